Background: an optimization exercise with open tools, aiming at small area. Do not read the settings as production practice.
At most, simulation tests tie the RTL to the original design; equivalence was not proved.
Runs are listed by start time; runs that overlapped did not see each other's results, and the first one shown may already differ from the original design.
Some runs may be left out. An edit can pass the tests and still lose a function that they never use.
Only the layout flow was run in runs 2, 3, 9 to 11, 21, 22 and 26; the RTL was not checked for function there.
The flow treats the clock pin as an ideal source, which a real chip does not have.

<file path="flow/run.sh">
#!/bin/bash
# synth_recipe.tcl (not shown) runs the flow's synth.tcl, then flattens the netlist and writes it again
# the make line also repeats each setting of config.mk as NAME=value (left out here)
make -C /OpenROAD-flow-scripts/flow DESIGN_CONFIG=/design/flow/config.mk WORK_HOME=/design/flow/orfs CLKGATE_MAP_FILE= SYNTH_SCRIPT=/design/flow/synth_recipe.tcl finish
</file>
<file path="flow/config.mk">
export PLATFORM = sky130hd
export DESIGN_NAME = quant_mac_top
export DESIGN_NICKNAME = quant_mac_top
export VERILOG_FILES = /design/flow/design.v
export SDC_FILE = /design/flow/constraint.sdc
export NUM_CORES = 4
export LEC_CHECK = 0
export CAP_MARGIN = 20
export CORE_MARGIN = 2
export CORE_UTILIZATION = 40
export SLEW_MARGIN = 20
</file>
<file path="flow/constraint.sdc">
create_clock -name core_clock -period 11.5 [get_ports {clk}]
set_input_delay 2.3000 -clock core_clock [delete_from_list [all_inputs] [get_ports {clk}]]
set_output_delay 2.3000 -clock core_clock [all_outputs]
set_load 0.01 [all_outputs]
</file>
<file path="flow/design.v">
module quant_mac_top (
    input  wire         clk,
    input  wire         mode,
    input  wire [15:0]  value,
    input  wire [15:0]  weight,
    input  wire [27:0]  ints,
    input  wire [17:0]  fps,
    output reg  [27:0]  intr,
    output reg  [17:0]  fpr
);
reg         mode_q;
reg [15:0]  value_q, weight_q;
reg [27:0]  ints_q;
reg [17:0]  fps_q;
wire [27:0] intr_d;
wire [17:0] fpr_d;
always @(posedge clk) begin
    mode_q   <= mode;
    value_q  <= value;
    weight_q <= weight;
    ints_q   <= ints;
    fps_q    <= fps;
    intr     <= intr_d;
    fpr      <= fpr_d;
end
mac_ve5_1intmode u_mac (
    .mode   (mode_q),
    .value  (value_q),
    .weight (weight_q),
    .ints   (ints_q),
    .fps    (fps_q),
    .intr   (intr_d),
    .fpr    (fpr_d)
);
endmodule

module mac_ve5_1intmode(
	mode,
    value, weight,
    ints, fps,
    intr, fpr
);
input   wire                mode;    
input   wire    [15: 0]     value, weight;
input   wire    [27: 0]     ints;    
input   wire    [17: 0]     fps;     
output  wire    [27: 0]     intr;    
output  wire    [17: 0]     fpr;     
wire                            weight_notzero  =   |weight;
wire                            value_notzero   =   |value;
wire    signed      [12: 0]     mul_weight  =   mode    ?   { weight[15] & weight_notzero, ~weight[15] & weight_notzero, weight[10:0] } :
                                                            { {5{weight[7]}}, weight[7:0] } ;
wire    signed      [12: 0]     mul_value   =   mode    ?   { 1'b0, value_notzero, value[10:0] } :
                                                            { 5'h0, value[7:0] } ;
wire    signed      [24: 0]     mul_result  =   mul_value * mul_weight;
wire    signed      [13: 0]     mul_result_fp=  mul_result[24:11]; 
wire    unsigned    [ 3: 0]     exp_weight  =   weight[14:11];
wire    unsigned    [ 4: 0]     exp_value   =   value[15:11];
wire    unsigned    [ 5: 0]     exp_mul_result = exp_value + exp_weight - 5'hc;
wire    unsigned    [ 4: 0]     fps_exp     =   fps[17:13];
wire    signed      [12: 0]     fps_man     =   fps[12:0];
assign                          intr        =   ints + { {12{mul_result[15]}}, mul_result[15:0] };
wire    signed      [ 5: 0]     shift       =   exp_mul_result - fps_exp;
wire                            mul_lt_fps  =   ~shift[5];
wire    signed      [13: 0]     acc_mul     =   mul_result_fp   >>> ( ~mul_lt_fps ? -shift : 0 );
wire    signed      [12: 0]     acc_fps     =   fps_man         >>> (  mul_lt_fps ?  shift : 0 );
wire    signed      [13: 0]     acc_fp_m    =   acc_mul + { acc_fps[12], acc_fps } ;
integer                         i;
reg     signed      [ 4: 0]     fpr_m_norm_shift;
always @* begin
    fpr_m_norm_shift = 0;
    for (i = 0; i < 13; i = i + 1) begin
        if (acc_fp_m[i] ^ acc_fp_m[13])
            fpr_m_norm_shift = 5'd11-i;
   end
end
wire    signed      [12: 0]     fpr_m       = &fpr_m_norm_shift ? acc_fp_m[13:1] : acc_fp_m << ( fpr_m_norm_shift );
wire    unsigned    [ 4: 0]     fpr_e       = ( mul_lt_fps ? exp_mul_result : fps_exp ) + ( -fpr_m_norm_shift );
assign                          fpr         =   { fpr_e, fpr_m };
endmodule 
</file>
==> impl_metrics.tcl, run 1 <==
set metrics [dict create \
    synth_compound_area_share_pct 15.3 \
    synth-xor-area-share_pct 5.08 \
    die_w_um 182 \
    avgSynthCellArea_sq_um 8.81 \
    synthMuxAreaShare_pct 3.38 \
    final_cell_mix "inv_1 (189), nand2_1 (158), ha_1 (145), clkdlybuf4s50_1 (125), dfxtp_1 (124)" \
    synthSimpleGateAreaFrac_pct 16.4 \
    grt_max_degree 23 \
    cts_max_path_buffers 2 \
    antenna_cells 0 \
    register_area_sq_um 2500 \
    hold_violations 0 \
    crit_fanout 8 \
    start_util_pct 40.4 \
    synth-main-ff-cell "dfxtp_1" \
    cts_made_buffers 17 \
    yosysTopAreaCellShare_pct 19.8 \
    required_ns 11.81 \
    cpMostUsedCell "fa_1" \
    finalSetupViolCount 0 \
    grt.overflow.total 0 \
    first_pass_iters 5 \
    seq_area_frac_synth_pct 19.8 \
    fin_util_pct 50.0 \
    post_drt_wl_per_cell_um 15.9 \
    cts.htree.levels 4 \
    r2r-end "fpr[17]" \
    port_buffers 125 \
    rrSetupSlack_ns 0.51 \
    grtUsageTotal_pct 20.4 \
    ant_nets 0 \
    clock_skew_ns 0.00870 \
    fin_crit_ns 10.99 \
    tightest_slew_ns 0.772 \
    slowest_delay_ns 0.55 \
    clkSinkCount 125 \
    start_kind "register" \
    place_inst 2015 \
    synthAdderAreaFrac_pct 32.8 \
    drcViolationCount 0 \
    cts_hold_buf 0 \
    r2r_cells 47 \
    synth.ff_latch_count 125 \
    maxSlewViolCount 0 \
    clkSlewWorstSetupHoldPaths_ns 0.07 \
    worstSetupEndpointType "register" \
    die_h_um 182 \
    max_slew_margin_pct 48.4 \
    syn_to_final_growth_pct 23.9 \
    synth-edff-count 0 \
    cpMaxStageDelayCell "fa_1" \
    synthArstFlopShare_pct 0 \
    synth_nets 1781 \
    cts_tree "yes" \
    die_area_sq_um 33100 \
    min_delay_path_depth 1 \
    synth_top_family_by_area "adder cells" \
    drive_above_1_share_pct 12.2 \
    grt_pass1_wl_um 53900 \
    min_path_type "reg -> reg" \
    viasPerCell 5.20 \
    antenna_found_initial 0 \
    hold_path_startpoint "ints_q[0]" \
    layout.nets 1983 \
    gp_congestion 0.876 \
    clk_latency_ns 0.44 \
    worst_hold_path.endpoint "intr[0]" \
    yosys_warnings 2 \
    drv_cap 0 \
    cts_root_buf "clkbuf_16" \
    grt_pass1_vias 11040 \
    postSynthCellCount 1438 \
    worstPathArrival_ns 11.30 \
    r2r-start "weight_q[4]" \
    num_vias 10686 \
    status "complete, no violations" \
    yosysTopAreaCell "dfxtp_1" \
    holdWs_ns 0.455 \
    pin_count 126 \
    crit_type "reg -> reg" \
    yosys-top-cells-area "dfxtp_1 (20%), fa_1 (18%), ha_1 (15%)" \
    num_rows 65 \
    fmax_mhz 91.0 \
    period_share_pct 95.5 \
    hpwl_um 26900 \
    drt_wl_total_um 32700 \
    layoutNonFillerInstCount 2055 \
    fillerInstances 3009 \
    final_common_cell "inv_1" \
    multiInputGateArea_sq_um 9350 \
    synthDistinctLibCells 83 \
    synth_area_sq_um 12700 \
    drtIter0Drc 556 \
    core-area_sq_um 31400 \
]
cell families (layout without fill, tap and decap cells):
group                    count (synthesis)  in the layout
multiplexers                            29             29
AO/OA/AOI/OAI                          288            288
flip-flops                             125            125
adder cells (fa/ha/maj)                263            263
XOR/XNOR                                71             71
AND/OR/NAND/NOR                        424            424
buffers and inverters                  238            453
state kept, by name (all words and copies together), names as in the netlist:
signal,count
fps_q,18
weight_q,16
mode_q,1
ints_q,28
value_q,16
intr,28
fpr,18
stage by stage:
stage / area [sq um] / setup TNS, ns / worst slack (ns)
after floorplan: 12700 / 0 / 0.413
after global placement: 15000 / 0 / 0.213
after detailed placement: 15000 / 0 / 0.133
after CTS: 15500 / 0 / 0.0608
after global routing: 15700 / -0.246 / -0.0782
final: 15700 / 0 / 0.515
metal layers:
| metal | up-vias | share of wire [%] | GRT usage (%) |
|---|---|---|---|
| met1 | 5124 | 44 | 24.8 |
| met3 | 34 | 3.6 | 3.51 |
| li1 | 5307 | - | - |
| met2 | 221 | 51 | 37.1 |
| met5 | - | 0 | 0 |
| met4 | 0 | 1.7 | 5.45 |
area by class of cell:
class / count / share of cell area (%)
clock inverter: 15 / 0.941
clock buffer: 17 / 2.71
inverter: 192 / 4.73
sequential: 125 / 15.9
timing repair buffer: 229 / 12.9
tap: 402 / 3.20
multi-input combinational: 1075 / 59.5
critical path, delay by kind of cell, from the launching register on:
family / cells / cell delay, ns
adder cells (fa/ha/maj): 10 / 3.76
XOR/XNOR: 3 / 0.52
AND/OR/NAND/NOR: 10 / 1.90
flip-flops: 1 / 0.31
AO/OA/AOI/OAI: 18 / 3.82
buffers and inverters: 6 / 0.53
Yosys cell counts (5+ instances only):
library cell	n
xnor2_1	43
clkbuf_1	43
mux2i_1	13
dfxtp_1	125
nor3_1	19
o21bai_1	10
nand4_1	10
or2_2	9
nand2b_1	14
nor2b_1	27
o221ai_1	5
inv_1	189
fa_1	115
xor2_1	26
a311oi_1	5
nand2_1	159
o211ai_1	8
a21o_1	31
o22ai_1	5
o21ai_0	56
or3_1	5
a21oi_1	69
a211oi_1	14
and3_1	23
o21a_1	9
a31oi_1	18
a211o_1	9
mux4_2	9
nor4_1	14
ha_1	148
nand3_1	21
nor2_1	69
and2_1	35
worst max-delay path by stage:
stage	startpoint	cells after the start	slack, ns	endpoint
detailed placement	weight_q[4]	45	0.13	fpr[10]
global route	weight_q[4]	49	-0.08	fpr[9]
CTS	weight_q[4]	45	0.06	fpr[10]
finish	weight_q[4]	47	0.51	fpr[17]
floorplan	weight_q[10]	47	0.41	fpr[17]
global placement	weight_q[4]	45	0.21	fpr[10]
what timing repair did:
item / 4_1_cts / 5_1_grt
setup buffers: 0 / 7
endpoints found under the setup margin: 0 / 16
resized for setup: 0 / 35
Power of run 1 is left out: the tool's default activity adds up to more than one toggle a clock period on the data nets, which glitch-free logic cannot reach.
==> run 2, diff against run 1 <==
==> flow/design.v (replaced) <==
module quant_mac_top (
    input  wire         clk,
    input  wire         mode,
    input  wire [15:0]  value,
    input  wire [15:0]  weight,
    input  wire [27:0]  ints,
    input  wire [17:0]  fps,
    output reg  [27:0]  intr,
    output reg  [17:0]  fpr
);
reg         mode_q;
reg [15:0]  value_q, weight_q;
reg [27:0]  ints_q;
reg [17:0]  fps_q;
wire [27:0] intr_d;
wire [17:0] fpr_d;
always @(posedge clk) begin
    mode_q   <= mode;
    value_q  <= value;
    weight_q <= weight;
    ints_q   <= ints;
    fps_q    <= fps;
    intr     <= intr_d;
    fpr      <= fpr_d;
end
mac_ve5_1intmode u_mac (
    .mode   (mode_q),
    .value  (value_q),
    .weight (weight_q),
    .ints   (ints_q),
    .fps    (fps_q),
    .intr   (intr_d),
    .fpr    (fpr_d)
);
endmodule

module mac_ve5_1intmode(
    mode,
    value, weight,
    ints, fps,
    intr, fpr
);
input   wire                mode;    
input   wire    [15: 0]     value, weight;
input   wire    [27: 0]     ints;    
input   wire    [17: 0]     fps;     
output  wire    [27: 0]     intr;    
output  wire    [17: 0]     fpr;     
wire nzv = |value;
wire nzw = |weight;
wire n0 = mode & value[8];
wire n1 = mode & value[9];
wire n2 = mode & value[10];
wire n3 = mode & nzv;
wire n4 = mode ? weight[8] : weight[7];
wire n5 = mode ? weight[9] : weight[7];
wire n6 = mode ? weight[10] : weight[7];
wire n7 = mode ? (~weight[15] & nzw) : weight[7];
wire n8 = mode ? weight[15] : weight[7];
wire n9 = value[0] & weight[0];
wire n10 = value[1] & weight[0];
wire n11 = value[2] & weight[0];
wire n12 = value[3] & weight[0];
wire n13 = value[4] & weight[0];
wire n14 = value[5] & weight[0];
wire n15 = value[6] & weight[0];
wire n16 = value[7] & weight[0];
wire n17 = n0 & weight[0];
wire n18 = n1 & weight[0];
wire n19 = n2 & weight[0];
wire n20 = n3 & weight[0];
wire n21 = value[0] & weight[1];
wire n22 = value[1] & weight[1];
wire n23 = value[2] & weight[1];
wire n24 = value[3] & weight[1];
wire n25 = value[4] & weight[1];
wire n26 = value[5] & weight[1];
wire n27 = value[6] & weight[1];
wire n28 = value[7] & weight[1];
wire n29 = n0 & weight[1];
wire n30 = n1 & weight[1];
wire n31 = n2 & weight[1];
wire n32 = n3 & weight[1];
wire n33 = value[0] & weight[2];
wire n34 = value[1] & weight[2];
wire n35 = value[2] & weight[2];
wire n36 = value[3] & weight[2];
wire n37 = value[4] & weight[2];
wire n38 = value[5] & weight[2];
wire n39 = value[6] & weight[2];
wire n40 = value[7] & weight[2];
wire n41 = n0 & weight[2];
wire n42 = n1 & weight[2];
wire n43 = n2 & weight[2];
wire n44 = n3 & weight[2];
wire n45 = value[0] & weight[3];
wire n46 = value[1] & weight[3];
wire n47 = value[2] & weight[3];
wire n48 = value[3] & weight[3];
wire n49 = value[4] & weight[3];
wire n50 = value[5] & weight[3];
wire n51 = value[6] & weight[3];
wire n52 = value[7] & weight[3];
wire n53 = n0 & weight[3];
wire n54 = n1 & weight[3];
wire n55 = n2 & weight[3];
wire n56 = n3 & weight[3];
wire n57 = value[0] & weight[4];
wire n58 = value[1] & weight[4];
wire n59 = value[2] & weight[4];
wire n60 = value[3] & weight[4];
wire n61 = value[4] & weight[4];
wire n62 = value[5] & weight[4];
wire n63 = value[6] & weight[4];
wire n64 = value[7] & weight[4];
wire n65 = n0 & weight[4];
wire n66 = n1 & weight[4];
wire n67 = n2 & weight[4];
wire n68 = n3 & weight[4];
wire n69 = value[0] & weight[5];
wire n70 = value[1] & weight[5];
wire n71 = value[2] & weight[5];
wire n72 = value[3] & weight[5];
wire n73 = value[4] & weight[5];
wire n74 = value[5] & weight[5];
wire n75 = value[6] & weight[5];
wire n76 = value[7] & weight[5];
wire n77 = n0 & weight[5];
wire n78 = n1 & weight[5];
wire n79 = n2 & weight[5];
wire n80 = n3 & weight[5];
wire n81 = value[0] & weight[6];
wire n82 = value[1] & weight[6];
wire n83 = value[2] & weight[6];
wire n84 = value[3] & weight[6];
wire n85 = value[4] & weight[6];
wire n86 = value[5] & weight[6];
wire n87 = value[6] & weight[6];
wire n88 = value[7] & weight[6];
wire n89 = n0 & weight[6];
wire n90 = n1 & weight[6];
wire n91 = n2 & weight[6];
wire n92 = n3 & weight[6];
wire n93 = value[0] & weight[7];
wire n94 = value[1] & weight[7];
wire n95 = value[2] & weight[7];
wire n96 = value[3] & weight[7];
wire n97 = value[4] & weight[7];
wire n98 = value[5] & weight[7];
wire n99 = value[6] & weight[7];
wire n100 = value[7] & weight[7];
wire n101 = n0 & weight[7];
wire n102 = n1 & weight[7];
wire n103 = n2 & weight[7];
wire n104 = n3 & weight[7];
wire n105 = value[0] & n4;
wire n106 = value[1] & n4;
wire n107 = value[2] & n4;
wire n108 = value[3] & n4;
wire n109 = value[4] & n4;
wire n110 = value[5] & n4;
wire n111 = value[6] & n4;
wire n112 = value[7] & n4;
wire n113 = n0 & n4;
wire n114 = n1 & n4;
wire n115 = n2 & n4;
wire n116 = n3 & n4;
wire n117 = value[0] & n5;
wire n118 = value[1] & n5;
wire n119 = value[2] & n5;
wire n120 = value[3] & n5;
wire n121 = value[4] & n5;
wire n122 = value[5] & n5;
wire n123 = value[6] & n5;
wire n124 = value[7] & n5;
wire n125 = n0 & n5;
wire n126 = n1 & n5;
wire n127 = n2 & n5;
wire n128 = n3 & n5;
wire n129 = value[0] & n6;
wire n130 = value[1] & n6;
wire n131 = value[2] & n6;
wire n132 = value[3] & n6;
wire n133 = value[4] & n6;
wire n134 = value[5] & n6;
wire n135 = value[6] & n6;
wire n136 = value[7] & n6;
wire n137 = n0 & n6;
wire n138 = n1 & n6;
wire n139 = n2 & n6;
wire n140 = n3 & n6;
wire n141 = value[0] & n7;
wire n142 = value[1] & n7;
wire n143 = value[2] & n7;
wire n144 = value[3] & n7;
wire n145 = value[4] & n7;
wire n146 = value[5] & n7;
wire n147 = value[6] & n7;
wire n148 = value[7] & n7;
wire n149 = n0 & n7;
wire n150 = n1 & n7;
wire n151 = n2 & n7;
wire n152 = n3 & n7;
wire n153 = ~(value[0] & n8);
wire n154 = ~(value[1] & n8);
wire n155 = ~(value[2] & n8);
wire n156 = ~(value[3] & n8);
wire n157 = ~(value[4] & n8);
wire n158 = ~(value[5] & n8);
wire n159 = ~(value[6] & n8);
wire n160 = ~(value[7] & n8);
wire n161 = ~(n0 & n8);
wire n162 = ~(n1 & n8);
wire n163 = ~(n2 & n8);
wire n164 = ~(n3 & n8);
wire n165, n166;
mac_ha u_n165 (.a(n18), .b(n29), .s(n165), .co(n166));
wire n167, n168;
mac_fa u_n167 (.a(n19), .b(n30), .c(n41), .s(n167), .co(n168));
wire n169, n170;
mac_ha u_n169 (.a(n52), .b(n63), .s(n169), .co(n170));
wire n171, n172;
mac_fa u_n171 (.a(n20), .b(n31), .c(n42), .s(n171), .co(n172));
wire n173, n174;
mac_fa u_n173 (.a(n53), .b(n64), .c(n75), .s(n173), .co(n174));
wire n175, n176;
mac_ha u_n175 (.a(n86), .b(n97), .s(n175), .co(n176));
wire n177, n178;
mac_fa u_n177 (.a(n32), .b(n43), .c(n54), .s(n177), .co(n178));
wire n179, n180;
mac_fa u_n179 (.a(n65), .b(n76), .c(n87), .s(n179), .co(n180));
wire n181, n182;
mac_fa u_n181 (.a(n98), .b(n109), .c(n120), .s(n181), .co(n182));
wire n183, n184;
mac_ha u_n183 (.a(n131), .b(n142), .s(n183), .co(n184));
wire n185, n186;
mac_fa u_n185 (.a(n44), .b(n55), .c(n66), .s(n185), .co(n186));
wire n187, n188;
mac_fa u_n187 (.a(n77), .b(n88), .c(n99), .s(n187), .co(n188));
wire n189, n190;
mac_fa u_n189 (.a(n110), .b(n121), .c(n132), .s(n189), .co(n190));
wire n191, n192;
mac_fa u_n191 (.a(n56), .b(n67), .c(n78), .s(n191), .co(n192));
wire n193, n194;
mac_fa u_n193 (.a(n89), .b(n100), .c(n111), .s(n193), .co(n194));
wire n195, n196;
mac_fa u_n195 (.a(n68), .b(n79), .c(n90), .s(n195), .co(n196));
wire n197, n198;
mac_ha u_n197 (.a(n15), .b(n26), .s(n197), .co(n198));
wire n199, n200;
mac_fa u_n199 (.a(n16), .b(n27), .c(n38), .s(n199), .co(n200));
wire n201, n202;
mac_ha u_n201 (.a(n49), .b(n60), .s(n201), .co(n202));
wire n203, n204;
mac_fa u_n203 (.a(n17), .b(n28), .c(n39), .s(n203), .co(n204));
wire n205, n206;
mac_fa u_n205 (.a(n50), .b(n61), .c(n72), .s(n205), .co(n206));
wire n207, n208;
mac_ha u_n207 (.a(n83), .b(n94), .s(n207), .co(n208));
wire n209, n210;
mac_fa u_n209 (.a(n165), .b(n40), .c(n51), .s(n209), .co(n210));
wire n211, n212;
mac_fa u_n211 (.a(n62), .b(n73), .c(n84), .s(n211), .co(n212));
wire n213, n214;
mac_fa u_n213 (.a(n95), .b(n106), .c(n117), .s(n213), .co(n214));
wire n215, n216;
mac_fa u_n215 (.a(n166), .b(n167), .c(n169), .s(n215), .co(n216));
wire n217, n218;
mac_fa u_n217 (.a(n74), .b(n85), .c(n96), .s(n217), .co(n218));
wire n219, n220;
mac_fa u_n219 (.a(n107), .b(n118), .c(n129), .s(n219), .co(n220));
wire n221, n222;
mac_fa u_n221 (.a(n168), .b(n170), .c(n171), .s(n221), .co(n222));
wire n223, n224;
mac_fa u_n223 (.a(n173), .b(n175), .c(n108), .s(n223), .co(n224));
wire n225, n226;
mac_fa u_n225 (.a(n119), .b(n130), .c(n141), .s(n225), .co(n226));
wire n227, n228;
mac_fa u_n227 (.a(n172), .b(n174), .c(n176), .s(n227), .co(n228));
wire n229, n230;
mac_fa u_n229 (.a(n177), .b(n179), .c(n181), .s(n229), .co(n230));
wire n231 = n183 ^ n153;
wire n232 = ~n231;
wire n233 = n183 | n153;
wire n234, n235;
mac_fa u_n234 (.a(n178), .b(n180), .c(n182), .s(n234), .co(n235));
wire n236, n237;
mac_fa u_n236 (.a(n184), .b(n185), .c(n187), .s(n236), .co(n237));
wire n238, n239;
mac_fa u_n238 (.a(n189), .b(n143), .c(n154), .s(n238), .co(n239));
wire n240, n241;
mac_fa u_n240 (.a(n186), .b(n188), .c(n190), .s(n240), .co(n241));
wire n242, n243;
mac_fa u_n242 (.a(n191), .b(n193), .c(n122), .s(n242), .co(n243));
wire n244, n245;
mac_fa u_n244 (.a(n133), .b(n144), .c(n155), .s(n244), .co(n245));
wire n246, n247;
mac_fa u_n246 (.a(n192), .b(n194), .c(n195), .s(n246), .co(n247));
wire n248, n249;
mac_fa u_n248 (.a(n101), .b(n112), .c(n123), .s(n248), .co(n249));
wire n250, n251;
mac_fa u_n250 (.a(n134), .b(n145), .c(n156), .s(n250), .co(n251));
wire n252, n253;
mac_fa u_n252 (.a(n196), .b(n80), .c(n91), .s(n252), .co(n253));
wire n254, n255;
mac_fa u_n254 (.a(n102), .b(n113), .c(n124), .s(n254), .co(n255));
wire n256, n257;
mac_fa u_n256 (.a(n135), .b(n146), .c(n157), .s(n256), .co(n257));
wire n258, n259;
mac_fa u_n258 (.a(n92), .b(n103), .c(n114), .s(n258), .co(n259));
wire n260, n261;
mac_fa u_n260 (.a(n125), .b(n136), .c(n147), .s(n260), .co(n261));
wire n262, n263;
mac_fa u_n262 (.a(n104), .b(n115), .c(n126), .s(n262), .co(n263));
wire n264, n265;
mac_ha u_n264 (.a(n13), .b(n24), .s(n264), .co(n265));
wire n266, n267;
mac_fa u_n266 (.a(n14), .b(n25), .c(n36), .s(n266), .co(n267));
wire n268, n269;
mac_ha u_n268 (.a(n47), .b(n58), .s(n268), .co(n269));
wire n270, n271;
mac_fa u_n270 (.a(n197), .b(n37), .c(n48), .s(n270), .co(n271));
wire n272, n273;
mac_fa u_n272 (.a(n59), .b(n70), .c(n81), .s(n272), .co(n273));
wire n274, n275;
mac_fa u_n274 (.a(n198), .b(n199), .c(n201), .s(n274), .co(n275));
wire n276, n277;
mac_fa u_n276 (.a(n71), .b(n82), .c(n93), .s(n276), .co(n277));
wire n278, n279;
mac_fa u_n278 (.a(n200), .b(n202), .c(n203), .s(n278), .co(n279));
wire n280, n281;
mac_fa u_n280 (.a(n205), .b(n207), .c(n105), .s(n280), .co(n281));
wire n282, n283;
mac_fa u_n282 (.a(n204), .b(n206), .c(n208), .s(n282), .co(n283));
wire n284, n285;
mac_fa u_n284 (.a(n209), .b(n211), .c(n213), .s(n284), .co(n285));
wire n286, n287;
mac_fa u_n286 (.a(n210), .b(n212), .c(n214), .s(n286), .co(n287));
wire n288, n289;
mac_fa u_n288 (.a(n215), .b(n217), .c(n219), .s(n288), .co(n289));
wire n290, n291;
mac_fa u_n290 (.a(n216), .b(n218), .c(n220), .s(n290), .co(n291));
wire n292, n293;
mac_fa u_n292 (.a(n221), .b(n223), .c(n225), .s(n292), .co(n293));
wire n294, n295;
mac_fa u_n294 (.a(n222), .b(n224), .c(n226), .s(n294), .co(n295));
wire n296, n297;
mac_fa u_n296 (.a(n227), .b(n229), .c(n232), .s(n296), .co(n297));
wire n298, n299;
mac_fa u_n298 (.a(n228), .b(n230), .c(n233), .s(n298), .co(n299));
wire n300, n301;
mac_fa u_n300 (.a(n234), .b(n236), .c(n238), .s(n300), .co(n301));
wire n302, n303;
mac_fa u_n302 (.a(n235), .b(n237), .c(n239), .s(n302), .co(n303));
wire n304, n305;
mac_fa u_n304 (.a(n240), .b(n242), .c(n244), .s(n304), .co(n305));
wire n306, n307;
mac_fa u_n306 (.a(n241), .b(n243), .c(n245), .s(n306), .co(n307));
wire n308, n309;
mac_fa u_n308 (.a(n246), .b(n248), .c(n250), .s(n308), .co(n309));
wire n310, n311;
mac_fa u_n310 (.a(n247), .b(n249), .c(n251), .s(n310), .co(n311));
wire n312, n313;
mac_fa u_n312 (.a(n252), .b(n254), .c(n256), .s(n312), .co(n313));
wire n314, n315;
mac_fa u_n314 (.a(n253), .b(n255), .c(n257), .s(n314), .co(n315));
wire n316, n317;
mac_fa u_n316 (.a(n258), .b(n260), .c(n158), .s(n316), .co(n317));
wire n318, n319;
mac_fa u_n318 (.a(n259), .b(n261), .c(n262), .s(n318), .co(n319));
wire n320, n321;
mac_fa u_n320 (.a(n137), .b(n148), .c(n159), .s(n320), .co(n321));
wire n322, n323;
mac_fa u_n322 (.a(n263), .b(n116), .c(n127), .s(n322), .co(n323));
wire n324, n325;
mac_fa u_n324 (.a(n138), .b(n149), .c(n160), .s(n324), .co(n325));
wire n326, n327;
mac_fa u_n326 (.a(n128), .b(n139), .c(n150), .s(n326), .co(n327));
wire n328, n329;
mac_ha u_n328 (.a(n12), .b(n23), .s(n328), .co(n329));
wire n330, n331;
mac_fa u_n330 (.a(n264), .b(n35), .c(n46), .s(n330), .co(n331));
wire n332, n333;
mac_fa u_n332 (.a(n265), .b(n266), .c(n268), .s(n332), .co(n333));
wire n334, n335;
mac_fa u_n334 (.a(n267), .b(n269), .c(n270), .s(n334), .co(n335));
wire n336, n337;
mac_fa u_n336 (.a(n271), .b(n273), .c(n274), .s(n336), .co(n337));
wire n338, n339;
mac_fa u_n338 (.a(n275), .b(n277), .c(n278), .s(n338), .co(n339));
wire n340, n341;
mac_fa u_n340 (.a(n279), .b(n281), .c(n282), .s(n340), .co(n341));
wire n342, n343;
mac_fa u_n342 (.a(n283), .b(n285), .c(n286), .s(n342), .co(n343));
wire n344, n345;
mac_fa u_n344 (.a(n287), .b(n289), .c(n290), .s(n344), .co(n345));
wire n346, n347;
mac_fa u_n346 (.a(n291), .b(n293), .c(n294), .s(n346), .co(n347));
wire n348, n349;
mac_fa u_n348 (.a(n295), .b(n297), .c(n298), .s(n348), .co(n349));
wire n350, n351;
mac_fa u_n350 (.a(n299), .b(n301), .c(n302), .s(n350), .co(n351));
wire n352, n353;
mac_fa u_n352 (.a(n303), .b(n305), .c(n306), .s(n352), .co(n353));
wire n354, n355;
mac_fa u_n354 (.a(n307), .b(n309), .c(n310), .s(n354), .co(n355));
wire n356, n357;
mac_fa u_n356 (.a(n311), .b(n313), .c(n314), .s(n356), .co(n357));
wire n358, n359;
mac_fa u_n358 (.a(n315), .b(n317), .c(n318), .s(n358), .co(n359));
wire n360, n361;
mac_fa u_n360 (.a(n319), .b(n321), .c(n322), .s(n360), .co(n361));
wire n362, n363;
mac_fa u_n362 (.a(n323), .b(n325), .c(n326), .s(n362), .co(n363));
wire n364, n365;
mac_fa u_n364 (.a(n327), .b(n140), .c(n151), .s(n364), .co(n365));
wire n366, n367;
mac_ha u_n366 (.a(n11), .b(n22), .s(n366), .co(n367));
wire n368, n369;
mac_fa u_n368 (.a(n328), .b(n34), .c(n45), .s(n368), .co(n369));
wire n370, n371;
mac_fa u_n370 (.a(n329), .b(n330), .c(n57), .s(n370), .co(n371));
wire n372, n373;
mac_fa u_n372 (.a(n331), .b(n332), .c(n69), .s(n372), .co(n373));
wire n374, n375;
mac_fa u_n374 (.a(n333), .b(n334), .c(n272), .s(n374), .co(n375));
wire n376, n377;
mac_fa u_n376 (.a(n335), .b(n336), .c(n276), .s(n376), .co(n377));
wire n378, n379;
mac_fa u_n378 (.a(n337), .b(n338), .c(n280), .s(n378), .co(n379));
wire n380, n381;
mac_fa u_n380 (.a(n339), .b(n340), .c(n284), .s(n380), .co(n381));
wire n382, n383;
mac_fa u_n382 (.a(n341), .b(n342), .c(n288), .s(n382), .co(n383));
wire n384, n385;
mac_fa u_n384 (.a(n343), .b(n344), .c(n292), .s(n384), .co(n385));
wire n386, n387;
mac_fa u_n386 (.a(n345), .b(n346), .c(n296), .s(n386), .co(n387));
wire n388, n389;
mac_fa u_n388 (.a(n347), .b(n348), .c(n300), .s(n388), .co(n389));
wire n390, n391;
mac_fa u_n390 (.a(n349), .b(n350), .c(n304), .s(n390), .co(n391));
wire n392, n393;
mac_fa u_n392 (.a(n351), .b(n352), .c(n308), .s(n392), .co(n393));
wire n394, n395;
mac_fa u_n394 (.a(n353), .b(n354), .c(n312), .s(n394), .co(n395));
wire n396, n397;
mac_fa u_n396 (.a(n355), .b(n356), .c(n316), .s(n396), .co(n397));
wire n398, n399;
mac_fa u_n398 (.a(n357), .b(n358), .c(n320), .s(n398), .co(n399));
wire n400, n401;
mac_fa u_n400 (.a(n359), .b(n360), .c(n324), .s(n400), .co(n401));
wire n402, n403;
mac_fa u_n402 (.a(n361), .b(n362), .c(n161), .s(n402), .co(n403));
wire n404, n405;
mac_fa u_n404 (.a(n363), .b(n364), .c(n162), .s(n404), .co(n405));
wire n406, n407;
mac_fa u_n406 (.a(n365), .b(n152), .c(n163), .s(n406), .co(n407));
wire n408 = n10 & n21;
wire n409 = n10 ^ n21;
wire n410 = n366 & n33;
wire n411 = n366 ^ n33;
wire n412 = n367 & n368;
wire n413 = n367 ^ n368;
wire n414 = n369 & n370;
wire n415 = n369 ^ n370;
wire n416 = n371 & n372;
wire n417 = n371 ^ n372;
wire n418 = n373 & n374;
wire n419 = n373 ^ n374;
wire n420 = n375 & n376;
wire n421 = n375 ^ n376;
wire n422 = n377 & n378;
wire n423 = n377 ^ n378;
wire n424 = n379 & n380;
wire n425 = n379 ^ n380;
wire n426 = n381 & n382;
wire n427 = n381 ^ n382;
wire n428 = n383 & n384;
wire n429 = n383 ^ n384;
wire n430 = n385 & n386;
wire n431 = n385 ^ n386;
wire n432 = n387 & n388;
wire n433 = n387 ^ n388;
wire n434 = n389 & n390;
wire n435 = n389 ^ n390;
wire n436 = n391 & n392;
wire n437 = n391 ^ n392;
wire n438 = n393 & n394;
wire n439 = n393 ^ n394;
wire n440 = n395 & n396;
wire n441 = n395 ^ n396;
wire n442 = n397 & n398;
wire n443 = n397 ^ n398;
wire n444 = n399 & n400;
wire n445 = n399 ^ n400;
wire n446 = n401 & n402;
wire n447 = n401 ^ n402;
wire n448 = n403 & n404;
wire n449 = n403 ^ n404;
wire n450 = n405 & n406;
wire n451 = n405 ^ n406;
wire n452 = n407 & n164;
wire n453 = n407 ^ n164;
wire n454 = n409 & n9;
wire n455 = n413 & n410;
wire n456 = n412 | n455;
wire n457 = n413 & n411;
wire n458 = n417 & n414;
wire n459 = n416 | n458;
wire n460 = n417 & n415;
wire n461 = n421 & n418;
wire n462 = n420 | n461;
wire n463 = n421 & n419;
wire n464 = n425 & n422;
wire n465 = n424 | n464;
wire n466 = n425 & n423;
wire n467 = n429 & n426;
wire n468 = n428 | n467;
wire n469 = n429 & n427;
wire n470 = n433 & n430;
wire n471 = n432 | n470;
wire n472 = n433 & n431;
wire n473 = n437 & n434;
wire n474 = n436 | n473;
wire n475 = n437 & n435;
wire n476 = n441 & n438;
wire n477 = n440 | n476;
wire n478 = n441 & n439;
wire n479 = n445 & n442;
wire n480 = n444 | n479;
wire n481 = n445 & n443;
wire n482 = n449 & n446;
wire n483 = n448 | n482;
wire n484 = n449 & n447;
wire n485 = n453 & n450;
wire n486 = n452 | n485;
wire n487 = n453 & n451;
wire n488 = n457 & n408;
wire n489 = n456 | n488;
wire n490 = n457 & n454;
wire n491 = n463 & n459;
wire n492 = n462 | n491;
wire n493 = n463 & n460;
wire n494 = n469 & n465;
wire n495 = n468 | n494;
wire n496 = n469 & n466;
wire n497 = n475 & n471;
wire n498 = n474 | n497;
wire n499 = n475 & n472;
wire n500 = n481 & n477;
wire n501 = n480 | n500;
wire n502 = n481 & n478;
wire n503 = n487 & n483;
wire n504 = n486 | n503;
wire n505 = n487 & n484;
wire n506 = n493 & n489;
wire n507 = n492 | n506;
wire n508 = n493 & n490;
wire n509 = n499 & n495;
wire n510 = n498 | n509;
wire n511 = n499 & n496;
wire n512 = n505 & n501;
wire n513 = n504 | n512;
wire n514 = n505 & n502;
wire n515 = n511 & n507;
wire n516 = n510 | n515;
wire n517 = n511 & n508;
wire n518 = n514 & n516;
wire n519 = n513 | n518;
wire n520 = n514 & n517;
wire n521 = n496 & n507;
wire n522 = n495 | n521;
wire n523 = n496 & n508;
wire n524 = n502 & n516;
wire n525 = n501 | n524;
wire n526 = n502 & n517;
wire n527 = n460 & n489;
wire n528 = n459 | n527;
wire n529 = n460 & n490;
wire n530 = n466 & n507;
wire n531 = n465 | n530;
wire n532 = n466 & n508;
wire n533 = n472 & n522;
wire n534 = n471 | n533;
wire n535 = n472 & n523;
wire n536 = n478 & n516;
wire n537 = n477 | n536;
wire n538 = n478 & n517;
wire n539 = n484 & n525;
wire n540 = n483 | n539;
wire n541 = n484 & n526;
wire n542 = n411 & n408;
wire n543 = n410 | n542;
wire n544 = n411 & n454;
wire n545 = n415 & n489;
wire n546 = n414 | n545;
wire n547 = n415 & n490;
wire n548 = n419 & n528;
wire n549 = n418 | n548;
wire n550 = n419 & n529;
wire n551 = n423 & n507;
wire n552 = n422 | n551;
wire n553 = n423 & n508;
wire n554 = n427 & n531;
wire n555 = n426 | n554;
wire n556 = n427 & n532;
wire n557 = n431 & n522;
wire n558 = n430 | n557;
wire n559 = n431 & n523;
wire n560 = n435 & n534;
wire n561 = n434 | n560;
wire n562 = n435 & n535;
wire n563 = n439 & n516;
wire n564 = n438 | n563;
wire n565 = n439 & n517;
wire n566 = n443 & n537;
wire n567 = n442 | n566;
wire n568 = n443 & n538;
wire n569 = n447 & n525;
wire n570 = n446 | n569;
wire n571 = n447 & n526;
wire n572 = n451 & n540;
wire n573 = n450 | n572;
wire n574 = n451 & n541;
wire n575 = n411 ^ n408;
wire n576 = n413 ^ n543;
wire n577 = n415 ^ n489;
wire n578 = n417 ^ n546;
wire n579 = n419 ^ n528;
wire n580 = n421 ^ n549;
wire n581 = n423 ^ n507;
wire n582 = n425 ^ n552;
wire n583 = n427 ^ n531;
wire n584 = n429 ^ n555;
wire n585 = n431 ^ n522;
wire n586 = n433 ^ n558;
wire n587 = n435 ^ n534;
wire n588 = n437 ^ n561;
wire n589 = n439 ^ n516;
wire n590 = n441 ^ n564;
wire n591 = n443 ^ n537;
wire n592 = n445 ^ n567;
wire n593 = n447 ^ n525;
wire n594 = n449 ^ n570;
wire n595 = n451 ^ n540;
wire n596 = n453 ^ n573;
wire n597 = ~n519;
wire [24:0] prod = {n597, n596, n595, n594, n593, n592, n591, n590, n589, n588, n587, n586, n585, n584, n583, n582, n581, n580, n579, n578, n577, n576, n575, n409, n9};
wire n598, n599;
mac_ha u_n598 (.a(ints[0]), .b(n9), .s(n598), .co(n599));
wire n600, n601;
mac_fa u_n600 (.a(ints[1]), .b(n409), .c(n599), .s(n600), .co(n601));
wire n602, n603;
mac_fa u_n602 (.a(ints[2]), .b(n575), .c(n601), .s(n602), .co(n603));
wire n604, n605;
mac_fa u_n604 (.a(ints[3]), .b(n576), .c(n603), .s(n604), .co(n605));
wire n606, n607;
mac_fa u_n606 (.a(ints[4]), .b(n577), .c(n605), .s(n606), .co(n607));
wire n608, n609;
mac_fa u_n608 (.a(ints[5]), .b(n578), .c(n607), .s(n608), .co(n609));
wire n610, n611;
mac_fa u_n610 (.a(ints[6]), .b(n579), .c(n609), .s(n610), .co(n611));
wire n612, n613;
mac_fa u_n612 (.a(ints[7]), .b(n580), .c(n611), .s(n612), .co(n613));
wire n614, n615;
mac_ha u_n614 (.a(ints[8]), .b(n581), .s(n614), .co(n615));
wire n616, n617;
mac_fa u_n616 (.a(ints[9]), .b(n582), .c(n615), .s(n616), .co(n617));
wire n618, n619;
mac_fa u_n618 (.a(ints[10]), .b(n583), .c(n617), .s(n618), .co(n619));
wire n620, n621;
mac_fa u_n620 (.a(ints[11]), .b(n584), .c(n619), .s(n620), .co(n621));
wire n622, n623;
mac_fa u_n622 (.a(ints[12]), .b(n585), .c(n621), .s(n622), .co(n623));
wire n624, n625;
mac_fa u_n624 (.a(ints[13]), .b(n586), .c(n623), .s(n624), .co(n625));
wire n626, n627;
mac_fa u_n626 (.a(ints[14]), .b(n587), .c(n625), .s(n626), .co(n627));
wire n628, n629;
mac_fa u_n628 (.a(ints[15]), .b(n588), .c(n627), .s(n628), .co(n629));
wire n630 = n614 ^ n613;
wire n631 = n613 & n614;
wire n632 = n616 ^ n631;
wire n633 = n614 & n616;
wire n634 = n613 & n633;
wire n635 = n618 ^ n634;
wire n636 = n633 & n618;
wire n637 = n613 & n636;
wire n638 = n620 ^ n637;
wire n639 = n636 & n620;
wire n640 = n613 & n639;
wire n641 = n622 ^ n640;
wire n642 = n639 & n622;
wire n643 = n613 & n642;
wire n644 = n624 ^ n643;
wire n645 = n642 & n624;
wire n646 = n613 & n645;
wire n647 = n626 ^ n646;
wire n648 = n645 & n626;
wire n649 = n613 & n648;
wire n650 = n628 ^ n649;
wire n651 = n648 & n628;
wire n652 = n613 & n651;
wire n653 = n629 | n652;
wire n654 = n653 & ~prod[15];
wire n655 = ~n653 & prod[15];
wire n656 = (n654 & 1) | (n655 & 1);
wire n657 = ints[16] ^ n656;
wire n658 = ~ints[16];
wire n659 = (n654 & ints[16]) | (n655 & n658);
wire n660 = ints[17] ^ n659;
wire n661 = ints[16] & ints[17];
wire n662 = ~ints[17];
wire n663 = n658 & n662;
wire n664 = (n654 & n661) | (n655 & n663);
wire n665 = ints[18] ^ n664;
wire n666 = n661 & ints[18];
wire n667 = ~ints[18];
wire n668 = n663 & n667;
wire n669 = (n654 & n666) | (n655 & n668);
wire n670 = ints[19] ^ n669;
wire n671 = n666 & ints[19];
wire n672 = ~ints[19];
wire n673 = n668 & n672;
wire n674 = (n654 & n671) | (n655 & n673);
wire n675 = ints[20] ^ n674;
wire n676 = n671 & ints[20];
wire n677 = ~ints[20];
wire n678 = n673 & n677;
wire n679 = (n654 & n676) | (n655 & n678);
wire n680 = ints[21] ^ n679;
wire n681 = n676 & ints[21];
wire n682 = ~ints[21];
wire n683 = n678 & n682;
wire n684 = (n654 & n681) | (n655 & n683);
wire n685 = ints[22] ^ n684;
wire n686 = n681 & ints[22];
wire n687 = ~ints[22];
wire n688 = n683 & n687;
wire n689 = (n654 & n686) | (n655 & n688);
wire n690 = ints[23] ^ n689;
wire n691 = n686 & ints[23];
wire n692 = ~ints[23];
wire n693 = n688 & n692;
wire n694 = (n654 & n691) | (n655 & n693);
wire n695 = ints[24] ^ n694;
wire n696 = n691 & ints[24];
wire n697 = ~ints[24];
wire n698 = n693 & n697;
wire n699 = (n654 & n696) | (n655 & n698);
wire n700 = ints[25] ^ n699;
wire n701 = n696 & ints[25];
wire n702 = ~ints[25];
wire n703 = n698 & n702;
wire n704 = (n654 & n701) | (n655 & n703);
wire n705 = ints[26] ^ n704;
wire n706 = n701 & ints[26];
wire n707 = ~ints[26];
wire n708 = n703 & n707;
wire n709 = (n654 & n706) | (n655 & n708);
wire n710 = ints[27] ^ n709;
wire n711 = n706 & ints[27];
wire n712 = ~ints[27];
wire n713 = n708 & n712;
assign intr = {n710, n705, n700, n695, n690, n685, n680, n675, n670, n665, n660, n657, n650, n647, n644, n641, n638, n635, n632, n630, n612, n610, n608, n606, n604, n602, n600, n598};
wire n714, n715;
mac_ha u_n714 (.a(value[13]), .b(weight[13]), .s(n714), .co(n715));
wire n716, n717;
mac_ha u_n716 (.a(value[14]), .b(weight[14]), .s(n716), .co(n717));
wire n718 = ~value[15];
wire n719, n720;
mac_ha u_n719 (.a(value[11]), .b(weight[11]), .s(n719), .co(n720));
wire n721, n722;
mac_fa u_n721 (.a(value[12]), .b(weight[12]), .c(n720), .s(n721), .co(n722));
wire n723 = n714 ^ n722;
wire n724 = ~n723;
wire n725 = n714 | n722;
wire n726, n727;
mac_fa u_n726 (.a(n715), .b(n716), .c(n725), .s(n726), .co(n727));
wire n728, n729;
mac_fa u_n728 (.a(n717), .b(n718), .c(n727), .s(n728), .co(n729));
wire n730 = value[15] ^ n729;
wire n731 = ~n730;
wire n732 = value[15] | n729;
wire [5:0] ep = {n731, n728, n726, n724, n721, n719};
wire n733 = ~fps[13];
wire n734 = ~fps[14];
wire n735 = ~fps[15];
wire n736 = ~fps[16];
wire n737 = ~fps[17];
wire n738, n739;
mac_ha u_n738 (.a(value[11]), .b(weight[11]), .s(n738), .co(n739));
wire n740, n741;
mac_ha u_n740 (.a(value[12]), .b(weight[12]), .s(n740), .co(n741));
wire n742, n743;
mac_fa u_n742 (.a(value[13]), .b(weight[13]), .c(n735), .s(n742), .co(n743));
wire n744, n745;
mac_ha u_n744 (.a(value[14]), .b(weight[14]), .s(n744), .co(n745));
wire n746, n747;
mac_ha u_n746 (.a(value[15]), .b(n737), .s(n746), .co(n747));
wire n748, n749;
mac_ha u_n748 (.a(n738), .b(n733), .s(n748), .co(n749));
wire n750, n751;
mac_fa u_n750 (.a(n739), .b(n740), .c(n734), .s(n750), .co(n751));
wire n752 = n741 ^ n742;
wire n753 = ~n752;
wire n754 = n741 | n742;
wire n755, n756;
mac_fa u_n755 (.a(n743), .b(n744), .c(n736), .s(n755), .co(n756));
wire n757 = n745 ^ n746;
wire n758 = ~n757;
wire n759 = n745 | n746;
wire n760 = ~n748;
wire n761, n762;
mac_fa u_n761 (.a(n749), .b(n750), .c(n748), .s(n761), .co(n762));
wire n763, n764;
mac_fa u_n763 (.a(n751), .b(n753), .c(n762), .s(n763), .co(n764));
wire n765, n766;
mac_fa u_n765 (.a(n754), .b(n755), .c(n764), .s(n765), .co(n766));
wire n767, n768;
mac_fa u_n767 (.a(n756), .b(n758), .c(n766), .s(n767), .co(n768));
wire n769, n770;
mac_fa u_n769 (.a(n759), .b(n747), .c(n768), .s(n769), .co(n770));
wire [5:0] d = {n769, n767, n765, n763, n761, n760};
wire neg = d[5];
wire n771 = d[0] ^ neg;
wire n772 = d[1] ^ neg;
wire n773 = d[2] ^ neg;
wire n774 = d[3] ^ neg;
wire n775 = d[4] ^ neg;
wire n776 = ~d[0] & neg;
wire n777 = n772 ^ n776;
wire n778 = n776 & n772;
wire n779 = n773 ^ n778;
wire n780 = n778 & n773;
wire n781 = n774 ^ n780;
wire n782 = n780 & n774;
wire n783 = n775 ^ n782;
wire n784 = n782 & n775;
wire [5:0] amt = {n784, n783, n781, n779, n777, n760};
wire [13:0] pm = prod[24:11];
wire [13:0] fm = {fps[12], fps[12:0]};
wire [13:0] xs = neg ? pm : fm;
wire [13:0] ys = neg ? fm : pm;
wire signed [13:0] xss = $signed(xs) >>> amt[3:0];
wire [13:0] xsh = (amt[5] | amt[4]) ? {14{xs[13]}} : xss;
wire n785 = xsh[0] & ys[0];
wire n786 = xsh[0] ^ ys[0];
wire n787 = xsh[1] & ys[1];
wire n788 = xsh[1] ^ ys[1];
wire n789 = xsh[2] & ys[2];
wire n790 = xsh[2] ^ ys[2];
wire n791 = xsh[3] & ys[3];
wire n792 = xsh[3] ^ ys[3];
wire n793 = xsh[4] & ys[4];
wire n794 = xsh[4] ^ ys[4];
wire n795 = xsh[5] & ys[5];
wire n796 = xsh[5] ^ ys[5];
wire n797 = xsh[6] & ys[6];
wire n798 = xsh[6] ^ ys[6];
wire n799 = xsh[7] & ys[7];
wire n800 = xsh[7] ^ ys[7];
wire n801 = xsh[8] & ys[8];
wire n802 = xsh[8] ^ ys[8];
wire n803 = xsh[9] & ys[9];
wire n804 = xsh[9] ^ ys[9];
wire n805 = xsh[10] & ys[10];
wire n806 = xsh[10] ^ ys[10];
wire n807 = xsh[11] & ys[11];
wire n808 = xsh[11] ^ ys[11];
wire n809 = xsh[12] & ys[12];
wire n810 = xsh[12] ^ ys[12];
wire n811 = xsh[13] & ys[13];
wire n812 = xsh[13] ^ ys[13];
wire n813 = n788 & n785;
wire n814 = n787 | n813;
wire n815 = n788 & n786;
wire n816 = n792 & n789;
wire n817 = n791 | n816;
wire n818 = n792 & n790;
wire n819 = n796 & n793;
wire n820 = n795 | n819;
wire n821 = n796 & n794;
wire n822 = n800 & n797;
wire n823 = n799 | n822;
wire n824 = n800 & n798;
wire n825 = n804 & n801;
wire n826 = n803 | n825;
wire n827 = n804 & n802;
wire n828 = n808 & n805;
wire n829 = n807 | n828;
wire n830 = n808 & n806;
wire n831 = n812 & n809;
wire n832 = n811 | n831;
wire n833 = n812 & n810;
wire n834 = n818 & n814;
wire n835 = n817 | n834;
wire n836 = n818 & n815;
wire n837 = n824 & n820;
wire n838 = n823 | n837;
wire n839 = n824 & n821;
wire n840 = n830 & n826;
wire n841 = n829 | n840;
wire n842 = n830 & n827;
wire n843 = n839 & n835;
wire n844 = n838 | n843;
wire n845 = n839 & n836;
wire n846 = n842 & n844;
wire n847 = n841 | n846;
wire n848 = n842 & n845;
wire n849 = n821 & n835;
wire n850 = n820 | n849;
wire n851 = n821 & n836;
wire n852 = n827 & n844;
wire n853 = n826 | n852;
wire n854 = n827 & n845;
wire n855 = n833 & n847;
wire n856 = n832 | n855;
wire n857 = n833 & n848;
wire n858 = n790 & n814;
wire n859 = n789 | n858;
wire n860 = n790 & n815;
wire n861 = n794 & n835;
wire n862 = n793 | n861;
wire n863 = n794 & n836;
wire n864 = n798 & n850;
wire n865 = n797 | n864;
wire n866 = n798 & n851;
wire n867 = n802 & n844;
wire n868 = n801 | n867;
wire n869 = n802 & n845;
wire n870 = n806 & n853;
wire n871 = n805 | n870;
wire n872 = n806 & n854;
wire n873 = n810 & n847;
wire n874 = n809 | n873;
wire n875 = n810 & n848;
wire n876 = n788 ^ n785;
wire n877 = n790 ^ n814;
wire n878 = n792 ^ n859;
wire n879 = n794 ^ n835;
wire n880 = n796 ^ n862;
wire n881 = n798 ^ n850;
wire n882 = n800 ^ n865;
wire n883 = n802 ^ n844;
wire n884 = n804 ^ n868;
wire n885 = n806 ^ n853;
wire n886 = n808 ^ n871;
wire n887 = n810 ^ n847;
wire n888 = n812 ^ n874;
wire [13:0] acc = {n888, n887, n886, n885, n884, n883, n882, n881, n880, n879, n878, n877, n876, n786};
wire [12:0] tt = acc[12:0] ^ {13{acc[13]}};
reg [3:0] L;
always @* begin
    casez (tt)
        13'b1????????????: L = 4'd0;
        13'b01???????????: L = 4'd1;
        13'b001??????????: L = 4'd2;
        13'b0001?????????: L = 4'd3;
        13'b00001????????: L = 4'd4;
        13'b000001???????: L = 4'd5;
        13'b0000001??????: L = 4'd6;
        13'b00000001?????: L = 4'd7;
        13'b000000001????: L = 4'd8;
        13'b0000000001???: L = 4'd9;
        13'b00000000001??: L = 4'd10;
        13'b000000000001?: L = 4'd11;
        13'b0000000000001: L = 4'd12;
        default: L = 4'd1;
    endcase
end
wire [13:0] accsh = acc << L;
wire n889 = neg ? fps[13] : ep[0];
wire n890 = neg ? fps[14] : ep[1];
wire n891 = neg ? fps[15] : ep[2];
wire n892 = neg ? fps[16] : ep[3];
wire n893 = neg ? fps[17] : ep[4];
wire n894 = ~n889;
wire n895 = n890 ^ n889;
wire n896 = n889 & n890;
wire n897 = n891 ^ n896;
wire n898 = n896 & n891;
wire n899 = n892 ^ n898;
wire n900 = n898 & n892;
wire n901 = n893 ^ n900;
wire n902 = n900 & n893;
wire n903 = ~L[0];
wire n904 = ~L[1];
wire n905 = ~L[2];
wire n906 = ~L[3];
wire n907 = n894 & n903;
wire n908 = n894 ^ n903;
wire n909 = n895 & n904;
wire n910 = n895 ^ n904;
wire n911 = n897 & n905;
wire n912 = n897 ^ n905;
wire n913 = n899 & n906;
wire n914 = n899 ^ n906;
wire n915 = ~n901;
wire n916 = n907 | n908;
wire n917 = n910 & n916;
wire n918 = n909 | n917;
wire n919 = n910 & n908;
wire n920 = n914 & n911;
wire n921 = n913 | n920;
wire n922 = n914 & n912;
wire n923 = n912 & n918;
wire n924 = n911 | n923;
wire n925 = n912 & n919;
wire n926 = n922 & n918;
wire n927 = n921 | n926;
wire n928 = n922 & n919;
wire n929 = n915 & n927;
wire n930 = n901 | n929;
wire n931 = n915 & n928;
wire n932 = ~n908;
wire n933 = n910 ^ n916;
wire n934 = n912 ^ n918;
wire n935 = n914 ^ n924;
wire n936 = n915 ^ n927;
assign fpr = {n936, n935, n934, n933, n932, accsh[13:1]};
endmodule
module mac_fa(a, b, c, s, co);
input wire a, b, c;
output wire s, co;
assign s = a ^ b ^ c;
assign co = (a & b) | (c & (a ^ b));
endmodule
module mac_ha(a, b, s, co);
input wire a, b;
output wire s, co;
assign s = a ^ b;
assign co = a & b;
endmodule
--- a/flow/config.mk
+++ b/flow/config.mk
@@ -10,2 +10,4 @@
 export CORE_UTILIZATION = 40
 export SLEW_MARGIN = 20
+export SYNTH_HIERARCHICAL = 1
+export SYNTH_MINIMUM_KEEP_SIZE = 0
==> run 2 against run 1 <==
Effect of this change: routed wire length fell by 12%; flip-flop and latch count unchanged; count of clock-buffer cells in the layout grew 5; die area shrank 9.0%; clock skew increased by 0.0028 ns; maximum frequency is 0.25% lower; global-route usage is 0.88 points lower; hold slack worse by 0.032 ns; via count down 18%; core utilization up 1.3 points; critical path depth grew 4; synthesized cell count is 20% lower.
==> impl_metrics.tcl, run 2 <==
set metrics [dict create \
    antenna_cells 0 \
    required_ns 11.81 \
    num_rows 62 \
    layoutNonFillerInstCount 1727 \
    netlist_top_cells_count "fa_1 (154), dfxtp_1 (125), and2_1 (90), inv_1 (87), nand2_1 (82)" \
    die_w_um 174 \
    num_vias 8733 \
    max_slew_margin_pct 50.4 \
    place_inst 1683 \
    first_pass_iters 6 \
    gp_congestion 0.935 \
    cpMostUsedCell "a21oi_2" \
    yosysTopAreaCell "fa_1" \
    postSynthCellCount 1157 \
    viasPerCell 5.06 \
    synth-main-ff-cell "dfxtp_1" \
    maxSlewViolCount 0 \
    post_drt_wl_per_cell_um 16.6 \
    port_buffers 125 \
    synthArstFlopShare_pct 0 \
    synth_nets 1462 \
    synth_area_sq_um 11500 \
    grt_pass1_vias 9025 \
    final_cell_area_sq_um 14600 \
    final_common_cell "fa_1" \
    fillerInstances 2635 \
    tightest_slew_ns 0.743 \
    synth_most_common_cell "fa_1" \
    worstPathArrival_ns 11.32 \
    seq_area_frac_synth_pct 21.8 \
    cts_root_buf "clkbuf_16" \
    drtIter0Drc 517 \
    ant_nets 0 \
    slowest_delay_ns 0.55 \
    cts_tree "yes" \
    clock_skew_ns 0.0115 \
    crit_fanout 5 \
    drt_wl_total_um 28700 \
    yosys-top-cells-area "fa_1 (27%), dfxtp_1 (22%), ha_1 (7.7%)" \
    hpwl_um 23000 \
    reg_top3 "intr x28, ints_q x28" \
    drive_above_1_share_pct 20.1 \
    start_kind "register" \
    fmax_mhz 90.8 \
    grt_pass1_wl_um 46500 \
    core-area_sq_um 28500 \
    clkSlewWorstSetupHoldPaths_ns 0.06 \
    yosysTopAreaCellShare_pct 26.8 \
    final_cell_mix "fa_1 (134), clkdlybuf4s50_1 (125), dfxtp_1 (119), buf_4 (111), and2_1 (86)" \
    hold_violations 0 \
    synthDistinctLibCells 66 \
    clk_latency_ns 0.42 \
    crit_type "reg -> reg" \
    clkSinkCount 125 \
    antenna_found_initial 0 \
    die_h_um 174 \
    crit_buf_inv 4 \
    synth-edff-count 0 \
    grt_max_degree 30 \
    status "complete, no violations" \
    syn_to_final_growth_pct 26.9 \
    worstSetupEndpointType "register" \
    placedInstanceArea_sq_um 13600 \
    synth.ff_latch_count 125 \
    min_path_type "reg -> reg" \
    cp_top_family "adder cells" \
    layout.nets 1637 \
    cts.htree.levels 4 \
    period_share_pct 95.8 \
    drcViolationCount 0 \
    drv_cap 0 \
    fin_setup_tns_ns 0 \
    die_area_sq_um 30100 \
    yosys_warnings 8 \
    cts_hold_buf 0 \
    cpMaxStageDelayCell "fa_2" \
    rsz0062_at_grt "true" \
    grtUsageTotal_pct 19.5 \
    avgSynthCellArea_sq_um 9.94 \
    fin_crit_ns 11.01 \
    cts_max_path_buffers 2 \
    pin_count 126 \
    start_util_pct 40.4 \
    finalSetupViolCount 0 \
    grt.overflow.total 0 \
    cts_made_buffers 17 \
]
run 2: final timing paths:
| path | from | to | slack [ns] | cells after the start |
|---|---|---|---|---|
| worst max register to register | value_q[1] | fpr[16] | 0.49 | 51 |
| worst min register to register | ints_q[27] | intr[27] | 0.42 | 1 |
| worst max-delay path | value_q[1] | fpr[16] | 0.49 | 51 |
| worst min-delay path | ints_q[27] | intr[27] | 0.42 | 1 |
run 2: final cells by class:
| type | instances | area (sq um) | area share (%) |
|---|---|---|---|
| multi-input combinational | 855 | 8600 | 58.9 |
| tap | 384 | 480 | 3.29 |
| inverter | 90 | 340 | 2.33 |
| clock inverter | 8 | 45.0 | 0.309 |
| sequential | 125 | 2510 | 17.2 |
| clock buffer | 22 | 464 | 3.18 |
| timing repair buffer | 243 | 2160 | 14.8 |
run 2: worst reg2reg max path: cells and delay by family (launching register included):
family | cells | cell delay, ns
flops | 1 | 0.33
fa+ha+maj | 13 | 5.03
mux | 2 | 0.49
simple gates | 10 | 1.69
buf+inv | 4 | 0.30
compound gates | 21 | 2.95
xor+xnor | 1 | 0.14
run 2: timing repair:
item                                    4_1_cts  5_1_grt
setup buffers                                 2       12
endpoints found under the setup margin        9       17
pin swaps                                     6       72
resized for setup                            12       84
run 2: kinds of logic (layout without fill, tap and decap cells):
family | count (synthesis) | in the layout | synth area share [%]
fa+ha+maj | 225 | 225 | 34.5
flops | 125 | 125 | 21.8
mux | 57 | 57 | 7.16
simple gates | 368 | 368 | 16.9
xor+xnor | 46 | 46 | 3.50
compound gates | 159 | 159 | 9.08
buf+inv | 177 | 363 | 7.04
run 2: per-layer routing:
layer  track usage, %  wire length, um
met5                0                0
met4             7.42              833
met3             3.14              995
met2             33.1            14200
met1             25.1            12600
run 2: per-module statistics from Yosys (local to each module, per instance):
| module | copies in the design | cell area (sq um) | flops+latches |
|---|---|---|---|
| mac_ha | 21 | 12.5 | 0 |
| mac_ve5_1intmode | 1 | 6050 | 0 |
| quant_mac_top | 1 | 2500 | 125 |
| mac_fa | 134 | 20.0 | 0 |
run 2: per-stage QoR:
step / setup slack, ns / utilization, % / hold slack, ns
2_1_floorplan: 0.00509 / - / 0.522
3_3_place_gp: -0.124 / 47.7 / 0.416
3_5_place_dp: -0.258 / 47.7 / 0.417
4_1_cts: 0.00550 / 49.8 / 0.424
5_1_grt: -0.145 / 51.3 / 0.438
6_report: 0.487 / 51.3 / 0.423
Power of run 2 is left out for the same reason.
==> run 3, diff against run 2 <==
==> flow/flow/run.sh (new file) <==
#!/bin/bash
# Standard ORFS layout with area-oriented settings:
#  - port buffers use the smallest buffer (buf_1) instead of the resizer's pick
#  - CTS with clkbuf_4 and no dummy loads
#  - power recovery (downsizing of cells with positive slack) after global route
# make's full output goes to flow.log in this folder; ORFS keeps per-step logs
# under orfs/logs/.
set -euo pipefail
bash standard.sh \
  BUFFER_PORTS_ARGS="-buffer_cell sky130_fd_sc_hd__buf_1" \
  CTS_ARGS="-sink_clustering_enable -repair_clock_nets -dont_use_dummy_load -buf_list sky130_fd_sc_hd__clkbuf_4 -sink_clustering_size 30" \
  RECOVER_POWER=100 \
  finish > flow.log 2>&1
==> flow/standard.sh (new file) <==
#!/bin/bash
# synth_recipe.tcl (not shown) runs the flow's synth.tcl, then flattens the netlist and writes it again
# the make line also repeats each setting of config.mk as NAME=value (left out here)
make -C /OpenROAD-flow-scripts/flow DESIGN_CONFIG=/design/flow/config.mk WORK_HOME=/design/flow/orfs CLKGATE_MAP_FILE= SYNTH_SCRIPT=/design/flow/synth_recipe.tcl "${@:-finish}"
--- a/flow/config.mk
+++ b/flow/config.mk
@@ -9,4 +9,7 @@
 export CORE_MARGIN = 2
 export CORE_UTILIZATION = 40
+export CTS_BUF_LIST = sky130_fd_sc_hd__clkbuf_4
+export CTS_CLUSTER_SIZE = 30
+export GPL_TIMING_DRIVEN = 0
 export SLEW_MARGIN = 20
 export SYNTH_HIERARCHICAL = 1
removed: flow/run.sh
==> run 3 against run 2 <==
Effect of this change: now fails the layout checks on setup timing; worst setup slack worse by 0.52 ns; sequential share of layout area up 1.3 points; via count up 0.90%; first-iteration DRC count down 4.6%; critical path depth up 2; routed wire length down 0.53%; clock skew up 0.024 ns; register-to-register slack worse by 0.52 ns; highest routed layer unchanged; count of clock-buffer cells in the layout down 5.
==> impl_metrics.tcl, run 3 <==
set metrics [dict create \
    fin_util_pct 47.9 \
    seq_area_frac_synth_pct 21.8 \
    worstPathArrival_ns 11.94 \
    yosysTopAreaCellShare_pct 26.8 \
    netlist_top_cells_count "fa_1 (154), dfxtp_1 (125), and2_1 (90), inv_1 (87), nand2_1 (82)" \
    hold_path_startpoint "ints_q[27]" \
    avgSynthCellArea_sq_um 9.94 \
    placedInstanceArea_sq_um 12500 \
    layout_setup_ws_ns -0.0377 \
    tightest_slew_ns 0.832 \
    final_cell_mix "fa_1 (132), buf_1 (125), dfxtp_1 (117), inv_1 (84), and2_1 (81)" \
    cts_root_buf "clkbuf_4" \
    worst_hold_path.endpoint "intr[27]" \
    cts_made_buffers 17 \
    synth_most_common_cell "fa_1" \
    fillerInstances 2738 \
    grt_max_degree 17 \
    r2r-start "value_q[0]" \
    register_area_sq_um 2510 \
    cts.htree.levels 4 \
    synth.ff_latch_count 125 \
    start_util_pct 40.4 \
    required_ns 11.90 \
    wl_met3_um 1140 \
    so_faults "setup timing" \
    fmax_mhz 86.7 \
    syn_to_final_growth_pct 18.5 \
    drv_cap 0 \
    final_cell_area_sq_um 13600 \
    crit_type "reg -> reg" \
    ant_nets 0 \
    max_slew_margin_pct 44.4 \
    rrSetupSlack_ns -0.04 \
    clk_latency_ns 0.55 \
    maxSlewViolCount 0 \
    finalSetupViolCount 2 \
    slowest_delay_ns 0.57 \
    post_drt_wl_per_cell_um 16.5 \
    start_kind "register" \
    grt.overflow.total 0 \
    min_path_type "reg -> reg" \
    die_area_sq_um 30100 \
    status "finished with violations" \
    cts_hold_buf 0 \
    crit_fanout 5 \
    antenna_found_initial 1 \
    die_h_um 174 \
    synth_area_sq_um 11500 \
    pin_count 126 \
    cpMostUsedCell "fa_2" \
    num_rows 62 \
    die_w_um 174 \
    core-area_sq_um 28500 \
    drive_above_1_share_pct 20.0 \
    fin_crit_ns 11.54 \
    drcViolationCount 0 \
    synth_nets 1462 \
    grt_pass1_wl_um 45800 \
    cts_tree "yes" \
    synthDistinctLibCells 66 \
    r2r-end "fpr[16]" \
    postSynthCellCount 1157 \
    yosysTopAreaCell "fa_1" \
    port_buffers 125 \
    clock_skew_ns 0.0357 \
    gp_congestion 0.888 \
    yosys_warnings 8 \
    drtIter0Drc 493 \
    wl_met2_um 14200 \
    clkSinkCount 125 \
    synth-main-ff-cell "dfxtp_1" \
    grtUsageTotal_pct 19.3 \
    crit_buf_inv 6 \
    cpMaxStageDelayCell "fa_2" \
    r2r_cells 53 \
    yosys-top-cells-area "fa_1 (27%), dfxtp_1 (22%), ha_1 (7.7%)" \
    grt_pass1_vias 8962 \
    final_common_cell "fa_1" \
    num_vias 8812 \
    layout.nets 1656 \
    period_share_pct 100 \
    rsz0062_at_grt "true" \
    cts_max_path_buffers 2 \
    cp_top_family "adder cells" \
    drt_wl_total_um 28600 \
    first_pass_iters 5 \
    highest_layer "met4" \
    min_delay_path_depth 2 \
    hpwl_um 22600 \
    wl_met1_um 12500 \
    place_ws_ns -2.30 \
    reg_top3 "intr x28, ints_q x28" \
    worstSetupEndpointType "register" \
    synthArstFlopShare_pct 0 \
    clkSlewWorstSetupHoldPaths_ns 0.10 \
    synth-edff-count 0 \
    hold_violations 0 \
    viasPerCell 5.08 \
    multiInputGateArea_sq_um 8790 \
]
[run 3: logic make-up after synthesis]
logic type / share of synthesized area [%]
buffers and inverters: 7.04
muxes: 7.16
DFF: 21.8
AOI/OAI and AO/OA: 9.08
adders and majority gates: 34.5
and+or+nand+nor: 16.9
xor gates and xnor gates: 3.50
[run 3: cell type report]
class,count,area share (%)
antenna,1,0.0184
buffer,83,3.54
clock buffer,17,0.936
inverter,90,2.50
multi-input combinational,856,64.5
sequential,125,18.5
tap,384,3.53
timing repair buffer,178,6.55
[run 3: through the flow]
stage	std cells	setup TNS [ns]	hold WS (ns)
after floorplan	1157	0	0.522
after global placement	1666	-27.22	0.533
after detailed placement	1666	-28.29	0.532
after CTS	1720	-0.0334	0.545
after global routing	1734	-3.23	0.553
final	1734	-0.0521	0.546
[run 3: metal layers]
metal,GRT usage [%],up-vias
li1,-,4216
met1,24.7,4315
met2,33.3,232
met3,3.25,49
met4,6.27,0
met5,0,-
[run 3: how the worst max path moves through the flow]
stage	from	endpoint	slack [ns]	depth (start not counted)
final	value_q[0]	fpr[16]	-0.04	53
after global routing	value_q[0]	fpr[16]	-0.49	51
after CTS	value_q[14]	fpr[16]	-0.03	51
after detailed placement	value_q[12]	fpr[16]	-2.30	49
after global placement	value_q[12]	fpr[16]	-2.24	49
after floorplan	value_q[12]	fpr[16]	0.005	54
[run 3: worst register-to-register path, delay by kind of cell, from the launching register on]
family                     cells  cell delay (ns)
buffers and inverters          6             0.52
adders and majority gates     13             5.02
AOI/OAI and AO/OA             21             3.08
muxes                          2             0.51
and+or+nand+nor               10             1.75
DFF                            1             0.38
xor gates and xnor gates       1             0.15
[run 3: Yosys stat by module, one instance, submodules excluded]
| module | flip-flops and latches | cell area [sq um] |
|---|---|---|
| mac_fa | 0 | 20.0 |
| mac_ha | 0 | 12.5 |
| mac_ve5_1intmode | 0 | 6050 |
| quant_mac_top | 125 | 2500 |
[run 3: repair_timing]
action	CTS	global route
setup buffers	40	14
endpoints found under the setup margin	18	17
pin swaps	66	52
resized for setup	108	50
gates cloned	0	1
Power of run 3 is left out for the same reason.
==> run 4, diff against run 3 <==
==> flow/design.v (replaced) <==
module quant_mac_top (
    input  wire         clk,
    input  wire         mode,
    input  wire [15:0]  value,
    input  wire [15:0]  weight,
    input  wire [27:0]  ints,
    input  wire [17:0]  fps,
    output reg  [27:0]  intr,
    output reg  [17:0]  fpr
);
reg         mode_q;
reg [15:0]  value_q, weight_q;
reg [27:0]  ints_q;
reg [17:0]  fps_q;
wire [27:0] intr_d;
wire [17:0] fpr_d;
always @(posedge clk) begin
    mode_q   <= mode;
    value_q  <= value;
    weight_q <= weight;
    ints_q   <= ints;
    fps_q    <= fps;
    intr     <= intr_d;
    fpr      <= fpr_d;
end
mac_ve5_1intmode u_mac (
    .mode   (mode_q),
    .value  (value_q),
    .weight (weight_q),
    .ints   (ints_q),
    .fps    (fps_q),
    .intr   (intr_d),
    .fpr    (fpr_d)
);
endmodule

module mac_ve5_1intmode(
    mode,
    value, weight,
    ints, fps,
    intr, fpr
);
input   wire                mode;    
input   wire    [15: 0]     value, weight;
input   wire    [27: 0]     ints;    
input   wire    [17: 0]     fps;     
output  wire    [27: 0]     intr;    
output  wire    [17: 0]     fpr;     
wire n1 = |value;
wire n2 = |weight;
wire n3;
c_and2 u_n3 (.a(mode), .b(value[8]), .y(n3));
wire n4;
c_and2 u_n4 (.a(mode), .b(value[9]), .y(n4));
wire n5;
c_and2 u_n5 (.a(mode), .b(value[10]), .y(n5));
wire n6;
c_and2 u_n6 (.a(mode), .b(n1), .y(n6));
wire n7;
c_mux2 u_n7 (.a(weight[7]), .b(weight[8]), .s(mode), .y(n7));
wire n8;
c_mux2 u_n8 (.a(weight[7]), .b(weight[9]), .s(mode), .y(n8));
wire n9;
c_mux2 u_n9 (.a(weight[7]), .b(weight[10]), .s(mode), .y(n9));
wire n10;
c_andn u_n10 (.a(n2), .b(weight[15]), .y(n10));
wire n11;
c_mux2 u_n11 (.a(weight[7]), .b(n10), .s(mode), .y(n11));
wire n12;
c_mux2 u_n12 (.a(weight[7]), .b(weight[15]), .s(mode), .y(n12));
wire n13;
c_nand2 u_n13 (.a(value[0]), .b(weight[0]), .y(n13));
wire n14;
c_nand2 u_n14 (.a(value[1]), .b(weight[0]), .y(n14));
wire n15;
c_nand2 u_n15 (.a(value[2]), .b(weight[0]), .y(n15));
wire n16;
c_nand2 u_n16 (.a(value[3]), .b(weight[0]), .y(n16));
wire n17;
c_nand2 u_n17 (.a(value[4]), .b(weight[0]), .y(n17));
wire n18;
c_nand2 u_n18 (.a(value[5]), .b(weight[0]), .y(n18));
wire n19;
c_nand2 u_n19 (.a(value[6]), .b(weight[0]), .y(n19));
wire n20;
c_nand2 u_n20 (.a(value[7]), .b(weight[0]), .y(n20));
wire n21;
c_nand2 u_n21 (.a(n3), .b(weight[0]), .y(n21));
wire n22;
c_nand2 u_n22 (.a(n4), .b(weight[0]), .y(n22));
wire n23;
c_nand2 u_n23 (.a(n5), .b(weight[0]), .y(n23));
wire n24;
c_nand2 u_n24 (.a(n6), .b(weight[0]), .y(n24));
wire n25;
c_nand2 u_n25 (.a(value[0]), .b(weight[1]), .y(n25));
wire n26;
c_nand2 u_n26 (.a(value[1]), .b(weight[1]), .y(n26));
wire n27;
c_nand2 u_n27 (.a(value[2]), .b(weight[1]), .y(n27));
wire n28;
c_nand2 u_n28 (.a(value[3]), .b(weight[1]), .y(n28));
wire n29;
c_nand2 u_n29 (.a(value[4]), .b(weight[1]), .y(n29));
wire n30;
c_nand2 u_n30 (.a(value[5]), .b(weight[1]), .y(n30));
wire n31;
c_nand2 u_n31 (.a(value[6]), .b(weight[1]), .y(n31));
wire n32;
c_nand2 u_n32 (.a(value[7]), .b(weight[1]), .y(n32));
wire n33;
c_nand2 u_n33 (.a(n3), .b(weight[1]), .y(n33));
wire n34;
c_nand2 u_n34 (.a(n4), .b(weight[1]), .y(n34));
wire n35;
c_nand2 u_n35 (.a(n5), .b(weight[1]), .y(n35));
wire n36;
c_nand2 u_n36 (.a(n6), .b(weight[1]), .y(n36));
wire n37;
c_nand2 u_n37 (.a(value[0]), .b(weight[2]), .y(n37));
wire n38;
c_nand2 u_n38 (.a(value[1]), .b(weight[2]), .y(n38));
wire n39;
c_nand2 u_n39 (.a(value[2]), .b(weight[2]), .y(n39));
wire n40;
c_nand2 u_n40 (.a(value[3]), .b(weight[2]), .y(n40));
wire n41;
c_nand2 u_n41 (.a(value[4]), .b(weight[2]), .y(n41));
wire n42;
c_nand2 u_n42 (.a(value[5]), .b(weight[2]), .y(n42));
wire n43;
c_nand2 u_n43 (.a(value[6]), .b(weight[2]), .y(n43));
wire n44;
c_nand2 u_n44 (.a(value[7]), .b(weight[2]), .y(n44));
wire n45;
c_nand2 u_n45 (.a(n3), .b(weight[2]), .y(n45));
wire n46;
c_nand2 u_n46 (.a(n4), .b(weight[2]), .y(n46));
wire n47;
c_nand2 u_n47 (.a(n5), .b(weight[2]), .y(n47));
wire n48;
c_nand2 u_n48 (.a(n6), .b(weight[2]), .y(n48));
wire n49;
c_nand2 u_n49 (.a(value[0]), .b(weight[3]), .y(n49));
wire n50;
c_nand2 u_n50 (.a(value[1]), .b(weight[3]), .y(n50));
wire n51;
c_nand2 u_n51 (.a(value[2]), .b(weight[3]), .y(n51));
wire n52;
c_nand2 u_n52 (.a(value[3]), .b(weight[3]), .y(n52));
wire n53;
c_nand2 u_n53 (.a(value[4]), .b(weight[3]), .y(n53));
wire n54;
c_nand2 u_n54 (.a(value[5]), .b(weight[3]), .y(n54));
wire n55;
c_nand2 u_n55 (.a(value[6]), .b(weight[3]), .y(n55));
wire n56;
c_nand2 u_n56 (.a(value[7]), .b(weight[3]), .y(n56));
wire n57;
c_nand2 u_n57 (.a(n3), .b(weight[3]), .y(n57));
wire n58;
c_nand2 u_n58 (.a(n4), .b(weight[3]), .y(n58));
wire n59;
c_nand2 u_n59 (.a(n5), .b(weight[3]), .y(n59));
wire n60;
c_nand2 u_n60 (.a(n6), .b(weight[3]), .y(n60));
wire n61;
c_nand2 u_n61 (.a(value[0]), .b(weight[4]), .y(n61));
wire n62;
c_nand2 u_n62 (.a(value[1]), .b(weight[4]), .y(n62));
wire n63;
c_nand2 u_n63 (.a(value[2]), .b(weight[4]), .y(n63));
wire n64;
c_nand2 u_n64 (.a(value[3]), .b(weight[4]), .y(n64));
wire n65;
c_nand2 u_n65 (.a(value[4]), .b(weight[4]), .y(n65));
wire n66;
c_nand2 u_n66 (.a(value[5]), .b(weight[4]), .y(n66));
wire n67;
c_nand2 u_n67 (.a(value[6]), .b(weight[4]), .y(n67));
wire n68;
c_nand2 u_n68 (.a(value[7]), .b(weight[4]), .y(n68));
wire n69;
c_nand2 u_n69 (.a(n3), .b(weight[4]), .y(n69));
wire n70;
c_nand2 u_n70 (.a(n4), .b(weight[4]), .y(n70));
wire n71;
c_nand2 u_n71 (.a(n5), .b(weight[4]), .y(n71));
wire n72;
c_nand2 u_n72 (.a(n6), .b(weight[4]), .y(n72));
wire n73;
c_nand2 u_n73 (.a(value[0]), .b(weight[5]), .y(n73));
wire n74;
c_nand2 u_n74 (.a(value[1]), .b(weight[5]), .y(n74));
wire n75;
c_nand2 u_n75 (.a(value[2]), .b(weight[5]), .y(n75));
wire n76;
c_nand2 u_n76 (.a(value[3]), .b(weight[5]), .y(n76));
wire n77;
c_nand2 u_n77 (.a(value[4]), .b(weight[5]), .y(n77));
wire n78;
c_nand2 u_n78 (.a(value[5]), .b(weight[5]), .y(n78));
wire n79;
c_nand2 u_n79 (.a(value[6]), .b(weight[5]), .y(n79));
wire n80;
c_nand2 u_n80 (.a(value[7]), .b(weight[5]), .y(n80));
wire n81;
c_nand2 u_n81 (.a(n3), .b(weight[5]), .y(n81));
wire n82;
c_nand2 u_n82 (.a(n4), .b(weight[5]), .y(n82));
wire n83;
c_nand2 u_n83 (.a(n5), .b(weight[5]), .y(n83));
wire n84;
c_nand2 u_n84 (.a(n6), .b(weight[5]), .y(n84));
wire n85;
c_nand2 u_n85 (.a(value[0]), .b(weight[6]), .y(n85));
wire n86;
c_nand2 u_n86 (.a(value[1]), .b(weight[6]), .y(n86));
wire n87;
c_nand2 u_n87 (.a(value[2]), .b(weight[6]), .y(n87));
wire n88;
c_nand2 u_n88 (.a(value[3]), .b(weight[6]), .y(n88));
wire n89;
c_nand2 u_n89 (.a(value[4]), .b(weight[6]), .y(n89));
wire n90;
c_nand2 u_n90 (.a(value[5]), .b(weight[6]), .y(n90));
wire n91;
c_nand2 u_n91 (.a(value[6]), .b(weight[6]), .y(n91));
wire n92;
c_nand2 u_n92 (.a(value[7]), .b(weight[6]), .y(n92));
wire n93;
c_nand2 u_n93 (.a(n3), .b(weight[6]), .y(n93));
wire n94;
c_nand2 u_n94 (.a(n4), .b(weight[6]), .y(n94));
wire n95;
c_nand2 u_n95 (.a(n5), .b(weight[6]), .y(n95));
wire n96;
c_nand2 u_n96 (.a(n6), .b(weight[6]), .y(n96));
wire n97;
c_nand2 u_n97 (.a(value[0]), .b(weight[7]), .y(n97));
wire n98;
c_nand2 u_n98 (.a(value[1]), .b(weight[7]), .y(n98));
wire n99;
c_nand2 u_n99 (.a(value[2]), .b(weight[7]), .y(n99));
wire n100;
c_nand2 u_n100 (.a(value[3]), .b(weight[7]), .y(n100));
wire n101;
c_nand2 u_n101 (.a(value[4]), .b(weight[7]), .y(n101));
wire n102;
c_nand2 u_n102 (.a(value[5]), .b(weight[7]), .y(n102));
wire n103;
c_nand2 u_n103 (.a(value[6]), .b(weight[7]), .y(n103));
wire n104;
c_nand2 u_n104 (.a(value[7]), .b(weight[7]), .y(n104));
wire n105;
c_nand2 u_n105 (.a(n3), .b(weight[7]), .y(n105));
wire n106;
c_nand2 u_n106 (.a(n4), .b(weight[7]), .y(n106));
wire n107;
c_nand2 u_n107 (.a(n5), .b(weight[7]), .y(n107));
wire n108;
c_nand2 u_n108 (.a(n6), .b(weight[7]), .y(n108));
wire n109;
c_nand2 u_n109 (.a(value[0]), .b(n7), .y(n109));
wire n110;
c_nand2 u_n110 (.a(value[1]), .b(n7), .y(n110));
wire n111;
c_nand2 u_n111 (.a(value[2]), .b(n7), .y(n111));
wire n112;
c_nand2 u_n112 (.a(value[3]), .b(n7), .y(n112));
wire n113;
c_nand2 u_n113 (.a(value[4]), .b(n7), .y(n113));
wire n114;
c_nand2 u_n114 (.a(value[5]), .b(n7), .y(n114));
wire n115;
c_nand2 u_n115 (.a(value[6]), .b(n7), .y(n115));
wire n116;
c_nand2 u_n116 (.a(value[7]), .b(n7), .y(n116));
wire n117;
c_nand2 u_n117 (.a(n3), .b(n7), .y(n117));
wire n118;
c_nand2 u_n118 (.a(n4), .b(n7), .y(n118));
wire n119;
c_nand2 u_n119 (.a(n5), .b(n7), .y(n119));
wire n120;
c_nand2 u_n120 (.a(n6), .b(n7), .y(n120));
wire n121;
c_nand2 u_n121 (.a(value[0]), .b(n8), .y(n121));
wire n122;
c_nand2 u_n122 (.a(value[1]), .b(n8), .y(n122));
wire n123;
c_nand2 u_n123 (.a(value[2]), .b(n8), .y(n123));
wire n124;
c_nand2 u_n124 (.a(value[3]), .b(n8), .y(n124));
wire n125;
c_nand2 u_n125 (.a(value[4]), .b(n8), .y(n125));
wire n126;
c_nand2 u_n126 (.a(value[5]), .b(n8), .y(n126));
wire n127;
c_nand2 u_n127 (.a(value[6]), .b(n8), .y(n127));
wire n128;
c_nand2 u_n128 (.a(value[7]), .b(n8), .y(n128));
wire n129;
c_nand2 u_n129 (.a(n3), .b(n8), .y(n129));
wire n130;
c_nand2 u_n130 (.a(n4), .b(n8), .y(n130));
wire n131;
c_nand2 u_n131 (.a(n5), .b(n8), .y(n131));
wire n132;
c_nand2 u_n132 (.a(n6), .b(n8), .y(n132));
wire n133;
c_nand2 u_n133 (.a(value[0]), .b(n9), .y(n133));
wire n134;
c_nand2 u_n134 (.a(value[1]), .b(n9), .y(n134));
wire n135;
c_nand2 u_n135 (.a(value[2]), .b(n9), .y(n135));
wire n136;
c_nand2 u_n136 (.a(value[3]), .b(n9), .y(n136));
wire n137;
c_nand2 u_n137 (.a(value[4]), .b(n9), .y(n137));
wire n138;
c_nand2 u_n138 (.a(value[5]), .b(n9), .y(n138));
wire n139;
c_nand2 u_n139 (.a(value[6]), .b(n9), .y(n139));
wire n140;
c_nand2 u_n140 (.a(value[7]), .b(n9), .y(n140));
wire n141;
c_nand2 u_n141 (.a(n3), .b(n9), .y(n141));
wire n142;
c_nand2 u_n142 (.a(n4), .b(n9), .y(n142));
wire n143;
c_nand2 u_n143 (.a(n5), .b(n9), .y(n143));
wire n144;
c_nand2 u_n144 (.a(n6), .b(n9), .y(n144));
wire n145;
c_nand2 u_n145 (.a(value[0]), .b(n11), .y(n145));
wire n146;
c_nand2 u_n146 (.a(value[1]), .b(n11), .y(n146));
wire n147;
c_nand2 u_n147 (.a(value[2]), .b(n11), .y(n147));
wire n148;
c_nand2 u_n148 (.a(value[3]), .b(n11), .y(n148));
wire n149;
c_nand2 u_n149 (.a(value[4]), .b(n11), .y(n149));
wire n150;
c_nand2 u_n150 (.a(value[5]), .b(n11), .y(n150));
wire n151;
c_nand2 u_n151 (.a(value[6]), .b(n11), .y(n151));
wire n152;
c_nand2 u_n152 (.a(value[7]), .b(n11), .y(n152));
wire n153;
c_nand2 u_n153 (.a(n3), .b(n11), .y(n153));
wire n154;
c_nand2 u_n154 (.a(n4), .b(n11), .y(n154));
wire n155;
c_nand2 u_n155 (.a(n5), .b(n11), .y(n155));
wire n156;
c_nand2 u_n156 (.a(n6), .b(n11), .y(n156));
wire n157;
c_and2 u_n157 (.a(value[0]), .b(n12), .y(n157));
wire n158;
c_and2 u_n158 (.a(value[1]), .b(n12), .y(n158));
wire n159;
c_and2 u_n159 (.a(value[2]), .b(n12), .y(n159));
wire n160;
c_and2 u_n160 (.a(value[3]), .b(n12), .y(n160));
wire n161;
c_and2 u_n161 (.a(value[4]), .b(n12), .y(n161));
wire n162;
c_and2 u_n162 (.a(value[5]), .b(n12), .y(n162));
wire n163;
c_and2 u_n163 (.a(value[6]), .b(n12), .y(n163));
wire n164;
c_and2 u_n164 (.a(value[7]), .b(n12), .y(n164));
wire n165;
c_and2 u_n165 (.a(n3), .b(n12), .y(n165));
wire n166;
c_and2 u_n166 (.a(n4), .b(n12), .y(n166));
wire n167;
c_and2 u_n167 (.a(n5), .b(n12), .y(n167));
wire n168;
c_and2 u_n168 (.a(n6), .b(n12), .y(n168));
wire n169;
c_xnor2 u_n169 (.a(n44), .b(n55), .y(n169));
wire n170;
c_or2 u_n170 (.a(n44), .b(n55), .y(n170));
wire n171, n172;
c_fa u_n171 (.a(n56), .b(n67), .c(n78), .s(n171), .co(n172));
wire n173;
c_xnor2 u_n173 (.a(n89), .b(n100), .y(n173));
wire n174;
c_or2 u_n174 (.a(n89), .b(n100), .y(n174));
wire n175, n176;
c_fa u_n175 (.a(n68), .b(n79), .c(n90), .s(n175), .co(n176));
wire n177, n178;
c_fa u_n177 (.a(n101), .b(n35), .c(n46), .s(n177), .co(n178));
wire n179;
c_xnor2 u_n179 (.a(n57), .b(n112), .y(n179));
wire n180;
c_or2 u_n180 (.a(n57), .b(n112), .y(n180));
wire n181, n182;
c_ha u_n181 (.a(n80), .b(n91), .s(n181), .co(n182));
wire n183, n184;
c_fa u_n183 (.a(n102), .b(n47), .c(n58), .s(n183), .co(n184));
wire n185, n186;
c_fa u_n185 (.a(n69), .b(n113), .c(n124), .s(n185), .co(n186));
wire n187;
c_xnor2 u_n187 (.a(n135), .b(n157), .y(n187));
wire n188;
c_or2 u_n188 (.a(n135), .b(n157), .y(n188));
wire n189, n190;
c_fa u_n189 (.a(n92), .b(n103), .c(n59), .s(n189), .co(n190));
wire n191, n192;
c_fa u_n191 (.a(n70), .b(n81), .c(n114), .s(n191), .co(n192));
wire n193, n194;
c_fa u_n193 (.a(n125), .b(n136), .c(n158), .s(n193), .co(n194));
wire n195, n196;
c_fa u_n195 (.a(n104), .b(n71), .c(n82), .s(n195), .co(n196));
wire n197, n198;
c_fa u_n197 (.a(n93), .b(n115), .c(n126), .s(n197), .co(n198));
wire n199, n200;
c_fa u_n199 (.a(n83), .b(n94), .c(n105), .s(n199), .co(n200));
wire n201;
c_xnor2 u_n201 (.a(n19), .b(n30), .y(n201));
wire n202;
c_or2 u_n202 (.a(n19), .b(n30), .y(n202));
wire n203, n204;
c_fa u_n203 (.a(n20), .b(n31), .c(n42), .s(n203), .co(n204));
wire n205;
c_xnor2 u_n205 (.a(n53), .b(n64), .y(n205));
wire n206;
c_or2 u_n206 (.a(n53), .b(n64), .y(n206));
wire n207, n208;
c_fa u_n207 (.a(n32), .b(n43), .c(n54), .s(n207), .co(n208));
wire n209, n210;
c_fa u_n209 (.a(n65), .b(n76), .c(n87), .s(n209), .co(n210));
wire n211;
c_xnor2 u_n211 (.a(n98), .b(n21), .y(n211));
wire n212;
c_or2 u_n212 (.a(n98), .b(n21), .y(n212));
wire n213, n214;
c_fa u_n213 (.a(n66), .b(n77), .c(n88), .s(n213), .co(n214));
wire n215, n216;
c_fa u_n215 (.a(n99), .b(n169), .c(n22), .s(n215), .co(n216));
wire n217, n218;
c_fa u_n217 (.a(n33), .b(n110), .c(n121), .s(n217), .co(n218));
wire n219, n220;
c_fa u_n219 (.a(n170), .b(n173), .c(n23), .s(n219), .co(n220));
wire n221, n222;
c_fa u_n221 (.a(n34), .b(n45), .c(n111), .s(n221), .co(n222));
wire n223, n224;
c_fa u_n223 (.a(n122), .b(n133), .c(n171), .s(n223), .co(n224));
wire n225, n226;
c_fa u_n225 (.a(n174), .b(n123), .c(n134), .s(n225), .co(n226));
wire n227, n228;
c_fa u_n227 (.a(n172), .b(n175), .c(n179), .s(n227), .co(n228));
wire n229, n230;
c_fa u_n229 (.a(n24), .b(n177), .c(n145), .s(n229), .co(n230));
wire n231, n232;
c_fa u_n231 (.a(n181), .b(n176), .c(n180), .s(n231), .co(n232));
wire n233, n234;
c_fa u_n233 (.a(n178), .b(n187), .c(n36), .s(n233), .co(n234));
wire n235, n236;
c_fa u_n235 (.a(n183), .b(n146), .c(n185), .s(n235), .co(n236));
wire n237, n238;
c_fa u_n237 (.a(n182), .b(n184), .c(n188), .s(n237), .co(n238));
wire n239, n240;
c_fa u_n239 (.a(n48), .b(n189), .c(n186), .s(n239), .co(n240));
wire n241, n242;
c_fa u_n241 (.a(n147), .b(n191), .c(n193), .s(n241), .co(n242));
wire n243, n244;
c_fa u_n243 (.a(n137), .b(n159), .c(n190), .s(n243), .co(n244));
wire n245, n246;
c_fa u_n245 (.a(n60), .b(n195), .c(n192), .s(n245), .co(n246));
wire n247, n248;
c_fa u_n247 (.a(n148), .b(n194), .c(n197), .s(n247), .co(n248));
wire n249, n250;
c_fa u_n249 (.a(n116), .b(n127), .c(n138), .s(n249), .co(n250));
wire n251, n252;
c_fa u_n251 (.a(n160), .b(n196), .c(n72), .s(n251), .co(n252));
wire n253, n254;
c_fa u_n253 (.a(n199), .b(n198), .c(n149), .s(n253), .co(n254));
wire n255, n256;
c_fa u_n255 (.a(n95), .b(n106), .c(n117), .s(n255), .co(n256));
wire n257, n258;
c_fa u_n257 (.a(n128), .b(n139), .c(n161), .s(n257), .co(n258));
wire n259, n260;
c_fa u_n259 (.a(n200), .b(n84), .c(n150), .s(n259), .co(n260));
wire n261, n262;
c_fa u_n261 (.a(n107), .b(n118), .c(n129), .s(n261), .co(n262));
wire n263, n264;
c_fa u_n263 (.a(n140), .b(n162), .c(n96), .s(n263), .co(n264));
wire n265, n266;
c_fa u_n265 (.a(n119), .b(n130), .c(n141), .s(n265), .co(n266));
wire n267;
c_xnor2 u_n267 (.a(n17), .b(n28), .y(n267));
wire n268;
c_or2 u_n268 (.a(n17), .b(n28), .y(n268));
wire n269, n270;
c_fa u_n269 (.a(n18), .b(n29), .c(n40), .s(n269), .co(n270));
wire n271;
c_xnor2 u_n271 (.a(n51), .b(n62), .y(n271));
wire n272;
c_or2 u_n272 (.a(n51), .b(n62), .y(n272));
wire n273, n274;
c_fa u_n273 (.a(n41), .b(n52), .c(n63), .s(n273), .co(n274));
wire n275, n276;
c_fa u_n275 (.a(n74), .b(n85), .c(n201), .s(n275), .co(n276));
wire n277, n278;
c_fa u_n277 (.a(n75), .b(n86), .c(n97), .s(n277), .co(n278));
wire n279, n280;
c_fa u_n279 (.a(n202), .b(n205), .c(n203), .s(n279), .co(n280));
wire n281, n282;
c_fa u_n281 (.a(n206), .b(n109), .c(n204), .s(n281), .co(n282));
wire n283, n284;
c_fa u_n283 (.a(n207), .b(n209), .c(n211), .s(n283), .co(n284));
wire n285, n286;
c_fa u_n285 (.a(n208), .b(n210), .c(n213), .s(n285), .co(n286));
wire n287, n288;
c_fa u_n287 (.a(n212), .b(n215), .c(n217), .s(n287), .co(n288));
wire n289, n290;
c_fa u_n289 (.a(n214), .b(n216), .c(n219), .s(n289), .co(n290));
wire n291, n292;
c_fa u_n291 (.a(n218), .b(n221), .c(n223), .s(n291), .co(n292));
wire n293, n294;
c_fa u_n293 (.a(n220), .b(n222), .c(n225), .s(n293), .co(n294));
wire n295, n296;
c_fa u_n295 (.a(n224), .b(n227), .c(n229), .s(n295), .co(n296));
wire n297, n298;
c_fa u_n297 (.a(n226), .b(n228), .c(n231), .s(n297), .co(n298));
wire n299, n300;
c_fa u_n299 (.a(n233), .b(n230), .c(n235), .s(n299), .co(n300));
wire n301, n302;
c_fa u_n301 (.a(n232), .b(n234), .c(n237), .s(n301), .co(n302));
wire n303, n304;
c_fa u_n303 (.a(n236), .b(n239), .c(n241), .s(n303), .co(n304));
wire n305, n306;
c_fa u_n305 (.a(n238), .b(n243), .c(n240), .s(n305), .co(n306));
wire n307, n308;
c_fa u_n307 (.a(n245), .b(n247), .c(n242), .s(n307), .co(n308));
wire n309, n310;
c_fa u_n309 (.a(n249), .b(n244), .c(n251), .s(n309), .co(n310));
wire n311, n312;
c_fa u_n311 (.a(n246), .b(n248), .c(n253), .s(n311), .co(n312));
wire n313, n314;
c_fa u_n313 (.a(n250), .b(n255), .c(n257), .s(n313), .co(n314));
wire n315, n316;
c_fa u_n315 (.a(n252), .b(n254), .c(n259), .s(n315), .co(n316));
wire n317, n318;
c_fa u_n317 (.a(n256), .b(n151), .c(n258), .s(n317), .co(n318));
wire n319, n320;
c_fa u_n319 (.a(n261), .b(n263), .c(n260), .s(n319), .co(n320));
wire n321, n322;
c_fa u_n321 (.a(n163), .b(n108), .c(n262), .s(n321), .co(n322));
wire n323, n324;
c_fa u_n323 (.a(n152), .b(n265), .c(n264), .s(n323), .co(n324));
wire n325, n326;
c_fa u_n325 (.a(n131), .b(n142), .c(n164), .s(n325), .co(n326));
wire n327, n328;
c_fa u_n327 (.a(n120), .b(n266), .c(n153), .s(n327), .co(n328));
wire n329, n330;
c_fa u_n329 (.a(n143), .b(n165), .c(n132), .s(n329), .co(n330));
wire n331;
c_xnor2 u_n331 (.a(n16), .b(n27), .y(n331));
wire n332;
c_or2 u_n332 (.a(n16), .b(n27), .y(n332));
wire n333, n334;
c_fa u_n333 (.a(n39), .b(n50), .c(n61), .s(n333), .co(n334));
wire n335, n336;
c_fa u_n335 (.a(n73), .b(n268), .c(n271), .s(n335), .co(n336));
wire n337, n338;
c_fa u_n337 (.a(n272), .b(n270), .c(n273), .s(n337), .co(n338));
wire n339, n340;
c_fa u_n339 (.a(n274), .b(n277), .c(n276), .s(n339), .co(n340));
wire n341, n342;
c_fa u_n341 (.a(n278), .b(n280), .c(n281), .s(n341), .co(n342));
wire n343, n344;
c_fa u_n343 (.a(n282), .b(n285), .c(n284), .s(n343), .co(n344));
wire n345, n346;
c_fa u_n345 (.a(n286), .b(n289), .c(n288), .s(n345), .co(n346));
wire n347, n348;
c_fa u_n347 (.a(n290), .b(n293), .c(n292), .s(n347), .co(n348));
wire n349, n350;
c_fa u_n349 (.a(n294), .b(n297), .c(n296), .s(n349), .co(n350));
wire n351, n352;
c_fa u_n351 (.a(n298), .b(n301), .c(n300), .s(n351), .co(n352));
wire n353, n354;
c_fa u_n353 (.a(n302), .b(n305), .c(n304), .s(n353), .co(n354));
wire n355, n356;
c_fa u_n355 (.a(n306), .b(n309), .c(n308), .s(n355), .co(n356));
wire n357, n358;
c_fa u_n357 (.a(n313), .b(n310), .c(n312), .s(n357), .co(n358));
wire n359, n360;
c_fa u_n359 (.a(n317), .b(n314), .c(n316), .s(n359), .co(n360));
wire n361, n362;
c_fa u_n361 (.a(n318), .b(n321), .c(n323), .s(n361), .co(n362));
wire n363, n364;
c_fa u_n363 (.a(n325), .b(n322), .c(n327), .s(n363), .co(n364));
wire n365, n366;
c_fa u_n365 (.a(n154), .b(n326), .c(n329), .s(n365), .co(n366));
wire n367, n368;
c_fa u_n367 (.a(n166), .b(n144), .c(n155), .s(n367), .co(n368));
wire n369;
c_xnor2 u_n369 (.a(n15), .b(n26), .y(n369));
wire n370;
c_or2 u_n370 (.a(n15), .b(n26), .y(n370));
wire n371, n372;
c_fa u_n371 (.a(n38), .b(n49), .c(n331), .s(n371), .co(n372));
wire n373, n374;
c_fa u_n373 (.a(n332), .b(n267), .c(n333), .s(n373), .co(n374));
wire n375, n376;
c_fa u_n375 (.a(n334), .b(n269), .c(n335), .s(n375), .co(n376));
wire n377, n378;
c_fa u_n377 (.a(n336), .b(n275), .c(n337), .s(n377), .co(n378));
wire n379, n380;
c_fa u_n379 (.a(n338), .b(n279), .c(n339), .s(n379), .co(n380));
wire n381, n382;
c_fa u_n381 (.a(n283), .b(n340), .c(n341), .s(n381), .co(n382));
wire n383, n384;
c_fa u_n383 (.a(n287), .b(n342), .c(n343), .s(n383), .co(n384));
wire n385, n386;
c_fa u_n385 (.a(n344), .b(n291), .c(n345), .s(n385), .co(n386));
wire n387, n388;
c_fa u_n387 (.a(n346), .b(n295), .c(n347), .s(n387), .co(n388));
wire n389, n390;
c_fa u_n389 (.a(n348), .b(n299), .c(n349), .s(n389), .co(n390));
wire n391, n392;
c_fa u_n391 (.a(n303), .b(n350), .c(n351), .s(n391), .co(n392));
wire n393, n394;
c_fa u_n393 (.a(n307), .b(n352), .c(n353), .s(n393), .co(n394));
wire n395, n396;
c_fa u_n395 (.a(n311), .b(n354), .c(n355), .s(n395), .co(n396));
wire n397, n398;
c_fa u_n397 (.a(n315), .b(n356), .c(n357), .s(n397), .co(n398));
wire n399, n400;
c_fa u_n399 (.a(n319), .b(n358), .c(n359), .s(n399), .co(n400));
wire n401, n402;
c_fa u_n401 (.a(n320), .b(n361), .c(n360), .s(n401), .co(n402));
wire n403, n404;
c_fa u_n403 (.a(n324), .b(n363), .c(n362), .s(n403), .co(n404));
wire n405, n406;
c_fa u_n405 (.a(n328), .b(n365), .c(n364), .s(n405), .co(n406));
wire n407, n408;
c_fa u_n407 (.a(n330), .b(n367), .c(n366), .s(n407), .co(n408));
wire n409, n410;
c_fa u_n409 (.a(n167), .b(n156), .c(n368), .s(n409), .co(n410));
wire n411;
c_xor2 u_n411 (.a(n14), .b(n25), .y(n411));
wire n412;
c_or2 u_n412 (.a(n14), .b(n25), .y(n412));
wire n413;
c_xnor2 u_n413 (.a(n369), .b(n37), .y(n413));
wire n414;
c_or2 u_n414 (.a(n369), .b(n37), .y(n414));
wire n415;
c_o21ai u_n415 (.a1(n413), .a2(n412), .b(n414), .y(n415));
wire n416;
c_xor2 u_n416 (.a(n413), .b(n412), .y(n416));
wire n417;
c_xor2 u_n417 (.a(n370), .b(n371), .y(n417));
wire n418;
c_nor2 u_n418 (.a(n370), .b(n371), .y(n418));
wire n419;
c_a21oi u_n419 (.a1(n417), .a2(n415), .b(n418), .y(n419));
wire n420;
c_xor2 u_n420 (.a(n417), .b(n415), .y(n420));
wire n421;
c_xnor2 u_n421 (.a(n372), .b(n373), .y(n421));
wire n422;
c_or2 u_n422 (.a(n372), .b(n373), .y(n422));
wire n423;
c_o21ai u_n423 (.a1(n421), .a2(n419), .b(n422), .y(n423));
wire n424;
c_xor2 u_n424 (.a(n421), .b(n419), .y(n424));
wire n425;
c_xor2 u_n425 (.a(n374), .b(n375), .y(n425));
wire n426;
c_nor2 u_n426 (.a(n374), .b(n375), .y(n426));
wire n427;
c_a21oi u_n427 (.a1(n425), .a2(n423), .b(n426), .y(n427));
wire n428;
c_xor2 u_n428 (.a(n425), .b(n423), .y(n428));
wire n429;
c_xnor2 u_n429 (.a(n376), .b(n377), .y(n429));
wire n430;
c_or2 u_n430 (.a(n376), .b(n377), .y(n430));
wire n431;
c_o21ai u_n431 (.a1(n429), .a2(n427), .b(n430), .y(n431));
wire n432;
c_xor2 u_n432 (.a(n429), .b(n427), .y(n432));
wire n433;
c_xor2 u_n433 (.a(n378), .b(n379), .y(n433));
wire n434;
c_nor2 u_n434 (.a(n378), .b(n379), .y(n434));
wire n435;
c_a21oi u_n435 (.a1(n433), .a2(n431), .b(n434), .y(n435));
wire n436;
c_xor2 u_n436 (.a(n433), .b(n431), .y(n436));
wire n437;
c_xnor2 u_n437 (.a(n380), .b(n381), .y(n437));
wire n438;
c_or2 u_n438 (.a(n380), .b(n381), .y(n438));
wire n439;
c_o21ai u_n439 (.a1(n437), .a2(n435), .b(n438), .y(n439));
wire n440;
c_xor2 u_n440 (.a(n437), .b(n435), .y(n440));
wire n441;
c_xor2 u_n441 (.a(n382), .b(n383), .y(n441));
wire n442;
c_nor2 u_n442 (.a(n382), .b(n383), .y(n442));
wire n443;
c_a21oi u_n443 (.a1(n441), .a2(n439), .b(n442), .y(n443));
wire n444;
c_xor2 u_n444 (.a(n441), .b(n439), .y(n444));
wire n445;
c_xnor2 u_n445 (.a(n384), .b(n385), .y(n445));
wire n446;
c_or2 u_n446 (.a(n384), .b(n385), .y(n446));
wire n447;
c_o21ai u_n447 (.a1(n445), .a2(n443), .b(n446), .y(n447));
wire n448;
c_xor2 u_n448 (.a(n445), .b(n443), .y(n448));
wire n449;
c_xor2 u_n449 (.a(n386), .b(n387), .y(n449));
wire n450;
c_nor2 u_n450 (.a(n386), .b(n387), .y(n450));
wire n451;
c_a21oi u_n451 (.a1(n449), .a2(n447), .b(n450), .y(n451));
wire n452;
c_xor2 u_n452 (.a(n449), .b(n447), .y(n452));
wire n453;
c_xnor2 u_n453 (.a(n388), .b(n389), .y(n453));
wire n454;
c_or2 u_n454 (.a(n388), .b(n389), .y(n454));
wire n455;
c_o21ai u_n455 (.a1(n453), .a2(n451), .b(n454), .y(n455));
wire n456;
c_xor2 u_n456 (.a(n453), .b(n451), .y(n456));
wire n457;
c_xor2 u_n457 (.a(n390), .b(n391), .y(n457));
wire n458;
c_nor2 u_n458 (.a(n390), .b(n391), .y(n458));
wire n459;
c_a21oi u_n459 (.a1(n457), .a2(n455), .b(n458), .y(n459));
wire n460;
c_xor2 u_n460 (.a(n457), .b(n455), .y(n460));
wire n461;
c_xnor2 u_n461 (.a(n392), .b(n393), .y(n461));
wire n462;
c_or2 u_n462 (.a(n392), .b(n393), .y(n462));
wire n463;
c_o21ai u_n463 (.a1(n461), .a2(n459), .b(n462), .y(n463));
wire n464;
c_xor2 u_n464 (.a(n461), .b(n459), .y(n464));
wire n465;
c_xor2 u_n465 (.a(n394), .b(n395), .y(n465));
wire n466;
c_nor2 u_n466 (.a(n394), .b(n395), .y(n466));
wire n467;
c_a21oi u_n467 (.a1(n465), .a2(n463), .b(n466), .y(n467));
wire n468;
c_xor2 u_n468 (.a(n465), .b(n463), .y(n468));
wire n469;
c_xnor2 u_n469 (.a(n396), .b(n397), .y(n469));
wire n470;
c_or2 u_n470 (.a(n396), .b(n397), .y(n470));
wire n471;
c_o21ai u_n471 (.a1(n469), .a2(n467), .b(n470), .y(n471));
wire n472;
c_xor2 u_n472 (.a(n469), .b(n467), .y(n472));
wire n473;
c_xor2 u_n473 (.a(n398), .b(n399), .y(n473));
wire n474;
c_nor2 u_n474 (.a(n398), .b(n399), .y(n474));
wire n475;
c_a21oi u_n475 (.a1(n473), .a2(n471), .b(n474), .y(n475));
wire n476;
c_xor2 u_n476 (.a(n473), .b(n471), .y(n476));
wire n477;
c_xnor2 u_n477 (.a(n400), .b(n401), .y(n477));
wire n478;
c_or2 u_n478 (.a(n400), .b(n401), .y(n478));
wire n479;
c_o21ai u_n479 (.a1(n477), .a2(n475), .b(n478), .y(n479));
wire n480;
c_xor2 u_n480 (.a(n477), .b(n475), .y(n480));
wire n481;
c_xor2 u_n481 (.a(n402), .b(n403), .y(n481));
wire n482;
c_nor2 u_n482 (.a(n402), .b(n403), .y(n482));
wire n483;
c_a21oi u_n483 (.a1(n481), .a2(n479), .b(n482), .y(n483));
wire n484;
c_xor2 u_n484 (.a(n481), .b(n479), .y(n484));
wire n485;
c_xnor2 u_n485 (.a(n404), .b(n405), .y(n485));
wire n486;
c_or2 u_n486 (.a(n404), .b(n405), .y(n486));
wire n487;
c_o21ai u_n487 (.a1(n485), .a2(n483), .b(n486), .y(n487));
wire n488;
c_xor2 u_n488 (.a(n485), .b(n483), .y(n488));
wire n489;
c_xor2 u_n489 (.a(n406), .b(n407), .y(n489));
wire n490;
c_nor2 u_n490 (.a(n406), .b(n407), .y(n490));
wire n491;
c_a21oi u_n491 (.a1(n489), .a2(n487), .b(n490), .y(n491));
wire n492;
c_xor2 u_n492 (.a(n489), .b(n487), .y(n492));
wire n493;
c_xnor2 u_n493 (.a(n408), .b(n409), .y(n493));
wire n494;
c_or2 u_n494 (.a(n408), .b(n409), .y(n494));
wire n495;
c_o21ai u_n495 (.a1(n493), .a2(n491), .b(n494), .y(n495));
wire n496;
c_xor2 u_n496 (.a(n493), .b(n491), .y(n496));
wire n497;
c_xor2 u_n497 (.a(n410), .b(n168), .y(n497));
wire n498;
c_nor2 u_n498 (.a(n410), .b(n168), .y(n498));
wire n499;
c_a21oi u_n499 (.a1(n497), .a2(n495), .b(n498), .y(n499));
wire n500;
c_xor2 u_n500 (.a(n497), .b(n495), .y(n500));
wire n501;
c_inv u_n501 (.a(n13), .y(n501));
wire [24:0] prod = {n499, n500, n496, n492, n488, n484, n480, n476, n472, n468, n464, n460, n456, n452, n448, n444, n440, n436, n432, n428, n424, n420, n416, n411, n501};
wire n502, n503;
c_ha u_n502 (.a(ints[0]), .b(n501), .s(n502), .co(n503));
wire n504, n505;
c_fa u_n504 (.a(ints[1]), .b(n411), .c(n503), .s(n504), .co(n505));
wire n506, n507;
c_fa u_n506 (.a(ints[2]), .b(n416), .c(n505), .s(n506), .co(n507));
wire n508, n509;
c_fa u_n508 (.a(ints[3]), .b(n420), .c(n507), .s(n508), .co(n509));
wire n510, n511;
c_fa u_n510 (.a(ints[4]), .b(n424), .c(n509), .s(n510), .co(n511));
wire n512, n513;
c_fa u_n512 (.a(ints[5]), .b(n428), .c(n511), .s(n512), .co(n513));
wire n514, n515;
c_fa u_n514 (.a(ints[6]), .b(n432), .c(n513), .s(n514), .co(n515));
wire n516, n517;
c_fa u_n516 (.a(ints[7]), .b(n436), .c(n515), .s(n516), .co(n517));
wire n518, n519;
c_fa u_n518 (.a(ints[8]), .b(n440), .c(n517), .s(n518), .co(n519));
wire n520, n521;
c_fa u_n520 (.a(ints[9]), .b(n444), .c(n519), .s(n520), .co(n521));
wire n522, n523;
c_fa u_n522 (.a(ints[10]), .b(n448), .c(n521), .s(n522), .co(n523));
wire n524, n525;
c_fa u_n524 (.a(ints[11]), .b(n452), .c(n523), .s(n524), .co(n525));
wire n526, n527;
c_fa u_n526 (.a(ints[12]), .b(n456), .c(n525), .s(n526), .co(n527));
wire n528, n529;
c_fa u_n528 (.a(ints[13]), .b(n460), .c(n527), .s(n528), .co(n529));
wire n530, n531;
c_fa u_n530 (.a(ints[14]), .b(n464), .c(n529), .s(n530), .co(n531));
wire n532, n533;
c_fa u_n532 (.a(ints[15]), .b(n468), .c(n531), .s(n532), .co(n533));
wire c16 = n533;
wire inc = c16 & ~prod[15];
wire dec = ~c16 & prod[15];
wire [11:0] ih = ints[27:16];
wire [11:0] ones, zeros;
assign ones[0] = 1'b1;
assign zeros[0] = 1'b1;
assign ones[1] = ones[0] & ih[0];
assign zeros[1] = zeros[0] & ~ih[0];
assign ones[2] = ones[1] & ih[1];
assign zeros[2] = zeros[1] & ~ih[1];
assign ones[3] = ones[2] & ih[2];
assign zeros[3] = zeros[2] & ~ih[2];
assign ones[4] = ones[3] & ih[3];
assign zeros[4] = zeros[3] & ~ih[3];
assign ones[5] = ones[4] & ih[4];
assign zeros[5] = zeros[4] & ~ih[4];
assign ones[6] = ones[5] & ih[5];
assign zeros[6] = zeros[5] & ~ih[5];
assign ones[7] = ones[6] & ih[6];
assign zeros[7] = zeros[6] & ~ih[6];
assign ones[8] = ones[7] & ih[7];
assign zeros[8] = zeros[7] & ~ih[7];
assign ones[9] = ones[8] & ih[8];
assign zeros[9] = zeros[8] & ~ih[8];
assign ones[10] = ones[9] & ih[9];
assign zeros[10] = zeros[9] & ~ih[9];
assign ones[11] = ones[10] & ih[10];
assign zeros[11] = zeros[10] & ~ih[10];
wire [11:0] hi = ih ^ (({12{inc}} & ones) | ({12{dec}} & zeros));
assign intr = {hi, n532, n530, n528, n526, n524, n522, n520, n518, n516, n514, n512, n510, n508, n506, n504, n502};
wire n534, n535;
c_ha u_n534 (.a(value[12]), .b(weight[12]), .s(n534), .co(n535));
wire n536;
c_xnor2 u_n536 (.a(value[13]), .b(weight[13]), .y(n536));
wire n537;
c_or2 u_n537 (.a(value[13]), .b(weight[13]), .y(n537));
wire n538, n539;
c_ha u_n538 (.a(value[14]), .b(weight[14]), .s(n538), .co(n539));
wire n540;
c_inv u_n540 (.a(value[11]), .y(n540));
wire n541, n542;
c_ha u_n541 (.a(n540), .b(weight[11]), .s(n541), .co(n542));
wire n543;
c_inv u_n543 (.a(fps[14]), .y(n543));
wire n544, n545;
c_fa u_n544 (.a(value[11]), .b(n543), .c(n534), .s(n544), .co(n545));
wire n546;
c_inv u_n546 (.a(fps[15]), .y(n546));
wire n547, n548;
c_fa u_n547 (.a(n546), .b(n535), .c(n536), .s(n547), .co(n548));
wire n549;
c_inv u_n549 (.a(fps[16]), .y(n549));
wire n550, n551;
c_fa u_n550 (.a(n549), .b(n537), .c(n538), .s(n550), .co(n551));
wire n552;
c_inv u_n552 (.a(n539), .y(n552));
wire n553, n554;
c_fa u_n553 (.a(value[15]), .b(fps[17]), .c(n552), .s(n553), .co(n554));
wire n555;
c_xnor2 u_n555 (.a(n541), .b(fps[13]), .y(n555));
wire n556;
c_orn u_n556 (.a(fps[13]), .b(n541), .y(n556));
wire n557;
c_xnor2 u_n557 (.a(n542), .b(n544), .y(n557));
wire n558;
c_nand2 u_n558 (.a(n542), .b(n544), .y(n558));
wire n559;
c_o21ai u_n559 (.a1(n557), .a2(n556), .b(n558), .y(n559));
wire n560;
c_xor2 u_n560 (.a(n557), .b(n556), .y(n560));
wire n561;
c_xor2 u_n561 (.a(n545), .b(n547), .y(n561));
wire n562;
c_and2 u_n562 (.a(n545), .b(n547), .y(n562));
wire n563;
c_a21oi u_n563 (.a1(n561), .a2(n559), .b(n562), .y(n563));
wire n564;
c_xor2 u_n564 (.a(n561), .b(n559), .y(n564));
wire n565;
c_xnor2 u_n565 (.a(n548), .b(n550), .y(n565));
wire n566;
c_nand2 u_n566 (.a(n548), .b(n550), .y(n566));
wire n567;
c_o21ai u_n567 (.a1(n565), .a2(n563), .b(n566), .y(n567));
wire n568;
c_xor2 u_n568 (.a(n565), .b(n563), .y(n568));
wire n569;
c_xnor2 u_n569 (.a(n551), .b(n553), .y(n569));
wire n570;
c_andn u_n570 (.a(n551), .b(n553), .y(n570));
wire n571;
c_a21oi u_n571 (.a1(n569), .a2(n567), .b(n570), .y(n571));
wire n572;
c_xor2 u_n572 (.a(n569), .b(n567), .y(n572));
wire n573;
c_xnor2 u_n573 (.a(n554), .b(value[15]), .y(n573));
wire n574;
c_xnor2 u_n574 (.a(n573), .b(n571), .y(n574));
wire [5:0] d = {n574, n572, n568, n564, n560, n555};
wire neg = d[5];
wire [3:0] amt;
assign amt[0] = d[0];
assign amt[1] = d[1] ^ (neg & d[0]);
assign amt[2] = d[2] ^ (neg & (d[1] | d[0]));
assign amt[3] = d[3] ^ (neg & (d[2] | d[1] | d[0]));
wire sat = neg ? (~d[4] | (d[3:0] == 4'd0)) : d[4];
wire n575;
c_xnor2 u_n575 (.a(value[13]), .b(weight[13]), .y(n575));
wire n576;
c_or2 u_n576 (.a(value[13]), .b(weight[13]), .y(n576));
wire n577, n578;
c_ha u_n577 (.a(value[14]), .b(weight[14]), .s(n577), .co(n578));
wire n579, n580;
c_ha u_n579 (.a(value[11]), .b(weight[11]), .s(n579), .co(n580));
wire n581;
c_inv u_n581 (.a(value[12]), .y(n581));
wire n582, n583;
c_fa u_n582 (.a(n581), .b(weight[12]), .c(n580), .s(n582), .co(n583));
wire n584, n585;
c_fa u_n584 (.a(value[12]), .b(n575), .c(n583), .s(n584), .co(n585));
wire n586, n587;
c_fa u_n586 (.a(n576), .b(n577), .c(n585), .s(n586), .co(n587));
wire n588;
c_inv u_n588 (.a(value[15]), .y(n588));
wire n589, n590;
c_fa u_n589 (.a(n578), .b(n588), .c(n587), .s(n589), .co(n590));
wire [4:0] ep2 = {n589, n586, n584, n582, n579};
wire [4:0] ef2 = {fps[17:14] + 4'd1, fps[13]};
wire [4:0] eb2 = neg ? ef2 : ep2;
wire n591;
c_mux2i u_n591 (.a(fps[0]), .b(n452), .s(neg), .y(n591));
wire n592;
c_mux2i u_n592 (.a(n452), .b(fps[0]), .s(neg), .y(n592));
wire n593;
c_mux2i u_n593 (.a(fps[1]), .b(n456), .s(neg), .y(n593));
wire n594;
c_mux2i u_n594 (.a(n456), .b(fps[1]), .s(neg), .y(n594));
wire n595;
c_mux2i u_n595 (.a(fps[2]), .b(n460), .s(neg), .y(n595));
wire n596;
c_mux2i u_n596 (.a(n460), .b(fps[2]), .s(neg), .y(n596));
wire n597;
c_mux2i u_n597 (.a(fps[3]), .b(n464), .s(neg), .y(n597));
wire n598;
c_mux2i u_n598 (.a(n464), .b(fps[3]), .s(neg), .y(n598));
wire n599;
c_mux2i u_n599 (.a(fps[4]), .b(n468), .s(neg), .y(n599));
wire n600;
c_mux2i u_n600 (.a(n468), .b(fps[4]), .s(neg), .y(n600));
wire n601;
c_mux2i u_n601 (.a(fps[5]), .b(n472), .s(neg), .y(n601));
wire n602;
c_mux2i u_n602 (.a(n472), .b(fps[5]), .s(neg), .y(n602));
wire n603;
c_mux2i u_n603 (.a(fps[6]), .b(n476), .s(neg), .y(n603));
wire n604;
c_mux2i u_n604 (.a(n476), .b(fps[6]), .s(neg), .y(n604));
wire n605;
c_mux2i u_n605 (.a(fps[7]), .b(n480), .s(neg), .y(n605));
wire n606;
c_mux2i u_n606 (.a(n480), .b(fps[7]), .s(neg), .y(n606));
wire n607;
c_mux2i u_n607 (.a(fps[8]), .b(n484), .s(neg), .y(n607));
wire n608;
c_mux2i u_n608 (.a(n484), .b(fps[8]), .s(neg), .y(n608));
wire n609;
c_mux2i u_n609 (.a(fps[9]), .b(n488), .s(neg), .y(n609));
wire n610;
c_mux2i u_n610 (.a(n488), .b(fps[9]), .s(neg), .y(n610));
wire n611;
c_mux2i u_n611 (.a(fps[10]), .b(n492), .s(neg), .y(n611));
wire n612;
c_mux2i u_n612 (.a(n492), .b(fps[10]), .s(neg), .y(n612));
wire n613;
c_mux2i u_n613 (.a(fps[11]), .b(n496), .s(neg), .y(n613));
wire n614;
c_mux2i u_n614 (.a(n496), .b(fps[11]), .s(neg), .y(n614));
wire n615;
c_mux2i u_n615 (.a(fps[12]), .b(n500), .s(neg), .y(n615));
wire n616;
c_mux2i u_n616 (.a(n500), .b(fps[12]), .s(neg), .y(n616));
wire n617;
c_mux2i u_n617 (.a(fps[12]), .b(n499), .s(neg), .y(n617));
wire n618;
c_mux2i u_n618 (.a(n499), .b(fps[12]), .s(neg), .y(n618));
wire n619;
c_mux2i u_n619 (.a(n591), .b(n593), .s(amt[0]), .y(n619));
wire n620;
c_mux2i u_n620 (.a(n593), .b(n595), .s(amt[0]), .y(n620));
wire n621;
c_mux2i u_n621 (.a(n595), .b(n597), .s(amt[0]), .y(n621));
wire n622;
c_mux2i u_n622 (.a(n597), .b(n599), .s(amt[0]), .y(n622));
wire n623;
c_mux2i u_n623 (.a(n599), .b(n601), .s(amt[0]), .y(n623));
wire n624;
c_mux2i u_n624 (.a(n601), .b(n603), .s(amt[0]), .y(n624));
wire n625;
c_mux2i u_n625 (.a(n603), .b(n605), .s(amt[0]), .y(n625));
wire n626;
c_mux2i u_n626 (.a(n605), .b(n607), .s(amt[0]), .y(n626));
wire n627;
c_mux2i u_n627 (.a(n607), .b(n609), .s(amt[0]), .y(n627));
wire n628;
c_mux2i u_n628 (.a(n609), .b(n611), .s(amt[0]), .y(n628));
wire n629;
c_mux2i u_n629 (.a(n611), .b(n613), .s(amt[0]), .y(n629));
wire n630;
c_mux2i u_n630 (.a(n613), .b(n615), .s(amt[0]), .y(n630));
wire n631;
c_mux2i u_n631 (.a(n615), .b(n617), .s(amt[0]), .y(n631));
wire n632;
c_mux2i u_n632 (.a(n619), .b(n621), .s(amt[1]), .y(n632));
wire n633;
c_mux2i u_n633 (.a(n620), .b(n622), .s(amt[1]), .y(n633));
wire n634;
c_mux2i u_n634 (.a(n621), .b(n623), .s(amt[1]), .y(n634));
wire n635;
c_mux2i u_n635 (.a(n622), .b(n624), .s(amt[1]), .y(n635));
wire n636;
c_mux2i u_n636 (.a(n623), .b(n625), .s(amt[1]), .y(n636));
wire n637;
c_mux2i u_n637 (.a(n624), .b(n626), .s(amt[1]), .y(n637));
wire n638;
c_mux2i u_n638 (.a(n625), .b(n627), .s(amt[1]), .y(n638));
wire n639;
c_mux2i u_n639 (.a(n626), .b(n628), .s(amt[1]), .y(n639));
wire n640;
c_mux2i u_n640 (.a(n627), .b(n629), .s(amt[1]), .y(n640));
wire n641;
c_mux2i u_n641 (.a(n628), .b(n630), .s(amt[1]), .y(n641));
wire n642;
c_mux2i u_n642 (.a(n629), .b(n631), .s(amt[1]), .y(n642));
wire n643;
c_inv u_n643 (.a(n617), .y(n643));
wire n644;
c_mux2i u_n644 (.a(n630), .b(n643), .s(amt[1]), .y(n644));
wire n645;
c_mux2i u_n645 (.a(n631), .b(n643), .s(amt[1]), .y(n645));
wire n646;
c_mux2i u_n646 (.a(n632), .b(n636), .s(amt[2]), .y(n646));
wire n647;
c_mux2i u_n647 (.a(n633), .b(n637), .s(amt[2]), .y(n647));
wire n648;
c_mux2i u_n648 (.a(n634), .b(n638), .s(amt[2]), .y(n648));
wire n649;
c_mux2i u_n649 (.a(n635), .b(n639), .s(amt[2]), .y(n649));
wire n650;
c_mux2i u_n650 (.a(n636), .b(n640), .s(amt[2]), .y(n650));
wire n651;
c_mux2i u_n651 (.a(n637), .b(n641), .s(amt[2]), .y(n651));
wire n652;
c_mux2i u_n652 (.a(n638), .b(n642), .s(amt[2]), .y(n652));
wire n653;
c_mux2i u_n653 (.a(n639), .b(n644), .s(amt[2]), .y(n653));
wire n654;
c_mux2i u_n654 (.a(n640), .b(n645), .s(amt[2]), .y(n654));
wire n655;
c_mux2i u_n655 (.a(n641), .b(n617), .s(amt[2]), .y(n655));
wire n656;
c_mux2i u_n656 (.a(n642), .b(n617), .s(amt[2]), .y(n656));
wire n657;
c_mux2i u_n657 (.a(n644), .b(n617), .s(amt[2]), .y(n657));
wire n658;
c_mux2i u_n658 (.a(n645), .b(n617), .s(amt[2]), .y(n658));
wire s8a = ~amt[3] & ~sat;
wire s8b = amt[3] & ~sat;
wire s8f = amt[3] | sat;
wire n659;
c_a222oi u_n659 (.a1(n646), .a2(s8a), .b1(n654), .b2(s8b), .c1(n643), .c2(sat), .y(n659));
wire n660;
c_a222oi u_n660 (.a1(n647), .a2(s8a), .b1(n655), .b2(s8b), .c1(n643), .c2(sat), .y(n660));
wire n661;
c_a222oi u_n661 (.a1(n648), .a2(s8a), .b1(n656), .b2(s8b), .c1(n643), .c2(sat), .y(n661));
wire n662;
c_a222oi u_n662 (.a1(n649), .a2(s8a), .b1(n657), .b2(s8b), .c1(n643), .c2(sat), .y(n662));
wire n663;
c_a222oi u_n663 (.a1(n650), .a2(s8a), .b1(n658), .b2(s8b), .c1(n643), .c2(sat), .y(n663));
wire n664;
c_mux2i u_n664 (.a(n651), .b(n643), .s(s8f), .y(n664));
wire n665;
c_mux2i u_n665 (.a(n652), .b(n643), .s(s8f), .y(n665));
wire n666;
c_mux2i u_n666 (.a(n653), .b(n643), .s(s8f), .y(n666));
wire n667;
c_mux2i u_n667 (.a(n654), .b(n643), .s(s8f), .y(n667));
wire n668;
c_mux2i u_n668 (.a(n655), .b(n643), .s(s8f), .y(n668));
wire n669;
c_mux2i u_n669 (.a(n656), .b(n643), .s(s8f), .y(n669));
wire n670;
c_mux2i u_n670 (.a(n657), .b(n643), .s(s8f), .y(n670));
wire n671;
c_mux2i u_n671 (.a(n658), .b(n643), .s(s8f), .y(n671));
wire n672;
c_xor2 u_n672 (.a(n659), .b(n592), .y(n672));
wire n673;
c_or2 u_n673 (.a(n659), .b(n592), .y(n673));
wire n674;
c_xnor2 u_n674 (.a(n660), .b(n594), .y(n674));
wire n675;
c_or2 u_n675 (.a(n660), .b(n594), .y(n675));
wire n676;
c_o21ai u_n676 (.a1(n674), .a2(n673), .b(n675), .y(n676));
wire n677;
c_xor2 u_n677 (.a(n674), .b(n673), .y(n677));
wire n678;
c_xor2 u_n678 (.a(n661), .b(n596), .y(n678));
wire n679;
c_nor2 u_n679 (.a(n661), .b(n596), .y(n679));
wire n680;
c_a21oi u_n680 (.a1(n678), .a2(n676), .b(n679), .y(n680));
wire n681;
c_xor2 u_n681 (.a(n678), .b(n676), .y(n681));
wire n682;
c_xnor2 u_n682 (.a(n662), .b(n598), .y(n682));
wire n683;
c_or2 u_n683 (.a(n662), .b(n598), .y(n683));
wire n684;
c_o21ai u_n684 (.a1(n682), .a2(n680), .b(n683), .y(n684));
wire n685;
c_xor2 u_n685 (.a(n682), .b(n680), .y(n685));
wire n686;
c_xor2 u_n686 (.a(n663), .b(n600), .y(n686));
wire n687;
c_nor2 u_n687 (.a(n663), .b(n600), .y(n687));
wire n688;
c_a21oi u_n688 (.a1(n686), .a2(n684), .b(n687), .y(n688));
wire n689;
c_xor2 u_n689 (.a(n686), .b(n684), .y(n689));
wire n690;
c_xnor2 u_n690 (.a(n664), .b(n602), .y(n690));
wire n691;
c_or2 u_n691 (.a(n664), .b(n602), .y(n691));
wire n692;
c_o21ai u_n692 (.a1(n690), .a2(n688), .b(n691), .y(n692));
wire n693;
c_xor2 u_n693 (.a(n690), .b(n688), .y(n693));
wire n694;
c_xor2 u_n694 (.a(n665), .b(n604), .y(n694));
wire n695;
c_nor2 u_n695 (.a(n665), .b(n604), .y(n695));
wire n696;
c_a21oi u_n696 (.a1(n694), .a2(n692), .b(n695), .y(n696));
wire n697;
c_xor2 u_n697 (.a(n694), .b(n692), .y(n697));
wire n698;
c_xnor2 u_n698 (.a(n666), .b(n606), .y(n698));
wire n699;
c_or2 u_n699 (.a(n666), .b(n606), .y(n699));
wire n700;
c_o21ai u_n700 (.a1(n698), .a2(n696), .b(n699), .y(n700));
wire n701;
c_xor2 u_n701 (.a(n698), .b(n696), .y(n701));
wire n702;
c_xor2 u_n702 (.a(n667), .b(n608), .y(n702));
wire n703;
c_nor2 u_n703 (.a(n667), .b(n608), .y(n703));
wire n704;
c_a21oi u_n704 (.a1(n702), .a2(n700), .b(n703), .y(n704));
wire n705;
c_xor2 u_n705 (.a(n702), .b(n700), .y(n705));
wire n706;
c_xnor2 u_n706 (.a(n668), .b(n610), .y(n706));
wire n707;
c_or2 u_n707 (.a(n668), .b(n610), .y(n707));
wire n708;
c_o21ai u_n708 (.a1(n706), .a2(n704), .b(n707), .y(n708));
wire n709;
c_xor2 u_n709 (.a(n706), .b(n704), .y(n709));
wire n710;
c_xor2 u_n710 (.a(n669), .b(n612), .y(n710));
wire n711;
c_nor2 u_n711 (.a(n669), .b(n612), .y(n711));
wire n712;
c_a21oi u_n712 (.a1(n710), .a2(n708), .b(n711), .y(n712));
wire n713;
c_xor2 u_n713 (.a(n710), .b(n708), .y(n713));
wire n714;
c_xnor2 u_n714 (.a(n670), .b(n614), .y(n714));
wire n715;
c_or2 u_n715 (.a(n670), .b(n614), .y(n715));
wire n716;
c_o21ai u_n716 (.a1(n714), .a2(n712), .b(n715), .y(n716));
wire n717;
c_xor2 u_n717 (.a(n714), .b(n712), .y(n717));
wire n718;
c_xor2 u_n718 (.a(n671), .b(n616), .y(n718));
wire n719;
c_nor2 u_n719 (.a(n671), .b(n616), .y(n719));
wire n720;
c_a21oi u_n720 (.a1(n718), .a2(n716), .b(n719), .y(n720));
wire n721;
c_xor2 u_n721 (.a(n718), .b(n716), .y(n721));
wire n722;
c_xor2 u_n722 (.a(n617), .b(n618), .y(n722));
wire n723;
c_xnor2 u_n723 (.a(n722), .b(n720), .y(n723));
wire [13:0] acc = {n723, n721, n717, n713, n709, n705, n701, n697, n693, n689, n685, n681, n677, n672};
wire [12:0] tt = acc[12:0] ^ {13{acc[13]}};
reg [3:0] L;
always @* begin
    casez (tt)
        13'b1????????????: L = 4'd0;
        13'b01???????????: L = 4'd1;
        13'b001??????????: L = 4'd2;
        13'b0001?????????: L = 4'd3;
        13'b00001????????: L = 4'd4;
        13'b000001???????: L = 4'd5;
        13'b0000001??????: L = 4'd6;
        13'b00000001?????: L = 4'd7;
        13'b000000001????: L = 4'd8;
        13'b0000000001???: L = 4'd9;
        13'b00000000001??: L = 4'd10;
        13'b000000000001?: L = 4'd11;
        13'b0000000000001: L = 4'd12;
        default: L = 4'd1;
    endcase
end
wire [13:0] accsh = acc << L;
wire n724;
c_xnor2 u_n724 (.a(eb2[0]), .b(L[0]), .y(n724));
wire n725;
c_orn u_n725 (.a(L[0]), .b(eb2[0]), .y(n725));
wire n726;
c_xor2 u_n726 (.a(eb2[1]), .b(L[1]), .y(n726));
wire n727;
c_orn u_n727 (.a(L[1]), .b(eb2[1]), .y(n727));
wire n728;
c_o21ai u_n728 (.a1(n726), .a2(n725), .b(n727), .y(n728));
wire n729;
c_xor2 u_n729 (.a(n726), .b(n725), .y(n729));
wire n730;
c_xnor2 u_n730 (.a(eb2[2]), .b(L[2]), .y(n730));
wire n731;
c_andn u_n731 (.a(eb2[2]), .b(L[2]), .y(n731));
wire n732;
c_a21oi u_n732 (.a1(n730), .a2(n728), .b(n731), .y(n732));
wire n733;
c_xor2 u_n733 (.a(n730), .b(n728), .y(n733));
wire n734;
c_xor2 u_n734 (.a(eb2[3]), .b(L[3]), .y(n734));
wire n735;
c_orn u_n735 (.a(L[3]), .b(eb2[3]), .y(n735));
wire n736;
c_o21ai u_n736 (.a1(n734), .a2(n732), .b(n735), .y(n736));
wire n737;
c_xor2 u_n737 (.a(n734), .b(n732), .y(n737));
wire n738;
c_xnor2 u_n738 (.a(eb2[4]), .b(n736), .y(n738));
assign fpr = {n738, n737, n733, n729, n724, accsh[13:1]};
endmodule
module c_a21oi(a1, a2, b, y);
input wire a1, a2, b;
output wire y;
assign y = ~((a1 & a2) | b);
endmodule
module c_a222oi(a1, a2, b1, b2, c1, c2, y);
input wire a1, a2, b1, b2, c1, c2;
output wire y;
assign y = ~((a1 & a2) | (b1 & b2) | (c1 & c2));
endmodule
module c_and2(a, b, y);
input wire a, b;
output wire y;
assign y = a & b;
endmodule
module c_andn(a, b, y);
input wire a, b;
output wire y;
assign y = a & ~b;
endmodule
module c_fa(a, b, c, s, co);
input wire a, b, c;
output wire s, co;
assign s = a ^ b ^ c;
assign co = (a & b) | (c & (a ^ b));
endmodule
module c_ha(a, b, s, co);
input wire a, b;
output wire s, co;
assign s = a ^ b;
assign co = a & b;
endmodule
module c_inv(a, y);
input wire a;
output wire y;
assign y = ~a;
endmodule
module c_mux2(a, b, s, y);
input wire a, b, s;
output wire y;
assign y = s ? b : a;
endmodule
module c_mux2i(a, b, s, y);
input wire a, b, s;
output wire y;
assign y = ~(s ? b : a);
endmodule
module c_nand2(a, b, y);
input wire a, b;
output wire y;
assign y = ~(a & b);
endmodule
module c_nor2(a, b, y);
input wire a, b;
output wire y;
assign y = ~(a | b);
endmodule
module c_o21ai(a1, a2, b, y);
input wire a1, a2, b;
output wire y;
assign y = ~((a1 | a2) & b);
endmodule
module c_or2(a, b, y);
input wire a, b;
output wire y;
assign y = a | b;
endmodule
module c_orn(a, b, y);
input wire a, b;
output wire y;
assign y = a | ~b;
endmodule
module c_xnor2(a, b, y);
input wire a, b;
output wire y;
assign y = ~(a ^ b);
endmodule
module c_xor2(a, b, y);
input wire a, b;
output wire y;
assign y = a ^ b;
endmodule
==> flow/run.sh (new file) <==
#!/bin/bash
# synth_recipe.tcl (not shown) runs the flow's synth.tcl, then flattens the netlist and writes it again
# the make line also repeats each setting of config.mk as NAME=value (left out here)
make -C /OpenROAD-flow-scripts/flow DESIGN_CONFIG=/design/flow/config.mk WORK_HOME=/design/flow/orfs CLKGATE_MAP_FILE= SYNTH_SCRIPT=/design/flow/synth_recipe.tcl finish
--- a/flow/config.mk
+++ b/flow/config.mk
@@ -9,7 +9,4 @@
 export CORE_MARGIN = 2
 export CORE_UTILIZATION = 40
-export CTS_BUF_LIST = sky130_fd_sc_hd__clkbuf_4
-export CTS_CLUSTER_SIZE = 30
-export GPL_TIMING_DRIVEN = 0
 export SLEW_MARGIN = 20
 export SYNTH_HIERARCHICAL = 1
removed: flow/flow/run.sh
removed: flow/standard.sh
==> run 4 against run 3 <==
Effect of this change: the run now finishes clean; via count is 18% lower; die area is 14% lower; maximum frequency is 7.8% higher; sequential share of layout area is 2.0 points higher; clock skew is 0.026 ns lower; worst setup slack better by 0.83 ns; synthesized area is 14% lower; flip-flop and latch count stayed put; first-iteration DRC count is 16% lower.
==> impl_metrics.tcl, run 4 <==
set metrics [dict create \
    yosysTopAreaCell "fa_1" \
    seq_area_frac_synth_pct 25.3 \
    met3_usage_pct 4.42 \
    yosys-top-cells-area "fa_1 (27%), dfxtp_1 (25%), mux2i_1 (10%)" \
    clock_skew_ns 0.00986 \
    crit_type "reg -> reg" \
    synthAdderAreaFrac_pct 28.0 \
    drcViolationCount 0 \
    r2r-start "weight_q[13]" \
    start_kind "register" \
    start_util_pct 40.7 \
    synthMuxAreaShare_pct 11.8 \
    drv_cap 0 \
    grt_pass1_vias 7800 \
    grt_max_degree 40 \
    min_path_type "reg -> reg" \
    fin_util_pct 50.9 \
    worstPathArrival_ns 11.00 \
    first_pass_iters 5 \
    avgSynthCellArea_sq_um 10.4 \
    cts_made_buffers 17 \
    drtIter0Drc 414 \
    cpMostUsedCell "o21ai_2" \
    postSynthCellCount 949 \
    clk_latency_ns 0.42 \
    grtUsageTotal_pct 19.3 \
    num_rows 57 \
    tightest_slew_ns 1.06 \
    cts_root_buf "clkbuf_16" \
    yosys_warnings 8 \
    r2r-end "fpr[7]" \
    synth_area_sq_um 9900 \
    grt_busiest_layer "met2" \
    finalSetupViolCount 0 \
    synth.ff_latch_count 125 \
    synthSimpleGateAreaFrac_pct 14.7 \
    synth_most_common_cell "nand2_1" \
    viasPerCell 5.05 \
    slowest_delay_ns 0.50 \
    r2r_cells 50 \
    placedInstanceArea_sq_um 11600 \
    fin_crit_ns 10.70 \
    yosysTopAreaCellShare_pct 26.7 \
    die_area_sq_um 26000 \
    cts.htree.levels 4 \
    antenna_cells 0 \
    pin_count 126 \
    synth-main-ff-cell "dfxtp_1" \
    antenna_found_initial 0 \
    gp_congestion 0.861 \
    crit_buf_inv 2 \
    hold_violations 0 \
    post_drt_wl_per_cell_um 16.5 \
    grt.overflow.total 0 \
    clkSinkCount 125 \
    fmax_mhz 93.4 \
    crit_fanout 17 \
    cts_tree "yes" \
    grt_util_met1_pct 26.1 \
    final_cell_area_sq_um 12400 \
    rrSetupSlack_ns 0.80 \
    final_common_cell "nand2_1" \
    synth_nets 1171 \
    syn_to_final_growth_pct 25.0 \
    period_share_pct 93.1 \
    drive_above_1_share_pct 13.8 \
    grt_pass1_wl_um 39300 \
    grt_use_met2_pct 31.0 \
    min_delay_path_depth 1 \
    synthDistinctLibCells 52 \
    netlist_top_cells_count "nand2_1 (158), fa_1 (132), dfxtp_1 (125), mux2i_1 (101), xor2_1 (68)" \
    max_slew_margin_pct 29.1 \
    cts_max_path_buffers 2 \
    layout.nets 1320 \
    hpwl_um 18200 \
    drt_wl_total_um 23700 \
    clkSlewWorstSetupHoldPaths_ns 0.06 \
    synth_compound_area_share_pct 6.45 \
    core-area_sq_um 24300 \
    port_buffers 125 \
    synth_top_family_by_area "adder cells" \
    hold_path_startpoint "ints_q[27]" \
    synth-xor-area-share_pct 10.7 \
    maxSlewViolCount 0 \
    synth-edff-count 0 \
    cts_hold_buf 0 \
    synthArstFlopShare_pct 0 \
    reg_top3 "intr x28, ints_q x28" \
    status "complete, no violations" \
    final_cell_mix "nand2_1 (158), fa_1 (132), clkdlybuf4s50_1 (125), dfxtp_1 (108), mux2i_1 (98)" \
    cpMaxStageDelayCell "fa_1" \
    worst_hold_path.endpoint "intr[27]" \
    num_vias 7246 \
    holdWs_ns 0.429 \
    worstSetupEndpointType "register" \
    cp_top_family "compound AO/OA/AOI/OAI gates" \
    ant_nets 0 \
    required_ns 11.80 \
    die_w_um 161 \
    die_h_um 161 \
]
[run 4: cell count changes in the layout (fill, tap and decap cells not counted), sizes merged, moves of 67 or more]
cell	delta
clkdlybuf4s50	+125
nand2	+77
inv	-67
mux2i	+75
buf	-173
and2	-71
[run 4: layout make-up]
class                      count  area, sq um
inverter                      20         75.1
fill                        2226        11900
timing repair buffer         162         1540
clock buffer                  20          457
sequential                   125         2540
clock inverter                11          118
tap                          324          405
multi-input combinational    772         7240
[run 4: what timing repair did]
action                                  4_1_cts  5_1_grt
gates resized for setup                      11       39
pin swaps                                     0        3
cloned                                        0        1
endpoints found under the setup margin        6       17
buffers inserted                              0        5
[run 4: cell families (layout without fill, tap and decap cells)]
| logic type | count (synthesis) | count (layout) |
|---|---|---|
| compound gates | 86 | 87 |
| xor+xnor | 121 | 121 |
| fa+ha+maj | 142 | 142 |
| buf+inv | 53 | 213 |
| flops | 125 | 125 |
| mux | 113 | 113 |
| simple gates | 309 | 309 |
[run 4: worst max-delay path by stage]
stage                       from      end  slack [ns]  depth (start not counted)
CTS                   value_q[5]  fpr[11]       0.003                         48
floorplan            value_q[12]  fpr[17]        0.49                         41
global placement    weight_q[13]  fpr[11]        0.19                         49
detailed placement   weight_q[7]  fpr[11]       -0.04                         47
finish              weight_q[13]   fpr[7]        0.80                         50
global route        weight_q[13]  fpr[11]       -0.04                         51
[run 4: per-stage QoR]
step	TNS [ns]	cells	setup WS [ns]
final	0	1434	0.795
after global routing	-0.101	1434	-0.0436
after CTS	0	1428	0.00338
after detailed placement	-0.0953	1397	-0.0445
after global placement	0	1397	0.192
after floorplan	0	949	0.493
[run 4: routing by layer]
layer	wire (um)	up-vias
met5	0	-
met4	361	0
met3	1490	23
met2	11100	224
met1	10800	3548
li1	-	3451
[run 4: Yosys stat by module, one instance, submodules excluded, excerpt]
module / times used / flops+latches
c_fa: 132 / 0
c_and2: 17 / 0
c_xor2: 64 / 0
quant_mac_top: 1 / 125
c_andn: 3 / 0
c_or2: 32 / 0
c_a222oi: 5 / 0
c_nor2: 17 / 0
c_mux2i: 75 / 0
c_inv: 9 / 0
c_orn: 4 / 0
c_o21ai: 21 / 0
c_ha: 7 / 0
[run 4: worst register-to-register path: cells and delay by family (launching register included)]
family                     cells  cell delay [ns]
muxes                          7             1.50
xor gates and xnor gates       4             0.84
buffers and inverters          2             0.35
AOI/OAI and AO/OA             26             4.17
adders and majority gates      4             1.78
and+or+nand+nor                7             1.56
DFF                            1             0.40
Power of run 4 is left out for the same reason.
==> run 5, diff against run 4 <==
==> flow/flow/run.sh (new file) <==
#!/bin/bash
# Standard ORFS layout with area-oriented settings:
#  - buffers from synthesis removed before placement (flow/pre_gpl.tcl),
#    placement not timing-driven (no speculative resizer buffering)
#  - port buffers use the smallest buffer (buf_1) instead of the resizer's pick
#  - CTS with clkbuf_8 and no dummy loads
# make's full output goes to flow.log in this folder; ORFS keeps per-step logs
# under orfs/logs/.
set -euo pipefail
HERE=$(pwd)
bash standard.sh \
  PRE_GLOBAL_PLACE_TCL="$HERE/flow/pre_gpl.tcl" \
  GPL_TIMING_DRIVEN=0 \
  BUFFER_PORTS_ARGS="-buffer_cell sky130_fd_sc_hd__buf_1" \
  CTS_ARGS="-sink_clustering_enable -repair_clock_nets -dont_use_dummy_load -buf_list sky130_fd_sc_hd__clkbuf_8 -sink_clustering_size 20" \
  finish > flow.log 2>&1
==> flow/flow/pre_gpl.tcl (new file) <==
# Remove the buffers synthesis left on pass-through nets before placement
# (the standard flow does this only in timing-driven placement mode).
remove_buffers
==> flow/standard.sh (new file) <==
#!/bin/bash
# synth_recipe.tcl (not shown) runs the flow's synth.tcl, then flattens the netlist and writes it again
# the make line also repeats each setting of config.mk as NAME=value (left out here)
make -C /OpenROAD-flow-scripts/flow DESIGN_CONFIG=/design/flow/config.mk WORK_HOME=/design/flow/orfs CLKGATE_MAP_FILE= SYNTH_SCRIPT=/design/flow/synth_recipe.tcl "${@:-finish}"
removed: flow/run.sh
==> run 5 against run 4 <==
Effect of this change: cell count shrank 1.0%; hold slack improved by 0.013 ns; flip-flop and latch count unchanged; core utilization fell by 4.0 points; synthesized area is the same; critical endpoint is now fpr[8]; highest routed layer unchanged; clock skew grew 0.024 ns; synthesized cell count is the same; sequential share of layout area increased by 1.9 points; critical path depth unchanged.
==> impl_metrics.tcl, run 5 <==
set metrics [dict create \
    status "complete, no violations" \
    final_cell_area_sq_um 11400 \
    crit_fanout 13 \
    final_common_cell "nand2_1" \
    r2r-start "weight_q[1]" \
    drt_wl_total_um 22500 \
    tightest_slew_ns 0.845 \
    start_util_pct 40.7 \
    grt_pass1_wl_um 37400 \
    gp_congestion 0.848 \
    finalSetupViolCount 0 \
    synthArstFlopShare_pct 0 \
    worstPathArrival_ns 11.26 \
    synthAdderAreaFrac_pct 28.0 \
    placedInstanceArea_sq_um 10600 \
    reg_top3 "intr x28, ints_q x28" \
    synth-main-ff-cell "dfxtp_1" \
    synthDistinctLibCells 52 \
    yosysTopAreaCellShare_pct 26.7 \
    first_pass_iters 5 \
    hpwl_um 16900 \
    crit_buf_inv 1 \
    crit_type "reg -> reg" \
    core-area_sq_um 24300 \
    rrSetupSlack_ns 0.60 \
    die_h_um 161 \
    fin_crit_ns 10.90 \
    synth_nets 1171 \
    clkSlewWorstSetupHoldPaths_ns 0.08 \
    cpMostUsedCell "a21oi_2" \
    place_inst 1371 \
    period_share_pct 94.8 \
    yosys-top-cells-area "fa_1 (27%), dfxtp_1 (25%), mux2i_1 (10%)" \
    synthMuxAreaShare_pct 11.8 \
    cts_max_path_buffers 2 \
    port_buffers 125 \
    pin_count 126 \
    yosysTopAreaCell "fa_1" \
    layoutNonFillerInstCount 1419 \
    worst_hold_path.endpoint "intr[27]" \
    worstSetupEndpointType "register" \
    hold_path_startpoint "ints_q[27]" \
    avgSynthCellArea_sq_um 10.4 \
    maxSlewViolCount 0 \
    die_area_sq_um 26000 \
    postSynthCellCount 949 \
    holdWs_ns 0.442 \
    clk_latency_ns 0.46 \
    synthSimpleGateAreaFrac_pct 14.7 \
    fillerInstances 2312 \
    fmax_mhz 91.7 \
    syn_to_final_growth_pct 15.2 \
    seq_area_frac_synth_pct 25.3 \
    cpMaxStageDelayCell "or4_4" \
    synth_top_family_by_area "adder cells" \
    grt_max_degree 19 \
    layout.nets 1319 \
    num_vias 7235 \
    num_rows 57 \
    cts_tree "yes" \
    synth-xor-area-share_pct 10.7 \
    antenna_found_initial 0 \
    drive_above_1_share_pct 13.7 \
    r2r-end "fpr[8]" \
    antenna_cells 0 \
    min_delay_path_depth 1 \
    drv_cap 0 \
    ant_nets 0 \
    clock_skew_ns 0.0339 \
    r2r_cells 50 \
    drtIter0Drc 435 \
    hold_violations 0 \
    drcViolationCount 0 \
    grt_pass1_vias 7564 \
    grtUsageTotal_pct 18.3 \
    required_ns 11.86 \
    synth_area_sq_um 9900 \
    synth_compound_area_share_pct 6.45 \
    cp_top_family "compound AO/OA/AOI/OAI gates" \
    die_w_um 161 \
    cts.htree.levels 4 \
    synth.ff_latch_count 125 \
    clkSinkCount 125 \
    min_path_type "reg -> reg" \
    start_kind "register" \
    cts_made_buffers 17 \
    cts_root_buf "clkbuf_8" \
    yosys_warnings 8 \
    synth_most_common_cell "nand2_1" \
    grt.overflow.total 0 \
    max_slew_margin_pct 43.5 \
    slowest_delay_ns 0.53 \
    final_cell_mix "nand2_1 (158), fa_1 (132), buf_1 (125), dfxtp_1 (108), mux2i_1 (98)" \
    synth-edff-count 0 \
    netlist_top_cells_count "nand2_1 (158), fa_1 (132), dfxtp_1 (125), mux2i_1 (101), xor2_1 (68)" \
    viasPerCell 5.10 \
    post_drt_wl_per_cell_um 15.8 \
]
run 5: how the worst max path moves through the flow:
stage | cells past startpoint | to | slack (ns) | from
finish | 50 | fpr[8] | 0.60 | weight_q[1]
floorplan | 41 | fpr[17] | 0.49 | value_q[12]
CTS | 53 | fpr[17] | 0.03 | weight_q[2]
detailed placement | 48 | fpr[17] | -1.35 | mode_q
global placement | 36 | fpr[17] | -2.35 | value_q[12]
global route | 50 | fpr[9] | -0.09 | value_q[2]
run 5: what timing repair did:
item                                    in CTS  in global routing
pin swaps                                    4                 12
buffers inserted                            13                 18
endpoints found under the setup margin      17                 17
gates resized for setup                     40                 34
hold buffers                                 0                  0
run 5: metal layers:
metal	track usage (%)	part of all wire [%]
met5	0	0
met4	6.49	2.1
met3	3.83	5.8
met2	30.0	47
met1	24.0	45
run 5: cell type report:
class	instances	area [sq um]	share of cell area (%)
Tap cell	324	405	3.55
Clock buffer	17	234	2.05
Timing Repair Buffer	162	798	7.00
Inverter	20	78.8	0.691
Multi-Input combinational cell	771	7330	64.3
Sequential cell	125	2560	22.4
run 5: cells by family (layout without fill, tap and decap cells):
kind of cell / after synthesis / after routing
muxes: 113 / 113
adders and majority gates: 142 / 142
and+or+nand+nor: 309 / 309
AOI/OAI and AO/OA: 86 / 86
buffers and inverters: 53 / 199
xor gates and xnor gates: 121 / 121
DFF: 125 / 125
run 5: Yosys stat by module (local to each module, per instance), excerpt:
module	area, sq um	cells inside
c_mux2	15.0	1
c_inv	3.75	1
c_mux2i	10.0	1
c_or2	6.26	1
c_andn	13.8	1
c_ha	12.5	1
run 5: metrics by stage:
| stage | worst slack, ns | utilization, % | TNS (ns) |
|---|---|---|---|
| floorplan | 0.493 | - | 0 |
| global placement | -2.35 | 43.3 | -34.77 |
| detailed placement | -1.35 | 43.8 | -17.97 |
| CTS | 0.0324 | 45.7 | 0 |
| global route | -0.0894 | 46.9 | -0.283 |
| finish | 0.597 | 46.9 | 0 |
Power of run 5 is left out for the same reason.
==> run 6, diff against run 5 <==
==> flow/flow/run.sh (replaced) <==
#!/bin/bash
# Standard ORFS layout with area-oriented settings:
#  - port buffers use the smallest buffer (buf_1) instead of the resizer's pick
#  - CTS with clkbuf_8 and no dummy loads
# make's full output goes to flow.log in this folder; ORFS keeps per-step logs
# under orfs/logs/.
set -euo pipefail
bash standard.sh \
  BUFFER_PORTS_ARGS="-buffer_cell sky130_fd_sc_hd__buf_1" \
  CTS_ARGS="-sink_clustering_enable -repair_clock_nets -dont_use_dummy_load -buf_list sky130_fd_sc_hd__clkbuf_8 -sink_clustering_size 20" \
  finish > flow.log 2>&1
removed: flow/flow/pre_gpl.tcl
==> run 6 against run 5 <==
Effect of this change: highest routed layer unchanged; synthesized area unchanged; design area is 0.70% lower; first-iteration DRC count shrank 9.9%; cell count rose by 1.1%; via count fell by 0.70%.
==> impl_metrics.tcl, run 6 <==
set metrics [dict create \
    tightest_slew_ns 0.919 \
    drtIter0Drc 392 \
    layout.nets 1334 \
    clk_latency_ns 0.45 \
    yosysTopAreaCellShare_pct 26.7 \
    maxSlewViolCount 0 \
    netlist_top_cells_count "nand2_1 (158), fa_1 (132), dfxtp_1 (125), mux2i_1 (101), xor2_1 (68)" \
    cts_made_buffers 17 \
    min_path_type "reg -> reg" \
    synthDistinctLibCells 52 \
    ant_nets 0 \
    start_util_pct 40.7 \
    grt_pass1_wl_um 38900 \
    crit_start "weight_q[6]" \
    avgSynthCellArea_sq_um 10.4 \
    finalSetupViolCount 0 \
    cpMostUsedCell "a21oi_2" \
    synth-xor-area-share_pct 10.7 \
    synth_compound_area_share_pct 6.45 \
    drt_wl_total_um 23400 \
    post_drt_wl_per_cell_um 16.3 \
    fin_crit_ns 10.82 \
    synthSimpleGateAreaFrac_pct 14.7 \
    die_area_sq_um 26000 \
    hpwl_um 18200 \
    grt.overflow.total 0 \
    port_buffers 125 \
    syn_to_final_growth_pct 14.4 \
    required_ns 11.83 \
    r2r-start "weight_q[6]" \
    clkSinkCount 125 \
    synth.ff_latch_count 125 \
    synthAdderAreaFrac_pct 28.0 \
    cts.htree.levels 4 \
    drv_cap 0 \
    synthMuxAreaShare_pct 11.8 \
    fmax_mhz 92.4 \
    yosysTopAreaCell "fa_1" \
    clock_skew_ns 0.0342 \
    drcViolationCount 0 \
    final_cell_mix "nand2_1 (158), fa_1 (132), buf_1 (125), dfxtp_1 (114), mux2i_1 (100)" \
    first_pass_iters 5 \
    die_w_um 161 \
    grt_pass1_vias 7618 \
    seq_area_frac_synth_pct 25.3 \
    clkSlewWorstSetupHoldPaths_ns 0.07 \
    gp_congestion 0.869 \
    cts_root_buf "clkbuf_8" \
    grt_max_degree 25 \
    slowest_delay_ns 0.54 \
    crit_type "reg -> reg" \
    fin_util_pct 46.6 \
    hold_violations 0 \
    cpMaxStageDelayCell "dfxtp_1" \
    hold_path_startpoint "ints_q[27]" \
    num_vias 7184 \
    postSynthCellCount 949 \
    reg_top3 "intr x28, ints_q x28" \
    drive_above_1_share_pct 12.8 \
    worstPathArrival_ns 11.15 \
    max_slew_margin_pct 38.5 \
    yosys-top-cells-area "fa_1 (27%), dfxtp_1 (25%), mux2i_1 (10%)" \
    status "complete, no violations" \
    antenna_found_initial 0 \
    post_cts_buffers 0 \
    synth_most_common_cell "nand2_1" \
    synth-edff-count 0 \
    cts_max_path_buffers 2 \
    synth_top_family_by_area "adder cells" \
    start_kind "register" \
    grtUsageTotal_pct 19.1 \
    worstSetupEndpointType "register" \
    core-area_sq_um 24300 \
    synth-main-ff-cell "dfxtp_1" \
    antenna_cells 0 \
    crit_fanout 8 \
    cts_tree "yes" \
    final_common_cell "nand2_1" \
    num_rows 57 \
    viasPerCell 5.01 \
    pin_count 126 \
    yosys_warnings 8 \
    synth_nets 1171 \
    synth_area_sq_um 9900 \
    period_share_pct 94.1 \
    die_h_um 161 \
    synthArstFlopShare_pct 0 \
]
## run 6: path summary, 6_finish.rpt
path	slack, ns	cells past startpoint	endpoint
worst max-delay path	0.68	49	fpr[7]
worst min-delay path	0.43	1	intr[27]
worst max register to register	0.68	49	fpr[7]
worst min register to register	0.43	1	intr[27]
## run 6: area by class of cell
cell class              instances  area, sq um
inverters                      20         75.1
clock buffers                  17          234
multi-input cells             771         7210
repair buffers                177          880
flip-flops and latches        125         2520
well taps                     324          405
fillers                      2340        13000
## run 6: per-layer routing
layer	GRT usage (%)	share of wire, %
met1	26.2	46
met3	3.93	5.1
met4	5.76	1.9
met2	30.5	47
met5	0	0
## run 6: repair_timing
action,CTS,global route
endpoints found under the setup margin,0,17
resized for setup,0,33
hold buffers,0,0
## run 6: logic make-up (layout without fill, tap and decap cells)
logic type                 count (synthesis)  after routing
DFF                                      125            125
and+or+nand+nor                          309            309
buffers and inverters                     53            214
muxes                                    113            113
adders and majority gates                142            142
xor gates and xnor gates                 121            121
AOI/OAI and AO/OA                         86             86
## run 6: per-stage QoR
step                      hold slack (ns)  setup TNS, ns  setup WS, ns  instances  area (sq um)
after floorplan                     0.414              0         0.493        949          9900
after global placement              0.427              0         0.356       1417         11000
after detailed placement            0.429              0         0.135       1417         11000
after CTS                           0.433              0        0.0562       1434         11200
after global routing                0.452         -0.120       -0.0544       1434         11300
final                               0.428              0         0.676       1434         11300
## run 6: worst max-delay path, delay by kind of cell, from the launching register on
kind	cells	cell delay, ns
flip-flops	1	0.54
AND/OR/NAND/NOR	3	0.72
buffers and inverters	4	0.69
multiplexers	6	1.10
XOR/XNOR	4	0.77
AO/OA/AOI/OAI	27	4.46
adder cells (fa/ha/maj)	5	2.40
## run 6: per-module statistics from Yosys (local to each module, per instance), a selection
module         area, sq um  times used  flip-flops and latches  cells
quant_mac_top         2500           1                     125    125
c_fa                  20.0         132                       0      1
c_a21oi               8.76          20                       0      1
c_xnor2               8.76          40                       0      1
c_orn                 6.26           4                       0      1
c_or2                 6.26          32                       0      1
c_nand2               3.75         146                       0      1
c_nor2                3.75          17                       0      1
Power of run 6 is left out for the same reason.
==> run 7, diff against run 6 <==
--- a/flow/flow/run.sh
+++ b/flow/flow/run.sh
@@ -1,4 +1,6 @@
 #!/bin/bash
 # Standard ORFS layout with area-oriented settings:
+#  - before placement, combinational cells are set to their smallest size
+#    (flow/pre_gpl.tcl); the resizer upsizes where timing needs it
 #  - port buffers use the smallest buffer (buf_1) instead of the resizer's pick
 #  - CTS with clkbuf_8 and no dummy loads
@@ -6,5 +8,7 @@
 # under orfs/logs/.
 set -euo pipefail
+HERE=$(pwd)
 bash standard.sh \
+  PRE_GLOBAL_PLACE_TCL="$HERE/flow/pre_gpl.tcl" \
   BUFFER_PORTS_ARGS="-buffer_cell sky130_fd_sc_hd__buf_1" \
   CTS_ARGS="-sink_clustering_enable -repair_clock_nets -dont_use_dummy_load -buf_list sky130_fd_sc_hd__clkbuf_8 -sink_clustering_size 20" \
==> flow/flow/pre_gpl.tcl (new file) <==
# Before global placement: set every combinational cell to its smallest
# drive strength (synthesis maps the one-gate modules in isolation and
# often picks larger sizes); the resizer upsizes where timing needs it.
set n 0
foreach inst [get_cells *] {
  set ref [get_property $inst ref_name]
  if {[regexp {^(sky130_fd_sc_hd__[a-z0-9]+)_([0-9]+)$} $ref -> base size]} {
    if {$size <= 1} { continue }
    if {[regexp {dfxtp|dfrtp|clkbuf|clkinv|conb|tap|fill|decap|dlygate|clkdly} $base]} { continue }
    set target "${base}_1"
    if {[llength [get_lib_cells -quiet */$target]] == 0} { continue }
    replace_cell [get_property $inst full_name] $target
    incr n
  }
}
puts "pre_gpl.tcl: downsized $n cells"
==> run 7 against run 6 <==
Effect of this change: first-iteration DRC count decreased by 5.9%; cell count decreased by 0.49%; synthesized cell count unchanged; core utilization decreased by 0.66 points; count of clock-buffer cells in the layout unchanged; clock skew decreased by 0.012 ns; maximum frequency decreased by 0.53%; critical path type unchanged; critical endpoint is now fpr[11]; largest cell class unchanged.
==> impl_metrics.tcl, run 7 <==
set metrics [dict create \
    cts_tree "yes" \
    first_pass_iters 5 \
    antenna_found_initial 0 \
    crit_fanout 17 \
    grt_pass1_wl_um 37600 \
    fillerInstances 2340 \
    ant_nets 0 \
    antenna_cells 0 \
    pin_count 126 \
    drive_above_1_share_pct 10.2 \
    synth-main-ff-cell "dfxtp_1" \
    cts_root_buf "clkbuf_8" \
    status "complete, no violations" \
    start_kind "register" \
    period_share_pct 94.6 \
    yosysTopAreaCell "fa_1" \
    num_rows 57 \
    required_ns 11.86 \
    yosys-top-cells-area "fa_1 (27%), dfxtp_1 (25%), mux2i_1 (10%)" \
    port_buffers 125 \
    grt_max_degree 25 \
    cts_hold_buf 0 \
    num_vias 7264 \
    min_path_type "reg -> reg" \
    max_slew_margin_pct 28.3 \
    clk_latency_ns 0.44 \
    avgSynthCellArea_sq_um 10.4 \
    min_delay_path_depth 1 \
    viasPerCell 5.09 \
    place_inst 1407 \
    synth_most_common_cell "nand2_1" \
    grt.overflow.total 0 \
    holdWs_ns 0.440 \
    reg_top3 "intr x28, ints_q x28" \
    fin_crit_ns 10.88 \
    yosys_warnings 8 \
    start_util_pct 40.7 \
    finalSetupViolCount 0 \
    cpMaxStageDelayCell "fa_1" \
    clkSlewWorstSetupHoldPaths_ns 0.08 \
    synthDistinctLibCells 52 \
    die_area_sq_um 26000 \
    yosysTopAreaCellShare_pct 26.7 \
    clkSinkCount 125 \
    postSynthCellCount 949 \
    cts.htree.levels 4 \
    drcViolationCount 0 \
    core-area_sq_um 24300 \
    hold_violations 0 \
    seq_area_frac_synth_pct 25.3 \
    synth.ff_latch_count 125 \
    worstPathArrival_ns 11.24 \
    crit_type "reg -> reg" \
    layout.nets 1327 \
    r2r_cells 51 \
    drv_cap 0 \
    grt_pass1_vias 7502 \
    layoutNonFillerInstCount 1427 \
    final_cell_mix "nand2_1 (159), fa_1 (132), buf_1 (125), dfxtp_1 (109), mux2i_1 (97)" \
    die_w_um 161 \
    tightest_slew_ns 1.07 \
    netlist_top_cells_count "nand2_1 (158), fa_1 (132), dfxtp_1 (125), mux2i_1 (101), xor2_1 (68)" \
    gp_congestion 0.900 \
    slowest_delay_ns 0.51 \
    worstSetupEndpointType "register" \
    clock_skew_ns 0.0222 \
    cts_made_buffers 17 \
    grtUsageTotal_pct 18.5 \
    cts_max_path_buffers 2 \
    synthArstFlopShare_pct 0 \
    maxSlewViolCount 0 \
    post_drt_wl_per_cell_um 16.0 \
    hpwl_um 17800 \
    fmax_mhz 91.9 \
    final_common_cell "nand2_1" \
    synth-edff-count 0 \
    drtIter0Drc 369 \
    synth_area_sq_um 9900 \
    drt_wl_total_um 22800 \
    synth_nets 1171 \
    die_h_um 161 \
    fin_setup_tns_ns 0 \
    rrSetupSlack_ns 0.62 \
    syn_to_final_growth_pct 12.8 \
]
run 7: kinds of logic after synthesis:
kind of cell / Yosys count / synth area share (%)
buffers and inverters: 53 / 3.09
flip-flops: 125 / 25.3
AND/OR/NAND/NOR: 309 / 14.7
multiplexers: 113 / 11.8
AO/OA/AOI/OAI: 86 / 6.45
XOR/XNOR: 121 / 10.7
adder cells (fa/ha/maj): 142 / 28.0
run 7: per-stage QoR:
stage,setup WS (ns),util [%],cell area [sq um]
6_report,0.618,45.9,11200
5_1_grt,-0.100,45.9,11200
4_1_cts,0.0116,45.2,11000
3_5_place_dp,-0.0916,44.1,10700
3_3_place_gp,0.0771,44.1,10700
2_1_floorplan,0.493,-,9900
run 7: repair_timing:
action,CTS,global route
gates resized for setup,12,44
setup endpoints to repair,6,17
setup buffers,0,3
cloned,0,0
pin swaps,1,8
run 7: modules after synthesis (local to each module, per instance), a selection:
module,cells,times used,flops+latches
c_ha,1,7,0
c_o21ai,1,21,0
c_nand2,1,146,0
c_mux2i,1,75,0
c_andn,1,3,0
c_a21oi,1,20,0
c_fa,1,132,0
mac_ve5_1intmode,227,1,0
c_nor2,1,17,0
quant_mac_top,125,1,125
run 7: critical path: cells and delay by family (launching register included):
kind                     cells  cell delay [ns]
buffers and inverters        2             0.40
XOR/XNOR                     4             0.76
AND/OR/NAND/NOR              6             1.41
flip-flops                   1             0.41
multiplexers                 8             1.78
AO/OA/AOI/OAI               27             4.24
adder cells (fa/ha/maj)      4             1.80
run 7: area by class of cell:
class / instances / area, sq um / area share [%]
tap: 324 / 405 / 3.63
timing repair buffer: 170 / 832 / 7.45
multi-input combinational: 771 / 7080 / 63.4
inverter: 20 / 75.1 / 0.672
sequential: 125 / 2540 / 22.8
clock buffer: 17 / 234 / 2.10
run 7: worst paths after layout:
check,end,startpoint
max,fpr[11],weight_q[2]
min,intr[27],ints_q[27]
max reg2reg,fpr[11],weight_q[2]
min reg2reg,intr[27],ints_q[27]
run 7: layer usage:
metal  up-vias  part of all wire (%)  global-route usage (%)
met2       218                    46                    29.3
met3        35                   5.7                    4.65
met4         0                   2.2                    5.84
met1      3563                    46                    25.1
met5         -                     0                       0
li1       3448                     -                       -
Power of run 7 is left out for the same reason.
==> run 8, diff against run 7 <==
==> flow/flow/run.sh (replaced) <==
#!/bin/bash
# Standard ORFS layout with area-oriented settings:
#  - before placement, combinational cells are set to their smallest size
#    (flow/pre_gpl.tcl); the resizer upsizes where timing needs it
#  - port buffers use the smallest buffer (buf_1) instead of the resizer's pick
#  - CTS with clkbuf_4 and no dummy loads
# make's full output goes to flow.log in this folder; ORFS keeps per-step logs
# under orfs/logs/.
set -euo pipefail
HERE=$(pwd)
bash standard.sh \
  PRE_GLOBAL_PLACE_TCL="$HERE/flow/pre_gpl.tcl" \
  BUFFER_PORTS_ARGS="-buffer_cell sky130_fd_sc_hd__buf_1" \
  CTS_ARGS="-sink_clustering_enable -repair_clock_nets -dont_use_dummy_load -buf_list sky130_fd_sc_hd__clkbuf_4 -sink_clustering_size 10 -sink_clustering_max_diameter 40" \
  finish > flow.log 2>&1
==> run 8 against run 7 <==
Effect of this change: critical path depth is 1 lower; design area is 1.0% lower; synthesized cell count stayed put; clock skew is 0.013 ns higher; critical path type unchanged.
==> impl_metrics.tcl, run 8 <==
set metrics [dict create \
    postSynthCellCount 949 \
    drt_wl_total_um 22800 \
    hold_violations 0 \
    period_share_pct 94.4 \
    drtIter0Drc 320 \
    layout.nets 1327 \
    yosys_warnings 8 \
    clkSinkCount 125 \
    drive_above_1_share_pct 10.1 \
    yosysTopAreaCellShare_pct 26.7 \
    cpMostUsedCell "a21oi_2" \
    grtUsageTotal_pct 18.4 \
    grt.overflow.total 0 \
    clk_latency_ns 0.53 \
    met3_usage_pct 4.11 \
    synth_nets 1171 \
    final_common_cell "nand2_1" \
    crit_buf_inv 4 \
    cpMaxStageDelayCell "fa_1" \
    required_ns 11.94 \
    cts_tree "yes" \
    crit_fanout 17 \
    start_kind "register" \
    cts_hold_buf 0 \
    fin_crit_ns 10.85 \
    synth-edff-count 0 \
    slowest_delay_ns 0.54 \
    grt_busiest_layer "met2" \
    avgSynthCellArea_sq_um 10.4 \
    max_slew_margin_pct 28.5 \
    cp_top_family "compound AO/OA/AOI/OAI gates" \
    drv_cap 0 \
    hpwl_um 17800 \
    cts.htree.levels 4 \
    pin_count 126 \
    first_pass_iters 5 \
    die_w_um 161 \
    synth_area_sq_um 9900 \
    maxSlewViolCount 0 \
    synthArstFlopShare_pct 0 \
    seq_area_frac_synth_pct 25.3 \
    synth_most_common_cell "nand2_1" \
    yosys-top-cells-area "fa_1 (27%), dfxtp_1 (25%), mux2i_1 (10%)" \
    drcViolationCount 0 \
    cp-endpoint "fpr[11]" \
    die_area_sq_um 26000 \
    viasPerCell 5.08 \
    cts_root_buf "clkbuf_4" \
    r2r-start "mode_q" \
    min_path_type "reg -> reg" \
    synthDistinctLibCells 52 \
    antenna_found_initial 1 \
    r2r_cells 50 \
    ant_nets 0 \
    yosysTopAreaCell "fa_1" \
    grt_util_met1_pct 25.2 \
    grt_pass1_wl_um 37600 \
    worstSetupEndpointType "register" \
    netlist_top_cells_count "nand2_1 (158), fa_1 (132), dfxtp_1 (125), mux2i_1 (101), xor2_1 (68)" \
    clock_skew_ns 0.0353 \
    synth-main-ff-cell "dfxtp_1" \
    status "complete, no violations" \
    crit_type "reg -> reg" \
    num_vias 7249 \
    syn_to_final_growth_pct 11.7 \
    fmax_mhz 92.2 \
    holdWs_ns 0.446 \
    num_rows 57 \
    crit_cells 50 \
    rrSetupSlack_ns 0.65 \
    grt_use_met2_pct 29.3 \
    worstPathArrival_ns 11.29 \
    cts_made_buffers 17 \
    reg_top3 "intr x28, ints_q x28" \
    post_drt_wl_per_cell_um 15.9 \
    port_buffers 125 \
    crit_start "mode_q" \
    r2r-end "fpr[11]" \
    synth.ff_latch_count 125 \
    layoutNonFillerInstCount 1428 \
    die_h_um 161 \
    clkSlewWorstSetupHoldPaths_ns 0.12 \
    gp_congestion 0.900 \
    grt_pass1_vias 7516 \
    final_cell_mix "nand2_1 (159), fa_1 (132), buf_1 (125), dfxtp_1 (109), mux2i_1 (98)" \
    tightest_slew_ns 1.07 \
    core-area_sq_um 24300 \
    start_util_pct 40.7 \
    finalSetupViolCount 0 \
    cts_max_path_buffers 2 \
    grt_max_degree 25 \
    place_inst 1407 \
]
[run 8: cell counts after synthesis]
No cell type changed its count.
[run 8: worst min path at each step]
stage                     from  endpoint  slack [ns]  depth (start not counted)
floorplan           ints_q[27]  intr[27]        0.41                          1
global placement    ints_q[27]  intr[27]        0.43                          1
detailed placement  ints_q[27]  intr[27]        0.44                          1
CTS                 ints_q[23]  intr[23]        0.45                          1
global route        ints_q[27]  intr[27]        0.48                          1
finish              ints_q[27]  intr[27]        0.45                          1
[run 8: cells by family (layout without fill, tap and decap cells)]
logic type / after synthesis / in the layout / synth area share (%)
muxes: 113 / 113 / 11.8
xor gates and xnor gates: 121 / 121 / 10.7
DFF: 125 / 125 / 25.3
buffers and inverters: 53 / 207 / 3.09
other: 0 / 1 / 0
and+or+nand+nor: 309 / 309 / 14.7
AOI/OAI and AO/OA: 86 / 86 / 6.45
adders and majority gates: 142 / 142 / 28.0
[run 8: final cells by class]
cell class / instances / area, sq um
Multi-Input combinational cell: 771 / 7070
Antenna cell: 1 / 2.50
Timing Repair Buffer: 170 / 832
Fill cell: 2372 / 13300
Tap cell: 324 / 405
Inverter: 20 / 75.1
Sequential cell: 125 / 2540
Clock buffer: 17 / 128
[run 8: Yosys stat by module, one instance, submodules excluded, a selection]
module            copies in the design  flip-flops and latches
c_a21oi                             20                       0
c_a222oi                             5                       0
c_and2                              17                       0
c_andn                               3                       0
c_fa                               132                       0
c_ha                                 7                       0
c_mux2                               5                       0
c_mux2i                             75                       0
c_nand2                            146                       0
c_o21ai                             21                       0
c_or2                               32                       0
c_orn                                4                       0
c_xnor2                             40                       0
c_xor2                              64                       0
mac_ve5_1intmode                     1                       0
quant_mac_top                        1                     125
[run 8: worst register-to-register path, delay by kind of cell (launching register included)]
family                   cells  cell delay [ns]
AO/OA/AOI/OAI               26             4.14
XOR/XNOR                     4             0.74
adder cells (fa/ha/maj)      5             2.40
buffers and inverters        4             0.77
flip-flops                   1             0.34
multiplexers                 7             1.40
AND/OR/NAND/NOR              4             0.98
[run 8: timing repair]
| item | CTS | global route |
|---|---|---|
| gates resized for setup | 12 | 42 |
| setup buffers | 0 | 3 |
| pin swaps | 1 | 8 |
| setup endpoints to repair | 7 | 17 |
[run 8: per-layer routing]
| metal | share of wire, % | vias to the layer above |
|---|---|---|
| met4 | 2.3 | 0 |
| li1 | - | 3456 |
| met2 | 45 | 220 |
| met1 | 46 | 3540 |
| met3 | 5.7 | 33 |
| met5 | 0 | - |
[run 8: metrics by stage]
stage               instance area [sq um]  TNS, ns  setup WS, ns  utilization, %
global route                        11100   -0.366       -0.0940            45.4
global placement                    10700        0        0.0771            44.1
detailed placement                  10700   -0.308       -0.0916            44.1
finish                              11100        0         0.649            45.4
CTS                                 10900        0       0.00494            44.8
floorplan                            9900        0         0.493               -
Power of run 8 is left out for the same reason.
## Run 9: large edit since run 8, in outline
flow/design.v: 1396 -> 1403 lines; modules unchanged: 17
  mac_ve5_1intmode: edited, 1278 -> 1280 lines, shown in part
  c_a22oi: new, 5 lines
==> module mac_ve5_1intmode, changes in run 9, first 50 of 2049 lines <==
@@ -11,820 +11,812 @@
 output  wire    [27: 0]     intr;    
 output  wire    [17: 0]     fpr;     
-wire n1 = |value;
-wire n2 = |weight;
+wire z = ~mode | ((|value) & (|weight));
+wire n1;
+c_and2 u_n1 (.a(mode), .b(value[8]), .y(n1));
+wire n2;
+c_and2 u_n2 (.a(mode), .b(value[9]), .y(n2));
 wire n3;
-c_and2 u_n3 (.a(mode), .b(value[8]), .y(n3));
+c_and2 u_n3 (.a(mode), .b(value[10]), .y(n3));
 wire n4;
-c_and2 u_n4 (.a(mode), .b(value[9]), .y(n4));
+c_mux2 u_n4 (.a(weight[7]), .b(weight[8]), .s(mode), .y(n4));
 wire n5;
-c_and2 u_n5 (.a(mode), .b(value[10]), .y(n5));
+c_mux2 u_n5 (.a(weight[7]), .b(weight[9]), .s(mode), .y(n5));
 wire n6;
-c_and2 u_n6 (.a(mode), .b(n1), .y(n6));
+c_mux2 u_n6 (.a(weight[7]), .b(weight[10]), .s(mode), .y(n6));
 wire n7;
-c_mux2 u_n7 (.a(weight[7]), .b(weight[8]), .s(mode), .y(n7));
+c_andn u_n7 (.a(mode), .b(weight[15]), .y(n7));
 wire n8;
-c_mux2 u_n8 (.a(weight[7]), .b(weight[9]), .s(mode), .y(n8));
+c_and2 u_n8 (.a(mode), .b(weight[15]), .y(n8));
 wire n9;
-c_mux2 u_n9 (.a(weight[7]), .b(weight[10]), .s(mode), .y(n9));
+c_andn u_n9 (.a(weight[7]), .b(mode), .y(n9));
 wire n10;
-c_andn u_n10 (.a(n2), .b(weight[15]), .y(n10));
+c_or2 u_n10 (.a(n9), .b(n8), .y(n10));
 wire n11;
-c_mux2 u_n11 (.a(weight[7]), .b(n10), .s(mode), .y(n11));
+c_inv u_n11 (.a(value[0]), .y(n11));
 wire n12;
-c_mux2 u_n12 (.a(weight[7]), .b(weight[15]), .s(mode), .y(n12));
+c_inv u_n12 (.a(value[1]), .y(n12));
 wire n13;
-c_nand2 u_n13 (.a(value[0]), .b(weight[0]), .y(n13));
+c_inv u_n13 (.a(value[2]), .y(n13));
 wire n14;
-c_nand2 u_n14 (.a(value[1]), .b(weight[0]), .y(n14));
+c_inv u_n14 (.a(value[3]), .y(n14));
 wire n15;
-c_nand2 u_n15 (.a(value[2]), .b(weight[0]), .y(n15));
+c_inv u_n15 (.a(value[4]), .y(n15));
 wire n16;
==> module c_a22oi as of run 9 <==
module c_a22oi(a1, a2, b1, b2, y);
input wire a1, a2, b1, b2;
output wire y;
assign y = ~((a1 & a2) | (b1 & b2));
endmodule
==> flow/flow/run.sh (replaced) <==
#!/bin/bash
# Standard ORFS layout with area-oriented settings:
#  - before placement, combinational cells are set to their smallest size
#    (flow/pre_gpl.tcl); the resizer upsizes where timing needs it
#  - port buffers use the smallest buffer (buf_1) instead of the resizer's pick
#  - CTS with clkbuf_8 and no dummy loads
# make's full output goes to flow.log in this folder; ORFS keeps per-step logs
# under orfs/logs/.
set -euo pipefail
HERE=$(pwd)
bash standard.sh \
  PRE_GLOBAL_PLACE_TCL="$HERE/flow/pre_gpl.tcl" \
  BUFFER_PORTS_ARGS="-buffer_cell sky130_fd_sc_hd__buf_1" \
  CTS_ARGS="-sink_clustering_enable -repair_clock_nets -dont_use_dummy_load -buf_list sky130_fd_sc_hd__clkbuf_8 -sink_clustering_size 20" \
  finish > flow.log 2>&1
==> run 9 against run 8 <==
Effect of this change: routed wire length rose by 5.3%; count of clock-buffer cells in the layout did not move; critical path depth rose by 2; hold slack improved by 0.011 ns; flip-flop and latch count did not move; register-to-register slack got worse by 0.15 ns; synthesized cell count rose by 0.74%; non-clock buffer count rose by 68; clock skew barely moved.
==> impl_metrics.tcl, run 9 <==
set metrics [dict create \
    status "complete, no violations" \
    wl_met1_um 10900 \
    first_pass_iters 6 \
    antenna_found_initial 0 \
    cts_hold_buf 0 \
    grtUsageTotal_pct 18.7 \
    synth_area_sq_um 9980 \
    synthArstFlopShare_pct 0 \
    yosysTopAreaCell "dfxtp_1" \
    die_h_um 162 \
    layout.nets 1392 \
    synthDistinctLibCells 64 \
    cts_root_buf "clkbuf_8" \
    yosys_warnings 8 \
    drcViolationCount 0 \
    cpMostUsedCell "a21oi_2" \
    final_common_cell "nand2_1" \
    netlist_top_cells_count "nand2_1 (157), dfxtp_1 (125), fa_1 (124), xor2_1 (69), mux2i_1 (67)" \
    post_drt_wl_per_cell_um 16.0 \
    drtIter0Drc 547 \
    hold_path_startpoint "ints_q[0]" \
    final_cell_area_sq_um 11700 \
    postSynthCellCount 956 \
    cpMaxStageDelayCell "fa_1" \
    clk_latency_ns 0.45 \
    core-area_sq_um 24400 \
    fmax_mhz 90.9 \
    synth-edff-count 0 \
    yosysTopAreaCellShare_pct 25.1 \
    die_w_um 162 \
    die_area_sq_um 26200 \
    syn_to_final_growth_pct 16.7 \
    yosys-top-cells-area "dfxtp_1 (25%), fa_1 (25%), mux2i_1 (6.7%)" \
    maxSlewViolCount 0 \
    wl_met2_um 11300 \
    crit_type "reg -> reg" \
    required_ns 11.82 \
    clock_skew_ns 0.0355 \
    crit_start "mode_q" \
    fin_setup_tns_ns 0 \
    tightest_slew_ns 0.976 \
    max_slew_margin_pct 34.7 \
    hold_violations 0 \
    layoutNonFillerInstCount 1500 \
    clkSlewWorstSetupHoldPaths_ns 0.07 \
    final_cell_mix "nand2_1 (158), buf_1 (125), fa_1 (124), buf_4 (111), dfxtp_1 (110)" \
    grt.overflow.total 0 \
    seq_area_frac_synth_pct 25.1 \
    period_share_pct 95.7 \
    reg_top3 "intr x28, ints_q x28" \
    port_buffers 125 \
    synth.ff_latch_count 125 \
    finalSetupViolCount 0 \
    start_util_pct 40.9 \
    worstPathArrival_ns 11.32 \
    clkSinkCount 125 \
    gp_congestion 0.953 \
    grt_max_degree 27 \
    fillerInstances 2407 \
    cts_tree "yes" \
    viasPerCell 5.13 \
    min_path_type "reg -> reg" \
    num_vias 7700 \
    worstSetupEndpointType "register" \
    drt_wl_total_um 24000 \
    ant_nets 0 \
    holdWs_ns 0.457 \
    grt_pass1_vias 7820 \
    wl_met3_um 1360 \
    synth_most_common_cell "nand2_1" \
    pin_count 126 \
    drv_cap 0 \
    avgSynthCellArea_sq_um 10.4 \
    cts.htree.levels 4 \
    crit_fanout 13 \
    hpwl_um 18600 \
    placedInstanceArea_sq_um 11100 \
    num_rows 57 \
    grt_pass1_wl_um 38700 \
    highest_layer "met4" \
    fin_crit_ns 11.00 \
    antenna_cells 0 \
    slowest_delay_ns 0.56 \
    synth_nets 1170 \
    cts_made_buffers 17 \
    synth-main-ff-cell "dfxtp_1" \
    start_kind "register" \
    r2r-start "mode_q" \
    place_inst 1475 \
    drive_above_1_share_pct 16.9 \
    cts_max_path_buffers 2 \
]
-- run 9: cell count changes after synthesis, moves of 5 or more --
cell,before,now
nor2b_4,3,10
a21oi_1,9,1
and2_1,20,11
buf_2,1,7
a222oi_1,5,16
o22ai_1,1,8
mux2i_1,101,67
mux2_2,7,2
inv_1,20,29
fa_1,132,124
a22oi_2,1,29
-- run 9: path summary, 6_finish.rpt --
kind / endpoint / slack (ns) / cells after the start
max: fpr[10] / 0.50 / 52
min: intr[0] / 0.46 / 1
max reg2reg: fpr[10] / 0.50 / 52
min reg2reg: intr[0] / 0.46 / 1
-- run 9: modules after synthesis, one instance, submodules excluded, a selection --
| module | cell area (sq um) | flip-flops and latches |
|---|---|---|
| quant_mac_top | 2500 | 125 |
| mac_ve5_1intmode | 1620 | 0 |
| c_mux2 | 15.0 | 0 |
| c_andn | 13.8 | 0 |
| c_a22oi | 12.5 | 0 |
| c_a222oi | 10.0 | 0 |
| c_mux2i | 10.0 | 0 |
| c_xor2 | 8.76 | 0 |
| c_a21oi | 8.76 | 0 |
| c_orn | 6.26 | 0 |
| c_and2 | 6.26 | 0 |
| c_or2 | 6.26 | 0 |
| c_o21ai | 5.00 | 0 |
| c_inv | 3.75 | 0 |
| c_nand2 | 3.75 | 0 |
| c_nor2 | 3.75 | 0 |
-- run 9: per-layer routing --
layer / up-vias / global-route usage (%)
met5: - / 0
met4: 0 / 5.43
met3: 31 / 3.35
met2: 258 / 30.2
met1: 3737 / 25.8
li1: 3674 / -
-- run 9: logic make-up (layout without fill, tap and decap cells) --
logic type                 count (synthesis)  count (layout)  share of synthesized area [%]
and+or+nand+nor                          310             310                           15.4
xor gates and xnor gates                 118             118                           10.4
AOI/OAI and AO/OA                        128             128                           11.4
adders and majority gates                134             134                           26.1
DFF                                      125             125                           25.1
buffers and inverters                     65             285                           3.55
muxes                                     76              76                           8.04
-- run 9: final cells by class --
type / instances / area [sq um] / area share (%)
Clock buffer: 17 / 234 / 2.01
Inverter: 30 / 116 / 0.999
Multi-Input combinational cell: 766 / 7040 / 60.4
Sequential cell: 125 / 2540 / 21.8
Tap cell: 324 / 405 / 3.48
Timing Repair Buffer: 238 / 1320 / 11.3
-- run 9: critical path: cells and delay by family, from the launching register on --
family / cells / cell delay (ns)
buffers and inverters: 9 / 1.54
AND/OR/NAND/NOR: 3 / 0.98
XOR/XNOR: 4 / 0.76
multiplexers: 5 / 0.82
flip-flops: 1 / 0.39
adder cells (fa/ha/maj): 4 / 2.01
AO/OA/AOI/OAI: 27 / 4.35
-- run 9: stage by stage --
| stage | util (%) | setup WS [ns] |
|---|---|---|
| 4_1_cts | 46.4 | 0.0762 |
| 3_3_place_gp | 45.4 | 0.140 |
| 3_5_place_dp | 45.4 | 0.0234 |
| 2_1_floorplan | - | 0.0838 |
| 5_1_grt | 47.8 | -0.125 |
| 6_report | 47.8 | 0.495 |
-- run 9: timing repair --
item / in CTS / in global routing
endpoints found under the setup margin: 4 / 17
buffers inserted: 0 / 7
resized for setup: 1 / 75
pin swaps: 0 / 11
gates cloned: 0 / 1
Power of run 9 is left out for the same reason.
==> run 10, diff against run 9 <==
--- a/flow/config.mk
+++ b/flow/config.mk
@@ -6,8 +6,8 @@
 export NUM_CORES = 4
 export LEC_CHECK = 0
-export CAP_MARGIN = 20
+export CAP_MARGIN = 5
 export CORE_MARGIN = 2
 export CORE_UTILIZATION = 40
-export SLEW_MARGIN = 20
+export SLEW_MARGIN = 5
 export SYNTH_HIERARCHICAL = 1
 export SYNTH_MINIMUM_KEEP_SIZE = 0
==> run 10 against run 9 <==
Effect of this change: still clean on timing, DRC and antenna; synthesized cell count stayed put; non-clock buffer count is 1 higher; via count about the same; worst setup slack is essentially flat; count of clock-buffer cells in the layout unchanged; first-iteration DRC count up 10%; die area stayed put; sequential share of layout area about the same; critical endpoint is now fpr[7].
==> impl_metrics.tcl, run 10 <==
set metrics [dict create \
    layout_setup_ws_ns 0.495 \
    gp_congestion 0.953 \
    fillerInstances 2404 \
    cts.htree.levels 4 \
    synth_area_sq_um 9980 \
    crit_start "mode_q" \
    yosysTopAreaCell "dfxtp_1" \
    synth_most_common_cell "nand2_1" \
    final_cell_mix "nand2_1 (158), buf_1 (125), fa_1 (124), buf_4 (112), dfxtp_1 (110)" \
    antenna_found_initial 0 \
    r2r-start "mode_q" \
    worstSetupEndpointType "register" \
    clkSlewWorstSetupHoldPaths_ns 0.07 \
    fin_crit_ns 11.01 \
    num_vias 7698 \
    num_rows 57 \
    netlist_top_cells_count "nand2_1 (157), dfxtp_1 (125), fa_1 (124), xor2_1 (69), mux2i_1 (67)" \
    viasPerCell 5.13 \
    crit_type "reg -> reg" \
    core-area_sq_um 24400 \
    clock_skew_ns 0.0355 \
    grtUsageTotal_pct 18.7 \
    synthArstFlopShare_pct 0 \
    clk_latency_ns 0.45 \
    max_slew_margin_pct 23.8 \
    r2r_cells 51 \
    grt_pass1_vias 7820 \
    drcViolationCount 0 \
    die_w_um 162 \
    grt.overflow.total 0 \
    tightest_slew_ns 1.14 \
    cts_root_buf "clkbuf_8" \
    clkSinkCount 125 \
    place_ws_ns 0.0234 \
    synth-edff-count 0 \
    hold_violations 0 \
    synthDistinctLibCells 64 \
    first_pass_iters 8 \
    yosysTopAreaCellShare_pct 25.1 \
    post_drt_wl_per_cell_um 15.9 \
    fmax_mhz 90.9 \
    rrSetupSlack_ns 0.49 \
    start_kind "register" \
    yosys-top-cells-area "dfxtp_1 (25%), fa_1 (25%), mux2i_1 (6.7%)" \
    cts_made_buffers 17 \
    r2r-end "fpr[7]" \
    finalSetupViolCount 0 \
    synth-main-ff-cell "dfxtp_1" \
    start_util_pct 40.9 \
    worstPathArrival_ns 11.31 \
    layout.nets 1393 \
    period_share_pct 95.7 \
    synth.ff_latch_count 125 \
    drv_cap 0 \
    maxSlewViolCount 0 \
    ant_nets 0 \
    drtIter0Drc 603 \
    required_ns 11.80 \
    port_buffers 125 \
    cts_hold_buf 0 \
    grt_pass1_wl_um 38700 \
    hpwl_um 18600 \
    min_path_type "reg -> reg" \
    die_area_sq_um 26200 \
    drive_above_1_share_pct 17.0 \
    avgSynthCellArea_sq_um 10.4 \
    crit_fanout 12 \
    pin_count 126 \
    status "complete, no violations" \
    drt_wl_total_um 23800 \
    seq_area_frac_synth_pct 25.1 \
    cts_max_path_buffers 2 \
    cts_tree "yes" \
    slowest_delay_ns 0.60 \
    die_h_um 162 \
    reg_top3 "intr x28, ints_q x28" \
    yosys_warnings 8 \
    syn_to_final_growth_pct 16.7 \
    synth_nets 1170 \
    postSynthCellCount 956 \
    grt_max_degree 27 \
    cp-endpoint "fpr[7]" \
    cpMostUsedCell "a21oi_2" \
    final_common_cell "nand2_1" \
    cpMaxStageDelayCell "a222oi_1" \
    antenna_cells 0 \
    fin_setup_tns_ns 0 \
]
run 10: cell counts after synthesis:
No cell type changed its count.
run 10: cell type report:
class                      count  area [sq um]  share of cell area, %
multi-input combinational    766          7030                   60.4
sequential                   125          2540                   21.8
timing repair buffer         239          1330                   11.4
tap                          324           405                   3.48
clock buffer                  17           234                   2.01
inverter                      30           116                  0.999
run 10: per-module statistics from Yosys (local to each module, per instance), a selection:
module | flops+latches | area (sq um)
c_fa | 0 | 20.0
c_orn | 0 | 6.26
c_xnor2 | 0 | 8.76
mac_ve5_1intmode | 0 | 1620
c_and2 | 0 | 6.26
c_mux2 | 0 | 15.0
c_mux2i | 0 | 10.0
c_inv | 0 | 3.75
c_or2 | 0 | 6.26
run 10: worst min-delay path by stage:
stage                     to        from  slack, ns  cells after the start
floorplan           intr[27]  ints_q[27]       0.41                      1
global placement    intr[27]  ints_q[27]       0.42                      1
detailed placement  intr[27]  ints_q[27]       0.42                      1
CTS                  intr[0]   ints_q[0]       0.46                      1
global route        intr[27]  ints_q[27]       0.48                      1
finish               intr[0]   ints_q[0]       0.46                      1
run 10: cell families (layout without fill, tap and decap cells):
logic type	Yosys count	count (layout)	share of synthesized area [%]
compound gates	128	128	11.4
simple gates	310	310	15.4
flops	125	125	25.1
buf+inv	65	286	3.55
xor+xnor	118	118	10.4
mux	76	76	8.04
fa+ha+maj	134	134	26.1
run 10: per-stage QoR:
step           hold slack [ns]  util, %  std cells  area [sq um]
3_5_place_dp             0.424     45.4       1475         11100
5_1_grt                  0.480     47.8       1501         11600
2_1_floorplan            0.409        -        956          9980
4_1_cts                  0.463     46.4       1492         11300
3_3_place_gp             0.415     45.4       1475         11100
6_report                 0.457     47.8       1501         11600
run 10: per-layer routing:
layer | part of all wire [%] | GRT usage, %
met1 | 45 | 25.8
met5 | 0 | 0
met2 | 47 | 30.2
met3 | 5.7 | 3.35
met4 | 1.8 | 5.43
run 10: worst max-delay path, delay by kind of cell (launching register included):
kind                       cells  cell delay [ns]
buffers and inverters          8             1.35
DFF                            1             0.39
muxes                          4             0.82
and+or+nand+nor                4             1.27
xor gates and xnor gates       4             0.76
AOI/OAI and AO/OA             27             4.25
adders and majority gates      4             2.01
run 10: what timing repair did:
item,4_1_cts,5_1_grt
resized for setup,1,75
pin swaps,0,11
hold endpoints to repair,0,0
cloned,0,1
buffers inserted,0,8
endpoints found under the setup margin,4,17
Power of run 10 is left out for the same reason.
==> run 11, diff against run 10 <==
--- a/flow/flow/run.sh
+++ b/flow/flow/run.sh
@@ -1,5 +1,6 @@
 #!/bin/bash
 # Standard ORFS layout with area-oriented settings:
-#  - before placement, combinational cells are set to their smallest size
+#  - placement not timing-driven (no speculative resizer buffering)
+#  - before placement, synthesis buffers removed and combinational cells are set to their smallest size
 #    (flow/pre_gpl.tcl); the resizer upsizes where timing needs it
 #  - port buffers use the smallest buffer (buf_1) instead of the resizer's pick
@@ -11,4 +12,5 @@
 bash standard.sh \
   PRE_GLOBAL_PLACE_TCL="$HERE/flow/pre_gpl.tcl" \
+  GPL_TIMING_DRIVEN=0 \
   BUFFER_PORTS_ARGS="-buffer_cell sky130_fd_sc_hd__buf_1" \
   CTS_ARGS="-sink_clustering_enable -repair_clock_nets -dont_use_dummy_load -buf_list sky130_fd_sc_hd__clkbuf_8 -sink_clustering_size 20" \
--- a/flow/flow/pre_gpl.tcl
+++ b/flow/flow/pre_gpl.tcl
@@ -1,5 +1,7 @@
-# Before global placement: set every combinational cell to its smallest
+# Before global placement: remove the buffers synthesis left (the standard
+# flow does this only in timing-driven placement mode), then set every combinational cell to its smallest
 # drive strength (synthesis maps the one-gate modules in isolation and
 # often picks larger sizes); the resizer upsizes where timing needs it.
+remove_buffers
 set n 0
 foreach inst [get_cells *] {
--- a/flow/config.mk
+++ b/flow/config.mk
@@ -6,8 +6,8 @@
 export NUM_CORES = 4
 export LEC_CHECK = 0
-export CAP_MARGIN = 5
+export CAP_MARGIN = 20
 export CORE_MARGIN = 2
 export CORE_UTILIZATION = 40
-export SLEW_MARGIN = 5
+export SLEW_MARGIN = 20
 export SYNTH_HIERARCHICAL = 1
 export SYNTH_MINIMUM_KEEP_SIZE = 0
==> run 11 against run 10 <==
Effect of this change: critical path type unchanged; via count down 1.1%; count of clock-buffer cells in the layout unchanged; still clean on timing, DRC and antenna; sequential share of layout area up 0.29 points.
==> impl_metrics.tcl, run 11 <==
set metrics [dict create \
    status "complete, no violations" \
    cts_max_path_buffers 2 \
    synth-edff-count 0 \
    tightest_slew_ns 0.960 \
    cts_made_buffers 17 \
    postSynthCellCount 956 \
    antenna_found_initial 0 \
    finalSetupViolCount 0 \
    fin_util_pct 47.6 \
    worstPathArrival_ns 11.41 \
    drv_cap 0 \
    die_area_sq_um 26200 \
    core-area_sq_um 24400 \
    gp_congestion 0.871 \
    holdWs_ns 0.433 \
    drive_above_1_share_pct 16.8 \
    fillerInstances 2350 \
    synthDistinctLibCells 64 \
    die_w_um 162 \
    hold_violations 0 \
    num_rows 57 \
    drt_wl_total_um 23800 \
    hold_path_startpoint "ints_q[27]" \
    grt_max_degree 20 \
    cts_tree "yes" \
    period_share_pct 96.6 \
    worstSetupEndpointType "register" \
    crit_fanout 7 \
    port_buffers 125 \
    multiInputGateArea_sq_um 7220 \
    clkSinkCount 125 \
    pin_count 126 \
    cts_hold_buf 0 \
    synth_area_sq_um 9980 \
    hpwl_um 16800 \
    syn_to_final_growth_pct 16.4 \
    register_area_sq_um 2560 \
    maxSlewViolCount 0 \
    netlist_top_cells_count "nand2_1 (157), dfxtp_1 (125), fa_1 (124), xor2_1 (69), mux2i_1 (67)" \
    crit_type "reg -> reg" \
    yosys_warnings 8 \
    drtIter0Drc 515 \
    cpMostUsedCell "a21oi_2" \
    yosysTopAreaCellShare_pct 25.1 \
    clock_skew_ns 0.0226 \
    synthArstFlopShare_pct 0 \
    reg_top3 "intr x28, ints_q x28" \
    drcViolationCount 0 \
    final_common_cell "nand2_1" \
    fin_setup_tns_ns 0 \
    start_util_pct 40.9 \
    cts.htree.levels 4 \
    grt.overflow.total 0 \
    fmax_mhz 90.1 \
    yosys-top-cells-area "dfxtp_1 (25%), fa_1 (25%), mux2i_1 (6.7%)" \
    num_vias 7617 \
    slowest_delay_ns 0.52 \
    synth.ff_latch_count 125 \
    required_ns 11.80 \
    synth-main-ff-cell "dfxtp_1" \
    seq_area_frac_synth_pct 25.1 \
    synth_nets 1170 \
    grtUsageTotal_pct 18.3 \
    crit_start "mode_q" \
    die_h_um 162 \
    ant_nets 0 \
    fin_crit_ns 11.10 \
    post_drt_wl_per_cell_um 16.3 \
    max_slew_margin_pct 35.8 \
    clk_latency_ns 0.44 \
    synth_most_common_cell "nand2_1" \
    grt_pass1_vias 7720 \
    layout.nets 1353 \
    cpMaxStageDelayCell "fa_1" \
    avgSynthCellArea_sq_um 10.4 \
    antenna_cells 0 \
    cts_root_buf "clkbuf_8" \
    grt_pass1_wl_um 38000 \
    r2r-start "mode_q" \
    clkSlewWorstSetupHoldPaths_ns 0.07 \
    yosysTopAreaCell "dfxtp_1" \
    min_path_type "reg -> reg" \
    viasPerCell 5.21 \
    final_cell_mix "nand2_1 (155), buf_1 (125), fa_1 (123), dfxtp_1 (107)" \
    start_kind "register" \
    first_pass_iters 5 \
]
run 11: cell counts after synthesis:
No cell type changed its count.
run 11: path summary, 6_finish.rpt:
kind              end  slack [ns]  depth (start not counted)
min          intr[27]        0.43                          1
max reg2reg    fpr[7]        0.40                         52
min reg2reg  intr[27]        0.43                          1
max            fpr[7]        0.40                         52
run 11: kinds of logic after synthesis:
kind of cell             after synthesis  share of synthesized area [%]
AO/OA/AOI/OAI                        128                           11.4
XOR/XNOR                             118                           10.4
adder cells (fa/ha/maj)              134                           26.1
buffers and inverters                 65                           3.55
flip-flops                           125                           25.1
multiplexers                          76                           8.04
AND/OR/NAND/NOR                      310                           15.4
run 11: area by class of cell:
cell class                      count  share of cell area, %
Inverter                           30                   1.02
Sequential cell                   125                   22.1
Multi-Input combinational cell    768                   62.2
Tap cell                          324                   3.49
Clock buffer                       17                   2.01
Timing Repair Buffer              197                   9.23
run 11: metal layers:
layer | track usage (%) | vias up | wire length (um)
li1 | - | 3594 | -
met1 | 23.8 | 3732 | 10400
met2 | 30.9 | 261 | 11700
met3 | 3.22 | 30 | 1290
met4 | 6.23 | 0 | 429
met5 | 0 | - | 0
run 11: per-module statistics from Yosys, one instance, submodules excluded, a selection:
module   cell area (sq um)  copies in the design  cells  flip-flops and latches
c_a22oi               12.5                    29      1                       0
c_a21oi               8.76                    20      1                       0
c_o21ai               5.00                    21      1                       0
c_or2                 6.26                    30      1                       0
c_nand2               3.75                   138      1                       0
c_ha                  12.5                     8      1                       0
c_and2                6.26                    10      1                       0
run 11: repair_timing:
| action | 4_1_cts | 5_1_grt |
|---|---|---|
| gates resized for setup | 77 | 59 |
| pin swaps | 9 | 53 |
| endpoints found under the setup margin | 17 | 17 |
| setup buffers | 20 | 45 |
| cloned | 0 | 2 |
run 11: stage by stage:
step / area [sq um] / std cells / setup WS (ns)
after floorplan: 9980 / 956 / 0.0838
after global placement: 10300 / 1370 / -5.37
after detailed placement: 10400 / 1377 / -2.52
after CTS: 11000 / 1414 / 0.000262
after global routing: 11600 / 1461 / -0.123
final: 11600 / 1461 / 0.397
run 11: critical path, delay by kind of cell, from the launching register on:
kind | cells | cell delay [ns]
XOR/XNOR | 3 | 0.41
AO/OA/AOI/OAI | 28 | 4.86
buffers and inverters | 5 | 0.76
multiplexers | 6 | 1.28
adder cells (fa/ha/maj) | 5 | 2.31
flip-flops | 1 | 0.34
AND/OR/NAND/NOR | 5 | 0.98
Power of run 11 is left out for the same reason.
==> run 12, diff against run 11 <==
--- a/flow/design.v
+++ b/flow/design.v
@@ -1210,11 +1210,11 @@
 c_xor2 u_n688 (.a(n685), .b(n683), .y(n688));
 wire n689;
-c_xnor2 u_n689 (.a(n657), .b(n597), .y(n689));
+c_inv u_n689 (.a(n687), .y(n689));
 wire n690;
-c_or2 u_n690 (.a(n657), .b(n597), .y(n690));
+c_xor2 u_n690 (.a(n657), .b(n597), .y(n690));
 wire n691;
-c_o21ai u_n691 (.a1(n689), .a2(n687), .b(n690), .y(n691));
+c_nor2 u_n691 (.a(n657), .b(n597), .y(n691));
 wire n692;
-c_xor2 u_n692 (.a(n689), .b(n687), .y(n692));
+c_xor2 u_n692 (.a(n690), .b(n689), .y(n692));
 wire n693;
 c_xor2 u_n693 (.a(n658), .b(n599), .y(n693));
@@ -1222,45 +1222,69 @@
 c_nor2 u_n694 (.a(n658), .b(n599), .y(n694));
 wire n695;
-c_a21oi u_n695 (.a1(n693), .a2(n691), .b(n694), .y(n695));
+c_a21o u_n695 (.a1(n689), .a2(n690), .b(n691), .y(n695));
 wire n696;
-c_xor2 u_n696 (.a(n693), .b(n691), .y(n696));
+c_xor2 u_n696 (.a(n693), .b(n695), .y(n696));
 wire n697;
-c_xnor2 u_n697 (.a(n659), .b(n601), .y(n697));
+c_a21o u_n697 (.a1(n693), .a2(n691), .b(n694), .y(n697));
 wire n698;
-c_or2 u_n698 (.a(n659), .b(n601), .y(n698));
+c_and2 u_n698 (.a(n690), .b(n693), .y(n698));
 wire n699;
-c_o21ai u_n699 (.a1(n697), .a2(n695), .b(n698), .y(n699));
+c_xor2 u_n699 (.a(n659), .b(n601), .y(n699));
 wire n700;
-c_xor2 u_n700 (.a(n697), .b(n695), .y(n700));
+c_nor2 u_n700 (.a(n659), .b(n601), .y(n700));
 wire n701;
-c_xor2 u_n701 (.a(n660), .b(n603), .y(n701));
+c_a21o u_n701 (.a1(n689), .a2(n698), .b(n697), .y(n701));
 wire n702;
-c_nor2 u_n702 (.a(n660), .b(n603), .y(n702));
+c_xor2 u_n702 (.a(n699), .b(n701), .y(n702));
 wire n703;
-c_a21oi u_n703 (.a1(n701), .a2(n699), .b(n702), .y(n703));
+c_a21o u_n703 (.a1(n699), .a2(n697), .b(n700), .y(n703));
 wire n704;
-c_xor2 u_n704 (.a(n701), .b(n699), .y(n704));
+c_and2 u_n704 (.a(n698), .b(n699), .y(n704));
 wire n705;
-c_xnor2 u_n705 (.a(n661), .b(n605), .y(n705));
+c_xor2 u_n705 (.a(n660), .b(n603), .y(n705));
 wire n706;
-c_or2 u_n706 (.a(n661), .b(n605), .y(n706));
+c_nor2 u_n706 (.a(n660), .b(n603), .y(n706));
 wire n707;
-c_o21ai u_n707 (.a1(n705), .a2(n703), .b(n706), .y(n707));
+c_a21o u_n707 (.a1(n689), .a2(n704), .b(n703), .y(n707));
 wire n708;
-c_xor2 u_n708 (.a(n705), .b(n703), .y(n708));
+c_xor2 u_n708 (.a(n705), .b(n707), .y(n708));
 wire n709;
-c_xor2 u_n709 (.a(n662), .b(n607), .y(n709));
+c_a21o u_n709 (.a1(n705), .a2(n703), .b(n706), .y(n709));
 wire n710;
-c_nor2 u_n710 (.a(n662), .b(n607), .y(n710));
+c_and2 u_n710 (.a(n704), .b(n705), .y(n710));
 wire n711;
-c_a21oi u_n711 (.a1(n709), .a2(n707), .b(n710), .y(n711));
+c_xor2 u_n711 (.a(n661), .b(n605), .y(n711));
 wire n712;
-c_xor2 u_n712 (.a(n709), .b(n707), .y(n712));
+c_nor2 u_n712 (.a(n661), .b(n605), .y(n712));
 wire n713;
-c_xor2 u_n713 (.a(n608), .b(n609), .y(n713));
+c_a21o u_n713 (.a1(n689), .a2(n710), .b(n709), .y(n713));
 wire n714;
-c_xnor2 u_n714 (.a(n713), .b(n711), .y(n714));
-wire [13:0] acc = {n714, n712, n708, n704, n700, n696, n692, n688, n684, n680, n676, n672, n668, n663};
-wire [12:0] tt = acc[12:0] ^ {13{acc[13]}};
+c_xor2 u_n714 (.a(n711), .b(n713), .y(n714));
+wire n715;
+c_a21o u_n715 (.a1(n711), .a2(n709), .b(n712), .y(n715));
+wire n716;
+c_and2 u_n716 (.a(n710), .b(n711), .y(n716));
+wire n717;
+c_xor2 u_n717 (.a(n662), .b(n607), .y(n717));
+wire n718;
+c_nor2 u_n718 (.a(n662), .b(n607), .y(n718));
+wire n719;
+c_a21o u_n719 (.a1(n689), .a2(n716), .b(n715), .y(n719));
+wire n720;
+c_xor2 u_n720 (.a(n717), .b(n719), .y(n720));
+wire n721;
+c_a21o u_n721 (.a1(n717), .a2(n715), .b(n718), .y(n721));
+wire n722;
+c_and2 u_n722 (.a(n716), .b(n717), .y(n722));
+wire n723;
+c_xor2 u_n723 (.a(n608), .b(n609), .y(n723));
+wire n724;
+c_nor2 u_n724 (.a(n608), .b(n609), .y(n724));
+wire n725;
+c_a21o u_n725 (.a1(n689), .a2(n722), .b(n721), .y(n725));
+wire n726;
+c_xor2 u_n726 (.a(n723), .b(n725), .y(n726));
+wire [13:0] acc = {n726, n720, n714, n708, n702, n696, n692, n688, n684, n680, n676, n672, n668, n663};
+wire [12:0] tt = acc[12:0] ^ acc[13:1];
 reg [3:0] L;
 always @* begin
@@ -1283,35 +1307,40 @@
 end
 wire [13:0] accsh = acc << L;
-wire n715;
-c_xnor2 u_n715 (.a(eb2[0]), .b(L[0]), .y(n715));
-wire n716;
-c_orn u_n716 (.a(L[0]), .b(eb2[0]), .y(n716));
-wire n717;
-c_xor2 u_n717 (.a(eb2[1]), .b(L[1]), .y(n717));
-wire n718;
-c_orn u_n718 (.a(L[1]), .b(eb2[1]), .y(n718));
-wire n719;
-c_o21ai u_n719 (.a1(n717), .a2(n716), .b(n718), .y(n719));
-wire n720;
-c_xor2 u_n720 (.a(n717), .b(n716), .y(n720));
-wire n721;
-c_xnor2 u_n721 (.a(eb2[2]), .b(L[2]), .y(n721));
-wire n722;
-c_andn u_n722 (.a(eb2[2]), .b(L[2]), .y(n722));
-wire n723;
-c_a21oi u_n723 (.a1(n721), .a2(n719), .b(n722), .y(n723));
-wire n724;
-c_xor2 u_n724 (.a(n721), .b(n719), .y(n724));
-wire n725;
-c_xor2 u_n725 (.a(eb2[3]), .b(L[3]), .y(n725));
-wire n726;
-c_orn u_n726 (.a(L[3]), .b(eb2[3]), .y(n726));
 wire n727;
-c_o21ai u_n727 (.a1(n725), .a2(n723), .b(n726), .y(n727));
+c_xnor2 u_n727 (.a(eb2[0]), .b(L[0]), .y(n727));
 wire n728;
-c_xor2 u_n728 (.a(n725), .b(n723), .y(n728));
+c_orn u_n728 (.a(L[0]), .b(eb2[0]), .y(n728));
 wire n729;
-c_xnor2 u_n729 (.a(eb2[4]), .b(n727), .y(n729));
-assign fpr = {n729, n728, n724, n720, n715, accsh[13:1]};
+c_xor2 u_n729 (.a(eb2[1]), .b(L[1]), .y(n729));
+wire n730;
+c_orn u_n730 (.a(L[1]), .b(eb2[1]), .y(n730));
+wire n731;
+c_o21ai u_n731 (.a1(n729), .a2(n728), .b(n730), .y(n731));
+wire n732;
+c_xor2 u_n732 (.a(n729), .b(n728), .y(n732));
+wire n733;
+c_xnor2 u_n733 (.a(eb2[2]), .b(L[2]), .y(n733));
+wire n734;
+c_andn u_n734 (.a(eb2[2]), .b(L[2]), .y(n734));
+wire n735;
+c_a21oi u_n735 (.a1(n733), .a2(n731), .b(n734), .y(n735));
+wire n736;
+c_xor2 u_n736 (.a(n733), .b(n731), .y(n736));
+wire n737;
+c_xor2 u_n737 (.a(eb2[3]), .b(L[3]), .y(n737));
+wire n738;
+c_orn u_n738 (.a(L[3]), .b(eb2[3]), .y(n738));
+wire n739;
+c_o21ai u_n739 (.a1(n737), .a2(n735), .b(n738), .y(n739));
+wire n740;
+c_xor2 u_n740 (.a(n737), .b(n735), .y(n740));
+wire n741;
+c_xnor2 u_n741 (.a(eb2[4]), .b(n739), .y(n741));
+assign fpr = {n741, n740, n736, n732, n727, accsh[13:1]};
+endmodule
+module c_a21o(a1, a2, b, y);
+input wire a1, a2, b;
+output wire y;
+assign y = (a1 & a2) | b;
 endmodule
 module c_a21oi(a1, a2, b, y);
==> run 12 against run 11 <==
Effect of this change: first-iteration DRC count rose by 14%; worst setup slack better by 0.21 ns; critical path depth fell by 7; clock skew up 0.0012 ns; non-clock buffer count is 46 lower; die area decreased by 0.59%; register-to-register slack improved by 0.21 ns; synthesized area fell by 0.60%; sequential share of layout area rose by 1.1 points; maximum frequency is 2.0% higher; critical path type unchanged; critical endpoint is now fpr[10].
==> impl_metrics.tcl, run 12 <==
set metrics [dict create \
    viasPerCell 5.20 \
    final_cell_mix "nand2_1 (161), buf_1 (125), fa_1 (124), dfxtp_1 (108), xor2_1 (64)" \
    cts_root_buf "clkbuf_8" \
    grt_pass1_vias 7407 \
    port_buffers 125 \
    synthArstFlopShare_pct 0 \
    maxSlewViolCount 0 \
    synthDistinctLibCells 62 \
    grt.overflow.total 0 \
    reg_top3 "intr x28, ints_q x28" \
    yosys_warnings 8 \
    start_util_pct 40.8 \
    postSynthCellCount 962 \
    drt_wl_total_um 22400 \
    drive_above_1_share_pct 9.58 \
    slowest_delay_ns 0.51 \
    fin_util_pct 45.5 \
    pin_count 126 \
    layout.nets 1312 \
    crit_fanout 17 \
    yosys-top-cells-area "dfxtp_1 (25%), fa_1 (25%), mux2i_1 (6.4%)" \
    first_pass_iters 9 \
    grtUsageTotal_pct 17.4 \
    synth-edff-count 0 \
    cts_tree "yes" \
    cts_made_buffers 17 \
    yosysTopAreaCellShare_pct 25.2 \
    rrSetupSlack_ns 0.61 \
    max_slew_margin_pct 34.2 \
    r2r-start "weight_q[7]" \
    post_drt_wl_per_cell_um 15.7 \
    worstSetupEndpointType "register" \
    clkSlewWorstSetupHoldPaths_ns 0.08 \
    netlist_top_cells_count "nand2_1 (161), dfxtp_1 (125), fa_1 (124), xor2_1 (72), mux2i_1 (63)" \
    crit_start "weight_q[7]" \
    hpwl_um 16400 \
    fmax_mhz 91.8 \
    r2r-end "fpr[10]" \
    syn_to_final_growth_pct 11.5 \
    antenna_cells 0 \
    grt_pass1_wl_um 36000 \
    grt_max_degree 27 \
    num_vias 7382 \
    cpMaxStageDelayCell "fa_1" \
    fin_crit_ns 10.89 \
    min_path_type "reg -> reg" \
    required_ns 11.81 \
    period_share_pct 94.7 \
    die_h_um 161 \
    core-area_sq_um 24300 \
    synth_most_common_cell "nand2_1" \
    drv_cap 0 \
    clock_skew_ns 0.0238 \
    yosysTopAreaCell "dfxtp_1" \
    gp_congestion 0.844 \
    r2r_cells 45 \
    cts_hold_buf 0 \
    seq_area_frac_synth_pct 25.2 \
    cts.htree.levels 4 \
    finalSetupViolCount 0 \
    drtIter0Drc 586 \
    tightest_slew_ns 0.983 \
    crit_type "reg -> reg" \
    cts_max_path_buffers 2 \
    synth_area_sq_um 9920 \
    hold_violations 0 \
    cp-endpoint "fpr[10]" \
    clk_latency_ns 0.45 \
    synth-main-ff-cell "dfxtp_1" \
    ant_nets 0 \
    num_rows 57 \
    drcViolationCount 0 \
    synth_nets 1176 \
    final_common_cell "nand2_1" \
    die_area_sq_um 26100 \
    status "complete, no violations" \
    synth.ff_latch_count 125 \
    clkSinkCount 125 \
    cpMostUsedCell "a21oi_1" \
    avgSynthCellArea_sq_um 10.3 \
    worstPathArrival_ns 11.20 \
    antenna_found_initial 0 \
    start_kind "register" \
    die_w_um 161 \
]
run 12: layout make-up:
cell class	instances	area [sq um]
Fill cell	2373	13300
Multi-Input combinational cell	773	7060
Clock buffer	17	234
Inverter	30	115
Tap cell	324	405
Timing Repair Buffer	151	683
Sequential cell	125	2560
run 12: kinds of logic (layout without fill, tap and decap cells):
family	count (synthesis)	count (layout)	synth area share, %
compound gates	137	138	12.0
xor+xnor	117	117	10.3
fa+ha+maj	134	134	26.3
buf+inv	66	198	3.44
flops	125	125	25.2
mux	71	71	7.38
simple gates	312	313	15.3
run 12: Yosys stat by module, one instance, submodules excluded, excerpt:
module         cells  flops+latches  copies in the design  cell area, sq um
c_nor2             1              0                    19              3.75
c_orn              1              0                     4              6.26
c_inv              1              0                    20              3.75
c_mux2             1              0                     3              15.0
c_o21ai            1              0                    18              5.00
c_xor2             1              0                    67              8.76
quant_mac_top    125            125                     1              2500
c_nand2            1              0                   138              3.75
c_andn             1              0                    10              13.8
c_xnor2            1              0                    35              8.76
c_a222oi           1              0                    16              10.0
c_a21o             1              0                    11              7.51
run 12: routing by layer:
| metal | track usage, % | share of wire [%] | vias up |
|---|---|---|---|
| met1 | 23.1 | 44 | 3616 |
| met2 | 29.3 | 48 | 236 |
| met5 | 0 | 0 | - |
| met3 | 3.11 | 6.3 | 17 |
| li1 | - | - | 3513 |
| met4 | 5.11 | 1.3 | 0 |
run 12: worst min-delay path by stage:
stage | startpoint | endpoint | cells after the start
finish | ints_q[27] | intr[27] | 1
CTS | ints_q[27] | intr[27] | 1
global route | ints_q[27] | intr[27] | 1
floorplan | ints_q[27] | intr[27] | 1
detailed placement | ints_q[27] | intr[27] | 1
global placement | ints_q[27] | intr[27] | 1
run 12: critical path, delay by kind of cell, from the launching register on:
family / cells / cell delay, ns
and+or+nand+nor: 4 / 0.91
xor gates and xnor gates: 3 / 0.76
muxes: 3 / 0.66
AOI/OAI and AO/OA: 27 / 5.19
buffers and inverters: 3 / 0.42
DFF: 1 / 0.48
adders and majority gates: 5 / 2.34
run 12: repair_timing:
action	in CTS	in global routing
buffers inserted	4	18
cloned	0	2
pin swaps	0	12
resized for setup	39	47
setup endpoints to repair	17	17
run 12: per-stage QoR:
stage	cells	TNS [ns]	setup WS [ns]	hold WS, ns	area, sq um
global route	1420	-0.168	-0.0492	0.453	11100
floorplan	962	0	0.595	0.409	9920
CTS	1400	0	0.0514	0.442	10700
global placement	1375	-26.87	-1.75	0.413	10300
finish	1420	0	0.610	0.436	11100
detailed placement	1379	-27.05	-1.78	0.436	10300
Power of run 12 is left out for the same reason.
==> run 13, diff against run 12 <==
==> flow/flow/run.sh (replaced) <==
#!/bin/bash
# Standard ORFS layout with area-oriented settings:
#  - before placement, combinational cells are set to their smallest size
#    (flow/pre_gpl.tcl); the resizer upsizes where timing needs it
#  - port buffers use the smallest buffer (buf_1) instead of the resizer's pick
#  - CTS with clkbuf_8 and no dummy loads
# make's full output goes to flow.log in this folder; ORFS keeps per-step logs
# under orfs/logs/.
set -euo pipefail
HERE=$(pwd)
bash standard.sh \
  PRE_GLOBAL_PLACE_TCL="$HERE/flow/pre_gpl.tcl" \
  BUFFER_PORTS_ARGS="-buffer_cell sky130_fd_sc_hd__buf_1" \
  CTS_ARGS="-sink_clustering_enable -repair_clock_nets -dont_use_dummy_load -buf_list sky130_fd_sc_hd__clkbuf_8 -sink_clustering_size 20" \
  finish > flow.log 2>&1
--- a/flow/flow/pre_gpl.tcl
+++ b/flow/flow/pre_gpl.tcl
@@ -1,7 +1,5 @@
-# Before global placement: remove the buffers synthesis left (the standard
-# flow does this only in timing-driven placement mode), then set every combinational cell to its smallest
+# Before global placement: set every combinational cell to its smallest
 # drive strength (synthesis maps the one-gate modules in isolation and
 # often picks larger sizes); the resizer upsizes where timing needs it.
-remove_buffers
 set n 0
 foreach inst [get_cells *] {
==> run 13 against run 12 <==
Effect of this change: still clean; critical path depth decreased by 1; design area decreased by 0.80%; register-to-register slack better by 0.13 ns; global-route usage increased by 0.96 points; count of clock-buffer cells in the layout unchanged; clock skew grew 0.0097 ns; synthesized area unchanged; routed wire length increased by 3.0%; worst setup slack improved by 0.13 ns; synthesized cell count did not move; core utilization shrank 0.37 points; critical path type unchanged.
==> impl_metrics.tcl, run 13 <==
set metrics [dict create \
    status "complete, no violations" \
    layoutNonFillerInstCount 1436 \
    grt_max_degree 28 \
    clk_latency_ns 0.45 \
    core-area_sq_um 24300 \
    slowest_delay_ns 0.53 \
    syn_to_final_growth_pct 10.6 \
    clkSlewWorstSetupHoldPaths_ns 0.08 \
    synthArstFlopShare_pct 0 \
    cpMaxStageDelayCell "fa_1" \
    antenna_cells 0 \
    fillerInstances 2375 \
    port_buffers 125 \
    min_path_type "reg -> reg" \
    grt.overflow.total 0 \
    drive_above_1_share_pct 8.18 \
    grt_pass1_vias 7458 \
    gp_congestion 0.986 \
    netlist_top_cells_count "nand2_1 (161), dfxtp_1 (125), fa_1 (124), xor2_1 (72), mux2i_1 (63)" \
    die_area_sq_um 26100 \
    pin_count 126 \
    drtIter0Drc 664 \
    finalSetupViolCount 0 \
    yosys_warnings 8 \
    start_util_pct 40.8 \
    maxSlewViolCount 0 \
    fmax_mhz 92.9 \
    cts_max_path_buffers 2 \
    hold_violations 0 \
    num_vias 7469 \
    cpMostUsedCell "o21ai_1" \
    avgSynthCellArea_sq_um 10.3 \
    rsz0062_at_grt "false" \
    required_ns 11.81 \
    place_inst 1417 \
    hpwl_um 18300 \
    yosys-top-cells-area "dfxtp_1 (25%), fa_1 (25%), mux2i_1 (6.4%)" \
    first_pass_iters 8 \
    die_w_um 161 \
    worstSetupEndpointType "register" \
    drt_wl_total_um 23000 \
    cts_root_buf "clkbuf_8" \
    cts_hold_buf 0 \
    grt_pass1_wl_um 37500 \
    seq_area_frac_synth_pct 25.2 \
    tightest_slew_ns 0.979 \
    yosysTopAreaCell "dfxtp_1" \
    drv_cap 0 \
    yosysTopAreaCellShare_pct 25.2 \
    synth_nets 1176 \
    fin_crit_ns 10.76 \
    clkSinkCount 125 \
    post_drt_wl_per_cell_um 16.0 \
    viasPerCell 5.20 \
    cts_made_buffers 17 \
    cts_tree "yes" \
    synth_area_sq_um 9920 \
    antenna_found_initial 0 \
    synth.ff_latch_count 125 \
    max_slew_margin_pct 34.5 \
    synthDistinctLibCells 62 \
    layout.nets 1328 \
    clock_skew_ns 0.0335 \
    postSynthCellCount 962 \
    cts.htree.levels 4 \
    final_common_cell "nand2_1" \
    drcViolationCount 0 \
    grtUsageTotal_pct 18.4 \
    period_share_pct 93.6 \
    crit_fanout 17 \
    start_kind "register" \
    final_cell_mix "nand2_1 (161), buf_1 (125), fa_1 (124), dfxtp_1 (112), xor2_1 (67)" \
    ant_nets 0 \
    reg_top3 "intr x28, ints_q x28" \
    fin_setup_tns_ns 0 \
    synth-edff-count 0 \
    synth-main-ff-cell "dfxtp_1" \
    crit_type "reg -> reg" \
    synth_most_common_cell "nand2_1" \
    worstPathArrival_ns 11.07 \
    die_h_um 161 \
    num_rows 57 \
]
-- run 13: cells by family (layout without fill, tap and decap cells) --
group | count (synthesis) | in the layout | share of synthesized area [%]
buf+inv | 66 | 216 | 3.44
fa+ha+maj | 134 | 134 | 26.3
compound gates | 137 | 137 | 12.0
simple gates | 312 | 312 | 15.3
mux | 71 | 71 | 7.38
flops | 125 | 125 | 25.2
xor+xnor | 117 | 117 | 10.3
-- run 13: per-layer routing --
metal	GRT usage, %	part of all wire, %	vias up
met2	29.8	47	264
met3	3.90	6.4	33
met1	24.9	45	3628
li1	-	-	3544
met4	5.19	1.6	0
met5	0	0	-
-- run 13: layout make-up --
cell class | instances | area, sq um | area share, %
tap | 324 | 405 | 3.70
multi-input combinational | 771 | 6890 | 62.8
clock buffer | 17 | 234 | 2.13
timing repair buffer | 169 | 800 | 7.29
inverter | 30 | 113 | 1.03
sequential | 125 | 2520 | 23.0
-- run 13: what timing repair did --
item	4_1_cts	5_1_grt
setup endpoints to repair	0	17
setup buffers	0	2
gates resized for setup	0	34
-- run 13: metrics by stage --
step | util, % | hold WS, ns | setup slack [ns] | cell area, sq um
2_1_floorplan | - | 0.409 | 0.595 | 9920
3_3_place_gp | 43.5 | 0.414 | 0.397 | 10600
3_5_place_dp | 43.5 | 0.419 | 0.202 | 10600
4_1_cts | 44.5 | 0.433 | 0.104 | 10800
5_1_grt | 45.1 | 0.443 | 0.0141 | 11000
6_report | 45.1 | 0.429 | 0.736 | 11000
-- run 13: path summary, 6_finish.rpt --
path               from       end  slack (ns)  depth (start not counted)
max              mode_q   fpr[11]        0.74                         44
min          ints_q[27]  intr[27]        0.43                          1
max reg2reg      mode_q   fpr[11]        0.74                         44
min reg2reg  ints_q[27]  intr[27]        0.43                          1
-- run 13: Yosys stat by module (local to each module, per instance), a selection --
module,flops+latches,copies in the design,area [sq um]
c_a22oi,0,29,12.5
c_andn,0,10,13.8
c_fa,0,124,20.0
c_ha,0,8,12.5
c_inv,0,20,3.75
mac_ve5_1intmode,0,1,1490
c_mux2i,0,47,10.0
c_a21o,0,11,7.51
c_a222oi,0,16,10.0
-- run 13: worst max-delay path, delay by kind of cell (launching register included) --
kind / cells / cell delay [ns]
fa+ha+maj: 5 / 2.34
buf+inv: 5 / 0.83
xor+xnor: 4 / 0.99
flops: 1 / 0.43
simple gates: 5 / 0.74
compound gates: 21 / 4.31
mux: 4 / 0.96
Power of run 13 is left out for the same reason.
==> run 14, diff against run 13 <==
--- a/flow/design.v
+++ b/flow/design.v
@@ -757,11 +757,11 @@
 c_xor2 u_n455 (.a(n452), .b(n450), .y(n455));
 wire n456;
-c_xnor2 u_n456 (.a(n381), .b(n382), .y(n456));
+c_inv u_n456 (.a(n454), .y(n456));
 wire n457;
-c_or2 u_n457 (.a(n381), .b(n382), .y(n457));
+c_xor2 u_n457 (.a(n381), .b(n382), .y(n457));
 wire n458;
-c_o21ai u_n458 (.a1(n456), .a2(n454), .b(n457), .y(n458));
+c_nor2 u_n458 (.a(n381), .b(n382), .y(n458));
 wire n459;
-c_xor2 u_n459 (.a(n456), .b(n454), .y(n459));
+c_xor2 u_n459 (.a(n457), .b(n456), .y(n459));
 wire n460;
 c_xor2 u_n460 (.a(n383), .b(n384), .y(n460));
@@ -769,88 +769,110 @@
 c_nor2 u_n461 (.a(n383), .b(n384), .y(n461));
 wire n462;
-c_a21oi u_n462 (.a1(n460), .a2(n458), .b(n461), .y(n462));
+c_a21o u_n462 (.a1(n456), .a2(n457), .b(n458), .y(n462));
 wire n463;
-c_xor2 u_n463 (.a(n460), .b(n458), .y(n463));
+c_xor2 u_n463 (.a(n460), .b(n462), .y(n463));
 wire n464;
-c_xnor2 u_n464 (.a(n385), .b(n386), .y(n464));
+c_a21o u_n464 (.a1(n460), .a2(n458), .b(n461), .y(n464));
 wire n465;
-c_or2 u_n465 (.a(n385), .b(n386), .y(n465));
+c_and2 u_n465 (.a(n457), .b(n460), .y(n465));
 wire n466;
-c_o21ai u_n466 (.a1(n464), .a2(n462), .b(n465), .y(n466));
+c_xor2 u_n466 (.a(n385), .b(n386), .y(n466));
 wire n467;
-c_xor2 u_n467 (.a(n464), .b(n462), .y(n467));
+c_nor2 u_n467 (.a(n385), .b(n386), .y(n467));
 wire n468;
-c_xor2 u_n468 (.a(n387), .b(n388), .y(n468));
+c_a21o u_n468 (.a1(n456), .a2(n465), .b(n464), .y(n468));
 wire n469;
-c_nor2 u_n469 (.a(n387), .b(n388), .y(n469));
+c_xor2 u_n469 (.a(n466), .b(n468), .y(n469));
 wire n470;
-c_a21oi u_n470 (.a1(n468), .a2(n466), .b(n469), .y(n470));
+c_a21o u_n470 (.a1(n466), .a2(n464), .b(n467), .y(n470));
 wire n471;
-c_xor2 u_n471 (.a(n468), .b(n466), .y(n471));
+c_and2 u_n471 (.a(n465), .b(n466), .y(n471));
 wire n472;
-c_xnor2 u_n472 (.a(n389), .b(n166), .y(n472));
+c_xor2 u_n472 (.a(n387), .b(n388), .y(n472));
 wire n473;
-c_or2 u_n473 (.a(n389), .b(n166), .y(n473));
+c_nor2 u_n473 (.a(n387), .b(n388), .y(n473));
 wire n474;
-c_o21ai u_n474 (.a1(n472), .a2(n470), .b(n473), .y(n474));
+c_a21o u_n474 (.a1(n456), .a2(n471), .b(n470), .y(n474));
 wire n475;
-c_xor2 u_n475 (.a(n472), .b(n470), .y(n475));
+c_xor2 u_n475 (.a(n472), .b(n474), .y(n475));
 wire n476;
-c_xnor2 u_n476 (.a(n9), .b(n167), .y(n476));
+c_a21o u_n476 (.a1(n472), .a2(n470), .b(n473), .y(n476));
 wire n477;
-c_andn u_n477 (.a(n9), .b(n167), .y(n477));
+c_and2 u_n477 (.a(n471), .b(n472), .y(n477));
 wire n478;
-c_a21oi u_n478 (.a1(n476), .a2(n474), .b(n477), .y(n478));
+c_xor2 u_n478 (.a(n389), .b(n166), .y(n478));
 wire n479;
-c_xor2 u_n479 (.a(n476), .b(n474), .y(n479));
+c_nor2 u_n479 (.a(n389), .b(n166), .y(n479));
 wire n480;
-c_xnor2 u_n480 (.a(n10), .b(n478), .y(n480));
+c_a21o u_n480 (.a1(n456), .a2(n477), .b(n476), .y(n480));
 wire n481;
-c_inv u_n481 (.a(n23), .y(n481));
-wire [24:0] prod = {n480, n479, n475, n471, n467, n463, n459, n455, n451, n447, n443, n439, n435, n431, n427, n423, n419, n415, n411, n407, n403, n399, n395, n390, n481};
+c_xor2 u_n481 (.a(n478), .b(n480), .y(n481));
 wire n482;
-c_and2 u_n482 (.a(n431), .b(z), .y(n482));
+c_a21o u_n482 (.a1(n478), .a2(n476), .b(n479), .y(n482));
 wire n483;
-c_and2 u_n483 (.a(n435), .b(z), .y(n483));
+c_and2 u_n483 (.a(n477), .b(n478), .y(n483));
 wire n484;
-c_and2 u_n484 (.a(n439), .b(z), .y(n484));
+c_xnor2 u_n484 (.a(n9), .b(n167), .y(n484));
 wire n485;
-c_and2 u_n485 (.a(n443), .b(z), .y(n485));
+c_andn u_n485 (.a(n9), .b(n167), .y(n485));
 wire n486;
-c_and2 u_n486 (.a(n447), .b(z), .y(n486));
-wire n487, n488;
-c_ha u_n487 (.a(ints[0]), .b(n481), .s(n487), .co(n488));
-wire n489, n490;
-c_fa u_n489 (.a(ints[1]), .b(n390), .c(n488), .s(n489), .co(n490));
-wire n491, n492;
-c_fa u_n491 (.a(ints[2]), .b(n395), .c(n490), .s(n491), .co(n492));
-wire n493, n494;
-c_fa u_n493 (.a(ints[3]), .b(n399), .c(n492), .s(n493), .co(n494));
-wire n495, n496;
-c_fa u_n495 (.a(ints[4]), .b(n403), .c(n494), .s(n495), .co(n496));
-wire n497, n498;
-c_fa u_n497 (.a(ints[5]), .b(n407), .c(n496), .s(n497), .co(n498));
-wire n499, n500;
-c_fa u_n499 (.a(ints[6]), .b(n411), .c(n498), .s(n499), .co(n500));
-wire n501, n502;
-c_fa u_n501 (.a(ints[7]), .b(n415), .c(n500), .s(n501), .co(n502));
-wire n503, n504;
-c_fa u_n503 (.a(ints[8]), .b(n419), .c(n502), .s(n503), .co(n504));
-wire n505, n506;
-c_fa u_n505 (.a(ints[9]), .b(n423), .c(n504), .s(n505), .co(n506));
-wire n507, n508;
-c_fa u_n507 (.a(ints[10]), .b(n427), .c(n506), .s(n507), .co(n508));
-wire n509, n510;
-c_fa u_n509 (.a(ints[11]), .b(n482), .c(n508), .s(n509), .co(n510));
-wire n511, n512;
-c_fa u_n511 (.a(ints[12]), .b(n483), .c(n510), .s(n511), .co(n512));
-wire n513, n514;
-c_fa u_n513 (.a(ints[13]), .b(n484), .c(n512), .s(n513), .co(n514));
-wire n515, n516;
-c_fa u_n515 (.a(ints[14]), .b(n485), .c(n514), .s(n515), .co(n516));
-wire n517, n518;
-c_fa u_n517 (.a(ints[15]), .b(n486), .c(n516), .s(n517), .co(n518));
-wire c16 = n518;
-wire p15 = n486;
+c_a21o u_n486 (.a1(n456), .a2(n483), .b(n482), .y(n486));
+wire n487;
+c_xor2 u_n487 (.a(n484), .b(n486), .y(n487));
+wire n488;
+c_a21o u_n488 (.a1(n484), .a2(n482), .b(n485), .y(n488));
+wire n489;
+c_and2 u_n489 (.a(n483), .b(n484), .y(n489));
+wire n490;
+c_a21o u_n490 (.a1(n456), .a2(n489), .b(n488), .y(n490));
+wire n491;
+c_xor2 u_n491 (.a(n10), .b(n490), .y(n491));
+wire n492;
+c_inv u_n492 (.a(n23), .y(n492));
+wire [24:0] prod = {n491, n487, n481, n475, n469, n463, n459, n455, n451, n447, n443, n439, n435, n431, n427, n423, n419, n415, n411, n407, n403, n399, n395, n390, n492};
+wire n493;
+c_and2 u_n493 (.a(n431), .b(z), .y(n493));
+wire n494;
+c_and2 u_n494 (.a(n435), .b(z), .y(n494));
+wire n495;
+c_and2 u_n495 (.a(n439), .b(z), .y(n495));
+wire n496;
+c_and2 u_n496 (.a(n443), .b(z), .y(n496));
+wire n497;
+c_and2 u_n497 (.a(n447), .b(z), .y(n497));
+wire n498, n499;
+c_ha u_n498 (.a(ints[0]), .b(n492), .s(n498), .co(n499));
+wire n500, n501;
+c_fa u_n500 (.a(ints[1]), .b(n390), .c(n499), .s(n500), .co(n501));
+wire n502, n503;
+c_fa u_n502 (.a(ints[2]), .b(n395), .c(n501), .s(n502), .co(n503));
+wire n504, n505;
+c_fa u_n504 (.a(ints[3]), .b(n399), .c(n503), .s(n504), .co(n505));
+wire n506, n507;
+c_fa u_n506 (.a(ints[4]), .b(n403), .c(n505), .s(n506), .co(n507));
+wire n508, n509;
+c_fa u_n508 (.a(ints[5]), .b(n407), .c(n507), .s(n508), .co(n509));
+wire n510, n511;
+c_fa u_n510 (.a(ints[6]), .b(n411), .c(n509), .s(n510), .co(n511));
+wire n512, n513;
+c_fa u_n512 (.a(ints[7]), .b(n415), .c(n511), .s(n512), .co(n513));
+wire n514, n515;
+c_fa u_n514 (.a(ints[8]), .b(n419), .c(n513), .s(n514), .co(n515));
+wire n516, n517;
+c_fa u_n516 (.a(ints[9]), .b(n423), .c(n515), .s(n516), .co(n517));
+wire n518, n519;
+c_fa u_n518 (.a(ints[10]), .b(n427), .c(n517), .s(n518), .co(n519));
+wire n520, n521;
+c_fa u_n520 (.a(ints[11]), .b(n493), .c(n519), .s(n520), .co(n521));
+wire n522, n523;
+c_fa u_n522 (.a(ints[12]), .b(n494), .c(n521), .s(n522), .co(n523));
+wire n524, n525;
+c_fa u_n524 (.a(ints[13]), .b(n495), .c(n523), .s(n524), .co(n525));
+wire n526, n527;
+c_fa u_n526 (.a(ints[14]), .b(n496), .c(n525), .s(n526), .co(n527));
+wire n528, n529;
+c_fa u_n528 (.a(ints[15]), .b(n497), .c(n527), .s(n528), .co(n529));
+wire c16 = n529;
+wire p15 = n497;
 wire inc = c16 & ~p15;
 wire dec = ~c16 & p15;
@@ -882,74 +904,74 @@
 assign zeros[11] = zeros[10] & ~ih[10];
 wire [11:0] hi = ih ^ (({12{inc}} & ones) | ({12{dec}} & zeros));
-assign intr = {hi, n517, n515, n513, n511, n509, n507, n505, n503, n501, n499, n497, n495, n493, n491, n489, n487};
-wire n519, n520;
-c_ha u_n519 (.a(value[12]), .b(weight[12]), .s(n519), .co(n520));
-wire n521;
-c_xnor2 u_n521 (.a(value[13]), .b(weight[13]), .y(n521));
-wire n522;
-c_or2 u_n522 (.a(value[13]), .b(weight[13]), .y(n522));
-wire n523, n524;
-c_ha u_n523 (.a(value[14]), .b(weight[14]), .s(n523), .co(n524));
-wire n525;
-c_inv u_n525 (.a(value[11]), .y(n525));
-wire n526, n527;
-c_ha u_n526 (.a(n525), .b(weight[11]), .s(n526), .co(n527));
-wire n528;
-c_inv u_n528 (.a(fps[14]), .y(n528));
-wire n529, n530;
-c_fa u_n529 (.a(value[11]), .b(n528), .c(n519), .s(n529), .co(n530));
-wire n531;
-c_inv u_n531 (.a(fps[15]), .y(n531));
-wire n532, n533;
-c_fa u_n532 (.a(n531), .b(n520), .c(n521), .s(n532), .co(n533));
-wire n534;
-c_inv u_n534 (.a(fps[16]), .y(n534));
-wire n535, n536;
-c_fa u_n535 (.a(n534), .b(n522), .c(n523), .s(n535), .co(n536));
-wire n537;
-c_inv u_n537 (.a(n524), .y(n537));
-wire n538, n539;
-c_fa u_n538 (.a(value[15]), .b(fps[17]), .c(n537), .s(n538), .co(n539));
-wire n540;
-c_xnor2 u_n540 (.a(n526), .b(fps[13]), .y(n540));
-wire n541;
-c_orn u_n541 (.a(fps[13]), .b(n526), .y(n541));
+assign intr = {hi, n528, n526, n524, n522, n520, n518, n516, n514, n512, n510, n508, n506, n504, n502, n500, n498};
+wire n530, n531;
+c_ha u_n530 (.a(value[12]), .b(weight[12]), .s(n530), .co(n531));
+wire n532;
+c_xnor2 u_n532 (.a(value[13]), .b(weight[13]), .y(n532));
+wire n533;
+c_or2 u_n533 (.a(value[13]), .b(weight[13]), .y(n533));
+wire n534, n535;
+c_ha u_n534 (.a(value[14]), .b(weight[14]), .s(n534), .co(n535));
+wire n536;
+c_inv u_n536 (.a(value[11]), .y(n536));
+wire n537, n538;
+c_ha u_n537 (.a(n536), .b(weight[11]), .s(n537), .co(n538));
+wire n539;
+c_inv u_n539 (.a(fps[14]), .y(n539));
+wire n540, n541;
+c_fa u_n540 (.a(value[11]), .b(n539), .c(n530), .s(n540), .co(n541));
 wire n542;
-c_xnor2 u_n542 (.a(n527), .b(n529), .y(n542));
-wire n543;
-c_nand2 u_n543 (.a(n527), .b(n529), .y(n543));
-wire n544;
-c_o21ai u_n544 (.a1(n542), .a2(n541), .b(n543), .y(n544));
+c_inv u_n542 (.a(fps[15]), .y(n542));
+wire n543, n544;
+c_fa u_n543 (.a(n542), .b(n531), .c(n532), .s(n543), .co(n544));
 wire n545;
-c_xor2 u_n545 (.a(n542), .b(n541), .y(n545));
-wire n546;
-c_xor2 u_n546 (.a(n530), .b(n532), .y(n546));
-wire n547;
-c_and2 u_n547 (.a(n530), .b(n532), .y(n547));
+c_inv u_n545 (.a(fps[16]), .y(n545));
+wire n546, n547;
+c_fa u_n546 (.a(n545), .b(n533), .c(n534), .s(n546), .co(n547));
 wire n548;
-c_a21oi u_n548 (.a1(n546), .a2(n544), .b(n547), .y(n548));
-wire n549;
-c_xor2 u_n549 (.a(n546), .b(n544), .y(n549));
-wire n550;
-c_xnor2 u_n550 (.a(n533), .b(n535), .y(n550));
+c_inv u_n548 (.a(n535), .y(n548));
+wire n549, n550;
+c_fa u_n549 (.a(value[15]), .b(fps[17]), .c(n548), .s(n549), .co(n550));
 wire n551;
-c_nand2 u_n551 (.a(n533), .b(n535), .y(n551));
+c_xnor2 u_n551 (.a(n537), .b(fps[13]), .y(n551));
 wire n552;
-c_o21ai u_n552 (.a1(n550), .a2(n548), .b(n551), .y(n552));
+c_orn u_n552 (.a(fps[13]), .b(n537), .y(n552));
 wire n553;
-c_xor2 u_n553 (.a(n550), .b(n548), .y(n553));
+c_xnor2 u_n553 (.a(n538), .b(n540), .y(n553));
 wire n554;
-c_xnor2 u_n554 (.a(n536), .b(n538), .y(n554));
+c_nand2 u_n554 (.a(n538), .b(n540), .y(n554));
 wire n555;
-c_andn u_n555 (.a(n536), .b(n538), .y(n555));
+c_o21ai u_n555 (.a1(n553), .a2(n552), .b(n554), .y(n555));
 wire n556;
-c_a21oi u_n556 (.a1(n554), .a2(n552), .b(n555), .y(n556));
+c_xor2 u_n556 (.a(n553), .b(n552), .y(n556));
 wire n557;
-c_xor2 u_n557 (.a(n554), .b(n552), .y(n557));
+c_xor2 u_n557 (.a(n541), .b(n543), .y(n557));
 wire n558;
-c_xnor2 u_n558 (.a(n539), .b(value[15]), .y(n558));
+c_and2 u_n558 (.a(n541), .b(n543), .y(n558));
 wire n559;
-c_xnor2 u_n559 (.a(n558), .b(n556), .y(n559));
-wire [5:0] d = {n559, n557, n553, n549, n545, n540};
+c_a21oi u_n559 (.a1(n557), .a2(n555), .b(n558), .y(n559));
+wire n560;
+c_xor2 u_n560 (.a(n557), .b(n555), .y(n560));
+wire n561;
+c_xnor2 u_n561 (.a(n544), .b(n546), .y(n561));
+wire n562;
+c_nand2 u_n562 (.a(n544), .b(n546), .y(n562));
+wire n563;
+c_o21ai u_n563 (.a1(n561), .a2(n559), .b(n562), .y(n563));
+wire n564;
+c_xor2 u_n564 (.a(n561), .b(n559), .y(n564));
+wire n565;
+c_xnor2 u_n565 (.a(n547), .b(n549), .y(n565));
+wire n566;
+c_andn u_n566 (.a(n547), .b(n549), .y(n566));
+wire n567;
+c_a21oi u_n567 (.a1(n565), .a2(n563), .b(n566), .y(n567));
+wire n568;
+c_xor2 u_n568 (.a(n565), .b(n563), .y(n568));
+wire n569;
+c_xnor2 u_n569 (.a(n550), .b(value[15]), .y(n569));
+wire n570;
+c_xnor2 u_n570 (.a(n569), .b(n567), .y(n570));
+wire [5:0] d = {n570, n568, n564, n560, n556, n551};
 wire neg = d[5];
 wire [3:0] amt;
@@ -959,331 +981,331 @@
 assign amt[3] = d[3] ^ (neg & (d[2] | d[1] | d[0]));
 wire sat = neg ? (~d[4] | (d[3:0] == 4'd0)) : d[4];
-wire n560;
-c_andn u_n560 (.a(n540), .b(neg), .y(n560));
-wire n561;
-c_andn u_n561 (.a(n545), .b(neg), .y(n561));
-wire n562;
-c_andn u_n562 (.a(n549), .b(neg), .y(n562));
-wire n563;
-c_andn u_n563 (.a(n553), .b(neg), .y(n563));
-wire n564;
-c_andn u_n564 (.a(n557), .b(neg), .y(n564));
-wire n565, n566;
-c_ha u_n565 (.a(n562), .b(fps[15]), .s(n565), .co(n566));
-wire n567, n568;
-c_ha u_n567 (.a(n563), .b(fps[16]), .s(n567), .co(n568));
-wire n569, n570;
-c_ha u_n569 (.a(n564), .b(fps[17]), .s(n569), .co(n570));
-wire n571, n572;
-c_ha u_n571 (.a(n560), .b(fps[13]), .s(n571), .co(n572));
+wire n571;
+c_andn u_n571 (.a(n551), .b(neg), .y(n571));
+wire n572;
+c_andn u_n572 (.a(n556), .b(neg), .y(n572));
 wire n573;
-c_inv u_n573 (.a(n561), .y(n573));
-wire n574, n575;
-c_fa u_n574 (.a(n573), .b(fps[14]), .c(n572), .s(n574), .co(n575));
+c_andn u_n573 (.a(n560), .b(neg), .y(n573));
+wire n574;
+c_andn u_n574 (.a(n564), .b(neg), .y(n574));
+wire n575;
+c_andn u_n575 (.a(n568), .b(neg), .y(n575));
 wire n576, n577;
-c_fa u_n576 (.a(n561), .b(n565), .c(n575), .s(n576), .co(n577));
+c_ha u_n576 (.a(n573), .b(fps[15]), .s(n576), .co(n577));
 wire n578, n579;
-c_fa u_n578 (.a(n566), .b(n567), .c(n577), .s(n578), .co(n579));
+c_ha u_n578 (.a(n574), .b(fps[16]), .s(n578), .co(n579));
 wire n580, n581;
-c_fa u_n580 (.a(n568), .b(n569), .c(n579), .s(n580), .co(n581));
-wire [4:0] eb2 = {n580, n578, n576, n574, n571};
+c_ha u_n580 (.a(n575), .b(fps[17]), .s(n580), .co(n581));
+wire n582, n583;
+c_ha u_n582 (.a(n571), .b(fps[13]), .s(n582), .co(n583));
+wire n584;
+c_inv u_n584 (.a(n572), .y(n584));
+wire n585, n586;
+c_fa u_n585 (.a(n584), .b(fps[14]), .c(n583), .s(n585), .co(n586));
+wire n587, n588;
+c_fa u_n587 (.a(n572), .b(n576), .c(n586), .s(n587), .co(n588));
+wire n589, n590;
+c_fa u_n589 (.a(n577), .b(n578), .c(n588), .s(n589), .co(n590));
+wire n591, n592;
+c_fa u_n591 (.a(n579), .b(n580), .c(n590), .s(n591), .co(n592));
+wire [4:0] eb2 = {n591, n589, n587, n585, n582};
 wire selpx = neg & z;
 wire selfx = ~neg;
 wire selpy = ~neg & z;
 wire selfy = neg;
-wire n582;
-c_a22oi u_n582 (.a1(selpx), .a2(n431), .b1(selfx), .b2(fps[0]), .y(n582));
-wire n583;
-c_a22oi u_n583 (.a1(selpy), .a2(n431), .b1(selfy), .b2(fps[0]), .y(n583));
-wire n584;
-c_a22oi u_n584 (.a1(selpx), .a2(n435), .b1(selfx), .b2(fps[1]), .y(n584));
-wire n585;
-c_a22oi u_n585 (.a1(selpy), .a2(n435), .b1(selfy), .b2(fps[1]), .y(n585));
-wire n586;
-c_a22oi u_n586 (.a1(selpx), .a2(n439), .b1(selfx), .b2(fps[2]), .y(n586));
-wire n587;
-c_a22oi u_n587 (.a1(selpy), .a2(n439), .b1(selfy), .b2(fps[2]), .y(n587));
-wire n588;
-c_a22oi u_n588 (.a1(selpx), .a2(n443), .b1(selfx), .b2(fps[3]), .y(n588));
-wire n589;
-c_a22oi u_n589 (.a1(selpy), .a2(n443), .b1(selfy), .b2(fps[3]), .y(n589));
-wire n590;
-c_a22oi u_n590 (.a1(selpx), .a2(n447), .b1(selfx), .b2(fps[4]), .y(n590));
-wire n591;
-c_a22oi u_n591 (.a1(selpy), .a2(n447), .b1(selfy), .b2(fps[4]), .y(n591));
-wire n592;
-c_a22oi u_n592 (.a1(selpx), .a2(n451), .b1(selfx), .b2(fps[5]), .y(n592));
 wire n593;
-c_a22oi u_n593 (.a1(selpy), .a2(n451), .b1(selfy), .b2(fps[5]), .y(n593));
+c_a22oi u_n593 (.a1(selpx), .a2(n431), .b1(selfx), .b2(fps[0]), .y(n593));
 wire n594;
-c_a22oi u_n594 (.a1(selpx), .a2(n455), .b1(selfx), .b2(fps[6]), .y(n594));
+c_a22oi u_n594 (.a1(selpy), .a2(n431), .b1(selfy), .b2(fps[0]), .y(n594));
 wire n595;
-c_a22oi u_n595 (.a1(selpy), .a2(n455), .b1(selfy), .b2(fps[6]), .y(n595));
+c_a22oi u_n595 (.a1(selpx), .a2(n435), .b1(selfx), .b2(fps[1]), .y(n595));
 wire n596;
-c_a22oi u_n596 (.a1(selpx), .a2(n459), .b1(selfx), .b2(fps[7]), .y(n596));
+c_a22oi u_n596 (.a1(selpy), .a2(n435), .b1(selfy), .b2(fps[1]), .y(n596));
 wire n597;
-c_a22oi u_n597 (.a1(selpy), .a2(n459), .b1(selfy), .b2(fps[7]), .y(n597));
+c_a22oi u_n597 (.a1(selpx), .a2(n439), .b1(selfx), .b2(fps[2]), .y(n597));
 wire n598;
-c_a22oi u_n598 (.a1(selpx), .a2(n463), .b1(selfx), .b2(fps[8]), .y(n598));
+c_a22oi u_n598 (.a1(selpy), .a2(n439), .b1(selfy), .b2(fps[2]), .y(n598));
 wire n599;
-c_a22oi u_n599 (.a1(selpy), .a2(n463), .b1(selfy), .b2(fps[8]), .y(n599));
+c_a22oi u_n599 (.a1(selpx), .a2(n443), .b1(selfx), .b2(fps[3]), .y(n599));
 wire n600;
-c_a22oi u_n600 (.a1(selpx), .a2(n467), .b1(selfx), .b2(fps[9]), .y(n600));
+c_a22oi u_n600 (.a1(selpy), .a2(n443), .b1(selfy), .b2(fps[3]), .y(n600));
 wire n601;
-c_a22oi u_n601 (.a1(selpy), .a2(n467), .b1(selfy), .b2(fps[9]), .y(n601));
+c_a22oi u_n601 (.a1(selpx), .a2(n447), .b1(selfx), .b2(fps[4]), .y(n601));
 wire n602;
-c_a22oi u_n602 (.a1(selpx), .a2(n471), .b1(selfx), .b2(fps[10]), .y(n602));
+c_a22oi u_n602 (.a1(selpy), .a2(n447), .b1(selfy), .b2(fps[4]), .y(n602));
 wire n603;
-c_a22oi u_n603 (.a1(selpy), .a2(n471), .b1(selfy), .b2(fps[10]), .y(n603));
+c_a22oi u_n603 (.a1(selpx), .a2(n451), .b1(selfx), .b2(fps[5]), .y(n603));
 wire n604;
-c_a22oi u_n604 (.a1(selpx), .a2(n475), .b1(selfx), .b2(fps[11]), .y(n604));
+c_a22oi u_n604 (.a1(selpy), .a2(n451), .b1(selfy), .b2(fps[5]), .y(n604));
 wire n605;
-c_a22oi u_n605 (.a1(selpy), .a2(n475), .b1(selfy), .b2(fps[11]), .y(n605));
+c_a22oi u_n605 (.a1(selpx), .a2(n455), .b1(selfx), .b2(fps[6]), .y(n605));
 wire n606;
-c_a22oi u_n606 (.a1(selpx), .a2(n479), .b1(selfx), .b2(fps[12]), .y(n606));
+c_a22oi u_n606 (.a1(selpy), .a2(n455), .b1(selfy), .b2(fps[6]), .y(n606));
 wire n607;
-c_a22oi u_n607 (.a1(selpy), .a2(n479), .b1(selfy), .b2(fps[12]), .y(n607));
+c_a22oi u_n607 (.a1(selpx), .a2(n459), .b1(selfx), .b2(fps[7]), .y(n607));
 wire n608;
-c_a22oi u_n608 (.a1(selpx), .a2(n480), .b1(selfx), .b2(fps[12]), .y(n608));
+c_a22oi u_n608 (.a1(selpy), .a2(n459), .b1(selfy), .b2(fps[7]), .y(n608));
 wire n609;
-c_a22oi u_n609 (.a1(selpy), .a2(n480), .b1(selfy), .b2(fps[12]), .y(n609));
+c_a22oi u_n609 (.a1(selpx), .a2(n463), .b1(selfx), .b2(fps[8]), .y(n609));
 wire n610;
-c_mux2i u_n610 (.a(n582), .b(n584), .s(amt[0]), .y(n610));
+c_a22oi u_n610 (.a1(selpy), .a2(n463), .b1(selfy), .b2(fps[8]), .y(n610));
 wire n611;
-c_mux2i u_n611 (.a(n584), .b(n586), .s(amt[0]), .y(n611));
+c_a22oi u_n611 (.a1(selpx), .a2(n469), .b1(selfx), .b2(fps[9]), .y(n611));
 wire n612;
-c_mux2i u_n612 (.a(n586), .b(n588), .s(amt[0]), .y(n612));
+c_a22oi u_n612 (.a1(selpy), .a2(n469), .b1(selfy), .b2(fps[9]), .y(n612));
 wire n613;
-c_mux2i u_n613 (.a(n588), .b(n590), .s(amt[0]), .y(n613));
+c_a22oi u_n613 (.a1(selpx), .a2(n475), .b1(selfx), .b2(fps[10]), .y(n613));
 wire n614;
-c_mux2i u_n614 (.a(n590), .b(n592), .s(amt[0]), .y(n614));
+c_a22oi u_n614 (.a1(selpy), .a2(n475), .b1(selfy), .b2(fps[10]), .y(n614));
 wire n615;
-c_mux2i u_n615 (.a(n592), .b(n594), .s(amt[0]), .y(n615));
+c_a22oi u_n615 (.a1(selpx), .a2(n481), .b1(selfx), .b2(fps[11]), .y(n615));
 wire n616;
-c_mux2i u_n616 (.a(n594), .b(n596), .s(amt[0]), .y(n616));
+c_a22oi u_n616 (.a1(selpy), .a2(n481), .b1(selfy), .b2(fps[11]), .y(n616));
 wire n617;
-c_mux2i u_n617 (.a(n596), .b(n598), .s(amt[0]), .y(n617));
+c_a22oi u_n617 (.a1(selpx), .a2(n487), .b1(selfx), .b2(fps[12]), .y(n617));
 wire n618;
-c_mux2i u_n618 (.a(n598), .b(n600), .s(amt[0]), .y(n618));
+c_a22oi u_n618 (.a1(selpy), .a2(n487), .b1(selfy), .b2(fps[12]), .y(n618));
 wire n619;
-c_mux2i u_n619 (.a(n600), .b(n602), .s(amt[0]), .y(n619));
+c_a22oi u_n619 (.a1(selpx), .a2(n491), .b1(selfx), .b2(fps[12]), .y(n619));
 wire n620;
-c_mux2i u_n620 (.a(n602), .b(n604), .s(amt[0]), .y(n620));
+c_a22oi u_n620 (.a1(selpy), .a2(n491), .b1(selfy), .b2(fps[12]), .y(n620));
 wire n621;
-c_mux2i u_n621 (.a(n604), .b(n606), .s(amt[0]), .y(n621));
+c_mux2i u_n621 (.a(n593), .b(n595), .s(amt[0]), .y(n621));
 wire n622;
-c_mux2i u_n622 (.a(n606), .b(n608), .s(amt[0]), .y(n622));
+c_mux2i u_n622 (.a(n595), .b(n597), .s(amt[0]), .y(n622));
 wire n623;
-c_mux2i u_n623 (.a(n610), .b(n612), .s(amt[1]), .y(n623));
+c_mux2i u_n623 (.a(n597), .b(n599), .s(amt[0]), .y(n623));
 wire n624;
-c_mux2i u_n624 (.a(n611), .b(n613), .s(amt[1]), .y(n624));
+c_mux2i u_n624 (.a(n599), .b(n601), .s(amt[0]), .y(n624));
 wire n625;
-c_mux2i u_n625 (.a(n612), .b(n614), .s(amt[1]), .y(n625));
+c_mux2i u_n625 (.a(n601), .b(n603), .s(amt[0]), .y(n625));
 wire n626;
-c_mux2i u_n626 (.a(n613), .b(n615), .s(amt[1]), .y(n626));
+c_mux2i u_n626 (.a(n603), .b(n605), .s(amt[0]), .y(n626));
 wire n627;
-c_mux2i u_n627 (.a(n614), .b(n616), .s(amt[1]), .y(n627));
+c_mux2i u_n627 (.a(n605), .b(n607), .s(amt[0]), .y(n627));
 wire n628;
-c_mux2i u_n628 (.a(n615), .b(n617), .s(amt[1]), .y(n628));
+c_mux2i u_n628 (.a(n607), .b(n609), .s(amt[0]), .y(n628));
 wire n629;
-c_mux2i u_n629 (.a(n616), .b(n618), .s(amt[1]), .y(n629));
+c_mux2i u_n629 (.a(n609), .b(n611), .s(amt[0]), .y(n629));
 wire n630;
-c_mux2i u_n630 (.a(n617), .b(n619), .s(amt[1]), .y(n630));
+c_mux2i u_n630 (.a(n611), .b(n613), .s(amt[0]), .y(n630));
 wire n631;
-c_mux2i u_n631 (.a(n618), .b(n620), .s(amt[1]), .y(n631));
+c_mux2i u_n631 (.a(n613), .b(n615), .s(amt[0]), .y(n631));
 wire n632;
-c_mux2i u_n632 (.a(n619), .b(n621), .s(amt[1]), .y(n632));
+c_mux2i u_n632 (.a(n615), .b(n617), .s(amt[0]), .y(n632));
 wire n633;
-c_mux2i u_n633 (.a(n620), .b(n622), .s(amt[1]), .y(n633));
+c_mux2i u_n633 (.a(n617), .b(n619), .s(amt[0]), .y(n633));
 wire n634;
-c_inv u_n634 (.a(n608), .y(n634));
+c_mux2i u_n634 (.a(n621), .b(n623), .s(amt[1]), .y(n634));
 wire n635;
-c_mux2i u_n635 (.a(n621), .b(n634), .s(amt[1]), .y(n635));
+c_mux2i u_n635 (.a(n622), .b(n624), .s(amt[1]), .y(n635));
 wire n636;
-c_mux2i u_n636 (.a(n622), .b(n634), .s(amt[1]), .y(n636));
+c_mux2i u_n636 (.a(n623), .b(n625), .s(amt[1]), .y(n636));
 wire n637;
-c_mux2i u_n637 (.a(n623), .b(n627), .s(amt[2]), .y(n637));
+c_mux2i u_n637 (.a(n624), .b(n626), .s(amt[1]), .y(n637));
 wire n638;
-c_mux2i u_n638 (.a(n624), .b(n628), .s(amt[2]), .y(n638));
+c_mux2i u_n638 (.a(n625), .b(n627), .s(amt[1]), .y(n638));
 wire n639;
-c_mux2i u_n639 (.a(n625), .b(n629), .s(amt[2]), .y(n639));
+c_mux2i u_n639 (.a(n626), .b(n628), .s(amt[1]), .y(n639));
 wire n640;
-c_mux2i u_n640 (.a(n626), .b(n630), .s(amt[2]), .y(n640));
+c_mux2i u_n640 (.a(n627), .b(n629), .s(amt[1]), .y(n640));
 wire n641;
-c_mux2i u_n641 (.a(n627), .b(n631), .s(amt[2]), .y(n641));
+c_mux2i u_n641 (.a(n628), .b(n630), .s(amt[1]), .y(n641));
 wire n642;
-c_mux2i u_n642 (.a(n628), .b(n632), .s(amt[2]), .y(n642));
+c_mux2i u_n642 (.a(n629), .b(n631), .s(amt[1]), .y(n642));
 wire n643;
-c_mux2i u_n643 (.a(n629), .b(n633), .s(amt[2]), .y(n643));
+c_mux2i u_n643 (.a(n630), .b(n632), .s(amt[1]), .y(n643));
 wire n644;
-c_mux2i u_n644 (.a(n630), .b(n635), .s(amt[2]), .y(n644));
+c_mux2i u_n644 (.a(n631), .b(n633), .s(amt[1]), .y(n644));
 wire n645;
-c_mux2i u_n645 (.a(n631), .b(n636), .s(amt[2]), .y(n645));
+c_inv u_n645 (.a(n619), .y(n645));
 wire n646;
-c_mux2i u_n646 (.a(n632), .b(n608), .s(amt[2]), .y(n646));
+c_mux2i u_n646 (.a(n632), .b(n645), .s(amt[1]), .y(n646));
 wire n647;
-c_mux2i u_n647 (.a(n633), .b(n608), .s(amt[2]), .y(n647));
+c_mux2i u_n647 (.a(n633), .b(n645), .s(amt[1]), .y(n647));
 wire n648;
-c_mux2i u_n648 (.a(n635), .b(n608), .s(amt[2]), .y(n648));
+c_mux2i u_n648 (.a(n634), .b(n638), .s(amt[2]), .y(n648));
 wire n649;
-c_mux2i u_n649 (.a(n636), .b(n608), .s(amt[2]), .y(n649));
-wire s8a = ~amt[3] & ~sat;
-wire s8b = amt[3] & ~sat;
-wire s8f = amt[3] | sat;
+c_mux2i u_n649 (.a(n635), .b(n639), .s(amt[2]), .y(n649));
 wire n650;
-c_a222oi u_n650 (.a1(n637), .a2(s8a), .b1(n645), .b2(s8b), .c1(n634), .c2(sat), .y(n650));
+c_mux2i u_n650 (.a(n636), .b(n640), .s(amt[2]), .y(n650));
 wire n651;
-c_a222oi u_n651 (.a1(n638), .a2(s8a), .b1(n646), .b2(s8b), .c1(n634), .c2(sat), .y(n651));
+c_mux2i u_n651 (.a(n637), .b(n641), .s(amt[2]), .y(n651));
 wire n652;
-c_a222oi u_n652 (.a1(n639), .a2(s8a), .b1(n647), .b2(s8b), .c1(n634), .c2(sat), .y(n652));
+c_mux2i u_n652 (.a(n638), .b(n642), .s(amt[2]), .y(n652));
 wire n653;
-c_a222oi u_n653 (.a1(n640), .a2(s8a), .b1(n648), .b2(s8b), .c1(n634), .c2(sat), .y(n653));
+c_mux2i u_n653 (.a(n639), .b(n643), .s(amt[2]), .y(n653));
 wire n654;
-c_a222oi u_n654 (.a1(n641), .a2(s8a), .b1(n649), .b2(s8b), .c1(n634), .c2(sat), .y(n654));
+c_mux2i u_n654 (.a(n640), .b(n644), .s(amt[2]), .y(n654));
 wire n655;
-c_mux2i u_n655 (.a(n642), .b(n634), .s(s8f), .y(n655));
+c_mux2i u_n655 (.a(n641), .b(n646), .s(amt[2]), .y(n655));
 wire n656;
-c_mux2i u_n656 (.a(n643), .b(n634), .s(s8f), .y(n656));
+c_mux2i u_n656 (.a(n642), .b(n647), .s(amt[2]), .y(n656));
 wire n657;
-c_mux2i u_n657 (.a(n644), .b(n634), .s(s8f), .y(n657));
+c_mux2i u_n657 (.a(n643), .b(n619), .s(amt[2]), .y(n657));
 wire n658;
-c_mux2i u_n658 (.a(n645), .b(n634), .s(s8f), .y(n658));
+c_mux2i u_n658 (.a(n644), .b(n619), .s(amt[2]), .y(n658));
 wire n659;
-c_mux2i u_n659 (.a(n646), .b(n634), .s(s8f), .y(n659));
+c_mux2i u_n659 (.a(n646), .b(n619), .s(amt[2]), .y(n659));
 wire n660;
-c_mux2i u_n660 (.a(n647), .b(n634), .s(s8f), .y(n660));
+c_mux2i u_n660 (.a(n647), .b(n619), .s(amt[2]), .y(n660));
+wire s8a = ~amt[3] & ~sat;
+wire s8b = amt[3] & ~sat;
+wire s8f = amt[3] | sat;
 wire n661;
-c_mux2i u_n661 (.a(n648), .b(n634), .s(s8f), .y(n661));
+c_a222oi u_n661 (.a1(n648), .a2(s8a), .b1(n656), .b2(s8b), .c1(n645), .c2(sat), .y(n661));
 wire n662;
-c_mux2i u_n662 (.a(n649), .b(n634), .s(s8f), .y(n662));
+c_a222oi u_n662 (.a1(n649), .a2(s8a), .b1(n657), .b2(s8b), .c1(n645), .c2(sat), .y(n662));
 wire n663;
-c_xor2 u_n663 (.a(n650), .b(n583), .y(n663));
+c_a222oi u_n663 (.a1(n650), .a2(s8a), .b1(n658), .b2(s8b), .c1(n645), .c2(sat), .y(n663));
 wire n664;
-c_or2 u_n664 (.a(n650), .b(n583), .y(n664));
+c_a222oi u_n664 (.a1(n651), .a2(s8a), .b1(n659), .b2(s8b), .c1(n645), .c2(sat), .y(n664));
 wire n665;
-c_xnor2 u_n665 (.a(n651), .b(n585), .y(n665));
+c_a222oi u_n665 (.a1(n652), .a2(s8a), .b1(n660), .b2(s8b), .c1(n645), .c2(sat), .y(n665));
 wire n666;
-c_or2 u_n666 (.a(n651), .b(n585), .y(n666));
+c_mux2i u_n666 (.a(n653), .b(n645), .s(s8f), .y(n666));
 wire n667;
-c_o21ai u_n667 (.a1(n665), .a2(n664), .b(n666), .y(n667));
+c_mux2i u_n667 (.a(n654), .b(n645), .s(s8f), .y(n667));
 wire n668;
-c_xor2 u_n668 (.a(n665), .b(n664), .y(n668));
+c_mux2i u_n668 (.a(n655), .b(n645), .s(s8f), .y(n668));
 wire n669;
-c_xor2 u_n669 (.a(n652), .b(n587), .y(n669));
+c_mux2i u_n669 (.a(n656), .b(n645), .s(s8f), .y(n669));
 wire n670;
-c_nor2 u_n670 (.a(n652), .b(n587), .y(n670));
+c_mux2i u_n670 (.a(n657), .b(n645), .s(s8f), .y(n670));
 wire n671;
-c_a21oi u_n671 (.a1(n669), .a2(n667), .b(n670), .y(n671));
+c_mux2i u_n671 (.a(n658), .b(n645), .s(s8f), .y(n671));
 wire n672;
-c_xor2 u_n672 (.a(n669), .b(n667), .y(n672));
+c_mux2i u_n672 (.a(n659), .b(n645), .s(s8f), .y(n672));
 wire n673;
-c_xnor2 u_n673 (.a(n653), .b(n589), .y(n673));
+c_mux2i u_n673 (.a(n660), .b(n645), .s(s8f), .y(n673));
 wire n674;
-c_or2 u_n674 (.a(n653), .b(n589), .y(n674));
+c_xor2 u_n674 (.a(n661), .b(n594), .y(n674));
 wire n675;
-c_o21ai u_n675 (.a1(n673), .a2(n671), .b(n674), .y(n675));
+c_or2 u_n675 (.a(n661), .b(n594), .y(n675));
 wire n676;
-c_xor2 u_n676 (.a(n673), .b(n671), .y(n676));
+c_xnor2 u_n676 (.a(n662), .b(n596), .y(n676));
 wire n677;
-c_xor2 u_n677 (.a(n654), .b(n591), .y(n677));
+c_or2 u_n677 (.a(n662), .b(n596), .y(n677));
 wire n678;
-c_nor2 u_n678 (.a(n654), .b(n591), .y(n678));
+c_o21ai u_n678 (.a1(n676), .a2(n675), .b(n677), .y(n678));
 wire n679;
-c_a21oi u_n679 (.a1(n677), .a2(n675), .b(n678), .y(n679));
+c_xor2 u_n679 (.a(n676), .b(n675), .y(n679));
 wire n680;
-c_xor2 u_n680 (.a(n677), .b(n675), .y(n680));
+c_xor2 u_n680 (.a(n663), .b(n598), .y(n680));
 wire n681;
-c_xnor2 u_n681 (.a(n655), .b(n593), .y(n681));
+c_nor2 u_n681 (.a(n663), .b(n598), .y(n681));
 wire n682;
-c_or2 u_n682 (.a(n655), .b(n593), .y(n682));
+c_a21oi u_n682 (.a1(n680), .a2(n678), .b(n681), .y(n682));
 wire n683;
-c_o21ai u_n683 (.a1(n681), .a2(n679), .b(n682), .y(n683));
+c_xor2 u_n683 (.a(n680), .b(n678), .y(n683));
 wire n684;
-c_xor2 u_n684 (.a(n681), .b(n679), .y(n684));
+c_xnor2 u_n684 (.a(n664), .b(n600), .y(n684));
 wire n685;
-c_xor2 u_n685 (.a(n656), .b(n595), .y(n685));
+c_or2 u_n685 (.a(n664), .b(n600), .y(n685));
 wire n686;
-c_nor2 u_n686 (.a(n656), .b(n595), .y(n686));
+c_o21ai u_n686 (.a1(n684), .a2(n682), .b(n685), .y(n686));
 wire n687;
-c_a21oi u_n687 (.a1(n685), .a2(n683), .b(n686), .y(n687));
+c_xor2 u_n687 (.a(n684), .b(n682), .y(n687));
 wire n688;
-c_xor2 u_n688 (.a(n685), .b(n683), .y(n688));
+c_xor2 u_n688 (.a(n665), .b(n602), .y(n688));
 wire n689;
-c_inv u_n689 (.a(n687), .y(n689));
+c_nor2 u_n689 (.a(n665), .b(n602), .y(n689));
 wire n690;
-c_xor2 u_n690 (.a(n657), .b(n597), .y(n690));
+c_a21oi u_n690 (.a1(n688), .a2(n686), .b(n689), .y(n690));
 wire n691;
-c_nor2 u_n691 (.a(n657), .b(n597), .y(n691));
+c_xor2 u_n691 (.a(n688), .b(n686), .y(n691));
 wire n692;
-c_xor2 u_n692 (.a(n690), .b(n689), .y(n692));
+c_xnor2 u_n692 (.a(n666), .b(n604), .y(n692));
 wire n693;
-c_xor2 u_n693 (.a(n658), .b(n599), .y(n693));
+c_or2 u_n693 (.a(n666), .b(n604), .y(n693));
 wire n694;
-c_nor2 u_n694 (.a(n658), .b(n599), .y(n694));
+c_o21ai u_n694 (.a1(n692), .a2(n690), .b(n693), .y(n694));
 wire n695;
-c_a21o u_n695 (.a1(n689), .a2(n690), .b(n691), .y(n695));
+c_xor2 u_n695 (.a(n692), .b(n690), .y(n695));
 wire n696;
-c_xor2 u_n696 (.a(n693), .b(n695), .y(n696));
+c_xor2 u_n696 (.a(n667), .b(n606), .y(n696));
 wire n697;
-c_a21o u_n697 (.a1(n693), .a2(n691), .b(n694), .y(n697));
+c_nor2 u_n697 (.a(n667), .b(n606), .y(n697));
 wire n698;
-c_and2 u_n698 (.a(n690), .b(n693), .y(n698));
+c_a21oi u_n698 (.a1(n696), .a2(n694), .b(n697), .y(n698));
 wire n699;
-c_xor2 u_n699 (.a(n659), .b(n601), .y(n699));
+c_xor2 u_n699 (.a(n696), .b(n694), .y(n699));
 wire n700;
-c_nor2 u_n700 (.a(n659), .b(n601), .y(n700));
+c_inv u_n700 (.a(n698), .y(n700));
 wire n701;
-c_a21o u_n701 (.a1(n689), .a2(n698), .b(n697), .y(n701));
+c_xor2 u_n701 (.a(n668), .b(n608), .y(n701));
 wire n702;
-c_xor2 u_n702 (.a(n699), .b(n701), .y(n702));
+c_nor2 u_n702 (.a(n668), .b(n608), .y(n702));
 wire n703;
-c_a21o u_n703 (.a1(n699), .a2(n697), .b(n700), .y(n703));
+c_xor2 u_n703 (.a(n701), .b(n700), .y(n703));
 wire n704;
-c_and2 u_n704 (.a(n698), .b(n699), .y(n704));
+c_xor2 u_n704 (.a(n669), .b(n610), .y(n704));
 wire n705;
-c_xor2 u_n705 (.a(n660), .b(n603), .y(n705));
+c_nor2 u_n705 (.a(n669), .b(n610), .y(n705));
 wire n706;
-c_nor2 u_n706 (.a(n660), .b(n603), .y(n706));
+c_a21o u_n706 (.a1(n700), .a2(n701), .b(n702), .y(n706));
 wire n707;
-c_a21o u_n707 (.a1(n689), .a2(n704), .b(n703), .y(n707));
+c_xor2 u_n707 (.a(n704), .b(n706), .y(n707));
 wire n708;
-c_xor2 u_n708 (.a(n705), .b(n707), .y(n708));
+c_a21o u_n708 (.a1(n704), .a2(n702), .b(n705), .y(n708));
 wire n709;
-c_a21o u_n709 (.a1(n705), .a2(n703), .b(n706), .y(n709));
+c_and2 u_n709 (.a(n701), .b(n704), .y(n709));
 wire n710;
-c_and2 u_n710 (.a(n704), .b(n705), .y(n710));
+c_xor2 u_n710 (.a(n670), .b(n612), .y(n710));
 wire n711;
-c_xor2 u_n711 (.a(n661), .b(n605), .y(n711));
+c_nor2 u_n711 (.a(n670), .b(n612), .y(n711));
 wire n712;
-c_nor2 u_n712 (.a(n661), .b(n605), .y(n712));
+c_a21o u_n712 (.a1(n700), .a2(n709), .b(n708), .y(n712));
 wire n713;
-c_a21o u_n713 (.a1(n689), .a2(n710), .b(n709), .y(n713));
+c_xor2 u_n713 (.a(n710), .b(n712), .y(n713));
 wire n714;
-c_xor2 u_n714 (.a(n711), .b(n713), .y(n714));
+c_a21o u_n714 (.a1(n710), .a2(n708), .b(n711), .y(n714));
 wire n715;
-c_a21o u_n715 (.a1(n711), .a2(n709), .b(n712), .y(n715));
+c_and2 u_n715 (.a(n709), .b(n710), .y(n715));
 wire n716;
-c_and2 u_n716 (.a(n710), .b(n711), .y(n716));
+c_xor2 u_n716 (.a(n671), .b(n614), .y(n716));
 wire n717;
-c_xor2 u_n717 (.a(n662), .b(n607), .y(n717));
+c_nor2 u_n717 (.a(n671), .b(n614), .y(n717));
 wire n718;
-c_nor2 u_n718 (.a(n662), .b(n607), .y(n718));
+c_a21o u_n718 (.a1(n700), .a2(n715), .b(n714), .y(n718));
 wire n719;
-c_a21o u_n719 (.a1(n689), .a2(n716), .b(n715), .y(n719));
+c_xor2 u_n719 (.a(n716), .b(n718), .y(n719));
 wire n720;
-c_xor2 u_n720 (.a(n717), .b(n719), .y(n720));
+c_a21o u_n720 (.a1(n716), .a2(n714), .b(n717), .y(n720));
 wire n721;
-c_a21o u_n721 (.a1(n717), .a2(n715), .b(n718), .y(n721));
+c_and2 u_n721 (.a(n715), .b(n716), .y(n721));
 wire n722;
-c_and2 u_n722 (.a(n716), .b(n717), .y(n722));
+c_xor2 u_n722 (.a(n672), .b(n616), .y(n722));
 wire n723;
-c_xor2 u_n723 (.a(n608), .b(n609), .y(n723));
+c_nor2 u_n723 (.a(n672), .b(n616), .y(n723));
 wire n724;
-c_nor2 u_n724 (.a(n608), .b(n609), .y(n724));
+c_a21o u_n724 (.a1(n700), .a2(n721), .b(n720), .y(n724));
 wire n725;
-c_a21o u_n725 (.a1(n689), .a2(n722), .b(n721), .y(n725));
+c_xor2 u_n725 (.a(n722), .b(n724), .y(n725));
 wire n726;
-c_xor2 u_n726 (.a(n723), .b(n725), .y(n726));
-wire [13:0] acc = {n726, n720, n714, n708, n702, n696, n692, n688, n684, n680, n676, n672, n668, n663};
+c_a21o u_n726 (.a1(n722), .a2(n720), .b(n723), .y(n726));
+wire n727;
+c_and2 u_n727 (.a(n721), .b(n722), .y(n727));
+wire n728;
+c_xor2 u_n728 (.a(n673), .b(n618), .y(n728));
+wire n729;
+c_nor2 u_n729 (.a(n673), .b(n618), .y(n729));
+wire n730;
+c_a21o u_n730 (.a1(n700), .a2(n727), .b(n726), .y(n730));
+wire n731;
+c_xor2 u_n731 (.a(n728), .b(n730), .y(n731));
+wire n732;
+c_a21o u_n732 (.a1(n728), .a2(n726), .b(n729), .y(n732));
+wire n733;
+c_and2 u_n733 (.a(n727), .b(n728), .y(n733));
+wire n734;
+c_xor2 u_n734 (.a(n619), .b(n620), .y(n734));
+wire n735;
+c_nor2 u_n735 (.a(n619), .b(n620), .y(n735));
+wire n736;
+c_a21o u_n736 (.a1(n700), .a2(n733), .b(n732), .y(n736));
+wire n737;
+c_xor2 u_n737 (.a(n734), .b(n736), .y(n737));
+wire [13:0] acc = {n737, n731, n725, n719, n713, n707, n703, n699, n695, n691, n687, n683, n679, n674};
 wire [12:0] tt = acc[12:0] ^ acc[13:1];
 reg [3:0] L;
@@ -1307,35 +1329,35 @@
 end
 wire [13:0] accsh = acc << L;
-wire n727;
-c_xnor2 u_n727 (.a(eb2[0]), .b(L[0]), .y(n727));
-wire n728;
-c_orn u_n728 (.a(L[0]), .b(eb2[0]), .y(n728));
-wire n729;
-c_xor2 u_n729 (.a(eb2[1]), .b(L[1]), .y(n729));
-wire n730;
-c_orn u_n730 (.a(L[1]), .b(eb2[1]), .y(n730));
-wire n731;
-c_o21ai u_n731 (.a1(n729), .a2(n728), .b(n730), .y(n731));
-wire n732;
-c_xor2 u_n732 (.a(n729), .b(n728), .y(n732));
-wire n733;
-c_xnor2 u_n733 (.a(eb2[2]), .b(L[2]), .y(n733));
-wire n734;
-c_andn u_n734 (.a(eb2[2]), .b(L[2]), .y(n734));
-wire n735;
-c_a21oi u_n735 (.a1(n733), .a2(n731), .b(n734), .y(n735));
-wire n736;
-c_xor2 u_n736 (.a(n733), .b(n731), .y(n736));
-wire n737;
-c_xor2 u_n737 (.a(eb2[3]), .b(L[3]), .y(n737));
 wire n738;
-c_orn u_n738 (.a(L[3]), .b(eb2[3]), .y(n738));
+c_xnor2 u_n738 (.a(eb2[0]), .b(L[0]), .y(n738));
 wire n739;
-c_o21ai u_n739 (.a1(n737), .a2(n735), .b(n738), .y(n739));
+c_orn u_n739 (.a(L[0]), .b(eb2[0]), .y(n739));
 wire n740;
-c_xor2 u_n740 (.a(n737), .b(n735), .y(n740));
+c_xor2 u_n740 (.a(eb2[1]), .b(L[1]), .y(n740));
 wire n741;
-c_xnor2 u_n741 (.a(eb2[4]), .b(n739), .y(n741));
-assign fpr = {n741, n740, n736, n732, n727, accsh[13:1]};
+c_orn u_n741 (.a(L[1]), .b(eb2[1]), .y(n741));
+wire n742;
+c_o21ai u_n742 (.a1(n740), .a2(n739), .b(n741), .y(n742));
+wire n743;
+c_xor2 u_n743 (.a(n740), .b(n739), .y(n743));
+wire n744;
+c_xnor2 u_n744 (.a(eb2[2]), .b(L[2]), .y(n744));
+wire n745;
+c_andn u_n745 (.a(eb2[2]), .b(L[2]), .y(n745));
+wire n746;
+c_a21oi u_n746 (.a1(n744), .a2(n742), .b(n745), .y(n746));
+wire n747;
+c_xor2 u_n747 (.a(n744), .b(n742), .y(n747));
+wire n748;
+c_xor2 u_n748 (.a(eb2[3]), .b(L[3]), .y(n748));
+wire n749;
+c_orn u_n749 (.a(L[3]), .b(eb2[3]), .y(n749));
+wire n750;
+c_o21ai u_n750 (.a1(n748), .a2(n746), .b(n749), .y(n750));
+wire n751;
+c_xor2 u_n751 (.a(n748), .b(n746), .y(n751));
+wire n752;
+c_xnor2 u_n752 (.a(eb2[4]), .b(n750), .y(n752));
+assign fpr = {n752, n751, n747, n743, n738, accsh[13:1]};
 endmodule
 module c_a21o(a1, a2, b, y);
==> run 14 against run 13 <==
Effect of this change: still clean on timing, DRC and antenna; critical path type unchanged; count of clock-buffer cells in the layout stayed put; via count shrank 0.78%; synthesized area up 0.67%; non-clock buffer count down 16.
==> impl_metrics.tcl, run 14 <==
set metrics [dict create \
    yosys_warnings 8 \
    clkSinkCount 125 \
    seq_area_frac_synth_pct 25.1 \
    hpwl_um 17800 \
    start_kind "register" \
    cpMaxStageDelayCell "fa_1" \
    cts.htree.levels 4 \
    drt_wl_total_um 22900 \
    synth.ff_latch_count 125 \
    yosysTopAreaCellShare_pct 25.1 \
    fillerInstances 2426 \
    cts_tree "yes" \
    period_share_pct 92.5 \
    antenna_cells 0 \
    clkSlewWorstSetupHoldPaths_ns 0.07 \
    reg_top3 "intr x28, ints_q x28" \
    required_ns 11.82 \
    status "complete, no violations" \
    synth-main-ff-cell "dfxtp_1" \
    synthDistinctLibCells 62 \
    hold_violations 0 \
    cts_max_path_buffers 2 \
    ant_nets 0 \
    crit_fanout 14 \
    rrSetupSlack_ns 0.86 \
    slowest_delay_ns 0.52 \
    synth_area_sq_um 9990 \
    clock_skew_ns 0.0232 \
    drive_above_1_share_pct 6.24 \
    post_drt_wl_per_cell_um 16.0 \
    port_buffers 125 \
    layout.nets 1321 \
    drv_cap 0 \
    synthArstFlopShare_pct 0 \
    rsz0062_at_grt "false" \
    clk_latency_ns 0.43 \
    grt.overflow.total 0 \
    place_ws_ns 0.385 \
    grt_max_degree 27 \
    worstPathArrival_ns 10.96 \
    antenna_found_initial 0 \
    max_slew_margin_pct 32.5 \
    multiInputGateArea_sq_um 6970 \
    num_rows 57 \
    layoutNonFillerInstCount 1429 \
    final_common_cell "nand2_1" \
    synth_nets 1184 \
    netlist_top_cells_count "nand2_1 (159), dfxtp_1 (125), fa_1 (124), xor2_1 (77), mux2i_1 (63)" \
    crit_type "reg -> reg" \
    min_path_type "reg -> reg" \
    syn_to_final_growth_pct 9.30 \
    hold_path_startpoint "ints_q[27]" \
    r2r-end "fpr[11]" \
    grt_pass1_vias 7656 \
    fin_setup_tns_ns 0 \
    die_w_um 162 \
    drtIter0Drc 568 \
    viasPerCell 5.19 \
    start_util_pct 40.9 \
    yosys-top-cells-area "dfxtp_1 (25%), fa_1 (25%), xor2_1 (6.8%)" \
    register_area_sq_um 2510 \
    synth-edff-count 0 \
    worst_hold_path.endpoint "intr[27]" \
    num_vias 7411 \
    die_area_sq_um 26200 \
    postSynthCellCount 970 \
    synth_most_common_cell "nand2_1" \
    avgSynthCellArea_sq_um 10.3 \
    gp_congestion 0.912 \
    maxSlewViolCount 0 \
    cts_root_buf "clkbuf_8" \
    holdWs_ns 0.446 \
    final_cell_mix "nand2_1 (159), buf_1 (125), fa_1 (124), dfxtp_1 (115), xor2_1 (71)" \
    worstSetupEndpointType "register" \
    place_inst 1411 \
    finalSetupViolCount 0 \
    min_delay_path_depth 1 \
    layout_setup_ws_ns 0.858 \
    first_pass_iters 6 \
    tightest_slew_ns 1.01 \
    yosysTopAreaCell "dfxtp_1" \
    r2r-start "mode_q" \
    fmax_mhz 94.0 \
    grtUsageTotal_pct 18.3 \
    die_h_um 162 \
    pin_count 126 \
    core-area_sq_um 24400 \
    r2r_cells 43 \
    cts_made_buffers 17 \
    fin_crit_ns 10.64 \
    drcViolationCount 0 \
    grt_pass1_wl_um 37900 \
]
## run 14: cell count changes after synthesis, moves of 2 or more
| cell | delta |
|---|---|
| a21oi_2 | -3 |
| or2_1 | -3 |
| a21o_1 | +11 |
| clkbuf_1 | -2 |
| and2_1 | +6 |
| nand2_1 | -2 |
| xor2_1 | +5 |
| xnor2_1 | -5 |
| o21ai_1 | -3 |
## run 14: Yosys stat by module (local to each module, per instance), excerpt
module	flops+latches	copies in the design
c_or2	0	24
c_andn	0	10
c_xnor2	0	31
c_nor2	0	22
c_fa	0	124
c_a21o	0	22
c_xor2	0	71
c_a21oi	0	14
c_and2	0	20
c_nand2	0	138
c_orn	0	4
quant_mac_top	125	1
c_ha	0	8
c_mux2	0	3
## run 14: through the flow
step           cell area, sq um  util [%]
3_3_place_gp              10500      43.2
5_1_grt                   10900      44.8
2_1_floorplan              9990         -
4_1_cts                   10800      44.2
3_5_place_dp              10500      43.2
6_report                  10900      44.8
## run 14: how the worst max path moves through the flow
stage | start | end | cells after the start
finish | mode_q | fpr[11] | 43
detailed placement | mode_q | fpr[9] | 42
floorplan | value_q[12] | fpr[17] | 38
CTS | mode_q | fpr[9] | 42
global placement | value_q[3] | fpr[8] | 46
global route | mode_q | fpr[11] | 45
## run 14: critical path, delay by kind of cell, from the launching register on
family                   cells  cell delay, ns
AO/OA/AOI/OAI               21            4.57
adder cells (fa/ha/maj)      4            1.80
multiplexers                 6            1.53
XOR/XNOR                     4            1.01
buffers and inverters        4            0.62
AND/OR/NAND/NOR              4            0.53
flip-flops                   1            0.46
## run 14: metal layers
| layer | track usage, % | part of all wire, % | up-vias |
|---|---|---|---|
| met1 | 24.6 | 45 | 3579 |
| li1 | - | - | 3525 |
| met5 | 0 | 0 | - |
| met3 | 3.27 | 5.9 | 37 |
| met2 | 30.2 | 47 | 270 |
| met4 | 5.95 | 2.1 | 0 |
## run 14: logic make-up after synthesis
| group | Yosys count | synth area share (%) |
|---|---|---|
| AND/OR/NAND/NOR | 314 | 15.4 |
| AO/OA/AOI/OAI | 143 | 12.4 |
| adder cells (fa/ha/maj) | 134 | 26.1 |
| flip-flops | 125 | 25.1 |
| XOR/XNOR | 117 | 10.3 |
| multiplexers | 71 | 7.33 |
| buffers and inverters | 66 | 3.43 |
## run 14: repair_timing
action	CTS	global route
resized for setup	0	27
hold buffers	0	0
endpoints found under the setup margin	0	17
buffers inserted	0	1
## run 14: final cells by class
type	instances	share of cell area, %
sequential	125	23.0
multi-input combinational	779	63.8
clock buffer	17	2.14
inverter	31	1.07
tap	324	3.71
timing repair buffer	153	6.22
Power of run 14 is left out for the same reason.
==> run 15, diff against run 14 <==
--- a/flow/config.mk
+++ b/flow/config.mk
@@ -8,5 +8,6 @@
 export CAP_MARGIN = 20
 export CORE_MARGIN = 2
-export CORE_UTILIZATION = 40
+export CORE_UTILIZATION = 60
+export PLACE_DENSITY = 0.75
 export SLEW_MARGIN = 20
 export SYNTH_HIERARCHICAL = 1
==> run 15 against run 14 <==
Effect of this change: still clean; maximum frequency hardly changed; global-route usage is 7.2 points higher; worst setup slack worse by 0.0022 ns; synthesized cell count stayed put; critical path depth stayed put; flip-flop and latch count stayed put; design area is 1.8% lower; routed wire length is 6.8% lower; clock skew hardly changed; register-to-register slack hardly changed; critical path type unchanged.
==> impl_metrics.tcl, run 15 <==
set metrics [dict create \
    status "complete, no violations" \
    port_buffers 125 \
    synth_area_sq_um 9990 \
    period_share_pct 92.6 \
    netlist_top_cells_count "nand2_1 (159), dfxtp_1 (125), fa_1 (124), xor2_1 (77), mux2i_1 (63)" \
    yosysTopAreaCell "dfxtp_1" \
    cts_root_buf "clkbuf_8" \
    tightest_slew_ns 1.09 \
    grt_max_degree 27 \
    clk_latency_ns 0.45 \
    drtIter0Drc 761 \
    antenna_found_initial 0 \
    synth.ff_latch_count 125 \
    synth_compound_area_share_pct 12.4 \
    yosys-top-cells-area "dfxtp_1 (25%), fa_1 (25%), xor2_1 (6.8%)" \
    cts_hold_buf 0 \
    r2r-start "mode_q" \
    synthMuxAreaShare_pct 7.33 \
    core-area_sq_um 16400 \
    crit_fanout 12 \
    synthArstFlopShare_pct 0 \
    crit_cells 43 \
    drcViolationCount 0 \
    seq_area_frac_synth_pct 25.1 \
    cpMostUsedCell "o21ai_1" \
    synth-edff-count 0 \
    gp_congestion 0.916 \
    layout.nets 1317 \
    cpMaxStageDelayCell "fa_1" \
    drv_cap 0 \
    fillerInstances 1393 \
    worstSetupEndpointType "register" \
    start_kind "register" \
    num_rows 47 \
    hold_violations 0 \
    slowest_delay_ns 0.55 \
    min_path_type "reg -> reg" \
    post_drt_wl_per_cell_um 16.1 \
    first_pass_iters 6 \
    drt_wl_total_um 21300 \
    reg_top3 "intr x28, ints_q x28" \
    start_util_pct 60.9 \
    die_w_um 133 \
    clock_skew_ns 0.0232 \
    cts_tree "yes" \
    synth_most_common_cell "nand2_1" \
    max_slew_margin_pct 27.1 \
    postSynthCellCount 970 \
    ant_nets 0 \
    fin_crit_ns 10.64 \
    crit_buf_inv 5 \
    final_cell_area_sq_um 10700 \
    yosys_warnings 8 \
    clkSinkCount 125 \
    r2r_cells 43 \
    crit_start "mode_q" \
    synth-main-ff-cell "dfxtp_1" \
    grt_pass1_wl_um 35700 \
    hold_path_startpoint "ints_q[27]" \
    grtUsageTotal_pct 25.5 \
    crit_type "reg -> reg" \
    rrSetupSlack_ns 0.86 \
    final_cell_mix "nand2_1 (159), buf_1 (125), fa_1 (124), dfxtp_1 (112), xor2_1 (73)" \
    die_h_um 133 \
    cts_max_path_buffers 2 \
    worstPathArrival_ns 10.98 \
    synthSimpleGateAreaFrac_pct 15.4 \
    fmax_mhz 93.9 \
    required_ns 11.83 \
    maxSlewViolCount 0 \
    pin_count 126 \
    viasPerCell 5.71 \
    synthAdderAreaFrac_pct 26.1 \
    synth_nets 1184 \
    grt_pass1_vias 7600 \
    cts.htree.levels 4 \
    clkSlewWorstSetupHoldPaths_ns 0.08 \
    avgSynthCellArea_sq_um 10.3 \
    drive_above_1_share_pct 6.27 \
    finalSetupViolCount 0 \
    r2r-end "fpr[9]" \
    num_vias 7539 \
    hpwl_um 16500 \
    final_common_cell "nand2_1" \
    syn_to_final_growth_pct 7.38 \
    synthDistinctLibCells 62 \
    synth-xor-area-share_pct 10.3 \
    cts_made_buffers 17 \
    placedInstanceArea_sq_um 10400 \
    fin_util_pct 65.4 \
    synth_top_family_by_area "adder cells" \
    grt.overflow.total 0 \
    die_area_sq_um 17700 \
    antenna_cells 0 \
    cp-endpoint "fpr[9]" \
    yosysTopAreaCellShare_pct 25.1 \
    cp_top_family "compound AO/OA/AOI/OAI gates" \
]
## run 15: cells by family after synthesis
group | count (synthesis)
AND/OR/NAND/NOR | 314
AO/OA/AOI/OAI | 143
adder cells (fa/ha/maj) | 134
flip-flops | 125
XOR/XNOR | 117
multiplexers | 71
buffers and inverters | 66
## run 15: stage by stage
step                setup WS (ns)  hold slack (ns)  setup TNS [ns]  instances
floorplan                   0.569            0.409               0        970
global placement            0.777            0.416               0       1299
detailed placement          0.375            0.419               0       1299
CTS                         0.362            0.431               0       1316
global route              -0.0451            0.464         -0.0929       1321
finish                      0.855            0.427               0       1321
## run 15: layout make-up
| cell class | instances | area (sq um) | area share (%) |
|---|---|---|---|
| clock buffers | 17 | 234 | 2.18 |
| inverters | 31 | 116 | 1.09 |
| multi-input cells | 779 | 6920 | 64.5 |
| flip-flops and latches | 125 | 2520 | 23.5 |
| well taps | 220 | 275 | 2.57 |
| repair buffers | 149 | 653 | 6.09 |
## run 15: what timing repair did
item                                    in CTS  in global routing
endpoints found under the setup margin       0                 17
resized for setup                            0                 30
buffers inserted                             0                  5
endpoints found under the hold margin        0                  0
## run 15: routing by layer
metal | global-route usage [%] | vias up | routed length, um
li1 | - | 3548 | -
met1 | 32.7 | 3600 | 8690
met2 | 42.6 | 349 | 10300
met3 | 6.21 | 42 | 1810
met4 | 8.78 | 0 | 526
met5 | 0 | - | 0
## run 15: worst reg2reg max path: cells and delay by family, from the launching register on
family,cells,cell delay (ns)
multiplexers,4,0.77
XOR/XNOR,4,0.81
AO/OA/AOI/OAI,22,4.47
buffers and inverters,5,0.86
AND/OR/NAND/NOR,3,0.93
adder cells (fa/ha/maj),5,2.34
flip-flops,1,0.35
## run 15: worst min-delay path by stage
stage                           to  slack (ns)  depth (start not counted)
after detailed placement  intr[27]        0.42                          1
after global routing      intr[27]        0.46                          1
after global placement    intr[27]        0.42                          1
final                     intr[27]        0.43                          1
after CTS                 intr[27]        0.43                          1
after floorplan           intr[27]        0.41                          1
## run 15: Yosys stat by module, one instance, submodules excluded, excerpt
| module | times used | area (sq um) | flip-flops and latches |
|---|---|---|---|
| c_a21o | 22 | 7.51 | 0 |
| c_andn | 10 | 13.8 | 0 |
| c_mux2 | 3 | 15.0 | 0 |
| c_a21oi | 14 | 8.76 | 0 |
| c_nand2 | 138 | 3.75 | 0 |
| c_ha | 8 | 12.5 | 0 |
| c_or2 | 24 | 6.26 | 0 |
Power of run 15 is left out for the same reason.
==> run 16, diff against run 15 <==
--- a/flow/config.mk
+++ b/flow/config.mk
@@ -8,6 +8,6 @@
 export CAP_MARGIN = 20
 export CORE_MARGIN = 2
-export CORE_UTILIZATION = 60
-export PLACE_DENSITY = 0.75
+export CORE_UTILIZATION = 75
+export PLACE_DENSITY = 0.85
 export SLEW_MARGIN = 20
 export SYNTH_HIERARCHICAL = 1
==> run 16 against run 15 <==
Effect of this change: still clean on timing, DRC and antenna; hold slack gained 0.027 ns; sequential share of layout area grew 0.27 points; synthesized area is the same; critical path depth shrank 2; design area shrank 1.2%; via count grew 4.6%; global-route usage grew 8.6 points; flip-flop and latch count is the same; critical path type unchanged.
==> impl_metrics.tcl, run 16 <==
set metrics [dict create \
    status "complete, no violations" \
    start_util_pct 76.0 \
    port_buffers 125 \
    cts.repair.resized 0 \
    gp_congestion 0.945 \
    post_drt_wl_per_cell_um 18.3 \
    drt_wl_total_um 23200 \
    post_cts_buffers 0 \
    clk_latency_ns 0.44 \
    worstPathArrival_ns 11.19 \
    synth-main-ff-cell "dfxtp_1" \
    grt_pass1_wl_um 38100 \
    viasPerCell 6.22 \
    drtIter0Drc 830 \
    crit_type "reg -> reg" \
    die_w_um 119 \
    synth_area_sq_um 9990 \
    grt_pass1_vias 8160 \
    hpwl_um 17400 \
    r2r_cells 41 \
    synthArstFlopShare_pct 0 \
    clkSinkCount 125 \
    final_common_cell "nand2_1" \
    start_kind "register" \
    multiInputGateArea_sq_um 6910 \
    synth.ff_latch_count 125 \
    final_cell_mix "nand2_1 (159), buf_1 (125), fa_1 (124), dfxtp_1 (109), xor2_1 (75)" \
    finalSetupViolCount 0 \
    cts_root_buf "clkbuf_8" \
    grtUsageTotal_pct 34.1 \
    fillerInstances 865 \
    worstSetupEndpointType "register" \
    cpMaxStageDelayCell "xor2_1" \
    avgSynthCellArea_sq_um 10.3 \
    cts_made_buffers 17 \
    core-area_sq_um 13100 \
    drcViolationCount 0 \
    min_delay_path_depth 1 \
    fin_setup_tns_ns 0 \
    cts_hold_buf 0 \
    max_slew_margin_pct 27.4 \
    grt_max_degree 27 \
    crit_fanout 13 \
    synth-edff-count 0 \
    clkSlewWorstSetupHoldPaths_ns 0.08 \
    fin_util_pct 80.7 \
    slowest_delay_ns 0.88 \
    hold_path_startpoint "ints_q[17]" \
    reg_top3 "intr x28, ints_q x28" \
    syn_to_final_growth_pct 6.10 \
    ant_nets 0 \
    period_share_pct 94.5 \
    antenna_cells 0 \
    worst_hold_path.endpoint "intr[17]" \
    hold_violations 0 \
    required_ns 11.82 \
    r2r-start "weight_q[2]" \
    rrSetupSlack_ns 0.64 \
    maxSlewViolCount 0 \
    fmax_mhz 92.0 \
    num_rows 42 \
    grt.overflow.total 0 \
    cts.htree.levels 4 \
    drive_above_1_share_pct 5.58 \
    tightest_slew_ns 1.08 \
    synth_nets 1184 \
    postSynthCellCount 970 \
    cts_max_path_buffers 2 \
    layout_setup_ws_ns 0.635 \
    antenna_found_initial 0 \
    yosys-top-cells-area "dfxtp_1 (25%), fa_1 (25%), xor2_1 (6.8%)" \
    die_area_sq_um 14300 \
    clock_skew_ns 0.0263 \
    seq_area_frac_synth_pct 25.1 \
    place_ws_ns 0.253 \
    drv_cap 0 \
    fin_crit_ns 10.86 \
    yosysTopAreaCellShare_pct 25.1 \
    first_pass_iters 9 \
    cpMostUsedCell "o21ai_1" \
    yosysTopAreaCell "dfxtp_1" \
    cts_tree "yes" \
    register_area_sq_um 2520 \
    synthDistinctLibCells 62 \
    synth_most_common_cell "nand2_1" \
    min_path_type "reg -> reg" \
    layout.nets 1309 \
    yosys_warnings 8 \
    pin_count 126 \
    r2r-end "fpr[9]" \
    netlist_top_cells_count "nand2_1 (159), dfxtp_1 (125), fa_1 (124), xor2_1 (77), mux2i_1 (63)" \
    num_vias 7887 \
    die_h_um 119 \
]
run 16: cell types whose count changed in the layout (fill, tap and decap cells not counted):
cell / previous run / this run
dfxtp_4: 2 / 0
xor2_2: 3 / 1
xnor2_2: 2 / 1
a21oi_1: 16 / 17
buf_6: 1 / 0
dfxtp_1: 112 / 109
xnor2_4: 0 / 1
a21oi_2: 1 / 0
buf_4: 23 / 16
xor2_1: 73 / 75
dfxtp_2: 11 / 16
run 16: worst max path at each step:
stage	startpoint	endpoint	slack (ns)	cells after the start
2_1_floorplan	value_q[12]	fpr[17]	0.57	38
3_3_place_gp	mode_q	fpr[9]	0.69	41
3_5_place_dp	mode_q	fpr[9]	0.25	40
6_report	weight_q[2]	fpr[9]	0.64	41
5_1_grt	value_q[3]	fpr[9]	-0.13	44
4_1_cts	weight_q[7]	fpr[9]	0.18	43
run 16: layout make-up:
type                            instances  share of cell area (%)
Timing Repair Buffer                  141                    5.56
Inverter                               31                    1.10
Multi-Input combinational cell        779                    65.2
Tap cell                              176                    2.08
Clock buffer                           17                    2.21
Sequential cell                       125                    23.8
run 16: metal layers:
layer	share of wire [%]	vias to the layer above	GRT usage [%]	wire length, um
li1	-	3528	-	-
met1	38	3796	41.5	8740
met2	48	465	56.1	11300
met3	9.7	98	9.00	2250
met4	4.2	0	17.8	978
met5	0	-	0	0
run 16: cell families after synthesis:
logic type               Yosys count  share of synthesized area (%)
XOR/XNOR                         117                           10.3
AND/OR/NAND/NOR                  314                           15.4
buffers and inverters             66                           3.43
AO/OA/AOI/OAI                    143                           12.4
flip-flops                       125                           25.1
adder cells (fa/ha/maj)          134                           26.1
multiplexers                      71                           7.33
run 16: per-stage QoR:
| step | cells | hold WS (ns) | area [sq um] |
|---|---|---|---|
| floorplan | 970 | 0.409 | 9990 |
| global placement | 1252 | 0.411 | 10300 |
| detailed placement | 1252 | 0.443 | 10300 |
| CTS | 1269 | 0.462 | 10500 |
| global route | 1269 | 0.484 | 10600 |
| finish | 1269 | 0.454 | 10600 |
run 16: worst max-delay path: cells and delay by family (launching register included):
kind	cells	cell delay, ns
fa+ha+maj	3	1.48
mux	4	0.71
compound gates	26	5.62
xor+xnor	4	1.51
simple gates	2	0.49
flops	1	0.54
buf+inv	2	0.36
run 16: per-module statistics from Yosys, one instance, submodules excluded, excerpt:
module	cells inside	area, sq um
c_mux2i	1	10.0
c_a222oi	1	10.0
c_o21ai	1	5.00
c_a21oi	1	8.76
c_inv	1	3.75
c_fa	1	20.0
c_xor2	1	8.76
Power of run 16 is left out for the same reason.
==> run 17, diff against run 16 <==
==> flow/flow/run.sh (replaced) <==
#!/bin/bash
# Standard ORFS layout with area-oriented settings:
#  - placement not timing-driven (no speculative resizer buffering)
#  - before placement, synthesis buffers removed and combinational cells set
#    to their smallest size (flow/pre_gpl.tcl); the resizer upsizes where
#    timing needs it
#  - port buffers use the smallest buffer (buf_1) instead of the resizer's pick
#  - CTS with clkbuf_8 and no dummy loads; afterwards the clock of the fpr
#    registers is delayed by a buffer chain (flow/post_cts.tcl), skew for the
#    internal register-to-register paths; timing is repaired after global
#    routing
# make's full output goes to flow.log in this folder; ORFS keeps per-step logs
# under orfs/logs/.
set -euo pipefail
HERE=$(pwd)
export SKEW_CELLS="sky130_fd_sc_hd__clkdlybuf4s50_1 sky130_fd_sc_hd__clkbuf_4"
bash standard.sh \
  PRE_GLOBAL_PLACE_TCL="$HERE/flow/pre_gpl.tcl" \
  POST_CTS_TCL="$HERE/flow/post_cts.tcl" \
  SKIP_CTS_REPAIR_TIMING=1 \
  GPL_TIMING_DRIVEN=0 \
  BUFFER_PORTS_ARGS="-buffer_cell sky130_fd_sc_hd__buf_1" \
  CTS_ARGS="-sink_clustering_enable -repair_clock_nets -dont_use_dummy_load -buf_list sky130_fd_sc_hd__clkbuf_8 -sink_clustering_size 20" \
  finish > flow.log 2>&1
==> flow/flow/post_cts.tcl (new file) <==
# After CTS: delay the clock of the fpr output registers, which end the
# longest register-to-register paths (operand registers -> fp16 result).
# Each clock net that reaches fpr registers gets a short chain of clock
# buffers in front of those registers only.  This is skew for the internal
# paths: it leaves less time, not more, on the paths from these registers
# to the output ports.
set cells $::env(SKEW_CELLS)
set groups [dict create]
foreach inst [get_cells *] {
  set name [get_property $inst full_name]
  if {![string match "fpr*" $name]} { continue }
  set pin [get_pins -of_objects $inst -filter "direction == input"]
  set clk ""
  foreach p $pin {
    if {[get_property $p lib_pin_name] == "CLK"} { set clk $p }
  }
  if {$clk == ""} { continue }
  set net [get_nets -of_objects $clk]
  dict lappend groups [get_property $net full_name] $clk
}
set i 0
dict for {netname pins} $groups {
  set net $netname
  set k 0
  foreach cell $cells {
    set nn "skewnet_${i}_$k"
    insert_buffer -buffer_cell $cell -net [get_nets $net] -load_pins $pins -buffer_name "skewbuf_${i}_$k" -net_name $nn
    set net $nn
    incr k
  }
  puts "post_cts.tcl: group $i on $netname: [llength $pins] registers"
  incr i
}
global_connect
detailed_placement
estimate_parasitics -placement
report_clock_skew
--- a/flow/flow/pre_gpl.tcl
+++ b/flow/flow/pre_gpl.tcl
@@ -1,5 +1,7 @@
-# Before global placement: set every combinational cell to its smallest
+# Before global placement: remove the buffers synthesis left (the standard
+# flow does this only in timing-driven placement mode), then set every combinational cell to its smallest
 # drive strength (synthesis maps the one-gate modules in isolation and
 # often picks larger sizes); the resizer upsizes where timing needs it.
+remove_buffers
 set n 0
 foreach inst [get_cells *] {
--- a/flow/config.mk
+++ b/flow/config.mk
@@ -8,6 +8,6 @@
 export CAP_MARGIN = 20
 export CORE_MARGIN = 2
-export CORE_UTILIZATION = 75
-export PLACE_DENSITY = 0.85
+export CORE_UTILIZATION = 60
+export PLACE_DENSITY = 0.75
 export SLEW_MARGIN = 20
 export SYNTH_HIERARCHICAL = 1
==> run 17 against run 16 <==
Effect of this change: die area rose by 24%; routed wire length fell by 12%; synthesized area did not move; first-iteration DRC count fell by 37%; still clean on timing, DRC and antenna; worst setup slack improved by 0.31 ns; largest cell class unchanged.
==> impl_metrics.tcl, run 17 <==
set metrics [dict create \
    r2r-start "mode_q" \
    synth-edff-count 0 \
    fmax_mhz 94.8 \
    fin_setup_tns_ns 0 \
    core-area_sq_um 16400 \
    yosys-top-cells-area "dfxtp_1 (25%), fa_1 (25%), xor2_1 (6.8%)" \
    final_common_cell "nand2_1" \
    avgSynthCellArea_sq_um 10.3 \
    synth_nets 1184 \
    register_area_sq_um 2530 \
    crit_type "reg -> reg" \
    drtIter0Drc 521 \
    pin_count 126 \
    die_area_sq_um 17700 \
    seq_area_frac_synth_pct 25.1 \
    num_vias 7421 \
    postSynthCellCount 970 \
    finalSetupViolCount 0 \
    layout_setup_ws_ns 0.947 \
    grt_max_degree 27 \
    die_w_um 133 \
    synth.ff_latch_count 125 \
    num_rows 47 \
    drv_cap 0 \
    maxSlewViolCount 0 \
    final_cell_mix "nand2_1 (159), buf_1 (125), fa_1 (124), dfxtp_1 (108), xor2_1 (72)" \
    die_h_um 133 \
    hold_path_startpoint "fps_q[13]" \
    synth-main-ff-cell "dfxtp_1" \
    clkSinkCount 125 \
    cts_tree "yes" \
    reg_top3 "intr x28, ints_q x28" \
    yosysTopAreaCellShare_pct 25.1 \
    cpMaxStageDelayCell "a221o_2" \
    yosysTopAreaCell "dfxtp_1" \
    antenna_found_initial 0 \
    multiInputGateArea_sq_um 6960 \
    worst_hold_path.endpoint "fpr[13]" \
    yosys_warnings 8 \
    r2r-end "fpr[17]" \
    first_pass_iters 6 \
    tightest_slew_ns 0.981 \
    max_slew_margin_pct 34.4 \
    grt_pass1_vias 7449 \
    min_delay_path_depth 2 \
    wl_met1_um 8630 \
    clock_skew_ns 0.631 \
    post_drt_wl_per_cell_um 15.6 \
    start_util_pct 60.9 \
    antenna_cells 0 \
    syn_to_final_growth_pct 7.27 \
    fillerInstances 1343 \
    worstSetupEndpointType "register" \
    r2r_cells 41 \
    rrSetupSlack_ns 0.95 \
    ant_nets 0 \
    synth_most_common_cell "nand2_1" \
    slowest_delay_ns 0.60 \
    start_kind "register" \
    grtUsageTotal_pct 24.1 \
    synthArstFlopShare_pct 0 \
    period_share_pct 91.8 \
    gp_congestion 0.908 \
    required_ns 12.45 \
    hpwl_um 15500 \
    highest_layer "met4" \
    port_buffers 125 \
    netlist_top_cells_count "nand2_1 (159), dfxtp_1 (125), fa_1 (124), xor2_1 (77), mux2i_1 (63)" \
    drcViolationCount 0 \
    min_path_type "reg -> reg" \
    crit_fanout 26 \
    place_ws_ns -1.01 \
    clkSlewWorstSetupHoldPaths_ns 0.06 \
    wl_met2_um 10000 \
    fin_util_pct 65.3 \
    clk_latency_ns 1.05 \
    fin_crit_ns 10.55 \
    layout.nets 1307 \
    wl_met3_um 1360 \
    drive_above_1_share_pct 5.96 \
    status "complete, no violations" \
    synthDistinctLibCells 62 \
    hold_violations 0 \
    grt.overflow.total 0 \
    synth_area_sq_um 9990 \
    grt_pass1_wl_um 33800 \
    cpMostUsedCell "o21ai_1" \
    viasPerCell 5.66 \
    worstPathArrival_ns 11.50 \
    drt_wl_total_um 20500 \
]
run 17: cell counts after synthesis:
Identical to the previous run, type by type.
run 17: modules after synthesis, one instance, submodules excluded, a selection:
module,cells inside,flops+latches
c_or2,1,0
c_o21ai,1,0
c_a21o,1,0
c_inv,1,0
c_a22oi,1,0
c_andn,1,0
c_and2,1,0
c_orn,1,0
run 17: worst max-delay path by stage:
stage              end         from  cells past startpoint  slack (ns)
2_1_floorplan  fpr[17]  value_q[12]                     38        0.57
3_3_place_gp   fpr[10]  weight_q[7]                     40       -0.99
3_5_place_dp   fpr[17]  weight_q[7]                     41       -1.01
5_1_grt        fpr[17]       mode_q                     42       -0.06
6_report       fpr[17]       mode_q                     41        0.95
run 17: kinds of logic (layout without fill, tap and decap cells):
| family | after synthesis | count (layout) | synth area share (%) |
|---|---|---|---|
| AND/OR/NAND/NOR | 314 | 314 | 15.4 |
| multiplexers | 71 | 71 | 7.33 |
| XOR/XNOR | 117 | 117 | 10.3 |
| buffers and inverters | 66 | 187 | 3.43 |
| flip-flops | 125 | 125 | 25.1 |
| adder cells (fa/ha/maj) | 134 | 134 | 26.1 |
| AO/OA/AOI/OAI | 143 | 143 | 12.4 |
run 17: area by class of cell, without the clock buffers:
class / instances / area share (%)
multi-input cells: 779 / 64.9
flip-flops and latches: 125 / 23.6
repair buffers: 131 / 4.98
well taps: 220 / 2.57
inverters: 31 / 1.09
run 17: per-stage QoR:
step / instance area (sq um) / std cells / hold slack, ns
finish: 10700 / 1311 / 0.144
global route: 10700 / 1311 / 0.165
detailed placement: 10300 / 1284 / 0.417
global placement: 10200 / 1280 / 0.415
floorplan: 9990 / 970 / 0.409
run 17: routing by layer:
metal,vias up,global-route usage (%)
met5,-,0
met4,0,10.1
met3,47,5.06
met2,289,39.8
met1,3576,31.1
li1,3509,-
run 17: worst max-delay path, delay by kind of cell, from the launching register on:
family	cells	cell delay, ns
AOI/OAI and AO/OA	22	4.94
xor gates and xnor gates	4	0.98
adders and majority gates	5	2.36
buffers and inverters	3	0.60
DFF	1	0.53
muxes	2	0.41
and+or+nand+nor	5	1.22
Power of run 17 is left out for the same reason.
==> run 18, diff against run 17 <==
--- a/flow/config.mk
+++ b/flow/config.mk
@@ -8,6 +8,5 @@
 export CAP_MARGIN = 20
 export CORE_MARGIN = 2
-export CORE_UTILIZATION = 60
-export PLACE_DENSITY = 0.75
+export CORE_UTILIZATION = 40
 export SLEW_MARGIN = 20
 export SYNTH_HIERARCHICAL = 1
==> run 18 against run 17 <==
Effect of this change: flip-flop and latch count did not move; hold slack got worse by 0.025 ns; maximum frequency rose by 0.30%; first-iteration DRC count fell by 10%; die area rose by 48%; design area rose by 0.71%; via count fell by 1.7%; synthesized cell count did not move; synthesized area did not move; critical path depth did not move; register-to-register slack improved by 0.03 ns; worst setup slack improved by 0.031 ns; highest routed layer unchanged.
==> impl_metrics.tcl, run 18 <==
set metrics [dict create \
    core-area_sq_um 24400 \
    min_path_type "reg -> reg" \
    wl_met2_um 10600 \
    seq_area_frac_synth_pct 25.1 \
    pin_count 126 \
    clkSinkCount 125 \
    antenna_found_initial 0 \
    synth-main-ff-cell "dfxtp_1" \
    rrSetupSlack_ns 0.98 \
    num_vias 7297 \
    synth-edff-count 0 \
    crit_buf_inv 4 \
    port_buffers 125 \
    synthAdderAreaFrac_pct 26.1 \
    die_h_um 162 \
    multiInputGateArea_sq_um 6950 \
    required_ns 12.49 \
    clkSlewWorstSetupHoldPaths_ns 0.10 \
    drcViolationCount 0 \
    die_w_um 162 \
    yosysTopAreaCellShare_pct 25.1 \
    synth-xor-area-share_pct 10.3 \
    r2r_cells 41 \
    avgSynthCellArea_sq_um 10.3 \
    fmax_mhz 95.0 \
    max_slew_margin_pct 36.2 \
    register_area_sq_um 2510 \
    num_rows 57 \
    hold_violations 0 \
    crit_cells 41 \
    finalSetupViolCount 0 \
    clock_skew_ns 0.642 \
    grt_pass1_vias 7528 \
    antenna_cells 0 \
    crit_type "reg -> reg" \
    synthArstFlopShare_pct 0 \
    grt_pass1_wl_um 37000 \
    postSynthCellCount 970 \
    crit_start "weight_q[7]" \
    viasPerCell 5.17 \
    tightest_slew_ns 0.953 \
    first_pass_iters 8 \
    cpMaxStageDelayCell "a221o_2" \
    final_cell_mix "nand2_1 (159), buf_1 (125), fa_1 (124), dfxtp_1 (118), xor2_1 (72)" \
    cp-endpoint "fpr[17]" \
    r2r-start "weight_q[7]" \
    wl_met1_um 10000 \
    post_drt_wl_per_cell_um 15.6 \
    fin_util_pct 44.2 \
    synth_top_family_by_area "adder cells" \
    synth_most_common_cell "nand2_1" \
    synth_area_sq_um 9990 \
    maxSlewViolCount 0 \
    cpMostUsedCell "o21ai_1" \
    worstPathArrival_ns 11.51 \
    drive_above_1_share_pct 4.69 \
    fin_crit_ns 10.52 \
    fillerInstances 2429 \
    start_util_pct 40.9 \
    yosysTopAreaCell "dfxtp_1" \
    grt_max_degree 27 \
    rsz0062_at_grt "false" \
    synth_compound_area_share_pct 12.4 \
    synthSimpleGateAreaFrac_pct 15.4 \
    r2r-end "fpr[17]" \
    wl_met3_um 1080 \
    slowest_delay_ns 0.61 \
    synth_nets 1184 \
    cp_top_family "compound AO/OA/AOI/OAI gates" \
    status "complete, no violations" \
    synthDistinctLibCells 62 \
    worstSetupEndpointType "register" \
    yosys_warnings 8 \
    hpwl_um 16900 \
    ant_nets 0 \
    synth.ff_latch_count 125 \
    gp_congestion 0.849 \
    netlist_top_cells_count "nand2_1 (159), dfxtp_1 (125), fa_1 (124), xor2_1 (77), mux2i_1 (63)" \
    syn_to_final_growth_pct 8.03 \
    die_area_sq_um 26200 \
    clk_latency_ns 1.05 \
    synthMuxAreaShare_pct 7.33 \
    drtIter0Drc 469 \
    period_share_pct 91.5 \
    grt.overflow.total 0 \
    highest_layer "met4" \
    cts_tree "yes" \
    crit_fanout 21 \
    reg_top3 "intr x28, ints_q x28" \
    yosys-top-cells-area "dfxtp_1 (25%), fa_1 (25%), xor2_1 (6.8%)" \
    start_kind "register" \
    drt_wl_total_um 22100 \
    drv_cap 0 \
    layout.nets 1303 \
    grtUsageTotal_pct 17.9 \
    final_common_cell "nand2_1" \
]
## run 18: cell counts after synthesis
No cell type changed its count.
## run 18: worst register-to-register path: cells and delay by family, from the launching register on
kind | cells | cell delay (ns)
muxes | 2 | 0.40
DFF | 1 | 0.60
buffers and inverters | 4 | 0.68
xor gates and xnor gates | 4 | 0.97
adders and majority gates | 5 | 2.33
and+or+nand+nor | 4 | 1.18
AOI/OAI and AO/OA | 22 | 4.96
## run 18: how the worst min path moves through the flow
stage | from | to | slack, ns | cells after the start
finish | fps_q[13] | fpr[13] | 0.12 | 2
global route | fps_q[13] | fpr[13] | 0.12 | 2
detailed placement | ints_q[27] | intr[27] | 0.42 | 1
global placement | ints_q[27] | intr[27] | 0.43 | 1
floorplan | ints_q[27] | intr[27] | 0.41 | 1
## run 18: metal layers
metal,vias to the layer above,global-route usage (%)
met5,-,0
met4,0,5.91
met3,33,3.58
met2,209,29.1
met1,3552,24.0
li1,3503,-
## run 18: through the flow
| stage | setup TNS (ns) | worst slack [ns] | area (sq um) | hold WS, ns | instances |
|---|---|---|---|---|---|
| 2_1_floorplan | 0 | 0.569 | 9990 | 0.409 | 970 |
| 3_3_place_gp | -16.44 | -1.15 | 10300 | 0.427 | 1384 |
| 3_5_place_dp | -16.61 | -1.17 | 10400 | 0.424 | 1388 |
| 5_1_grt | 0 | 0.0100 | 10800 | 0.120 | 1411 |
| 6_report | 0 | 0.978 | 10800 | 0.118 | 1411 |
## run 18: area by class of cell, without the clock buffers
type | count | share of cell area, %
timing repair buffer | 129 | 4.77
sequential | 125 | 23.3
tap | 324 | 3.76
inverter | 31 | 1.08
multi-input combinational | 779 | 64.4
## run 18: cells by family after synthesis
logic type / Yosys count
and+or+nand+nor: 314
AOI/OAI and AO/OA: 143
adders and majority gates: 134
buffers and inverters: 66
DFF: 125
muxes: 71
xor gates and xnor gates: 117
## run 18: modules after synthesis, one instance, submodules excluded, a selection
module | flops+latches | times used
quant_mac_top | 125 | 1
c_fa | 0 | 124
c_mux2 | 0 | 3
c_andn | 0 | 10
c_a21oi | 0 | 14
c_a21o | 0 | 22
c_orn | 0 | 4
c_and2 | 0 | 20
c_or2 | 0 | 24
c_nand2 | 0 | 138
Power of run 18 is left out for the same reason.
==> run 19, diff against run 18 <==
==> flow/flow/run.sh (replaced) <==
#!/bin/bash
# Standard ORFS layout with area-oriented settings:
#  - before placement, combinational cells are set to their smallest size
#    (flow/pre_gpl.tcl); the resizer upsizes where timing needs it
#  - port buffers use the smallest buffer (buf_1) instead of the resizer's pick
#  - CTS with clkbuf_8 and no dummy loads
# make's full output goes to flow.log in this folder; ORFS keeps per-step logs
# under orfs/logs/.
set -euo pipefail
HERE=$(pwd)
bash standard.sh \
  PRE_GLOBAL_PLACE_TCL="$HERE/flow/pre_gpl.tcl" \
  BUFFER_PORTS_ARGS="-buffer_cell sky130_fd_sc_hd__buf_1" \
  CTS_ARGS="-sink_clustering_enable -repair_clock_nets -dont_use_dummy_load -buf_list sky130_fd_sc_hd__clkbuf_8 -sink_clustering_size 30 -sink_clustering_max_diameter 100" \
  finish > flow.log 2>&1
--- a/flow/flow/pre_gpl.tcl
+++ b/flow/flow/pre_gpl.tcl
@@ -1,7 +1,5 @@
-# Before global placement: remove the buffers synthesis left (the standard
-# flow does this only in timing-driven placement mode), then set every combinational cell to its smallest
+# Before global placement: set every combinational cell to its smallest
 # drive strength (synthesis maps the one-gate modules in isolation and
 # often picks larger sizes); the resizer upsizes where timing needs it.
-remove_buffers
 set n 0
 foreach inst [get_cells *] {
--- a/flow/config.mk
+++ b/flow/config.mk
@@ -8,5 +8,6 @@
 export CAP_MARGIN = 20
 export CORE_MARGIN = 2
-export CORE_UTILIZATION = 40
+export CORE_UTILIZATION = 75
+export PLACE_DENSITY = 0.85
 export SLEW_MARGIN = 20
 export SYNTH_HIERARCHICAL = 1
removed: flow/flow/post_cts.tcl
==> run 19 against run 18 <==
Effect of this change: still clean; first-iteration DRC count grew 77%; critical path depth unchanged; synthesized area did not move; critical path type unchanged; critical endpoint is now fpr[9].
==> impl_metrics.tcl, run 19 <==
set metrics [dict create \
    status "complete, no violations" \
    rrSetupSlack_ns 0.64 \
    drtIter0Drc 830 \
    fin_crit_ns 10.86 \
    final_cell_mix "nand2_1 (159), buf_1 (125), fa_1 (124), dfxtp_1 (109), xor2_1 (75)" \
    grt_pass1_wl_um 38100 \
    tightest_slew_ns 1.08 \
    post_drt_wl_per_cell_um 18.3 \
    ant_nets 0 \
    min_path_type "reg -> reg" \
    yosysTopAreaCellShare_pct 25.1 \
    port_buffers 125 \
    crit_type "reg -> reg" \
    reg_top3 "intr x28, ints_q x28" \
    antenna_cells 0 \
    grt_max_degree 27 \
    synth-main-ff-cell "dfxtp_1" \
    slowest_delay_ns 0.88 \
    synthArstFlopShare_pct 0 \
    cts_tree "yes" \
    yosysTopAreaCell "dfxtp_1" \
    worstPathArrival_ns 11.19 \
    seq_area_frac_synth_pct 25.1 \
    cts_made_buffers 17 \
    period_share_pct 94.5 \
    viasPerCell 6.22 \
    crit_buf_inv 2 \
    synth_most_common_cell "nand2_1" \
    fin_util_pct 80.7 \
    place_ws_ns 0.253 \
    worstSetupEndpointType "register" \
    die_h_um 119 \
    start_util_pct 76.0 \
    drive_above_1_share_pct 5.58 \
    max_slew_margin_pct 27.4 \
    pin_count 126 \
    place_inst 1252 \
    cts_hold_buf 0 \
    synth_nets 1184 \
    synth-edff-count 0 \
    cpMaxStageDelayCell "xor2_1" \
    die_w_um 119 \
    clkSlewWorstSetupHoldPaths_ns 0.08 \
    cp_top_family "compound AO/OA/AOI/OAI gates" \
    yosys_warnings 8 \
    num_vias 7887 \
    die_area_sq_um 14300 \
    layoutNonFillerInstCount 1269 \
    postSynthCellCount 970 \
    gp_congestion 0.945 \
    clock_skew_ns 0.0263 \
    syn_to_final_growth_pct 6.10 \
    avgSynthCellArea_sq_um 10.3 \
    grt_pass1_vias 8160 \
    grt.overflow.total 0 \
    final_common_cell "nand2_1" \
    cts_max_path_buffers 2 \
    clkSinkCount 125 \
    layout.nets 1309 \
    drt_wl_total_um 23200 \
    cts.htree.levels 4 \
    clk_latency_ns 0.44 \
    synth.ff_latch_count 125 \
    layout_setup_ws_ns 0.635 \
    netlist_top_cells_count "nand2_1 (159), dfxtp_1 (125), fa_1 (124), xor2_1 (77), mux2i_1 (63)" \
    finalSetupViolCount 0 \
    cts_root_buf "clkbuf_8" \
    grtUsageTotal_pct 34.1 \
    fmax_mhz 92.0 \
    required_ns 11.82 \
    yosys-top-cells-area "dfxtp_1 (25%), fa_1 (25%), xor2_1 (6.8%)" \
    num_rows 42 \
    post_cts_buffers 0 \
    hpwl_um 17400 \
    start_kind "register" \
    cpMostUsedCell "o21ai_1" \
    crit_fanout 13 \
    core-area_sq_um 13100 \
    first_pass_iters 9 \
    drv_cap 0 \
    synthDistinctLibCells 62 \
    synth_area_sq_um 9990 \
    hold_violations 0 \
    maxSlewViolCount 0 \
    drcViolationCount 0 \
    antenna_found_initial 0 \
]
-- run 19: cell types whose count changed in the layout (fill, tap and decap cells not counted), sizes merged --
| cell | delta |
|---|---|
| clkbuf | -3 |
| buf | +12 |
| clkdlybuf4s50 | -3 |
-- run 19: path summary, 6_finish.rpt --
| check | startpoint | endpoint | depth (start not counted) |
|---|---|---|---|
| max | weight_q[2] | fpr[9] | 41 |
| min | ints_q[17] | intr[17] | 1 |
| max reg2reg | weight_q[2] | fpr[9] | 41 |
| min reg2reg | ints_q[17] | intr[17] | 1 |
-- run 19: per-layer routing --
layer | GRT usage, % | vias to the layer above | wire length (um) | share of wire, %
met5 | 0 | - | 0 | 0
met4 | 17.8 | 0 | 978 | 4.2
met3 | 9.00 | 98 | 2250 | 9.7
met2 | 56.1 | 465 | 11300 | 48
met1 | 41.5 | 3796 | 8740 | 38
li1 | - | 3528 | - | -
-- run 19: metrics by stage --
step	hold WS [ns]	TNS [ns]	cell area [sq um]
floorplan	0.409	0	9990
global placement	0.411	0	10300
detailed placement	0.443	0	10300
CTS	0.462	0	10500
global route	0.484	-0.305	10600
finish	0.454	0	10600
-- run 19: area by class of cell --
| class | instances | area, sq um |
|---|---|---|
| fillers | 865 | 2540 |
| flip-flops and latches | 125 | 2520 |
| inverters | 31 | 116 |
| repair buffers | 141 | 589 |
| clock buffers | 17 | 234 |
| multi-input cells | 779 | 6910 |
| well taps | 176 | 220 |
-- run 19: cell families after synthesis --
kind of cell    count (synthesis)  share of synthesized area, %
compound gates                143                          12.4
xor+xnor                      117                          10.3
fa+ha+maj                     134                          26.1
buf+inv                        66                          3.43
flops                         125                          25.1
mux                            71                          7.33
simple gates                  314                          15.4
-- run 19: worst register-to-register path, delay by kind of cell (launching register included) --
family                   cells  cell delay, ns
buffers and inverters        2            0.37
AND/OR/NAND/NOR              2            0.49
XOR/XNOR                     4            1.51
AO/OA/AOI/OAI               26            5.63
multiplexers                 4            0.71
adder cells (fa/ha/maj)      3            1.48
flip-flops                   1            0.54
-- run 19: what timing repair did --
item | 4_1_cts | 5_1_grt
gates resized for setup | 0 | 27
setup endpoints to repair | 0 | 17
endpoints found under the hold margin | 0 | 0
-- run 19: Yosys stat by module (local to each module, per instance), excerpt --
module	area, sq um	times used	cells inside
c_mux2	15.0	3	1
c_orn	6.26	4	1
c_fa	20.0	124	1
c_and2	6.26	20	1
c_xor2	8.76	71	1
c_mux2i	10.0	47	1
c_a222oi	10.0	16	1
Power of run 19 is left out for the same reason.
==> run 20, diff against run 19 <==
==> flow/flow/run.sh (replaced) <==
#!/bin/bash
# Standard ORFS layout with area-oriented settings:
#  - placement not timing-driven (no speculative resizer buffering)
#  - before placement, synthesis buffers removed and combinational cells set
#    to their smallest size (flow/pre_gpl.tcl); the resizer upsizes where
#    timing needs it
#  - port buffers use the smallest buffer (buf_1) instead of the resizer's pick
#  - CTS with clkbuf_8 and no dummy loads; afterwards the clock of the fpr
#    registers is delayed by a buffer chain (flow/post_cts.tcl), skew for the
#    internal register-to-register paths; timing is repaired after global
#    routing, followed by power recovery (downsizing where slack allows)
# make's full output goes to flow.log in this folder; ORFS keeps per-step logs
# under orfs/logs/.
set -euo pipefail
HERE=$(pwd)
export SKEW_CELLS="sky130_fd_sc_hd__clkdlybuf4s50_1 sky130_fd_sc_hd__clkbuf_4"
bash standard.sh \
  PRE_GLOBAL_PLACE_TCL="$HERE/flow/pre_gpl.tcl" \
  POST_CTS_TCL="$HERE/flow/post_cts.tcl" \
  SKIP_CTS_REPAIR_TIMING=1 \
  RECOVER_POWER=100 \
  GPL_TIMING_DRIVEN=0 \
  BUFFER_PORTS_ARGS="-buffer_cell sky130_fd_sc_hd__buf_1" \
  CTS_ARGS="-sink_clustering_enable -repair_clock_nets -dont_use_dummy_load -buf_list sky130_fd_sc_hd__clkbuf_8 -sink_clustering_size 20" \
  finish > flow.log 2>&1
==> flow/flow/post_cts.tcl (new file) <==
# After CTS: delay the clock of the fpr output registers, which end the
# longest register-to-register paths (operand registers -> fp16 result).
# Each clock net that reaches fpr registers gets a short chain of clock
# buffers in front of those registers only.  This is skew for the internal
# paths: it leaves less time, not more, on the paths from these registers
# to the output ports.
set cells $::env(SKEW_CELLS)
set groups [dict create]
foreach inst [get_cells *] {
  set name [get_property $inst full_name]
  if {![string match "fpr*" $name]} { continue }
  set pin [get_pins -of_objects $inst -filter "direction == input"]
  set clk ""
  foreach p $pin {
    if {[get_property $p lib_pin_name] == "CLK"} { set clk $p }
  }
  if {$clk == ""} { continue }
  set net [get_nets -of_objects $clk]
  dict lappend groups [get_property $net full_name] $clk
}
set i 0
dict for {netname pins} $groups {
  set net $netname
  set k 0
  foreach cell $cells {
    set nn "skewnet_${i}_$k"
    insert_buffer -buffer_cell $cell -net [get_nets $net] -load_pins $pins -buffer_name "skewbuf_${i}_$k" -net_name $nn
    set net $nn
    incr k
  }
  puts "post_cts.tcl: group $i on $netname: [llength $pins] registers"
  incr i
}
global_connect
detailed_placement
estimate_parasitics -placement
report_clock_skew
--- a/flow/flow/pre_gpl.tcl
+++ b/flow/flow/pre_gpl.tcl
@@ -1,5 +1,7 @@
-# Before global placement: set every combinational cell to its smallest
+# Before global placement: remove the buffers synthesis left (the standard
+# flow does this only in timing-driven placement mode), then set every combinational cell to its smallest
 # drive strength (synthesis maps the one-gate modules in isolation and
 # often picks larger sizes); the resizer upsizes where timing needs it.
+remove_buffers
 set n 0
 foreach inst [get_cells *] {
--- a/flow/config.mk
+++ b/flow/config.mk
@@ -8,6 +8,5 @@
 export CAP_MARGIN = 20
 export CORE_MARGIN = 2
-export CORE_UTILIZATION = 75
-export PLACE_DENSITY = 0.85
+export CORE_UTILIZATION = 40
 export SLEW_MARGIN = 20
 export SYNTH_HIERARCHICAL = 1
==> run 20 against run 19 <==
Effect of this change: die area grew 84%; clock skew grew 0.62 ns; register-to-register slack gained 0.34 ns; routed wire length shrank 5.0%; global-route usage shrank 16 points; cell count grew 11%; flip-flop and latch count is the same; core utilization shrank 36 points; maximum frequency grew 3.3%; first-iteration DRC count shrank 43%; highest routed layer unchanged.
==> impl_metrics.tcl, run 20 <==
set metrics [dict create \
    status "complete, no violations" \
    clkSlewWorstSetupHoldPaths_ns 0.10 \
    drt_wl_total_um 22100 \
    viasPerCell 5.17 \
    grt_pass1_vias 7528 \
    antenna_cells 0 \
    drv_cap 0 \
    fin_crit_ns 10.52 \
    synth_area_sq_um 9990 \
    r2r_cells 41 \
    pin_count 126 \
    reg_top3 "intr x28, ints_q x28" \
    tightest_slew_ns 0.953 \
    r2r-end "fpr[17]" \
    clock_skew_ns 0.642 \
    crit_fanout 21 \
    synthMuxAreaShare_pct 7.33 \
    min_delay_path_depth 2 \
    start_util_pct 40.9 \
    grt_max_degree 27 \
    maxSlewViolCount 0 \
    num_rows 57 \
    synth-main-ff-cell "dfxtp_1" \
    synth_compound_area_share_pct 12.4 \
    worstSetupEndpointType "register" \
    required_ns 12.49 \
    antenna_found_initial 0 \
    clk_latency_ns 1.05 \
    cts_tree "yes" \
    synth-edff-count 0 \
    postSynthCellCount 970 \
    rrSetupSlack_ns 0.98 \
    avgSynthCellArea_sq_um 10.3 \
    hold_path_startpoint "fps_q[13]" \
    hold_violations 0 \
    gp_congestion 0.849 \
    synth_most_common_cell "nand2_1" \
    fmax_mhz 95.0 \
    period_share_pct 91.5 \
    yosysTopAreaCell "dfxtp_1" \
    max_slew_margin_pct 36.2 \
    min_path_type "reg -> reg" \
    slowest_delay_ns 0.61 \
    finalSetupViolCount 0 \
    syn_to_final_growth_pct 8.03 \
    die_w_um 162 \
    clkSinkCount 125 \
    synthArstFlopShare_pct 0 \
    die_area_sq_um 26200 \
    fillerInstances 2429 \
    crit_type "reg -> reg" \
    die_h_um 162 \
    port_buffers 125 \
    drcViolationCount 0 \
    register_area_sq_um 2510 \
    grtUsageTotal_pct 17.9 \
    synth_nets 1184 \
    core-area_sq_um 24400 \
    ant_nets 0 \
    yosys_warnings 8 \
    fin_setup_tns_ns 0 \
    final_common_cell "nand2_1" \
    synth.ff_latch_count 125 \
    synthSimpleGateAreaFrac_pct 15.4 \
    synthDistinctLibCells 62 \
    crit_buf_inv 4 \
    first_pass_iters 8 \
    worstPathArrival_ns 11.51 \
    place_inst 1388 \
    final_cell_mix "nand2_1 (159), buf_1 (125), fa_1 (124), dfxtp_1 (118), xor2_1 (72)" \
    final_cell_area_sq_um 10800 \
    synth-xor-area-share_pct 10.3 \
    cpMostUsedCell "o21ai_1" \
    placedInstanceArea_sq_um 10400 \
    rsz0062_at_grt "false" \
    num_vias 7297 \
    grt.overflow.total 0 \
    cp_top_family "compound AO/OA/AOI/OAI gates" \
    synth_top_family_by_area "adder cells" \
    drive_above_1_share_pct 4.69 \
    drtIter0Drc 469 \
    cpMaxStageDelayCell "a221o_2" \
    layout.nets 1303 \
    grt_pass1_wl_um 37000 \
    r2r-start "weight_q[7]" \
    start_kind "register" \
    multiInputGateArea_sq_um 6950 \
    yosysTopAreaCellShare_pct 25.1 \
    seq_area_frac_synth_pct 25.1 \
    synthAdderAreaFrac_pct 26.1 \
    netlist_top_cells_count "nand2_1 (159), dfxtp_1 (125), fa_1 (124), xor2_1 (77), mux2i_1 (63)" \
    worst_hold_path.endpoint "fpr[13]" \
    layoutNonFillerInstCount 1411 \
    post_drt_wl_per_cell_um 15.6 \
    hpwl_um 16900 \
    yosys-top-cells-area "dfxtp_1 (25%), fa_1 (25%), xor2_1 (6.8%)" \
]
==> run 20: cell counts after synthesis <==
No cell type changed its count.
==> run 20: cells by family after synthesis <==
logic type,after synthesis
AOI/OAI and AO/OA,143
xor gates and xnor gates,117
adders and majority gates,134
buffers and inverters,66
DFF,125
muxes,71
and+or+nand+nor,314
==> run 20: modules after synthesis (local to each module, per instance), a selection <==
module / times used / cell area, sq um / cells inside
c_a21o: 22 / 7.51 / 1
c_a21oi: 14 / 8.76 / 1
c_a222oi: 16 / 10.0 / 1
c_andn: 10 / 13.8 / 1
c_fa: 124 / 20.0 / 1
c_mux2: 3 / 15.0 / 1
c_mux2i: 47 / 10.0 / 1
c_nand2: 138 / 3.75 / 1
c_nor2: 22 / 3.75 / 1
c_o21ai: 15 / 5.00 / 1
c_or2: 24 / 6.26 / 1
c_xnor2: 31 / 8.76 / 1
c_xor2: 71 / 8.76 / 1
quant_mac_top: 1 / 2500 / 125
==> run 20: worst max-delay path by stage <==
stage | start | to | slack, ns | cells past startpoint
2_1_floorplan | value_q[12] | fpr[17] | 0.57 | 38
3_3_place_gp | weight_q[7] | fpr[17] | -1.15 | 41
3_5_place_dp | weight_q[7] | fpr[17] | -1.17 | 41
5_1_grt | weight_q[0] | fpr[17] | 0.01 | 43
6_report | weight_q[7] | fpr[17] | 0.98 | 41
==> run 20: worst min-delay path: cells and delay by family, from the launching register on <==
kind,cells,cell delay [ns]
xor gates and xnor gates,1,0.08
adders and majority gates,1,0.18
DFF,1,0.40
==> run 20: layout make-up, without the clock buffers <==
type	count	area share (%)
Multi-Input combinational cell	779	64.4
Tap cell	324	3.76
Sequential cell	125	23.3
Inverter	31	1.08
Timing Repair Buffer	129	4.77
==> run 20: stage by stage <==
step                      setup WS [ns]  hold WS, ns  util, %
after global placement            -1.15        0.427     42.4
after detailed placement          -1.17        0.424     42.7
final                             0.978        0.118     44.2
after global routing             0.0100        0.120     44.2
after floorplan                   0.569        0.409        -
==> run 20: routing by layer <==
| metal | GRT usage (%) | wire (um) | vias up | share of wire (%) |
|---|---|---|---|---|
| met5 | 0 | 0 | - | 0 |
| met4 | 5.91 | 403 | 0 | 1.8 |
| met3 | 3.58 | 1080 | 33 | 4.9 |
| met2 | 29.1 | 10600 | 209 | 48 |
| met1 | 24.0 | 10000 | 3552 | 45 |
| li1 | - | - | 3503 | - |
Power of run 20 is left out for the same reason.
==> run 21, diff against run 20 <==
--- a/flow/design.v
+++ b/flow/design.v
@@ -934,44 +934,22 @@
 c_fa u_n549 (.a(value[15]), .b(fps[17]), .c(n548), .s(n549), .co(n550));
 wire n551;
-c_xnor2 u_n551 (.a(n537), .b(fps[13]), .y(n551));
-wire n552;
-c_orn u_n552 (.a(fps[13]), .b(n537), .y(n552));
-wire n553;
-c_xnor2 u_n553 (.a(n538), .b(n540), .y(n553));
-wire n554;
-c_nand2 u_n554 (.a(n538), .b(n540), .y(n554));
-wire n555;
-c_o21ai u_n555 (.a1(n553), .a2(n552), .b(n554), .y(n555));
-wire n556;
-c_xor2 u_n556 (.a(n553), .b(n552), .y(n556));
-wire n557;
-c_xor2 u_n557 (.a(n541), .b(n543), .y(n557));
-wire n558;
-c_and2 u_n558 (.a(n541), .b(n543), .y(n558));
-wire n559;
-c_a21oi u_n559 (.a1(n557), .a2(n555), .b(n558), .y(n559));
+c_inv u_n551 (.a(fps[13]), .y(n551));
+wire n552, n553;
+c_ha u_n552 (.a(n537), .b(n551), .s(n552), .co(n553));
+wire n554, n555;
+c_fa u_n554 (.a(n538), .b(n540), .c(n553), .s(n554), .co(n555));
+wire n556, n557;
+c_fa u_n556 (.a(n541), .b(n543), .c(n555), .s(n556), .co(n557));
+wire n558, n559;
+c_fa u_n558 (.a(n544), .b(n546), .c(n557), .s(n558), .co(n559));
 wire n560;
-c_xor2 u_n560 (.a(n557), .b(n555), .y(n560));
-wire n561;
-c_xnor2 u_n561 (.a(n544), .b(n546), .y(n561));
-wire n562;
-c_nand2 u_n562 (.a(n544), .b(n546), .y(n562));
+c_inv u_n560 (.a(n549), .y(n560));
+wire n561, n562;
+c_fa u_n561 (.a(n547), .b(n560), .c(n559), .s(n561), .co(n562));
 wire n563;
-c_o21ai u_n563 (.a1(n561), .a2(n559), .b(n562), .y(n563));
-wire n564;
-c_xor2 u_n564 (.a(n561), .b(n559), .y(n564));
-wire n565;
-c_xnor2 u_n565 (.a(n547), .b(n549), .y(n565));
-wire n566;
-c_andn u_n566 (.a(n547), .b(n549), .y(n566));
-wire n567;
-c_a21oi u_n567 (.a1(n565), .a2(n563), .b(n566), .y(n567));
-wire n568;
-c_xor2 u_n568 (.a(n565), .b(n563), .y(n568));
-wire n569;
-c_xnor2 u_n569 (.a(n550), .b(value[15]), .y(n569));
-wire n570;
-c_xnor2 u_n570 (.a(n569), .b(n567), .y(n570));
-wire [5:0] d = {n570, n568, n564, n560, n556, n551};
+c_inv u_n563 (.a(n550), .y(n563));
+wire n564, n565;
+c_fa u_n564 (.a(n563), .b(value[15]), .c(n562), .s(n564), .co(n565));
+wire [5:0] d = {n564, n561, n558, n556, n554, n552};
 wire neg = d[5];
 wire [3:0] amt;
@@ -981,119 +959,129 @@
 assign amt[3] = d[3] ^ (neg & (d[2] | d[1] | d[0]));
 wire sat = neg ? (~d[4] | (d[3:0] == 4'd0)) : d[4];
-wire n571;
-c_andn u_n571 (.a(n551), .b(neg), .y(n571));
-wire n572;
-c_andn u_n572 (.a(n556), .b(neg), .y(n572));
-wire n573;
-c_andn u_n573 (.a(n560), .b(neg), .y(n573));
-wire n574;
-c_andn u_n574 (.a(n564), .b(neg), .y(n574));
-wire n575;
-c_andn u_n575 (.a(n568), .b(neg), .y(n575));
-wire n576, n577;
-c_ha u_n576 (.a(n573), .b(fps[15]), .s(n576), .co(n577));
-wire n578, n579;
-c_ha u_n578 (.a(n574), .b(fps[16]), .s(n578), .co(n579));
+wire n566;
+c_andn u_n566 (.a(n552), .b(neg), .y(n566));
+wire n567;
+c_andn u_n567 (.a(n554), .b(neg), .y(n567));
+wire n568;
+c_andn u_n568 (.a(n556), .b(neg), .y(n568));
+wire n569;
+c_andn u_n569 (.a(n558), .b(neg), .y(n569));
+wire n570;
+c_andn u_n570 (.a(n561), .b(neg), .y(n570));
+wire n571, n572;
+c_ha u_n571 (.a(n568), .b(fps[15]), .s(n571), .co(n572));
+wire n573, n574;
+c_ha u_n573 (.a(n569), .b(fps[16]), .s(n573), .co(n574));
+wire n575, n576;
+c_ha u_n575 (.a(n570), .b(fps[17]), .s(n575), .co(n576));
+wire n577, n578;
+c_ha u_n577 (.a(n566), .b(fps[13]), .s(n577), .co(n578));
+wire n579;
+c_inv u_n579 (.a(n567), .y(n579));
 wire n580, n581;
-c_ha u_n580 (.a(n575), .b(fps[17]), .s(n580), .co(n581));
+c_fa u_n580 (.a(n579), .b(fps[14]), .c(n578), .s(n580), .co(n581));
 wire n582, n583;
-c_ha u_n582 (.a(n571), .b(fps[13]), .s(n582), .co(n583));
-wire n584;
-c_inv u_n584 (.a(n572), .y(n584));
-wire n585, n586;
-c_fa u_n585 (.a(n584), .b(fps[14]), .c(n583), .s(n585), .co(n586));
-wire n587, n588;
-c_fa u_n587 (.a(n572), .b(n576), .c(n586), .s(n587), .co(n588));
-wire n589, n590;
-c_fa u_n589 (.a(n577), .b(n578), .c(n588), .s(n589), .co(n590));
-wire n591, n592;
-c_fa u_n591 (.a(n579), .b(n580), .c(n590), .s(n591), .co(n592));
-wire [4:0] eb2 = {n591, n589, n587, n585, n582};
+c_fa u_n582 (.a(n567), .b(n571), .c(n581), .s(n582), .co(n583));
+wire n584, n585;
+c_fa u_n584 (.a(n572), .b(n573), .c(n583), .s(n584), .co(n585));
+wire n586, n587;
+c_fa u_n586 (.a(n574), .b(n575), .c(n585), .s(n586), .co(n587));
+wire [4:0] eb2 = {n586, n584, n582, n580, n577};
 wire selpx = neg & z;
 wire selfx = ~neg;
 wire selpy = ~neg & z;
 wire selfy = neg;
+wire n588;
+c_a22oi u_n588 (.a1(selpx), .a2(n431), .b1(selfx), .b2(fps[0]), .y(n588));
+wire n589;
+c_a22oi u_n589 (.a1(selpy), .a2(n431), .b1(selfy), .b2(fps[0]), .y(n589));
+wire n590;
+c_a22oi u_n590 (.a1(selpx), .a2(n435), .b1(selfx), .b2(fps[1]), .y(n590));
+wire n591;
+c_a22oi u_n591 (.a1(selpy), .a2(n435), .b1(selfy), .b2(fps[1]), .y(n591));
+wire n592;
+c_a22oi u_n592 (.a1(selpx), .a2(n439), .b1(selfx), .b2(fps[2]), .y(n592));
 wire n593;
-c_a22oi u_n593 (.a1(selpx), .a2(n431), .b1(selfx), .b2(fps[0]), .y(n593));
+c_a22oi u_n593 (.a1(selpy), .a2(n439), .b1(selfy), .b2(fps[2]), .y(n593));
 wire n594;
-c_a22oi u_n594 (.a1(selpy), .a2(n431), .b1(selfy), .b2(fps[0]), .y(n594));
+c_a22oi u_n594 (.a1(selpx), .a2(n443), .b1(selfx), .b2(fps[3]), .y(n594));
 wire n595;
-c_a22oi u_n595 (.a1(selpx), .a2(n435), .b1(selfx), .b2(fps[1]), .y(n595));
+c_a22oi u_n595 (.a1(selpy), .a2(n443), .b1(selfy), .b2(fps[3]), .y(n595));
 wire n596;
-c_a22oi u_n596 (.a1(selpy), .a2(n435), .b1(selfy), .b2(fps[1]), .y(n596));
+c_a22oi u_n596 (.a1(selpx), .a2(n447), .b1(selfx), .b2(fps[4]), .y(n596));
 wire n597;
-c_a22oi u_n597 (.a1(selpx), .a2(n439), .b1(selfx), .b2(fps[2]), .y(n597));
+c_a22oi u_n597 (.a1(selpy), .a2(n447), .b1(selfy), .b2(fps[4]), .y(n597));
 wire n598;
-c_a22oi u_n598 (.a1(selpy), .a2(n439), .b1(selfy), .b2(fps[2]), .y(n598));
+c_a22oi u_n598 (.a1(selpx), .a2(n451), .b1(selfx), .b2(fps[5]), .y(n598));
 wire n599;
-c_a22oi u_n599 (.a1(selpx), .a2(n443), .b1(selfx), .b2(fps[3]), .y(n599));
+c_a22oi u_n599 (.a1(selpy), .a2(n451), .b1(selfy), .b2(fps[5]), .y(n599));
 wire n600;
-c_a22oi u_n600 (.a1(selpy), .a2(n443), .b1(selfy), .b2(fps[3]), .y(n600));
+c_a22oi u_n600 (.a1(selpx), .a2(n455), .b1(selfx), .b2(fps[6]), .y(n600));
 wire n601;
-c_a22oi u_n601 (.a1(selpx), .a2(n447), .b1(selfx), .b2(fps[4]), .y(n601));
+c_a22oi u_n601 (.a1(selpy), .a2(n455), .b1(selfy), .b2(fps[6]), .y(n601));
 wire n602;
-c_a22oi u_n602 (.a1(selpy), .a2(n447), .b1(selfy), .b2(fps[4]), .y(n602));
+c_a22oi u_n602 (.a1(selpx), .a2(n459), .b1(selfx), .b2(fps[7]), .y(n602));
 wire n603;
-c_a22oi u_n603 (.a1(selpx), .a2(n451), .b1(selfx), .b2(fps[5]), .y(n603));
+c_a22oi u_n603 (.a1(selpy), .a2(n459), .b1(selfy), .b2(fps[7]), .y(n603));
 wire n604;
-c_a22oi u_n604 (.a1(selpy), .a2(n451), .b1(selfy), .b2(fps[5]), .y(n604));
+c_a22oi u_n604 (.a1(selpx), .a2(n463), .b1(selfx), .b2(fps[8]), .y(n604));
 wire n605;
-c_a22oi u_n605 (.a1(selpx), .a2(n455), .b1(selfx), .b2(fps[6]), .y(n605));
+c_a22oi u_n605 (.a1(selpy), .a2(n463), .b1(selfy), .b2(fps[8]), .y(n605));
 wire n606;
-c_a22oi u_n606 (.a1(selpy), .a2(n455), .b1(selfy), .b2(fps[6]), .y(n606));
+c_a22oi u_n606 (.a1(selpx), .a2(n469), .b1(selfx), .b2(fps[9]), .y(n606));
 wire n607;
-c_a22oi u_n607 (.a1(selpx), .a2(n459), .b1(selfx), .b2(fps[7]), .y(n607));
+c_a22oi u_n607 (.a1(selpy), .a2(n469), .b1(selfy), .b2(fps[9]), .y(n607));
 wire n608;
-c_a22oi u_n608 (.a1(selpy), .a2(n459), .b1(selfy), .b2(fps[7]), .y(n608));
+c_a22oi u_n608 (.a1(selpx), .a2(n475), .b1(selfx), .b2(fps[10]), .y(n608));
 wire n609;
-c_a22oi u_n609 (.a1(selpx), .a2(n463), .b1(selfx), .b2(fps[8]), .y(n609));
+c_a22oi u_n609 (.a1(selpy), .a2(n475), .b1(selfy), .b2(fps[10]), .y(n609));
 wire n610;
-c_a22oi u_n610 (.a1(selpy), .a2(n463), .b1(selfy), .b2(fps[8]), .y(n610));
+c_a22oi u_n610 (.a1(selpx), .a2(n481), .b1(selfx), .b2(fps[11]), .y(n610));
 wire n611;
-c_a22oi u_n611 (.a1(selpx), .a2(n469), .b1(selfx), .b2(fps[9]), .y(n611));
+c_a22oi u_n611 (.a1(selpy), .a2(n481), .b1(selfy), .b2(fps[11]), .y(n611));
 wire n612;
-c_a22oi u_n612 (.a1(selpy), .a2(n469), .b1(selfy), .b2(fps[9]), .y(n612));
+c_a22oi u_n612 (.a1(selpx), .a2(n487), .b1(selfx), .b2(fps[12]), .y(n612));
 wire n613;
-c_a22oi u_n613 (.a1(selpx), .a2(n475), .b1(selfx), .b2(fps[10]), .y(n613));
+c_a22oi u_n613 (.a1(selpy), .a2(n487), .b1(selfy), .b2(fps[12]), .y(n613));
 wire n614;
-c_a22oi u_n614 (.a1(selpy), .a2(n475), .b1(selfy), .b2(fps[10]), .y(n614));
+c_a22oi u_n614 (.a1(selpx), .a2(n491), .b1(selfx), .b2(fps[12]), .y(n614));
 wire n615;
-c_a22oi u_n615 (.a1(selpx), .a2(n481), .b1(selfx), .b2(fps[11]), .y(n615));
+c_a22oi u_n615 (.a1(selpy), .a2(n491), .b1(selfy), .b2(fps[12]), .y(n615));
 wire n616;
-c_a22oi u_n616 (.a1(selpy), .a2(n481), .b1(selfy), .b2(fps[11]), .y(n616));
+c_mux2i u_n616 (.a(n588), .b(n590), .s(amt[0]), .y(n616));
 wire n617;
-c_a22oi u_n617 (.a1(selpx), .a2(n487), .b1(selfx), .b2(fps[12]), .y(n617));
+c_mux2i u_n617 (.a(n590), .b(n592), .s(amt[0]), .y(n617));
 wire n618;
-c_a22oi u_n618 (.a1(selpy), .a2(n487), .b1(selfy), .b2(fps[12]), .y(n618));
+c_mux2i u_n618 (.a(n592), .b(n594), .s(amt[0]), .y(n618));
 wire n619;
-c_a22oi u_n619 (.a1(selpx), .a2(n491), .b1(selfx), .b2(fps[12]), .y(n619));
+c_mux2i u_n619 (.a(n594), .b(n596), .s(amt[0]), .y(n619));
 wire n620;
-c_a22oi u_n620 (.a1(selpy), .a2(n491), .b1(selfy), .b2(fps[12]), .y(n620));
+c_mux2i u_n620 (.a(n596), .b(n598), .s(amt[0]), .y(n620));
 wire n621;
-c_mux2i u_n621 (.a(n593), .b(n595), .s(amt[0]), .y(n621));
+c_mux2i u_n621 (.a(n598), .b(n600), .s(amt[0]), .y(n621));
 wire n622;
-c_mux2i u_n622 (.a(n595), .b(n597), .s(amt[0]), .y(n622));
+c_mux2i u_n622 (.a(n600), .b(n602), .s(amt[0]), .y(n622));
 wire n623;
-c_mux2i u_n623 (.a(n597), .b(n599), .s(amt[0]), .y(n623));
+c_mux2i u_n623 (.a(n602), .b(n604), .s(amt[0]), .y(n623));
 wire n624;
-c_mux2i u_n624 (.a(n599), .b(n601), .s(amt[0]), .y(n624));
+c_mux2i u_n624 (.a(n604), .b(n606), .s(amt[0]), .y(n624));
 wire n625;
-c_mux2i u_n625 (.a(n601), .b(n603), .s(amt[0]), .y(n625));
+c_mux2i u_n625 (.a(n606), .b(n608), .s(amt[0]), .y(n625));
 wire n626;
-c_mux2i u_n626 (.a(n603), .b(n605), .s(amt[0]), .y(n626));
+c_mux2i u_n626 (.a(n608), .b(n610), .s(amt[0]), .y(n626));
 wire n627;
-c_mux2i u_n627 (.a(n605), .b(n607), .s(amt[0]), .y(n627));
+c_mux2i u_n627 (.a(n610), .b(n612), .s(amt[0]), .y(n627));
 wire n628;
-c_mux2i u_n628 (.a(n607), .b(n609), .s(amt[0]), .y(n628));
+c_mux2i u_n628 (.a(n612), .b(n614), .s(amt[0]), .y(n628));
 wire n629;
-c_mux2i u_n629 (.a(n609), .b(n611), .s(amt[0]), .y(n629));
+c_mux2i u_n629 (.a(n616), .b(n618), .s(amt[1]), .y(n629));
 wire n630;
-c_mux2i u_n630 (.a(n611), .b(n613), .s(amt[0]), .y(n630));
+c_mux2i u_n630 (.a(n617), .b(n619), .s(amt[1]), .y(n630));
 wire n631;
-c_mux2i u_n631 (.a(n613), .b(n615), .s(amt[0]), .y(n631));
+c_mux2i u_n631 (.a(n618), .b(n620), .s(amt[1]), .y(n631));
 wire n632;
-c_mux2i u_n632 (.a(n615), .b(n617), .s(amt[0]), .y(n632));
+c_mux2i u_n632 (.a(n619), .b(n621), .s(amt[1]), .y(n632));
 wire n633;
-c_mux2i u_n633 (.a(n617), .b(n619), .s(amt[0]), .y(n633));
+c_mux2i u_n633 (.a(n620), .b(n622), .s(amt[1]), .y(n633));
 wire n634;
 c_mux2i u_n634 (.a(n621), .b(n623), .s(amt[1]), .y(n634));
@@ -1109,19 +1097,19 @@
 c_mux2i u_n639 (.a(n626), .b(n628), .s(amt[1]), .y(n639));
 wire n640;
-c_mux2i u_n640 (.a(n627), .b(n629), .s(amt[1]), .y(n640));
+c_inv u_n640 (.a(n614), .y(n640));
 wire n641;
-c_mux2i u_n641 (.a(n628), .b(n630), .s(amt[1]), .y(n641));
+c_mux2i u_n641 (.a(n627), .b(n640), .s(amt[1]), .y(n641));
 wire n642;
-c_mux2i u_n642 (.a(n629), .b(n631), .s(amt[1]), .y(n642));
+c_mux2i u_n642 (.a(n628), .b(n640), .s(amt[1]), .y(n642));
 wire n643;
-c_mux2i u_n643 (.a(n630), .b(n632), .s(amt[1]), .y(n643));
+c_mux2i u_n643 (.a(n629), .b(n633), .s(amt[2]), .y(n643));
 wire n644;
-c_mux2i u_n644 (.a(n631), .b(n633), .s(amt[1]), .y(n644));
+c_mux2i u_n644 (.a(n630), .b(n634), .s(amt[2]), .y(n644));
 wire n645;
-c_inv u_n645 (.a(n619), .y(n645));
+c_mux2i u_n645 (.a(n631), .b(n635), .s(amt[2]), .y(n645));
 wire n646;
-c_mux2i u_n646 (.a(n632), .b(n645), .s(amt[1]), .y(n646));
+c_mux2i u_n646 (.a(n632), .b(n636), .s(amt[2]), .y(n646));
 wire n647;
-c_mux2i u_n647 (.a(n633), .b(n645), .s(amt[1]), .y(n647));
+c_mux2i u_n647 (.a(n633), .b(n637), .s(amt[2]), .y(n647));
 wire n648;
 c_mux2i u_n648 (.a(n634), .b(n638), .s(amt[2]), .y(n648));
@@ -1129,183 +1117,173 @@
 c_mux2i u_n649 (.a(n635), .b(n639), .s(amt[2]), .y(n649));
 wire n650;
-c_mux2i u_n650 (.a(n636), .b(n640), .s(amt[2]), .y(n650));
+c_mux2i u_n650 (.a(n636), .b(n641), .s(amt[2]), .y(n650));
 wire n651;
-c_mux2i u_n651 (.a(n637), .b(n641), .s(amt[2]), .y(n651));
+c_mux2i u_n651 (.a(n637), .b(n642), .s(amt[2]), .y(n651));
 wire n652;
-c_mux2i u_n652 (.a(n638), .b(n642), .s(amt[2]), .y(n652));
+c_mux2i u_n652 (.a(n638), .b(n614), .s(amt[2]), .y(n652));
 wire n653;
-c_mux2i u_n653 (.a(n639), .b(n643), .s(amt[2]), .y(n653));
+c_mux2i u_n653 (.a(n639), .b(n614), .s(amt[2]), .y(n653));
 wire n654;
-c_mux2i u_n654 (.a(n640), .b(n644), .s(amt[2]), .y(n654));
+c_mux2i u_n654 (.a(n641), .b(n614), .s(amt[2]), .y(n654));
 wire n655;
-c_mux2i u_n655 (.a(n641), .b(n646), .s(amt[2]), .y(n655));
+c_mux2i u_n655 (.a(n642), .b(n614), .s(amt[2]), .y(n655));
+wire s8a = ~amt[3] & ~sat;
+wire s8b = amt[3] & ~sat;
+wire s8f = amt[3] | sat;
 wire n656;
-c_mux2i u_n656 (.a(n642), .b(n647), .s(amt[2]), .y(n656));
+c_a222oi u_n656 (.a1(n643), .a2(s8a), .b1(n651), .b2(s8b), .c1(n640), .c2(sat), .y(n656));
 wire n657;
-c_mux2i u_n657 (.a(n643), .b(n619), .s(amt[2]), .y(n657));
+c_a222oi u_n657 (.a1(n644), .a2(s8a), .b1(n652), .b2(s8b), .c1(n640), .c2(sat), .y(n657));
 wire n658;
-c_mux2i u_n658 (.a(n644), .b(n619), .s(amt[2]), .y(n658));
+c_a222oi u_n658 (.a1(n645), .a2(s8a), .b1(n653), .b2(s8b), .c1(n640), .c2(sat), .y(n658));
 wire n659;
-c_mux2i u_n659 (.a(n646), .b(n619), .s(amt[2]), .y(n659));
+c_a222oi u_n659 (.a1(n646), .a2(s8a), .b1(n654), .b2(s8b), .c1(n640), .c2(sat), .y(n659));
 wire n660;
-c_mux2i u_n660 (.a(n647), .b(n619), .s(amt[2]), .y(n660));
-wire s8a = ~amt[3] & ~sat;
-wire s8b = amt[3] & ~sat;
-wire s8f = amt[3] | sat;
+c_a222oi u_n660 (.a1(n647), .a2(s8a), .b1(n655), .b2(s8b), .c1(n640), .c2(sat), .y(n660));
 wire n661;
-c_a222oi u_n661 (.a1(n648), .a2(s8a), .b1(n656), .b2(s8b), .c1(n645), .c2(sat), .y(n661));
+c_mux2i u_n661 (.a(n648), .b(n640), .s(s8f), .y(n661));
 wire n662;
-c_a222oi u_n662 (.a1(n649), .a2(s8a), .b1(n657), .b2(s8b), .c1(n645), .c2(sat), .y(n662));
+c_mux2i u_n662 (.a(n649), .b(n640), .s(s8f), .y(n662));
 wire n663;
-c_a222oi u_n663 (.a1(n650), .a2(s8a), .b1(n658), .b2(s8b), .c1(n645), .c2(sat), .y(n663));
+c_mux2i u_n663 (.a(n650), .b(n640), .s(s8f), .y(n663));
 wire n664;
-c_a222oi u_n664 (.a1(n651), .a2(s8a), .b1(n659), .b2(s8b), .c1(n645), .c2(sat), .y(n664));
+c_mux2i u_n664 (.a(n651), .b(n640), .s(s8f), .y(n664));
 wire n665;
-c_a222oi u_n665 (.a1(n652), .a2(s8a), .b1(n660), .b2(s8b), .c1(n645), .c2(sat), .y(n665));
+c_mux2i u_n665 (.a(n652), .b(n640), .s(s8f), .y(n665));
 wire n666;
-c_mux2i u_n666 (.a(n653), .b(n645), .s(s8f), .y(n666));
+c_mux2i u_n666 (.a(n653), .b(n640), .s(s8f), .y(n666));
 wire n667;
-c_mux2i u_n667 (.a(n654), .b(n645), .s(s8f), .y(n667));
+c_mux2i u_n667 (.a(n654), .b(n640), .s(s8f), .y(n667));
 wire n668;
-c_mux2i u_n668 (.a(n655), .b(n645), .s(s8f), .y(n668));
+c_mux2i u_n668 (.a(n655), .b(n640), .s(s8f), .y(n668));
 wire n669;
-c_mux2i u_n669 (.a(n656), .b(n645), .s(s8f), .y(n669));
+c_xor2 u_n669 (.a(n656), .b(n589), .y(n669));
 wire n670;
-c_mux2i u_n670 (.a(n657), .b(n645), .s(s8f), .y(n670));
+c_or2 u_n670 (.a(n656), .b(n589), .y(n670));
 wire n671;
-c_mux2i u_n671 (.a(n658), .b(n645), .s(s8f), .y(n671));
+c_xnor2 u_n671 (.a(n657), .b(n591), .y(n671));
 wire n672;
-c_mux2i u_n672 (.a(n659), .b(n645), .s(s8f), .y(n672));
+c_or2 u_n672 (.a(n657), .b(n591), .y(n672));
 wire n673;
-c_mux2i u_n673 (.a(n660), .b(n645), .s(s8f), .y(n673));
+c_o21ai u_n673 (.a1(n671), .a2(n670), .b(n672), .y(n673));
 wire n674;
-c_xor2 u_n674 (.a(n661), .b(n594), .y(n674));
+c_xor2 u_n674 (.a(n671), .b(n670), .y(n674));
 wire n675;
-c_or2 u_n675 (.a(n661), .b(n594), .y(n675));
+c_xor2 u_n675 (.a(n658), .b(n593), .y(n675));
 wire n676;
-c_xnor2 u_n676 (.a(n662), .b(n596), .y(n676));
+c_nor2 u_n676 (.a(n658), .b(n593), .y(n676));
 wire n677;
-c_or2 u_n677 (.a(n662), .b(n596), .y(n677));
+c_a21oi u_n677 (.a1(n675), .a2(n673), .b(n676), .y(n677));
 wire n678;
-c_o21ai u_n678 (.a1(n676), .a2(n675), .b(n677), .y(n678));
+c_xor2 u_n678 (.a(n675), .b(n673), .y(n678));
 wire n679;
-c_xor2 u_n679 (.a(n676), .b(n675), .y(n679));
+c_xnor2 u_n679 (.a(n659), .b(n595), .y(n679));
 wire n680;
-c_xor2 u_n680 (.a(n663), .b(n598), .y(n680));
+c_or2 u_n680 (.a(n659), .b(n595), .y(n680));
 wire n681;
-c_nor2 u_n681 (.a(n663), .b(n598), .y(n681));
+c_o21ai u_n681 (.a1(n679), .a2(n677), .b(n680), .y(n681));
 wire n682;
-c_a21oi u_n682 (.a1(n680), .a2(n678), .b(n681), .y(n682));
+c_xor2 u_n682 (.a(n679), .b(n677), .y(n682));
 wire n683;
-c_xor2 u_n683 (.a(n680), .b(n678), .y(n683));
+c_xor2 u_n683 (.a(n660), .b(n597), .y(n683));
 wire n684;
-c_xnor2 u_n684 (.a(n664), .b(n600), .y(n684));
+c_nor2 u_n684 (.a(n660), .b(n597), .y(n684));
 wire n685;
-c_or2 u_n685 (.a(n664), .b(n600), .y(n685));
+c_a21oi u_n685 (.a1(n683), .a2(n681), .b(n684), .y(n685));
 wire n686;
-c_o21ai u_n686 (.a1(n684), .a2(n682), .b(n685), .y(n686));
+c_xor2 u_n686 (.a(n683), .b(n681), .y(n686));
 wire n687;
-c_xor2 u_n687 (.a(n684), .b(n682), .y(n687));
+c_xnor2 u_n687 (.a(n661), .b(n599), .y(n687));
 wire n688;
-c_xor2 u_n688 (.a(n665), .b(n602), .y(n688));
+c_or2 u_n688 (.a(n661), .b(n599), .y(n688));
 wire n689;
-c_nor2 u_n689 (.a(n665), .b(n602), .y(n689));
+c_o21ai u_n689 (.a1(n687), .a2(n685), .b(n688), .y(n689));
 wire n690;
-c_a21oi u_n690 (.a1(n688), .a2(n686), .b(n689), .y(n690));
+c_xor2 u_n690 (.a(n687), .b(n685), .y(n690));
 wire n691;
-c_xor2 u_n691 (.a(n688), .b(n686), .y(n691));
+c_xor2 u_n691 (.a(n662), .b(n601), .y(n691));
 wire n692;
-c_xnor2 u_n692 (.a(n666), .b(n604), .y(n692));
+c_nor2 u_n692 (.a(n662), .b(n601), .y(n692));
 wire n693;
-c_or2 u_n693 (.a(n666), .b(n604), .y(n693));
+c_a21oi u_n693 (.a1(n691), .a2(n689), .b(n692), .y(n693));
 wire n694;
-c_o21ai u_n694 (.a1(n692), .a2(n690), .b(n693), .y(n694));
+c_xor2 u_n694 (.a(n691), .b(n689), .y(n694));
 wire n695;
-c_xor2 u_n695 (.a(n692), .b(n690), .y(n695));
+c_inv u_n695 (.a(n693), .y(n695));
 wire n696;
-c_xor2 u_n696 (.a(n667), .b(n606), .y(n696));
+c_xor2 u_n696 (.a(n663), .b(n603), .y(n696));
 wire n697;
-c_nor2 u_n697 (.a(n667), .b(n606), .y(n697));
+c_nor2 u_n697 (.a(n663), .b(n603), .y(n697));
 wire n698;
-c_a21oi u_n698 (.a1(n696), .a2(n694), .b(n697), .y(n698));
+c_xor2 u_n698 (.a(n696), .b(n695), .y(n698));
 wire n699;
-c_xor2 u_n699 (.a(n696), .b(n694), .y(n699));
+c_xor2 u_n699 (.a(n664), .b(n605), .y(n699));
 wire n700;
-c_inv u_n700 (.a(n698), .y(n700));
+c_nor2 u_n700 (.a(n664), .b(n605), .y(n700));
 wire n701;
-c_xor2 u_n701 (.a(n668), .b(n608), .y(n701));
+c_a21o u_n701 (.a1(n695), .a2(n696), .b(n697), .y(n701));
 wire n702;
-c_nor2 u_n702 (.a(n668), .b(n608), .y(n702));
+c_xor2 u_n702 (.a(n699), .b(n701), .y(n702));
 wire n703;
-c_xor2 u_n703 (.a(n701), .b(n700), .y(n703));
+c_a21o u_n703 (.a1(n699), .a2(n697), .b(n700), .y(n703));
 wire n704;
-c_xor2 u_n704 (.a(n669), .b(n610), .y(n704));
+c_and2 u_n704 (.a(n696), .b(n699), .y(n704));
 wire n705;
-c_nor2 u_n705 (.a(n669), .b(n610), .y(n705));
+c_xor2 u_n705 (.a(n665), .b(n607), .y(n705));
 wire n706;
-c_a21o u_n706 (.a1(n700), .a2(n701), .b(n702), .y(n706));
+c_nor2 u_n706 (.a(n665), .b(n607), .y(n706));
 wire n707;
-c_xor2 u_n707 (.a(n704), .b(n706), .y(n707));
+c_a21o u_n707 (.a1(n695), .a2(n704), .b(n703), .y(n707));
 wire n708;
-c_a21o u_n708 (.a1(n704), .a2(n702), .b(n705), .y(n708));
+c_xor2 u_n708 (.a(n705), .b(n707), .y(n708));
 wire n709;
-c_and2 u_n709 (.a(n701), .b(n704), .y(n709));
+c_a21o u_n709 (.a1(n705), .a2(n703), .b(n706), .y(n709));
 wire n710;
-c_xor2 u_n710 (.a(n670), .b(n612), .y(n710));
+c_and2 u_n710 (.a(n704), .b(n705), .y(n710));
 wire n711;
-c_nor2 u_n711 (.a(n670), .b(n612), .y(n711));
+c_xor2 u_n711 (.a(n666), .b(n609), .y(n711));
 wire n712;
-c_a21o u_n712 (.a1(n700), .a2(n709), .b(n708), .y(n712));
+c_nor2 u_n712 (.a(n666), .b(n609), .y(n712));
 wire n713;
-c_xor2 u_n713 (.a(n710), .b(n712), .y(n713));
+c_a21o u_n713 (.a1(n695), .a2(n710), .b(n709), .y(n713));
 wire n714;
-c_a21o u_n714 (.a1(n710), .a2(n708), .b(n711), .y(n714));
+c_xor2 u_n714 (.a(n711), .b(n713), .y(n714));
 wire n715;
-c_and2 u_n715 (.a(n709), .b(n710), .y(n715));
+c_a21o u_n715 (.a1(n711), .a2(n709), .b(n712), .y(n715));
 wire n716;
-c_xor2 u_n716 (.a(n671), .b(n614), .y(n716));
+c_and2 u_n716 (.a(n710), .b(n711), .y(n716));
 wire n717;
-c_nor2 u_n717 (.a(n671), .b(n614), .y(n717));
+c_xor2 u_n717 (.a(n667), .b(n611), .y(n717));
 wire n718;
-c_a21o u_n718 (.a1(n700), .a2(n715), .b(n714), .y(n718));
+c_nor2 u_n718 (.a(n667), .b(n611), .y(n718));
 wire n719;
-c_xor2 u_n719 (.a(n716), .b(n718), .y(n719));
+c_a21o u_n719 (.a1(n695), .a2(n716), .b(n715), .y(n719));
 wire n720;
-c_a21o u_n720 (.a1(n716), .a2(n714), .b(n717), .y(n720));
+c_xor2 u_n720 (.a(n717), .b(n719), .y(n720));
 wire n721;
-c_and2 u_n721 (.a(n715), .b(n716), .y(n721));
+c_a21o u_n721 (.a1(n717), .a2(n715), .b(n718), .y(n721));
 wire n722;
-c_xor2 u_n722 (.a(n672), .b(n616), .y(n722));
+c_and2 u_n722 (.a(n716), .b(n717), .y(n722));
 wire n723;
-c_nor2 u_n723 (.a(n672), .b(n616), .y(n723));
+c_xor2 u_n723 (.a(n668), .b(n613), .y(n723));
 wire n724;
-c_a21o u_n724 (.a1(n700), .a2(n721), .b(n720), .y(n724));
+c_nor2 u_n724 (.a(n668), .b(n613), .y(n724));
 wire n725;
-c_xor2 u_n725 (.a(n722), .b(n724), .y(n725));
+c_a21o u_n725 (.a1(n695), .a2(n722), .b(n721), .y(n725));
 wire n726;
-c_a21o u_n726 (.a1(n722), .a2(n720), .b(n723), .y(n726));
+c_xor2 u_n726 (.a(n723), .b(n725), .y(n726));
 wire n727;
-c_and2 u_n727 (.a(n721), .b(n722), .y(n727));
+c_a21o u_n727 (.a1(n723), .a2(n721), .b(n724), .y(n727));
 wire n728;
-c_xor2 u_n728 (.a(n673), .b(n618), .y(n728));
+c_and2 u_n728 (.a(n722), .b(n723), .y(n728));
 wire n729;
-c_nor2 u_n729 (.a(n673), .b(n618), .y(n729));
+c_xor2 u_n729 (.a(n614), .b(n615), .y(n729));
 wire n730;
-c_a21o u_n730 (.a1(n700), .a2(n727), .b(n726), .y(n730));
+c_nor2 u_n730 (.a(n614), .b(n615), .y(n730));
 wire n731;
-c_xor2 u_n731 (.a(n728), .b(n730), .y(n731));
+c_a21o u_n731 (.a1(n695), .a2(n728), .b(n727), .y(n731));
 wire n732;
-c_a21o u_n732 (.a1(n728), .a2(n726), .b(n729), .y(n732));
-wire n733;
-c_and2 u_n733 (.a(n727), .b(n728), .y(n733));
-wire n734;
-c_xor2 u_n734 (.a(n619), .b(n620), .y(n734));
-wire n735;
-c_nor2 u_n735 (.a(n619), .b(n620), .y(n735));
-wire n736;
-c_a21o u_n736 (.a1(n700), .a2(n733), .b(n732), .y(n736));
-wire n737;
-c_xor2 u_n737 (.a(n734), .b(n736), .y(n737));
-wire [13:0] acc = {n737, n731, n725, n719, n713, n707, n703, n699, n695, n691, n687, n683, n679, n674};
+c_xor2 u_n732 (.a(n729), .b(n731), .y(n732));
+wire [13:0] acc = {n732, n726, n720, n714, n708, n702, n698, n694, n690, n686, n682, n678, n674, n669};
 wire [12:0] tt = acc[12:0] ^ acc[13:1];
 reg [3:0] L;
@@ -1329,35 +1307,35 @@
 end
 wire [13:0] accsh = acc << L;
+wire n733;
+c_xnor2 u_n733 (.a(eb2[0]), .b(L[0]), .y(n733));
+wire n734;
+c_orn u_n734 (.a(L[0]), .b(eb2[0]), .y(n734));
+wire n735;
+c_xor2 u_n735 (.a(eb2[1]), .b(L[1]), .y(n735));
+wire n736;
+c_orn u_n736 (.a(L[1]), .b(eb2[1]), .y(n736));
+wire n737;
+c_o21ai u_n737 (.a1(n735), .a2(n734), .b(n736), .y(n737));
 wire n738;
-c_xnor2 u_n738 (.a(eb2[0]), .b(L[0]), .y(n738));
+c_xor2 u_n738 (.a(n735), .b(n734), .y(n738));
 wire n739;
-c_orn u_n739 (.a(L[0]), .b(eb2[0]), .y(n739));
+c_xnor2 u_n739 (.a(eb2[2]), .b(L[2]), .y(n739));
 wire n740;
-c_xor2 u_n740 (.a(eb2[1]), .b(L[1]), .y(n740));
+c_andn u_n740 (.a(eb2[2]), .b(L[2]), .y(n740));
 wire n741;
-c_orn u_n741 (.a(L[1]), .b(eb2[1]), .y(n741));
+c_a21oi u_n741 (.a1(n739), .a2(n737), .b(n740), .y(n741));
 wire n742;
-c_o21ai u_n742 (.a1(n740), .a2(n739), .b(n741), .y(n742));
+c_xor2 u_n742 (.a(n739), .b(n737), .y(n742));
 wire n743;
-c_xor2 u_n743 (.a(n740), .b(n739), .y(n743));
+c_xor2 u_n743 (.a(eb2[3]), .b(L[3]), .y(n743));
 wire n744;
-c_xnor2 u_n744 (.a(eb2[2]), .b(L[2]), .y(n744));
+c_orn u_n744 (.a(L[3]), .b(eb2[3]), .y(n744));
 wire n745;
-c_andn u_n745 (.a(eb2[2]), .b(L[2]), .y(n745));
+c_o21ai u_n745 (.a1(n743), .a2(n741), .b(n744), .y(n745));
 wire n746;
-c_a21oi u_n746 (.a1(n744), .a2(n742), .b(n745), .y(n746));
+c_xor2 u_n746 (.a(n743), .b(n741), .y(n746));
 wire n747;
-c_xor2 u_n747 (.a(n744), .b(n742), .y(n747));
-wire n748;
-c_xor2 u_n748 (.a(eb2[3]), .b(L[3]), .y(n748));
-wire n749;
-c_orn u_n749 (.a(L[3]), .b(eb2[3]), .y(n749));
-wire n750;
-c_o21ai u_n750 (.a1(n748), .a2(n746), .b(n749), .y(n750));
-wire n751;
-c_xor2 u_n751 (.a(n748), .b(n746), .y(n751));
-wire n752;
-c_xnor2 u_n752 (.a(eb2[4]), .b(n750), .y(n752));
-assign fpr = {n752, n751, n747, n743, n738, accsh[13:1]};
+c_xnor2 u_n747 (.a(eb2[4]), .b(n745), .y(n747));
+assign fpr = {n747, n746, n742, n738, n733, accsh[13:1]};
 endmodule
 module c_a21o(a1, a2, b, y);
==> flow/flow/run.sh (replaced) <==
#!/bin/bash
# Standard ORFS layout with area-oriented settings:
#  - before placement, combinational cells are set to their smallest size
#    (flow/pre_gpl.tcl); the resizer upsizes where timing needs it
#  - port buffers use the smallest buffer (buf_1) instead of the resizer's pick
#  - CTS with clkbuf_4 and no dummy loads
# make's full output goes to flow.log in this folder; ORFS keeps per-step logs
# under orfs/logs/.
set -euo pipefail
HERE=$(pwd)
bash standard.sh \
  PRE_GLOBAL_PLACE_TCL="$HERE/flow/pre_gpl.tcl" \
  BUFFER_PORTS_ARGS="-buffer_cell sky130_fd_sc_hd__buf_1" \
  CTS_ARGS="-sink_clustering_enable -repair_clock_nets -dont_use_dummy_load -buf_list sky130_fd_sc_hd__clkbuf_4 -sink_clustering_size 10 -sink_clustering_max_diameter 40" \
  finish > flow.log 2>&1
--- a/flow/flow/pre_gpl.tcl
+++ b/flow/flow/pre_gpl.tcl
@@ -1,7 +1,5 @@
-# Before global placement: remove the buffers synthesis left (the standard
-# flow does this only in timing-driven placement mode), then set every combinational cell to its smallest
+# Before global placement: set every combinational cell to its smallest
 # drive strength (synthesis maps the one-gate modules in isolation and
 # often picks larger sizes); the resizer upsizes where timing needs it.
-remove_buffers
 set n 0
 foreach inst [get_cells *] {
--- a/flow/config.mk
+++ b/flow/config.mk
@@ -8,5 +8,6 @@
 export CAP_MARGIN = 20
 export CORE_MARGIN = 2
-export CORE_UTILIZATION = 40
+export CORE_UTILIZATION = 75
+export PLACE_DENSITY = 0.85
 export SLEW_MARGIN = 20
 export SYNTH_HIERARCHICAL = 1
removed: flow/flow/post_cts.tcl
==> run 21 against run 20 <==
Effect of this change: clock skew decreased by 0.60 ns; flip-flop and latch count unchanged; first-iteration DRC count increased by 84%; sequential share of layout area increased by 0.65 points; critical path depth unchanged; cell count decreased by 10%; design area decreased by 2.3%; critical path type unchanged.
==> impl_metrics.tcl, run 21 <==
set metrics [dict create \
    status "complete, no violations" \
    crit_start "mode_q" \
    yosys-top-cells-area "fa_1 (26%), dfxtp_1 (25%), mux2i_1 (6.3%)" \
    core-area_sq_um 13100 \
    postSynthCellCount 962 \
    synth_nets 1182 \
    final_cell_mix "nand2_1 (159), fa_1 (129), buf_1 (125), dfxtp_1 (110), xor2_1 (69)" \
    cts.htree.levels 4 \
    reg_top3 "intr x28, ints_q x28" \
    pin_count 126 \
    yosysTopAreaCell "fa_1" \
    gp_congestion 0.975 \
    synthDistinctLibCells 62 \
    crit_fanout 26 \
    placedInstanceArea_sq_um 10300 \
    finalSetupViolCount 0 \
    grtUsageTotal_pct 33.1 \
    start_util_pct 76.1 \
    drcViolationCount 0 \
    max_slew_margin_pct 34.2 \
    crit_cells 41 \
    final_common_cell "nand2_1" \
    cpMaxStageDelayCell "fa_1" \
    clk_latency_ns 0.53 \
    cts_hold_buf 0 \
    synthAdderAreaFrac_pct 27.3 \
    synth_area_sq_um 9960 \
    netlist_top_cells_count "nand2_1 (159), fa_1 (129), dfxtp_1 (125), xor2_1 (71), mux2i_1 (63)" \
    fmax_mhz 93.2 \
    cts_made_buffers 17 \
    port_buffers 125 \
    crit_type "reg -> reg" \
    drtIter0Drc 865 \
    die_area_sq_um 14200 \
    synth.ff_latch_count 125 \
    fin_crit_ns 10.72 \
    cts_max_path_buffers 2 \
    fillerInstances 850 \
    r2r-start "mode_q" \
    drt_wl_total_um 22100 \
    grt_pass1_vias 7936 \
    ant_nets 0 \
    crit_buf_inv 3 \
    synth-edff-count 0 \
    worstSetupEndpointType "register" \
    final_cell_area_sq_um 10500 \
    hold_violations 0 \
    antenna_found_initial 1 \
    clock_skew_ns 0.0406 \
    synth_most_common_cell "nand2_1" \
    post_drt_wl_per_cell_um 17.4 \
    r2r-end "fpr[9]" \
    synth_top_family_by_area "adder cells" \
    cp_top_family "compound AO/OA/AOI/OAI gates" \
    yosysTopAreaCellShare_pct 25.9 \
    cts_root_buf "clkbuf_4" \
    worstPathArrival_ns 11.10 \
    cts_tree "yes" \
    grt_max_degree 27 \
    cp-endpoint "fpr[9]" \
    multiInputGateArea_sq_um 6880 \
    period_share_pct 93.3 \
    num_vias 7686 \
    die_h_um 119 \
    first_pass_iters 9 \
    synth-xor-area-share_pct 9.33 \
    yosys_warnings 8 \
    drive_above_1_share_pct 6.31 \
    r2r_cells 41 \
    tightest_slew_ns 0.984 \
    synth_compound_area_share_pct 12.1 \
    clkSinkCount 125 \
    synthMuxAreaShare_pct 7.35 \
    die_w_um 119 \
    min_path_type "reg -> reg" \
    rrSetupSlack_ns 0.78 \
    syn_to_final_growth_pct 5.83 \
    required_ns 11.87 \
    layout.nets 1315 \
    num_rows 42 \
    avgSynthCellArea_sq_um 10.3 \
    register_area_sq_um 2520 \
    drv_cap 0 \
    start_kind "register" \
    grt_pass1_wl_um 36800 \
    synth-main-ff-cell "dfxtp_1" \
    seq_area_frac_synth_pct 25.1 \
    fin_setup_tns_ns 0 \
    grt.overflow.total 0 \
    clkSlewWorstSetupHoldPaths_ns 0.12 \
    hpwl_um 17400 \
    synthSimpleGateAreaFrac_pct 15.2 \
    slowest_delay_ns 0.54 \
    viasPerCell 6.05 \
    synthArstFlopShare_pct 0 \
    maxSlewViolCount 0 \
]
-- run 21: how the worst min path moves through the flow --
stage	from	to	slack [ns]	depth (start not counted)
6_report	ints_q[26]	intr[26]	0.43	1
5_1_grt	ints_q[26]	intr[26]	0.46	1
4_1_cts	ints_q[26]	intr[26]	0.43	1
3_5_place_dp	ints_q[27]	intr[27]	0.43	1
3_3_place_gp	ints_q[27]	intr[27]	0.41	1
2_1_floorplan	ints_q[27]	intr[27]	0.41	1
-- run 21: kinds of logic after synthesis --
kind of cell	count (synthesis)
compound gates	138
xor+xnor	106
simple gates	312
buf+inv	70
mux	71
fa+ha+maj	140
flops	125
-- run 21: through the flow --
step	setup slack (ns)	util, %	instances	hold WS [ns]
after floorplan	0.942	-	962	0.409
final	0.776	80.5	1270	0.427
after detailed placement	0.174	78.6	1248	0.433
after global routing	-0.00585	80.5	1270	0.463
after global placement	0.527	78.6	1248	0.413
after CTS	0.0484	79.6	1265	0.434
-- run 21: repair_timing --
item | in CTS | in global routing
setup buffers | 0 | 4
endpoints found under the setup margin | 0 | 17
resized for setup | 0 | 31
-- run 21: final cells by class --
cell class / count / share of cell area (%)
Tap cell: 176 / 2.09
Clock buffer: 17 / 1.21
Antenna cell: 1 / 0.0238
Inverter: 34 / 1.21
Timing Repair Buffer: 150 / 6.23
Sequential cell: 125 / 24.0
Multi-Input combinational cell: 767 / 65.3
-- run 21: modules after synthesis (local to each module, per instance), a selection --
module,cells,times used,flops+latches,area [sq um]
c_fa,1,129,0,20.0
c_a22oi,1,29,0,12.5
c_xor2,1,66,0,8.76
c_a222oi,1,16,0,10.0
c_or2,1,24,0,6.26
c_xnor2,1,25,0,8.76
-- run 21: layer usage --
metal  wire [um]  part of all wire (%)  GRT usage (%)
met1        8670                    39           42.0
met2       10700                    49           54.6
met3        1860                   8.4           7.47
met4         843                   3.8           14.8
met5           0                     0              0
Power of run 21 is left out for the same reason.
==> run 22, diff against run 21 <==
==> flow/flow/run.sh (replaced) <==
#!/bin/bash
# Standard ORFS layout with area-oriented settings:
#  - placement not timing-driven (no speculative resizer buffering)
#  - before placement, synthesis buffers removed and combinational cells set
#    to their smallest size (flow/pre_gpl.tcl); the resizer upsizes where
#    timing needs it
#  - port buffers use the smallest buffer (buf_1) instead of the resizer's pick
#  - CTS with clkbuf_4 and no dummy loads; afterwards the clock of the fpr
#    registers is delayed by a buffer chain (flow/post_cts.tcl), skew for the
#    internal register-to-register paths; timing is repaired after global
#    routing
# make's full output goes to flow.log in this folder; ORFS keeps per-step logs
# under orfs/logs/.
set -euo pipefail
HERE=$(pwd)
export SKEW_CELLS="sky130_fd_sc_hd__clkdlybuf4s50_1 sky130_fd_sc_hd__clkbuf_4"
bash standard.sh \
  PRE_GLOBAL_PLACE_TCL="$HERE/flow/pre_gpl.tcl" \
  POST_CTS_TCL="$HERE/flow/post_cts.tcl" \
  SKIP_CTS_REPAIR_TIMING=1 \
  GPL_TIMING_DRIVEN=0 \
  BUFFER_PORTS_ARGS="-buffer_cell sky130_fd_sc_hd__buf_1" \
  CTS_ARGS="-sink_clustering_enable -repair_clock_nets -dont_use_dummy_load -buf_list sky130_fd_sc_hd__clkbuf_4 -sink_clustering_size 10 -sink_clustering_max_diameter 40" \
  finish > flow.log 2>&1
==> flow/flow/post_cts.tcl (new file) <==
# After CTS: delay the clock of the fpr output registers, which end the
# longest register-to-register paths (operand registers -> fp16 result).
# Each clock net that reaches fpr registers gets a short chain of clock
# buffers in front of those registers only.  This is skew for the internal
# paths: it leaves less time, not more, on the paths from these registers
# to the output ports.
set cells $::env(SKEW_CELLS)
set groups [dict create]
foreach inst [get_cells *] {
  set name [get_property $inst full_name]
  if {![string match "fpr*" $name]} { continue }
  set pin [get_pins -of_objects $inst -filter "direction == input"]
  set clk ""
  foreach p $pin {
    if {[get_property $p lib_pin_name] == "CLK"} { set clk $p }
  }
  if {$clk == ""} { continue }
  set net [get_nets -of_objects $clk]
  dict lappend groups [get_property $net full_name] $clk
}
set i 0
dict for {netname pins} $groups {
  set net $netname
  set k 0
  foreach cell $cells {
    set nn "skewnet_${i}_$k"
    insert_buffer -buffer_cell $cell -net [get_nets $net] -load_pins $pins -buffer_name "skewbuf_${i}_$k" -net_name $nn
    set net $nn
    incr k
  }
  puts "post_cts.tcl: group $i on $netname: [llength $pins] registers"
  incr i
}
global_connect
detailed_placement
estimate_parasitics -placement
report_clock_skew
--- a/flow/flow/pre_gpl.tcl
+++ b/flow/flow/pre_gpl.tcl
@@ -1,5 +1,7 @@
-# Before global placement: set every combinational cell to its smallest
+# Before global placement: remove the buffers synthesis left (the standard
+# flow does this only in timing-driven placement mode), then set every combinational cell to its smallest
 # drive strength (synthesis maps the one-gate modules in isolation and
 # often picks larger sizes); the resizer upsizes where timing needs it.
+remove_buffers
 set n 0
 foreach inst [get_cells *] {
==> run 22 against run 21 <==
Effect of this change: the layout now fails its checks (hold timing); die area stayed put; design area is essentially flat; flip-flop and latch count is the same; maximum frequency rose by 0.25%; register-to-register slack better by 0.03 ns; critical endpoint is now fpr[17]; critical path type unchanged; clock skew rose by 0.59 ns; worst setup slack better by 0.027 ns; cell count down 0.71%; routed wire length is 4.6% lower; core utilization decreased by 0.077 points.
==> impl_metrics.tcl, run 22 <==
set metrics [dict create \
    status "finished with violations" \
    so_faults "hold timing" \
    placedInstanceArea_sq_um 10200 \
    avgSynthCellArea_sq_um 10.3 \
    layout.nets 1306 \
    synth-main-ff-cell "dfxtp_1" \
    grtUsageTotal_pct 31.3 \
    yosys_warnings 8 \
    grt_max_degree 28 \
    drv_cap 0 \
    finalSetupViolCount 0 \
    hpwl_um 16000 \
    first_pass_iters 8 \
    drcViolationCount 0 \
    drt_wl_total_um 21100 \
    synthArstFlopShare_pct 0 \
    cts_tree "yes" \
    maxSlewViolCount 0 \
    postSynthCellCount 962 \
    final_common_cell "nand2_1" \
    core-area_sq_um 13100 \
    reg_top3 "intr x28, ints_q x28" \
    die_h_um 119 \
    num_vias 7567 \
    synth.ff_latch_count 125 \
    synth_nets 1182 \
    yosys-top-cells-area "fa_1 (26%), dfxtp_1 (25%), mux2i_1 (6.3%)" \
    cpMaxStageDelayCell "a221o_4" \
    drive_above_1_share_pct 5.63 \
    final_cell_mix "nand2_1 (159), fa_1 (129), buf_1 (125), dfxtp_1 (110), xor2_1 (66)" \
    clkSlewWorstSetupHoldPaths_ns 0.09 \
    slowest_delay_ns 0.58 \
    hold_violations 1 \
    netlist_top_cells_count "nand2_1 (159), fa_1 (129), dfxtp_1 (125), xor2_1 (71), mux2i_1 (63)" \
    max_slew_margin_pct 33.6 \
    final_cell_area_sq_um 10500 \
    drtIter0Drc 692 \
    cpMostUsedCell "o21ai_1" \
    antenna_found_initial 1 \
    required_ns 12.54 \
    viasPerCell 6.00 \
    tightest_slew_ns 0.993 \
    yosysTopAreaCellShare_pct 25.9 \
    grt_pass1_wl_um 35000 \
    grt_pass1_vias 7717 \
    holdWs_ns -0.00155 \
    port_buffers 125 \
    synth_most_common_cell "nand2_1" \
    period_share_pct 93.0 \
    min_path_type "reg -> reg" \
    crit_type "reg -> reg" \
    start_util_pct 76.1 \
    post_drt_wl_per_cell_um 16.7 \
    fin_crit_ns 10.70 \
    worstPathArrival_ns 11.73 \
    crit_fanout 21 \
    die_area_sq_um 14200 \
    clock_skew_ns 0.630 \
    synth_area_sq_um 9960 \
    synth-edff-count 0 \
    num_rows 42 \
    synthDistinctLibCells 62 \
    rsz0062_at_grt "false" \
    syn_to_final_growth_pct 5.73 \
    die_w_um 119 \
    pin_count 126 \
    yosysTopAreaCell "fa_1" \
    start_kind "register" \
    grt.overflow.total 0 \
    seq_area_frac_synth_pct 25.1 \
    gp_congestion 0.947 \
    ant_nets 0 \
    worstSetupEndpointType "register" \
    clkSinkCount 125 \
    clk_latency_ns 1.12 \
    fmax_mhz 93.5 \
]
run 22: cell counts after synthesis:
Identical to the previous run, type by type.
run 22: logic make-up (layout without fill, tap and decap cells):
family / Yosys count / after routing / share of synthesized area, %
other cells: 0 / 1 / 0
xor+xnor: 106 / 106 / 9.33
flops: 125 / 125 / 25.1
fa+ha+maj: 140 / 140 / 27.3
mux: 71 / 71 / 7.35
compound gates: 138 / 138 / 12.1
simple gates: 312 / 312 / 15.2
buf+inv: 70 / 192 / 3.58
run 22: final timing paths:
check / startpoint / to / slack (ns) / cells past startpoint
setup / recovery: weight_q[7] / fpr[17] / 0.80 / 42
hold / removal: fps_q[13] / fpr[13] / -0.002 / 2
setup reg to reg: weight_q[7] / fpr[17] / 0.80 / 42
hold reg to reg: fps_q[13] / fpr[13] / -0.002 / 2
run 22: worst max-delay path, delay by kind of cell, from the launching register on:
kind                     cells  cell delay (ns)
AO/OA/AOI/OAI               22             5.08
XOR/XNOR                     4             1.00
adder cells (fa/ha/maj)      5             2.32
buffers and inverters        5             0.82
flip-flops                   1             0.49
multiplexers                 2             0.42
AND/OR/NAND/NOR              4             1.04
run 22: per-stage QoR:
step | std cells | hold slack (ns) | util, % | setup WS, ns | setup TNS (ns)
3_3_place_gp | 1227 | 0.412 | 77.4 | -0.988 | -14.29
3_5_place_dp | 1229 | 0.422 | 77.7 | -1.16 | -16.00
2_1_floorplan | 962 | 0.409 | - | 0.942 | 0
6_report | 1261 | -0.00155 | 80.4 | 0.803 | 0
5_1_grt | 1261 | 0.00956 | 80.4 | 0.0359 | 0
run 22: Yosys stat by module (local to each module, per instance), excerpt:
module / flops+latches / cells inside / copies in the design / area, sq um
c_orn: 0 / 1 / 3 / 6.26
c_nor2: 0 / 1 / 22 / 3.75
c_mux2: 0 / 1 / 3 / 15.0
c_a222oi: 0 / 1 / 16 / 10.0
c_fa: 0 / 1 / 129 / 20.0
c_andn: 0 / 1 / 9 / 13.8
c_a22oi: 0 / 1 / 29 / 12.5
c_mux2i: 0 / 1 / 47 / 10.0
quant_mac_top: 125 / 125 / 1 / 2500
run 22: final cells by class, without the clock buffers:
type | count | area, sq um
Multi-Input combinational cell | 767 | 6910
Fill cell | 844 | 2560
Sequential cell | 125 | 2530
Timing Repair Buffer | 131 | 522
Tap cell | 176 | 220
Inverter | 34 | 131
Antenna cell | 1 | 2.50
run 22: routing by layer:
metal | wire length (um) | track usage, % | up-vias
li1 | - | - | 3490
met1 | 8160 | 38.7 | 3607
met2 | 10500 | 53.1 | 406
met3 | 1730 | 6.61 | 64
met4 | 688 | 14.0 | 0
met5 | 0 | 0 | -
Power of run 22 is left out for the same reason.
==> run 23, diff against run 22 <==
==> flow/design.v: back to that of run 14 <==
==> flow/flow/run.sh (replaced) <==
#!/bin/bash
# Standard ORFS layout with area-oriented settings:
#  - before placement, combinational cells are set to their smallest size
#    (flow/pre_gpl.tcl); the resizer upsizes where timing needs it
#  - port buffers use the smallest buffer (buf_1) instead of the resizer's pick
#  - CTS with clkbuf_4 and no dummy loads
# make's full output goes to flow.log in this folder; ORFS keeps per-step logs
# under orfs/logs/.
set -euo pipefail
HERE=$(pwd)
bash standard.sh \
  PRE_GLOBAL_PLACE_TCL="$HERE/flow/pre_gpl.tcl" \
  BUFFER_PORTS_ARGS="-buffer_cell sky130_fd_sc_hd__buf_1" \
  CTS_ARGS="-sink_clustering_enable -repair_clock_nets -dont_use_dummy_load -buf_list sky130_fd_sc_hd__clkbuf_4 -sink_clustering_size 10 -sink_clustering_max_diameter 40" \
  finish > flow.log 2>&1
--- a/flow/flow/pre_gpl.tcl
+++ b/flow/flow/pre_gpl.tcl
@@ -1,7 +1,5 @@
-# Before global placement: remove the buffers synthesis left (the standard
-# flow does this only in timing-driven placement mode), then set every combinational cell to its smallest
+# Before global placement: set every combinational cell to its smallest
 # drive strength (synthesis maps the one-gate modules in isolation and
 # often picks larger sizes); the resizer upsizes where timing needs it.
-remove_buffers
 set n 0
 foreach inst [get_cells *] {
removed: flow/flow/post_cts.tcl
==> run 23 against run 22 <==
Effect of this change: now clean on timing, DRC and antenna; via count increased by 2.7%; global-route usage up 2.3 points; synthesized cell count rose by 0.83%; routed wire length grew 7.1%; critical path type unchanged; critical endpoint is now fpr[9]; largest cell class unchanged.
==> impl_metrics.tcl, run 23 <==
set metrics [dict create \
    cts_tree "yes" \
    drtIter0Drc 914 \
    clk_latency_ns 0.57 \
    fillerInstances 870 \
    final_common_cell "nand2_1" \
    required_ns 11.97 \
    reg_top3 "intr x28, ints_q x28" \
    fin_crit_ns 10.85 \
    crit_start "value_q[6]" \
    period_share_pct 94.3 \
    final_cell_mix "nand2_1 (159), buf_1 (125), fa_1 (124), dfxtp_1 (109), xor2_1 (75)" \
    synth.ff_latch_count 125 \
    status "complete, no violations" \
    cts_made_buffers 17 \
    pin_count 126 \
    max_slew_margin_pct 33.6 \
    num_vias 7774 \
    yosysTopAreaCell "dfxtp_1" \
    synth-main-ff-cell "dfxtp_1" \
    layout.nets 1309 \
    multiInputGateArea_sq_um 6910 \
    rrSetupSlack_ns 0.65 \
    die_h_um 119 \
    hold_violations 0 \
    clkSinkCount 125 \
    start_kind "register" \
    cts.htree.levels 4 \
    avgSynthCellArea_sq_um 10.3 \
    r2r-start "value_q[6]" \
    antenna_found_initial 1 \
    gp_congestion 0.945 \
    slowest_delay_ns 0.56 \
    register_area_sq_um 2520 \
    worstPathArrival_ns 11.31 \
    grt_pass1_wl_um 37400 \
    clkSlewWorstSetupHoldPaths_ns 0.12 \
    viasPerCell 6.12 \
    synthDistinctLibCells 62 \
    grt.overflow.total 0 \
    die_w_um 119 \
    cts_max_path_buffers 2 \
    hpwl_um 17400 \
    cp-endpoint "fpr[9]" \
    maxSlewViolCount 0 \
    grt_pass1_vias 8015 \
    drv_cap 0 \
    cpMaxStageDelayCell "fa_1" \
    synthArstFlopShare_pct 0 \
    drcViolationCount 0 \
    drt_wl_total_um 22600 \
    clock_skew_ns 0.0509 \
    crit_type "reg -> reg" \
    cts_root_buf "clkbuf_4" \
    first_pass_iters 10 \
    start_util_pct 76.0 \
    yosys_warnings 8 \
    crit_fanout 14 \
    post_drt_wl_per_cell_um 17.8 \
    synth_area_sq_um 9990 \
    core-area_sq_um 13100 \
    synth-edff-count 0 \
    min_path_type "reg -> reg" \
    synth_nets 1184 \
    drive_above_1_share_pct 5.58 \
    post_cts_buffers 0 \
    worstSetupEndpointType "register" \
    syn_to_final_growth_pct 5.06 \
    finalSetupViolCount 0 \
    tightest_slew_ns 0.992 \
    r2r_cells 42 \
    num_rows 42 \
    synth_most_common_cell "nand2_1" \
    grt_max_degree 27 \
    fmax_mhz 92.2 \
    yosysTopAreaCellShare_pct 25.1 \
    r2r-end "fpr[9]" \
    port_buffers 125 \
    yosys-top-cells-area "dfxtp_1 (25%), fa_1 (25%), xor2_1 (6.8%)" \
    ant_nets 0 \
    fin_setup_tns_ns 0 \
    grtUsageTotal_pct 33.6 \
    seq_area_frac_synth_pct 25.1 \
    postSynthCellCount 970 \
    netlist_top_cells_count "nand2_1 (159), dfxtp_1 (125), fa_1 (124), xor2_1 (77), mux2i_1 (63)" \
    die_area_sq_um 14300 \
]
-- run 23: logic make-up after synthesis --
group | Yosys count | synth area share (%)
XOR/XNOR | 117 | 10.3
flip-flops | 125 | 25.1
AND/OR/NAND/NOR | 314 | 15.4
AO/OA/AOI/OAI | 143 | 12.4
buffers and inverters | 66 | 3.43
multiplexers | 71 | 7.33
adder cells (fa/ha/maj) | 134 | 26.1
-- run 23: area by class of cell --
cell class,instances,area share (%)
multi-input cells,779,65.9
flip-flops and latches,125,24.0
repair buffers,141,5.62
well taps,176,2.10
clock buffers,17,1.22
inverters,31,1.11
diodes,1,0.0238
-- run 23: worst min-delay path by stage --
| stage | start | end | slack (ns) | depth (start not counted) |
|---|---|---|---|---|
| 2_1_floorplan | ints_q[27] | intr[27] | 0.41 | 1 |
| 3_3_place_gp | ints_q[27] | intr[27] | 0.41 | 1 |
| 3_5_place_dp | ints_q[0] | intr[0] | 0.44 | 1 |
| 4_1_cts | ints_q[17] | intr[17] | 0.45 | 1 |
| 5_1_grt | ints_q[27] | intr[27] | 0.49 | 1 |
| 6_report | ints_q[17] | intr[17] | 0.45 | 1 |
-- run 23: critical path, delay by kind of cell (launching register included) --
kind / cells / cell delay (ns)
DFF: 1 / 0.54
xor gates and xnor gates: 4 / 1.16
adders and majority gates: 4 / 2.00
muxes: 4 / 0.70
buffers and inverters: 3 / 0.51
and+or+nand+nor: 3 / 0.65
AOI/OAI and AO/OA: 24 / 5.16
-- run 23: routing by layer --
layer | vias to the layer above | track usage [%] | share of wire, %
met1 | 3730 | 41.1 | 38
met2 | 431 | 55.4 | 49
met5 | - | 0 | 0
met3 | 88 | 9.67 | 9.5
li1 | 3525 | - | -
met4 | 0 | 15.4 | 3.7
-- run 23: per-stage QoR --
stage | setup WS (ns) | instance area (sq um) | instances | util (%) | hold slack [ns]
CTS | 0.216 | 10400 | 1269 | 79.2 | 0.452
global route | -0.0904 | 10500 | 1270 | 79.9 | 0.490
finish | 0.653 | 10500 | 1270 | 79.9 | 0.451
global placement | 0.688 | 10300 | 1252 | 78.3 | 0.411
detailed placement | 0.253 | 10300 | 1252 | 78.3 | 0.443
floorplan | 0.569 | 9990 | 970 | - | 0.409
-- run 23: timing repair --
| item | in CTS | in global routing |
|---|---|---|
| gates resized for setup | 0 | 27 |
| endpoints found under the setup margin | 0 | 17 |
| hold buffers | 0 | 0 |
-- run 23: Yosys stat by module (local to each module, per instance), a selection --
| module | flops+latches | cells | times used |
|---|---|---|---|
| c_a21oi | 0 | 1 | 14 |
| c_andn | 0 | 1 | 10 |
| c_o21ai | 0 | 1 | 15 |
| c_nand2 | 0 | 1 | 138 |
| c_mux2 | 0 | 1 | 3 |
| c_a222oi | 0 | 1 | 16 |
| c_nor2 | 0 | 1 | 22 |
| c_inv | 0 | 1 | 21 |
| c_a22oi | 0 | 1 | 29 |
| c_fa | 0 | 1 | 124 |
| c_xor2 | 0 | 1 | 71 |
Power of run 23 is left out for the same reason.
==> run 24, diff against run 23 <==
--- a/flow/config.mk
+++ b/flow/config.mk
@@ -8,6 +8,6 @@
 export CAP_MARGIN = 20
 export CORE_MARGIN = 2
-export CORE_UTILIZATION = 75
-export PLACE_DENSITY = 0.85
+export CORE_UTILIZATION = 80
+export PLACE_DENSITY = 0.9
 export SLEW_MARGIN = 20
 export SYNTH_HIERARCHICAL = 1
==> run 24 against run 23 <==
Effect of this change: highest routed layer unchanged; first-iteration DRC count is 11% higher; design area is 1.2% higher; via count is 1.4% higher; hold slack worse by 0.017 ns; flip-flop and latch count stayed put; die area is 6.0% lower; maximum frequency is 2.1% lower.
==> impl_metrics.tcl, run 24 <==
set metrics [dict create \
    drive_above_1_share_pct 6.53 \
    pin_count 126 \
    gp_congestion 0.969 \
    required_ns 11.92 \
    clkSinkCount 125 \
    min_delay_path_depth 1 \
    cts_made_buffers 17 \
    hold_path_startpoint "ints_q[27]" \
    yosys-top-cells-area "dfxtp_1 (25%), fa_1 (25%), xor2_1 (6.8%)" \
    status "complete, no violations" \
    core-area_sq_um 12100 \
    drt_wl_total_um 23800 \
    max_slew_margin_pct 28.4 \
    synthAdderAreaFrac_pct 26.1 \
    drtIter0Drc 1015 \
    crit_buf_inv 3 \
    finalSetupViolCount 0 \
    layout.nets 1318 \
    grt_pass1_wl_um 37500 \
    period_share_pct 96.3 \
    num_vias 7883 \
    first_pass_iters 9 \
    rrSetupSlack_ns 0.42 \
    synth.ff_latch_count 125 \
    hpwl_um 18000 \
    antenna_found_initial 0 \
    highest_layer "met4" \
    yosysTopAreaCell "dfxtp_1" \
    seq_area_frac_synth_pct 25.1 \
    final_cell_mix "nand2_1 (159), buf_1 (125), fa_1 (124), dfxtp_1 (110), xor2_1 (71)" \
    netlist_top_cells_count "nand2_1 (159), dfxtp_1 (125), fa_1 (124), xor2_1 (77), mux2i_1 (63)" \
    postSynthCellCount 970 \
    crit_fanout 12 \
    fin_crit_ns 11.08 \
    clkSlewWorstSetupHoldPaths_ns 0.11 \
    cpMaxStageDelayCell "fa_1" \
    synth_top_family_by_area "adder cells" \
    start_kind "register" \
    hold_violations 0 \
    wl_met1_um 8600 \
    start_util_pct 82.5 \
    num_rows 40 \
    r2r-start "mode_q" \
    synthDistinctLibCells 62 \
    viasPerCell 6.21 \
    tightest_slew_ns 1.07 \
    avgSynthCellArea_sq_um 10.3 \
    synthSimpleGateAreaFrac_pct 15.4 \
    synthMuxAreaShare_pct 7.33 \
    grt_max_degree 26 \
    synth-edff-count 0 \
    grtUsageTotal_pct 36.6 \
    synth_nets 1184 \
    min_path_type "reg -> reg" \
    synth_compound_area_share_pct 12.4 \
    synthArstFlopShare_pct 0 \
    reg_top3 "intr x28, ints_q x28" \
    crit_type "reg -> reg" \
    post_drt_wl_per_cell_um 18.7 \
    synth_area_sq_um 9990 \
    ant_nets 0 \
    final_common_cell "nand2_1" \
    cts_root_buf "clkbuf_4" \
    clk_latency_ns 0.57 \
    cts_hold_buf 0 \
    clock_skew_ns 0.0397 \
    worst_hold_path.endpoint "intr[27]" \
    grt_pass1_vias 8073 \
    r2r-end "fpr[9]" \
    port_buffers 125 \
    cts_tree "yes" \
    yosys_warnings 8 \
    place_ws_ns 0.147 \
    yosysTopAreaCellShare_pct 25.1 \
    die_h_um 116 \
    cts.htree.levels 4 \
    grt.overflow.total 0 \
    drv_cap 0 \
    worstSetupEndpointType "register" \
    die_area_sq_um 13400 \
    syn_to_final_growth_pct 6.34 \
    drcViolationCount 0 \
    fillerInstances 647 \
    crit_cells 41 \
    synth_most_common_cell "nand2_1" \
    cts_max_path_buffers 2 \
    fmax_mhz 90.3 \
    die_w_um 116 \
    cp_top_family "compound AO/OA/AOI/OAI gates" \
    maxSlewViolCount 0 \
    worstPathArrival_ns 11.50 \
    r2r_cells 41 \
    synth-main-ff-cell "dfxtp_1" \
    slowest_delay_ns 0.52 \
    wl_met2_um 11700 \
    wl_met3_um 2440 \
    antenna_cells 0 \
    layout_setup_ws_ns 0.422 \
    synth-xor-area-share_pct 10.3 \
]
-- run 24: cell counts after synthesis --
Identical to the previous run, type by type.
-- run 24: modules after synthesis (local to each module, per instance), a selection --
module,area (sq um),cells inside,copies in the design,flip-flops and latches
quant_mac_top,2500,125,1,125
c_andn,13.8,1,10,0
c_ha,12.5,1,8,0
c_a22oi,12.5,1,29,0
c_xor2,8.76,1,71,0
c_a21o,7.51,1,22,0
c_and2,6.26,1,20,0
c_orn,6.26,1,4,0
c_inv,3.75,1,21,0
-- run 24: final cells by class --
class	instances	area, sq um	share of cell area (%)
Clock buffer	17	128	1.20
Tap cell	168	210	1.98
Timing Repair Buffer	150	669	6.30
Sequential cell	125	2520	23.7
Multi-Input combinational cell	779	6980	65.7
Inverter	31	116	1.10
-- run 24: repair_timing --
item | CTS | global route
gates resized for setup | 0 | 31
setup endpoints to repair | 0 | 16
buffers inserted | 0 | 6
-- run 24: cell families (layout without fill, tap and decap cells) --
family / count (synthesis) / count (layout)
muxes: 71 / 71
AOI/OAI and AO/OA: 143 / 143
DFF: 125 / 125
adders and majority gates: 134 / 134
xor gates and xnor gates: 117 / 117
buffers and inverters: 66 / 198
and+or+nand+nor: 314 / 314
-- run 24: worst max path at each step --
stage	start	to	slack [ns]
finish	mode_q	fpr[9]	0.42
global route	mode_q	fpr[9]	-0.22
global placement	mode_q	fpr[6]	0.62
detailed placement	mode_q	fpr[9]	0.15
CTS	mode_q	fpr[17]	0.03
floorplan	value_q[12]	fpr[17]	0.57
-- run 24: through the flow --
stage	cell area [sq um]	util, %	instances	setup TNS, ns	hold slack (ns)
4_1_cts	10400	86.1	1264	0	0.437
5_1_grt	10600	87.7	1270	-1.18	0.453
3_3_place_gp	10300	85.0	1247	0	0.416
6_report	10600	87.7	1270	0	0.434
3_5_place_dp	10300	85.0	1247	0	0.420
2_1_floorplan	9990	-	970	0	0.409
-- run 24: worst reg2reg max path: cells and delay by family (launching register included) --
family / cells / cell delay, ns
adder cells (fa/ha/maj): 5 / 2.32
flip-flops: 1 / 0.41
buffers and inverters: 3 / 0.48
AND/OR/NAND/NOR: 3 / 1.08
XOR/XNOR: 4 / 0.86
multiplexers: 5 / 1.05
AO/OA/AOI/OAI: 21 / 4.77
-- run 24: routing by layer --
metal,vias up,track usage (%)
li1,3533,-
met1,3724,44.3
met2,511,62.4
met3,115,9.05
met4,0,16.7
met5,-,0
Power of run 24 is left out for the same reason.
==> run 25, diff against run 24 <==
--- a/flow/config.mk
+++ b/flow/config.mk
@@ -8,6 +8,6 @@
 export CAP_MARGIN = 20
 export CORE_MARGIN = 2
-export CORE_UTILIZATION = 80
-export PLACE_DENSITY = 0.9
+export CORE_UTILIZATION = 70
+export PLACE_DENSITY = 0.8
 export SLEW_MARGIN = 20
 export SYNTH_HIERARCHICAL = 1
==> run 25 against run 24 <==
Effect of this change: die area grew 14%; still clean; hold slack gained 0.018 ns; count of clock-buffer cells in the layout unchanged; design area fell by 0.16%; cell count increased by 0.94%; maximum frequency is 4.8% higher; worst setup slack improved by 0.50 ns; routed wire length fell by 7.9%.
==> impl_metrics.tcl, run 25 <==
set metrics [dict create \
    cts_max_path_buffers 2 \
    place_inst 1262 \
    fmax_mhz 94.6 \
    status "complete, no violations" \
    cts_hold_buf 0 \
    maxSlewViolCount 0 \
    min_path_type "reg -> reg" \
    synth-main-ff-cell "dfxtp_1" \
    fin_setup_tns_ns 0 \
    min_delay_path_depth 1 \
    start_kind "register" \
    grt_max_degree 27 \
    grt_pass1_wl_um 35600 \
    clkSlewWorstSetupHoldPaths_ns 0.10 \
    first_pass_iters 6 \
    seq_area_frac_synth_pct 25.1 \
    antenna_cells 0 \
    grt.overflow.total 0 \
    cts_root_buf "clkbuf_4" \
    rsz0062_at_grt "false" \
    postSynthCellCount 970 \
    r2r-start "weight_q[7]" \
    yosysTopAreaCellShare_pct 25.1 \
    period_share_pct 91.9 \
    rrSetupSlack_ns 0.93 \
    viasPerCell 5.93 \
    drv_cap 0 \
    worstPathArrival_ns 10.96 \
    num_rows 43 \
    cts_tree "yes" \
    port_buffers 125 \
    required_ns 11.89 \
    synthAdderAreaFrac_pct 26.1 \
    final_common_cell "nand2_1" \
    synth_top_family_by_area "adder cells" \
    drtIter0Drc 705 \
    holdWs_ns 0.452 \
    num_vias 7602 \
    syn_to_final_growth_pct 6.16 \
    clkSinkCount 125 \
    synth_compound_area_share_pct 12.4 \
    drt_wl_total_um 21900 \
    pin_count 126 \
    worstSetupEndpointType "register" \
    yosysTopAreaCell "dfxtp_1" \
    start_util_pct 71.7 \
    cpMaxStageDelayCell "fa_1" \
    yosys_warnings 8 \
    synthArstFlopShare_pct 0 \
    layoutNonFillerInstCount 1282 \
    drcViolationCount 0 \
    antenna_found_initial 0 \
    synth-edff-count 0 \
    hold_violations 0 \
    die_h_um 123 \
    crit_type "reg -> reg" \
    synth.ff_latch_count 125 \
    finalSetupViolCount 0 \
    hold_path_startpoint "ints_q[27]" \
    grtUsageTotal_pct 30.6 \
    post_drt_wl_per_cell_um 17.1 \
    slowest_delay_ns 0.57 \
    hpwl_um 17200 \
    reg_top3 "intr x28, ints_q x28" \
    gp_congestion 0.955 \
    fin_crit_ns 10.57 \
    crit_fanout 12 \
    core-area_sq_um 13900 \
    r2r-end "fpr[10]" \
    ant_nets 0 \
    tightest_slew_ns 1.06 \
    final_cell_mix "nand2_1 (159), buf_1 (125), fa_1 (124), dfxtp_1 (109), xor2_1 (72)" \
    synth-xor-area-share_pct 10.3 \
    synthSimpleGateAreaFrac_pct 15.4 \
    max_slew_margin_pct 29.1 \
    clock_skew_ns 0.0487 \
    synth_area_sq_um 9990 \
    cts.htree.levels 4 \
    worst_hold_path.endpoint "intr[27]" \
    fin_util_pct 76.1 \
    netlist_top_cells_count "nand2_1 (159), dfxtp_1 (125), fa_1 (124), xor2_1 (77), mux2i_1 (63)" \
    die_area_sq_um 15200 \
    synth_nets 1184 \
    r2r_cells 42 \
    grt_pass1_vias 7718 \
    die_w_um 123 \
    avgSynthCellArea_sq_um 10.3 \
    clk_latency_ns 0.55 \
    cts_made_buffers 17 \
    synthDistinctLibCells 62 \
    layout.nets 1318 \
    synthMuxAreaShare_pct 7.33 \
    yosys-top-cells-area "dfxtp_1 (25%), fa_1 (25%), xor2_1 (6.8%)" \
    synth_most_common_cell "nand2_1" \
    drive_above_1_share_pct 6.62 \
]
[run 25: per-stage QoR]
stage	worst slack, ns	area (sq um)
after floorplan	0.569	9990
after global placement	0.633	10300
after detailed placement	0.300	10300
after CTS	0.212	10500
after global routing	0.0644	10600
final	0.927	10600
[run 25: logic make-up (layout without fill, tap and decap cells)]
logic type               Yosys count  in the layout
AND/OR/NAND/NOR                  314            314
adder cells (fa/ha/maj)          134            134
multiplexers                      71             71
buffers and inverters             66            198
AO/OA/AOI/OAI                    143            143
flip-flops                       125            125
XOR/XNOR                         117            117
[run 25: layout make-up]
class	instances	area (sq um)
inverters	31	116
multi-input cells	779	6940
fillers	1017	3330
repair buffers	150	657
well taps	180	225
flip-flops and latches	125	2540
clock buffers	17	128
[run 25: timing repair]
item | CTS | global route
setup endpoints to repair | 0 | 17
buffers inserted | 0 | 3
gates resized for setup | 0 | 36
[run 25: worst max-delay path, delay by kind of cell (launching register included)]
| family | cells | cell delay (ns) |
|---|---|---|
| multiplexers | 3 | 0.53 |
| adder cells (fa/ha/maj) | 5 | 2.38 |
| buffers and inverters | 5 | 0.82 |
| XOR/XNOR | 4 | 0.83 |
| AND/OR/NAND/NOR | 3 | 0.68 |
| AO/OA/AOI/OAI | 22 | 4.72 |
| flip-flops | 1 | 0.45 |
[run 25: per-module statistics from Yosys, one instance, submodules excluded, excerpt]
module	cell area [sq um]	copies in the design	flops+latches
c_nand2	3.75	138	0
c_orn	6.26	4	0
c_a222oi	10.0	16	0
c_xor2	8.76	71	0
c_ha	12.5	8	0
mac_ve5_1intmode	1490	1	0
c_a21oi	8.76	14	0
c_andn	13.8	10	0
c_nor2	3.75	22	0
c_a22oi	12.5	29	0
[run 25: how the worst max path moves through the flow]
stage,from,endpoint,slack (ns)
2_1_floorplan,value_q[12],fpr[17],0.57
3_3_place_gp,mode_q,fpr[10],0.63
3_5_place_dp,mode_q,fpr[10],0.30
4_1_cts,mode_q,fpr[10],0.21
5_1_grt,mode_q,fpr[17],0.06
6_report,weight_q[7],fpr[10],0.93
[run 25: routing by layer]
metal | share of wire, % | vias up | track usage, %
met4 | 3.5 | 0 | 12.8
met5 | 0 | - | 0
met2 | 49 | 352 | 51.6
met3 | 8.3 | 60 | 8.21
li1 | - | 3540 | -
met1 | 39 | 3650 | 37.2
Power of run 25 is left out for the same reason.
==> run 26, diff against run 25 <==
==> flow/design.v: back to that of run 21 <==
--- a/flow/config.mk
+++ b/flow/config.mk
@@ -8,6 +8,7 @@
 export CAP_MARGIN = 20
 export CORE_MARGIN = 2
-export CORE_UTILIZATION = 70
-export PLACE_DENSITY = 0.8
+export CORE_UTILIZATION = 75
+export GPL_ROUTABILITY_DRIVEN = 0
+export PLACE_DENSITY = 0.85
 export SLEW_MARGIN = 20
 export SYNTH_HIERARCHICAL = 1
==> run 26 against run 25 <==
Effect of this change: global-route usage grew 2.1 points; flip-flop and latch count is the same; via count grew 0.80%; synthesized cell count shrank 0.82%; sequential share of layout area grew 0.20 points; non-clock buffer count shrank 6; die area shrank 6.7%; count of clock-buffer cells in the layout is the same; clock skew shrank 0.0048 ns; critical path depth shrank 1; worst setup slack lost 0.22 ns; design area shrank 0.99%.
==> impl_metrics.tcl, run 26 <==
set metrics [dict create \
    maxSlewViolCount 0 \
    drv_cap 0 \
    min_path_type "reg -> reg" \
    clock_skew_ns 0.0439 \
    grt_pass1_vias 7963 \
    core-area_sq_um 13100 \
    die_h_um 119 \
    synth_nets 1182 \
    grt_busiest_layer "met2" \
    period_share_pct 93.9 \
    final_cell_mix "nand2_1 (159), fa_1 (129), buf_1 (125), dfxtp_1 (108), xor2_1 (67)" \
    synthDistinctLibCells 62 \
    clkSinkCount 125 \
    grt_util_met1_pct 40.2 \
    drive_above_1_share_pct 5.98 \
    reg_top3 "intr x28, ints_q x28" \
    ant_nets 0 \
    cts_made_buffers 17 \
    pin_count 126 \
    worstSetupEndpointType "register" \
    clkSlewWorstSetupHoldPaths_ns 0.09 \
    yosysTopAreaCell "fa_1" \
    cts_tree "yes" \
    fmax_mhz 92.6 \
    final_common_cell "nand2_1" \
    num_rows 42 \
    fin_util_pct 80.2 \
    drtIter0Drc 831 \
    netlist_top_cells_count "nand2_1 (159), fa_1 (129), dfxtp_1 (125), xor2_1 (71), mux2i_1 (63)" \
    grt_pass1_wl_um 36300 \
    place_inst 1246 \
    cts_root_buf "clkbuf_4" \
    layout.nets 1309 \
    postSynthCellCount 962 \
    drt_wl_total_um 22100 \
    cts_hold_buf 0 \
    yosys_warnings 8 \
    avgSynthCellArea_sq_um 10.3 \
    layoutNonFillerInstCount 1263 \
    synth_most_common_cell "nand2_1" \
    start_kind "register" \
    seq_area_frac_synth_pct 25.1 \
    holdWs_ns 0.431 \
    clk_latency_ns 0.54 \
    viasPerCell 6.07 \
    drcViolationCount 0 \
    cpMaxStageDelayCell "fa_1" \
    finalSetupViolCount 0 \
    fin_setup_tns_ns 0 \
    crit_type "reg -> reg" \
    post_cts_buffers 0 \
    met3_usage_pct 8.86 \
    grtUsageTotal_pct 32.7 \
    die_area_sq_um 14200 \
    yosysTopAreaCellShare_pct 25.9 \
    synth.ff_latch_count 125 \
    synth_area_sq_um 9960 \
    syn_to_final_growth_pct 5.44 \
    cts_max_path_buffers 2 \
    grt.overflow.total 0 \
    synthArstFlopShare_pct 0 \
    grt_max_degree 27 \
    num_vias 7663 \
    status "complete, no violations" \
    antenna_found_initial 0 \
    hpwl_um 17300 \
    cts.repair.resized 0 \
    synth-main-ff-cell "dfxtp_1" \
    crit_fanout 19 \
    die_w_um 119 \
    first_pass_iters 9 \
    fin_crit_ns 10.80 \
    worstPathArrival_ns 11.21 \
    grt_use_met2_pct 53.7 \
    max_slew_margin_pct 33.6 \
    hold_violations 0 \
    post_drt_wl_per_cell_um 17.5 \
    yosys-top-cells-area "fa_1 (26%), dfxtp_1 (25%), mux2i_1 (6.3%)" \
    port_buffers 125 \
    start_util_pct 76.1 \
    fillerInstances 864 \
    tightest_slew_ns 0.992 \
    slowest_delay_ns 0.53 \
    synth-edff-count 0 \
    cts.htree.levels 4 \
    required_ns 11.92 \
    antenna_cells 0 \
]
-- run 26: per-layer routing --
| layer | share of wire, % | vias up |
|---|---|---|
| met4 | 3.6 | 0 |
| met1 | 39 | 3669 |
| met5 | 0 | - |
| met2 | 49 | 423 |
| met3 | 9.0 | 85 |
| li1 | - | 3486 |
-- run 26: per-stage QoR --
stage               instance area, sq um  setup WS, ns
finish                             10500         0.702
global route                       10500       -0.0208
CTS                                10400        0.0458
global placement                   10300         0.632
floorplan                           9960         0.942
detailed placement                 10300         0.122
-- run 26: critical path, delay by kind of cell, from the launching register on --
family / cells / cell delay, ns
AO/OA/AOI/OAI: 20 / 4.39
XOR/XNOR: 3 / 0.84
adder cells (fa/ha/maj): 5 / 2.32
buffers and inverters: 5 / 0.80
flip-flops: 1 / 0.52
multiplexers: 4 / 0.91
AND/OR/NAND/NOR: 4 / 0.90
-- run 26: layout make-up --
type | count | area, sq um | share of cell area [%]
multi-input combinational | 767 | 6880 | 65.5
sequential | 125 | 2530 | 24.1
timing repair buffer | 144 | 612 | 5.83
tap | 176 | 220 | 2.10
clock buffer | 17 | 128 | 1.22
inverter | 34 | 128 | 1.22
-- run 26: modules after synthesis, one instance, submodules excluded, a selection --
module            cells inside  copies in the design  area [sq um]
c_ha                         1                     9          12.5
c_o21ai                      1                    13          5.00
c_a22oi                      1                    29          12.5
c_xor2                       1                    66          8.76
c_andn                       1                     9          13.8
c_orn                        1                     3          6.26
quant_mac_top              125                     1          2500
c_inv                        1                    24          3.75
c_nand2                      1                   136          3.75
c_mux2i                      1                    47          10.0
mac_ve5_1intmode           229                     1          1490
c_a21o                       1                    22          7.51
c_fa                         1                   129          20.0
c_and2                       1                    19          6.26
c_a21oi                      1                    12          8.76
c_mux2                       1                     3          15.0
-- run 26: logic make-up (layout without fill, tap and decap cells) --
family,Yosys count,after routing,synth area share [%]
simple gates,312,312,15.2
fa+ha+maj,140,140,27.3
compound gates,138,138,12.1
flops,125,125,25.1
xor+xnor,106,106,9.33
mux,71,71,7.35
buf+inv,70,195,3.58
-- run 26: path summary, 6_finish.rpt --
kind              start       end  slack (ns)  depth (start not counted)
max              mode_q    fpr[6]        0.70                         41
min          ints_q[27]  intr[27]        0.43                          1
max reg2reg      mode_q    fpr[6]        0.70                         41
min reg2reg  ints_q[27]  intr[27]        0.43                          1
Power of run 26 is left out for the same reason.
==> run 27, diff against run 26 <==
==> flow/design.v: back to that of run 14 <==
==> run 27 against run 26 <==
Effect of this change: via count is 0.35% higher; maximum frequency up 0.17%; core utilization fell by 0.41 points; largest cell class unchanged; synthesized cell count rose by 0.83%; non-clock buffer count shrank 2; global-route usage fell by 0.31 points.
==> impl_metrics.tcl, run 27 <==
set metrics [dict create \
    min_path_type "reg -> reg" \
    cp_top_family "compound AO/OA/AOI/OAI gates" \
    tightest_slew_ns 1.09 \
    drt_wl_total_um 22100 \
    final_common_cell "nand2_1" \
    hpwl_um 17100 \
    yosysTopAreaCellShare_pct 25.1 \
    cpMaxStageDelayCell "dfxtp_1" \
    start_util_pct 76.0 \
    grt_max_degree 27 \
    cts.htree.levels 4 \
    required_ns 11.94 \
    cts_tree "yes" \
    highest_layer "met4" \
    hold_path_startpoint "ints_q[27]" \
    grt_pass1_wl_um 36100 \
    grt_pass1_vias 7939 \
    synth.ff_latch_count 125 \
    clock_skew_ns 0.0473 \
    clkSinkCount 125 \
    synthDistinctLibCells 62 \
    netlist_top_cells_count "nand2_1 (159), dfxtp_1 (125), fa_1 (124), xor2_1 (77), mux2i_1 (63)" \
    fin_crit_ns 10.78 \
    seq_area_frac_synth_pct 25.1 \
    postSynthCellCount 970 \
    num_rows 42 \
    slowest_delay_ns 0.69 \
    drive_above_1_share_pct 5.39 \
    drcViolationCount 0 \
    finalSetupViolCount 0 \
    wl_met3_um 2010 \
    crit_buf_inv 5 \
    cts_max_path_buffers 2 \
    period_share_pct 93.7 \
    grt.overflow.total 0 \
    die_w_um 119 \
    port_buffers 125 \
    start_kind "register" \
    hold_violations 0 \
    yosysTopAreaCell "dfxtp_1" \
    avgSynthCellArea_sq_um 10.3 \
    antenna_found_initial 1 \
    r2r-start "weight_q[6]" \
    drtIter0Drc 804 \
    synthArstFlopShare_pct 0 \
    layout.nets 1310 \
    placedInstanceArea_sq_um 10300 \
    pin_count 126 \
    synth_area_sq_um 9990 \
    max_slew_margin_pct 27.0 \
    synth_nets 1184 \
    worstSetupEndpointType "register" \
    wl_met1_um 8430 \
    synth-edff-count 0 \
    cts_made_buffers 17 \
    yosys-top-cells-area "dfxtp_1 (25%), fa_1 (25%), xor2_1 (6.8%)" \
    synth-main-ff-cell "dfxtp_1" \
    fmax_mhz 92.8 \
    synth_most_common_cell "nand2_1" \
    grtUsageTotal_pct 32.4 \
    cts.repair.resized 0 \
    wl_met2_um 10800 \
    crit_fanout 15 \
    maxSlewViolCount 0 \
    num_vias 7690 \
    cts_hold_buf 0 \
    ant_nets 0 \
    die_area_sq_um 14300 \
    post_cts_buffers 0 \
    syn_to_final_growth_pct 5.00 \
    clkSlewWorstSetupHoldPaths_ns 0.11 \
    viasPerCell 6.05 \
    status "complete, no violations" \
    final_cell_area_sq_um 10500 \
    cts_root_buf "clkbuf_4" \
    fillerInstances 889 \
    die_h_um 119 \
    reg_top3 "intr x28, ints_q x28" \
    core-area_sq_um 13100 \
    crit_type "reg -> reg" \
    clk_latency_ns 0.55 \
    final_cell_mix "nand2_1 (159), buf_1 (125), fa_1 (124), dfxtp_1 (111), xor2_1 (75)" \
    post_drt_wl_per_cell_um 17.4 \
    yosys_warnings 8 \
    drv_cap 0 \
    worstPathArrival_ns 11.22 \
    crit_start "weight_q[6]" \
    first_pass_iters 7 \
]
run 27: cell types whose count changed in the layout (fill, tap and decap cells not counted), moves of 3 or more:
cell,change
xnor2_1,+3
xor2_1,+8
inv_1,-3
dfxtp_4,-4
fa_1,-5
dfxtp_1,+3
run 27: worst reg2reg max path, delay by kind of cell, from the launching register on:
family                   cells  cell delay (ns)
buffers and inverters        5             0.75
adder cells (fa/ha/maj)      4             1.95
AND/OR/NAND/NOR              3             0.58
XOR/XNOR                     4             1.10
flip-flops                   1             0.69
AO/OA/AOI/OAI               24             5.06
multiplexers                 3             0.54
run 27: worst paths after layout:
| check | end | slack (ns) | depth (start not counted) |
|---|---|---|---|
| setup / recovery | fpr[9] | 0.72 | 43 |
| hold / removal | intr[27] | 0.44 | 1 |
| setup reg to reg | fpr[9] | 0.72 | 43 |
| hold reg to reg | intr[27] | 0.44 | 1 |
run 27: per-stage QoR:
| stage | setup slack (ns) | instances | utilization [%] | hold slack (ns) | TNS, ns |
|---|---|---|---|---|---|
| final | 0.720 | 1271 | 79.8 | 0.441 | 0 |
| after global routing | -0.0140 | 1271 | 79.8 | 0.455 | -0.0265 |
| after CTS | 0.280 | 1270 | 79.3 | 0.439 | 0 |
| after detailed placement | 0.317 | 1253 | 78.3 | 0.421 | 0 |
| after global placement | 0.781 | 1253 | 78.3 | 0.412 | 0 |
| after floorplan | 0.569 | 970 | - | 0.409 | 0 |
run 27: cell families (layout without fill, tap and decap cells):
| family | after synthesis | after routing | share of synthesized area, % |
|---|---|---|---|
| AO/OA/AOI/OAI | 143 | 143 | 12.4 |
| XOR/XNOR | 117 | 117 | 10.3 |
| adder cells (fa/ha/maj) | 134 | 134 | 26.1 |
| buffers and inverters | 66 | 190 | 3.43 |
| flip-flops | 125 | 125 | 25.1 |
| multiplexers | 71 | 71 | 7.33 |
| other | 0 | 1 | 0 |
| AND/OR/NAND/NOR | 314 | 314 | 15.4 |
run 27: routing by layer:
layer	GRT usage [%]	vias to the layer above
met3	8.86	91
met5	0	-
met2	54.5	426
met4	15.3	0
li1	-	3521
met1	38.8	3652
run 27: Yosys stat by module, one instance, submodules excluded, excerpt:
module / cells inside / flip-flops and latches
c_a21o: 1 / 0
c_a222oi: 1 / 0
c_and2: 1 / 0
c_andn: 1 / 0
c_fa: 1 / 0
c_inv: 1 / 0
c_mux2i: 1 / 0
c_nor2: 1 / 0
c_or2: 1 / 0
quant_mac_top: 125 / 125
run 27: cell type report:
cell class,instances,area (sq um),area share [%]
inverter,31,116,1.11
clock buffer,17,128,1.22
multi-input combinational,779,6900,65.8
sequential,125,2520,24.0
timing repair buffer,142,597,5.69
antenna,1,2.50,0.0239
tap,176,220,2.10
Power of run 27 is left out for the same reason.

afterwards: timing with drivers on the ports:
No port has a modelled driver above. Below, the same layouts with a new extraction and two added sets of constraints.
Step 1: set_driving_cell puts a clkbuf_16 on clk and a buf_2 on each other input, an assumption about the parent block.
Step 2, shift: input delay + t, output delay - t, t = (earliest + latest rising clock arrival at the registers) / 2. This alone moves slack from input paths to output paths.
a / b / c = ideal ports / drivers / drivers and shift; a / b = the first two.
run	t (ns)	slack for setup (ns)	hold WS [ns]	latest minus earliest clock arrival (ns)
run 1	0.486	0.515 / 0.515 / 0.515	0.455 / 0.455 / 0.455	0.009 / 0.009
run 2	0.466	0.487 / 0.487 / 0.487	0.423 / 0.423 / 0.423	0.012 / 0.012
run 3	0.569	-0.038 / -0.038 / -0.038	0.546 / 0.546 / 0.546	0.036 / 0.036
run 4	0.464	0.795 / 0.795 / 0.795	0.429 / 0.429 / 0.429	0.009 / 0.010
run 5	0.491	0.597 / 0.597 / 0.597	0.442 / 0.442 / 0.442	0.034 / 0.034
run 6	0.476	0.676 / 0.676 / 0.676	0.428 / 0.428 / 0.428	0.036 / 0.035
run 7	0.477	0.618 / 0.618 / 0.618	0.440 / 0.440 / 0.440	0.023 / 0.023
run 8	0.558	0.649 / 0.649 / 0.649	0.446 / 0.446 / 0.446	0.037 / 0.037
run 9	0.474	0.495 / 0.495 / 0.495	0.457 / 0.457 / 0.457	0.036 / 0.036
run 10	0.474	0.495 / 0.495 / 0.495	0.457 / 0.457 / 0.457	0.035 / 0.036
run 11	0.477	0.397 / 0.397 / 0.397	0.433 / 0.433 / 0.433	0.030 / 0.029
run 12	0.484	0.610 / 0.610 / 0.610	0.436 / 0.436 / 0.436	0.024 / 0.024
run 13	0.485	0.736 / 0.736 / 0.736	0.429 / 0.429 / 0.429	0.034 / 0.034
run 14	0.466	0.858 / 0.858 / 0.858	0.446 / 0.446 / 0.446	0.023 / 0.023
run 15	0.479	0.855 / 0.855 / 0.855	0.427 / 0.427 / 0.427	0.028 / 0.029
run 16	0.462	0.635 / 0.635 / 0.635	0.454 / 0.454 / 0.454	0.027 / 0.027
run 17	0.773	0.947 / 0.947 / 0.947	0.144 / 0.144 / 0.144	0.631 / 0.631
run 18	0.772	0.978 / 0.978 / 0.978	0.118 / 0.118 / 0.118	0.642 / 0.642
run 19	0.462	0.635 / 0.635 / 0.635	0.454 / 0.454 / 0.454	0.027 / 0.027
run 20	0.772	0.978 / 0.978 / 0.978	0.118 / 0.118 / 0.118	0.642 / 0.642
run 21	0.560	0.776 / 0.776 / 0.776	0.427 / 0.427 / 0.427	0.050 / 0.050
run 22	0.842	0.803 / 0.803 / 0.803	-0.002 / -0.002 / -0.002	0.630 / 0.631
run 23	0.581	0.653 / 0.653 / 0.653	0.451 / 0.451 / 0.451	0.051 / 0.051
run 24	0.585	0.422 / 0.422 / 0.422	0.434 / 0.434 / 0.434	0.046 / 0.046
run 25	0.565	0.927 / 0.927 / 0.927	0.452 / 0.452 / 0.452	0.049 / 0.049
run 26	0.553	0.702 / 0.702 / 0.702	0.431 / 0.431 / 0.431	0.050 / 0.050
run 27	0.566	0.720 / 0.720 / 0.720	0.441 / 0.441 / 0.441	0.047 / 0.048
Clock arrivals are far apart in run 17, run 18, run 20 and run 22, so t is only a midpoint there and step 2 fits no single register.
